Background: an optimization exercise with open tools, aiming at small area and a short achievable clock period. Do not read the settings as production practice. At most, simulation tests tie the RTL to the original design; equivalence was not proved. Order is by start time. A run may have started before the one above it ended, and the first run may already hold edits. The series may have gaps, and a smaller design here may also do less where the tests do not look. The RTL of runs 1 to 3, 7, 9 to 16, 21 to 23, 25 to 32 and 36 was laid out without a check of its function. Power figures rest on the tool's default switching activity, not on a simulated workload.

==> design/flow/design.v <==
module cla(A,B,CIN,COUT,S);
input [3:0] A,B ;
input CIN ;
output COUT ;
output [3:0] S ;
wire [3:0] P,G ;
assign P = A^B ;
assign G = A&B ;
wire [3:0] Carry ;
assign Carry[0] = G[0] | (P[0]&CIN) ;
assign Carry[1] = G[1] | (P[1]&G[0]) | (P[1]&P[0]&CIN) ;
assign Carry[2] = G[2] | (P[2]&G[1]) | (P[2]&P[1]&G[0]) | (P[2]&P[1]&P[0]&CIN) ;
assign Carry[3] = G[3] | (P[3]&G[2]) | (P[3]&P[2]&G[1]) | (P[3]&P[2]&P[1]&G[0]) | (P[3]&P[2]&P[1]&P[0]&CIN) ;
assign COUT = Carry[3] ;
assign S = P ^ {Carry[2:0],CIN} ;
endmodule 
module hcla(A,B,CIN,COUT,S);
		input  [1:0] A, B;
		input  CIN;
		output COUT;
		output [1:0] S;
	wire [1:0] P, G; 
	assign P = A ^ B;
	assign G = A & B;
	wire [1:0] CARRY;
	assign CARRY[0] = G[0] | (P[0] & CIN);										 
	assign CARRY[1] = G[1] | (P[1] & G[0]) | (P[1] & P[0] & CIN);		 
	assign COUT  = CARRY[1];
	assign S = P ^ {CARRY[0], CIN};
endmodule 
module ha(A,B,SUM,COUT);
		input  A, B;
		output SUM, COUT;
	assign SUM  = A^B;
	assign COUT = A&B;
endmodule
module ocla(A,CIN,COUT,S);
		input  [3:0] A;
		input  CIN;
		output COUT;
		output [3:0] S;
	wire [3:0] CARRY;	
	assign CARRY[0] = (A[0] & CIN);								 
	assign CARRY[1] = (A[1] & A[0] & CIN);						 
	assign CARRY[2] = (A[2] & A[1] & A[0] & CIN);			 
	assign CARRY[3] = (A[3] & A[2] & A[1] & A[0] & CIN);	 
	assign COUT  = CARRY[3];
	assign S = A ^ {CARRY[2:0], CIN};
endmodule 
module tcla(A,CIN,COUT,S);
		input  [1:0] A;
		input  CIN;
		output COUT;
		output [1:0] S;
	wire [1:0] CARRY;
	assign CARRY[0] = (A[0] & CIN);				 
	assign CARRY[1] = (A[1] & A[0] & CIN);		 
	assign COUT  = CARRY[1];
	assign S = A ^ {CARRY[0], CIN};
endmodule 
module twos_cla(B,CIN,COUT,S);
		input  [3:0] B;
		input  CIN;
		output COUT;
		output [3:0] S;
	wire [3:0] CARRY;
	assign CARRY[0] = (B[0] & CIN);								 
	assign CARRY[1] = (B[1] & B[0] & CIN);						 
	assign CARRY[2] = (B[2] & B[1] & B[0] & CIN);			 
	assign CARRY[3] = (B[3] & B[2] & B[1] & B[0] & CIN);	 
	assign COUT  = CARRY[3];
	assign S = (B ^ {CARRY[2:0], CIN});
endmodule 
module cla_add(A,B,CIN,OUT,OF);
		input  [23:0] A,B;
		input   CIN;
		output [23:0] OUT;
		output  OF;
	wire COUT0, COUT1, COUT2, COUT3, COUT4,COUT5;
	cla claalu_0(.A(A[3:0]), .B(B[3:0]^{4{CIN}}), .CIN(CIN),   .COUT(COUT0), .S(OUT[3:0]));
	cla claalu_1(.A(A[7:4]), .B(B[7:4]^{4{CIN}}), .CIN(COUT0), .COUT(COUT1), .S(OUT[7:4]));
	cla claalu_2(.A(A[11:8]), .B(B[11:8]^{4{CIN}}), .CIN(COUT1), .COUT(COUT2), .S(OUT[11:8]));
	cla claalu_3(.A(A[15:12]), .B(B[15:12]^{4{CIN}}), .CIN(COUT2), .COUT(COUT3), .S(OUT[15:12]));
	cla claalu_4(.A(A[19:16]),	.B(B[19:16]^{4{CIN}}), .CIN(COUT3), .COUT(COUT4), .S(OUT[19:16]));
	cla claalu_5(.A(A[23:20]),	.B(B[23:20]^{4{CIN}}), .CIN(COUT4), .COUT(COUT5), .S(OUT[23:20]));
	assign OF = COUT5;
endmodule 
module twoscomp(B,OUT);
		input  [23:0] B;
		output [23:0] OUT;
	wire COUT0, COUT1, COUT2, COUT3, COUT4;
	twos_cla t0(.B(~B[3:0]), .CIN(1'b1),   .COUT(COUT0), .S(OUT[3:0]));
	twos_cla t1(.B(~B[7:4]), .CIN(COUT0),  .COUT(COUT1), .S(OUT[7:4]));
	twos_cla t2(.B(~B[11:8]), .CIN(COUT1),  .COUT(COUT2), .S(OUT[11:8]));
	twos_cla t3(.B(~B[15:12]), .CIN(COUT2),  .COUT(COUT3), .S(OUT[15:12]));
	twos_cla t4(.B(~B[19:16]), .CIN(COUT3),  .COUT(COUT4), .S(OUT[19:16]));
	twos_cla t5(.B(~B[23:20]), .CIN(COUT4),  .COUT(),      .S(OUT[23:20]));
endmodule 
module shifter(IN,BY,OUT);
		input  [23:0] IN;
		input  [7:0]  BY;
		output reg [23:0] OUT;
	wire COUT_INT;
	wire [3:0] BY_COMPL_L0WER,BY_COMP_UPPER;
	wire [7:0] BY_COMPL;
	assign BY_COMPL = {BY_COMP_UPPER,BY_COMPL_L0WER} ;	
	twos_cla t_shft0(
		.B(~BY[3:0]), 
		.CIN(1'b1),   
		.COUT(COUT_INT), 
		.S(BY_COMPL_L0WER)
	);
	twos_cla t_shft1(
		.B(~BY[7:4]), 
		.CIN(COUT_INT),   
		.COUT(), 
		.S(BY_COMP_UPPER)
	);
	always@(*) 
    begin
		if (BY[7] == 1'b0) 
            begin	 
			    OUT = IN >> BY;
		    end 
        else 
            begin					 
			    OUT = IN >> BY_COMPL;
		    end
	end
endmodule 
module normal(IN,INOF,OUT,COUNT,ZEROFLAG);
			input  [23:0] IN;
			input  INOF;
			output reg [22:0] OUT;
			output reg [7:0] COUNT;
			output reg ZEROFLAG;
	always@(*) 
	begin
		if (INOF == 1'b1) 
		begin
			OUT   <= IN[23:1];	COUNT <= 8'b1;	  ZEROFLAG <= 1'b0;
		end 
		else 
		begin
			casez (IN)			
				24'b1???????????????????????:
					begin
						OUT <= IN[22:0];	COUNT <= 8'd0;  ZEROFLAG <= 1'b0;
					end 
				24'b01??????????????????????:
					begin
						OUT <= {IN[21:0], 1'b0};  COUNT <= -8'd1;  ZEROFLAG <= 1'b0;
					end
				24'b001?????????????????????:
					begin
						OUT <= {IN[20:0], 2'b0};  COUNT <= -8'd2;  ZEROFLAG <= 1'b0;
					end 
				24'b0001????????????????????:
					begin
						OUT <= {IN[19:0], 3'b0};  COUNT <= -8'd3;  ZEROFLAG <= 1'b0;
					end 
				24'b00001???????????????????:
					begin
						OUT <= {IN[18:0], 4'b0};  COUNT <= -8'd4;  ZEROFLAG <= 1'b0;
					end 
				24'b000001??????????????????:
					begin
						OUT <= {IN[17:0], 5'b0};  COUNT <= -8'd5;  ZEROFLAG <= 1'b0;
					end 
				24'b0000001?????????????????:
					begin
						OUT <= {IN[16:0], 6'b0};  COUNT <= -8'd6;  ZEROFLAG <= 1'b0;
					end 
				24'b00000001????????????????:
					begin
						OUT <= {IN[15:0], 7'b0};  COUNT <= -8'd7;  ZEROFLAG <= 1'b0;
					end 
				24'b000000001???????????????:
					begin
						OUT <= {IN[14:0], 8'b0};  COUNT <= -8'd8;  ZEROFLAG <= 1'b0;
					end 
				24'b0000000001??????????????:
					begin
						OUT <= {IN[13:0], 9'b0};  COUNT <= -8'd9;  ZEROFLAG <= 1'b0;
					end 
				24'b00000000001?????????????:
					begin
						OUT <= {IN[12:0], 10'b0};  COUNT <= -8'd10;  ZEROFLAG <= 1'b0;
					end 
				24'b000000000001????????????:
					begin
						OUT <= {IN[11:0], 11'b0};  COUNT <= -8'd11;  ZEROFLAG <= 1'b0;
					end 
				24'b0000000000001???????????:
					begin
						OUT <= {IN[10:0], 12'b0};  COUNT <= -8'd12;  ZEROFLAG <= 1'b0;
					end 
				24'b00000000000001??????????:
					begin
						OUT <= {IN[9:0], 13'b0};  COUNT <= -8'd13;  ZEROFLAG <= 1'b0;
					end 
				24'b000000000000001?????????:
					begin
						OUT <= {IN[8:0], 14'b0};  COUNT <= -8'd14;  ZEROFLAG <= 1'b0;
					end 
				24'b0000000000000001????????:
					begin
						OUT <= {IN[7:0], 15'b0};  COUNT <= -8'd15;  ZEROFLAG <= 1'b0;
					end 
				24'b00000000000000001???????:
					begin
						OUT <= {IN[6:0], 16'b0};  COUNT <= -8'd16;  ZEROFLAG <= 1'b0;
					end 
				24'b000000000000000001??????:
					begin
						OUT <= {IN[5:0], 17'b0};  COUNT <= -8'd17;  ZEROFLAG <= 1'b0;
					end 
				24'b0000000000000000001?????:
					begin
						OUT <= {IN[4:0], 18'b0};  COUNT <= -8'd18;  ZEROFLAG <= 1'b0;
					end 
				24'b00000000000000000001????:
					begin
						OUT <= {IN[3:0], 19'b0};  COUNT <= -8'd19;  ZEROFLAG <= 1'b0;
					end 
				24'b000000000000000000001???:
					begin
						OUT <= {IN[2:0], 20'b0};  COUNT <= -8'd20;  ZEROFLAG <= 1'b0;
					end 
				24'b0000000000000000000001??:
					begin
						OUT <= {IN[1:0], 21'b0};  COUNT <= -8'd21;  ZEROFLAG <= 1'b0;
					end 
				24'b00000000000000000000001?:
					begin
						OUT <= {IN[0], 22'b0};  COUNT <= -8'd22;  ZEROFLAG <= 1'b0;
					end
				24'b000000000000000000000001:
					begin
						OUT <= {23'b0};  COUNT <= -8'd23;  ZEROFLAG <= 1'b0;
					end
				default:
					begin
						OUT <= {23'b0};  COUNT <= -8'd24;  ZEROFLAG <= 1'b1;
					end 
			endcase
		end
	end
endmodule 
module mul_l1(A,B,OUT12,OUT34,OUT56,OUT78,OUT910,OUT1112,OUT1314,OUT1516,OUT1718,OUT1920,OUT2122,OUT2324);
input [23:0] A,B ;
output [2:0] OUT12 ;
output [4:0] OUT34 ;
output [6:0] OUT56 ;
output [8:0] OUT78 ;
output [10:0] OUT910 ;
output [12:0] OUT1112 ;
output [14:0] OUT1314 ;
output [16:0] OUT1516 ;
output [18:0] OUT1718 ;
output [20:0] OUT1920 ;
output [22:0] OUT2122 ;
output [24:0] OUT2324 ;
	wire W1;
	wire [1:0] W2;
	wire [2:0] W3;
	wire [3:0] W4;
	wire [4:0] W5;
	wire [5:0] W6;
	wire [6:0] W7;
	wire [7:0] W8;
	wire [8:0] W9;
	wire [9:0] W10;
	wire [10:0] W11;
	wire [11:0] W12;
	wire [12:0] W13;
	wire [13:0] W14;
	wire [14:0] W15;
	wire [15:0] W16;
	wire [16:0] W17;
	wire [17:0] W18;
	wire [18:0] W19;
	wire [19:0] W20;
	wire [20:0] W21;
	wire [21:0] W22;
	wire [22:0] W23;
	wire [23:0] W24;
	assign W1  = (B[0]  == 1'b1) ? A[23]    : 1'b0;
	assign W2  = (B[1]  == 1'b1) ? A[23:22] : 2'b0;
	assign W3  = (B[2]  == 1'b1) ? A[23:21] : 3'b0;
	assign W4  = (B[3]  == 1'b1) ? A[23:20] : 4'b0;
	assign W5  = (B[4]  == 1'b1) ? A[23:19] : 5'b0;
	assign W6  = (B[5]  == 1'b1) ? A[23:18] : 6'b0;
	assign W7  = (B[6]  == 1'b1) ? A[23:17] : 7'b0;
	assign W8  = (B[7]  == 1'b1) ? A[23:16] : 8'b0;
	assign W9  = (B[8]  == 1'b1) ? A[23:15] : 9'b0;
	assign W10 = (B[9]  == 1'b1) ? A[23:14] : 10'b0;
	assign W11 = (B[10] == 1'b1) ? A[23:13] : 11'b0;
	assign W12 = (B[11] == 1'b1) ? A[23:12] : 12'b0;
	assign W13 = (B[12] == 1'b1) ? A[23:11] : 13'b0;
	assign W14 = (B[13] == 1'b1) ? A[23:10] : 14'b0;
	assign W15 = (B[14] == 1'b1) ? A[23:9]  : 15'b0;
	assign W16 = (B[15] == 1'b1) ? A[23:8]  : 16'b0;
	assign W17 = (B[16] == 1'b1) ? A[23:7]  : 17'b0;
	assign W18 = (B[17] == 1'b1) ? A[23:6]  : 18'b0;
	assign W19 = (B[18] == 1'b1) ? A[23:5]  : 19'b0;
	assign W20 = (B[19] == 1'b1) ? A[23:4]  : 20'b0;
	assign W21 = (B[20] == 1'b1) ? A[23:3]  : 21'b0;
	assign W22 = (B[21] == 1'b1) ? A[23:2]  : 22'b0;
	assign W23 = (B[22] == 1'b1) ? A[23:1]  : 23'b0;
	assign W24 = (B[23] == 1'b1) ? A[23:0]  : 24'b0;
	hcla l1_00(.A({1'b0,W1}), .B(W2), .CIN(1'b0), .COUT(OUT12[2]), .S(OUT12[1:0]));
	cla  l1_10(.A({1'b0,W3}), .B(W4), .CIN(1'b0), .COUT(OUT34[4]), .S(OUT34[3:0]));
	wire CARRY56;
	cla  l1_20(.A(W5[3:0]), .B(W6[3:0]), .CIN(1'b0), .COUT(CARRY56), .S(OUT56[3:0]));
	hcla l1_21(.A({1'b0,W5[4]}), .B(W6[5:4]), .CIN(CARRY56), .COUT(OUT56[6]), .S(OUT56[5:4]));
	wire CARRY78;
	cla  l1_30(.A(W7[3:0]), .B(W8[3:0]), .CIN(1'b0), .COUT(CARRY78), .S(OUT78[3:0]));
	cla  l1_31(.A({1'b0,W7[6:4]}), .B(W8[7:4]), .CIN(CARRY78), .COUT(OUT78[8]), .S(OUT78[7:4]));
	wire CARRY910_0, CARRY910_1;
	cla  l1_40(.A(W9[3:0]), .B(W10[3:0]), .CIN(1'b0), .COUT(CARRY910_0), .S(OUT910[3:0]));
	cla  l1_41(.A(W9[7:4]), .B(W10[7:4]), .CIN(CARRY910_0), .COUT(CARRY910_1), .S(OUT910[7:4]));
	hcla l1_42(.A({1'b0,W9[8]}), .B(W10[9:8]), .CIN(CARRY910_1), .COUT(OUT910[10]), .S(OUT910[9:8]));
	wire CARRY1112_0, CARRY1112_1;
	cla  l1_50(.A(W11[3:0]), .B(W12[3:0]), .CIN(1'b0), .COUT(CARRY1112_0), .S(OUT1112[3:0]));
	cla  l1_51(.A(W11[7:4]), .B(W12[7:4]), .CIN(CARRY1112_0), .COUT(CARRY1112_1), .S(OUT1112[7:4]));
	cla  l1_52(.A({1'b0,W11[10:8]}), .B(W12[11:8]), .CIN(CARRY1112_1), .COUT(OUT1112[12]), .S(OUT1112[11:8]));
	wire CARRY1314_0, CARRY1314_1, CARRY1314_2;
	cla  l1_60(.A(W13[3:0]), .B(W14[3:0]), .CIN(1'b0), .COUT(CARRY1314_0), .S(OUT1314[3:0]));
	cla  l1_61(.A(W13[7:4]), .B(W14[7:4]), .CIN(CARRY1314_0), .COUT(CARRY1314_1), .S(OUT1314[7:4]));
	cla  l1_62(.A(W13[11:8]), .B(W14[11:8]), .CIN(CARRY1314_1), .COUT(CARRY1314_2), .S(OUT1314[11:8]));
	hcla l1_63(.A({1'b0,W13[12]}), .B(W14[13:12]), .CIN(CARRY1314_2), .COUT(OUT1314[14]), .S(OUT1314[13:12]));
	wire CARRY1516_0, CARRY1516_1, CARRY1516_2;
	cla  l1_70(.A(W15[3:0]), .B(W16[3:0]), .CIN(1'b0), .COUT(CARRY1516_0), .S(OUT1516[3:0]));
	cla  l1_71(.A(W15[7:4]), .B(W16[7:4]), .CIN(CARRY1516_0), .COUT(CARRY1516_1), .S(OUT1516[7:4]));
	cla  l1_72(.A(W15[11:8]), .B(W16[11:8]), .CIN(CARRY1516_1), .COUT(CARRY1516_2), .S(OUT1516[11:8]));
	cla  l1_73(.A({1'b0,W15[14:12]}), .B(W16[15:12]), .CIN(CARRY1516_2), .COUT(OUT1516[16]), .S(OUT1516[15:12]));
	wire CARRY1718_0, CARRY1718_1, CARRY1718_2, CARRY1718_3;
	cla  l1_80(.A(W17[3:0]), .B(W18[3:0]), .CIN(1'b0), .COUT(CARRY1718_0), .S(OUT1718[3:0]));
	cla  l1_81(.A(W17[7:4]), .B(W18[7:4]), .CIN(CARRY1718_0), .COUT(CARRY1718_1), .S(OUT1718[7:4]));
	cla  l1_82(.A(W17[11:8]), .B(W18[11:8]), .CIN(CARRY1718_1), .COUT(CARRY1718_2), .S(OUT1718[11:8]));
	cla  l1_83(.A(W17[15:12]), .B(W18[15:12]), .CIN(CARRY1718_2), .COUT(CARRY1718_3), .S(OUT1718[15:12]));
	hcla l1_84(.A({1'b0,W17[16]}), .B(W18[17:16]), .CIN(CARRY1718_3), .COUT(OUT1718[18]), .S(OUT1718[17:16]));
	wire CARRY1920_0, CARRY1920_1, CARRY1920_2, CARRY1920_3;
	cla  l1_90(.A(W19[3:0]), .B(W20[3:0]), .CIN(1'b0), .COUT(CARRY1920_0), .S(OUT1920[3:0]));
	cla  l1_91(.A(W19[7:4]), .B(W20[7:4]), .CIN(CARRY1920_0), .COUT(CARRY1920_1), .S(OUT1920[7:4]));
	cla  l1_92(.A(W19[11:8]), .B(W20[11:8]), .CIN(CARRY1920_1), .COUT(CARRY1920_2), .S(OUT1920[11:8]));
	cla  l1_93(.A(W19[15:12]), .B(W20[15:12]), .CIN(CARRY1920_2), .COUT(CARRY1920_3), .S(OUT1920[15:12]));
	cla  l1_94(.A({1'b0,W19[18:16]}), .B(W20[19:16]), .CIN(CARRY1920_3), .COUT(OUT1920[20]), .S(OUT1920[19:16]));
	wire CARRY2122_0, CARRY2122_1, CARRY2122_2, CARRY2122_3, CARRY2122_4;
	cla  l1_100(.A(W21[3:0]), .B(W22[3:0]), .CIN(1'b0), .COUT(CARRY2122_0), .S(OUT2122[3:0]));
	cla  l1_101(.A(W21[7:4]), .B(W22[7:4]), .CIN(CARRY2122_0), .COUT(CARRY2122_1), .S(OUT2122[7:4]));
	cla  l1_102(.A(W21[11:8]), .B(W22[11:8]), .CIN(CARRY2122_1), .COUT(CARRY2122_2), .S(OUT2122[11:8]));
	cla  l1_103(.A(W21[15:12]), .B(W22[15:12]), .CIN(CARRY2122_2), .COUT(CARRY2122_3), .S(OUT2122[15:12]));
	cla  l1_104(.A(W21[19:16]), .B(W22[19:16]), .CIN(CARRY2122_3), .COUT(CARRY2122_4), .S(OUT2122[19:16]));
	hcla l1_105(.A({1'b0,W21[20]}), .B(W22[21:20]), .CIN(CARRY2122_4), .COUT(OUT2122[22]), .S(OUT2122[21:20]));
	wire CARRY2324_0, CARRY2324_1, CARRY2324_2, CARRY2324_3, CARRY2324_4;
	cla  l1_110(.A(W23[3:0]), .B(W24[3:0]), .CIN(1'b0), .COUT(CARRY2324_0), .S(OUT2324[3:0]));
	cla  l1_111(.A(W23[7:4]), .B(W24[7:4]), .CIN(CARRY2324_0), .COUT(CARRY2324_1), .S(OUT2324[7:4]));
	cla  l1_112(.A(W23[11:8]), .B(W24[11:8]), .CIN(CARRY2324_1), .COUT(CARRY2324_2), .S(OUT2324[11:8]));
	cla  l1_113(.A(W23[15:12]), .B(W24[15:12]), .CIN(CARRY2324_2), .COUT(CARRY2324_3), .S(OUT2324[15:12]));
	cla  l1_114(.A(W23[19:16]), .B(W24[19:16]), .CIN(CARRY2324_3), .COUT(CARRY2324_4), .S(OUT2324[19:16]));
	cla  l1_115(.A({1'b0,W23[22:20]}), .B(W24[23:20]), .CIN(CARRY2324_4), .COUT(OUT2324[24]), .S(OUT2324[23:20]));
endmodule
module mul_l2(W12,W34,W56,W78,W910,W1112,W1314,W1516,W1718,W1920,W2122,W2324,OUT1234,OUT5678,OUT9101112,OUT13141516,OUT17181920,OUT21222324);
    input  [2:0]  W12;
	input  [4:0]  W34;
	input  [6:0]  W56;
	input  [8:0]  W78;
	input  [10:0] W910;
	input  [12:0] W1112;
	input  [14:0] W1314;
	input  [16:0] W1516;
	input  [18:0] W1718;
	input  [20:0] W1920;
	input  [22:0] W2122;
	input  [24:0] W2324;
	output [5:0]  OUT1234;
	output [9:0]  OUT5678;
	output [13:0] OUT9101112;
	output [17:0] OUT13141516;
	output [21:0] OUT17181920;
	output [24:0] OUT21222324 ;
	wire CARRY1234_0;
	cla l2_00(.A({1'b0,W12}), .B(W34[3:0]), .CIN(1'b0), .COUT(CARRY1234_0), .S(OUT1234[3:0]));
	ha  l2_01(.A(W34[4]), .B(CARRY1234_0), .COUT(OUT1234[5]), .SUM(OUT1234[4]));
	wire CARRY5678_0, CARRY5678_1;
	cla l2_10(.A(W56[3:0]), .B(W78[3:0]), .CIN(1'b0), .COUT(CARRY5678_0), .S(OUT5678[3:0]));
	cla l2_11(.A({1'b0,W56[6:4]}), .B(W78[7:4]), .CIN(CARRY5678_0), .COUT(CARRY5678_1), .S(OUT5678[7:4]));
	ha  l2_12(.A(W78[8]), .B(CARRY5678_1), .COUT(OUT5678[9]), .SUM(OUT5678[8]));
	wire CARRY9101112_0, CARRY9101112_1, CARRY9101112_2;
	cla l2_20(.A(W910[3:0]), .B(W1112[3:0]), .CIN(1'b0), .COUT(CARRY9101112_0), .S(OUT9101112[3:0]));
	cla l2_21(.A(W910[7:4]), .B(W1112[7:4]), .CIN(CARRY9101112_0), .COUT(CARRY9101112_1), .S(OUT9101112[7:4]));
	cla l2_22(.A({1'b0,W910[10:8]}), .B(W1112[11:8]), .CIN(CARRY9101112_1), .COUT(CARRY9101112_2), .S(OUT9101112[11:8]));
	ha  l2_23(.A(W1112[12]), .B(CARRY9101112_2), .COUT(OUT9101112[13]), .SUM(OUT9101112[12]));
	wire CARRY13141516_0, CARRY13141516_1, CARRY13141516_2, CARRY13141516_3;
	cla l2_30(.A(W1314[3:0]), .B(W1516[3:0]), .CIN(1'b0), .COUT(CARRY13141516_0), .S(OUT13141516[3:0]));
	cla l2_31(.A(W1314[7:4]), .B(W1516[7:4]), .CIN(CARRY13141516_0), .COUT(CARRY13141516_1), .S(OUT13141516[7:4]));
	cla l2_32(.A(W1314[11:8]), .B(W1516[11:8]), .CIN(CARRY13141516_1), .COUT(CARRY13141516_2), .S(OUT13141516[11:8]));
	cla l2_33(.A({1'b0,W1314[14:12]}), .B(W1516[15:12]), .CIN(CARRY13141516_2), .COUT(CARRY13141516_3), .S(OUT13141516[15:12]));
	ha  l2_34(.A(W1516[16]), .B(CARRY13141516_3), .COUT(OUT13141516[17]), .SUM(OUT13141516[16]));
	wire CARRY17181920_0, CARRY17181920_1, CARRY17181920_2, CARRY17181920_3, CARRY17181920_4;
	cla l2_40(.A(W1718[3:0]), .B(W1920[3:0]), .CIN(1'b0), .COUT(CARRY17181920_0), .S(OUT17181920[3:0]));
	cla l2_41(.A(W1718[7:4]), .B(W1920[7:4]), .CIN(CARRY17181920_0), .COUT(CARRY17181920_1), .S(OUT17181920[7:4]));
	cla l2_42(.A(W1718[11:8]), .B(W1920[11:8]), .CIN(CARRY17181920_1), .COUT(CARRY17181920_2), .S(OUT17181920[11:8]));
	cla l2_43(.A(W1718[15:12]), .B(W1920[15:12]), .CIN(CARRY17181920_2), .COUT(CARRY17181920_3), .S(OUT17181920[15:12]));
	cla l2_44(.A({1'b0,W1718[18:16]}), .B(W1920[19:16]), .CIN(CARRY17181920_3), .COUT(CARRY17181920_4), .S(OUT17181920[19:16]));
	ha  l2_45(.A(W1920[20]), .B(CARRY17181920_4), .COUT(OUT17181920[21]), .SUM(OUT17181920[20]));
	wire CARRY21222324_0, CARRY21222324_1, CARRY21222324_2, CARRY21222324_3, CARRY21222324_4, CARRY21222324_5;
	cla l2_50(.A(W2122[3:0]), .B(W2324[3:0]), .CIN(1'b0), .COUT(CARRY21222324_0), .S(OUT21222324[3:0]));
	cla l2_51(.A(W2122[7:4]), .B(W2324[7:4]), .CIN(CARRY21222324_0), .COUT(CARRY21222324_1), .S(OUT21222324[7:4]));
	cla l2_52(.A(W2122[11:8]), .B(W2324[11:8]), .CIN(CARRY21222324_1), .COUT(CARRY21222324_2), .S(OUT21222324[11:8]));
	cla l2_53(.A(W2122[15:12]), .B(W2324[15:12]), .CIN(CARRY21222324_2), .COUT(CARRY21222324_3), .S(OUT21222324[15:12]));
	cla l2_54(.A(W2122[19:16]), .B(W2324[19:16]), .CIN(CARRY21222324_3), .COUT(CARRY21222324_4), .S(OUT21222324[19:16]));
	cla l2_55(.A({1'b0,W2122[22:20]}), .B(W2324[23:20]), .CIN(CARRY21222324_4), .COUT(CARRY21222324_5), .S(OUT21222324[23:20]));
	ha  l2_56(.A(W2324[24]), .B(CARRY21222324_5), .COUT(), .SUM(OUT21222324[24]));
endmodule 
module mul_l3(W1234,W5678,W9101112,W13141516,W17181920,W21222324,OUT12345678,OUT910111213141516,OUT1718192021222324);
        input  [5:0]  W1234;
		input  [9:0]  W5678;
		input  [13:0] W9101112;
		input  [17:0] W13141516;
		input  [21:0] W17181920;
		input  [24:0] W21222324;
		output [10:0] OUT12345678;
		output [18:0] OUT910111213141516;
		output [24:0] OUT1718192021222324;
	wire CARRY12345678_0, CARRY12345678_1;
	cla  l3_00(.A(W1234[3:0]), .B(W5678[3:0]), .CIN(1'b0), .COUT(CARRY12345678_0), .S(OUT12345678[3:0]));
	cla  l3_01(.A({2'b0,W1234[5:4]}), .B(W5678[7:4]), .CIN(CARRY12345678_0), .COUT(CARRY12345678_1), .S(OUT12345678[7:4]));
	tcla l3_02(.A(W5678[9:8]), .CIN(CARRY12345678_1), .COUT(OUT12345678[10]), .S(OUT12345678[9:8]));
	wire CARRY910111213141516_0, CARRY910111213141516_1, CARRY910111213141516_2, CARRY910111213141516_3;
	cla  l3_10(.A(W9101112[3:0]), .B(W13141516[3:0]), .CIN(1'b0), .COUT(CARRY910111213141516_0), .S(OUT910111213141516[3:0]));
	cla  l3_11(.A(W9101112[7:4]), .B(W13141516[7:4]), .CIN(CARRY910111213141516_0), .COUT(CARRY910111213141516_1), .S(OUT910111213141516[7:4]));
	cla  l3_12(.A(W9101112[11:8]), .B(W13141516[11:8]), .CIN(CARRY910111213141516_1), .COUT(CARRY910111213141516_2), .S(OUT910111213141516[11:8]));
	cla  l3_13(.A({2'b0,W9101112[13:12]}), .B(W13141516[15:12]), .CIN(CARRY910111213141516_2), .COUT(CARRY910111213141516_3), .S(OUT910111213141516[15:12]));
	tcla l3_14(.A(W13141516[17:16]), .CIN(CARRY910111213141516_3), .COUT(OUT910111213141516[18]), .S(OUT910111213141516[17:16]));
	wire CARRY1718192021222324_0, CARRY1718192021222324_1, CARRY1718192021222324_2, CARRY1718192021222324_3, CARRY1718192021222324_4, CARRY1718192021222324_5;
	cla l3_20(.A(W17181920[3:0]), .B(W21222324[3:0]), .CIN(1'b0), .COUT(CARRY1718192021222324_0), .S(OUT1718192021222324[3:0]));
	cla l3_21(.A(W17181920[7:4]), .B(W21222324[7:4]), .CIN(CARRY1718192021222324_0), .COUT(CARRY1718192021222324_1), .S(OUT1718192021222324[7:4]));
	cla l3_22(.A(W17181920[11:8]), .B(W21222324[11:8]), .CIN(CARRY1718192021222324_1), .COUT(CARRY1718192021222324_2), .S(OUT1718192021222324[11:8]));
	cla l3_23(.A(W17181920[15:12]), .B(W21222324[15:12]), .CIN(CARRY1718192021222324_2), .COUT(CARRY1718192021222324_3), .S(OUT1718192021222324[15:12]));
	cla l3_24(.A(W17181920[19:16]), .B(W21222324[19:16]), .CIN(CARRY1718192021222324_3), .COUT(CARRY1718192021222324_4), .S(OUT1718192021222324[19:16]));
	cla l3_25(.A({2'b0,W17181920[21:20]}), .B(W21222324[23:20]), .CIN(CARRY1718192021222324_4), .COUT(CARRY1718192021222324_5), .S(OUT1718192021222324[23:20]));
	ha  l3_26(.A(W21222324[24]), .B(CARRY1718192021222324_5), .COUT(), .SUM(OUT1718192021222324[24]));
endmodule 
module mul_l4(W12345678,W910111213141516,W1718192021222324,OUT12345678910111213141516,OUT1718192021222324);
		input  [10:0] W12345678;
		input  [18:0] W910111213141516;
		input  [24:0] W1718192021222324;
		output [19:0] OUT12345678910111213141516;
		output [24:0] OUT1718192021222324;
	wire CARRY12345678910111213141516_0, CARRY12345678910111213141516_1, CARRY12345678910111213141516_2, CARRY12345678910111213141516_3;
	cla  l4_00(.A(W12345678[3:0]), .B(W910111213141516[3:0]), .CIN(1'b0), .COUT(CARRY12345678910111213141516_0), .S(OUT12345678910111213141516[3:0]));
	cla  l4_01(.A(W12345678[7:4]), .B(W910111213141516[7:4]), .CIN(CARRY12345678910111213141516_0), .COUT(CARRY12345678910111213141516_1), .S(OUT12345678910111213141516[7:4]));
	cla  l4_02(.A({1'b0,W12345678[10:8]}), .B(W910111213141516[11:8]), .CIN(CARRY12345678910111213141516_1), .COUT(CARRY12345678910111213141516_2), .S(OUT12345678910111213141516[11:8]));
	ocla l4_03(.A(W910111213141516[15:12]), .CIN(CARRY12345678910111213141516_2), .COUT(CARRY12345678910111213141516_3), .S(OUT12345678910111213141516[15:12]));
	ocla l4_04(.A({1'b0,W910111213141516[18:16]}), .CIN(CARRY12345678910111213141516_3), .COUT(), .S(OUT12345678910111213141516[19:16]));
	assign OUT1718192021222324 = W1718192021222324;
endmodule 
module mul_l5(W12345678910111213141516,W1718192021222324,OUT);
		input  [19:0] W12345678910111213141516;
		input  [24:0] W1718192021222324;
		output [24:0] OUT;
	wire CARRY_0, CARRY_1, CARRY_2, CARRY_3, CARRY_4, CARRY_5;
	cla  l5_00(.A(W12345678910111213141516[3:0]), .B(W1718192021222324[3:0]), .CIN(1'b0), .COUT(CARRY_0), .S(OUT[3:0]));
	cla  l5_01(.A(W12345678910111213141516[7:4]), .B(W1718192021222324[7:4]), .CIN(CARRY_0), .COUT(CARRY_1), .S(OUT[7:4]));
	cla  l5_02(.A(W12345678910111213141516[11:8]), .B(W1718192021222324[11:8]), .CIN(CARRY_1), .COUT(CARRY_2), .S(OUT[11:8]));
	cla  l5_03(.A(W12345678910111213141516[15:12]), .B(W1718192021222324[15:12]), .CIN(CARRY_2), .COUT(CARRY_3), .S(OUT[15:12]));
	cla  l5_04(.A(W12345678910111213141516[19:16]), .B(W1718192021222324[19:16]), .CIN(CARRY_3), .COUT(CARRY_4), .S(OUT[19:16]));
	ocla l5_05(.A(W1718192021222324[23:20]), .CIN(CARRY_4), .COUT(CARRY_5), .S(OUT[23:20]));
	ha   l5_06(.A(W1718192021222324[24]), .B(CARRY_5), .COUT(), .SUM(OUT[24]));
endmodule 
module alu(FPUCLK,RST,A,B,CTRL,OUT);
input FPUCLK,RST;
input [31:0] A,B;
input [2:0] CTRL;
output reg [31:0] OUT;
    parameter ADD = 3'b000 ;
    parameter SUB = 3'b001 ;
    parameter MUL = 3'b010 ;
    parameter DIV = 3'b011 ;
    parameter NONE = 3'b111 ;
    reg [23:0] APP0,APP1,BPP0,BPP1,RESM2 ;       
    reg [31:0] OUT0, SP0, SP1, SP2;              
    reg ASIGN0, ASIGN1, BSIGN0, BSIGN1, SIGN2, OF2, SPBIT0, SPBIT1, SPBIT2;  
    reg [2:0]  CTRL0, CTRL1, CTRL2;     
    reg [7:0] EXPONENT, AEXP0, BEXP0;            
	reg  EXPCIN;			                                 
	wire [7:0] EXPCAL_w_int, EXPCAL_w;		                 
	wire COUT_EX0, COUT_EX1;
	reg  [7:0]  EXPCARRY1, EXPCARRY2, ADDNORM;	 
	reg  EXPZFLAG0, EXPZFLAG1, EXPZFLAG2;
	cla claexp_00(.A(A[26:23]), .B(B[26:23]^{4{EXPCIN}}), .CIN(EXPCIN),   .COUT(COUT_EX0), .S(EXPCAL_w_int[3:0]));	
	cla claexp_01(.A(A[30:27]), .B(B[30:27]^{4{EXPCIN}}), .CIN(COUT_EX0), .COUT(),         .S(EXPCAL_w_int[7:4]));
	cla claexp_10(.A(EXPCAL_w_int[3:0]), .B(ADDNORM[3:0]), .CIN(1'b0),     .COUT(COUT_EX1), .S(EXPCAL_w[3:0]));	
	cla claexp_11(.A(EXPCAL_w_int[7:4]), .B(ADDNORM[7:4]), .CIN(COUT_EX1), .COUT(),         .S(EXPCAL_w[7:4]));
    reg [7:0] EXPCAL0;   
    reg [23:0] TBSHIFTED ;
    wire [23:0] SHIFTOUT_w ;
    shifter shift_0
    (
        .IN(TBSHIFTED),
        .BY(EXPCAL0),
        .OUT(SHIFTOUT_w)
    );
	reg  [23:0] A_ALUIN, B_ALUIN;
	wire [23:0] ALUOUT;
	reg ALUCIN;
	wire OVERFLOW;
    cla_add cla_add0
    (
		.A(A_ALUIN),
		.B(B_ALUIN),
		.CIN(ALUCIN),
		.OUT(ALUOUT),
		.OF(OVERFLOW)
	);
	wire [23:0] TWOSOUT;
	twoscomp twosconv0
    (
		.B(ALUOUT),
		.OUT(TWOSOUT)
	);
    wire [22:0] NORMOUT ;
    wire NORMFLAG , NORMZERO ;
    wire [7:0] NORM_SHIFT , NORM_SHAMT ;
    reg [7:0] NORM_MULSHIFT ;
    reg NORMCIN ;
    normal normalize0
    (
		.IN(RESM2),
		.INOF(OF2),
		.OUT(NORMOUT),
		.COUNT(NORM_SHIFT),
		.ZEROFLAG(NORMZERO)
	);
	wire COUT_SRES;
	wire [7:0] EXPSRES;
	assign NORM_SHAMT = (CTRL2 == MUL) ? NORM_MULSHIFT : NORM_SHIFT;   
	cla clasresexp_0(.A(EXPCARRY2[3:0]),.B(NORM_SHAMT[3:0]^{4{NORMCIN}}), .CIN(NORMCIN)  , .COUT(COUT_SRES), .S(EXPSRES[3:0]));
	cla clasresexp_1(.A(EXPCARRY2[7:4]),.B(NORM_SHAMT[7:4]^{4{NORMCIN}}), .CIN(COUT_SRES), .COUT(),          .S(EXPSRES[7:4]));
	wire [2:0]  WML1_12;
	wire [4:0]  WML1_34;
	wire [6:0]  WML1_56;
	wire [8:0]  WML1_78;
	wire [10:0] WML1_910;
	wire [12:0] WML1_1112;
	wire [14:0] WML1_1314;
	wire [16:0] WML1_1516;
	wire [18:0] WML1_1718;
	wire [20:0] WML1_1920;
	wire [22:0] WML1_2122;
	wire [24:0] WML1_2324;
	reg [2:0]  RML1_12;
	reg [4:0]  RML1_34;
	reg [6:0]  RML1_56;
	reg [8:0]  RML1_78;
	reg [10:0] RML1_910;
	reg [12:0] RML1_1112;
	reg [14:0] RML1_1314;
	reg [16:0] RML1_1516;
	reg [18:0] RML1_1718;
	reg [20:0] RML1_1920;
	reg [22:0] RML1_2122;
	reg [24:0] RML1_2324;
	mul_l1 l1
    (   .A(APP0),
        .B(BPP0),
        .OUT12(WML1_12),
        .OUT34(WML1_34), 
        .OUT56(WML1_56), 
        .OUT78(WML1_78), 
        .OUT910(WML1_910), 
        .OUT1112(WML1_1112), 
		.OUT1314(WML1_1314), 
        .OUT1516(WML1_1516), 
        .OUT1718(WML1_1718), 
        .OUT1920(WML1_1920), 
        .OUT2122(WML1_2122), 
        .OUT2324(WML1_2324)
    );
	wire [5:0]  WML2_1234;
	wire [9:0]  WML2_5678;
	wire [13:0] WML2_9101112;
	wire [17:0] WML2_13141516;
	wire [21:0] WML2_17181920;
	wire [24:0] WML2_21222324;	
	mul_l2 l2
    (   
        .W12(RML1_12), 
        .W34(RML1_34), 
        .W56(RML1_56), 
        .W78(RML1_78), 
        .W910(RML1_910), 
        .W1112(RML1_1112), 
        .W1314(RML1_1314), 
        .W1516(RML1_1516), 
		.W1718(RML1_1718), 
        .W1920(RML1_1920), 
        .W2122(RML1_2122), 
        .W2324(RML1_2324), 
        .OUT1234(WML2_1234), 
        .OUT5678(WML2_5678),
		.OUT9101112(WML2_9101112), 
        .OUT13141516(WML2_13141516), 
        .OUT17181920(WML2_17181920), 
        .OUT21222324(WML2_21222324)
    );
	wire [10:0] WML3_12345678;
	wire [18:0] WML3_910111213141516;
	wire [24:0] WML3_1718192021222324;
	reg [10:0] RML3_12345678;
	reg [18:0] RML3_910111213141516;
	reg [24:0] RML3_1718192021222324;
	mul_l3 l3
    (
        .W1234(WML2_1234), 
        .W5678(WML2_5678), 
        .W9101112(WML2_9101112), 
        .W13141516(WML2_13141516), 
        .W17181920(WML2_17181920), 
		.W21222324(WML2_21222324), 
        .OUT12345678(WML3_12345678), 
        .OUT910111213141516(WML3_910111213141516), 
		.OUT1718192021222324(WML3_1718192021222324)
    );
    wire [19:0] WML4_12345678910111213141516;
	wire [24:0] WML4_1718192021222324;	
	mul_l4 l4
    (
        .W12345678(RML3_12345678), 
        .W910111213141516(RML3_910111213141516), 
        .W1718192021222324(RML3_1718192021222324), 
		.OUT12345678910111213141516(WML4_12345678910111213141516), 
        .OUT1718192021222324(WML4_1718192021222324)
    );
    wire [24:0] WML5_OUT;
	mul_l5 l5
    (
        .W12345678910111213141516(WML4_12345678910111213141516), 
        .W1718192021222324(WML4_1718192021222324), 
        .OUT(WML5_OUT)
    );
always @(*) 
begin
    if (CTRL == ADD | CTRL == SUB) 
	begin
        ADDNORM = 8'b0;
        EXPCIN = 1'b1;
    end
    else if (CTRL == MUL) 
	begin
        ADDNORM = 8'b10000001;    
        EXPCIN = 1'b0;
    end
    else
	begin
        ADDNORM = 8'b0;
        EXPCIN = 1'b1;
    end
    if (CTRL0 == ADD | CTRL0 == SUB) 
	begin
        if (EXPCAL0[7] == 1'b0)
            TBSHIFTED = BPP0;  
        else
            TBSHIFTED = APP0;  
    end
    else
        TBSHIFTED = 24'b0;
    if (CTRL1 == ADD) 
	begin
        if (((ASIGN1 == 1'b0) & (BSIGN1 == 1'b0)) | ((ASIGN1 == 1'b1) & (BSIGN1 == 1'b1)))  
		begin
            A_ALUIN = APP1;
            B_ALUIN = BPP1;
            ALUCIN = 1'b0;
        end
        else if ((ASIGN1 == 1'b0) & (BSIGN1 == 1'b1))   
		begin
            A_ALUIN = APP1;
            B_ALUIN = BPP1;
            ALUCIN = 1'b1;
        end
        else if ((ASIGN1 == 1'b1) & (BSIGN1 == 1'b0))   
		begin
            A_ALUIN = BPP1;
            B_ALUIN = APP1;
            ALUCIN = 1'b1;
        end
        else 
		begin
            A_ALUIN = 24'b0;
            B_ALUIN = 24'b0;
            ALUCIN = 1'b0;
        end
    end
    else if (CTRL1 == SUB) 
	begin
        if (((ASIGN1 == 1'b0) & (BSIGN1 == 1'b1)) | ((ASIGN1 == 1'b1) & (BSIGN1 == 1'b0)))   
		begin
            A_ALUIN = APP1;
            B_ALUIN = BPP1;
            ALUCIN = 1'b0;
        end
        else if ((ASIGN1 == 1'b0) & (BSIGN1 == 1'b0))   
		begin
            A_ALUIN = APP1;
            B_ALUIN = BPP1;
            ALUCIN = 1'b1;
        end
        else if ((ASIGN1 == 1'b1) & (BSIGN1 == 1'b1))   
		begin
            A_ALUIN = BPP1;
            B_ALUIN = APP1;
            ALUCIN = 1'b1;
        end
        else 
		begin
            A_ALUIN = 24'b0;
            B_ALUIN = 24'b0;
            ALUCIN = 1'b0;
        end
    end
    else 
	begin
        A_ALUIN = 24'b0;
        B_ALUIN = 24'b0;
        ALUCIN = 1'b0;
    end
    if ((CTRL2 == ADD) | (CTRL2 == SUB)) 
	begin
        NORMCIN = 1'b0;
        if ((EXPZFLAG2 == 1'b1) & (NORMZERO == 1'b1)) 
		begin
            NORM_MULSHIFT = 7'b0;
            EXPONENT = 8'b0;
        end
        else 
		begin
            NORM_MULSHIFT = 7'b0;
            EXPONENT = EXPSRES;
        end
    end
    else if (CTRL2 == MUL) 
	begin
        NORMCIN = 1'b0;
        if (WML5_OUT[24] == 1'b0) 
		begin
            NORM_MULSHIFT = 7'b0;
            EXPONENT = EXPCARRY2;
        end
        else 
		begin
            NORM_MULSHIFT = 7'b1;
            EXPONENT = EXPSRES;
        end
    end
    else 
	begin
        NORMCIN = 1'b0;
        NORM_MULSHIFT = 7'b0;
        EXPONENT = EXPSRES;
    end
end
    always @(posedge FPUCLK or negedge RST)
    begin
		if (~RST) begin
			APP0    <= 24'b0;
			BPP0    <= 24'b0;
			ASIGN0  <= 1'b0;
			BSIGN0  <= 1'b0;
			AEXP0	  <= 8'b0;
			BEXP0	  <= 8'b0;
			EXPCAL0 <= 8'b0;
			CTRL0	  <= 3'b0;
			EXPZFLAG0 <= 1'b0;
			EXPZFLAG1 <= 1'b0;
			CTRL1  <= 3'b0;					
			ASIGN1 <= 1'b0;
			BSIGN1 <= 1'b0;
			APP1      <= 24'b0;
			BPP1      <= 24'b0;
			EXPCARRY1 <= 8'b0; 	
			RML1_12   <= 3'b0;
			RML1_34   <= 5'b0;
			RML1_56   <= 7'b0;
			RML1_78   <= 9'b0;
			RML1_910  <= 11'b0;
			RML1_1112 <= 13'b0;
			RML1_1314 <= 15'b0;
			RML1_1516 <= 17'b0;
			RML1_1718 <= 19'b0;
			RML1_1920 <= 21'b0;
			RML1_2122 <= 23'b0;
			RML1_2324 <= 25'b0;
			EXPZFLAG2 <= 1'b0;
			CTRL2 <= 3'b0;
			RESM2 <= 24'b0;
			OF2  <= 1'b0;
			EXPCARRY2 <= 3'b0;
			SIGN2 <= 1'b0;
			RML3_12345678         <= 11'b0;
			RML3_910111213141516  <= 19'b0;
			RML3_1718192021222324 <= 25'b0;
			OUT <= 23'b0;
			SPBIT0 <= 1'b0;
			SP0 <= 31'b0;
			SPBIT1 <= 1'b0;
			SP1 <= 31'b0;
			SPBIT2 <= 1'b0;
			SP2 <= 31'b0;	
		end      
        else
        begin
            if(CTRL == ADD | CTRL == SUB | CTRL == MUL)
            begin
                APP0 <= {1'b1,A[22:0]};
                BPP0 <= {1'b1,B[22:0]};
                ASIGN0 <= A[31];
                BSIGN0 <= B[31];
                AEXP0 <= A[30:23];
                BEXP0 <= B[30:23];
                EXPCAL0 <= EXPCAL_w;
                CTRL0 <= CTRL;
            end
            if(EXPCAL_w == 8'b0) 
                EXPZFLAG0 <= 1'b1 ;
            else
                EXPZFLAG0 <= 1'b0 ;
			if (CTRL == ADD) 
            begin
				if (A[30:23] == 8'b11111111) 
                begin
					SPBIT0 <= 1'b1;
					SP0 <= {A[31],3'b111,28'hf800000};	 
				end 
                else if (B[30:23] == 8'b11111111) 
                begin
					SPBIT0 <= 1'b1;
					SP0 <= {B[31],3'b111,28'hf800000};	 
				end 
                else if (A == 32'b0) 
                begin
					SPBIT0 <= 1'b1;
					SP0 <= B;
				end 
                else if (B == 32'b0) 
                begin
					SPBIT0 <= 1'b1;
					SP0 <= A;
				end 
                else 
                begin
					SPBIT0 <= 1'b0;
					SP0 <= 32'b0;
				end
            end
            else if (CTRL == SUB)   
            begin
                if (A[30:23] == 8'b11111111) 
                begin
					SPBIT0 <= 1'b1;
					SP0 <= {A[31],3'b111,28'hf800000};	 
				end 
                else if (B[30:23] == 8'b11111111) 
                begin
					SPBIT0 <= 1'b1;
					SP0 <= {B[31],3'b111,28'hf800000};	 
				end 
                else if (A == 32'b0) 
                begin
					SPBIT0 <= 1'b1;
					SP0 <= {1'b1,B[30:0]};
				end 
                else if (B == 32'b0) 
                begin
					SPBIT0 <= 1'b1;
					SP0 <= A;
				end 
                else 
                begin
					SPBIT0 <= 1'b0;
					SP0 <= 32'b0;
				end
            end
            else if (CTRL == MUL) 
            begin
				if (A[30:23] == 8'b11111111 | B[30:23] == 8'b11111111) 
                begin
					SPBIT0 <= 1'b1;
					SP0 <= {A[31]^B[31],3'b111,28'hf800000};	 
				end 
                else if (A == 32'b0 | B == 32'b0) 
                begin
					SPBIT0 <= 1'b1;
					SP0 <= 32'b0;	
				end 
                else 
                begin
					SPBIT0 <= 1'b0;
					SP0 <= 32'b0;
				end	
			end 
            else 
            begin
				SPBIT0 <= 1'b0;
				SP0 <= 32'b0;
			end
            if (CTRL0 == ADD | CTRL0 == SUB)
            begin
                EXPZFLAG1 <= EXPZFLAG0 ;
                CTRL1 <= CTRL0 ;
                ASIGN1 <= ASIGN0 ;
                BSIGN1 <= BSIGN0 ;
                if (EXPCAL0[7] == 1'b0) 
                begin			 
					APP1      <= APP0;
					BPP1      <= SHIFTOUT_w;
					EXPCARRY1  <= AEXP0; 
				end 
                else 
                begin			 
					APP1  	 <= SHIFTOUT_w;
					BPP1      <= BPP0;
					EXPCARRY1  <= BEXP0;					
				end
            end
            else if (CTRL0 == MUL)
            begin
                CTRL1  <= CTRL0;
				ASIGN1 <= ASIGN0;
				BSIGN1 <= BSIGN0;
				EXPCARRY1 <= EXPCAL0;
				RML1_12   <= WML1_12;
				RML1_34   <= WML1_34;
				RML1_56   <= WML1_56;
				RML1_78   <= WML1_78;
				RML1_910  <= WML1_910;
				RML1_1112 <= WML1_1112;
				RML1_1314 <= WML1_1314;
				RML1_1516 <= WML1_1516;
				RML1_1718 <= WML1_1718;
				RML1_1920 <= WML1_1920;
				RML1_2122 <= WML1_2122;
				RML1_2324 <= WML1_2324;
            end
            SPBIT1 <= SPBIT0 ;
            SP1 <= SP0 ;
        if (CTRL1 == ADD) 
        begin
			EXPZFLAG2 <= EXPZFLAG1;
			CTRL2 <= CTRL1;
			if (((ASIGN1 == 1'b0) & (BSIGN1 == 1'b0)) | ((ASIGN1 == 1'b1) & (BSIGN1 == 1'b1))) 
            begin 	 
				RESM2 <= ALUOUT;
				OF2  <= OVERFLOW;
				EXPCARRY2 <= EXPCARRY1;
				SIGN2 <= ASIGN1;
			end 
            else if ((ASIGN1 == 1'b0) & (BSIGN1 == 1'b1)) 
            begin
				if (OVERFLOW == 1'b0) 
                begin
						RESM2 <= TWOSOUT;
                end
				else 
                begin
						RESM2 <= ALUOUT;
				end	
					OF2 <= 1'b0;
					EXPCARRY2 <= EXPCARRY1;
					SIGN2 <= ~OVERFLOW;
			end 
            else if ((ASIGN1 == 1'b1) & (BSIGN1 == 1'b0)) 
            begin
					if (OVERFLOW == 1'b0) 
                    begin
						RESM2 <= TWOSOUT;
					end 
                    else 
                    begin
						RESM2 <= ALUOUT;
					end
					OF2 <= 1'b0;
					EXPCARRY2 <= EXPCARRY1;
					SIGN2 <= ~OVERFLOW;
				end
			end 
            else if (CTRL1 == SUB) 
            begin
				CTRL2 <= CTRL1;
				EXPZFLAG2 <= EXPZFLAG1;
				if (((ASIGN1 == 1'b0) & (BSIGN1 == 1'b1)) | ((ASIGN1 == 1'b1) & (BSIGN1 == 1'b0))) 
                begin 	 
					RESM2 <= ALUOUT;
					OF2 <= OVERFLOW;
					EXPCARRY2 <= EXPCARRY1;
					SIGN2 <= ASIGN1;
				end 
                else if ((ASIGN1 == 1'b0) & (BSIGN1 == 1'b0)) 
                begin
					if (OVERFLOW == 1'b0) 
                    begin
						RESM2 <= TWOSOUT;
					end 
                    else 
                    begin
						RESM2 <= ALUOUT;
					end
					OF2 <= 1'b0;
					EXPCARRY2 <= EXPCARRY1;
					SIGN2 <= ~OVERFLOW;
				end 
                else if ((ASIGN1 == 1'b1) & (BSIGN1 == 1'b1))   
                begin
					if (OVERFLOW == 1'b0) 
                    begin
						RESM2 <= TWOSOUT;
					end 
                    else 
                    begin
						RESM2 <= ALUOUT;
					end
					OF2 <= 1'b0;
					EXPCARRY2 <= EXPCARRY1;
					SIGN2 <= ~OVERFLOW;
				end
			end 
            else if (CTRL1 == MUL) 
            begin
				CTRL2 <= CTRL1;
				EXPCARRY2 <= EXPCARRY1;
				SIGN2 <= ASIGN1 ^ BSIGN1;
				RML3_12345678         <= WML3_12345678;
				RML3_910111213141516  <= WML3_910111213141516;
				RML3_1718192021222324 <= WML3_1718192021222324;
			end
			SP2 <= SP1;
			SPBIT2 <= SPBIT1;
			if (SPBIT2) 
            begin
				OUT <= SP2;
			end 
            else 
            begin
				if ((CTRL2 == ADD)|(CTRL2 == SUB)) 
                begin
					OUT <= {SIGN2, EXPONENT, NORMOUT};
				end 
                else if (CTRL2 == MUL) 
                begin
					if (WML5_OUT[24] == 1'b0) 
                    begin
						OUT <= {SIGN2, EXPONENT, WML5_OUT[22:0]};
					end 
                    else 
                    begin
						OUT <= {SIGN2, EXPONENT, WML5_OUT[23:1]};
					end
				end 
			end
        end
    end
endmodule
==> design/flow/run.sh <==
#!/bin/bash
# synth_recipe.tcl (not shown) runs the flow's synth.tcl, then flattens the netlist and writes it again
# the make line also repeats each setting of config.mk as NAME=value (left out here)
make -C /OpenROAD-flow-scripts/flow DESIGN_CONFIG=/design/flow/config.mk WORK_HOME=/design/flow/orfs CLKGATE_MAP_FILE= SYNTH_SCRIPT=/design/flow/synth_recipe.tcl finish
==> design/flow/config.mk <==
export PLATFORM = sky130hd
export DESIGN_NAME = alu
export DESIGN_NICKNAME = alu
export VERILOG_FILES = /design/flow/design.v
export SDC_FILE = /design/flow/constraint.sdc
export NUM_CORES = 4
export LEC_CHECK = 0
export CAP_MARGIN = 20
export CELL_PAD_IN_SITES_DETAIL_PLACEMENT = 1
export CORE_MARGIN = 2
export CORE_UTILIZATION = 35
export SLEW_MARGIN = 20
==> design/flow/constraint.sdc <==
create_clock -name core_clock -period 7.0 [get_ports {FPUCLK}]
set_input_delay 1.4000 -clock core_clock [delete_from_list [all_inputs] [get_ports {FPUCLK}]]
set_output_delay 1.4000 -clock core_clock [all_outputs]
set_load 0.01 [all_outputs]
==> reports/metrics.csv, run 1 <==
metric;value;unit
Comb pwr share;0.589;
clk buf depth;3;
most frequent CP cell;a21o_1;
VDD IR max;0.2507;mV
Post-Synthesis Cells;4665;
worst setup path start;RML3_910111213141516[1];
Synth area leader;dfrtp_1;
GRT Overall Usage;0.2335;
placed cell count;6064;
hold_sp;SP0[5];
Netlist cell types;93;
Lkg Pwr;21.64;nW
post-synthesis async set-or-reset flop share;1.000;
worst-path fanout max;4;
H-tree Lvls;2;
Tightest Hold Check Type;reg -> reg;
starting density of the core;0.3532;
fin cells;6179;
top cells by area, synth;dfrtp_1 (33%), ha_1 (11%), nand2_1 (7.1%);
number of global-route vias before repair;36559;
post-DP HPWL;101500;um
max frequency;0.1504;GHz
WL/cell;22.47;um
PortBufs;100;
Worst slew margin;0.2575;
Syn Std Cell Area;40390;sq um
sw frac;0.4739;
Initial DRC Count;3085;
cts repair resizes;0;
fin crit period;6.647;ns
clk latency of the worst-skew pair;0.67;ns
Routed Antenna Nets;0;
crit share post-route;0.9496;
outcome;finished clean;
Nets;5132;
Worst-Margin Slew;1.114;ns
Vias/cell;5.688;
maxcap violations;0;
initial antenna violation count;18;
CP Buf/Inv Count;2;
area of the multi-input gates;25370;sq um
die area;118100;sq um
Top Family by Delay on Critical Path;compound AO/OA/AOI/OAI gates;
# IOs;101;
Register Area;13290;sq um
Slew Viols, Final;0;
clock power share;0.174;
drt drc;0;
NetSw;0.009975;W
Congestion Overflow GR;0;
Final Setup Violations;0;
Post-CTS Setup Bufs;0;
CTS Sinks;531;
Reg2Reg Launch Point;RML3_910111213141516[1];
drt pass-1 iters;9;
largest net degree at the start of global routing;170;
Critical Path End Type;flip-flop;
Final Hold Fails;0;
Die H;343.7;um
CTS tree;yes;
final wirelength;138800;um
CP arrival;7.17;ns
hold-fix buffers at CTS;0;
Yosys top cell area share;0.3290;
clock skew;0.02694;ns
sequential power share;0.237;
Synth warnings;3;
CTS Root Cell;clkbuf_16;
#FFs+latches synth;531;
PD cells;465.8;nW/um^2
required time of the critical path;7.52;ns
Avg Cell Area, Syn;8.658;sq um
DIE WIDTH;343.7;um
crit start category;flip-flop;
CP max-delay cell;nor4b_2;
row cnt;124;
Layout Area Growth over Synthesis;11.90;%
EDFF count, synth;0;
# fillers;13371;
ys flop type;dfrtp_1;
register area share after synthesis;0.3290;
Synth Net Count;5183;
CTS clk-pin slew, worst paths;0.06;ns
core area;114300;sq um
GPL Wtd Cong;0.9384;
Finished Core Util;0.3953;
Via Count;35146;
layout cell share with drive strength beyond 1;0.05852;
slowest stage delay, CP;0.46;ns
critical path class;reg -> reg;
Int Pwr;0.01108;W
Inserted Clock Buffers;60;
global-route wire length before repair;216100;um
==> kinds of logic (layout without fill, tap and decap cells) <==
| kind of cell | count (synthesis) | count (layout) | synth area share |
|---|---|---|---|
| AO/OA/AOI/OAI | 1150 | 1150 | 0.1863 |
| XOR/XNOR | 291 | 291 | 0.06329 |
| adder cells (fa/ha/maj) | 451 | 451 | 0.1567 |
| buffers and inverters | 486 | 486 | 0.04541 |
| flip-flops | 531 | 531 | 0.3290 |
| multiplexers | 104 | 104 | 0.02695 |
| other | 0 | 2 | 0 |
| AND/OR/NAND/NOR | 1652 | 1652 | 0.1924 |
==> final timing paths <==
kind                                       to  cells after the start  slack [ns]
worst min register to register         SP1[5]                      0        0.35
max in group asynchronous       RML1_1920[13]                      2        4.74
worst max register to register        OUT[30]                     32        0.35
min in group asynchronous        RML1_1516[4]                      1        0.79
worst max-delay path                  OUT[30]                     32        0.35
worst min-delay path                   SP1[5]                      0        0.35
==> worst register-to-register path: cells and delay by family (launching register included) <==
family | cells | cell delay (ns)
AOI/OAI and AO/OA | 21 | 3.83
xor gates and xnor gates | 1 | 0.10
adders and majority gates | 4 | 1.10
buffers and inverters | 2 | 0.22
DFF | 1 | 0.40
and+or+nand+nor | 4 | 0.89
==> power by group through the flow <==
stage / sequential (W) / clock [W] / combinational (W)
final: 0.00500 / 0.00366 / 0.0124
after detailed placement: 0.00504 / 0 / 0.0122
after global placement: 0.00499 / 0 / 0.0117
after CTS: 0.00499 / 0.00371 / 0.0123
after floorplan: 0.00449 / 0 / 0.00843
after global routing: 0.00512 / 0.00382 / 0.0136
==> Yosys cell counts, types with 6 or more instances <==
library cell	number
nand2b_1	20
a21oi_1	221
o21a_1	29
a211o_1	10
xnor2_1	175
o31ai_1	24
mux2i_1	66
nand3_1	50
mux2_2	38
a31oi_1	19
nor2_1	265
a21o_1	105
a2111oi_0	10
buf_1	28
or2_2	10
a41o_1	6
ha_1	357
a222oi_1	22
buf_2	8
a22oi_1	63
inv_1	189
clkbuf_1	257
a22o_1	36
and3_1	41
or3_1	37
fa_1	92
a221o_1	13
o21bai_1	35
xor2_1	115
nor4_1	32
a221oi_1	51
a211oi_1	44
dfrtp_1	531
and4_1	7
a31o_2	7
and2_1	280
nor2b_1	30
nand2_1	761
o211ai_1	30
nand4_1	25
o21ai_0	354
nor3_1	62
==> per-layer routing <==
metal  vias up  GRT usage  share of wire
met5         -          0        0.00048
met4        10    0.06769          0.030
met3       257    0.03824          0.067
met2      1045     0.3645           0.44
met1     17700     0.3316           0.46
li1      16134          -              -
==> cells in the final DEF, fill, tap and decap left out, types with 50 or more instances in the layout <==
| master | netlist | routed |
|---|---|---|
| a21o_1 | 105 | 105 |
| a21oi_1 | 221 | 220 |
| a221oi_1 | 51 | 51 |
| a22oi_1 | 63 | 63 |
| and2_1 | 280 | 279 |
| buf_4 | 0 | 77 |
| clkbuf_16 | 0 | 60 |
| clkdlybuf4s50_1 | 0 | 99 |
| dfrtp_1 | 531 | 529 |
| fa_1 | 92 | 92 |
| ha_1 | 357 | 357 |
| inv_1 | 189 | 189 |
| mux2i_1 | 66 | 66 |
| nand2_1 | 761 | 758 |
| nand3_1 | 50 | 50 |
| nor2_1 | 265 | 261 |
| nor3_1 | 62 | 62 |
| o21ai_0 | 354 | 354 |
| xnor2_1 | 175 | 175 |
| xor2_1 | 115 | 115 |
==> through the flow <==
stage	TNS (ns)	total power, W	setup WS [ns]	cell area (sq um)	hold slack (ns)
after global placement	0	0.01669	0.2415	42890	0.3342
final	0	0.02105	0.3528	45200	0.3479
after CTS	0	0.02100	0.02301	45160	0.3474
after floorplan	0	0.01292	0.3611	40390	0.3312
after global routing	-0.01112	0.02255	-0.01039	45190	0.3488
after detailed placement	0	0.01719	0.08561	42890	0.3358
==> final cells by class <==
type,instances,share of cell area
Tap cell,1512,0.04186
Inverter,193,0.01603
Timing Repair Buffer,180,0.03638
Sequential cell,531,0.2941
Clock inverter,30,0.01154
Multi-Input combinational cell,3648,0.5613
Clock buffer,83,0.03867
Antenna cell,2,0.0001107
==> state kept, by name, summed over array words and instances (netlist names), 21 cells and up <==
register,cells
SP2,32
RML3_1718192021222324,25
SP0,32
OUT,32
RESM2,24
RML1_2122,23
APP1,24
RML1_2324,25
APP0,24
RML1_1920,21
BPP1,24
BPP0,23
SP1,32
==> inputs of run 2 (changes only) <==
==> design/flow/design.v (replaced) <==
module alu(FPUCLK, RST, A, B, CTRL, OUT);
  input FPUCLK, RST;
  input [31:0] A, B;
  input [2:0] CTRL;
  output reg [31:0] OUT;
  wire s1, c2, s3, c4, s5, c6, s7, c8, s9, c10, s11, c12, s13, c14, s15, c16, s17, c18, s19, c20, s21, c22, s23, c24, s25, c26, s27, c28, s29, c30, s31, c32, s33, c34, s35, c36, s37, c38, s39, c40, s41, c42, s43, c44, s45, c46, s47, c48, s49, c50, s51, c52, s53, c54, s55, c56, s57, c58, s59, c60, s61, c62, s63, c64, s65, c66, s67, c68, s69, c70, s71, c72, s73, c74, s75, c76, s77, c78, s79, c80, s81, c82, s83, c84, s85, c86, s87, c88, s89, c90, s91, c92, s93, c94, s95, c96, s97, c98, s99, c100, s101, c102, s103, c104, s105, c106, s107, c108, s109, c110, s111, c112, s113, c114, s115, c116, s117, c118, s119, c120, s121, c122, s123, c124, s125, c126, s127, c128, s129, c130, s131, c132, s133, c134, s135, c136, s137, c138, s139, c140, s141, c142, s143, c144, s145, c146, s147, c148, s149, c150, s151, c152, s153, c154, s155, c156, s157, c158, s159, c160, s161, c162, s163, c164, s165, c166, s167, c168, s169, c170, s171, c172, s173, c174, s175, c176, s177, c178, s179, c180, s181, c182, s183, c184, s185, c186, s187, c188, s189, c190, s191, c192, s193, c194, s195, c196, s197, c198, s199, c200, s201, c202, s203, c204, s205, c206, s207, c208, s209, c210, s211, c212, s213, c214, s215, c216, s217, c218, s219, c220, s221, c222, s223, c224, s225, c226, s227, c228, s229, c230, s231, c232, s233, c234, s235, c236, s237, c238, s239, c240, s241, c242, s243, c244, s245, c246, s247, c248, s249, c250, s251, c252, s253, c254, s255, c256, s257, c258, s259, c260, s261, c262, s263, c264, s265, c266, s267, c268, s269, c270, s271, c272, s273, c274, s275, c276, s277, c278, s279, c280, s281, c282, s283, c284, s285, c286, s287, c288, s289, c290, s291, c292, s293, c294, s295, c296, s297, c298, s299, c300, s301, c302, s303, c304, s305, c306, s307, c308, s309, c310, s311, c312, s313, c314, s315, c316, s317, c318, s319, c320, s321, c322, s323, c324, s325, c326, s327, c328, s329, c330, s331, c332, s333, c334, s335, c336, s337, c338, s339, c340, s341, c342, s343, c344, s345, c346, s347, c348, s349, c350, s351, c352, s353, c354, s355, c356, s357, c358, s359, c360, s361, c362, s363, c364, s365, c366, s367, c368, s369, c370, s371, c372, s373, c374, s375, c376, s377, c378, s379, c380, s381, c382, s383, c384, s385, c386, s387, c388, s389, c390, s391, c392, s393, c394, s395, c396, s397, c398, s399, c400, s401, c402, s403, c404, s405, c406, s407, c408, s409, c410, s411, c412, s413, c414, s415, c416, s417, c418, s419, c420, s421, c422, s423, c424, s425, c426, s427, c428, s429, c430, s431, c432, s433, c434, s435, c436, s437, c438, s439, c440, s441, c442, s443, c444, s445, c446, s447, c448, s449, c450, s451, c452, s453, c454, s455, c456, s457, c458, s459, c460, s461, c462, s463, c464, s465, c466, s467, c468, s469, c470, s471, c472, s473, c474, s475, c476, s477, c478, s479, c480, s481, c482, s483, c484, s485, c486, s487, c488, s489, c490, s491, c492, s493, c494, s495, c496, s497, c498, s499, c500, s501, c502, s503, c504, s505, c506, s507, c508, s509, c510, s511, c512, s513, c514, s515, c516, s517, c518, s519, c520, s521, c522, s523, c524, s525, c526;
  reg [31:0] r1_a, r1_b;
  reg r1_mul, r1_sub;
  always @(posedge FPUCLK) begin
    r1_a <= A; r1_b <= B;
    r1_mul <= CTRL[1]; r1_sub <= CTRL[0];
  end
  wire sa = r1_a[31], sb = r1_b[31];
  wire [7:0] ea = r1_a[30:23], eb = r1_b[30:23];
  wire [22:0] ma = r1_a[22:0], mb = r1_b[22:0];
  wire a_inf = &ea, b_inf = &eb;
  wire a_zero = ~|r1_a, b_zero = ~|r1_b;
  wire [8:0] dab = {1'b0, ea} - {1'b0, eb};
  wire [7:0] dba = eb - ea;
  wire d_zero = (ea == eb);
  wire f_lt = (ma < mb);
  wire sp_b = a_zero;             
  wire sp_a = ~a_zero & b_zero;   
  wire sel_b = sp_b | (~sp_a & (dab[7] | (d_zero & f_lt)));
  wire [7:0] sh = sel_b ? dba : dab[7:0];
  wire sh_big = (sh > 8'd23) | sp_a | sp_b;
  wire [23:0] big = sel_b ? {1'b1, mb} : {1'b1, ma};
  wire [23:0] sml0 = sel_b ? {1'b1, ma} : {1'b1, mb};
  wire [23:0] sml = sh_big ? 24'd0 : (sml0 >> sh[4:0]);
  wire [7:0] e_add = sel_b ? eb : ea;
  wire eff_sub = sa ^ sb ^ r1_sub;
  wire s_add = sp_b ? (sb | r1_sub) : (sel_b ? (sb ^ r1_sub) : sa);
  wire inf_s_add = a_inf ? sa : sb;
  wire [7:0] e_mul = ea + eb + 8'h81;
  wire s_mul = sa ^ sb;
  assign s1 = mb[0] ^ (ma[22] & mb[1]) ^ (ma[21] & mb[2]);
  assign c2 = (mb[0] & (ma[22] & mb[1])) | (mb[0] & (ma[21] & mb[2])) | ((ma[22] & mb[1]) & (ma[21] & mb[2]));
  assign s3 = (ma[20] & mb[3]) ^ (ma[19] & mb[4]) ^ (ma[18] & mb[5]);
  assign c4 = ((ma[20] & mb[3]) & (ma[19] & mb[4])) | ((ma[20] & mb[3]) & (ma[18] & mb[5])) | ((ma[19] & mb[4]) & (ma[18] & mb[5]));
  assign s5 = (ma[17] & mb[6]) ^ (ma[16] & mb[7]);
  assign c6 = (ma[17] & mb[6]) & (ma[16] & mb[7]);
  assign s7 = mb[1] ^ (ma[22] & mb[2]) ^ (ma[21] & mb[3]);
  assign c8 = (mb[1] & (ma[22] & mb[2])) | (mb[1] & (ma[21] & mb[3])) | ((ma[22] & mb[2]) & (ma[21] & mb[3]));
  assign s9 = (ma[20] & mb[4]) ^ (ma[19] & mb[5]) ^ (ma[18] & mb[6]);
  assign c10 = ((ma[20] & mb[4]) & (ma[19] & mb[5])) | ((ma[20] & mb[4]) & (ma[18] & mb[6])) | ((ma[19] & mb[5]) & (ma[18] & mb[6]));
  assign s11 = (ma[17] & mb[7]) ^ (ma[16] & mb[8]) ^ (ma[15] & mb[9]);
  assign c12 = ((ma[17] & mb[7]) & (ma[16] & mb[8])) | ((ma[17] & mb[7]) & (ma[15] & mb[9])) | ((ma[16] & mb[8]) & (ma[15] & mb[9]));
  assign s13 = (ma[14] & mb[10]) ^ (ma[13] & mb[11]);
  assign c14 = (ma[14] & mb[10]) & (ma[13] & mb[11]);
  assign s15 = mb[2] ^ (ma[22] & mb[3]) ^ (ma[21] & mb[4]);
  assign c16 = (mb[2] & (ma[22] & mb[3])) | (mb[2] & (ma[21] & mb[4])) | ((ma[22] & mb[3]) & (ma[21] & mb[4]));
  assign s17 = (ma[20] & mb[5]) ^ (ma[19] & mb[6]) ^ (ma[18] & mb[7]);
  assign c18 = ((ma[20] & mb[5]) & (ma[19] & mb[6])) | ((ma[20] & mb[5]) & (ma[18] & mb[7])) | ((ma[19] & mb[6]) & (ma[18] & mb[7]));
  assign s19 = (ma[17] & mb[8]) ^ (ma[16] & mb[9]) ^ (ma[15] & mb[10]);
  assign c20 = ((ma[17] & mb[8]) & (ma[16] & mb[9])) | ((ma[17] & mb[8]) & (ma[15] & mb[10])) | ((ma[16] & mb[9]) & (ma[15] & mb[10]));
  assign s21 = (ma[14] & mb[11]) ^ (ma[13] & mb[12]);
  assign c22 = (ma[14] & mb[11]) & (ma[13] & mb[12]);
  assign s23 = mb[3] ^ (ma[22] & mb[4]) ^ (ma[21] & mb[5]);
  assign c24 = (mb[3] & (ma[22] & mb[4])) | (mb[3] & (ma[21] & mb[5])) | ((ma[22] & mb[4]) & (ma[21] & mb[5]));
  assign s25 = (ma[20] & mb[6]) ^ (ma[19] & mb[7]) ^ (ma[18] & mb[8]);
  assign c26 = ((ma[20] & mb[6]) & (ma[19] & mb[7])) | ((ma[20] & mb[6]) & (ma[18] & mb[8])) | ((ma[19] & mb[7]) & (ma[18] & mb[8]));
  assign s27 = (ma[17] & mb[9]) ^ (ma[16] & mb[10]) ^ (ma[15] & mb[11]);
  assign c28 = ((ma[17] & mb[9]) & (ma[16] & mb[10])) | ((ma[17] & mb[9]) & (ma[15] & mb[11])) | ((ma[16] & mb[10]) & (ma[15] & mb[11]));
  assign s29 = mb[4] ^ (ma[22] & mb[5]) ^ (ma[21] & mb[6]);
  assign c30 = (mb[4] & (ma[22] & mb[5])) | (mb[4] & (ma[21] & mb[6])) | ((ma[22] & mb[5]) & (ma[21] & mb[6]));
  assign s31 = (ma[20] & mb[7]) ^ (ma[19] & mb[8]) ^ (ma[18] & mb[9]);
  assign c32 = ((ma[20] & mb[7]) & (ma[19] & mb[8])) | ((ma[20] & mb[7]) & (ma[18] & mb[9])) | ((ma[19] & mb[8]) & (ma[18] & mb[9]));
  assign s33 = mb[5] ^ (ma[22] & mb[6]) ^ (ma[21] & mb[7]);
  assign c34 = (mb[5] & (ma[22] & mb[6])) | (mb[5] & (ma[21] & mb[7])) | ((ma[22] & mb[6]) & (ma[21] & mb[7]));
  assign s35 = s1 ^ s3 ^ s5;
  assign c36 = (s1 & s3) | (s1 & s5) | (s3 & s5);
  assign s37 = (ma[15] & mb[8]) ^ (ma[14] & mb[9]) ^ (ma[13] & mb[10]);
  assign c38 = ((ma[15] & mb[8]) & (ma[14] & mb[9])) | ((ma[15] & mb[8]) & (ma[13] & mb[10])) | ((ma[14] & mb[9]) & (ma[13] & mb[10]));
  assign s39 = (ma[12] & mb[11]) ^ (ma[11] & mb[12]) ^ (ma[10] & mb[13]);
  assign c40 = ((ma[12] & mb[11]) & (ma[11] & mb[12])) | ((ma[12] & mb[11]) & (ma[10] & mb[13])) | ((ma[11] & mb[12]) & (ma[10] & mb[13]));
  assign s41 = s7 ^ s9 ^ s11;
  assign c42 = (s7 & s9) | (s7 & s11) | (s9 & s11);
  assign s43 = s13 ^ (ma[12] & mb[12]) ^ (ma[11] & mb[13]);
  assign c44 = (s13 & (ma[12] & mb[12])) | (s13 & (ma[11] & mb[13])) | ((ma[12] & mb[12]) & (ma[11] & mb[13]));
  assign s45 = (ma[10] & mb[14]) ^ (ma[9] & mb[15]) ^ (ma[8] & mb[16]);
  assign c46 = ((ma[10] & mb[14]) & (ma[9] & mb[15])) | ((ma[10] & mb[14]) & (ma[8] & mb[16])) | ((ma[9] & mb[15]) & (ma[8] & mb[16]));
  assign s47 = (ma[7] & mb[17]) ^ (ma[6] & mb[18]) ^ (ma[5] & mb[19]);
  assign c48 = ((ma[7] & mb[17]) & (ma[6] & mb[18])) | ((ma[7] & mb[17]) & (ma[5] & mb[19])) | ((ma[6] & mb[18]) & (ma[5] & mb[19]));
  assign s49 = (ma[4] & mb[20]) ^ (ma[3] & mb[21]);
  assign c50 = (ma[4] & mb[20]) & (ma[3] & mb[21]);
  assign s51 = s15 ^ s17 ^ s19;
  assign c52 = (s15 & s17) | (s15 & s19) | (s17 & s19);
  assign s53 = s21 ^ (ma[12] & mb[13]) ^ (ma[11] & mb[14]);
  assign c54 = (s21 & (ma[12] & mb[13])) | (s21 & (ma[11] & mb[14])) | ((ma[12] & mb[13]) & (ma[11] & mb[14]));
  assign s55 = (ma[10] & mb[15]) ^ (ma[9] & mb[16]) ^ (ma[8] & mb[17]);
  assign c56 = ((ma[10] & mb[15]) & (ma[9] & mb[16])) | ((ma[10] & mb[15]) & (ma[8] & mb[17])) | ((ma[9] & mb[16]) & (ma[8] & mb[17]));
  assign s57 = (ma[7] & mb[18]) ^ (ma[6] & mb[19]) ^ (ma[5] & mb[20]);
  assign c58 = ((ma[7] & mb[18]) & (ma[6] & mb[19])) | ((ma[7] & mb[18]) & (ma[5] & mb[20])) | ((ma[6] & mb[19]) & (ma[5] & mb[20]));
  assign s59 = (ma[4] & mb[21]) ^ (ma[3] & mb[22]) ^ ma[2];
  assign c60 = ((ma[4] & mb[21]) & (ma[3] & mb[22])) | ((ma[4] & mb[21]) & ma[2]) | ((ma[3] & mb[22]) & ma[2]);
  assign s61 = c8 ^ c10;
  assign c62 = c8 & c10;
  assign s63 = s23 ^ s25 ^ s27;
  assign c64 = (s23 & s25) | (s23 & s27) | (s25 & s27);
  assign s65 = (ma[14] & mb[12]) ^ (ma[13] & mb[13]) ^ (ma[12] & mb[14]);
  assign c66 = ((ma[14] & mb[12]) & (ma[13] & mb[13])) | ((ma[14] & mb[12]) & (ma[12] & mb[14])) | ((ma[13] & mb[13]) & (ma[12] & mb[14]));
  assign s67 = (ma[11] & mb[15]) ^ (ma[10] & mb[16]) ^ (ma[9] & mb[17]);
  assign c68 = ((ma[11] & mb[15]) & (ma[10] & mb[16])) | ((ma[11] & mb[15]) & (ma[9] & mb[17])) | ((ma[10] & mb[16]) & (ma[9] & mb[17]));
  assign s69 = (ma[8] & mb[18]) ^ (ma[7] & mb[19]) ^ (ma[6] & mb[20]);
  assign c70 = ((ma[8] & mb[18]) & (ma[7] & mb[19])) | ((ma[8] & mb[18]) & (ma[6] & mb[20])) | ((ma[7] & mb[19]) & (ma[6] & mb[20]));
  assign s71 = (ma[5] & mb[21]) ^ (ma[4] & mb[22]) ^ ma[3];
  assign c72 = ((ma[5] & mb[21]) & (ma[4] & mb[22])) | ((ma[5] & mb[21]) & ma[3]) | ((ma[4] & mb[22]) & ma[3]);
  assign s73 = c16 ^ c18 ^ c20;
  assign c74 = (c16 & c18) | (c16 & c20) | (c18 & c20);
  assign s75 = s29 ^ s31 ^ (ma[17] & mb[10]);
  assign c76 = (s29 & s31) | (s29 & (ma[17] & mb[10])) | (s31 & (ma[17] & mb[10]));
  assign s77 = (ma[16] & mb[11]) ^ (ma[15] & mb[12]) ^ (ma[14] & mb[13]);
  assign c78 = ((ma[16] & mb[11]) & (ma[15] & mb[12])) | ((ma[16] & mb[11]) & (ma[14] & mb[13])) | ((ma[15] & mb[12]) & (ma[14] & mb[13]));
  assign s79 = (ma[13] & mb[14]) ^ (ma[12] & mb[15]) ^ (ma[11] & mb[16]);
  assign c80 = ((ma[13] & mb[14]) & (ma[12] & mb[15])) | ((ma[13] & mb[14]) & (ma[11] & mb[16])) | ((ma[12] & mb[15]) & (ma[11] & mb[16]));
  assign s81 = (ma[10] & mb[17]) ^ (ma[9] & mb[18]) ^ (ma[8] & mb[19]);
  assign c82 = ((ma[10] & mb[17]) & (ma[9] & mb[18])) | ((ma[10] & mb[17]) & (ma[8] & mb[19])) | ((ma[9] & mb[18]) & (ma[8] & mb[19]));
  assign s83 = (ma[7] & mb[20]) ^ (ma[6] & mb[21]) ^ (ma[5] & mb[22]);
  assign c84 = ((ma[7] & mb[20]) & (ma[6] & mb[21])) | ((ma[7] & mb[20]) & (ma[5] & mb[22])) | ((ma[6] & mb[21]) & (ma[5] & mb[22]));
  assign s85 = ma[4] ^ c24 ^ c26;
  assign c86 = (ma[4] & c24) | (ma[4] & c26) | (c24 & c26);
  assign s87 = s33 ^ (ma[20] & mb[8]) ^ (ma[19] & mb[9]);
  assign c88 = (s33 & (ma[20] & mb[8])) | (s33 & (ma[19] & mb[9])) | ((ma[20] & mb[8]) & (ma[19] & mb[9]));
  assign s89 = (ma[18] & mb[10]) ^ (ma[17] & mb[11]) ^ (ma[16] & mb[12]);
  assign c90 = ((ma[18] & mb[10]) & (ma[17] & mb[11])) | ((ma[18] & mb[10]) & (ma[16] & mb[12])) | ((ma[17] & mb[11]) & (ma[16] & mb[12]));
  assign s91 = (ma[15] & mb[13]) ^ (ma[14] & mb[14]) ^ (ma[13] & mb[15]);
  assign c92 = ((ma[15] & mb[13]) & (ma[14] & mb[14])) | ((ma[15] & mb[13]) & (ma[13] & mb[15])) | ((ma[14] & mb[14]) & (ma[13] & mb[15]));
  assign s93 = (ma[12] & mb[16]) ^ (ma[11] & mb[17]) ^ (ma[10] & mb[18]);
  assign c94 = ((ma[12] & mb[16]) & (ma[11] & mb[17])) | ((ma[12] & mb[16]) & (ma[10] & mb[18])) | ((ma[11] & mb[17]) & (ma[10] & mb[18]));
  assign s95 = (ma[9] & mb[19]) ^ (ma[8] & mb[20]) ^ (ma[7] & mb[21]);
  assign c96 = ((ma[9] & mb[19]) & (ma[8] & mb[20])) | ((ma[9] & mb[19]) & (ma[7] & mb[21])) | ((ma[8] & mb[20]) & (ma[7] & mb[21]));
  assign s97 = (ma[6] & mb[22]) ^ ma[5] ^ c30;
  assign c98 = ((ma[6] & mb[22]) & ma[5]) | ((ma[6] & mb[22]) & c30) | (ma[5] & c30);
  assign s99 = mb[6] ^ (ma[22] & mb[7]) ^ (ma[21] & mb[8]);
  assign c100 = (mb[6] & (ma[22] & mb[7])) | (mb[6] & (ma[21] & mb[8])) | ((ma[22] & mb[7]) & (ma[21] & mb[8]));
  assign s101 = (ma[20] & mb[9]) ^ (ma[19] & mb[10]) ^ (ma[18] & mb[11]);
  assign c102 = ((ma[20] & mb[9]) & (ma[19] & mb[10])) | ((ma[20] & mb[9]) & (ma[18] & mb[11])) | ((ma[19] & mb[10]) & (ma[18] & mb[11]));
  assign s103 = (ma[17] & mb[12]) ^ (ma[16] & mb[13]) ^ (ma[15] & mb[14]);
  assign c104 = ((ma[17] & mb[12]) & (ma[16] & mb[13])) | ((ma[17] & mb[12]) & (ma[15] & mb[14])) | ((ma[16] & mb[13]) & (ma[15] & mb[14]));
  assign s105 = (ma[14] & mb[15]) ^ (ma[13] & mb[16]) ^ (ma[12] & mb[17]);
  assign c106 = ((ma[14] & mb[15]) & (ma[13] & mb[16])) | ((ma[14] & mb[15]) & (ma[12] & mb[17])) | ((ma[13] & mb[16]) & (ma[12] & mb[17]));
  assign s107 = (ma[11] & mb[18]) ^ (ma[10] & mb[19]) ^ (ma[9] & mb[20]);
  assign c108 = ((ma[11] & mb[18]) & (ma[10] & mb[19])) | ((ma[11] & mb[18]) & (ma[9] & mb[20])) | ((ma[10] & mb[19]) & (ma[9] & mb[20]));
  assign s109 = (ma[8] & mb[21]) ^ (ma[7] & mb[22]) ^ ma[6];
  assign c110 = ((ma[8] & mb[21]) & (ma[7] & mb[22])) | ((ma[8] & mb[21]) & ma[6]) | ((ma[7] & mb[22]) & ma[6]);
  assign s111 = mb[7] ^ (ma[22] & mb[8]) ^ (ma[21] & mb[9]);
  assign c112 = (mb[7] & (ma[22] & mb[8])) | (mb[7] & (ma[21] & mb[9])) | ((ma[22] & mb[8]) & (ma[21] & mb[9]));
  assign s113 = (ma[20] & mb[10]) ^ (ma[19] & mb[11]) ^ (ma[18] & mb[12]);
  assign c114 = ((ma[20] & mb[10]) & (ma[19] & mb[11])) | ((ma[20] & mb[10]) & (ma[18] & mb[12])) | ((ma[19] & mb[11]) & (ma[18] & mb[12]));
  assign s115 = (ma[17] & mb[13]) ^ (ma[16] & mb[14]) ^ (ma[15] & mb[15]);
  assign c116 = ((ma[17] & mb[13]) & (ma[16] & mb[14])) | ((ma[17] & mb[13]) & (ma[15] & mb[15])) | ((ma[16] & mb[14]) & (ma[15] & mb[15]));
  assign s117 = (ma[14] & mb[16]) ^ (ma[13] & mb[17]) ^ (ma[12] & mb[18]);
  assign c118 = ((ma[14] & mb[16]) & (ma[13] & mb[17])) | ((ma[14] & mb[16]) & (ma[12] & mb[18])) | ((ma[13] & mb[17]) & (ma[12] & mb[18]));
  assign s119 = (ma[11] & mb[19]) ^ (ma[10] & mb[20]) ^ (ma[9] & mb[21]);
  assign c120 = ((ma[11] & mb[19]) & (ma[10] & mb[20])) | ((ma[11] & mb[19]) & (ma[9] & mb[21])) | ((ma[10] & mb[20]) & (ma[9] & mb[21]));
  assign s121 = mb[8] ^ (ma[22] & mb[9]) ^ (ma[21] & mb[10]);
  assign c122 = (mb[8] & (ma[22] & mb[9])) | (mb[8] & (ma[21] & mb[10])) | ((ma[22] & mb[9]) & (ma[21] & mb[10]));
  assign s123 = (ma[20] & mb[11]) ^ (ma[19] & mb[12]) ^ (ma[18] & mb[13]);
  assign c124 = ((ma[20] & mb[11]) & (ma[19] & mb[12])) | ((ma[20] & mb[11]) & (ma[18] & mb[13])) | ((ma[19] & mb[12]) & (ma[18] & mb[13]));
  assign s125 = (ma[17] & mb[14]) ^ (ma[16] & mb[15]) ^ (ma[15] & mb[16]);
  assign c126 = ((ma[17] & mb[14]) & (ma[16] & mb[15])) | ((ma[17] & mb[14]) & (ma[15] & mb[16])) | ((ma[16] & mb[15]) & (ma[15] & mb[16]));
  assign s127 = (ma[14] & mb[17]) ^ (ma[13] & mb[18]) ^ (ma[12] & mb[19]);
  assign c128 = ((ma[14] & mb[17]) & (ma[13] & mb[18])) | ((ma[14] & mb[17]) & (ma[12] & mb[19])) | ((ma[13] & mb[18]) & (ma[12] & mb[19]));
  assign s129 = mb[9] ^ (ma[22] & mb[10]) ^ (ma[21] & mb[11]);
  assign c130 = (mb[9] & (ma[22] & mb[10])) | (mb[9] & (ma[21] & mb[11])) | ((ma[22] & mb[10]) & (ma[21] & mb[11]));
  assign s131 = (ma[20] & mb[12]) ^ (ma[19] & mb[13]) ^ (ma[18] & mb[14]);
  assign c132 = ((ma[20] & mb[12]) & (ma[19] & mb[13])) | ((ma[20] & mb[12]) & (ma[18] & mb[14])) | ((ma[19] & mb[13]) & (ma[18] & mb[14]));
  assign s133 = (ma[17] & mb[15]) ^ (ma[16] & mb[16]) ^ (ma[15] & mb[17]);
  assign c134 = ((ma[17] & mb[15]) & (ma[16] & mb[16])) | ((ma[17] & mb[15]) & (ma[15] & mb[17])) | ((ma[16] & mb[16]) & (ma[15] & mb[17]));
  assign s135 = mb[10] ^ (ma[22] & mb[11]) ^ (ma[21] & mb[12]);
  assign c136 = (mb[10] & (ma[22] & mb[11])) | (mb[10] & (ma[21] & mb[12])) | ((ma[22] & mb[11]) & (ma[21] & mb[12]));
  assign s137 = (ma[20] & mb[13]) ^ (ma[19] & mb[14]) ^ (ma[18] & mb[15]);
  assign c138 = ((ma[20] & mb[13]) & (ma[19] & mb[14])) | ((ma[20] & mb[13]) & (ma[18] & mb[15])) | ((ma[19] & mb[14]) & (ma[18] & mb[15]));
  assign s139 = mb[11] ^ (ma[22] & mb[12]) ^ (ma[21] & mb[13]);
  assign c140 = (mb[11] & (ma[22] & mb[12])) | (mb[11] & (ma[21] & mb[13])) | ((ma[22] & mb[12]) & (ma[21] & mb[13]));
  assign s141 = s35 ^ s37 ^ s39;
  assign c142 = (s35 & s37) | (s35 & s39) | (s37 & s39);
  assign s143 = (ma[9] & mb[14]) ^ (ma[8] & mb[15]) ^ (ma[7] & mb[16]);
  assign c144 = ((ma[9] & mb[14]) & (ma[8] & mb[15])) | ((ma[9] & mb[14]) & (ma[7] & mb[16])) | ((ma[8] & mb[15]) & (ma[7] & mb[16]));
  assign s145 = s41 ^ s43 ^ s45;
  assign c146 = (s41 & s43) | (s41 & s45) | (s43 & s45);
  assign s147 = s47 ^ s49 ^ (ma[2] & mb[22]);
  assign c148 = (s47 & s49) | (s47 & (ma[2] & mb[22])) | (s49 & (ma[2] & mb[22]));
  assign s149 = ma[1] ^ c2 ^ c4;
  assign c150 = (ma[1] & c2) | (ma[1] & c4) | (c2 & c4);
  assign s151 = s51 ^ s53 ^ s55;
  assign c152 = (s51 & s53) | (s51 & s55) | (s53 & s55);
  assign s153 = s57 ^ s59 ^ s61;
  assign c154 = (s57 & s59) | (s57 & s61) | (s59 & s61);
  assign s155 = c12 ^ c14 ^ c42;
  assign c156 = (c12 & c14) | (c12 & c42) | (c14 & c42);
  assign s157 = c44 ^ c46;
  assign c158 = c44 & c46;
  assign s159 = s63 ^ s65 ^ s67;
  assign c160 = (s63 & s65) | (s63 & s67) | (s65 & s67);
  assign s161 = s69 ^ s71 ^ s73;
  assign c162 = (s69 & s71) | (s69 & s73) | (s71 & s73);
  assign s163 = c22 ^ c52 ^ c54;
  assign c164 = (c22 & c52) | (c22 & c54) | (c52 & c54);
  assign s165 = c56 ^ c58 ^ c60;
  assign c166 = (c56 & c58) | (c56 & c60) | (c58 & c60);
  assign s167 = s75 ^ s77 ^ s79;
  assign c168 = (s75 & s77) | (s75 & s79) | (s77 & s79);
  assign s169 = s81 ^ s83 ^ s85;
  assign c170 = (s81 & s83) | (s81 & s85) | (s83 & s85);
  assign s171 = c28 ^ c64 ^ c66;
  assign c172 = (c28 & c64) | (c28 & c66) | (c64 & c66);
  assign s173 = c68 ^ c70 ^ c72;
  assign c174 = (c68 & c70) | (c68 & c72) | (c70 & c72);
  assign s175 = s87 ^ s89 ^ s91;
  assign c176 = (s87 & s89) | (s87 & s91) | (s89 & s91);
  assign s177 = s93 ^ s95 ^ s97;
  assign c178 = (s93 & s95) | (s93 & s97) | (s95 & s97);
  assign s179 = c32 ^ c76 ^ c78;
  assign c180 = (c32 & c76) | (c32 & c78) | (c76 & c78);
  assign s181 = c80 ^ c82 ^ c84;
  assign c182 = (c80 & c82) | (c80 & c84) | (c82 & c84);
  assign s183 = s99 ^ s101 ^ s103;
  assign c184 = (s99 & s101) | (s99 & s103) | (s101 & s103);
  assign s185 = s105 ^ s107 ^ s109;
  assign c186 = (s105 & s107) | (s105 & s109) | (s107 & s109);
  assign s187 = c34 ^ c88 ^ c90;
  assign c188 = (c34 & c88) | (c34 & c90) | (c88 & c90);
  assign s189 = c92 ^ c94 ^ c96;
  assign c190 = (c92 & c94) | (c92 & c96) | (c94 & c96);
  assign s191 = s111 ^ s113 ^ s115;
  assign c192 = (s111 & s113) | (s111 & s115) | (s113 & s115);
  assign s193 = s117 ^ s119 ^ (ma[8] & mb[22]);
  assign c194 = (s117 & s119) | (s117 & (ma[8] & mb[22])) | (s119 & (ma[8] & mb[22]));
  assign s195 = ma[7] ^ c100 ^ c102;
  assign c196 = (ma[7] & c100) | (ma[7] & c102) | (c100 & c102);
  assign s197 = c104 ^ c106 ^ c108;
  assign c198 = (c104 & c106) | (c104 & c108) | (c106 & c108);
  assign s199 = s121 ^ s123 ^ s125;
  assign c200 = (s121 & s123) | (s121 & s125) | (s123 & s125);
  assign s201 = s127 ^ (ma[11] & mb[20]) ^ (ma[10] & mb[21]);
  assign c202 = (s127 & (ma[11] & mb[20])) | (s127 & (ma[10] & mb[21])) | ((ma[11] & mb[20]) & (ma[10] & mb[21]));
  assign s203 = (ma[9] & mb[22]) ^ ma[8] ^ c112;
  assign c204 = ((ma[9] & mb[22]) & ma[8]) | ((ma[9] & mb[22]) & c112) | (ma[8] & c112);
  assign s205 = c114 ^ c116 ^ c118;
  assign c206 = (c114 & c116) | (c114 & c118) | (c116 & c118);
  assign s207 = s129 ^ s131 ^ s133;
  assign c208 = (s129 & s131) | (s129 & s133) | (s131 & s133);
  assign s209 = (ma[14] & mb[18]) ^ (ma[13] & mb[19]) ^ (ma[12] & mb[20]);
  assign c210 = ((ma[14] & mb[18]) & (ma[13] & mb[19])) | ((ma[14] & mb[18]) & (ma[12] & mb[20])) | ((ma[13] & mb[19]) & (ma[12] & mb[20]));
  assign s211 = (ma[11] & mb[21]) ^ (ma[10] & mb[22]) ^ ma[9];
  assign c212 = ((ma[11] & mb[21]) & (ma[10] & mb[22])) | ((ma[11] & mb[21]) & ma[9]) | ((ma[10] & mb[22]) & ma[9]);
  assign s213 = c122 ^ c124 ^ c126;
  assign c214 = (c122 & c124) | (c122 & c126) | (c124 & c126);
  assign s215 = s135 ^ s137 ^ (ma[17] & mb[16]);
  assign c216 = (s135 & s137) | (s135 & (ma[17] & mb[16])) | (s137 & (ma[17] & mb[16]));
  assign s217 = (ma[16] & mb[17]) ^ (ma[15] & mb[18]) ^ (ma[14] & mb[19]);
  assign c218 = ((ma[16] & mb[17]) & (ma[15] & mb[18])) | ((ma[16] & mb[17]) & (ma[14] & mb[19])) | ((ma[15] & mb[18]) & (ma[14] & mb[19]));
  assign s219 = (ma[13] & mb[20]) ^ (ma[12] & mb[21]) ^ (ma[11] & mb[22]);
  assign c220 = ((ma[13] & mb[20]) & (ma[12] & mb[21])) | ((ma[13] & mb[20]) & (ma[11] & mb[22])) | ((ma[12] & mb[21]) & (ma[11] & mb[22]));
  assign s221 = ma[10] ^ c130 ^ c132;
  assign c222 = (ma[10] & c130) | (ma[10] & c132) | (c130 & c132);
  assign s223 = s139 ^ (ma[20] & mb[14]) ^ (ma[19] & mb[15]);
  assign c224 = (s139 & (ma[20] & mb[14])) | (s139 & (ma[19] & mb[15])) | ((ma[20] & mb[14]) & (ma[19] & mb[15]));
  assign s225 = (ma[18] & mb[16]) ^ (ma[17] & mb[17]) ^ (ma[16] & mb[18]);
  assign c226 = ((ma[18] & mb[16]) & (ma[17] & mb[17])) | ((ma[18] & mb[16]) & (ma[16] & mb[18])) | ((ma[17] & mb[17]) & (ma[16] & mb[18]));
  assign s227 = (ma[15] & mb[19]) ^ (ma[14] & mb[20]) ^ (ma[13] & mb[21]);
  assign c228 = ((ma[15] & mb[19]) & (ma[14] & mb[20])) | ((ma[15] & mb[19]) & (ma[13] & mb[21])) | ((ma[14] & mb[20]) & (ma[13] & mb[21]));
  assign s229 = (ma[12] & mb[22]) ^ ma[11] ^ c136;
  assign c230 = ((ma[12] & mb[22]) & ma[11]) | ((ma[12] & mb[22]) & c136) | (ma[11] & c136);
  assign s231 = mb[12] ^ (ma[22] & mb[13]) ^ (ma[21] & mb[14]);
  assign c232 = (mb[12] & (ma[22] & mb[13])) | (mb[12] & (ma[21] & mb[14])) | ((ma[22] & mb[13]) & (ma[21] & mb[14]));
  assign s233 = (ma[20] & mb[15]) ^ (ma[19] & mb[16]) ^ (ma[18] & mb[17]);
  assign c234 = ((ma[20] & mb[15]) & (ma[19] & mb[16])) | ((ma[20] & mb[15]) & (ma[18] & mb[17])) | ((ma[19] & mb[16]) & (ma[18] & mb[17]));
  assign s235 = (ma[17] & mb[18]) ^ (ma[16] & mb[19]) ^ (ma[15] & mb[20]);
  assign c236 = ((ma[17] & mb[18]) & (ma[16] & mb[19])) | ((ma[17] & mb[18]) & (ma[15] & mb[20])) | ((ma[16] & mb[19]) & (ma[15] & mb[20]));
  assign s237 = (ma[14] & mb[21]) ^ (ma[13] & mb[22]) ^ ma[12];
  assign c238 = ((ma[14] & mb[21]) & (ma[13] & mb[22])) | ((ma[14] & mb[21]) & ma[12]) | ((ma[13] & mb[22]) & ma[12]);
  assign s239 = mb[13] ^ (ma[22] & mb[14]) ^ (ma[21] & mb[15]);
  assign c240 = (mb[13] & (ma[22] & mb[14])) | (mb[13] & (ma[21] & mb[15])) | ((ma[22] & mb[14]) & (ma[21] & mb[15]));
  assign s241 = (ma[20] & mb[16]) ^ (ma[19] & mb[17]) ^ (ma[18] & mb[18]);
  assign c242 = ((ma[20] & mb[16]) & (ma[19] & mb[17])) | ((ma[20] & mb[16]) & (ma[18] & mb[18])) | ((ma[19] & mb[17]) & (ma[18] & mb[18]));
  assign s243 = (ma[17] & mb[19]) ^ (ma[16] & mb[20]) ^ (ma[15] & mb[21]);
  assign c244 = ((ma[17] & mb[19]) & (ma[16] & mb[20])) | ((ma[17] & mb[19]) & (ma[15] & mb[21])) | ((ma[16] & mb[20]) & (ma[15] & mb[21]));
  assign s245 = mb[14] ^ (ma[22] & mb[15]) ^ (ma[21] & mb[16]);
  assign c246 = (mb[14] & (ma[22] & mb[15])) | (mb[14] & (ma[21] & mb[16])) | ((ma[22] & mb[15]) & (ma[21] & mb[16]));
  assign s247 = (ma[20] & mb[17]) ^ (ma[19] & mb[18]) ^ (ma[18] & mb[19]);
  assign c248 = ((ma[20] & mb[17]) & (ma[19] & mb[18])) | ((ma[20] & mb[17]) & (ma[18] & mb[19])) | ((ma[19] & mb[18]) & (ma[18] & mb[19]));
  assign s249 = mb[15] ^ (ma[22] & mb[16]) ^ (ma[21] & mb[17]);
  assign c250 = (mb[15] & (ma[22] & mb[16])) | (mb[15] & (ma[21] & mb[17])) | ((ma[22] & mb[16]) & (ma[21] & mb[17]));
  assign s251 = s141 ^ s143 ^ (ma[6] & mb[17]);
  assign c252 = (s141 & s143) | (s141 & (ma[6] & mb[17])) | (s143 & (ma[6] & mb[17]));
  assign s253 = (ma[5] & mb[18]) ^ (ma[4] & mb[19]);
  assign c254 = (ma[5] & mb[18]) & (ma[4] & mb[19]);
  assign s255 = s145 ^ s147 ^ s149;
  assign c256 = (s145 & s147) | (s145 & s149) | (s147 & s149);
  assign s257 = c6 ^ c36 ^ c38;
  assign c258 = (c6 & c36) | (c6 & c38) | (c36 & c38);
  assign s259 = c40 ^ c142;
  assign c260 = c40 & c142;
  assign s261 = s151 ^ s153 ^ s155;
  assign c262 = (s151 & s153) | (s151 & s155) | (s153 & s155);
  assign s263 = s157 ^ c48 ^ c50;
  assign c264 = (s157 & c48) | (s157 & c50) | (c48 & c50);
  assign s265 = c146 ^ c148 ^ c150;
  assign c266 = (c146 & c148) | (c146 & c150) | (c148 & c150);
  assign s267 = s159 ^ s161 ^ s163;
  assign c268 = (s159 & s161) | (s159 & s163) | (s161 & s163);
  assign s269 = s165 ^ c62 ^ c152;
  assign c270 = (s165 & c62) | (s165 & c152) | (c62 & c152);
  assign s271 = c154 ^ c156 ^ c158;
  assign c272 = (c154 & c156) | (c154 & c158) | (c156 & c158);
  assign s273 = s167 ^ s169 ^ s171;
  assign c274 = (s167 & s169) | (s167 & s171) | (s169 & s171);
  assign s275 = s173 ^ c74 ^ c160;
  assign c276 = (s173 & c74) | (s173 & c160) | (c74 & c160);
  assign s277 = c162 ^ c164 ^ c166;
  assign c278 = (c162 & c164) | (c162 & c166) | (c164 & c166);
  assign s279 = s175 ^ s177 ^ s179;
  assign c280 = (s175 & s177) | (s175 & s179) | (s177 & s179);
  assign s281 = s181 ^ c86 ^ c168;
  assign c282 = (s181 & c86) | (s181 & c168) | (c86 & c168);
  assign s283 = c170 ^ c172 ^ c174;
  assign c284 = (c170 & c172) | (c170 & c174) | (c172 & c174);
  assign s285 = s183 ^ s185 ^ s187;
  assign c286 = (s183 & s185) | (s183 & s187) | (s185 & s187);
  assign s287 = s189 ^ c98 ^ c176;
  assign c288 = (s189 & c98) | (s189 & c176) | (c98 & c176);
  assign s289 = c178 ^ c180 ^ c182;
  assign c290 = (c178 & c180) | (c178 & c182) | (c180 & c182);
  assign s291 = s191 ^ s193 ^ s195;
  assign c292 = (s191 & s193) | (s191 & s195) | (s193 & s195);
  assign s293 = s197 ^ c110 ^ c184;
  assign c294 = (s197 & c110) | (s197 & c184) | (c110 & c184);
  assign s295 = c186 ^ c188 ^ c190;
  assign c296 = (c186 & c188) | (c186 & c190) | (c188 & c190);
  assign s297 = s199 ^ s201 ^ s203;
  assign c298 = (s199 & s201) | (s199 & s203) | (s201 & s203);
  assign s299 = s205 ^ c120 ^ c192;
  assign c300 = (s205 & c120) | (s205 & c192) | (c120 & c192);
  assign s301 = c194 ^ c196 ^ c198;
  assign c302 = (c194 & c196) | (c194 & c198) | (c196 & c198);
  assign s303 = s207 ^ s209 ^ s211;
  assign c304 = (s207 & s209) | (s207 & s211) | (s209 & s211);
  assign s305 = s213 ^ c128 ^ c200;
  assign c306 = (s213 & c128) | (s213 & c200) | (c128 & c200);
  assign s307 = c202 ^ c204 ^ c206;
  assign c308 = (c202 & c204) | (c202 & c206) | (c204 & c206);
  assign s309 = s215 ^ s217 ^ s219;
  assign c310 = (s215 & s217) | (s215 & s219) | (s217 & s219);
  assign s311 = s221 ^ c134 ^ c208;
  assign c312 = (s221 & c134) | (s221 & c208) | (c134 & c208);
  assign s313 = c210 ^ c212 ^ c214;
  assign c314 = (c210 & c212) | (c210 & c214) | (c212 & c214);
  assign s315 = s223 ^ s225 ^ s227;
  assign c316 = (s223 & s225) | (s223 & s227) | (s225 & s227);
  assign s317 = s229 ^ c138 ^ c216;
  assign c318 = (s229 & c138) | (s229 & c216) | (c138 & c216);
  assign s319 = c218 ^ c220 ^ c222;
  assign c320 = (c218 & c220) | (c218 & c222) | (c220 & c222);
  assign s321 = s231 ^ s233 ^ s235;
  assign c322 = (s231 & s233) | (s231 & s235) | (s233 & s235);
  assign s323 = s237 ^ c140 ^ c224;
  assign c324 = (s237 & c140) | (s237 & c224) | (c140 & c224);
  assign s325 = c226 ^ c228 ^ c230;
  assign c326 = (c226 & c228) | (c226 & c230) | (c228 & c230);
  assign s327 = s239 ^ s241 ^ s243;
  assign c328 = (s239 & s241) | (s239 & s243) | (s241 & s243);
  assign s329 = (ma[14] & mb[22]) ^ ma[13] ^ c232;
  assign c330 = ((ma[14] & mb[22]) & ma[13]) | ((ma[14] & mb[22]) & c232) | (ma[13] & c232);
  assign s331 = c234 ^ c236 ^ c238;
  assign c332 = (c234 & c236) | (c234 & c238) | (c236 & c238);
  assign s333 = s245 ^ s247 ^ (ma[17] & mb[20]);
  assign c334 = (s245 & s247) | (s245 & (ma[17] & mb[20])) | (s247 & (ma[17] & mb[20]));
  assign s335 = (ma[16] & mb[21]) ^ (ma[15] & mb[22]) ^ ma[14];
  assign c336 = ((ma[16] & mb[21]) & (ma[15] & mb[22])) | ((ma[16] & mb[21]) & ma[14]) | ((ma[15] & mb[22]) & ma[14]);
  assign s337 = c240 ^ c242 ^ c244;
  assign c338 = (c240 & c242) | (c240 & c244) | (c242 & c244);
  assign s339 = s249 ^ (ma[20] & mb[18]) ^ (ma[19] & mb[19]);
  assign c340 = (s249 & (ma[20] & mb[18])) | (s249 & (ma[19] & mb[19])) | ((ma[20] & mb[18]) & (ma[19] & mb[19]));
  assign s341 = (ma[18] & mb[20]) ^ (ma[17] & mb[21]) ^ (ma[16] & mb[22]);
  assign c342 = ((ma[18] & mb[20]) & (ma[17] & mb[21])) | ((ma[18] & mb[20]) & (ma[16] & mb[22])) | ((ma[17] & mb[21]) & (ma[16] & mb[22]));
  assign s343 = ma[15] ^ c246 ^ c248;
  assign c344 = (ma[15] & c246) | (ma[15] & c248) | (c246 & c248);
  assign s345 = mb[16] ^ (ma[22] & mb[17]) ^ (ma[21] & mb[18]);
  assign c346 = (mb[16] & (ma[22] & mb[17])) | (mb[16] & (ma[21] & mb[18])) | ((ma[22] & mb[17]) & (ma[21] & mb[18]));
  assign s347 = (ma[20] & mb[19]) ^ (ma[19] & mb[20]) ^ (ma[18] & mb[21]);
  assign c348 = ((ma[20] & mb[19]) & (ma[19] & mb[20])) | ((ma[20] & mb[19]) & (ma[18] & mb[21])) | ((ma[19] & mb[20]) & (ma[18] & mb[21]));
  assign s349 = (ma[17] & mb[22]) ^ ma[16] ^ c250;
  assign c350 = ((ma[17] & mb[22]) & ma[16]) | ((ma[17] & mb[22]) & c250) | (ma[16] & c250);
  assign s351 = mb[17] ^ (ma[22] & mb[18]) ^ (ma[21] & mb[19]);
  assign c352 = (mb[17] & (ma[22] & mb[18])) | (mb[17] & (ma[21] & mb[19])) | ((ma[22] & mb[18]) & (ma[21] & mb[19]));
  assign s353 = (ma[20] & mb[20]) ^ (ma[19] & mb[21]) ^ (ma[18] & mb[22]);
  assign c354 = ((ma[20] & mb[20]) & (ma[19] & mb[21])) | ((ma[20] & mb[20]) & (ma[18] & mb[22])) | ((ma[19] & mb[21]) & (ma[18] & mb[22]));
  assign s355 = mb[18] ^ (ma[22] & mb[19]) ^ (ma[21] & mb[20]);
  assign c356 = (mb[18] & (ma[22] & mb[19])) | (mb[18] & (ma[21] & mb[20])) | ((ma[22] & mb[19]) & (ma[21] & mb[20]));
  assign s357 = s251 ^ s253 ^ (ma[3] & mb[20]);
  assign c358 = (s251 & s253) | (s251 & (ma[3] & mb[20])) | (s253 & (ma[3] & mb[20]));
  assign s359 = s255 ^ s257 ^ s259;
  assign c360 = (s255 & s257) | (s255 & s259) | (s257 & s259);
  assign s361 = c144 ^ c252;
  assign c362 = c144 & c252;
  assign s363 = s261 ^ s263 ^ s265;
  assign c364 = (s261 & s263) | (s261 & s265) | (s263 & s265);
  assign s365 = c256 ^ c258 ^ c260;
  assign c366 = (c256 & c258) | (c256 & c260) | (c258 & c260);
  assign s367 = s267 ^ s269 ^ s271;
  assign c368 = (s267 & s269) | (s267 & s271) | (s269 & s271);
  assign s369 = c262 ^ c264 ^ c266;
  assign c370 = (c262 & c264) | (c262 & c266) | (c264 & c266);
  assign s371 = s273 ^ s275 ^ s277;
  assign c372 = (s273 & s275) | (s273 & s277) | (s275 & s277);
  assign s373 = c268 ^ c270 ^ c272;
  assign c374 = (c268 & c270) | (c268 & c272) | (c270 & c272);
  assign s375 = s279 ^ s281 ^ s283;
  assign c376 = (s279 & s281) | (s279 & s283) | (s281 & s283);
  assign s377 = c274 ^ c276 ^ c278;
  assign c378 = (c274 & c276) | (c274 & c278) | (c276 & c278);
  assign s379 = s285 ^ s287 ^ s289;
  assign c380 = (s285 & s287) | (s285 & s289) | (s287 & s289);
  assign s381 = c280 ^ c282 ^ c284;
  assign c382 = (c280 & c282) | (c280 & c284) | (c282 & c284);
  assign s383 = s291 ^ s293 ^ s295;
  assign c384 = (s291 & s293) | (s291 & s295) | (s293 & s295);
  assign s385 = c286 ^ c288 ^ c290;
  assign c386 = (c286 & c288) | (c286 & c290) | (c288 & c290);
  assign s387 = s297 ^ s299 ^ s301;
  assign c388 = (s297 & s299) | (s297 & s301) | (s299 & s301);
  assign s389 = c292 ^ c294 ^ c296;
  assign c390 = (c292 & c294) | (c292 & c296) | (c294 & c296);
  assign s391 = s303 ^ s305 ^ s307;
  assign c392 = (s303 & s305) | (s303 & s307) | (s305 & s307);
  assign s393 = c298 ^ c300 ^ c302;
  assign c394 = (c298 & c300) | (c298 & c302) | (c300 & c302);
  assign s395 = s309 ^ s311 ^ s313;
  assign c396 = (s309 & s311) | (s309 & s313) | (s311 & s313);
  assign s397 = c304 ^ c306 ^ c308;
  assign c398 = (c304 & c306) | (c304 & c308) | (c306 & c308);
  assign s399 = s315 ^ s317 ^ s319;
  assign c400 = (s315 & s317) | (s315 & s319) | (s317 & s319);
  assign s401 = c310 ^ c312 ^ c314;
  assign c402 = (c310 & c312) | (c310 & c314) | (c312 & c314);
  assign s403 = s321 ^ s323 ^ s325;
  assign c404 = (s321 & s323) | (s321 & s325) | (s323 & s325);
  assign s405 = c316 ^ c318 ^ c320;
  assign c406 = (c316 & c318) | (c316 & c320) | (c318 & c320);
  assign s407 = s327 ^ s329 ^ s331;
  assign c408 = (s327 & s329) | (s327 & s331) | (s329 & s331);
  assign s409 = c322 ^ c324 ^ c326;
  assign c410 = (c322 & c324) | (c322 & c326) | (c324 & c326);
  assign s411 = s333 ^ s335 ^ s337;
  assign c412 = (s333 & s335) | (s333 & s337) | (s335 & s337);
  assign s413 = c328 ^ c330 ^ c332;
  assign c414 = (c328 & c330) | (c328 & c332) | (c330 & c332);
  assign s415 = s339 ^ s341 ^ s343;
  assign c416 = (s339 & s341) | (s339 & s343) | (s341 & s343);
  assign s417 = c334 ^ c336 ^ c338;
  assign c418 = (c334 & c336) | (c334 & c338) | (c336 & c338);
  assign s419 = s345 ^ s347 ^ s349;
  assign c420 = (s345 & s347) | (s345 & s349) | (s347 & s349);
  assign s421 = c340 ^ c342 ^ c344;
  assign c422 = (c340 & c342) | (c340 & c344) | (c342 & c344);
  assign s423 = s351 ^ s353 ^ ma[17];
  assign c424 = (s351 & s353) | (s351 & ma[17]) | (s353 & ma[17]);
  assign s425 = c346 ^ c348 ^ c350;
  assign c426 = (c346 & c348) | (c346 & c350) | (c348 & c350);
  assign s427 = s355 ^ (ma[20] & mb[21]) ^ (ma[19] & mb[22]);
  assign c428 = (s355 & (ma[20] & mb[21])) | (s355 & (ma[19] & mb[22])) | ((ma[20] & mb[21]) & (ma[19] & mb[22]));
  assign s429 = ma[18] ^ c352 ^ c354;
  assign c430 = (ma[18] & c352) | (ma[18] & c354) | (c352 & c354);
  assign s431 = mb[19] ^ (ma[22] & mb[20]) ^ (ma[21] & mb[21]);
  assign c432 = (mb[19] & (ma[22] & mb[20])) | (mb[19] & (ma[21] & mb[21])) | ((ma[22] & mb[20]) & (ma[21] & mb[21]));
  assign s433 = (ma[20] & mb[22]) ^ ma[19] ^ c356;
  assign c434 = ((ma[20] & mb[22]) & ma[19]) | ((ma[20] & mb[22]) & c356) | (ma[19] & c356);
  assign s435 = mb[20] ^ (ma[22] & mb[21]) ^ (ma[21] & mb[22]);
  assign c436 = (mb[20] & (ma[22] & mb[21])) | (mb[20] & (ma[21] & mb[22])) | ((ma[22] & mb[21]) & (ma[21] & mb[22]));
  reg [89:0] r2_m;
  reg [22:0] r2_big;
  reg [23:0] r2_sml;
  reg [7:0] r2_e;
  reg r2_mul, r2_sub, r2_s, r2_inf, r2_zero;
  always @(posedge FPUCLK) begin
    r2_m <= {ma[22], mb[22], c436, ma[21], (ma[22] & mb[22]), mb[21], c434, c432, ma[20], s435, c430, c428, s433, s431, c426, c424, s429, s427, c422, c420, s425, s423, c418, c416, s421, s419, c414, c412, s417, s415, c410, c408, s413, s411, c406, c404, s409, s407, c402, c400, s405, s403, c398, c396, s401, s399, c394, c392, s397, s395, c390, c388, s393, s391, c386, c384, s389, s387, c382, c380, s385, s383, c378, c376, s381, s379, c374, c372, s377, s375, c370, c368, s373, s371, c366, c364, s369, s367, c362, c360, s365, s363, c358, c254, s361, s359, ma[0], (ma[1] & mb[22]), (ma[2] & mb[21]), s357};
    r2_big <= big[22:0];
    r2_sml <= sml;
    r2_e <= r1_mul ? e_mul : e_add;
    r2_mul <= r1_mul;
    r2_sub <= eff_sub;
    r2_s <= r1_mul ? s_mul : ((a_inf | b_inf) ? inf_s_add : s_add);
    r2_inf <= a_inf | b_inf;
    r2_zero <= r1_mul & (a_zero | b_zero);
  end
  assign s437 = r2_m[0] ^ r2_m[1];
  assign c438 = r2_m[0] & r2_m[1];
  assign s439 = r2_m[4] ^ r2_m[5] ^ r2_m[6];
  assign c440 = (r2_m[4] & r2_m[5]) | (r2_m[4] & r2_m[6]) | (r2_m[5] & r2_m[6]);
  assign s441 = r2_m[8] ^ r2_m[9] ^ r2_m[10];
  assign c442 = (r2_m[8] & r2_m[9]) | (r2_m[8] & r2_m[10]) | (r2_m[9] & r2_m[10]);
  assign s443 = r2_m[12] ^ r2_m[13] ^ r2_m[14];
  assign c444 = (r2_m[12] & r2_m[13]) | (r2_m[12] & r2_m[14]) | (r2_m[13] & r2_m[14]);
  assign s445 = r2_m[16] ^ r2_m[17] ^ r2_m[18];
  assign c446 = (r2_m[16] & r2_m[17]) | (r2_m[16] & r2_m[18]) | (r2_m[17] & r2_m[18]);
  assign s447 = r2_m[20] ^ r2_m[21] ^ r2_m[22];
  assign c448 = (r2_m[20] & r2_m[21]) | (r2_m[20] & r2_m[22]) | (r2_m[21] & r2_m[22]);
  assign s449 = r2_m[24] ^ r2_m[25] ^ r2_m[26];
  assign c450 = (r2_m[24] & r2_m[25]) | (r2_m[24] & r2_m[26]) | (r2_m[25] & r2_m[26]);
  assign s451 = r2_m[28] ^ r2_m[29] ^ r2_m[30];
  assign c452 = (r2_m[28] & r2_m[29]) | (r2_m[28] & r2_m[30]) | (r2_m[29] & r2_m[30]);
  assign s453 = r2_m[32] ^ r2_m[33] ^ r2_m[34];
  assign c454 = (r2_m[32] & r2_m[33]) | (r2_m[32] & r2_m[34]) | (r2_m[33] & r2_m[34]);
  assign s455 = r2_m[36] ^ r2_m[37] ^ r2_m[38];
  assign c456 = (r2_m[36] & r2_m[37]) | (r2_m[36] & r2_m[38]) | (r2_m[37] & r2_m[38]);
  assign s457 = r2_m[40] ^ r2_m[41] ^ r2_m[42];
  assign c458 = (r2_m[40] & r2_m[41]) | (r2_m[40] & r2_m[42]) | (r2_m[41] & r2_m[42]);
  assign s459 = r2_m[44] ^ r2_m[45] ^ r2_m[46];
  assign c460 = (r2_m[44] & r2_m[45]) | (r2_m[44] & r2_m[46]) | (r2_m[45] & r2_m[46]);
  assign s461 = r2_m[48] ^ r2_m[49] ^ r2_m[50];
  assign c462 = (r2_m[48] & r2_m[49]) | (r2_m[48] & r2_m[50]) | (r2_m[49] & r2_m[50]);
  assign s463 = r2_m[52] ^ r2_m[53] ^ r2_m[54];
  assign c464 = (r2_m[52] & r2_m[53]) | (r2_m[52] & r2_m[54]) | (r2_m[53] & r2_m[54]);
  assign s465 = r2_m[56] ^ r2_m[57] ^ r2_m[58];
  assign c466 = (r2_m[56] & r2_m[57]) | (r2_m[56] & r2_m[58]) | (r2_m[57] & r2_m[58]);
  assign s467 = r2_m[60] ^ r2_m[61] ^ r2_m[62];
  assign c468 = (r2_m[60] & r2_m[61]) | (r2_m[60] & r2_m[62]) | (r2_m[61] & r2_m[62]);
  assign s469 = r2_m[64] ^ r2_m[65] ^ r2_m[66];
  assign c470 = (r2_m[64] & r2_m[65]) | (r2_m[64] & r2_m[66]) | (r2_m[65] & r2_m[66]);
  assign s471 = r2_m[68] ^ r2_m[69] ^ r2_m[70];
  assign c472 = (r2_m[68] & r2_m[69]) | (r2_m[68] & r2_m[70]) | (r2_m[69] & r2_m[70]);
  assign s473 = r2_m[72] ^ r2_m[73] ^ r2_m[74];
  assign c474 = (r2_m[72] & r2_m[73]) | (r2_m[72] & r2_m[74]) | (r2_m[73] & r2_m[74]);
  assign s475 = r2_m[76] ^ r2_m[77] ^ r2_m[78];
  assign c476 = (r2_m[76] & r2_m[77]) | (r2_m[76] & r2_m[78]) | (r2_m[77] & r2_m[78]);
  assign s477 = r2_m[80] ^ r2_m[81] ^ r2_m[82];
  assign c478 = (r2_m[80] & r2_m[81]) | (r2_m[80] & r2_m[82]) | (r2_m[81] & r2_m[82]);
  assign s479 = r2_m[84] ^ r2_m[85] ^ r2_m[86];
  assign c480 = (r2_m[84] & r2_m[85]) | (r2_m[84] & r2_m[86]) | (r2_m[85] & r2_m[86]);
  assign s481 = s437 ^ r2_m[2];
  assign c482 = s437 & r2_m[2];
  assign s483 = s439 ^ r2_m[7] ^ c438;
  assign c484 = (s439 & r2_m[7]) | (s439 & c438) | (r2_m[7] & c438);
  assign s485 = s441 ^ r2_m[11] ^ c440;
  assign c486 = (s441 & r2_m[11]) | (s441 & c440) | (r2_m[11] & c440);
  assign s487 = s443 ^ r2_m[15] ^ c442;
  assign c488 = (s443 & r2_m[15]) | (s443 & c442) | (r2_m[15] & c442);
  assign s489 = s445 ^ r2_m[19] ^ c444;
  assign c490 = (s445 & r2_m[19]) | (s445 & c444) | (r2_m[19] & c444);
  assign s491 = s447 ^ r2_m[23] ^ c446;
  assign c492 = (s447 & r2_m[23]) | (s447 & c446) | (r2_m[23] & c446);
  assign s493 = s449 ^ r2_m[27] ^ c448;
  assign c494 = (s449 & r2_m[27]) | (s449 & c448) | (r2_m[27] & c448);
  assign s495 = s451 ^ r2_m[31] ^ c450;
  assign c496 = (s451 & r2_m[31]) | (s451 & c450) | (r2_m[31] & c450);
  assign s497 = s453 ^ r2_m[35] ^ c452;
  assign c498 = (s453 & r2_m[35]) | (s453 & c452) | (r2_m[35] & c452);
  assign s499 = s455 ^ r2_m[39] ^ c454;
  assign c500 = (s455 & r2_m[39]) | (s455 & c454) | (r2_m[39] & c454);
  assign s501 = s457 ^ r2_m[43] ^ c456;
  assign c502 = (s457 & r2_m[43]) | (s457 & c456) | (r2_m[43] & c456);
  assign s503 = s459 ^ r2_m[47] ^ c458;
  assign c504 = (s459 & r2_m[47]) | (s459 & c458) | (r2_m[47] & c458);
  assign s505 = s461 ^ r2_m[51] ^ c460;
  assign c506 = (s461 & r2_m[51]) | (s461 & c460) | (r2_m[51] & c460);
  assign s507 = s463 ^ r2_m[55] ^ c462;
  assign c508 = (s463 & r2_m[55]) | (s463 & c462) | (r2_m[55] & c462);
  assign s509 = s465 ^ r2_m[59] ^ c464;
  assign c510 = (s465 & r2_m[59]) | (s465 & c464) | (r2_m[59] & c464);
  assign s511 = s467 ^ r2_m[63] ^ c466;
  assign c512 = (s467 & r2_m[63]) | (s467 & c466) | (r2_m[63] & c466);
  assign s513 = s469 ^ r2_m[67] ^ c468;
  assign c514 = (s469 & r2_m[67]) | (s469 & c468) | (r2_m[67] & c468);
  assign s515 = s471 ^ r2_m[71] ^ c470;
  assign c516 = (s471 & r2_m[71]) | (s471 & c470) | (r2_m[71] & c470);
  assign s517 = s473 ^ r2_m[75] ^ c472;
  assign c518 = (s473 & r2_m[75]) | (s473 & c472) | (r2_m[75] & c472);
  assign s519 = s475 ^ r2_m[79] ^ c474;
  assign c520 = (s475 & r2_m[79]) | (s475 & c474) | (r2_m[79] & c474);
  assign s521 = s477 ^ r2_m[83] ^ c476;
  assign c522 = (s477 & r2_m[83]) | (s477 & c476) | (r2_m[83] & c476);
  assign s523 = s479 ^ r2_m[87] ^ c478;
  assign c524 = (s479 & r2_m[87]) | (s479 & c478) | (r2_m[87] & c478);
  assign s525 = r2_m[88] ^ r2_m[89] ^ c480;
  assign c526 = (r2_m[88] & r2_m[89]) | (r2_m[88] & c480) | (r2_m[89] & c480);
  wire [24:0] mrow0 = {1'b0, 1'b1, s525, s523, s521, s519, s517, s515, s513, s511, s509, s507, s505, s503, s501, s499, s497, s495, s493, s491, s489, s487, s485, s483, s481};
  wire [24:0] mrow1 = {1'b0, c526, c524, c522, c520, c518, c516, c514, c512, c510, c508, c506, c504, c502, c500, c498, c496, c494, c492, c490, c488, c486, c484, c482, r2_m[3]};
  wire [24:0] msum = mrow0 + mrow1;
  wire [24:0] asum = {1'b0, 1'b1, r2_big} + {1'b0, r2_sml ^ {24{r2_sub}}} + r2_sub;
  wire [24:0] m3 = r2_mul ? msum : {asum[24] & ~r2_sub, asum[23:0]};
  reg [24:0] r3_m;
  reg [7:0] r3_e;
  reg r3_s, r3_inf, r3_zero;
  always @(posedge FPUCLK) begin
    r3_m <= m3;
    r3_e <= r2_e;
    r3_s <= r2_s;
    r3_inf <= r2_inf;
    r3_zero <= r2_zero;
  end
  reg [4:0] lz;
  integer i;
  always @(*) begin
    lz = 5'd24;
    for (i = 0; i < 24; i = i + 1)
      if (r3_m[i]) lz = 5'd23 - i;
  end
  wire [23:0] nsh = r3_m[23:0] << lz;
  wire m_zero = ~|r3_m;
  wire [22:0] frac = r3_m[24] ? r3_m[23:1] : nsh[22:0];
  wire [7:0] e_n = r3_m[24] ? r3_e + 8'd1 : r3_e - {3'b0, lz};
  wire [31:0] res = r3_inf ? {r3_s, 8'hff, 23'd0} :
                    (r3_zero | m_zero) ? 32'd0 : {r3_s, e_n, frac};
  always @(posedge FPUCLK or negedge RST) begin
    if (!RST) OUT <= 32'd0;
    else OUT <= res;
  end
endmodule
==> reports/metrics.csv, run 2 <==
metric;value;unit
cts repair resizes;0;
die area;63130;sq um
PD cells;505.5;nW/um^2
worst setup path start;r1_b[7];
outcome;finished clean;
setup tns final;0;ns
Int Pwr;0.006423;W
largest net degree at the start of global routing;73;
Synth warnings;1;
GPL Wtd Cong;0.9318;
Synth Net Count;2624;
RSZ-0062 raised after global routing;no;
post-DP HPWL;54240;um
Layout Area Growth over Synthesis;14.96;%
global-route wire length before repair;112700;um
initial antenna violation count;0;
Worst-Margin Slew;1.021;ns
clk buf depth;3;
Cell Area, Placed;23370;sq um
Worst slew margin;0.3160;
# IOs;101;
Tightest Hold Check Type;reg -> reg;
clock skew;0.03294;ns
Yosys top cell area share;0.2414;
required time of the critical path;7.45;ns
NetSw;0.006011;W
fin crit period;5.215;ns
crit share post-route;0.7451;
clock power share;0.156;
Reg2Reg Launch Point;r1_b[7];
core area;60360;sq um
drt pass-1 iters;5;
# fillers;6781;
top-count cell post-synth;fa_1;
row cnt;90;
worst-path fanout max;20;
Vias/cell;5.485;
design area;24600;sq um
Syn Std Cell Area;21400;sq um
clk latency of the worst-skew pair;0.57;ns
hold-fix buffers at CTS;0;
starting density of the core;0.3545;
Nets;2716;
Comb pwr share;0.643;
final wirelength;73740;um
Lkg Pwr;10.99;nW
H-tree Lvls;2;
most common cell after layout, fill and taps aside;fa_1;
sw frac;0.4834;
Via Count;16845;
Synth area leader;fa_1;
Final Power;0.01243;W
sequential power share;0.201;
WL/cell;24.01;um
most frequent cells after synthesis;fa_1 (258), dfxtp_1 (252), inv_1 (234), nor2_1 (160), nand2_1 (150);
DIE WIDTH;251.3;um
#FFs+latches synth;284;
Avg Cell Area, Syn;9.851;sq um
Biggest register;r2_m;
layout cell share with drive strength beyond 1;0.07561;
FF-to-FF End;r2_sml[3];
most frequent cells in the layout;fa_1 (258), dfxtp_1 (251), inv_1 (234);
Routed Antenna Nets;0;
max frequency;0.1917;GHz
CTS Sinks;284;
crit start category;flip-flop;
top cells by area, synth;fa_1 (24%), dfxtp_1 (24%), ha_1 (7.3%);
drt drc;0;
Final Hold Fails;0;
Final Setup Violations;0;
CTS tree;yes;
PortBufs;99;
EDFF count, synth;0;
Post-Synthesis Cells;2172;
number of global-route vias before repair;18618;
register area share after synthesis;0.2732;
VDD IR max;0.2638;mV
GRT Overall Usage;0.2365;
CP arrival;5.67;ns
ys flop type;dfxtp_1;
reg-to-reg slack, setup;1.78;ns
post-synthesis async set-or-reset flop share;0.1127;
Initial DRC Count;1243;
max reg flops;90;
Slew Viols, Final;0;
Netlist cell types;79;
CP Capture Point;r2_sml[3];
Die H;251.3;um
maxcap violations;0;
worst reg2reg path depth;14;
Congestion Overflow GR;0;
CTS clk-pin slew, worst paths;0.07;ns
Critical Path End Type;flip-flop;
critical path class;reg -> reg;
Inserted Clock Buffers;35;
CTS Root Cell;clkbuf_16;
Post-CTS Setup Bufs;0;
run 2: cell count changes after synthesis, moves of 105 or more:
cell,previous run,this run
and2_1,280,146
clkbuf_1,257,74
dfrtp_1,531,32
dfxtp_1,0,252
fa_1,92,258
ha_1,357,125
nand2_1,761,150
nor2_1,265,160
o21ai_0,354,92
xnor2_1,175,41
run 2: worst min-delay path by stage:
stage              end  cells after the start  slack (ns)  startpoint
6_report       r3_zero                      0        0.32     r2_zero
5_1_grt        r3_e[4]                      0        0.33     r2_e[4]
4_1_cts        r3_zero                      0        0.33     r2_zero
3_5_place_dp   r3_zero                      0        0.31     r2_zero
3_3_place_gp   r3_e[4]                      0        0.32     r2_e[4]
2_1_floorplan  r3_e[0]                      0        0.31     r2_e[0]
run 2: kinds of logic after synthesis:
| logic type | after synthesis | share of synthesized area |
|---|---|---|
| flip-flops | 284 | 0.2732 |
| XOR/XNOR | 87 | 0.03631 |
| AND/OR/NAND/NOR | 606 | 0.1396 |
| buffers and inverters | 336 | 0.06082 |
| adder cells (fa/ha/maj) | 383 | 0.3145 |
| AO/OA/AOI/OAI | 374 | 0.1120 |
| multiplexers | 102 | 0.06350 |
run 2: worst max-delay path, cell delays in order, from the launching register on:
cell,delay [ns]
dfxtp_1,0.77
inv_1,0.30
ha_1,0.36
nand4_1,0.09
nor3_1,0.28
nand2_1,0.09
o211ai_1,0.42
a311oi_4,0.28
nor2_4,0.51
mux2i_4,0.84
buf_4,0.30
mux2i_1,0.31
mux2_2,0.24
a2bb2oi_1,0.19
o21ai_0,0.10
run 2: power by group through the flow:
stage,sequential (W),combinational (W),clock (W)
after floorplan,0.00242,0.00500,0
after global placement,0.00251,0.00751,0
after detailed placement,0.00253,0.00783,0
after CTS,0.00250,0.00793,0.00197
after global routing,0.00256,0.00864,0.00204
final,0.00250,0.00800,0.00193
run 2: routing by layer:
metal	vias to the layer above	wire length, um	GRT usage
met4	0	4375	0.1241
met5	-	0	0
met3	219	5228	0.04380
met2	700	33940	0.3843
met1	8564	30190	0.3000
li1	7362	-	-
run 2: final cells by class:
| cell class | count | area, sq um | area share |
|---|---|---|---|
| antenna | 1 | 2.502 | 0.0001017 |
| clock buffer | 41 | 928.4 | 0.03774 |
| clock inverter | 20 | 291.5 | 0.01185 |
| inverter | 244 | 915.9 | 0.03723 |
| multi-input combinational | 1552 | 14270 | 0.5802 |
| sequential | 284 | 5847 | 0.2377 |
| tap | 782 | 978.4 | 0.03978 |
| timing repair buffer | 147 | 1364 | 0.05544 |
run 2: per-stage QoR:
| stage | hold slack (ns) | setup slack [ns] | utilization | cells |
|---|---|---|---|---|
| finish | 0.3244 | 1.785 | 0.4075 | 3071 |
| global route | 0.3339 | 1.617 | 0.4075 | 3070 |
| floorplan | 0.3096 | 2.876 | - | 2172 |
| global placement | 0.3159 | 1.996 | 0.3872 | 3009 |
| CTS | 0.3254 | 1.863 | 0.4074 | 3070 |
| detailed placement | 0.3143 | 1.881 | 0.3872 | 3009 |
==> inputs of run 3 (changes only) <==
--- a/design/flow/design.v
+++ b/design/flow/design.v
@@ -4,5 +4,5 @@
   input [2:0] CTRL;
   output reg [31:0] OUT;
-  wire s1, c2, s3, c4, s5, c6, s7, c8, s9, c10, s11, c12, s13, c14, s15, c16, s17, c18, s19, c20, s21, c22, s23, c24, s25, c26, s27, c28, s29, c30, s31, c32, s33, c34, s35, c36, s37, c38, s39, c40, s41, c42, s43, c44, s45, c46, s47, c48, s49, c50, s51, c52, s53, c54, s55, c56, s57, c58, s59, c60, s61, c62, s63, c64, s65, c66, s67, c68, s69, c70, s71, c72, s73, c74, s75, c76, s77, c78, s79, c80, s81, c82, s83, c84, s85, c86, s87, c88, s89, c90, s91, c92, s93, c94, s95, c96, s97, c98, s99, c100, s101, c102, s103, c104, s105, c106, s107, c108, s109, c110, s111, c112, s113, c114, s115, c116, s117, c118, s119, c120, s121, c122, s123, c124, s125, c126, s127, c128, s129, c130, s131, c132, s133, c134, s135, c136, s137, c138, s139, c140, s141, c142, s143, c144, s145, c146, s147, c148, s149, c150, s151, c152, s153, c154, s155, c156, s157, c158, s159, c160, s161, c162, s163, c164, s165, c166, s167, c168, s169, c170, s171, c172, s173, c174, s175, c176, s177, c178, s179, c180, s181, c182, s183, c184, s185, c186, s187, c188, s189, c190, s191, c192, s193, c194, s195, c196, s197, c198, s199, c200, s201, c202, s203, c204, s205, c206, s207, c208, s209, c210, s211, c212, s213, c214, s215, c216, s217, c218, s219, c220, s221, c222, s223, c224, s225, c226, s227, c228, s229, c230, s231, c232, s233, c234, s235, c236, s237, c238, s239, c240, s241, c242, s243, c244, s245, c246, s247, c248, s249, c250, s251, c252, s253, c254, s255, c256, s257, c258, s259, c260, s261, c262, s263, c264, s265, c266, s267, c268, s269, c270, s271, c272, s273, c274, s275, c276, s277, c278, s279, c280, s281, c282, s283, c284, s285, c286, s287, c288, s289, c290, s291, c292, s293, c294, s295, c296, s297, c298, s299, c300, s301, c302, s303, c304, s305, c306, s307, c308, s309, c310, s311, c312, s313, c314, s315, c316, s317, c318, s319, c320, s321, c322, s323, c324, s325, c326, s327, c328, s329, c330, s331, c332, s333, c334, s335, c336, s337, c338, s339, c340, s341, c342, s343, c344, s345, c346, s347, c348, s349, c350, s351, c352, s353, c354, s355, c356, s357, c358, s359, c360, s361, c362, s363, c364, s365, c366, s367, c368, s369, c370, s371, c372, s373, c374, s375, c376, s377, c378, s379, c380, s381, c382, s383, c384, s385, c386, s387, c388, s389, c390, s391, c392, s393, c394, s395, c396, s397, c398, s399, c400, s401, c402, s403, c404, s405, c406, s407, c408, s409, c410, s411, c412, s413, c414, s415, c416, s417, c418, s419, c420, s421, c422, s423, c424, s425, c426, s427, c428, s429, c430, s431, c432, s433, c434, s435, c436, s437, c438, s439, c440, s441, c442, s443, c444, s445, c446, s447, c448, s449, c450, s451, c452, s453, c454, s455, c456, s457, c458, s459, c460, s461, c462, s463, c464, s465, c466, s467, c468, s469, c470, s471, c472, s473, c474, s475, c476, s477, c478, s479, c480, s481, c482, s483, c484, s485, c486, s487, c488, s489, c490, s491, c492, s493, c494, s495, c496, s497, c498, s499, c500, s501, c502, s503, c504, s505, c506, s507, c508, s509, c510, s511, c512, s513, c514, s515, c516, s517, c518, s519, c520, s521, c522, s523, c524, s525, c526;
+  wire s1, c2, s3, c4, s5, c6, s7, c8, s9, c10, s11, c12, s13, c14, s15, c16, s17, c18, s19, c20, s21, c22, s23, c24, s25, c26, s27, c28, s29, c30, s31, c32, s33, c34, s35, c36, s37, c38, s39, c40, s41, c42, s43, c44, s45, c46, s47, c48, s49, c50, s51, c52, s53, c54, s55, c56, s57, c58, s59, c60, s61, c62, s63, c64, s65, c66, s67, c68, s69, c70, s71, c72, s73, c74, s75, c76, s77, c78, s79, c80, s81, c82, s83, c84, s85, c86, s87, c88, s89, c90, s91, c92, s93, c94, s95, c96, s97, c98, s99, c100, s101, c102, s103, c104, s105, c106, s107, c108, s109, c110, s111, c112, s113, c114, s115, c116, s117, c118, s119, c120, s121, c122, s123, c124, s125, c126, s127, c128, s129, c130, s131, c132, s133, c134, s135, c136, s137, c138, s139, c140, s141, c142, s143, c144, s145, c146, s147, c148, s149, c150, s151, c152, s153, c154, s155, c156, s157, c158, s159, c160, s161, c162, s163, c164, s165, c166, s167, c168, s169, c170, s171, c172, s173, c174, s175, c176, s177, c178, s179, c180, s181, c182, s183, c184, s185, c186, s187, c188, s189, c190, s191, c192, s193, c194, s195, c196, s197, c198, s199, c200, s201, c202, s203, c204, s205, c206, s207, c208, s209, c210, s211, c212, s213, c214, s215, c216, s217, c218, s219, c220, s221, c222, s223, c224, s225, c226, s227, c228, s229, c230, s231, c232, s233, c234, s235, c236, s237, c238, s239, c240, s241, c242, s243, c244, s245, c246, s247, c248, s249, c250, s251, c252, s253, c254, s255, c256, s257, c258, s259, c260, s261, c262, s263, c264, s265, c266, s267, c268, s269, c270, s271, c272, s273, c274, s275, c276, s277, c278, s279, c280, s281, c282, s283, c284, s285, c286, s287, c288, s289, c290, s291, c292, s293, c294, s295, c296, s297, c298, s299, c300, s301, c302, s303, c304, s305, c306, s307, c308, s309, c310, s311, c312, s313, c314, s315, c316, s317, c318, s319, c320, s321, c322, s323, c324, s325, c326, s327, c328, s329, c330, s331, c332, s333, c334, s335, c336, s337, c338, s339, c340, s341, c342, s343, c344, s345, c346, s347, c348, s349, c350, s351, c352, s353, c354, s355, c356, s357, c358, s359, c360, s361, c362, s363, c364, s365, c366, s367, c368, s369, c370, s371, c372, s373, c374, s375, c376, s377, c378, s379, c380, s381, c382, s383, c384, s385, c386, s387, c388, s389, c390, s391, c392, s393, c394, s395, c396, s397, c398, s399, c400, s401, c402, s403, c404, s405, c406, s407, c408, s409, c410, s411, c412, s413, c414, s415, c416, s417, c418, s419, c420, s421, c422, s423, c424, s425, c426, s427, c428, s429, c430, s431, c432, s433, c434, s435, c436, s437, c438, s439, c440, s441, c442, s443, c444, s445, c446, s447, c448, s449, c450, s451, c452, s453, c454, s455, c456, s457, c458, s459, c460, s461, c462, s463, c464, s465, c466, s467, c468, s469, c470, s471, c472, s473, c474, s475, c476, s477, c478, s479, c480, s481, c482, s483, c484, s485, c486, s487, c488, s489, c490, s491, c492, s493, c494, s495, c496, s497, c498, s499, c500, s501, c502, s503, c504, s505, c506, s507, c508, s509, c510, s511, c512, s513, c514, s515, c516, s517, c518, s519, c520, s521, c522, s523, c524, s525, c526, s527, c528;
   reg [31:0] r1_a, r1_b;
   reg r1_mul, r1_sub;
@@ -28,6 +28,7 @@
   wire [23:0] sml0 = sel_b ? {1'b1, ma} : {1'b1, mb};
   wire [23:0] sml = sh_big ? 24'd0 : (sml0 >> sh[4:0]);
-  wire [7:0] e_add = sel_b ? eb : ea;
   wire eff_sub = sa ^ sb ^ r1_sub;
+  wire [23:0] smx = sml ^ {24{eff_sub}};
+  wire [7:0] e_add = sel_b ? eb : ea;
   wire s_add = sp_b ? (sb | r1_sub) : (sel_b ? (sb ^ r1_sub) : sa);
   wire inf_s_add = a_inf ? sa : sb;
@@ -470,16 +471,12 @@
   assign s435 = mb[20] ^ (ma[22] & mb[21]) ^ (ma[21] & mb[22]);
   assign c436 = (mb[20] & (ma[22] & mb[21])) | (mb[20] & (ma[21] & mb[22])) | ((ma[22] & mb[21]) & (ma[21] & mb[22]));
-  reg [89:0] r2_m;
-  reg [22:0] r2_big;
-  reg [23:0] r2_sml;
+  reg [91:0] r2_m;
   reg [7:0] r2_e;
   reg r2_mul, r2_sub, r2_s, r2_inf, r2_zero;
   always @(posedge FPUCLK) begin
-    r2_m <= {ma[22], mb[22], c436, ma[21], (ma[22] & mb[22]), mb[21], c434, c432, ma[20], s435, c430, c428, s433, s431, c426, c424, s429, s427, c422, c420, s425, s423, c418, c416, s421, s419, c414, c412, s417, s415, c410, c408, s413, s411, c406, c404, s409, s407, c402, c400, s405, s403, c398, c396, s401, s399, c394, c392, s397, s395, c390, c388, s393, s391, c386, c384, s389, s387, c382, c380, s385, s383, c378, c376, s381, s379, c374, c372, s377, s375, c370, c368, s373, s371, c366, c364, s369, s367, c362, c360, s365, s363, c358, c254, s361, s359, ma[0], (ma[1] & mb[22]), (ma[2] & mb[21]), s357};
-    r2_big <= big[22:0];
-    r2_sml <= sml;
+    r2_m <= {(r1_mul ? 1'b0 : smx[23]), (r1_mul ? 1'b0 : big[23]), (r1_mul ? ma[22] : smx[22]), (r1_mul ? mb[22] : big[22]), (r1_mul & c436), (r1_mul & ma[21]), (r1_mul ? (ma[22] & mb[22]) : smx[21]), (r1_mul ? mb[21] : big[21]), (r1_mul & c434), (r1_mul & c432), (r1_mul ? ma[20] : smx[20]), (r1_mul ? s435 : big[20]), (r1_mul & c430), (r1_mul & c428), (r1_mul ? s433 : smx[19]), (r1_mul ? s431 : big[19]), (r1_mul & c426), (r1_mul & c424), (r1_mul ? s429 : smx[18]), (r1_mul ? s427 : big[18]), (r1_mul & c422), (r1_mul & c420), (r1_mul ? s425 : smx[17]), (r1_mul ? s423 : big[17]), (r1_mul & c418), (r1_mul & c416), (r1_mul ? s421 : smx[16]), (r1_mul ? s419 : big[16]), (r1_mul & c414), (r1_mul & c412), (r1_mul ? s417 : smx[15]), (r1_mul ? s415 : big[15]), (r1_mul & c410), (r1_mul & c408), (r1_mul ? s413 : smx[14]), (r1_mul ? s411 : big[14]), (r1_mul & c406), (r1_mul & c404), (r1_mul ? s409 : smx[13]), (r1_mul ? s407 : big[13]), (r1_mul & c402), (r1_mul & c400), (r1_mul ? s405 : smx[12]), (r1_mul ? s403 : big[12]), (r1_mul & c398), (r1_mul & c396), (r1_mul ? s401 : smx[11]), (r1_mul ? s399 : big[11]), (r1_mul & c394), (r1_mul & c392), (r1_mul ? s397 : smx[10]), (r1_mul ? s395 : big[10]), (r1_mul & c390), (r1_mul & c388), (r1_mul ? s393 : smx[9]), (r1_mul ? s391 : big[9]), (r1_mul & c386), (r1_mul & c384), (r1_mul ? s389 : smx[8]), (r1_mul ? s387 : big[8]), (r1_mul & c382), (r1_mul & c380), (r1_mul ? s385 : smx[7]), (r1_mul ? s383 : big[7]), (r1_mul & c378), (r1_mul & c376), (r1_mul ? s381 : smx[6]), (r1_mul ? s379 : big[6]), (r1_mul & c374), (r1_mul & c372), (r1_mul ? s377 : smx[5]), (r1_mul ? s375 : big[5]), (r1_mul & c370), (r1_mul & c368), (r1_mul ? s373 : smx[4]), (r1_mul ? s371 : big[4]), (r1_mul & c366), (r1_mul & c364), (r1_mul ? s369 : smx[3]), (r1_mul ? s367 : big[3]), (r1_mul & c362), (r1_mul & c360), (r1_mul ? s365 : smx[2]), (r1_mul ? s363 : big[2]), (r1_mul & c358), (r1_mul & c254), (r1_mul ? s361 : smx[1]), (r1_mul ? s359 : big[1]), (r1_mul & ma[0]), (r1_mul ? (ma[1] & mb[22]) : eff_sub), (r1_mul ? (ma[2] & mb[21]) : smx[0]), (r1_mul ? s357 : big[0])};
     r2_e <= r1_mul ? e_mul : e_add;
     r2_mul <= r1_mul;
-    r2_sub <= eff_sub;
+    r2_sub <= ~r1_mul & eff_sub;
     r2_s <= r1_mul ? s_mul : ((a_inf | b_inf) ? inf_s_add : s_add);
     r2_inf <= a_inf | b_inf;
@@ -576,9 +573,10 @@
   assign s525 = r2_m[88] ^ r2_m[89] ^ c480;
   assign c526 = (r2_m[88] & r2_m[89]) | (r2_m[88] & c480) | (r2_m[89] & c480);
-  wire [24:0] mrow0 = {1'b0, 1'b1, s525, s523, s521, s519, s517, s515, s513, s511, s509, s507, s505, s503, s501, s499, s497, s495, s493, s491, s489, s487, s485, s483, s481};
+  assign s527 = r2_m[90] ^ r2_m[91] ^ r2_mul;
+  assign c528 = (r2_m[90] & r2_m[91]) | (r2_m[90] & r2_mul) | (r2_m[91] & r2_mul);
+  wire [24:0] mrow0 = {c528, s527, s525, s523, s521, s519, s517, s515, s513, s511, s509, s507, s505, s503, s501, s499, s497, s495, s493, s491, s489, s487, s485, s483, s481};
   wire [24:0] mrow1 = {1'b0, c526, c524, c522, c520, c518, c516, c514, c512, c510, c508, c506, c504, c502, c500, c498, c496, c494, c492, c490, c488, c486, c484, c482, r2_m[3]};
   wire [24:0] msum = mrow0 + mrow1;
-  wire [24:0] asum = {1'b0, 1'b1, r2_big} + {1'b0, r2_sml ^ {24{r2_sub}}} + r2_sub;
-  wire [24:0] m3 = r2_mul ? msum : {asum[24] & ~r2_sub, asum[23:0]};
+  wire [24:0] m3 = {msum[24] & ~r2_sub, msum[23:0]};
   reg [24:0] r3_m;
   reg [7:0] r3_e;
--- a/design/flow/config.mk
+++ b/design/flow/config.mk
@@ -10,3 +10,4 @@
 export CORE_MARGIN = 2
 export CORE_UTILIZATION = 35
+export SETUP_SLACK_MARGIN = 3
 export SLEW_MARGIN = 20
==> reports/metrics.csv, run 3 <==
metric;value;unit
setup tns final;0;ns
CTS clk-pin slew, worst paths;0.06;ns
Final Hold Fails;0;
fin crit period;4.321;ns
Vias/cell;5.465;
CTS Sinks;239;
PD cells;430.2;nW/um^2
die area;59460;sq um
most frequent cells after synthesis;inv_1 (294), fa_1 (258), dfxtp_1 (207), nor2_1 (203), and2_1 (167);
register area share after synthesis;0.2456;
CP arrival;4.77;ns
DIE WIDTH;243.8;um
clock power share;0.134;
Routed Antenna Nets;0;
Initial DRC Count;1284;
slowest stage delay, CP;0.56;ns
mux cell area share after synthesis;0.07712;
Compound-Gate Fraction of Synth Area;0.09601;
simple-gate share of the synthesized area;0.1596;
drt drc;0;
Congestion Overflow GR;0;
top-count cell post-synth;inv_1;
starting density of the core;0.3557;
crit share post-route;0.6173;
clk buf depth;3;
clk latency of the worst-skew pair;0.59;ns
top cells by area, synth;fa_1 (26%), dfxtp_1 (21%), ha_1 (6.5%);
met2 Track Usage GR;0.4274;
Synth Net Count;2567;
initial antenna violation count;1;
xor-xnor portion of the synthesized cell area;0.02250;
Biggest register;r2_m;
cells along the critical path;clkinvlp_4 -> buf_8 -> ha_4 -> nand4_1 -> nor4_2 -> a311oi_2 -> buf_4 -> a211oi_4 -> buf_12 -> buf_16 -> mux4_2 -> mux4_2 -> a22o_1 -> a31oi_1 -> mux2i_1 -> o211ai_1;
Synth warnings;1;
critical path class;reg -> reg;
# IOs;101;
main combinational cell family by area after synthesis;adder cells;
CP Buf/Inv Count;5;
Int Pwr;0.005982;W
Synth Area in Adders;0.3212;
H-tree Lvls;1;
maxcap violations;0;
Lkg Pwr;11.37;nW
core area;56600;sq um
Layout Area Growth over Synthesis;25.09;%
GRT Overall Usage;0.2493;
CTS tree;yes;
Comb pwr share;0.668;
#FFs+latches synth;239;
Nets;2776;
row cnt;87;
Worst-Margin Slew;0.9278;ns
VDD IR max;0.2785;mV
GPL Wtd Cong;0.9226;
Slew Viols, Final;0;
Netlist cell types;73;
NetSw;0.004853;W
PortBufs;99;
Yosys top cell area share;0.2565;
fin worst setup slack;2.679;ns
Place WS;1.982;ns
Worst slew margin;0.3792;
WL/cell;24.45;um
final wirelength;76320;um
post-DP HPWL;53580;um
CP max-delay cell;mux4_2;
most common cell after layout, fill and taps aside;inv_1;
Post-Synthesis Cells;2136;
Syn Std Cell Area;20130;sq um
ys flop type;dfxtp_1;
crit start category;flip-flop;
Inserted Clock Buffers;29;
Die H;243.8;um
# fillers;6373;
max frequency;0.2314;GHz
EDFF count, synth;0;
Avg Cell Area, Syn;9.426;sq um
clock skew;0.02687;ns
post-synthesis async set-or-reset flop share;0.1339;
hold-fix buffers at CTS;0;
Critical Path End Type;flip-flop;
largest net degree at the start of global routing;61;
Final Setup Violations;0;
RSZ-0062 raised after global routing;yes;
most frequent CP cell;mux4_2;
Synth area leader;fa_1;
Top Family by Delay on Critical Path;multiplexers;
number of global-route vias before repair;18774;
worst-path fanout max;7;
layout cell share with drive strength beyond 1;0.1936;
max reg flops;92;
Antenna Cells;0;
met3 usage;0.03756;
outcome;finished clean;
sequential power share;0.197;
met1 Track Usage GR;0.3065;
most frequent cells in the layout;inv_1 (281), fa_1 (254), nor2_1 (199);
required time of the critical path;7.45;ns
drt pass-1 iters;5;
CTS Root Cell;clkbuf_16;
Via Count;17061;
global-route wire length before repair;112900;um
sw frac;0.4479;
busiest layer in global routing;met2;
Tightest Hold Check Type;reg -> reg;
run 3: routing by layer:
layer	up-vias	wire, um	part of all wire
met5	-	0	0
met1	8679	29360	0.38
met2	790	36740	0.48
li1	7328	-	-
met4	0	4781	0.063
met3	264	5440	0.071
run 3: cells by family (layout without fill, tap and decap cells):
logic type                 Yosys count  in the layout
adders and majority gates          362            362
xor gates and xnor gates            50             50
DFF                                239            239
and+or+nand+nor                    658            659
AOI/OAI and AO/OA                  300            301
buffers and inverters              405            632
muxes                              122            123
run 3: power groups by stage:
stage,Combinational [W],Clock (W),Sequential [W]
2_1_floorplan,0.00405,0,0.00207
3_3_place_gp,0.00575,0,0.00213
3_5_place_dp,0.00596,0,0.00215
4_1_cts,0.00655,0.00148,0.00213
5_1_grt,0.00787,0.00154,0.00218
6_report,0.00724,0.00146,0.00214
run 3: worst paths after layout:
path / from / endpoint / slack (ns) / depth (start not counted)
max: r1_b[20] / r2_m[29] / 2.68 / 16
min: r2_e[3] / r3_e[3] / 0.32 / 0
max reg2reg: r1_b[20] / r2_m[29] / 2.68 / 16
min reg2reg: r2_e[3] / r3_e[3] / 0.32 / 0
max in group asynchronous: RST / OUT[19] / 5.48 / 2
min in group asynchronous: RST / OUT[10] / 1.22 / 2
run 3: area by class of cell:
cell class	instances	area (sq um)	share of cell area
repair buffers	273	2586	0.1027
inverters	307	1210	0.04804
clock inverters	15	122.6	0.004868
clock buffers	37	785.8	0.03120
flip-flops and latches	239	5020	0.1993
multi-input cells	1495	14520	0.5764
well taps	756	945.9	0.03756
run 3: timing repair:
item,4_1_cts,5_1_grt
cloned,2,4
setup endpoints to repair,50,64
gates resized for setup,141,139
pin swaps,28,52
setup buffers,71,43
run 3: metrics by stage:
| stage | util | total power (W) | instance area (sq um) | hold WS (ns) | std cells |
|---|---|---|---|---|---|
| floorplan | - | 0.006121 | 20140 | 0.3096 | 2136 |
| CTS | 0.4263 | 0.01016 | 24130 | 0.3221 | 3075 |
| finish | 0.4450 | 0.01083 | 25190 | 0.3226 | 3122 |
| global route | 0.4450 | 0.01159 | 25190 | 0.3355 | 3122 |
| global placement | 0.3906 | 0.007874 | 22110 | 0.3140 | 2950 |
| detailed placement | 0.3906 | 0.008112 | 22110 | 0.3135 | 2950 |
==> run 4: too many edits to list; what changed since run 3 <==
design/flow/design.v: 608 -> 624 lines; modules unchanged: 0
  alu: edited, 608 -> 624 lines, not shown
--- a/design/flow/config.mk
+++ b/design/flow/config.mk
@@ -10,4 +10,4 @@
 export CORE_MARGIN = 2
 export CORE_UTILIZATION = 35
-export SETUP_SLACK_MARGIN = 3
+export SETUP_SLACK_MARGIN = 4
 export SLEW_MARGIN = 20
==> reports/metrics.csv, run 4 <==
metric;value;unit
required time of the critical path;7.46;ns
most frequent cells after synthesis;inv_1 (312), and2_1 (262), fa_1 (258), dfxtp_1 (206), nand2_1 (142);
register area share after synthesis;0.2373;
final wirelength;76070;um
placed cell count;3003;
GPL Wtd Cong;0.9238;
VDD IR max;0.2698;mV
Lkg Pwr;11.94;nW
# IOs;101;
Yosys top cell area share;0.2489;
Critical Path End Type;flip-flop;
CTS clk-pin slew, worst paths;0.06;ns
max reg flops;92;
DIE WIDTH;247.5;um
Vias/cell;5.432;
GRT Overall Usage;0.2401;
CP arrival;4.24;ns
#FFs+latches synth;238;
core area;58800;sq um
PD cells;503.0;nW/um^2
clock skew;0.04735;ns
Layout Area Growth over Synthesis;32.12;%
Synth warnings;1;
Int Pwr;0.007357;W
Routed Antenna Nets;0;
Comb pwr share;0.704;
Initial DRC Count;1003;
global-route wire length before repair;113000;um
Avg Cell Area, Syn;9.301;sq um
most common cell after layout, fill and taps aside;inv_1;
RSZ-0062 raised after global routing;yes;
Post-Synthesis Cells;2231;
top-count cell post-synth;inv_1;
H-tree Lvls;1;
sw frac;0.4664;
outcome;finished clean;
Synth area leader;fa_1;
post-synthesis async set-or-reset flop share;0.1345;
row cnt;89;
largest net degree at the start of global routing;88;
Final Power;0.01379;W
most frequent cells in the layout;inv_1 (255), and2_1 (233), fa_1 (184);
crit start category;input port;
clk latency of the worst-skew pair;0.61;ns
Synth Net Count;2651;
ys flop type;dfxtp_1;
Slew Viols, Final;0;
fin crit period;3.777;ns
hold-fix buffers at CTS;0;
WL/cell;23.65;um
starting density of the core;0.3529;
Inserted Clock Buffers;28;
Netlist cell types;82;
Nets;2842;
drt drc;0;
drt pass-1 iters;5;
critical path class;in -> reg;
Final Hold Fails;0;
CTS tree;yes;
Worst-Margin Slew;1.139;ns
Worst slew margin;0.2382;
setup tns final;0;ns
Via Count;17475;
clk buf depth;3;
sequential power share;0.181;
worst-path fanout max;4;
Congestion Overflow GR;0;
number of global-route vias before repair;19430;
max frequency;0.2648;GHz
largest registers;r2_m (92), OUT (32), r3_m (25);
fin cells;3217;
Antenna Cells;0;
CTS Sinks;238;
Syn Std Cell Area;20750;sq um
PortBufs;99;
die area;61250;sq um
Die H;247.5;um
EDFF count, synth;0;
CTS Root Cell;clkbuf_16;
NetSw;0.006432;W
layout cell share with drive strength beyond 1;0.3130;
initial antenna violation count;2;
Biggest register;r2_m;
maxcap violations;0;
Final Setup Violations;0;
top cells by area, synth;fa_1 (25%), dfxtp_1 (20%), and2_1 (7.9%);
clock power share;0.116;
post-DP HPWL;49700;um
Tightest Hold Check Type;reg -> reg;
crit share post-route;0.5396;
run 4: changes by cell type in the layout (fill, tap and decap cells not counted), sizes merged, moves of 13 or more:
cell           delta
nor2             -86
a22oi            +16
mux2             +38
and2             +95
xnor2            +15
dlymetal6s2s     +17
clkdlybuf4s50    -54
mux2i            -57
buf              +21
inv              +26
nor2b            +14
nand3            -18
nand2b           +13
o21ai            +24
run 4: critical path: stages:
cell and delay [ns]:
dlygate4sd2_1 0.33, ha_1 0.37, nor2b_1 0.18, a2111oi_4 0.36, o21ai_2 0.13, a21oi_4 0.19
o311ai_4 0.12, buf_6 0.15, a21oi_4 0.18, buf_12 0.16, buf_12 0.13, buf_12 0.11
buf_16 0.11, mux2_4 0.30
run 4: kinds of logic after synthesis:
kind of cell,synth area share
and+or+nand+nor,0.1717
buffers and inverters,0.08050
AOI/OAI and AO/OA,0.1184
adders and majority gates,0.3050
DFF,0.2373
muxes,0.06000
xor gates and xnor gates,0.02701
run 4: repair_timing:
| action | 4_1_cts | 5_1_grt |
|---|---|---|
| hold endpoints to repair | 0 | 0 |
| gates resized for setup | 519 | 260 |
| pin swaps | 136 | 128 |
| cloned | 14 | 0 |
| setup endpoints to repair | 159 | 145 |
| setup buffers | 110 | 38 |
run 4: routing by layer:
layer  vias up  track usage  part of all wire
li1       7660            -                 -
met1      8967       0.2916              0.39
met2       653       0.4316              0.50
met3       193      0.02703             0.056
met4         2      0.09775             0.048
met5         -            0           0.00017
run 4: path summary, 6_finish.rpt:
path | cells past startpoint | slack (ns) | from | endpoint
max in group asynchronous | 2 | 5.52 | RST | OUT[28]
min in group asynchronous | 2 | 1.20 | RST | OUT[11]
hold / removal | 0 | 0.33 | r1_inf | r2_inf
setup reg to reg | 10 | 3.27 | ma[15] | r2_m[4]
hold reg to reg | 0 | 0.33 | r1_inf | r2_inf
setup / recovery | 14 | 3.22 | A[14] | mb[0]
run 4: area by class of cell:
class	count	area, sq um
clock buffers	34	763.2
clock inverters	18	252.7
fillers	6542	31380
inverters	314	1222
multi-input cells	1561	16160
flip-flops and latches	238	5066
well taps	773	967.2
repair buffers	278	2970
repair inverters	1	8.758
run 4: power groups by stage:
stage / logic [W] / clock network [W] / registers [W]
after floorplan: 0.00546 / 0 / 0.00217
after global placement: 0.00726 / 0 / 0.00243
after detailed placement: 0.00764 / 0 / 0.00246
after CTS: 0.00898 / 0.00162 / 0.00245
after global routing: 0.0106 / 0.00168 / 0.00254
final: 0.00970 / 0.00159 / 0.00249
run 4: stage by stage:
stage	instance area, sq um	setup slack (ns)	hold WS, ns	utilization
detailed placement	22800	1.616	0.3135	0.3878
CTS	26230	3.290	0.3281	0.4462
global route	27420	3.191	0.3326	0.4663
finish	27420	3.223	0.3267	0.4663
global placement	22800	1.651	0.3139	0.3878
floorplan	21380	3.312	0.3096	-
==> inputs of run 5 (changes only) <==
--- a/design/flow/config.mk
+++ b/design/flow/config.mk
@@ -10,4 +10,4 @@
 export CORE_MARGIN = 2
 export CORE_UTILIZATION = 35
-export SETUP_SLACK_MARGIN = 4
+export SETUP_SLACK_MARGIN = 2
 export SLEW_MARGIN = 20
==> reports/metrics.csv, run 5 <==
metric;value;unit
Initial DRC Count;979;
crit start category;input port;
Nets;2678;
outcome;finished clean;
drt drc;0;
most common cell after layout, fill and taps aside;inv_1;
PortBufs;99;
Antenna Cells;0;
clk buf depth;3;
largest registers;r2_m (92), OUT (32), r3_m (25);
most frequent cells in the layout;inv_1 (312), and2_1 (262), fa_1 (258);
CTS clk-pin slew, worst paths;0.06;ns
hold-fix buffers at CTS;0;
CTS Sinks;238;
core area;58800;sq um
EDFF count, synth;0;
initial antenna violation count;4;
CP arrival;5.16;ns
critical path class;in -> reg;
#FFs+latches synth;238;
worst-path fanout max;69;
PD cells;485.5;nW/um^2
die area;61250;sq um
cells along the critical path;clkdlybuf4s50_1 -> inv_1 -> ha_1 -> nor2b_1 -> o21ai_1 -> a21o_1 -> a21oi_1 -> o21ai_0 -> o311ai_1 -> buf_4 -> a21oi_4 -> buf_6 -> mux2_2;
Lkg Pwr;10.30;nW
Top Family by Delay on Critical Path;buffers and inverters;
number of global-route vias before repair;18142;
setup tns final;0;ns
Die H;247.5;um
Slew Viols, Final;0;
H-tree Lvls;1;
starting density of the core;0.3529;
max frequency;0.2125;GHz
maxcap violations;0;
max reg flops;92;
CP max-delay cell;clkdlybuf4s50_1;
Syn Std Cell Area;20750;sq um
drt pass-1 iters;5;
Synth Net Count;2651;
DIE WIDTH;247.5;um
Register Area;4930;sq um
Worst-Margin Slew;1.160;ns
row cnt;89;
ys flop type;dfxtp_1;
global-route wire length before repair;104300;um
Synth warnings;1;
Congestion Overflow GR;0;
Yosys top cell area share;0.2489;
Final Power;0.01134;W
post-synthesis async set-or-reset flop share;0.1345;
area of the multi-input gates;14170;sq um
final wirelength;66170;um
Final Setup Violations;0;
Tightest Hold Check Type;reg -> reg;
Vias/cell;5.371;
crit share post-route;0.6722;
CP Buf/Inv Count;4;
Netlist cell types;82;
fin crit period;4.706;ns
top cells by area, synth;fa_1 (25%), dfxtp_1 (20%), and2_1 (7.9%);
GPL Wtd Cong;0.8921;
CTS Root Cell;clkbuf_16;
Final Hold Fails;0;
Post-Synthesis Cells;2231;
layout cell share with drive strength beyond 1;0.06667;
WL/cell;21.68;um
largest net degree at the start of global routing;70;
clock skew;0.01893;ns
Biggest register;r2_m;
Layout Area Growth over Synthesis;12.57;%
post-DP HPWL;50900;um
Critical Path End Type;flip-flop;
Synth area leader;fa_1;
register area share after synthesis;0.2373;
VDD IR max;0.2551;mV
Routed Antenna Nets;0;
CTS tree;yes;
Avg Cell Area, Syn;9.301;sq um
RSZ-0062 raised after global routing;no;
top-count cell post-synth;inv_1;
Via Count;16397;
most frequent cells after synthesis;inv_1 (312), and2_1 (262), fa_1 (258), dfxtp_1 (206), nand2_1 (142);
GRT Overall Usage;0.2196;
clk latency of the worst-skew pair;0.58;ns
Worst slew margin;0.2255;
# fillers;6756;
Inserted Clock Buffers;28;
required time of the critical path;7.45;ns
# IOs;101;
slowest stage delay, CP;0.74;ns
==> run 5: cell counts after synthesis <==
Identical to the previous run, type by type.
==> run 5: metrics by stage <==
step	util	std cells	setup slack (ns)	hold slack, ns	cell area, sq um
CTS	0.3972	3053	2.148	0.3188	23350
detailed placement	0.3801	3001	1.544	0.3135	22350
floorplan	-	2231	3.124	0.3096	20750
finish	0.3973	3053	2.294	0.3161	23360
global placement	0.3801	3001	1.642	0.3121	22350
global route	0.3973	3053	2.132	0.3248	23360
==> run 5: path summary, 6_finish.rpt <==
kind | from | to | slack, ns | depth (start not counted)
worst max-delay path | A[24] | ma[21] | 2.29 | 13
worst min-delay path | r2_e[5] | r3_e[5] | 0.32 | 0
worst max register to register | r2_m[4] | r3_m[23] | 2.51 | 14
worst min register to register | r2_e[5] | r3_e[5] | 0.32 | 0
max in group asynchronous | RST | OUT[20] | 5.51 | 2
min in group asynchronous | RST | OUT[6] | 1.21 | 2
==> run 5: logic make-up after synthesis <==
kind of cell               count (synthesis)  share of synthesized area
and+or+nand+nor                          677                     0.1717
DFF                                      238                     0.2373
AOI/OAI and AO/OA                        373                     0.1184
muxes                                     96                    0.06000
adders and majority gates                351                     0.3050
buffers and inverters                    432                    0.08050
xor gates and xnor gates                  64                    0.02701
==> run 5: where the power goes <==
group	total (W)	switching, W	internal [W]
clock	0.00157	0.000632	0.000935
combinational	0.00734	0.00415	0.00320
sequential	0.00243	0.000558	0.00187
==> run 5: layout make-up <==
cell class                 instances  area share
multi-input combinational       1561      0.6065
sequential                       238      0.2111
inverter                         314     0.05046
timing repair buffer             115     0.04773
tap                              773     0.04141
clock buffer                      33     0.03257
clock inverter                    19     0.01028
==> run 5: timing repair <==
item	4_1_cts	5_1_grt
setup buffers	0	0
resized for setup	0	1
setup endpoints to repair	0	24
==> run 5: layer usage <==
layer  track usage  wire length (um)  up-vias
li1              -                 -     7328
met2        0.3872             32760      549
met5             0                 0        -
met1        0.2775             27390     8377
met4       0.07608              2403        0
met3       0.02519              3622      143
==> inputs of run 6 (changes only) <==
--- a/design/flow/config.mk
+++ b/design/flow/config.mk
@@ -10,4 +10,4 @@
 export CORE_MARGIN = 2
 export CORE_UTILIZATION = 35
-export SETUP_SLACK_MARGIN = 2
+export SETUP_SLACK_MARGIN = 5
 export SLEW_MARGIN = 20
==> reports/metrics.csv, run 6 <==
metric;value;unit
outcome;finished clean;
clock skew;0.02174;ns
Lkg Pwr;12.57;nW
CP Buf/Inv Count;8;
Slew Viols, Final;0;
post-synthesis async set-or-reset flop share;0.1345;
EDFF count, synth;0;
WL/cell;25.12;um
largest registers;r2_m (92), OUT (32), r3_m (25);
Synth Net Count;2651;
most frequent cells in the layout;inv_1 (241), and2_1 (191), fa_1 (153);
maxcap violations;0;
Final Hold Fails;0;
largest net degree at the start of global routing;88;
CTS tree;yes;
# fillers;6403;
starting density of the core;0.3529;
required time of the critical path;7.49;ns
top cells by area, synth;fa_1 (25%), dfxtp_1 (20%), and2_1 (7.9%);
clk buf depth;3;
row cnt;89;
die area;61250;sq um
Top Family by Delay on Critical Path;compound AO/OA/AOI/OAI gates;
final wirelength;83080;um
Nets;2932;
Inserted Clock Buffers;27;
core area;58800;sq um
Final Power;0.01530;W
global-route wire length before repair;120000;um
Finished Core Util;0.4934;
RSZ-0062 raised after global routing;yes;
Biggest register;r2_m;
hold-fix buffers at CTS;0;
top-count cell post-synth;inv_1;
CP arrival;4.54;ns
CTS clk-pin slew, worst paths;0.07;ns
number of global-route vias before repair;20426;
Worst slew margin;0.2786;
#FFs+latches synth;238;
H-tree Lvls;1;
most frequent cells after synthesis;inv_1 (312), and2_1 (262), fa_1 (258), dfxtp_1 (206), nand2_1 (142);
GPL Wtd Cong;0.8972;
# IOs;101;
CP max-delay cell;a2111oi_4;
VDD IR max;0.3167;mV
worst setup path start;B[9];
most common cell after layout, fill and taps aside;inv_1;
Worst-Margin Slew;1.078;ns
design area;29010;sq um
Post-Synthesis Cells;2231;
CTS Root Cell;clkbuf_16;
register area share after synthesis;0.2373;
Netlist cell types;82;
GRT Overall Usage;0.2564;
clk latency of the worst-skew pair;0.60;ns
Tightest Hold Check Type;reg -> reg;
Yosys top cell area share;0.2489;
Synth warnings;1;
Critical Path End Type;flip-flop;
Vias/cell;5.550;
crit share post-route;0.5781;
crit start category;input port;
Final Setup Violations;0;
Initial DRC Count;1232;
setup tns final;0;ns
Layout Area Growth over Synthesis;39.80;%
hold_sp;r2_e[4];
slowest stage delay, CP;0.46;ns
Via Count;18355;
DIE WIDTH;247.5;um
Congestion Overflow GR;0;
ys flop type;dfxtp_1;
post-DP HPWL;49490;um
PD cells;527.3;nW/um^2
CTS Sinks;238;
worst-path fanout max;7;
initial antenna violation count;1;
cells along the critical path;buf_12 -> inv_12 -> ha_4 -> a21o_1 -> a221o_1 -> a2111oi_4 -> o21ai_1 -> a21oi_2 -> o311ai_2 -> buf_6 -> a21oi_4 -> buf_12 -> buf_12 -> buf_12 -> buf_16 -> buf_6 -> nand2_2 -> o21ai_1;
PortBufs;99;
drt drc;0;
Syn Std Cell Area;20750;sq um
Reg2Reg Launch Point;ma[15];
layout cell share with drive strength beyond 1;0.4212;
Die H;247.5;um
Cell Area, Placed;22970;sq um
Routed Antenna Nets;0;
drt pass-1 iters;5;
most frequent CP cell;buf_12;
Synth area leader;fa_1;
Avg Cell Area, Syn;9.301;sq um
max reg flops;92;
fin crit period;4.047;ns
critical path class;in -> reg;
max frequency;0.2471;GHz
[run 6: cell counts after synthesis]
Identical to the previous run, type by type.
[run 6: cell families (layout without fill, tap and decap cells)]
family | Yosys count | after routing | share of synthesized area
simple gates | 677 | 677 | 0.1717
buf+inv | 432 | 733 | 0.08050
compound gates | 373 | 374 | 0.1184
fa+ha+maj | 351 | 351 | 0.3050
flops | 238 | 238 | 0.2373
mux | 96 | 96 | 0.06000
xor+xnor | 64 | 64 | 0.02701
other cells | 0 | 1 | 0
[run 6: area by class of cell]
type | instances | area, sq um | area share
Antenna cell | 1 | 2.502 | 0.00008626
Clock buffer | 36 | 792.0 | 0.02730
Clock inverter | 14 | 215.2 | 0.007419
Inverter | 314 | 1226 | 0.04227
Multi-Input combinational cell | 1562 | 16940 | 0.5839
Sequential cell | 238 | 5082 | 0.1752
Tap cell | 773 | 967.2 | 0.03334
Timing Repair Buffer | 367 | 3770 | 0.1300
Timing Repair inverter | 2 | 16.27 | 0.0005607
[run 6: through the flow]
step | worst slack, ns | hold slack (ns) | cells
2_1_floorplan | 3.312 | 0.3096 | 2231
3_3_place_gp | 1.635 | 0.3154 | 3000
3_5_place_dp | 1.583 | 0.3135 | 3000
4_1_cts | 3.319 | 0.3288 | 3233
5_1_grt | 2.956 | 0.3326 | 3306
6_report | 2.953 | 0.3291 | 3307
[run 6: metal layers]
metal	GRT usage	share of wire
met5	0	0.00022
met4	0.1161	0.057
met3	0.03266	0.059
met2	0.4599	0.51
met1	0.3052	0.38
[run 6: path summary, 6_finish.rpt]
| kind | to | slack (ns) | cells past startpoint |
|---|---|---|---|
| worst min-delay path | r3_e[4] | 0.33 | 0 |
| worst max register to register | r2_m[4] | 3.29 | 10 |
| max in group asynchronous | OUT[30] | 5.49 | 2 |
| min in group asynchronous | OUT[17] | 1.22 | 2 |
| worst max-delay path | mb[12] | 2.95 | 18 |
| worst min register to register | r3_e[4] | 0.33 | 0 |
[run 6: report_power, final]
part           leakage, nW  switching [W]  internal, W  total, W
Sequential            2.11       0.000553      0.00191   0.00247
Combinational         9.97        0.00583      0.00538    0.0112
Clock                0.491       0.000664     0.000956   0.00162
[run 6: repair_timing]
action,in CTS,in global routing
resized for setup,974,236
pin swaps,213,137
setup endpoints to repair,236,233
buffers inserted,167,72
gates cloned,16,1
==> run 7: too many edits to list; what changed since run 6 <==
design/flow/design.v: 624 -> 877 lines; modules unchanged: 0
  alu: edited, 624 -> 877 lines, shown in part
==> module alu as of run 7, first 5 of 877 lines <==
module alu(FPUCLK, RST, A, B, CTRL, OUT);
  input FPUCLK, RST;
  input [31:0] A, B;
  input [2:0] CTRL;
  output reg [31:0] OUT;
--- a/design/flow/config.mk
+++ b/design/flow/config.mk
@@ -10,4 +10,4 @@
 export CORE_MARGIN = 2
 export CORE_UTILIZATION = 35
-export SETUP_SLACK_MARGIN = 5
+export SETUP_SLACK_MARGIN = 4
 export SLEW_MARGIN = 20
==> reports/metrics.csv, run 7 <==
metric;value;unit
Critical Path End Type;flip-flop;
Routed Antenna Nets;0;
post-synthesis async set-or-reset flop share;0.1345;
core area;61480;sq um
GRT Overall Usage;0.2345;
clk latency of the worst-skew pair;0.58;ns
starting density of the core;0.3525;
hold-fix buffers at CTS;0;
die area;63930;sq um
# fillers;7134;
layout cell share with drive strength beyond 1;0.2262;
outcome;finished clean;
fin crit period;3.582;ns
RSZ-0062 raised after global routing;yes;
Vias/cell;5.677;
drt pass-1 iters;7;
Netlist cell types;89;
Yosys top cell area share;0.1903;
largest net degree at the start of global routing;83;
CTS tree;yes;
GPL Wtd Cong;0.9286;
initial antenna violation count;0;
Final Hold Fails;0;
PD cells;593.7;nW/um^2
Synth warnings;1;
most common cell after layout, fill and taps aside;xnor2_1;
EDFF count, synth;0;
final wirelength;83810;um
Avg Cell Area, Syn;8.081;sq um
Inserted Clock Buffers;27;
crit share post-route;0.5118;
#FFs+latches synth;238;
WL/cell;23.10;um
Synth Net Count;2849;
largest registers;r2_m (92), OUT (32), r3_m (25);
Die H;252.8;um
Syn Std Cell Area;21670;sq um
Lkg Pwr;10.92;nW
Slew Viols, Final;0;
CTS Root Cell;clkbuf_16;
CP arrival;4.02;ns
Tightest Hold Check Type;reg -> reg;
max reg flops;92;
critical path class;in -> reg;
DIE WIDTH;252.8;um
Via Count;20597;
top cells by area, synth;dfxtp_1 (19%), xnor2_1 (16%), nand2_1 (6.8%);
number of global-route vias before repair;20997;
Biggest register;r2_m;
Final Power;0.01643;W
CTS Sinks;238;
H-tree Lvls;1;
maxcap violations;0;
setup tns final;0;ns
design area;27670;sq um
Congestion Overflow GR;0;
clock skew;0.02239;ns
Final Setup Violations;0;
post-DP HPWL;50120;um
Initial DRC Count;1473;
most frequent cells after synthesis;xnor2_1 (400), nand2_1 (391), dfxtp_1 (206), nor2_1 (183), a21oi_1 (159);
Fin Hold WS;0.3268;ns
worst-path fanout max;5;
Worst slew margin;0.1540;
Layout Area Growth over Synthesis;27.68;%
# IOs;101;
Finished Core Util;0.4500;
top-count cell post-synth;xnor2_1;
clk buf depth;3;
crit start category;input port;
PortBufs;99;
CTS clk-pin slew, worst paths;0.06;ns
Antenna Cells;0;
Synth area leader;dfxtp_1;
ys flop type;dfxtp_1;
Nets;2984;
drt drc;0;
global-route wire length before repair;118300;um
most frequent cells in the layout;xnor2_1 (375), nand2_1 (368), nor2_1 (169);
register area share after synthesis;0.2272;
row cnt;91;
Cell Area, Placed;23340;sq um
Worst-Margin Slew;1.265;ns
VDD IR max;0.3350;mV
max frequency;0.2791;GHz
Post-Synthesis Cells;2682;
required time of the critical path;7.44;ns
==> run 7: cell count changes after synthesis, moves of 34 or more <==
cell / previous run / this run
xnor2_1: 51 / 400
fa_1: 258 / 5
nand2_1: 142 / 391
and2_1: 262 / 34
inv_1: 312 / 113
maj3_1: 0 / 145
xor2_1: 13 / 143
a21oi_1: 82 / 159
nor2_1: 118 / 183
buf_2: 14 / 48
==> run 7: final timing paths <==
kind	slack, ns	from	cells after the start	end
setup / recovery	3.42	A[26]	14	r1_shbig
hold / removal	0.33	r1_e[1]	0	r2_e[1]
setup reg to reg	3.53	r3_m[18]	16	OUT[30]
hold reg to reg	0.33	r1_e[1]	0	r2_e[1]
max in group asynchronous	5.44	RST	2	OUT[26]
min in group asynchronous	1.25	RST	2	OUT[9]
==> run 7: repair_timing <==
item | in CTS | in global routing
setup endpoints to repair | 145 | 124
pin swaps | 72 | 114
cloned | 7 | 5
gates resized for setup | 444 | 295
setup buffers | 57 | 59
==> run 7: report_power, final <==
| group | internal (W) | switching (W) | total [W] | leakage [nW] |
|---|---|---|---|---|
| registers | 0.00194 | 0.000618 | 0.00255 | 2.11 |
| clock network | 0.000906 | 0.000622 | 0.00153 | 0.453 |
| logic | 0.00583 | 0.00652 | 0.0123 | 8.36 |
| total | 0.00867 | 0.00776 | 0.0164 | 10.9 |
==> run 7: per-stage QoR <==
stage / setup slack [ns] / instances
floorplan: 3.139 / 2682
global placement: 1.497 / 3450
detailed placement: 1.408 / 3450
CTS: 3.575 / 3564
global route: 3.360 / 3628
finish: 3.418 / 3628
==> run 7: critical path, stage by stage <==
cell and delay [ns]:
buf_6 0.11, inv_2 0.07, ha_4 0.32, clkinvlp_4 0.11, a211oi_2 0.27, o22a_2 0.29
xnor2_4 0.14, buf_6 0.18, buf_6 0.14, mux2i_4 0.27, o21bai_1 0.11, a21oi_1 0.20
mux2i_1 0.25, nand4b_1 0.14
==> run 7: cell type report <==
type | instances | area [sq um] | area share
Timing Repair Buffer | 253 | 2633 | 0.09514
Sequential cell | 238 | 5027 | 0.1817
Multi-Input combinational cell | 2179 | 17600 | 0.6361
Tap cell | 790 | 988.4 | 0.03572
Inverter | 118 | 476.7 | 0.01723
Clock inverter | 13 | 190.2 | 0.006873
Clock buffer | 37 | 753.2 | 0.02722
==> run 7: layer usage <==
layer	track usage	vias up	wire length, um
met5	0	-	0
met4	0.1043	0	4774
met3	0.03516	309	4720
met2	0.4105	801	40620
met1	0.2834	10155	33700
li1	-	9332	-
==> run 7: logic make-up after synthesis <==
kind of cell | Yosys count | synth area share
fa+ha+maj | 248 | 0.1279
buf+inv | 265 | 0.05323
simple gates | 767 | 0.1528
xor+xnor | 557 | 0.2338
flops | 238 | 0.2272
mux | 122 | 0.06593
compound gates | 485 | 0.1391
==> inputs of run 8 (changes only) <==
==> design/flow/design.v: back to that of run 4 <==
==> design/flow/flow/run.sh (new file) <==
#!/bin/bash
set -euo pipefail
cd "$(dirname "$0")/.."
export BUFFER_PORTS_ARGS="-buffer_cell sky130_fd_sc_hd__buf_2"
bash standard.sh > standard_flow.log 2>&1
==> design/flow/standard.sh (new file) <==
#!/bin/bash
# synth_recipe.tcl (not shown) runs the flow's synth.tcl, then flattens the netlist and writes it again
# the make line also repeats each setting of config.mk as NAME=value (left out here)
make -C /OpenROAD-flow-scripts/flow DESIGN_CONFIG=/design/flow/config.mk WORK_HOME=/design/flow/orfs CLKGATE_MAP_FILE= SYNTH_SCRIPT=/design/flow/synth_recipe.tcl "${@:-finish}"
removed: design/flow/run.sh
==> reports/metrics.csv, run 8 <==
metric;value;unit
outcome;finished clean;
post-synthesis async set-or-reset flop share;0.1345;
register area share after synthesis;0.2373;
most frequent cells after synthesis;inv_1 (312), and2_1 (262), fa_1 (258), dfxtp_1 (206), nand2_1 (142);
die area;61250;sq um
top cells by area, synth;fa_1 (25%), dfxtp_1 (20%), and2_1 (7.9%);
ys flop type;dfxtp_1;
CTS Root Cell;clkbuf_16;
CTS tree;yes;
Die H;247.5;um
Antenna Cells;0;
Inserted Clock Buffers;28;
Final Setup Violations;0;
CP Buf/Inv Count;3;
Post-Synthesis Cells;2231;
most frequent CP cell;fa_2;
PD cells;508.4;nW/um^2
Synth Net Count;2651;
Congestion Overflow GR;0;
# IOs;101;
#FFs+latches synth;238;
CTS clk-pin slew, worst paths;0.07;ns
worst-path fanout max;6;
Layout Area Growth over Synthesis;28.06;%
initial antenna violation count;0;
Worst slew margin;0.3159;
required time of the critical path;7.46;ns
slowest stage delay, CP;0.55;ns
Critical Path End Type;flip-flop;
drt drc;0;
GPL Wtd Cong;0.9065;
Final Hold Fails;0;
Syn Std Cell Area;20750;sq um
EDFF count, synth;0;
Worst-Margin Slew;1.025;ns
critical path class;reg -> reg;
hold-fix buffers at CTS;0;
Synth warnings;1;
CP arrival;4.14;ns
Yosys top cell area share;0.2489;
CTS Sinks;238;
DIE WIDTH;247.5;um
max reg flops;92;
drt pass-1 iters;8;
GRT Overall Usage;0.2372;
# fillers;6539;
Synth area leader;fa_1;
fin crit period;3.675;ns
maxcap violations;0;
largest registers;r2_m (92), OUT (32), r3_m (25);
most common cell after layout, fill and taps aside;inv_1;
Biggest register;r2_m;
clk buf depth;3;
Via Count;17357;
max frequency;0.2721;GHz
setup tns final;0;ns
top-count cell post-synth;inv_1;
Vias/cell;5.436;
starting density of the core;0.3529;
global-route wire length before repair;111600;um
VDD IR max;0.2397;mV
Slew Viols, Final;0;
cells along the critical path;buf_12 -> and2_4 -> fa_1 -> fa_1 -> inv_2 -> fa_2 -> inv_2 -> fa_2 -> fa_2 -> mux2_2;
Routed Antenna Nets;0;
largest net degree at the start of global routing;51;
Top Family by Delay on Critical Path;adder cells;
Initial DRC Count;1014;
RSZ-0062 raised after global routing;yes;
clock skew;0.04407;ns
core area;58800;sq um
Nets;2818;
PortBufs;99;
clk latency of the worst-skew pair;0.61;ns
Tightest Hold Check Type;reg -> reg;
Final Power;0.01351;W
crit start category;flip-flop;
Netlist cell types;82;
CP max-delay cell;fa_1;
H-tree Lvls;1;
WL/cell;23.48;um
number of global-route vias before repair;19217;
Lkg Pwr;11.69;nW
final wirelength;74990;um
most frequent cells in the layout;inv_1 (260), and2_1 (217), fa_1 (191);
row cnt;89;
post-DP HPWL;49440;um
layout cell share with drive strength beyond 1;0.3273;
crit share post-route;0.5249;
Avg Cell Area, Syn;9.301;sq um
-- run 8: cell types whose count changed in the layout (fill, tap and decap cells not counted), moves of 143 or more --
cell | previous run | this run
inv_1 | 91 | 260
fa_1 | 2 | 191
nand2_1 | 368 | 114
and2_1 | 34 | 217
xnor2_1 | 375 | 46
maj3_1 | 143 | 0
-- run 8: timing repair --
item	in CTS	in global routing
endpoints found under the setup margin	157	146
gates cloned	15	0
buffers inserted	96	31
pin swaps	118	114
resized for setup	379	211
-- run 8: logic make-up (layout without fill, tap and decap cells) --
kind of cell | after synthesis | count (layout) | synth area share
xor+xnor | 64 | 64 | 0.02701
simple gates | 677 | 677 | 0.1717
mux | 96 | 96 | 0.06000
compound gates | 373 | 374 | 0.1184
buf+inv | 432 | 620 | 0.08050
flops | 238 | 238 | 0.2373
fa+ha+maj | 351 | 351 | 0.3050
-- run 8: worst paths after layout --
kind                       startpoint       end  slack [ns]  cells past startpoint
hold / removal                r1_e[4]   r2_e[4]        0.33                      0
setup reg to reg               ma[20]  r2_m[16]        3.33                     10
setup / recovery               ma[20]  r2_m[16]        3.33                     10
hold reg to reg               r1_e[4]   r2_e[4]        0.33                      0
max in group asynchronous         RST    OUT[2]        5.67                      1
min in group asynchronous         RST   OUT[23]        0.86                      1
-- run 8: cell type report --
class	instances	area, sq um	share of cell area
timing repair inverter	1	8.758	0.0003296
tap	773	967.2	0.03640
clock inverter	18	225.2	0.008476
timing repair buffer	253	2328	0.08763
clock buffer	34	774.5	0.02915
sequential	238	5062	0.1905
inverter	314	1217	0.04582
multi-input combinational	1562	15990	0.6017
-- run 8: metrics by stage --
stage | worst slack, ns | util | cells | hold slack, ns | instance area [sq um]
4_1_cts | 3.315 | 0.4344 | 3162 | 0.3281 | 25540
5_1_grt | 3.221 | 0.4519 | 3193 | 0.3371 | 26570
3_5_place_dp | 2.163 | 0.3788 | 2999 | 0.3135 | 22270
3_3_place_gp | 2.179 | 0.3788 | 2999 | 0.3149 | 22270
2_1_floorplan | 3.312 | - | 2231 | 0.3096 | 21380
6_report | 3.325 | 0.4519 | 3193 | 0.3270 | 26570
-- run 8: routing by layer --
layer  global-route usage  wire length [um]  up-vias
met4               0.1081              3549        0
met3              0.03136              4509      206
li1                     -                 -     7607
met2               0.4242             37690      671
met5                    0                 0        -
met1               0.2824             29240     8873
-- run 8: power by group --
part | switching (W) | leakage [nW] | internal [W]
registers | 0.000571 | 2.11 | 0.00190
clock network | 0.000657 | 0.493 | 0.000914
logic | 0.00516 | 9.08 | 0.00430
total | 0.00639 | 11.7 | 0.00712
--- run 9: outline of the changes from run 8 ---
design/flow/design.v: 624 -> 877 lines; modules unchanged: 0
  alu: edited, 624 -> 877 lines, shown in part
==> module alu as of run 9, first 5 of 877 lines <==
module alu(FPUCLK, RST, A, B, CTRL, OUT);
  input FPUCLK, RST;
  input [31:0] A, B;
  input [2:0] CTRL;
  output reg [31:0] OUT;
removed: design/flow/flow/run.sh
removed: design/flow/standard.sh
==> design/flow/run.sh (new file) <==
#!/bin/bash
# synth_recipe.tcl (not shown) runs the flow's synth.tcl, then flattens the netlist and writes it again
# the make line also repeats each setting of config.mk as NAME=value (left out here)
make -C /OpenROAD-flow-scripts/flow DESIGN_CONFIG=/design/flow/config.mk WORK_HOME=/design/flow/orfs CLKGATE_MAP_FILE= SYNTH_SCRIPT=/design/flow/synth_recipe.tcl finish
==> reports/metrics.csv, run 9 <==
metric;value;unit
outcome;finished clean;
Congestion Overflow GR;0;
most frequent cells after synthesis;xnor2_1 (391), nand2_1 (362), dfxtp_1 (185), nor2_1 (172), maj3_1 (162);
PD cells;638.1;nW/um^2
Final Hold Fails;0;
CTS Root Cell;clkbuf_16;
CP arrival;4.54;ns
CTS clk-pin slew, worst paths;0.07;ns
post-synthesis async set-or-reset flop share;0.1475;
Die H;249.4;um
global-route wire length before repair;127600;um
drt pass-1 iters;8;
Avg Cell Area, Syn;8.099;sq um
EDFF count, synth;0;
met3 usage;0.04485;
worst-path fanout max;5;
# IOs;101;
Post-Synthesis Cells;2603;
Initial DRC Count;2226;
CTS tree;yes;
GRT Overall Usage;0.2593;
met2 Track Usage GR;0.4569;
ys flop type;dfxtp_1;
max reg flops;71;
CTS Sinks;217;
layout cell share with drive strength beyond 1;0.3160;
Synth warnings;1;
VDD IR max;0.3609;mV
met1 Track Usage GR;0.2992;
largest net degree at the start of global routing;73;
Netlist cell types;77;
Cell Area, Placed;22850;sq um
fin crit period;4.061;ns
H-tree Lvls;1;
most frequent cells in the layout;nand2_1 (329), xnor2_1 (286), buf_4 (181);
post-DP HPWL;50730;um
PortBufs;99;
Nets;3047;
top cells by area, synth;dfxtp_1 (18%), xnor2_1 (16%), maj3_1 (7.7%);
placed cell count;3351;
fin worst setup slack;2.939;ns
initial antenna violation count;4;
Tightest Hold Check Type;reg -> reg;
Synth Net Count;2770;
Lkg Pwr;12.14;nW
RSZ-0062 raised after global routing;yes;
DIE WIDTH;249.4;um
busiest layer in global routing;met2;
setup tns final;0;ns
max frequency;0.2463;GHz
Place WS;1.287;ns
crit share post-route;0.5801;
most common cell after layout, fill and taps aside;nand2_1;
Critical Path End Type;flip-flop;
crit start category;input port;
clk buf depth;3;
design area;29410;sq um
Fin Hold WS;0.3281;ns
largest registers;r2_m (71), OUT (32), r3_m (25);
core area;59240;sq um
hold-fix buffers at CTS;0;
Vias/cell;6.160;
GPL Wtd Cong;0.8820;
clk latency of the worst-skew pair;0.62;ns
die area;62220;sq um
drt drc;0;
critical path class;in -> reg;
fin cells;3676;
Synth area leader;dfxtp_1;
row cnt;89;
Inserted Clock Buffers;26;
Final Setup Violations;0;
Yosys top cell area share;0.1757;
top-count cell post-synth;xnor2_1;
#FFs+latches synth;217;
Biggest register;r2_m;
WL/cell;29.22;um
final wirelength;107400;um
Worst-Margin Slew;0.9986;ns
required time of the critical path;7.48;ns
maxcap violations;0;
Slew Viols, Final;0;
register area share after synthesis;0.2136;
Routed Antenna Nets;0;
Syn Std Cell Area;21080;sq um
Worst slew margin;0.3335;
number of global-route vias before repair;22243;
starting density of the core;0.3559;
Via Count;22644;
clock skew;0.04666;ns
Layout Area Growth over Synthesis;39.49;%
run 9: changes by cell type after synthesis, sizes merged, moves of 69 or more:
cell	delta
and2	-240
fa	-253
buf	+69
nand2	+227
inv	-197
maj3	+177
xnor2	+355
xor2	+142
run 9: layout make-up:
type                       instances  area (sq um)
tap                              773         967.2
multi-input combinational       2119         18090
timing repair inverter             1         11.26
sequential                       217          4681
inverter                         118         501.7
fill                            6649         29830
clock inverter                    16         197.7
antenna                            4         10.01
clock buffer                      31         689.4
timing repair buffer             397          4257
run 9: final timing paths:
kind,start,depth (start not counted),slack (ns),to
max in group asynchronous,RST,2,5.49,OUT[23]
setup reg to reg,r3_m[1],19,2.94,OUT[29]
setup / recovery,B[15],15,2.94,ma[13]
min in group asynchronous,RST,2,1.22,OUT[14]
hold reg to reg,r1_e[6],0,0.33,r2_e[6]
hold / removal,r1_e[6],0,0.33,r2_e[6]
run 9: repair_timing:
action / in CTS / in global routing
setup buffers: 119 / 131
resized for setup: 437 / 398
cloned: 15 / 9
pin swaps: 110 / 208
setup endpoints to repair: 145 / 128
run 9: kinds of logic after synthesis:
| family | synth area share |
|---|---|
| buf+inv | 0.05460 |
| compound gates | 0.1291 |
| simple gates | 0.1448 |
| fa+ha+maj | 0.1449 |
| xor+xnor | 0.2464 |
| flops | 0.2136 |
| mux | 0.06653 |
run 9: metrics by stage:
stage	total power [W]	util
after global placement	0.01204	0.3857
after global routing	0.01947	0.4963
final	0.01877	0.4964
after CTS	0.01509	0.4429
after floorplan	0.01020	-
after detailed placement	0.01246	0.3857
run 9: worst max-delay path, cell delays in order:
cell and delay, ns:
dlygate4sd2_1 0.31, inv_1 0.19, ha_1 0.24, a21o_1 0.23, a21o_1 0.20, a21oi_2 0.21
o21a_1 0.18, o2111ai_2 0.13, a41oi_2 0.28, o22a_4 0.22, o21a_4 0.20, buf_12 0.13
buf_12 0.11, buf_8 0.13, mux2_4 0.36
run 9: power breakdown:
group / total [W] / internal [W] / switching [W]
Combinational: 0.0149 / 0.00703 / 0.00792
Sequential: 0.00233 / 0.00177 / 0.000563
Clock: 0.00148 / 0.000824 / 0.000659
Total: 0.0188 / 0.00962 / 0.00914
run 9: layer usage:
metal	wire, um	up-vias	share of wire
met5	23	-	0.00021
met4	10580	4	0.099
met3	10800	729	0.10
met2	49720	1504	0.46
met1	36270	11055	0.34
li1	-	9352	-
==> inputs of run 10 (changes only) <==
==> design/flow/flow/run.sh (new file) <==
#!/bin/bash
set -euo pipefail
cd "$(dirname "$0")/.."
export BUFFER_PORTS_ARGS="-buffer_cell sky130_fd_sc_hd__buf_2"
bash standard.sh > standard_flow.log 2>&1
==> design/flow/standard.sh (new file) <==
#!/bin/bash
# synth_recipe.tcl (not shown) runs the flow's synth.tcl, then flattens the netlist and writes it again
# the make line also repeats each setting of config.mk as NAME=value (left out here)
make -C /OpenROAD-flow-scripts/flow DESIGN_CONFIG=/design/flow/config.mk WORK_HOME=/design/flow/orfs CLKGATE_MAP_FILE= SYNTH_SCRIPT=/design/flow/synth_recipe.tcl "${@:-finish}"
removed: design/flow/run.sh
==> reports/metrics.csv, run 10 <==
metric;value;unit
outcome;finished clean;
core area;59240;sq um
top-count cell post-synth;xnor2_1;
Place WS;1.758;ns
top cells by area, synth;dfxtp_1 (18%), xnor2_1 (16%), maj3_1 (7.7%);
worst reg2reg path depth;11;
max reg flops;71;
drt pass-1 iters;9;
crit start category;flip-flop;
hold-fix buffers at CTS;0;
Biggest register;r2_m;
Hold EP;r2_e[4];
CTS Sinks;217;
Avg Cell Area, Syn;8.099;sq um
CP max-delay cell;xor2_1;
required time of the critical path;7.45;ns
CTS clk-pin slew, worst paths;0.08;ns
fin cells;3666;
crit share post-route;0.7329;
RSZ-0062 raised after global routing;yes;
Reg2Reg Launch Point;ma[9];
maxcap violations;0;
H-tree Lvls;1;
Congestion Overflow GR;0;
Comb pwr share;0.812;
WL/cell;32.76;um
ys flop type;dfxtp_1;
layout cell share with drive strength beyond 1;0.3432;
GRT Overall Usage;0.2513;
DIE WIDTH;249.4;um
clock skew;0.02770;ns
CTS tree;yes;
worst setup path start;ma[9];
drt drc;0;
CP arrival;5.58;ns
# fillers;6660;
Initial DRC Count;2849;
initial antenna violation count;13;
Top Family by Delay on Critical Path;XOR/XNOR gates;
Finished Core Util;0.4907;
Via Count;23910;
largest registers;r2_m (71), OUT (32), r3_m (25);
register area share after synthesis;0.2136;
most frequent cells in the layout;nand2_1 (321), xnor2_1 (267), buf_4 (184);
Slew Viols, Final;0;
clk latency of the worst-skew pair;0.59;ns
NetSw;0.01018;W
clock power share;0.069;
Inserted Clock Buffers;25;
Synth warnings;1;
row cnt;89;
worst-path fanout max;13;
Worst-Margin Slew;1.185;ns
Routed Antenna Nets;0;
GPL Wtd Cong;0.8791;
Lkg Pwr;12.15;nW
starting density of the core;0.3559;
Final Setup Violations;0;
# IOs;101;
Tightest Hold Check Type;reg -> reg;
sw frac;0.5187;
sequential power share;0.119;
Syn Std Cell Area;21080;sq um
die area;62220;sq um
#FFs+latches synth;217;
largest net degree at the start of global routing;72;
most frequent cells after synthesis;xnor2_1 (391), nand2_1 (362), dfxtp_1 (185), nor2_1 (172), maj3_1 (162);
most common cell after layout, fill and taps aside;nand2_1;
Die H;249.4;um
max frequency;0.1949;GHz
CTS Root Cell;clkbuf_16;
fin worst setup slack;1.870;ns
Final Hold Fails;0;
design area;29070;sq um
hold_sp;r1_e[4];
Critical Path End Type;flip-flop;
Netlist cell types;77;
setup tns final;0;ns
Worst slew margin;0.2074;
slowest stage delay, CP;0.96;ns
EDFF count, synth;0;
clk buf depth;3;
Int Pwr;0.009444;W
post-synthesis async set-or-reset flop share;0.1475;
final wirelength;120100;um
Post-Synthesis Cells;2603;
reg-to-reg slack, setup;1.87;ns
post-DP HPWL;50560;um
CP Buf/Inv Count;1;
Layout Area Growth over Synthesis;37.88;%
VDD IR max;0.4599;mV
placed cell count;3353;
global-route wire length before repair;124600;um
Vias/cell;6.522;
cells along the critical path;nand2_1 -> maj3_1 -> maj3_1 -> and3_1 -> nor2b_2 -> xor2_1 -> buf_4 -> xnor2_1 -> xnor2_1 -> o21bai_1 -> a21oi_1;
Yosys top cell area share;0.1757;
fin crit period;5.130;ns
critical path class;reg -> reg;
Cell Area, Placed;22370;sq um
Synth Net Count;2770;
PD cells;675.1;nW/um^2
number of global-route vias before repair;22121;
Synth area leader;dfxtp_1;
PortBufs;99;
Hold Path Depth;0;
FF-to-FF End;r2_m[23];
Nets;3034;
run 10: worst max path at each step:
stage	to	slack [ns]	depth (start not counted)
3_3_place_gp	ma[16]	1.75	11
6_report	r2_m[23]	1.87	11
5_1_grt	r2_m[18]	1.93	11
4_1_cts	OUT[30]	3.29	18
2_1_floorplan	OUT[30]	3.16	21
3_5_place_dp	ma[19]	1.76	11
run 10: area by class of cell:
| cell class | count | area, sq um | area share |
|---|---|---|---|
| antenna | 8 | 20.02 | 0.0006887 |
| clock buffer | 33 | 716.9 | 0.02466 |
| clock inverter | 12 | 95.09 | 0.003271 |
| inverter | 118 | 511.7 | 0.01761 |
| multi-input combinational | 2121 | 18190 | 0.6258 |
| sequential | 217 | 4677 | 0.1609 |
| tap | 773 | 967.2 | 0.03327 |
| timing repair buffer | 383 | 3880 | 0.1335 |
| timing repair inverter | 1 | 8.758 | 0.0003013 |
run 10: power by group through the flow:
stage	logic [W]	registers (W)	clock network (W)
after floorplan	0.00819	0.00202	0
after global placement	0.00973	0.00225	0
after detailed placement	0.0101	0.00228	0
after CTS	0.0116	0.00225	0.00131
after global routing	0.0163	0.00234	0.00141
final	0.0159	0.00233	0.00135
run 10: through the flow:
stage          hold WS [ns]  total power (W)
2_1_floorplan        0.3096          0.01020
3_3_place_gp         0.3124          0.01198
3_5_place_dp         0.3135          0.01240
4_1_cts              0.3260          0.01516
5_1_grt              0.3322          0.02009
6_report             0.3263          0.01962
run 10: worst reg2reg max path, stage by stage, from the launching register on:
cell and delay (ns):
dfxtp_4 0.59, nand2_1 0.44, maj3_1 0.56, maj3_1 0.41, and3_1 0.20, nor2b_2 0.32, xor2_1 0.96, buf_4 0.26
xnor2_1 0.11, xnor2_1 0.77, o21bai_1 0.26, a21oi_1 0.11
run 10: logic make-up (layout without fill, tap and decap cells):
logic type / after synthesis / in the layout / share of synthesized area
simple gates: 708 / 708 / 0.1448
xor+xnor: 568 / 568 / 0.2464
compound gates: 442 / 446 / 0.1291
fa+ha+maj: 275 / 275 / 0.1449
buf+inv: 269 / 547 / 0.05460
flops: 217 / 217 / 0.2136
mux: 124 / 124 / 0.06653
other cells: 0 / 8 / 0
run 10: layer usage:
layer | routed length (um) | share of wire | GRT usage
met2 | 52240 | 0.44 | 0.4375
met3 | 15830 | 0.13 | 0.05413
met1 | 38210 | 0.32 | 0.2853
met5 | 127 | 0.0011 | 0
met4 | 13680 | 0.11 | 0.1399
run 10: repair_timing:
item	in CTS	in global routing
gates resized for setup	307	427
setup buffers	96	136
endpoints found under the setup margin	142	130
cloned	16	12
pin swaps	111	221
==> inputs of run 11 (changes only) <==
--- a/design/flow/design.v
+++ b/design/flow/design.v
@@ -3,5 +3,5 @@
   input [31:0] A, B;
   input [2:0] CTRL;
-  output reg [31:0] OUT;
+  output [31:0] OUT;
   wire s1, c2, x3, s4, c5, x6, s7, c8, s9, c10, x11, s12, c13, x14, s15, c16, x17, s18, c19, s20, c21, x22, s23, c24, x25, s26, c27, x28, s29, c30, s31, c32, x33, s34, c35, x36, s37, c38, x39, s40, c41, x42, s43, c44, x45, s46, c47, x48, s49, c50, x51, s52, c53, x54, s55, c56, x57, s58, c59, x60, s61, c62, x63, s64, c65, x66, s67, c68, x69, s70, c71, s72, c73, x74, s75, c76, x77, s78, c79, x80, s81, c82, x83, s84, c85, x86, s87, c88, s89, c90, x91, s92, c93, x94, s95, c96, x97, s98, c99, x100, s101, c102, x103, s104, c105, x106, s107, c108, x109, s110, c111, x112, s113, c114, x115, s116, c117, x118, s119, c120, x121, s122, c123, x124, s125, c126, x127, s128, c129, x130, s131, c132, x133, s134, c135, x136, s137, c138, x139, s140, c141, x142, s143, c144, x145, s146, c147, x148, s149, c150, x151, s152, c153, x154, s155, c156, x157, s158, c159, x160, s161, c162, x163, s164, c165, x166, s167, c168, x169, s170, c171, x172, s173, c174, x175, s176, c177, x178, s179, c180, x181, s182, c183, x184, s185, c186, x187, s188, c189, x190, s191, c192, x193, s194, c195, x196, s197, c198, x199, s200, c201, x202, s203, c204, x205, s206, c207, x208, s209, c210, x211, s212, c213, x214, s215, c216, x217, s218, c219, x220, s221, c222, x223, s224, c225, x226, s227, c228, x229, s230, c231, s232, c233, x234, s235, c236, x237, s238, c239, x240, s241, c242, x243, s244, c245, x246, s247, c248, x249, s250, c251, x252, s253, c254, x255, s256, c257, x258, s259, c260, x261, s262, c263, x264, s265, c266, x267, s268, c269, x270, s271, c272, x273, s274, c275, x276, s277, c278, x279, s280, c281, x282, s283, c284, x285, s286, c287, x288, s289, c290, x291, s292, c293, x294, s295, c296, x297, s298, c299, x300, s301, c302, x303, s304, c305, x306, s307, c308, x309, s310, c311, x312, s313, c314, x315, s316, c317, x318, s319, c320, x321, s322, c323, x324, s325, c326, x327, s328, c329, x330, s331, c332, x333, s334, c335, x336, s337, c338, x339, s340, c341, x342, s343, c344, x345, s346, c347, x348, s349, c350, x351, s352, c353, x354, s355, c356, x357, s358, c359, x360, s361, c362, x363, s364, c365, x366, s367, c368, x369, s370, c371, x372, s373, c374, s375, c376, x377, s378, c379, x380, s381, c382, s383, c384, x385, s386, c387, x388, s389, c390, x391, s392, c393, x394, s395, c396, x397, s398, c399, x400, s401, c402, x403, s404, c405, x406, s407, c408, x409, s410, c411, x412, s413, c414, x415, s416, c417, x418, s419, c420, x421, s422, c423, x424, s425, c426, x427, s428, c429, x430, s431, c432, x433, s434, c435, x436, s437, c438, x439, s440, c441, x442, s443, c444, x445, s446, c447, x448, s449, c450, x451, s452, c453, x454, s455, c456, x457, s458, c459, x460, s461, c462, x463, s464, c465, x466, s467, c468, x469, s470, c471, x472, s473, c474, x475, s476, c477, x478, s479, c480, x481, s482, c483, x484, s485, c486, x487, s488, c489, x490, s491, c492, x493, s494, c495, x496, s497, c498, x499, s500, c501, x502, s503, c504, x505, s506, c507, x508, s509, c510, x511, s512, c513, x514, s515, c516, x517, s518, c519, x520, s521, c522, x523, s524, c525, x526, s527, c528, x529, s530, c531, x532, s533, c534, s535, c536, x537, s538, c539, x540, s541, c542, x543, s544, c545, x546, s547, c548, x549, s550, c551, x552, s553, c554, x555, s556, c557, x558, s559, c560, x561, s562, c563, x564, s565, c566, x567, s568, c569, x570, s571, c572, x573, s574, c575, x576, s577, c578, x579, s580, c581, x582, s583, c584, x585, s586, c587, x588, s589, c590, x591, s592, c593, x594, s595, c596, x597, s598, c599, x600, s601, c602, x603, s604, c605, x606, s607, c608, x609, s610, c611, x612, s613, c614, x615, s616, c617, x618, s619, c620, x621, s622, c623, x624, s625, c626, x627, s628, c629, x630, s631, c632, x633, s634, c635, x636, s637, c638, x639, s640, c641, x642, s643, c644, x645, s646, c647, s648, c649, x650, s651, c652, x653, s654, c655, x656, s657, c658, x659, s660, c661, x662, s663, c664, x665, s666, c667, x668, s669, c670, x671, s672, c673, x674, s675, c676, x677, s678, c679, x680, s681, c682, x683, s684, c685, x686, s687, c688, x689, s690, c691, x692, s693, c694, x695, s696, c697, x698, s699, c700, x701, s702, c703, x704, s705, c706, x707, s708, c709, x710, s711, c712, s713, c714, x715, s716, c717, x718, s719, c720, x721, s722, c723, x724, s725, c726, x727, s728, c729, x730, s731, c732, x733, s734, c735, x736, s737, c738, x739, s740, c741, x742, s743, c744, x745, s746, c747, x748, s749, c750, x751, s752, c753, x754, s755, c756, x757, s758, c759, x760, s761, c762, x763, s764, c765, x766, s767, c768, x769, s770, c771, x772, s773, c774, x775, s776, c777, x778, s779, c780, x781;
   wire mul0 = CTRL[1], sub0 = CTRL[0];
@@ -28,10 +28,11 @@
   wire s_mul = sa ^ sb;
   reg [22:0] ma, mb;        
-  reg r1_mul, r1_sub, r1_shbig, r1_s, r1_inf, r1_zero;
+  reg r1_swap, r1_mul, r1_sub, r1_shbig, r1_s, r1_inf, r1_zero;
   reg [4:0] r1_sh;
   reg [7:0] r1_e;
   always @(posedge FPUCLK) begin
-    ma <= swap ? fb : fa;
-    mb <= swap ? fa : fb;
+    ma <= fa;
+    mb <= fb;
+    r1_swap <= swap;
     r1_mul <= mul0;
     r1_sub <= ~mul0 & eff_sub;
@@ -43,6 +44,8 @@
     r1_zero <= mul0 & (a_zero | b_zero);
   end
-  wire [23:0] big = {1'b1, ma};
-  wire [23:0] sh0 = r1_shbig ? 24'd0 : {1'b1, mb};
+  wire [22:0] xa = r1_swap ? mb : ma;
+  wire [22:0] xb = r1_swap ? ma : mb;
+  wire [23:0] big = {1'b1, xa};
+  wire [23:0] sh0 = r1_shbig ? 24'd0 : {1'b1, xb};
   wire [23:0] sh1 = r1_sh[0] ? {1'b0, sh0[23:1]} : sh0;
   wire [23:0] sh2 = r1_sh[1] ? {2'b0, sh1[23:2]} : sh1;
@@ -868,10 +871,23 @@
   wire m_zero = ~|r3_m;
   wire [22:0] frac = r3_m[24] ? r3_m[23:1] : nsh[22:0];
-  wire [7:0] e_n = r3_m[24] ? r3_e + 8'd1 : r3_e - {3'b0, lz};
-  wire [31:0] res = r3_inf ? {r3_s, 8'hff, 23'd0} :
-                    (r3_zero | m_zero) ? 32'd0 : {r3_s, e_n, frac};
+  wire [7:0] r3_e1 = r3_e + 8'd1;
+  wire kill = r3_zero | m_zero;                  
+  wire fixed = r3_inf | kill;                    
+  wire [7:0] e_base = r3_inf ? 8'hff : kill ? 8'h00 : (r3_m[24] ? r3_e1 : r3_e);
+  wire [4:0] e_dec = (fixed | r3_m[24]) ? 5'd0 : lz;
+  reg r4_s;
+  reg [7:0] r4_e;
+  reg [4:0] r4_d;
+  reg [22:0] r4_f;
   always @(posedge FPUCLK or negedge RST) begin
-    if (!RST) OUT <= 32'd0;
-    else OUT <= res;
+    if (!RST) begin
+      r4_s <= 1'b0; r4_e <= 8'd0; r4_d <= 5'd0; r4_f <= 23'd0;
+    end else begin
+      r4_s <= r3_s & (r3_inf | ~kill);
+      r4_e <= e_base;
+      r4_d <= e_dec;
+      r4_f <= fixed ? 23'd0 : frac;
+    end
   end
+  assign OUT = {r4_s, r4_e - {3'b0, r4_d}, r4_f};
 endmodule
--- a/design/flow/config.mk
+++ b/design/flow/config.mk
@@ -12,2 +12,3 @@
 export SETUP_SLACK_MARGIN = 4
 export SLEW_MARGIN = 20
+export TNS_END_PERCENT = 5
==> reports/metrics.csv, run 11 <==
metric;value;unit
Die H;250.5;um
Reg2Reg Launch Point;r3_m[19];
crit start category;flip-flop;
#FFs+latches synth;223;
H-tree Lvls;1;
Slew Viols, Final;0;
post-synthesis async set-or-reset flop share;0.1659;
clk latency of the worst-skew pair;0.56;ns
CTS clk-pin slew, worst paths;0.06;ns
critical path class;reg -> out;
Syn Std Cell Area;21270;sq um
Inserted Clock Buffers;25;
Nets;2822;
Layout Area Growth over Synthesis;17.54;%
area of the multi-input gates;16110;sq um
top-count cell post-synth;xnor2_1;
hold_sp;r1_zero;
cells along the critical path;ha_4 -> fa_2 -> inv_1 -> a21oi_2 -> o21bai_2 -> buf_4 -> xor2_1 -> buf_2;
max reg flops;71;
Initial DRC Count;1210;
number of global-route vias before repair;20931;
CTS Root Cell;clkbuf_16;
worst setup path start;r4_d[0];
drt drc;0;
Via Count;19796;
final wirelength;78660;um
outcome;finished clean;
drt pass-1 iters;5;
largest registers;r2_m (71), r3_m (25);
RSZ-0062 raised after global routing;yes;
# IOs;101;
slowest stage delay, CP;0.40;ns
maxcap violations;0;
global-route wire length before repair;120200;um
most frequent cells in the layout;xnor2_1 (348), nand2_1 (343), nor2_1 (168);
required time of the critical path;5.60;ns
hold-fix buffers at CTS;0;
PD cells;399.9;nW/um^2
starting density of the core;0.3531;
row cnt;90;
Vias/cell;5.716;
GPL Wtd Cong;0.9007;
Congestion Overflow GR;0;
Final Hold Fails;0;
max frequency;0.2693;GHz
crit share post-route;0.5304;
Critical Path End Type;output port;
Final Setup Violations;0;
Finished Core Util;0.4150;
clock skew;0.02627;ns
design area;25000;sq um
register area share after synthesis;0.2186;
setup tns final;0;ns
Post-Synthesis Cells;2565;
initial antenna violation count;7;
layout cell share with drive strength beyond 1;0.1566;
Routed Antenna Nets;0;
CTS Sinks;223;
clk buf depth;3;
EDFF count, synth;0;
Synth warnings;1;
ys flop type;dfxtp_1;
Synth Net Count;2730;
Netlist cell types;72;
post-DP HPWL;51920;um
most frequent cells after synthesis;xnor2_1 (362), nand2_1 (347), dfxtp_1 (186), maj3_1 (170), nor2_1 (170);
CP arrival;2.31;ns
Worst slew margin;0.3361;
largest net degree at the start of global routing;52;
top cells by area, synth;dfxtp_1 (18%), xnor2_1 (15%), maj3_1 (8.0%);
Yosys top cell area share;0.1751;
DIE WIDTH;250.5;um
Worst-Margin Slew;0.9945;ns
CTS tree;yes;
fin crit period;3.713;ns
WL/cell;22.71;um
die area;62760;sq um
Tightest Hold Check Type;reg -> reg;
PortBufs;99;
core area;60250;sq um
most common cell after layout, fill and taps aside;xnor2_1;
Register Area;4747;sq um
Synth area leader;dfxtp_1;
Biggest register;r2_m;
Lkg Pwr;10.36;nW
Cell Area, Placed;22530;sq um
VDD IR max;0.2184;mV
CP max-delay cell;dfrtp_1;
# fillers;6998;
Avg Cell Area, Syn;8.293;sq um
worst-path fanout max;2;
GRT Overall Usage;0.2431;
CP Buf/Inv Count;3;
Top Family by Delay on Critical Path;adder cells;
-- run 11: cell type report --
| class | count | share of cell area |
|---|---|---|
| Tap cell | 782 | 0.03914 |
| Clock inverter | 14 | 0.008708 |
| Antenna cell | 6 | 0.0006005 |
| Sequential cell | 223 | 0.1899 |
| Multi-Input combinational cell | 2083 | 0.6444 |
| Inverter | 114 | 0.01772 |
| Clock buffer | 31 | 0.02672 |
| Timing Repair Buffer | 210 | 0.07287 |
-- run 11: final timing paths --
check / end / slack, ns / cells after the start
max: OUT[27] / 3.29 / 8
min: r2_zero / 0.31 / 0
max reg2reg: r4_f[19] / 3.46 / 9
min reg2reg: r2_zero / 0.31 / 0
max in group asynchronous: r4_d[0] / 5.57 / 1
min in group asynchronous: r4_f[9] / 0.93 / 1
-- run 11: through the flow --
step	instances	worst slack, ns	hold WS [ns]	power (W)
2_1_floorplan	2565	3.428	0.3096	0.006488
3_3_place_gp	3336	2.696	0.3121	0.007764
3_5_place_dp	3336	2.708	0.3135	0.008000
4_1_cts	3441	3.250	0.2995	0.009746
5_1_grt	3459	3.177	0.3151	0.01065
6_report	3463	3.287	0.3120	0.009999
-- run 11: what timing repair did --
item / CTS / global route
buffers inserted: 52 / 16
setup endpoints to repair: 107 / 94
gates cloned: 8 / 0
pin swaps: 33 / 36
gates resized for setup: 135 / 64
-- run 11: routing by layer --
layer | vias up | track usage | part of all wire
met4 | 4 | 0.1172 | 0.054
li1 | 8991 | - | -
met3 | 291 | 0.04126 | 0.067
met5 | - | 0 | 0.00032
met2 | 764 | 0.4167 | 0.47
met1 | 9746 | 0.2952 | 0.41
-- run 11: logic make-up after synthesis --
group | synth area share
buf+inv | 0.04759
xor+xnor | 0.2492
compound gates | 0.1318
simple gates | 0.1496
flops | 0.2186
fa+ha+maj | 0.1404
mux | 0.06288
-- run 11: where the power goes --
group / switching (W) / total [W] / internal (W)
Combinational: 0.00358 / 0.00649 / 0.00291
Sequential: 0.000399 / 0.00208 / 0.00168
Clock: 0.000562 / 0.00143 / 0.000869
==> inputs of run 12 (changes only) <==
--- a/design/flow/config.mk
+++ b/design/flow/config.mk
@@ -10,4 +10,5 @@
 export CORE_MARGIN = 2
 export CORE_UTILIZATION = 35
+export CTS_BUF_LIST = sky130_fd_sc_hd__clkbuf_8
 export SETUP_SLACK_MARGIN = 4
 export SLEW_MARGIN = 20
==> reports/metrics.csv, run 12 <==
metric;value;unit
Critical Path End Type;output port;
GPL Wtd Cong;0.9007;
Final Setup Violations;0;
Final Hold Fails;0;
Congestion Overflow GR;0;
global-route wire length before repair;122600;um
CTS clk-pin slew, worst paths;0.07;ns
number of global-route vias before repair;21373;
hold-fix buffers at CTS;0;
Worst-Margin Slew;1.014;ns
FF-to-FF End;r4_f[16];
CP arrival;2.38;ns
crit share post-route;0.5404;
Routed Antenna Nets;0;
Synth warnings;1;
CTS Root Cell;clkbuf_8;
hold_sp;r1_zero;
mux cell area share after synthesis;0.06288;
Inserted Clock Buffers;39;
post-DP HPWL;51920;um
Reg2Reg Launch Point;r3_m[23];
Worst slew margin;0.3228;
drt pass-1 iters;5;
clock skew;0.03312;ns
crit start category;flip-flop;
layout cell share with drive strength beyond 1;0.1697;
largest registers;r2_m (71), r3_m (25);
die area;62760;sq um
most frequent cells after synthesis;xnor2_1 (362), nand2_1 (347), dfxtp_1 (186), maj3_1 (170), nor2_1 (170);
PD cells;403.6;nW/um^2
RSZ-0062 raised after global routing;yes;
Compound-Gate Fraction of Synth Area;0.1318;
Slew Viols, Final;0;
top cells by area, synth;dfxtp_1 (18%), xnor2_1 (15%), maj3_1 (8.0%);
CTS Sinks;223;
worst reg2reg path depth;10;
simple-gate share of the synthesized area;0.1496;
maxcap violations;0;
outcome;finished clean;
PortBufs;99;
Tightest Hold Check Type;reg -> reg;
EDFF count, synth;0;
Final Power;0.01017;W
post-synthesis async set-or-reset flop share;0.1659;
most common cell after layout, fill and taps aside;xnor2_1;
Yosys top cell area share;0.1751;
CP Capture Point;OUT[30];
max frequency;0.2644;GHz
reg-to-reg slack, setup;3.38;ns
Netlist cell types;72;
#FFs+latches synth;223;
Synth area leader;dfxtp_1;
xor-xnor portion of the synthesized cell area;0.2492;
row cnt;90;
required time of the critical path;5.60;ns
register area share after synthesis;0.2186;
main combinational cell family by area after synthesis;XOR/XNOR gates;
core area;60250;sq um
slowest stage delay, CP;0.38;ns
DIE WIDTH;250.5;um
Die H;250.5;um
Layout Area Growth over Synthesis;18.50;%
worst-path fanout max;2;
worst setup path start;r4_d[1];
Syn Std Cell Area;21270;sq um
H-tree Lvls;2;
starting density of the core;0.3531;
CP max-delay cell;dfrtp_1;
Lkg Pwr;10.49;nW
GRT Overall Usage;0.2485;
CTS tree;yes;
Synth Area in Adders;0.1404;
ys flop type;dfxtp_1;
Avg Cell Area, Syn;8.293;sq um
top-count cell post-synth;xnor2_1;
VDD IR max;0.1628;mV
most frequent cells in the layout;xnor2_1 (344), nand2_1 (343), nor2_1 (169);
Via Count;19965;
cells along the critical path;inv_1 -> ha_1 -> a21o_1 -> a21oi_2 -> o21bai_1 -> a21o_1 -> nor3_2 -> xor2_1 -> buf_2;
Post-Synthesis Cells;2565;
WL/cell;23.10;um
most frequent CP cell;a21o_1;
initial antenna violation count;7;
Hold Path Depth;0;
Biggest register;r2_m;
max reg flops;71;
Nets;2842;
Vias/cell;5.717;
final wirelength;80660;um
clk latency of the worst-skew pair;0.59;ns
largest net degree at the start of global routing;52;
# IOs;101;
fin crit period;3.783;ns
setup tns final;0;ns
critical path class;reg -> out;
drt drc;0;
Synth Net Count;2730;
clk buf depth;3;
Initial DRC Count;1349;
[run 12: routing by layer]
metal / wire length, um / track usage
met5: 23 / 0
met4: 4414 / 0.1257
met3: 5467 / 0.04687
met2: 38070 / 0.4247
met1: 32690 / 0.2975
[run 12: cell type report]
type	instances	area, sq um
fill	7032	35040
multi-input combinational	2083	16150
sequential	223	4753
timing repair buffer	216	1907
tap	782	978.4
clock buffer	49	674.4
inverter	114	452.9
clock inverter	20	281.5
antenna	5	12.51
[run 12: where the power goes]
group          internal, W  total, W  switching [W]
Sequential         0.00168   0.00208       0.000402
Combinational      0.00297   0.00659        0.00362
Clock             0.000894   0.00150       0.000601
Total              0.00555    0.0102        0.00463
[run 12: worst min path at each step]
stage | end | slack (ns)
finish | r2_zero | 0.31
global route | r2_zero | 0.30
CTS | r2_zero | 0.29
detailed placement | r2_e[6] | 0.31
global placement | r3_zero | 0.31
floorplan | r2_e[0] | 0.31
[run 12: logic make-up (layout without fill, tap and decap cells)]
kind of cell               Yosys count  in the layout
and+or+nand+nor                    727            727
xor gates and xnor gates           527            527
AOI/OAI and AO/OA                  452            452
adders and majority gates          270            270
buffers and inverters              259            399
DFF                                223            223
muxes                              107            107
other                                0              5
[run 12: critical path, delay by kind of cell, from the launching register on]
family	cells	cell delay, ns
XOR/XNOR	1	0.21
adder cells (fa/ha/maj)	1	0.27
flip-flops	1	0.38
buffers and inverters	2	0.23
AND/OR/NAND/NOR	1	0.13
AO/OA/AOI/OAI	4	0.57
[run 12: what timing repair did]
| action | CTS | global route |
|---|---|---|
| gates cloned | 9 | 0 |
| resized for setup | 153 | 61 |
| endpoints found under the setup margin | 108 | 106 |
| pin swaps | 41 | 39 |
| buffers inserted | 53 | 20 |
[run 12: stage by stage]
stage | instances | hold WS [ns] | utilization | instance area [sq um] | worst slack [ns]
after floorplan | 2565 | 0.3096 | - | 21370 | 3.428
after global placement | 3336 | 0.3121 | 0.3740 | 22530 | 2.696
after detailed placement | 3336 | 0.3135 | 0.3740 | 22530 | 2.708
after CTS | 3467 | 0.2950 | 0.4115 | 24790 | 3.098
after global routing | 3491 | 0.3014 | 0.4183 | 25200 | 3.128
final | 3492 | 0.3088 | 0.4184 | 25210 | 3.217
==> inputs of run 13 (changes only) <==
--- a/design/flow/design.v
+++ b/design/flow/design.v
@@ -22,13 +22,11 @@
   wire swap = ~mul0 & sel_b;
   wire eff_sub = sa ^ sb ^ sub0;
-  wire [7:0] e_add = sel_b ? eb : ea;
-  wire s_add = sp_b ? (sb | sub0) : (sel_b ? (sb ^ sub0) : sa);
   wire inf_s_add = a_inf ? sa : sb;
   wire [7:0] e_mul = ea + eb + 8'h81;
   wire s_mul = sa ^ sb;
   reg [22:0] ma, mb;        
-  reg r1_swap, r1_mul, r1_sub, r1_shbig, r1_s, r1_inf, r1_zero;
+  reg r1_swap, r1_mul, r1_sub, r1_shbig, r1_sa, r1_sb, r1_inf, r1_zero;
   reg [4:0] r1_sh;
-  reg [7:0] r1_e;
+  reg [7:0] r1_ea, r1_eb;
   always @(posedge FPUCLK) begin
     ma <= fa;
@@ -39,6 +37,8 @@
     r1_shbig <= sh_big;
     r1_sh <= sh[4:0];
-    r1_e <= mul0 ? e_mul : e_add;
-    r1_s <= mul0 ? s_mul : ((a_inf | b_inf) ? inf_s_add : s_add);
+    r1_ea <= mul0 ? e_mul : ea;
+    r1_eb <= eb;
+    r1_sa <= mul0 ? s_mul : ((a_inf | b_inf) ? inf_s_add : sa);
+    r1_sb <= (a_inf | b_inf) ? inf_s_add : (sp_b ? (sb | sub0) : (sb ^ sub0));
     r1_inf <= a_inf | b_inf;
     r1_zero <= mul0 & (a_zero | b_zero);
@@ -769,8 +769,8 @@
   always @(posedge FPUCLK) begin
     r2_m <= {(r1_mul ? 1'b0 : smx[23]), (r1_mul ? 1'b0 : big[23]), (r1_mul & c709), (r1_mul ? ma[22] : smx[22]), (r1_mul ? mb[22] : big[22]), (r1_mul & c706), (r1_mul ? c644 : smx[21]), (r1_mul ? s708 : big[21]), (r1_mul & c703), (r1_mul ? c641 : smx[20]), (r1_mul ? s705 : big[20]), (r1_mul & c700), (r1_mul ? c635 : smx[19]), (r1_mul ? s702 : big[19]), (r1_mul & c697), (r1_mul ? c629 : smx[18]), (r1_mul ? s699 : big[18]), (r1_mul & c694), (r1_mul ? c623 : smx[17]), (r1_mul ? s696 : big[17]), (r1_mul & c691), (r1_mul ? c617 : smx[16]), (r1_mul ? s693 : big[16]), (r1_mul & c688), (r1_mul ? c611 : smx[15]), (r1_mul ? s690 : big[15]), (r1_mul & c685), (r1_mul ? c605 : smx[14]), (r1_mul ? s687 : big[14]), (r1_mul & c682), (r1_mul ? c599 : smx[13]), (r1_mul ? s684 : big[13]), (r1_mul & c679), (r1_mul ? c593 : smx[12]), (r1_mul ? s681 : big[12]), (r1_mul & c676), (r1_mul ? c587 : smx[11]), (r1_mul ? s678 : big[11]), (r1_mul & c673), (r1_mul ? c581 : smx[10]), (r1_mul ? s675 : big[10]), (r1_mul & c670), (r1_mul ? c575 : smx[9]), (r1_mul ? s672 : big[9]), (r1_mul & c667), (r1_mul ? c569 : smx[8]), (r1_mul ? s669 : big[8]), (r1_mul & c664), (r1_mul ? c563 : smx[7]), (r1_mul ? s666 : big[7]), (r1_mul & c661), (r1_mul ? c557 : smx[6]), (r1_mul ? s663 : big[6]), (r1_mul & c658), (r1_mul ? c551 : smx[5]), (r1_mul ? s660 : big[5]), (r1_mul & c655), (r1_mul ? c545 : smx[4]), (r1_mul ? s657 : big[4]), (r1_mul & c652), (r1_mul ? c539 : smx[3]), (r1_mul ? s654 : big[3]), (r1_mul & c649), (r1_mul ? c534 : smx[2]), (r1_mul ? s651 : big[2]), (r1_mul & c647), (r1_mul ? c528 : smx[1]), (r1_mul ? s648 : big[1]), (r1_mul ? ma[0] : r1_sub), (r1_mul ? (ma[1] & mb[22]) : smx[0]), (r1_mul ? s646 : big[0])};
-    r2_e <= r1_e;
+    r2_e <= r1_swap ? r1_eb : r1_ea;
     r2_mul <= r1_mul;
     r2_sub <= r1_sub;
-    r2_s <= r1_s;
+    r2_s <= r1_swap ? r1_sb : r1_sa;
     r2_inf <= r1_inf;
     r2_zero <= r1_zero;
@@ -876,18 +876,23 @@
   wire [7:0] e_base = r3_inf ? 8'hff : kill ? 8'h00 : (r3_m[24] ? r3_e1 : r3_e);
   wire [4:0] e_dec = (fixed | r3_m[24]) ? 5'd0 : lz;
-  reg r4_s;
-  reg [7:0] r4_e;
-  reg [4:0] r4_d;
+  wire [5:0] e_lo = {1'b0, e_base[4:0]} - {1'b0, e_dec};
+  wire [2:0] e_hm1 = e_base[7:5] - 3'd1;
+  reg r4_s, r4_b, r4_fx;
+  reg [4:0] r4_lo;
+  reg [2:0] r4_hi, r4_hm1;
   reg [22:0] r4_f;
   always @(posedge FPUCLK or negedge RST) begin
     if (!RST) begin
-      r4_s <= 1'b0; r4_e <= 8'd0; r4_d <= 5'd0; r4_f <= 23'd0;
+      r4_s <= 1'b0; r4_b <= 1'b0; r4_fx <= 1'b0; r4_lo <= 5'd0; r4_hi <= 3'd0; r4_hm1 <= 3'd0; r4_f <= 23'd0;
     end else begin
       r4_s <= r3_s & (r3_inf | ~kill);
-      r4_e <= e_base;
-      r4_d <= e_dec;
-      r4_f <= fixed ? 23'd0 : frac;
+      r4_b <= e_lo[5];
+      r4_lo <= e_lo[4:0];
+      r4_hi <= e_base[7:5];
+      r4_hm1 <= e_hm1;
+      r4_fx <= fixed;
+      r4_f <= frac;
     end
   end
-  assign OUT = {r4_s, r4_e - {3'b0, r4_d}, r4_f};
+  assign OUT = {r4_s, r4_b ? r4_hm1 : r4_hi, r4_lo, r4_f & {23{~r4_fx}}};
 endmodule
--- a/design/flow/config.mk
+++ b/design/flow/config.mk
@@ -10,5 +10,4 @@
 export CORE_MARGIN = 2
 export CORE_UTILIZATION = 35
-export CTS_BUF_LIST = sky130_fd_sc_hd__clkbuf_8
 export SETUP_SLACK_MARGIN = 4
 export SLEW_MARGIN = 20
==> reports/metrics.csv, run 13 <==
metric;value;unit
CP arrival;3.99;ns
crit share post-route;0.5086;
top-count cell post-synth;xnor2_1;
Slew Viols, Final;0;
required time of the critical path;7.43;ns
Netlist cell types;71;
FF-to-FF End;r3_m[24];
number of global-route vias before repair;19945;
drt drc;0;
CP Depth;14;
outcome;finished clean;
Post-Synthesis Cells;2599;
Cell Area, Placed;22500;sq um
EDFF count, synth;0;
Top Family by Delay on Critical Path;compound AO/OA/AOI/OAI gates;
Worst slew margin;0.2956;
drt pass-1 iters;5;
post-synthesis async set-or-reset flop share;0.1595;
ys flop type;dfxtp_1;
Nets;2845;
Avg Cell Area, Syn;8.226;sq um
WL/cell;21.92;um
#FFs+latches synth;232;
Reg2Reg Launch Point;r2_m[0];
CTS Root Cell;clkbuf_16;
PD cells;421.1;nW/um^2
top cells by area, synth;dfxtp_1 (18%), xnor2_1 (17%), maj3_1 (7.6%);
register area share after synthesis;0.2259;
design area;24930;sq um
most frequent cells after synthesis;xnor2_1 (407), nand2_1 (362), dfxtp_1 (195), nor2_1 (165), maj3_1 (162);
Layout Area Growth over Synthesis;16.62;%
RSZ-0062 raised after global routing;yes;
most common cell after layout, fill and taps aside;xnor2_1;
maxcap violations;0;
M1 WL;31240;um
clk buf depth;3;
Final Setup Violations;0;
# fillers;7137;
VDD IR max;0.2060;mV
max reg flops;71;
Vias/cell;5.635;
H-tree Lvls;1;
final wirelength;76240;um
max frequency;0.2809;GHz
largest net degree at the start of global routing;52;
Inserted Clock Buffers;24;
post-DP HPWL;48190;um
row cnt;90;
cells along the critical path;buf_2 -> inv_1 -> ha_1 -> inv_1 -> nor2_1 -> nor2_1 -> o22ai_1 -> nor2_2 -> xnor2_4 -> mux2_4 -> o31ai_1 -> a21oi_1 -> xnor2_1 -> nand2_1;
CTS tree;yes;
Final Hold Fails;0;
setup tns final;0;ns
Congestion Overflow GR;0;
GRT Overall Usage;0.2194;
Routed Antenna Nets;0;
CP Capture Point;r1_shbig;
initial antenna violation count;0;
Antenna Cells;0;
clk latency of the worst-skew pair;0.57;ns
CP Buf/Inv Count;3;
Worst-Margin Slew;1.055;ns
global-route wire length before repair;110200;um
CP max-delay cell;mux2_4;
reg-to-reg slack, setup;3.62;ns
clock skew;0.02521;ns
Die H;251.2;um
Syn Std Cell Area;21380;sq um
Initial DRC Count;1374;
Final Power;0.01050;W
Top Metal Used;met4;
fin worst setup slack;3.440;ns
Tightest Hold Check Type;reg -> reg;
crit start category;input port;
Via Count;19603;
Biggest register;r2_m;
Synth Net Count;2765;
Yosys top cell area share;0.1826;
critical path class;in -> reg;
worst reg2reg path depth;15;
starting density of the core;0.3542;
CTS clk-pin slew, worst paths;0.07;ns
worst setup path start;A[28];
Synth warnings;1;
Lkg Pwr;10.15;nW
GPL Wtd Cong;0.8732;
routed wl met3;5125;um
fin crit period;3.560;ns
PortBufs;99;
die area;63080;sq um
DIE WIDTH;251.2;um
slowest stage delay, CP;0.36;ns
worst-path fanout max;7;
core area;60360;sq um
Critical Path End Type;flip-flop;
largest registers;r2_m (71), r3_m (25);
most frequent cells in the layout;xnor2_1 (388), nand2_1 (361), nor2_1 (162);
Place WS;2.806;ns
CTS Sinks;232;
# IOs;101;
Synth area leader;dfxtp_1;
routed length on met2;35950;um
layout cell share with drive strength beyond 1;0.1717;
run 13: changes by cell type after synthesis, sizes merged, moves of 19 or more:
cell and change:
xnor2 +46, buf +28, clkbuf -25, nor2b +25, xnor3 -21, mux2 +19
run 13: final cells by class:
| cell class | count | area, sq um | share of cell area |
|---|---|---|---|
| clock buffer | 28 | 666.9 | 0.02675 |
| clock inverter | 16 | 175.2 | 0.007025 |
| inverter | 121 | 457.9 | 0.01837 |
| multi-input combinational | 2098 | 16020 | 0.6424 |
| sequential | 232 | 4955 | 0.1987 |
| tap | 782 | 978.4 | 0.03924 |
| timing repair buffer | 202 | 1684 | 0.06754 |
run 13: timing repair:
| action | in CTS | in global routing |
|---|---|---|
| endpoints found under the setup margin | 121 | 113 |
| gates resized for setup | 121 | 80 |
| hold buffers | 0 | 0 |
| pin swaps | 37 | 50 |
| gates cloned | 2 | 7 |
| buffers inserted | 35 | 33 |
run 13: kinds of logic (layout without fill, tap and decap cells):
kind of cell | Yosys count | count (layout) | synth area share
AO/OA/AOI/OAI | 427 | 427 | 0.1214
AND/OR/NAND/NOR | 719 | 719 | 0.1457
adder cells (fa/ha/maj) | 270 | 270 | 0.1402
flip-flops | 232 | 232 | 0.2259
XOR/XNOR | 559 | 559 | 0.2417
buffers and inverters | 269 | 367 | 0.05115
multiplexers | 123 | 123 | 0.07409
run 13: worst min path at each step:
stage | start | end | slack, ns | cells past startpoint
2_1_floorplan | r1_inf | r2_inf | 0.31 | 0
3_3_place_gp | r2_zero | r3_zero | 0.31 | 0
3_5_place_dp | r2_s | r3_s | 0.31 | 0
4_1_cts | r2_s | r3_s | 0.33 | 0
5_1_grt | r2_inf | r3_inf | 0.33 | 0
6_report | r2_inf | r3_inf | 0.33 | 0
run 13: power by group:
group          internal, W  switching, W
Combinational      0.00318       0.00372
Clock             0.000796      0.000586
Sequential         0.00175      0.000467
Total              0.00573       0.00477
run 13: per-stage QoR:
| stage | instances | util | hold slack (ns) |
|---|---|---|---|
| after floorplan | 2599 | - | 0.3096 |
| after global placement | 3357 | 0.3727 | 0.3115 |
| after detailed placement | 3357 | 0.3727 | 0.3135 |
| after CTS | 3438 | 0.3998 | 0.3288 |
| after global routing | 3479 | 0.4131 | 0.3337 |
| final | 3479 | 0.4131 | 0.3280 |
run 13: worst reg2reg max path: stages (launching register included):
cell,delay [ns]
dfxtp_2,0.33
ha_4,0.24
ha_4,0.16
fa_2,0.39
a21o_1,0.19
a21oi_2,0.20
o21bai_2,0.10
a21oi_2,0.21
o21bai_2,0.10
a211oi_2,0.24
and3b_2,0.26
o31ai_4,0.33
buf_4,0.18
o41ai_2,0.06
xnor2_1,0.23
nor2_1,0.07
run 13: per-layer routing:
layer | global-route usage | up-vias
li1 | - | 8930
met1 | 0.2743 | 9645
met2 | 0.3803 | 760
met3 | 0.02661 | 268
met4 | 0.09320 | 0
met5 | 0 | -
==> inputs of run 14 (changes only) <==
--- a/design/flow/config.mk
+++ b/design/flow/config.mk
@@ -6,4 +6,5 @@
 export NUM_CORES = 4
 export LEC_CHECK = 0
+export ABC_AREA = 1
 export CAP_MARGIN = 20
 export CELL_PAD_IN_SITES_DETAIL_PLACEMENT = 1
==> reports/metrics.csv, run 14 <==
metric;value;unit
CTS Sinks;232;
crit share post-route;0.4941;
EDFF count, synth;0;
clk latency of the worst-skew pair;0.61;ns
Comb pwr share;0.636;
PortBufs;99;
PD cells;375.5;nW/um^2
Avg Cell Area, Syn;6.115;sq um
top-count cell post-synth;nand2_1;
Via Count;25865;
Synth warnings;1;
VDD IR max;0.2055;mV
CTS clk-pin slew, worst paths;0.06;ns
max frequency;0.2891;GHz
number of global-route vias before repair;24871;
CTS tree;yes;
layout cell share with drive strength beyond 1;0.1589;
WL/cell;20.70;um
top cells by area, synth;nand2_1 (19%), dfxtp_1 (18%), inv_1 (7.4%);
ys flop type;dfxtp_1;
critical path class;reg -> reg;
maxcap violations;0;
Final Hold Fails;0;
row cnt;91;
Routed Antenna Nets;0;
most frequent cells after synthesis;nand2_1 (1074), inv_1 (427), nand3_1 (307), nor2_1 (227), dfxtp_1 (195);
Layout Area Growth over Synthesis;21.46;%
Worst-Margin Slew;0.9730;ns
final wirelength;93270;um
core area;61370;sq um
fin crit period;3.459;ns
largest registers;r2_m (71), r3_m (25);
Worst slew margin;0.3504;
initial antenna violation count;0;
clock skew;0.02927;ns
required time of the critical path;7.49;ns
Finished Core Util;0.4283;
most frequent cells in the layout;nand2_1 (1040), inv_1 (401), nand3_1 (274);
Tightest Hold Check Type;reg -> reg;
post-synthesis async set-or-reset flop share;0.1595;
# IOs;101;
Syn Std Cell Area;21640;sq um
register area share after synthesis;0.2232;
Vias/cell;5.741;
Lkg Pwr;13.50;nW
starting density of the core;0.3526;
most common cell after layout, fill and taps aside;nand2_1;
Inserted Clock Buffers;27;
Int Pwr;0.004936;W
GRT Overall Usage;0.2650;
Critical Path End Type;flip-flop;
drt pass-1 iters;6;
GPL Wtd Cong;0.9493;
clock power share;0.152;
DIE WIDTH;252.7;um
Die H;252.7;um
global-route wire length before repair;134300;um
H-tree Lvls;1;
CP arrival;3.95;ns
Yosys top cell area share;0.1863;
die area;63830;sq um
Slew Viols, Final;0;
sequential power share;0.212;
largest net degree at the start of global routing;72;
# fillers;8058;
max reg flops;71;
Netlist cell types;63;
sw frac;0.5000;
worst-path fanout max;14;
Congestion Overflow GR;0;
Post-Synthesis Cells;3539;
Nets;3861;
Synth area leader;nand2_1;
crit start category;flip-flop;
Biggest register;r2_m;
Final Setup Violations;0;
RSZ-0062 raised after global routing;yes;
#FFs+latches synth;232;
Synth Net Count;3705;
setup tns final;0;ns
CTS Root Cell;clkbuf_16;
drt drc;0;
Initial DRC Count;2283;
outcome;finished clean;
clk buf depth;3;
post-DP HPWL;62340;um
NetSw;0.004936;W
## run 14: power by group through the flow
stage | clock [W] | sequential (W) | combinational [W]
after floorplan | 0 | 0.00193 | 0.00383
after global placement | 0 | 0.00207 | 0.00494
after detailed placement | 0 | 0.00209 | 0.00511
after CTS | 0.00152 | 0.00207 | 0.00559
after global routing | 0.00158 | 0.00213 | 0.00686
final | 0.00150 | 0.00209 | 0.00628
## run 14: path summary, 6_finish.rpt
| path | slack (ns) | cells after the start | start | to |
|---|---|---|---|---|
| max | 3.54 | 18 | mb[14] | r2_m[9] |
| min | 0.33 | 0 | r2_e[5] | r3_e[5] |
| max reg2reg | 3.54 | 18 | mb[14] | r2_m[9] |
| min reg2reg | 0.33 | 0 | r2_e[5] | r3_e[5] |
| max in group asynchronous | 5.58 | 1 | RST | r4_lo[1] |
| min in group asynchronous | 0.91 | 1 | RST | r4_f[19] |
## run 14: area by class of cell
class                   count  area (sq um)  area share
well taps                 790         988.4     0.03760
inverters                 443          1768     0.06726
multi-input cells        2734         15630      0.5948
clock buffers              37         764.5     0.02908
repair buffers            254          2046     0.07783
clock inverters            11         157.7    0.005998
diodes                      1         2.502  0.00009520
repair inverters            3         15.01   0.0005712
flip-flops and latches    232          4910      0.1868
## run 14: repair_timing
action | 4_1_cts | 5_1_grt
resized for setup | 157 | 216
setup endpoints to repair | 120 | 122
gates cloned | 5 | 6
hold buffers | 0 | 0
pin swaps | 23 | 83
setup buffers | 40 | 78
## run 14: kinds of logic after synthesis
logic type / synth area share
AOI/OAI and AO/OA: 0.1512
xor gates and xnor gates: 0.08250
adders and majority gates: 0.07031
buffers and inverters: 0.1051
DFF: 0.2232
muxes: 0.007574
and+or+nand+nor: 0.3601
## run 14: critical path, stage by stage, from the launching register on
cell      delay (ns)
dfxtp_1         0.31
buf_4           0.27
inv_2           0.20
o21ai_2         0.27
a21boi_0        0.33
ha_1            0.31
inv_1           0.10
nor2_1          0.06
nor2_1          0.20
xor2_1          0.24
nand3b_1        0.21
nand3b_1        0.17
buf_4           0.18
nand2_2         0.08
inv_1           0.06
nand2_1         0.08
nand2_1         0.10
nand2_1         0.09
nand2_1         0.07
## run 14: metal layers
layer	vias up	global-route usage	part of all wire
met2	1179	0.4496	0.46
met4	0	0.1366	0.070
li1	11883	-	-
met3	429	0.04851	0.084
met5	-	0	0
met1	12374	0.3189	0.39
## run 14: metrics by stage
step	cells	hold WS, ns	worst slack, ns	area, sq um	power, W
4_1_cts	4420	0.3293	3.783	24760	0.009183
3_3_place_gp	4327	0.3109	2.723	22800	0.007010
2_1_floorplan	3539	0.3096	3.583	21700	0.005759
3_5_place_dp	4327	0.3144	2.689	22800	0.007200
5_1_grt	4504	0.3368	3.412	26280	0.01056
6_report	4505	0.3266	3.541	26290	0.009871
==> inputs of run 15 (changes only) <==
--- a/design/flow/design.v
+++ b/design/flow/design.v
@@ -11,6 +11,8 @@
   wire a_inf = &ea, b_inf = &eb;
   wire a_zero = ~|A, b_zero = ~|B;
-  wire [7:0] dab = ea - eb;
-  wire [7:0] dba = eb - ea;
+  wire [7:0] ex = ea + (eb ^ {8{~mul0}}) + 8'd1;
+  wire [7:0] dab = ex;
+  wire neg = dab[7];
+  wire [6:0] u = dab[6:0] ^ {7{neg}};    
   wire d_zero = (ea == eb);
   wire f_lt = (fa < fb);
@@ -18,14 +20,14 @@
   wire sp_a = ~a_zero & b_zero;   
   wire sel_b = sp_b | (~sp_a & (dab[7] | (d_zero & f_lt)));
-  wire [7:0] sh = dab[7] ? dba : dab;
-  wire sh_big = (sh > 8'd23) | sp_a | sp_b;
+  wire sh_big = (|u[6:5]) | (&u[4:3]) | (neg & (u[4:0] == 5'd23)) | sp_a | sp_b;
   wire swap = ~mul0 & sel_b;
   wire eff_sub = sa ^ sb ^ sub0;
   wire inf_s_add = a_inf ? sa : sb;
-  wire [7:0] e_mul = ea + eb + 8'h81;
+  wire [7:0] e_mul = ex ^ 8'h80;
   wire s_mul = sa ^ sb;
   reg [22:0] ma, mb;        
   reg r1_swap, r1_mul, r1_sub, r1_shbig, r1_sa, r1_sb, r1_inf, r1_zero;
   reg [4:0] r1_sh;
+  reg r1_neg;
   reg [7:0] r1_ea, r1_eb;
   always @(posedge FPUCLK) begin
@@ -36,5 +38,6 @@
     r1_sub <= ~mul0 & eff_sub;
     r1_shbig <= sh_big;
-    r1_sh <= sh[4:0];
+    r1_sh <= u[4:0];
+    r1_neg <= neg;
     r1_ea <= mul0 ? e_mul : ea;
     r1_eb <= eb;
@@ -52,5 +55,6 @@
   wire [23:0] sh3 = r1_sh[2] ? {4'b0, sh2[23:4]} : sh2;
   wire [23:0] sh4 = r1_sh[3] ? {8'b0, sh3[23:8]} : sh3;
-  wire [23:0] sml = r1_sh[4] ? {16'b0, sh4[23:16]} : sh4;
+  wire [23:0] sh5 = r1_sh[4] ? {16'b0, sh4[23:16]} : sh4;
+  wire [23:0] sml = r1_neg ? {1'b0, sh5[23:1]} : sh5;
   wire [23:0] smx = sml ^ {24{r1_sub}};
   assign x3 = mb[0] ^ (ma[22] & mb[1]);
--- a/design/flow/config.mk
+++ b/design/flow/config.mk
@@ -6,5 +6,4 @@
 export NUM_CORES = 4
 export LEC_CHECK = 0
-export ABC_AREA = 1
 export CAP_MARGIN = 20
 export CELL_PAD_IN_SITES_DETAIL_PLACEMENT = 1
==> reports/metrics.csv, run 15 <==
metric;value;unit
Congestion Overflow GR;0;
PD cells;435.9;nW/um^2
fin crit period;3.604;ns
WL/cell;21.62;um
most frequent cells in the layout;xnor2_1 (384), nand2_1 (359), maj3_1 (152);
drt drc;0;
required time of the critical path;7.44;ns
Nets;2814;
most frequent cells after synthesis;xnor2_1 (396), nand2_1 (361), dfxtp_1 (196), maj3_1 (158), a21oi_1 (149);
Lkg Pwr;10.05;nW
Biggest register;r2_m;
Yosys top cell area share;0.1840;
row cnt;90;
clk latency of the worst-skew pair;0.56;ns
RSZ-0062 raised after global routing;yes;
drt pass-1 iters;5;
global-route wire length before repair;115400;um
Post-Synthesis Cells;2589;
Worst-Margin Slew;0.9269;ns
Int Pwr;0.005808;W
clk buf depth;3;
Synth area leader;dfxtp_1;
Netlist cell types;68;
CP arrival;4.05;ns
sw frac;0.4604;
hold-fix buffers at CTS;0;
GPL Wtd Cong;0.8951;
top cells by area, synth;dfxtp_1 (18%), xnor2_1 (16%), maj3_1 (7.4%);
M1 WL;30990;um
setup tns final;0;ns
#FFs+latches synth;233;
core area;60250;sq um
Critical Path End Type;flip-flop;
maxcap violations;0;
GRT Overall Usage;0.2310;
clock power share;0.124;
largest net degree at the start of global routing;59;
PortBufs;99;
CTS clk-pin slew, worst paths;0.07;ns
# IOs;101;
EDFF count, synth;0;
die area;62920;sq um
worst-path fanout max;3;
Slew Viols, Final;0;
Avg Cell Area, Syn;8.237;sq um
Syn Std Cell Area;21330;sq um
layout cell share with drive strength beyond 1;0.1618;
crit start category;flip-flop;
Comb pwr share;0.661;
Final Hold Fails;0;
Synth warnings;1;
CTS Root Cell;clkbuf_16;
Tightest Hold Check Type;reg -> reg;
Routed Antenna Nets;0;
max reg flops;71;
clock skew;0.02123;ns
largest registers;r2_m (71), r3_m (25);
crit share post-route;0.5149;
critical path class;reg -> reg;
Top Metal Used;met5;
post-DP HPWL;47520;um
post-synthesis async set-or-reset flop share;0.1588;
Initial DRC Count;1386;
sequential power share;0.215;
top-count cell post-synth;xnor2_1;
CTS Sinks;233;
routed wl met3;4573;um
Vias/cell;5.603;
H-tree Lvls;1;
final wirelength;75040;um
NetSw;0.004955;W
VDD IR max;0.2246;mV
Synth Net Count;2733;
DIE WIDTH;250.8;um
ys flop type;dfxtp_1;
CTS tree;yes;
Fin Hold WS;0.3290;ns
Final Setup Violations;0;
max frequency;0.2775;GHz
Inserted Clock Buffers;25;
Layout Area Growth over Synthesis;15.77;%
Final Power;0.01076;W
register area share after synthesis;0.2274;
number of global-route vias before repair;20461;
outcome;finished clean;
# fillers;7111;
most common cell after layout, fill and taps aside;xnor2_1;
initial antenna violation count;6;
routed length on met2;35950;um
Die H;250.8;um
Worst slew margin;0.3821;
starting density of the core;0.3540;
Via Count;19449;
-- run 15: cell types whose count changed after synthesis, sizes merged, moves of 65 or more --
cell / previous run / this run
maj3: 27 / 164
xnor2: 72 / 399
nand3: 314 / 34
nand4: 80 / 15
nand2: 1075 / 361
nor2: 227 / 147
mux2i: 13 / 85
inv: 442 / 102
o21ai: 225 / 136
-- run 15: worst paths after layout --
kind / start / to / slack (ns) / depth (start not counted)
min in group asynchronous: RST / r4_f[19] / 0.94 / 1
worst max-delay path: r2_m[6] / r3_m[24] / 3.40 / 15
worst min register to register: r2_zero / r3_zero / 0.33 / 0
max in group asynchronous: RST / r4_s / 5.54 / 1
worst max register to register: r2_m[6] / r3_m[24] / 3.40 / 15
worst min-delay path: r2_zero / r3_zero / 0.33 / 0
-- run 15: stage by stage --
| step | std cells | setup slack, ns | utilization | area [sq um] |
|---|---|---|---|---|
| floorplan | 2589 | 3.505 | - | 21430 |
| global placement | 3343 | 2.948 | 0.3727 | 22450 |
| detailed placement | 3343 | 2.818 | 0.3727 | 22450 |
| CTS | 3461 | 3.508 | 0.4054 | 24420 |
| global route | 3470 | 3.275 | 0.4098 | 24690 |
| finish | 3471 | 3.396 | 0.4098 | 24690 |
-- run 15: critical path, cell delays in order (launching register included) --
cell and delay [ns]:
dfxtp_1 0.35, xnor2_1 0.29, xnor2_2 0.18, ha_4 0.25, a21o_1 0.20, a21oi_2 0.17, o21bai_1 0.09, a21oi_2 0.24
o21bai_1 0.12, a31o_2 0.30, a2111oi_4 0.49, o21a_1 0.22, o21ai_2 0.09, a221oi_2 0.28, xor2_1 0.17, nor2_1 0.06
-- run 15: cell families after synthesis --
family | after synthesis | share of synthesized area
AOI/OAI and AO/OA | 445 | 0.1262
and+or+nand+nor | 704 | 0.1446
DFF | 233 | 0.2274
adders and majority gates | 239 | 0.1224
xor gates and xnor gates | 563 | 0.2474
muxes | 146 | 0.08319
buffers and inverters | 259 | 0.04887
-- run 15: area by class of cell --
class                           instances  area [sq um]  area share
Antenna cell                            1         2.502   0.0001014
Clock buffer                           33         695.7     0.02818
Multi-Input combinational cell       2097         15800      0.6399
Clock inverter                         12         111.4    0.004510
Timing Repair Buffer                  210          1743     0.07059
Sequential cell                       233          4961      0.2009
Tap cell                              782         978.4     0.03963
Inverter                              103         399.1     0.01617
-- run 15: metal layers --
metal	global-route usage	vias up
met1	0.2841	9578
met3	0.03375	239
met2	0.3992	694
met5	0	-
li1	-	8928
met4	0.1037	10
-- run 15: power by group through the flow --
stage / logic (W) / clock network, W / registers [W]
global route: 0.00770 / 0.00140 / 0.00237
detailed placement: 0.00637 / 0 / 0.00233
CTS: 0.00672 / 0.00134 / 0.00229
floorplan: 0.00514 / 0 / 0.00200
global placement: 0.00617 / 0 / 0.00231
finish: 0.00711 / 0.00133 / 0.00232
-- run 15: what timing repair did --
action / CTS / global route
gates resized for setup: 116 / 44
endpoints found under the setup margin: 128 / 120
pin swaps: 42 / 35
setup buffers: 66 / 8
gates cloned: 7 / 1
==> inputs of run 16 (changes only) <==
--- a/design/flow/config.mk
+++ b/design/flow/config.mk
@@ -9,5 +9,5 @@
 export CELL_PAD_IN_SITES_DETAIL_PLACEMENT = 1
 export CORE_MARGIN = 2
-export CORE_UTILIZATION = 35
+export CORE_UTILIZATION = 55
 export SETUP_SLACK_MARGIN = 4
 export SLEW_MARGIN = 20
==> reports/metrics.csv, run 16 <==
metric;value;unit
RSZ-0062 raised after global routing;yes;
row cnt;72;
CTS Root Cell;clkbuf_16;
Die H;200.9;um
Worst slew margin;0.2290;
drt drc;0;
post-synthesis async set-or-reset flop share;0.1588;
layout cell share with drive strength beyond 1;0.1760;
drt pass-1 iters;6;
EDFF count, synth;0;
register area share after synthesis;0.2274;
CP Buf/Inv Count;2;
DIE WIDTH;200.9;um
post-DP HPWL;48100;um
Nets;2827;
clk latency of the worst-skew pair;0.59;ns
outcome;finished clean;
max reg flops;71;
max frequency;0.2773;GHz
H-tree Lvls;1;
Final Hold Fails;0;
initial antenna violation count;4;
Inserted Clock Buffers;28;
busiest layer in global routing;met2;
VDD IR max;0.2985;mV
Final Setup Violations;0;
PD cells;462.5;nW/um^2
WL/cell;26.16;um
final wirelength;84360;um
met3 usage;0.08295;
reg-to-reg slack, setup;3.39;ns
CP max-delay cell;dfxtp_2;
fin crit period;3.606;ns
worst reg2reg path depth;13;
ys flop type;dfxtp_1;
Lkg Pwr;10.29;nW
clk buf depth;3;
Biggest register;r2_m;
met1 Track Usage GR;0.4545;
Layout Area Growth over Synthesis;16.45;%
slowest stage delay, CP;0.57;ns
hold_sp;r2_e[3];
CP Depth;13;
CTS tree;yes;
most frequent CP cell;xnor2_1;
required time of the critical path;7.50;ns
CTS clk-pin slew, worst paths;0.06;ns
#FFs+latches synth;233;
Synth area leader;dfxtp_1;
Syn Std Cell Area;21330;sq um
Hold Path Depth;0;
critical path class;reg -> reg;
cells along the critical path;nand2_1 -> xnor3_1 -> xnor2_1 -> xnor2_1 -> buf_4 -> xnor2_2 -> buf_4 -> maj3_2 -> xnor2_1 -> xnor2_1 -> xnor2_1 -> nand2_1 -> o21ai_1;
FF-to-FF End;r2_m[9];
core area;38470;sq um
Slew Viols, Final;0;
largest net degree at the start of global routing;78;
Synth Net Count;2733;
Critical Path End Type;flip-flop;
Via Count;20545;
Yosys top cell area share;0.1840;
most common cell after layout, fill and taps aside;xnor2_1;
Reg2Reg Launch Point;mb[3];
# IOs;101;
hold-fix buffers at CTS;0;
top-count cell post-synth;xnor2_1;
most frequent cells after synthesis;xnor2_1 (396), nand2_1 (361), dfxtp_1 (196), maj3_1 (158), a21oi_1 (149);
most frequent cells in the layout;xnor2_1 (372), nand2_1 (357), dfxtp_1 (158);
Tightest Hold Check Type;reg -> reg;
CP arrival;4.10;ns
PortBufs;99;
setup tns final;0;ns
design area;24840;sq um
top cells by area, synth;dfxtp_1 (18%), xnor2_1 (16%), maj3_1 (7.4%);
Routed Antenna Nets;0;
worst-path fanout max;11;
CTS Sinks;233;
Avg Cell Area, Syn;8.237;sq um
starting density of the core;0.5544;
clock skew;0.03402;ns
Cell Area, Placed;22150;sq um
largest registers;r2_m (71), r3_m (25);
crit start category;flip-flop;
number of global-route vias before repair;22154;
maxcap violations;0;
GPL Wtd Cong;0.8731;
Hold EP;r3_e[3];
Worst-Margin Slew;1.155;ns
Top Family by Delay on Critical Path;XOR/XNOR gates;
crit share post-route;0.5152;
Vias/cell;6.373;
die area;40370;sq um
met2 Track Usage GR;0.6906;
Post-Synthesis Cells;2589;
Congestion Overflow GR;0;
GRT Overall Usage;0.3966;
Synth warnings;1;
global-route wire length before repair;125900;um
Initial DRC Count;1481;
Netlist cell types;68;
==> run 16: cell count changes in the layout (fill, tap and decap cells not counted), moves of 4 or more <==
cell | previous run | this run
dfxtp_2 | 23 | 15
xnor2_2 | 14 | 25
xnor2_1 | 384 | 372
nor4_4 | 0 | 4
dfxtp_1 | 151 | 158
clkinv_2 | 4 | 11
==> run 16: kinds of logic (layout without fill, tap and decap cells) <==
group	after synthesis	in the layout	share of synthesized area
DFF	233	233	0.2274
other	0	1	0
muxes	146	146	0.08319
buffers and inverters	259	375	0.04887
xor gates and xnor gates	563	563	0.2474
AOI/OAI and AO/OA	445	445	0.1262
adders and majority gates	239	239	0.1224
and+or+nand+nor	704	704	0.1446
==> run 16: repair_timing <==
action | in CTS | in global routing
pin swaps | 51 | 39
setup buffers | 67 | 13
endpoints found under the setup margin | 130 | 121
resized for setup | 165 | 45
gates cloned | 9 | 0
==> run 16: metal layers <==
layer / vias up / share of wire
met3: 426 / 0.083
met1: 10103 / 0.37
met4: 6 / 0.065
met5: - / 0.00051
met2: 1064 / 0.48
li1: 8946 / -
==> run 16: area by class of cell <==
class	instances	area [sq um]
Antenna cell	1	2.502
Clock buffer	36	770.7
Clock inverter	16	127.6
Fill cell	4471	13630
Inverter	103	399.1
Multi-Input combinational cell	2097	16030
Sequential cell	233	4955
Tap cell	518	648.1
Timing Repair Buffer	220	1907
==> run 16: stage by stage <==
| stage | hold slack, ns | instances | setup slack [ns] | util | total power [W] |
|---|---|---|---|---|---|
| final | 0.3272 | 3224 | 3.394 | 0.6456 | 0.01149 |
| after global routing | 0.3352 | 3223 | 3.319 | 0.6456 | 0.01213 |
| after CTS | 0.3272 | 3210 | 3.434 | 0.6378 | 0.01076 |
| after detailed placement | 0.3135 | 3082 | 2.855 | 0.5757 | 0.008707 |
| after global placement | 0.3115 | 3082 | 2.847 | 0.5757 | 0.008420 |
| after floorplan | 0.3096 | 2589 | 3.505 | - | 0.007141 |
==> run 16: worst max-delay path by stage <==
| stage | startpoint | end | slack [ns] |
|---|---|---|---|
| floorplan | B[8] | r1_swap | 3.50 |
| global placement | B[1] | r1_swap | 2.85 |
| detailed placement | B[1] | r1_swap | 2.85 |
| CTS | r2_m[1] | r3_m[24] | 3.43 |
| global route | mb[3] | r2_m[9] | 3.32 |
| finish | mb[3] | r2_m[9] | 3.39 |
==> run 16: power by group <==
part / switching [W] / internal (W)
Sequential: 0.000507 / 0.00179
Combinational: 0.00422 / 0.00350
Clock: 0.000645 / 0.000818
Total: 0.00538 / 0.00611
==> run 16: worst register-to-register path: stages (launching register included) <==
cell and delay [ns]:
dfxtp_2 0.57, nand2_1 0.27, xnor3_1 0.56, xnor2_1 0.21, xnor2_1 0.27, buf_4 0.18
xnor2_2 0.10, buf_4 0.17, maj3_2 0.33, xnor2_1 0.15, xnor2_1 0.28, xnor2_1 0.19
nand2_1 0.10, o21ai_1 0.15
--- run 17: outline of the changes from run 16 ---
design/flow/design.v: 902 -> 645 lines; modules unchanged: 0
  alu: edited, 902 -> 645 lines, shown in part
==> module alu as of run 17, first 5 of 645 lines <==
module alu(FPUCLK, RST, A, B, CTRL, OUT);
  input FPUCLK, RST;
  input [31:0] A, B;
  input [2:0] CTRL;
  output [31:0] OUT;
--- a/design/flow/config.mk
+++ b/design/flow/config.mk
@@ -9,5 +9,5 @@
 export CELL_PAD_IN_SITES_DETAIL_PLACEMENT = 1
 export CORE_MARGIN = 2
-export CORE_UTILIZATION = 55
+export CORE_UTILIZATION = 35
 export SETUP_SLACK_MARGIN = 4
 export SLEW_MARGIN = 20
==> reports/metrics.csv, run 17 <==
metric;value;unit
initial antenna violation count;2;
Cell Area, Placed;22210;sq um
post-DP HPWL;48800;um
Inserted Clock Buffers;29;
setup tns final;0;ns
Biggest register;r2_m;
Initial DRC Count;933;
row cnt;89;
GPL Wtd Cong;0.8793;
VDD IR max;0.2766;mV
crit share post-route;0.5225;
Int Pwr;0.005313;W
# fillers;6681;
Congestion Overflow GR;0;
Vias/cell;5.325;
max frequency;0.2734;GHz
Synth area leader;fa_1;
most frequent cells after synthesis;inv_1 (301), and2_1 (263), fa_1 (258), dfxtp_1 (216), nand2_1 (162);
Tightest Hold Check Type;reg -> reg;
NetSw;0.004423;W
PD cells;401.3;nW/um^2
maxcap violations;0;
worst-path fanout max;4;
critical path class;reg -> reg;
CTS clk-pin slew, worst paths;0.07;ns
core area;59020;sq um
Yosys top cell area share;0.2477;
crit start category;flip-flop;
drt pass-1 iters;5;
largest net degree at the start of global routing;61;
EDFF count, synth;0;
GRT Overall Usage;0.2270;
die area;61550;sq um
largest registers;r2_m (92), r3_m (25);
Critical Path End Type;flip-flop;
RSZ-0062 raised after global routing;yes;
H-tree Lvls;1;
top cells by area, synth;fa_1 (25%), dfxtp_1 (21%), and2_1 (7.9%);
met2 Track Usage GR;0.3870;
sequential power share;0.241;
Lkg Pwr;11.09;nW
PortBufs;99;
Final Setup Violations;0;
Die H;248.1;um
fin worst setup slack;3.343;ns
met1 Track Usage GR;0.2819;
max reg flops;92;
CP arrival;4.16;ns
Syn Std Cell Area;20860;sq um
CTS tree;yes;
reg-to-reg slack, setup;3.34;ns
clock power share;0.163;
Final Hold Fails;0;
#FFs+latches synth;253;
Synth Net Count;2600;
Place WS;2.686;ns
CTS Root Cell;clkbuf_16;
outcome;finished clean;
CTS Sinks;253;
# IOs;101;
Post-Synthesis Cells;2181;
WL/cell;22.74;um
global-route wire length before repair;106500;um
post-synthesis async set-or-reset flop share;0.1462;
clk latency of the worst-skew pair;0.59;ns
final wirelength;69960;um
top-count cell post-synth;inv_1;
design area;24260;sq um
drt drc;0;
Layout Area Growth over Synthesis;16.31;%
most frequent cells in the layout;inv_1 (291), fa_1 (253), and2_1 (248);
Avg Cell Area, Syn;9.562;sq um
Worst slew margin;0.2575;
met3 usage;0.03900;
Netlist cell types;80;
Synth warnings;1;
Via Count;16385;
most common cell after layout, fill and taps aside;inv_1;
Nets;2699;
starting density of the core;0.3534;
required time of the critical path;7.51;ns
Worst-Margin Slew;1.112;ns
register area share after synthesis;0.2517;
sw frac;0.4543;
clock skew;0.01234;ns
busiest layer in global routing;met2;
fin crit period;3.657;ns
layout cell share with drive strength beyond 1;0.1707;
ys flop type;dfxtp_1;
clk buf depth;3;
hold-fix buffers at CTS;0;
DIE WIDTH;248.1;um
Slew Viols, Final;0;
number of global-route vias before repair;18029;
Routed Antenna Nets;0;
Comb pwr share;0.596;
## run 17: cell types whose count changed in the layout (fill, tap and decap cells not counted), sizes merged, moves of 164 or more
cell / change
nand2: -199
and2: +232
fa: +255
maj3: -164
inv: +202
xnor2: -356
## run 17: final timing paths
kind	cells after the start	to	from
worst max-delay path	14	r3_m[23]	r2_m[4]
worst min-delay path	0	r3_e[1]	r2_e[1]
worst max register to register	14	r3_m[23]	r2_m[4]
worst min register to register	0	r3_e[1]	r2_e[1]
max in group asynchronous	1	r4_hi[1]	RST
min in group asynchronous	1	r4_f[5]	RST
## run 17: final cells by class
| type | count | area [sq um] | area share |
|---|---|---|---|
| Tap cell | 773 | 967.2 | 0.03987 |
| Timing Repair Buffer | 180 | 1413 | 0.05823 |
| Clock buffer | 36 | 782.0 | 0.03224 |
| Antenna cell | 2 | 5.005 | 0.0002063 |
| Inverter | 303 | 1164 | 0.04797 |
| Sequential cell | 253 | 5325 | 0.2195 |
| Multi-Input combinational cell | 1513 | 14400 | 0.5938 |
| Clock inverter | 17 | 198.9 | 0.008201 |
## run 17: cell families after synthesis
kind of cell               Yosys count  share of synthesized area
DFF                                253                     0.2517
xor gates and xnor gates            63                    0.02736
AOI/OAI and AO/OA                  294                    0.09125
buffers and inverters              415                    0.07673
muxes                              136                    0.07967
and+or+nand+nor                    670                     0.1704
adders and majority gates          350                     0.3029
## run 17: routing by layer
metal	vias up	wire, um
li1	7220	-
met1	8360	28080
met2	596	34170
met3	207	4400
met4	2	3296
met5	-	13
## run 17: worst max-delay path, stage by stage, from the launching register on
cell and delay (ns):
dfxtp_2 0.32, fa_1 0.52, inv_1 0.05, fa_1 0.49, inv_2 0.06, ha_4 0.25
a211oi_4 0.25, o21ai_1 0.10, a31o_2 0.27, o311a_4 0.35, o31ai_4 0.19, a211o_1 0.21
nand2_2 0.08, a311oi_2 0.28, xnor2_1 0.16
## run 17: power by group through the flow
stage / combinational, W / clock, W / sequential (W)
finish: 0.00580 / 0.00159 / 0.00235
global route: 0.00640 / 0.00168 / 0.00240
CTS: 0.00563 / 0.00162 / 0.00231
detailed placement: 0.00520 / 0 / 0.00234
global placement: 0.00501 / 0 / 0.00231
floorplan: 0.00376 / 0 / 0.00210
## run 17: what timing repair did
action                     CTS  global route
setup endpoints to repair  125           129
buffers inserted            32            16
gates cloned                 5             0
gates resized for setup     85            74
pin swaps                   30            20
## run 17: through the flow
step,hold slack (ns),instances,util,total power [W]
after floorplan,0.3096,2181,-,0.005858
after global placement,0.3137,2969,0.3763,0.007319
after detailed placement,0.3154,2969,0.3763,0.007536
after CTS,0.3234,3059,0.4046,0.009558
after global routing,0.3331,3075,0.4109,0.01049
final,0.3207,3077,0.4110,0.009735
==> inputs of run 18 (changes only) <==
==> design/flow/flow/run.sh (replaced) <==
#!/bin/bash
set -euo pipefail
cd "$(dirname "$0")/.."
export BUFFER_PORTS_ARGS="-buffer_cell sky130_fd_sc_hd__buf_2"
export SYNTH_ARGS="-noabc"
bash standard.sh > standard_flow.log 2>&1
==> reports/metrics.csv, run 18 <==
metric;value;unit
worst-path fanout max;15;
GPL Wtd Cong;0.9437;
Synth Net Count;2462;
most frequent cells in the layout;and2_1 (291), fa_1 (238), dfxtp_1 (189);
FF-to-FF End;r2_m[12];
max reg flops;92;
maxcap violations;0;
drt drc;0;
DIE WIDTH;247.4;um
GRT Overall Usage;0.2265;
largest registers;r2_m (92), r3_m (25);
Netlist cell types;89;
Via Count;16242;
layout cell share with drive strength beyond 1;0.1769;
register area share after synthesis;0.2533;
Final Power;0.01030;W
post-DP HPWL;49520;um
Biggest register;r2_m;
Tightest Hold Check Type;reg -> reg;
Synth warnings;1;
PortBufs;99;
Slew Viols, Final;0;
initial antenna violation count;1;
RSZ-0062 raised after global routing;yes;
fin crit period;3.461;ns
Comb pwr share;0.612;
H-tree Lvls;1;
Int Pwr;0.005734;W
required time of the critical path;7.43;ns
slowest stage delay, CP;0.57;ns
clk buf depth;3;
CTS Sinks;253;
Congestion Overflow GR;0;
Hold Path Depth;0;
Worst-Margin Slew;1.154;ns
Cell Area, Placed;21970;sq um
EDFF count, synth;0;
Reg2Reg Launch Point;mb[11];
Top Family by Delay on Critical Path;adder cells;
cells along the critical path;buf_6 -> and2_1 -> fa_1 -> fa_2 -> fa_2 -> fa_1 -> fa_1 -> nand2_1 -> o21ai_2;
starting density of the core;0.3525;
Nets;2530;
Layout Area Growth over Synthesis;14.43;%
CTS tree;yes;
most frequent CP cell;fa_1;
max frequency;0.2889;GHz
Vias/cell;5.601;
ys flop type;dfxtp_1;
worst reg2reg path depth;9;
critical path class;reg -> reg;
CTS Root Cell;clkbuf_16;
#FFs+latches synth;253;
largest net degree at the start of global routing;70;
fin worst setup slack;3.539;ns
clock skew;0.01741;ns
outcome;finished clean;
CP Buf/Inv Count;1;
VDD IR max;0.2921;mV
Lkg Pwr;10.00;nW
sequential power share;0.227;
Final Hold Fails;0;
CP max-delay cell;fa_2;
Critical Path End Type;flip-flop;
setup tns final;0;ns
sw frac;0.4436;
final wirelength;68890;um
Avg Cell Area, Syn;10.18;sq um
Hold EP;r3_zero;
crit share post-route;0.4944;
Routed Antenna Nets;0;
NetSw;0.004571;W
die area;61180;sq um
PD cells;434.4;nW/um^2
WL/cell;23.75;um
# IOs;101;
Final Setup Violations;0;
Die H;247.4;um
top-count cell post-synth;and2_1;
Post-Synthesis Cells;2037;
worst setup path start;mb[11];
post-synthesis async set-or-reset flop share;0.1462;
most frequent cells after synthesis;and2_1 (299), fa_1 (258), dfxtp_1 (216), nand2_1 (110), ha_1 (98);
top cells by area, synth;fa_1 (25%), dfxtp_1 (21%), and2_1 (9.0%);
crit start category;flip-flop;
CTS clk-pin slew, worst paths;0.06;ns
design area;23720;sq um
Syn Std Cell Area;20730;sq um
clk latency of the worst-skew pair;0.58;ns
Yosys top cell area share;0.2492;
reg-to-reg slack, setup;3.54;ns
drt pass-1 iters;6;
CP arrival;3.89;ns
hold_sp;r2_zero;
most common cell after layout, fill and taps aside;and2_1;
number of global-route vias before repair;17956;
Synth area leader;fa_1;
core area;58800;sq um
row cnt;89;
Inserted Clock Buffers;30;
Finished Core Util;0.4034;
global-route wire length before repair;106300;um
clock power share;0.162;
Initial DRC Count;1258;
Worst slew margin;0.2295;
Place WS;2.668;ns
[run 18: what timing repair did]
item	4_1_cts	5_1_grt
gates resized for setup	84	43
endpoints found under the hold margin	0	0
setup endpoints to repair	117	129
pin swaps	34	36
buffers inserted	17	8
cloned	2	0
hold buffers	0	0
[run 18: metal layers]
metal / track usage / part of all wire / up-vias
li1: - / - / 7077
met1: 0.2920 / 0.41 / 8379
met2: 0.3887 / 0.49 / 624
met3: 0.03363 / 0.061 / 162
met4: 0.07520 / 0.036 / 0
met5: 0 / 0 / -
[run 18: how the worst max path moves through the flow]
stage                     endpoint  depth (start not counted)
final                     r2_m[12]                          9
after global routing      r3_m[22]                         11
after CTS                  r2_m[0]                          9
after detailed placement  r2_m[12]                          9
after global placement    r2_m[16]                          9
after floorplan           r1_shbig                         10
[run 18: final cells by class]
type / instances / area (sq um)
clock buffers: 41 / 884.6
well taps: 773 / 967.2
clock inverters: 12 / 176.4
diodes: 1 / 2.502
repair buffers: 150 / 1015
multi-input cells: 1585 / 15030
flip-flops and latches: 253 / 5324
inverters: 85 / 319.1
fillers: 6582 / 35080
[run 18: logic make-up after synthesis]
| kind of cell | share of synthesized area |
|---|---|
| simple gates | 0.1818 |
| compound gates | 0.1170 |
| fa+ha+maj | 0.3083 |
| flops | 0.2533 |
| buf+inv | 0.03863 |
| mux | 0.07262 |
| xor+xnor | 0.02831 |
[run 18: power by group through the flow]
stage | Sequential, W | Clock (W) | Combinational [W]
finish | 0.00234 | 0.00166 | 0.00630
global route | 0.00238 | 0.00175 | 0.00689
CTS | 0.00233 | 0.00169 | 0.00577
detailed placement | 0.00236 | 0 | 0.00555
global placement | 0.00234 | 0 | 0.00536
floorplan | 0.00209 | 0 | 0.00412
[run 18: worst register-to-register path, cell delays in order (launching register included)]
cell and delay (ns):
dfxtp_1 0.32, buf_6 0.21, and2_1 0.18, fa_1 0.45, fa_2 0.57, fa_2 0.46
fa_1 0.53, fa_1 0.43, nand2_1 0.10, o21ai_2 0.07
[run 18: per-stage QoR]
stage	hold WS, ns	std cells
floorplan	0.3096	2037
global placement	0.3110	2819
detailed placement	0.3135	2819
CTS	0.3142	2891
global route	0.3268	2899
finish	0.3233	2900
==> inputs of run 19 (changes only) <==
--- a/design/flow/config.mk
+++ b/design/flow/config.mk
@@ -12,3 +12,3 @@
 export SETUP_SLACK_MARGIN = 4
 export SLEW_MARGIN = 20
-export TNS_END_PERCENT = 5
+export TNS_END_PERCENT = 20
==> reports/metrics.csv, run 19 <==
metric;value;unit
outcome;finished clean;
most frequent cells after synthesis;and2_1 (299), fa_1 (258), dfxtp_1 (216), nand2_1 (110), ha_1 (98);
required time of the critical path;7.49;ns
Synth warnings;1;
Avg Cell Area, Syn;10.18;sq um
Yosys top cell area share;0.2492;
Initial DRC Count;1395;
worst-path fanout max;6;
top-count cell post-synth;and2_1;
Final Hold Fails;0;
ys flop type;dfxtp_1;
Final Setup Violations;0;
Die H;247.4;um
largest registers;r2_m (92), r3_m (25);
clk latency of the worst-skew pair;0.58;ns
fin crit period;3.497;ns
Syn Std Cell Area;20730;sq um
maxcap violations;0;
# IOs;101;
Layout Area Growth over Synthesis;18.02;%
Worst slew margin;0.2582;
Post-Synthesis Cells;2037;
Critical Path End Type;flip-flop;
fin cells;2928;
PortBufs;99;
most frequent cells in the layout;and2_1 (276), fa_1 (205), dfxtp_1 (168);
Nets;2559;
CTS Root Cell;clkbuf_16;
final wirelength;74910;um
crit start category;flip-flop;
CTS Sinks;253;
Routed Antenna Nets;0;
WL/cell;25.58;um
Final Power;0.01058;W
max frequency;0.2859;GHz
die area;61180;sq um
largest net degree at the start of global routing;71;
Vias/cell;5.715;
post-DP HPWL;50750;um
Place WS;3.034;ns
Tightest Hold Check Type;reg -> reg;
H-tree Lvls;1;
Worst-Margin Slew;1.111;ns
Lkg Pwr;10.20;nW
hold-fix buffers at CTS;0;
placed cell count;2816;
DIE WIDTH;247.4;um
CP arrival;3.98;ns
Cell Area, Placed;21980;sq um
GPL Wtd Cong;0.9360;
GRT Overall Usage;0.2417;
core area;58800;sq um
Synth area leader;fa_1;
Biggest register;r2_m;
RSZ-0062 raised after global routing;yes;
clock skew;0.03259;ns
Via Count;16734;
drt pass-1 iters;5;
design area;24460;sq um
register area share after synthesis;0.2533;
critical path class;reg -> reg;
reg-to-reg slack, setup;3.50;ns
Inserted Clock Buffers;29;
max reg flops;92;
starting density of the core;0.3525;
crit share post-route;0.4996;
clk buf depth;3;
CTS tree;yes;
most common cell after layout, fill and taps aside;and2_1;
number of global-route vias before repair;18307;
Congestion Overflow GR;0;
Netlist cell types;89;
EDFF count, synth;0;
setup tns final;0;ns
post-synthesis async set-or-reset flop share;0.1462;
VDD IR max;0.2640;mV
#FFs+latches synth;253;
top cells by area, synth;fa_1 (25%), dfxtp_1 (21%), and2_1 (9.0%);
PD cells;432.7;nW/um^2
global-route wire length before repair;112000;um
Slew Viols, Final;0;
initial antenna violation count;1;
drt drc;0;
layout cell share with drive strength beyond 1;0.2419;
row cnt;89;
Synth Net Count;2462;
fin worst setup slack;3.503;ns
CTS clk-pin slew, worst paths;0.07;ns
# fillers;6505;
## run 19: changes by cell type in the layout (fill, tap and decap cells not counted), sizes merged
| cell | delta |
|---|---|
| clkinv | -1 |
| bufbuf | +2 |
| inv | +4 |
| buf | +23 |
## run 19: metal layers
metal  vias up  share of wire  GRT usage
met5         -              0          0
met4         0          0.051     0.1194
met3       206          0.065    0.03817
met2       731           0.49     0.4037
met1      8653           0.40     0.3042
li1       7144              -          -
## run 19: per-stage QoR
stage            util  hold WS [ns]
2_1_floorplan       -        0.3096
4_1_cts        0.4046        0.3220
3_3_place_gp   0.3738        0.3132
6_report       0.4161        0.3214
3_5_place_dp   0.3738        0.3143
5_1_grt        0.4160        0.3345
## run 19: path summary, 6_finish.rpt
check / startpoint / to / depth (start not counted)
max: ma[20] / r2_m[12] / 9
min: r2_e[5] / r3_e[5] / 0
max reg2reg: ma[20] / r2_m[12] / 9
min reg2reg: r2_e[5] / r3_e[5] / 0
max in group asynchronous: RST / r4_f[2] / 1
min in group asynchronous: RST / r4_f[1] / 1
## run 19: cell families (layout without fill, tap and decap cells)
| group | Yosys count | after routing | synth area share |
|---|---|---|---|
| and+or+nand+nor | 687 | 687 | 0.1818 |
| AOI/OAI and AO/OA | 357 | 357 | 0.1170 |
| adders and majority gates | 356 | 356 | 0.3083 |
| DFF | 253 | 253 | 0.2533 |
| buffers and inverters | 199 | 316 | 0.03863 |
| muxes | 118 | 118 | 0.07262 |
| xor gates and xnor gates | 67 | 67 | 0.02831 |
| other | 0 | 1 | 0 |
## run 19: timing repair
item                       4_1_cts  5_1_grt
gates resized for setup        122      161
pin swaps                       45       62
setup endpoints to repair      107      123
buffers inserted                38       18
cloned                           4        0
## run 19: cell type report
class	instances	area [sq um]	area share
multi-input combinational	1585	15400	0.6296
antenna	1	2.502	0.0001023
sequential	253	5365	0.2193
clock buffer	36	803.3	0.03284
tap	773	967.2	0.03954
inverter	85	326.6	0.01335
clock inverter	15	198.9	0.008133
timing repair buffer	180	1396	0.05708
## run 19: power breakdown
part,switching (W),internal [W],total (W)
sequential,0.000540,0.00189,0.00243
clock,0.000646,0.000963,0.00161
combinational,0.00359,0.00295,0.00654
## run 19: critical path, stage by stage (launching register included)
cell	delay (ns)
dfxtp_4	0.36
buf_12	0.14
and2_1	0.16
fa_2	0.58
fa_2	0.45
fa_2	0.56
fa_2	0.46
fa_2	0.55
nand2_1	0.05
o21ai_1	0.09
==> inputs of run 20 (changes only) <==
--- a/design/flow/config.mk
+++ b/design/flow/config.mk
@@ -10,5 +10,5 @@
 export CORE_MARGIN = 2
 export CORE_UTILIZATION = 35
-export SETUP_SLACK_MARGIN = 4
+export SETUP_SLACK_MARGIN = 5
 export SLEW_MARGIN = 20
-export TNS_END_PERCENT = 20
+export TNS_END_PERCENT = 5
==> reports/metrics.csv, run 20 <==
metric;value;unit
outcome;finished clean;
post-DP HPWL;50600;um
core area;58800;sq um
largest registers;r2_m (92), r3_m (25);
sequential power share;0.218;
Routed Antenna Nets;0;
Int Pwr;0.006101;W
initial antenna violation count;2;
post-synthesis async set-or-reset flop share;0.1462;
FF-to-FF End;r2_m[4];
GRT Overall Usage;0.2397;
hold_sp;r2_e[3];
#FFs+latches synth;253;
Avg Cell Area, Syn;10.18;sq um
CTS clk-pin slew, worst paths;0.06;ns
clock skew;0.02165;ns
Fin Hold WS;0.3283;ns
PortBufs;99;
most common cell after layout, fill and taps aside;and2_1;
max frequency;0.2895;GHz
clock power share;0.154;
die area;61180;sq um
Reg2Reg Launch Point;ma[21];
Netlist cell types;89;
crit start category;flip-flop;
Worst slew margin;0.2475;
# IOs;101;
worst reg2reg path depth;9;
Synth warnings;1;
top-count cell post-synth;and2_1;
Lkg Pwr;10.53;nW
slowest stage delay, CP;0.61;ns
# fillers;6461;
Final Hold Fails;0;
Congestion Overflow GR;0;
Via Count;17065;
Slew Viols, Final;0;
CP Buf/Inv Count;1;
most frequent cells after synthesis;and2_1 (299), fa_1 (258), dfxtp_1 (216), nand2_1 (110), ha_1 (98);
Initial DRC Count;1470;
reg-to-reg slack, setup;3.55;ns
register area share after synthesis;0.2533;
max reg flops;92;
H-tree Lvls;1;
sw frac;0.4477;
most frequent CP cell;fa_2;
CP arrival;3.87;ns
starting density of the core;0.3525;
Syn Std Cell Area;20730;sq um
NetSw;0.004945;W
drt drc;0;
Critical Path End Type;flip-flop;
Place WS;2.888;ns
Synth Net Count;2462;
Final Setup Violations;0;
row cnt;89;
fin worst setup slack;3.546;ns
Vias/cell;5.736;
fin cells;2975;
worst-path fanout max;4;
placed cell count;2819;
ys flop type;dfxtp_1;
Hold EP;r3_e[3];
global-route wire length before repair;111100;um
WL/cell;25.77;um
largest net degree at the start of global routing;73;
fin crit period;3.454;ns
Comb pwr share;0.628;
Synth area leader;fa_1;
number of global-route vias before repair;18075;
CTS Sinks;253;
required time of the critical path;7.42;ns
Worst-Margin Slew;1.127;ns
maxcap violations;0;
clk buf depth;3;
Die H;247.4;um
clk latency of the worst-skew pair;0.57;ns
top cells by area, synth;fa_1 (25%), dfxtp_1 (21%), and2_1 (9.0%);
Tightest Hold Check Type;reg -> reg;
cells along the critical path;buf_8 -> and2_1 -> fa_1 -> fa_2 -> fa_2 -> fa_1 -> fa_2 -> nand2_1 -> o21ai_0;
final wirelength;76660;um
layout cell share with drive strength beyond 1;0.2576;
PD cells;439.9;nW/um^2
Yosys top cell area share;0.2492;
crit share post-route;0.4934;
Post-Synthesis Cells;2037;
CP max-delay cell;fa_2;
most frequent cells in the layout;and2_1 (283), fa_1 (227), dfxtp_1 (168);
Biggest register;r2_m;
DIE WIDTH;247.4;um
EDFF count, synth;0;
critical path class;reg -> reg;
CTS Root Cell;clkbuf_16;
CTS tree;yes;
drt pass-1 iters;6;
Top Family by Delay on Critical Path;adder cells;
worst setup path start;ma[21];
VDD IR max;0.2967;mV
Nets;2604;
Layout Area Growth over Synthesis;21.14;%
GPL Wtd Cong;0.9102;
setup tns final;0;ns
Inserted Clock Buffers;28;
Hold Path Depth;0;
RSZ-0062 raised after global routing;yes;
## run 20: changes by cell type in the layout (fill, tap and decap cells not counted), sizes merged
cell      change
clkbuf        +1
buf          +44
clkinv        +2
bufinv        +2
clkinvlp      -1
or4           +1
inv           -2
## run 20: area by class of cell
class / count / area [sq um] / area share
flip-flops and latches: 253 / 5378 / 0.2142
diodes: 1 / 2.502 / 0.00009966
multi-input cells: 1586 / 15590 / 0.6210
well taps: 773 / 967.2 / 0.03852
inverters: 85 / 331.6 / 0.01321
clock buffers: 36 / 833.3 / 0.03319
repair buffers: 225 / 1759 / 0.07006
clock inverters: 16 / 244.0 / 0.009717
## run 20: kinds of logic (layout without fill, tap and decap cells)
family                   Yosys count  in the layout  share of synthesized area
AND/OR/NAND/NOR                  687            688                     0.1818
AO/OA/AOI/OAI                    357            357                     0.1170
XOR/XNOR                          67             67                    0.02831
multiplexers                     118            118                    0.07262
other                              0              1                          0
adder cells (fa/ha/maj)          356            356                     0.3083
flip-flops                       253            253                     0.2533
buffers and inverters            199            362                    0.03863
## run 20: timing repair
| action | in CTS | in global routing |
|---|---|---|
| hold buffers | 0 | 0 |
| gates resized for setup | 109 | 209 |
| setup endpoints to repair | 187 | 190 |
| pin swaps | 51 | 66 |
| setup buffers | 38 | 58 |
| gates cloned | 4 | 3 |
## run 20: metal layers
metal | GRT usage | share of wire | up-vias | wire, um
li1 | - | - | 7231 | -
met1 | 0.3067 | 0.40 | 8787 | 30290
met2 | 0.4087 | 0.49 | 823 | 37220
met3 | 0.03157 | 0.071 | 224 | 5425
met4 | 0.09739 | 0.049 | 0 | 3723
met5 | 0 | 0 | - | 0
## run 20: how the worst max path moves through the flow
stage               slack [ns]        to  cells past startpoint
floorplan                 3.61  r1_shbig                     10
global placement          2.97  r2_m[12]                      9
detailed placement        2.89  r2_m[12]                      9
CTS                       3.53   r2_m[8]                      9
global route              3.45  r3_m[22]                     11
finish                    3.55   r2_m[4]                      9
## run 20: per-stage QoR
step | total power [W] | instance area, sq um | utilization
global placement | 0.007755 | 21980 | 0.3738
floorplan | 0.006213 | 20840 | -
CTS | 0.01013 | 23830 | 0.4052
global route | 0.01174 | 25110 | 0.4270
detailed placement | 0.007941 | 21980 | 0.3738
finish | 0.01105 | 25110 | 0.4271
## run 20: power by group through the flow
stage / clock network [W] / logic [W] / registers, W
after detailed placement: 0 / 0.00556 / 0.00238
after CTS: 0.00171 / 0.00608 / 0.00234
after floorplan: 0 / 0.00412 / 0.00209
final: 0.00170 / 0.00694 / 0.00241
after global routing: 0.00180 / 0.00749 / 0.00244
after global placement: 0 / 0.00539 / 0.00237
## Run 21: large edit since run 20, in outline
design/flow/design.v: 645 -> 651 lines; modules unchanged: 0
  alu: edited, 645 -> 651 lines, not shown
--- a/design/flow/config.mk
+++ b/design/flow/config.mk
@@ -10,5 +10,5 @@
 export CORE_MARGIN = 2
 export CORE_UTILIZATION = 35
-export SETUP_SLACK_MARGIN = 5
+export SETUP_SLACK_MARGIN = 4
 export SLEW_MARGIN = 20
 export TNS_END_PERCENT = 5
==> reports/metrics.csv, run 21 <==
metric;value;unit
outcome;finished clean;
layout cell share with drive strength beyond 1;0.1988;
Register Area;5383;sq um
Reg2Reg Launch Point;r1_mul;
Biggest register;r2_m;
PD cells;432.6;nW/um^2
required time of the critical path;7.45;ns
post-DP HPWL;49100;um
Congestion Overflow GR;0;
worst reg2reg path depth;8;
Fin Hold WS;0.3229;ns
register area share after synthesis;0.2569;
cells along the critical path;buf_12 -> and3_4 -> fa_1 -> fa_1 -> fa_1 -> fa_2 -> fa_1 -> or4b_1;
CP max-delay cell;fa_1;
Vias/cell;5.854;
most common cell after layout, fill and taps aside;and3_1;
Post-Synthesis Cells;1998;
number of global-route vias before repair;18266;
GRT Overall Usage;0.2361;
post-synthesis async set-or-reset flop share;0.1457;
Final Setup Violations;0;
critical path class;reg -> reg;
FF-to-FF End;r2_m[17];
Antenna Cells;0;
Worst-Margin Slew;0.9844;ns
hold-fix buffers at CTS;0;
CTS Sinks;254;
# fillers;6344;
top-count cell post-synth;and3_1;
maxcap violations;0;
most frequent cells after synthesis;and3_1 (260), fa_1 (256), dfxtp_1 (217), clkbuf_1 (120), nor2_1 (112);
CP arrival;4.17;ns
EDFF count, synth;0;
Yosys top cell area share;0.2498;
top cells by area, synth;fa_1 (25%), dfxtp_1 (21%), and3_1 (7.9%);
clock skew;0.03017;ns
CP Capture Point;r2_m[17];
Final Hold Fails;0;
crit share post-route;0.5310;
#FFs+latches synth;254;
# IOs;101;
most frequent cells in the layout;and3_1 (252), fa_1 (220), dfxtp_1 (171);
Synth Net Count;2413;
CTS tree;yes;
largest net degree at the start of global routing;52;
drt drc;0;
crit start category;flip-flop;
Finished Core Util;0.4126;
worst setup path start;r1_mul;
row cnt;88;
Lkg Pwr;11.11;nW
Synth area leader;fa_1;
Worst slew margin;0.3334;
Inserted Clock Buffers;28;
RSZ-0062 raised after global routing;yes;
Slew Viols, Final;0;
slowest stage delay, CP;0.57;ns
core area;57810;sq um
WL/cell;25.31;um
reg-to-reg slack, setup;3.28;ns
Avg Cell Area, Syn;10.27;sq um
setup tns final;0;ns
Netlist cell types;81;
starting density of the core;0.3549;
GPL Wtd Cong;0.9273;
CTS clk-pin slew, worst paths;0.07;ns
worst-path fanout max;13;
area of the multi-input gates;14860;sq um
Via Count;16608;
Critical Path End Type;flip-flop;
most frequent CP cell;fa_1;
Tightest Hold Check Type;reg -> reg;
clk buf depth;3;
Die H;246.1;um
initial antenna violation count;1;
Synth warnings;1;
largest registers;r2_m (91), r3_m (25);
max reg flops;91;
Nets;2465;
global-route wire length before repair;109800;um
H-tree Lvls;1;
clk latency of the worst-skew pair;0.59;ns
Initial DRC Count;1215;
Layout Area Growth over Synthesis;16.26;%
die area;60570;sq um
fin crit period;3.717;ns
Final Power;0.01032;W
VDD IR max;0.2682;mV
DIE WIDTH;246.1;um
Routed Antenna Nets;0;
Syn Std Cell Area;20520;sq um
max frequency;0.2691;GHz
PortBufs;99;
ys flop type;dfxtp_1;
final wirelength;71810;um
CTS Root Cell;clkbuf_16;
drt pass-1 iters;5;
run 21: critical path, delay by kind of cell, from the launching register on:
| family | cells | cell delay (ns) |
|---|---|---|
| adders and majority gates | 5 | 2.40 |
| DFF | 1 | 0.38 |
| buffers and inverters | 1 | 0.16 |
| and+or+nand+nor | 2 | 0.65 |
run 21: metal layers:
| layer | part of all wire | up-vias | track usage |
|---|---|---|---|
| li1 | - | 7153 | - |
| met1 | 0.41 | 8540 | 0.3034 |
| met2 | 0.48 | 715 | 0.3995 |
| met3 | 0.068 | 200 | 0.03529 |
| met4 | 0.043 | 0 | 0.09037 |
| met5 | 0 | - | 0 |
run 21: repair_timing:
| item | 4_1_cts | 5_1_grt |
|---|---|---|
| cloned | 10 | 0 |
| resized for setup | 93 | 101 |
| endpoints found under the setup margin | 144 | 135 |
| hold endpoints to repair | 0 | 0 |
| setup buffers | 12 | 15 |
| pin swaps | 41 | 35 |
run 21: kinds of logic (layout without fill, tap and decap cells):
logic type      after synthesis  after routing  share of synthesized area
compound gates              347            347                     0.1177
xor+xnor                     67             67                    0.02897
fa+ha+maj                   346            346                     0.3047
buf+inv                     217            291                    0.04190
flops                       254            254                     0.2569
mux                         122            122                    0.07580
simple gates                645            645                     0.1741
run 21: worst min-delay path by stage:
stage          startpoint      end  depth (start not counted)
2_1_floorplan      r1_inf   r2_inf                          0
3_3_place_gp       r1_inf   r2_inf                          0
6_report          r2_e[7]  r3_e[7]                          0
4_1_cts           r2_e[7]  r3_e[7]                          0
3_5_place_dp      r2_e[2]  r3_e[2]                          0
5_1_grt           r2_e[7]  r3_e[7]                          0
run 21: power breakdown:
part	internal [W]	switching, W	total (W)	leakage, nW
clock	0.000905	0.000640	0.00154	0.470
sequential	0.00191	0.000449	0.00236	2.26
combinational	0.00287	0.00354	0.00642	8.38
run 21: final cells by class:
cell class	count	share of cell area
inverters	78	0.01227
well taps	765	0.04013
clock inverters	17	0.007711
clock buffers	35	0.03268
multi-input cells	1527	0.6231
flip-flops and latches	254	0.2257
repair buffers	161	0.05843
run 21: stage by stage:
stage / std cells / setup slack [ns] / cell area [sq um]
CTS: 2822 / 3.295 / 23350
global placement: 2748 / 2.511 / 21650
detailed placement: 2748 / 2.330 / 21650
floorplan: 1998 / 3.332 / 20610
finish: 2837 / 3.283 / 23850
global route: 2837 / 3.205 / 23850
==> inputs of run 22 (changes only) <==
--- a/design/flow/design.v
+++ b/design/flow/design.v
@@ -22,5 +22,5 @@
   wire [7:0] e_mul = ea + eb + 8'h81;
   wire s_mul = sa ^ sb;
-  reg [22:0] ma, mb;        
+  reg [22:0] nma, nmb;      
   reg r1_swap, r1_mul, r1_sub, r1_sa, r1_sb, r1_inf, r1_zero;
   reg [7:0] r1_d;
@@ -28,6 +28,6 @@
   reg [7:0] r1_ea, r1_eb;
   always @(posedge FPUCLK) begin
-    ma <= fa;
-    mb <= fb;
+    nma <= ~fa;
+    nmb <= ~fb;
     r1_swap <= swap;
     r1_mul <= mul0;
@@ -42,4 +42,5 @@
     r1_zero <= mul0 & (a_zero | b_zero);
   end
+  wire [22:0] ma = ~nma, mb = ~nmb;
   wire [22:0] mg = mb & {23{r1_mul}};
   wire [22:0] mag = ma & {23{r1_mul}};
==> reports/metrics.csv, run 22 <==
metric;value;unit
placed cell count;2711;
CTS Root Cell;clkbuf_16;
fin crit period;3.709;ns
EDFF count, synth;0;
PD cells;445.8;nW/um^2
setup tns final;0;ns
WL/cell;24.41;um
register area share after synthesis;0.2685;
max reg flops;91;
most frequent CP cell;fa_1;
Synth area leader;fa_1;
clk buf depth;3;
Post-Synthesis Cells;1952;
post-DP HPWL;49260;um
Inserted Clock Buffers;29;
Yosys top cell area share;0.2611;
slowest stage delay, CP;0.56;ns
crit share post-route;0.5299;
clk latency of the worst-skew pair;0.59;ns
top-count cell post-synth;nor2_1;
ys flop type;dfxtp_1;
Worst slew margin;0.1872;
Final Hold Fails;0;
number of global-route vias before repair;17428;
Slew Viols, Final;0;
most common cell after layout, fill and taps aside;nor2_1;
PortBufs;99;
Reg2Reg Launch Point;r2_m[4];
initial antenna violation count;2;
# fillers;6224;
Syn Std Cell Area;19630;sq um
largest net degree at the start of global routing;55;
hold-fix buffers at CTS;0;
Die H;240.8;um
Layout Area Growth over Synthesis;15.80;%
fin cells;2811;
Biggest register;r2_m;
Critical Path End Type;flip-flop;
H-tree Lvls;1;
most frequent cells in the layout;nor2_1 (316), fa_1 (249), dfxtp_1 (195);
GRT Overall Usage;0.2401;
GPL Wtd Cong;0.9253;
Lkg Pwr;10.23;nW
worst-path fanout max;5;
CTS tree;yes;
hold_sp;r2_e[7];
Netlist cell types;81;
most frequent cells after synthesis;nor2_1 (335), fa_1 (256), dfxtp_1 (217), inv_1 (115), ha_1 (90);
Worst-Margin Slew;1.218;ns
CP max-delay cell;fa_1;
clock skew;0.01445;ns
critical path class;reg -> reg;
max frequency;0.2696;GHz
worst setup path start;r2_m[4];
Tightest Hold Check Type;reg -> reg;
Congestion Overflow GR;0;
Synth Net Count;2367;
drt pass-1 iters;6;
Synth warnings;1;
die area;57980;sq um
Initial DRC Count;1220;
CTS Sinks;254;
Final Setup Violations;0;
drt drc;0;
global-route wire length before repair;105100;um
row cnt;86;
VDD IR max;0.3238;mV
starting density of the core;0.3549;
top cells by area, synth;fa_1 (26%), dfxtp_1 (22%), nor2_1 (6.4%);
largest registers;r2_m (91), r3_m (25);
CP arrival;4.18;ns
core area;55310;sq um
post-synthesis async set-or-reset flop share;0.1457;
layout cell share with drive strength beyond 1;0.1866;
maxcap violations;0;
Vias/cell;5.646;
Routed Antenna Nets;0;
Antenna Cells;0;
crit start category;flip-flop;
CTS clk-pin slew, worst paths;0.07;ns
Avg Cell Area, Syn;10.05;sq um
cells along the critical path;fa_1 -> fa_2 -> buf_4 -> fa_1 -> a211oi_2 -> o21a_1 -> o21ai_1 -> nand2_1 -> o2111ai_4 -> a31oi_4 -> o21ai_4 -> a311o_1;
#FFs+latches synth;254;
final wirelength;68610;um
# IOs;101;
outcome;finished clean;
Via Count;15872;
Nets;2455;
RSZ-0062 raised after global routing;yes;
required time of the critical path;7.47;ns
DIE WIDTH;240.8;um
run 22: cell count changes after synthesis, moves of 18 or more:
cell,previous run,this run
a21oi_1,76,56
and2_1,51,2
and3_1,260,9
clkbuf_1,120,88
inv_1,78,115
mux2i_1,73,53
nand2b_1,11,31
nor2_1,112,335
nor2b_1,34,52
run 22: power by group:
group / switching [W] / leakage (nW) / internal, W
clock: 0.000675 / 0.520 / 0.00100
combinational: 0.00356 / 7.46 / 0.00259
sequential: 0.000409 / 2.25 / 0.00189
total: 0.00465 / 10.2 / 0.00548
run 22: cells by family after synthesis:
kind of cell | Yosys count | synth area share
mux | 117 | 0.07727
simple gates | 612 | 0.1422
xor+xnor | 78 | 0.03615
fa+ha+maj | 346 | 0.3185
flops | 254 | 0.2685
compound gates | 319 | 0.1112
buf+inv | 226 | 0.04616
run 22: layout make-up:
class,instances,area (sq um),share of cell area
multi-input cells,1475,13920,0.6126
flip-flops and latches,254,5303,0.2333
repair buffers,163,1072,0.04718
well taps,748,935.9,0.04118
clock buffers,38,842.1,0.03705
inverters,117,439.2,0.01932
clock inverters,16,212.7,0.009359
run 22: metal layers:
metal	global-route usage	vias to the layer above	wire [um]	share of wire
met1	0.3086	8228	28690	0.42
met3	0.03649	189	4420	0.064
met2	0.4062	681	32590	0.47
met4	0.09559	0	2912	0.042
met5	0	-	0	0
li1	-	6774	-	-
run 22: final timing paths:
path,cells past startpoint,to,slack (ns)
max,12,r3_m[24],3.29
min,0,r3_e[7],0.33
max reg2reg,12,r3_m[24],3.29
min reg2reg,0,r3_e[7],0.33
max in group asynchronous,1,r4_f[7],5.63
min in group asynchronous,1,r4_lo[0],0.89
run 22: metrics by stage:
stage / instance area, sq um / util / total power, W / setup WS (ns) / hold slack (ns)
detailed placement: 20830 / 0.3766 / 0.007670 / 2.241 / 0.3143
global placement: 20820 / 0.3764 / 0.007453 / 2.330 / 0.3113
floorplan: 19800 / - / 0.005871 / 3.492 / 0.3096
global route: 22730 / 0.4109 / 0.01077 / 3.158 / 0.3369
CTS: 22490 / 0.4066 / 0.009818 / 3.355 / 0.3297
finish: 22730 / 0.4109 / 0.01013 / 3.291 / 0.3260
run 22: critical path: cells and delay by family, from the launching register on:
family / cells / cell delay [ns]
buf+inv: 1 / 0.17
flops: 1 / 0.32
compound gates: 7 / 1.42
simple gates: 1 / 0.17
fa+ha+maj: 3 / 1.50
run 22: repair_timing:
| action | 4_1_cts | 5_1_grt |
|---|---|---|
| gates resized for setup | 69 | 37 |
| setup endpoints to repair | 131 | 135 |
| gates cloned | 6 | 0 |
| pin swaps | 20 | 21 |
| buffers inserted | 29 | 11 |
--- run 23: outline of the changes from run 22 ---
design/flow/design.v: 652 -> 650 lines; modules unchanged: 0
  alu: edited, 652 -> 650 lines, shown in part
==> module alu as of run 23, first 5 of 650 lines <==
module alu(FPUCLK, RST, A, B, CTRL, OUT);
  input FPUCLK, RST;
  input [31:0] A, B;
  input [2:0] CTRL;
  output [31:0] OUT;
--- a/design/flow/config.mk
+++ b/design/flow/config.mk
@@ -10,5 +10,5 @@
 export CORE_MARGIN = 2
 export CORE_UTILIZATION = 35
-export SETUP_SLACK_MARGIN = 4
+export SETUP_SLACK_MARGIN = 3.6
 export SLEW_MARGIN = 20
 export TNS_END_PERCENT = 5
==> reports/metrics.csv, run 23 <==
metric;value;unit
outcome;finished clean;
CP max-delay cell;fa_1;
final wirelength;67370;um
crit share post-route;0.5617;
top-count cell post-synth;nor2_1;
Top Family by Delay on Critical Path;adder cells;
hold_sp;r2_e[0];
most frequent CP cell;or4_4;
PD cells;440.0;nW/um^2
Vias/cell;5.548;
max reg flops;92;
global-route wire length before repair;103700;um
required time of the critical path;7.50;ns
Netlist cell types;72;
maxcap violations;0;
Reg2Reg Launch Point;r2_m[28];
CTS Root Cell;clkbuf_16;
drt pass-1 iters;5;
design area;22820;sq um
Synth Net Count;2485;
ys flop type;dfxtp_1;
Layout Area Growth over Synthesis;13.15;%
Worst-Margin Slew;1.114;ns
initial antenna violation count;0;
hold-fix buffers at CTS;0;
setup tns final;0;ns
largest net degree at the start of global routing;101;
Routed Antenna Nets;0;
Finished Core Util;0.4024;
Synth area leader;fa_1;
layout cell share with drive strength beyond 1;0.1759;
slowest stage delay, CP;0.57;ns
max frequency;0.2543;GHz
fin worst setup slack;3.068;ns
Slew Viols, Final;0;
Die H;244.1;um
EDFF count, synth;0;
Tightest Hold Check Type;reg -> reg;
Cell Area, Placed;21400;sq um
Hold Path Depth;0;
Lkg Pwr;10.00;nW
placed cell count;2833;
worst reg2reg path depth;12;
Antenna Cells;0;
post-synthesis async set-or-reset flop share;0.1445;
row cnt;87;
core area;56710;sq um
Yosys top cell area share;0.2551;
CP arrival;4.44;ns
Final Hold Fails;0;
fin cells;2899;
VDD IR max;0.2330;mV
Critical Path End Type;flip-flop;
most frequent cells in the layout;nor2_1 (310), fa_1 (243), dfxtp_1 (199);
register area share after synthesis;0.2633;
clk buf depth;3;
Final Setup Violations;0;
Inserted Clock Buffers;29;
Nets;2536;
GPL Wtd Cong;0.9506;
clk latency of the worst-skew pair;0.59;ns
top cells by area, synth;fa_1 (26%), dfxtp_1 (22%), nor2_1 (5.8%);
critical path class;reg -> reg;
DIE WIDTH;244.1;um
CTS tree;yes;
crit start category;flip-flop;
post-DP HPWL;48980;um
largest registers;r2_m (92), r3_m (25);
Post-Synthesis Cells;2069;
cells along the critical path;fa_1 -> fa_2 -> ha_4 -> or4_4 -> a21o_1 -> o211ai_1 -> o41a_1 -> o31ai_2 -> or4_4 -> a31o_4 -> a21oi_2 -> xnor2_1;
FF-to-FF End;r3_m[23];
# IOs;101;
most common cell after layout, fill and taps aside;nor2_1;
CTS clk-pin slew, worst paths;0.06;ns
most frequent cells after synthesis;nor2_1 (310), fa_1 (257), dfxtp_1 (219), inv_1 (157), clkbuf_1 (101);
Syn Std Cell Area;20170;sq um
WL/cell;23.24;um
CP Buf/Inv Count;0;
fin crit period;3.932;ns
Avg Cell Area, Syn;9.749;sq um
reg-to-reg slack, setup;3.07;ns
Initial DRC Count;1012;
CP Depth;12;
# fillers;6365;
Congestion Overflow GR;0;
Worst slew margin;0.2564;
H-tree Lvls;1;
die area;59570;sq um
CTS Sinks;256;
starting density of the core;0.3557;
worst-path fanout max;4;
number of global-route vias before repair;17798;
Via Count;16085;
#FFs+latches synth;256;
Synth warnings;1;
GRT Overall Usage;0.2246;
clock skew;0.01370;ns
Place WS;2.800;ns
Biggest register;r2_m;
PortBufs;99;
RSZ-0062 raised after global routing;yes;
drt drc;0;
Hold EP;r3_e[0];
## run 23: cell type report
type                    instances  area, sq um  share of cell area
well taps                     756        945.9             0.04145
clock inverters                18        183.9            0.008059
multi-input cells            1534        14030              0.6148
inverters                     157        589.3             0.02582
clock buffers                  36        813.3             0.03563
flip-flops and latches        256         5343              0.2341
repair buffers                142        915.9             0.04013
## run 23: worst max-delay path by stage
stage	from	end	slack (ns)
2_1_floorplan	r2_m[36]	r3_m[23]	3.49
3_3_place_gp	r3_m[23]	r4_lo[4]	2.79
3_5_place_dp	nma[17]	r2_m[4]	2.80
4_1_cts	r2_m[36]	r3_m[23]	3.13
5_1_grt	r2_m[4]	r3_m[23]	3.01
6_report	r2_m[28]	r3_m[23]	3.07
## run 23: power breakdown
group | switching, W | internal, W
registers | 0.000376 | 0.00190
clock network | 0.000660 | 0.000910
logic | 0.00348 | 0.00271
## run 23: logic make-up (layout without fill, tap and decap cells)
| group | Yosys count | in the layout | share of synthesized area |
|---|---|---|---|
| and+or+nand+nor | 651 | 651 | 0.1496 |
| adders and majority gates | 347 | 347 | 0.3109 |
| AOI/OAI and AO/OA | 342 | 342 | 0.1086 |
| buffers and inverters | 279 | 353 | 0.05415 |
| DFF | 256 | 256 | 0.2633 |
| muxes | 127 | 127 | 0.08399 |
| xor gates and xnor gates | 67 | 67 | 0.02946 |
## run 23: metrics by stage
step	total power, W	hold slack (ns)
detailed placement	0.008039	0.3135
floorplan	0.006244	0.3096
finish	0.01004	0.3232
global placement	0.007861	0.3126
global route	0.01077	0.3316
CTS	0.009800	0.3244
## run 23: layer usage
layer  global-route usage  share of wire  vias up
met5                    0              0        -
met4              0.08931          0.045        0
met3              0.03073          0.055      174
met2               0.3800           0.48      578
met1               0.2902           0.42     8283
li1                     -              -     7050
## run 23: timing repair
action	CTS	global route
gates resized for setup	48	25
pin swaps	15	24
endpoints found under the setup margin	79	90
cloned	2	0
buffers inserted	4	6
==> inputs of run 24 (changes only) <==
--- a/design/flow/design.v
+++ b/design/flow/design.v
@@ -12,4 +12,5 @@
   wire a_zero = ~|A, b_zero = ~|B;
   wire [7:0] dab = ea - eb;
+  wire [7:0] dba = eb - ea;
   wire d_zero = (ea == eb);
   wire f_lt = (fa < fb);
@@ -17,4 +18,6 @@
   wire sp_a = ~a_zero & b_zero;   
   wire sel_b = sp_b | (~sp_a & (dab[7] | (d_zero & f_lt)));
+  wire [7:0] sh = dab[7] ? dba : dab;
+  wire sh_big = (sh > 8'd23) | sp_a | sp_b;
   wire swap = ~mul0 & sel_b;
   wire eff_sub = sa ^ sb ^ sub0;
@@ -22,17 +25,16 @@
   wire [7:0] e_mul = ea + eb + 8'h81;
   wire s_mul = sa ^ sb;
-  reg [22:0] nma, nmb;      
-  reg r1_swap, r1_mul, r1_sub, r1_sa, r1_sb, r1_inf, r1_zero;
-  reg [7:0] r1_d;
-  reg r1_sp;
+  reg [22:0] ma, mb;        
+  reg r1_swap, r1_mul, r1_sub, r1_shbig, r1_sa, r1_sb, r1_inf, r1_zero;
+  reg [4:0] r1_sh;
   reg [7:0] r1_ea, r1_eb;
   always @(posedge FPUCLK) begin
-    nma <= ~fa;
-    nmb <= ~fb;
+    ma <= fa;
+    mb <= fb;
     r1_swap <= swap;
     r1_mul <= mul0;
     r1_sub <= ~mul0 & eff_sub;
-    r1_d <= dab;
-    r1_sp <= sp_a | sp_b;
+    r1_shbig <= sh_big;
+    r1_sh <= sh[4:0];
     r1_ea <= mul0 ? e_mul : ea;
     r1_eb <= eb;
@@ -42,20 +44,13 @@
     r1_zero <= mul0 & (a_zero | b_zero);
   end
-  wire [22:0] ma = ~nma, mb = ~nmb;
   wire [22:0] xa = r1_swap ? mb : ma;
   wire [22:0] xb = r1_swap ? ma : mb;
   wire [23:0] big = {1'b1, xa};
-  wire neg = r1_d[7];
-  wire [6:0] u = r1_d[6:0] ^ {7{neg}};
-  wire [4:0] r1_sh = u[4:0];
-  wire r1_shbig = (|u[6:5]) | (&u[4:3]) | (neg & (u[4:0] == 5'd23)) | r1_sp;
-  wire [23:0] sh0 = {1'b1, xb};
+  wire [23:0] sh0 = r1_shbig ? 24'd0 : {1'b1, xb};
   wire [23:0] sh1 = r1_sh[0] ? {1'b0, sh0[23:1]} : sh0;
   wire [23:0] sh2 = r1_sh[1] ? {2'b0, sh1[23:2]} : sh1;
   wire [23:0] sh3 = r1_sh[2] ? {4'b0, sh2[23:4]} : sh2;
   wire [23:0] sh4 = r1_sh[3] ? {8'b0, sh3[23:8]} : sh3;
-  wire [23:0] sh5 = r1_sh[4] ? {16'b0, sh4[23:16]} : sh4;
-  wire [23:0] sh6 = neg ? {1'b0, sh5[23:1]} : sh5;
-  wire [23:0] sml = r1_shbig ? 24'd0 : sh6;
+  wire [23:0] sml = r1_sh[4] ? {16'b0, sh4[23:16]} : sh4;
   wire [23:0] smx = sml ^ {24{r1_sub}};
   assign s1 = mb[0] ^ (ma[22] & mb[1]) ^ (ma[21] & mb[2]);
==> reports/metrics.csv, run 24 <==
metric;value;unit
Post-Synthesis Cells;2037;
most common cell after layout, fill and taps aside;and2_1;
Comb pwr share;0.605;
register area share after synthesis;0.2533;
Compound-Gate Fraction of Synth Area;0.1170;
Layout Area Growth over Synthesis;13.75;%
most frequent cells in the layout;and2_1 (293), fa_1 (249), dfxtp_1 (190);
Die H;247.4;um
most frequent cells after synthesis;and2_1 (299), fa_1 (258), dfxtp_1 (216), nand2_1 (110), ha_1 (98);
Congestion Overflow GR;0;
die area;61180;sq um
NetSw;0.004437;W
crit share post-route;0.4941;
number of global-route vias before repair;18190;
clock power share;0.155;
max frequency;0.2891;GHz
EDFF count, synth;0;
Nets;2527;
CP arrival;3.88;ns
Reg2Reg Launch Point;ma[21];
#FFs+latches synth;253;
post-synthesis async set-or-reset flop share;0.1462;
Routed Antenna Nets;0;
Critical Path End Type;flip-flop;
outcome;finished clean;
Via Count;16257;
core area;58800;sq um
VDD IR max;0.2383;mV
top cells by area, synth;fa_1 (25%), dfxtp_1 (21%), and2_1 (9.0%);
H-tree Lvls;1;
main combinational cell family by area after synthesis;adder cells;
CTS clk-pin slew, worst paths;0.06;ns
sw frac;0.4554;
Inserted Clock Buffers;29;
xor-xnor portion of the synthesized cell area;0.02831;
Int Pwr;0.005306;W
Final Hold Fails;0;
Final Setup Violations;0;
Synth Area in Adders;0.3083;
ys flop type;dfxtp_1;
drt pass-1 iters;5;
post-DP HPWL;50040;um
final wirelength;70280;um
sequential power share;0.240;
crit start category;flip-flop;
Avg Cell Area, Syn;10.18;sq um
fin crit period;3.459;ns
FF-to-FF End;r2_m[12];
Biggest register;r2_m;
Vias/cell;5.612;
DIE WIDTH;247.4;um
Hold Path Depth;0;
Lkg Pwr;10.02;nW
Synth Net Count;2462;
Hold EP;r3_e[3];
PD cells;413.2;nW/um^2
global-route wire length before repair;109600;um
reg-to-reg slack, setup;3.54;ns
CTS Sinks;253;
largest net degree at the start of global routing;66;
Worst-Margin Slew;1.130;ns
WL/cell;24.26;um
max reg flops;92;
largest registers;r2_m (92), r3_m (25);
clk latency of the worst-skew pair;0.57;ns
CTS tree;yes;
# fillers;6586;
layout cell share with drive strength beyond 1;0.1634;
GRT Overall Usage;0.2343;
critical path class;reg -> reg;
Synth warnings;1;
top-count cell post-synth;and2_1;
clk buf depth;3;
Netlist cell types;89;
Slew Viols, Final;0;
Finished Core Util;0.4010;
row cnt;89;
CTS Root Cell;clkbuf_16;
GPL Wtd Cong;0.9010;
worst setup path start;ma[21];
Synth area leader;fa_1;
Register Area;5310;sq um
worst reg2reg path depth;9;
area of the multi-input gates;14860;sq um
worst-path fanout max;10;
simple-gate share of the synthesized area;0.1818;
Worst slew margin;0.2454;
starting density of the core;0.3525;
Tightest Hold Check Type;reg -> reg;
RSZ-0062 raised after global routing;yes;
# IOs;101;
clock skew;0.01482;ns
PortBufs;99;
Initial DRC Count;1179;
drt drc;0;
initial antenna violation count;1;
required time of the critical path;7.43;ns
mux cell area share after synthesis;0.07262;
Syn Std Cell Area;20730;sq um
maxcap violations;0;
Yosys top cell area share;0.2492;
hold_sp;r2_e[3];
setup tns final;0;ns
## run 24: changes by cell type after synthesis, sizes merged, moves of 14 or more
cell	change
and2	+258
clkbuf	-14
inv	-72
nand2	+17
nor2	-219
or2	-41
## run 24: per-stage QoR
stage          cells  hold WS (ns)  total power, W  setup slack, ns  area [sq um]
6_report        2897        0.3224        0.009743            3.541         23580
5_1_grt         2896        0.3203         0.01047            3.431         23570
4_1_cts         2896        0.3186        0.009667            3.572         23530
3_5_place_dp    2823        0.3132        0.007913            3.012         21960
3_3_place_gp    2823        0.3105        0.007727            3.035         21960
2_1_floorplan   2037        0.3096        0.006208            3.564         20790
## run 24: cell type report
class	instances	share of cell area
Clock buffer	35	0.03343
Multi-Input combinational cell	1585	0.6305
Sequential cell	253	0.2252
Inverter	85	0.01353
Timing Repair Buffer	148	0.04951
Clock inverter	17	0.006687
Antenna cell	1	0.0001061
Tap cell	773	0.04102
## run 24: logic make-up (layout without fill, tap and decap cells)
logic type                 after synthesis  count (layout)
other                                    0               1
adders and majority gates              356             356
buffers and inverters                  199             285
DFF                                    253             253
AOI/OAI and AO/OA                      357             357
muxes                                  118             118
xor gates and xnor gates                67              67
and+or+nand+nor                        687             687
## run 24: timing repair
action / 4_1_cts / 5_1_grt
setup endpoints to repair: 60 / 31
gates cloned: 8 / 0
gates resized for setup: 91 / 9
buffers inserted: 13 / 0
pin swaps: 41 / 1
hold buffers: 0 / 0
hold endpoints to repair: 0 / 0
## run 24: worst max-delay path, stage by stage, from the launching register on
cell and delay [ns]:
dfxtp_4 0.35, buf_12 0.15, and2_4 0.15, fa_1 0.49
fa_1 0.60, fa_1 0.45, fa_1 0.54, fa_1 0.43
nand2_1 0.08, o21ai_1 0.08
## run 24: worst max-delay path by stage
stage               endpoint  depth (start not counted)  slack [ns]
CTS                 r2_m[12]                          9        3.57
detailed placement  r1_shbig                         11        3.01
global route        r3_m[22]                         11        3.43
finish              r2_m[12]                          9        3.54
global placement    r1_shbig                         11        3.04
floorplan           r2_m[21]                          9        3.56
## run 24: power by group through the flow
stage / clock (W) / sequential [W] / combinational (W)
6_report: 0.00151 / 0.00234 / 0.00589
5_1_grt: 0.00161 / 0.00238 / 0.00648
4_1_cts: 0.00154 / 0.00232 / 0.00580
3_5_place_dp: 0 / 0.00234 / 0.00557
3_3_place_gp: 0 / 0.00233 / 0.00540
2_1_floorplan: 0 / 0.00209 / 0.00412
## run 24: routing by layer
metal,track usage,wire length [um],vias up
met1,0.2984,29160,8426
met5,0,0,-
met4,0.08612,2829,0
met3,0.03449,4115,165
li1,-,-,7063
met2,0.4026,34170,603
==> inputs of run 25 (changes only) <==
--- a/design/flow/design.v
+++ b/design/flow/design.v
@@ -12,5 +12,4 @@
   wire a_zero = ~|A, b_zero = ~|B;
   wire [7:0] dab = ea - eb;
-  wire [7:0] dba = eb - ea;
   wire d_zero = (ea == eb);
   wire f_lt = (fa < fb);
@@ -18,6 +17,4 @@
   wire sp_a = ~a_zero & b_zero;   
   wire sel_b = sp_b | (~sp_a & (dab[7] | (d_zero & f_lt)));
-  wire [7:0] sh = dab[7] ? dba : dab;
-  wire sh_big = (sh > 8'd23) | sp_a | sp_b;
   wire swap = ~mul0 & sel_b;
   wire eff_sub = sa ^ sb ^ sub0;
@@ -25,16 +22,17 @@
   wire [7:0] e_mul = ea + eb + 8'h81;
   wire s_mul = sa ^ sb;
-  reg [22:0] ma, mb;        
-  reg r1_swap, r1_mul, r1_sub, r1_shbig, r1_sa, r1_sb, r1_inf, r1_zero;
-  reg [4:0] r1_sh;
+  reg [22:0] nma, nmb;      
+  reg r1_swap, r1_mul, r1_sub, r1_sa, r1_sb, r1_inf, r1_zero;
+  reg [7:0] r1_d;
+  reg r1_sp;
   reg [7:0] r1_ea, r1_eb;
   always @(posedge FPUCLK) begin
-    ma <= fa;
-    mb <= fb;
+    nma <= ~(swap ? fb : fa);    
+    nmb <= ~(swap ? fa : fb);
     r1_swap <= swap;
     r1_mul <= mul0;
     r1_sub <= ~mul0 & eff_sub;
-    r1_shbig <= sh_big;
-    r1_sh <= sh[4:0];
+    r1_d <= dab;
+    r1_sp <= sp_a | sp_b;
     r1_ea <= mul0 ? e_mul : ea;
     r1_eb <= eb;
@@ -44,13 +42,20 @@
     r1_zero <= mul0 & (a_zero | b_zero);
   end
-  wire [22:0] xa = r1_swap ? mb : ma;
-  wire [22:0] xb = r1_swap ? ma : mb;
+  wire [22:0] ma = ~nma, mb = ~nmb;
+  wire [22:0] xa = ma;
+  wire [22:0] xb = mb;
   wire [23:0] big = {1'b1, xa};
-  wire [23:0] sh0 = r1_shbig ? 24'd0 : {1'b1, xb};
+  wire neg = r1_d[7];
+  wire [6:0] u = r1_d[6:0] ^ {7{neg}};
+  wire [4:0] r1_sh = u[4:0];
+  wire r1_shbig = (|u[6:5]) | (&u[4:3]) | (neg & (u[4:0] == 5'd23)) | r1_sp;
+  wire [23:0] sh0 = {1'b1, xb};
   wire [23:0] sh1 = r1_sh[0] ? {1'b0, sh0[23:1]} : sh0;
   wire [23:0] sh2 = r1_sh[1] ? {2'b0, sh1[23:2]} : sh1;
   wire [23:0] sh3 = r1_sh[2] ? {4'b0, sh2[23:4]} : sh2;
   wire [23:0] sh4 = r1_sh[3] ? {8'b0, sh3[23:8]} : sh3;
-  wire [23:0] sml = r1_sh[4] ? {16'b0, sh4[23:16]} : sh4;
+  wire [23:0] sh5 = r1_sh[4] ? {16'b0, sh4[23:16]} : sh4;
+  wire [23:0] sh6 = neg ? {1'b0, sh5[23:1]} : sh5;
+  wire [23:0] sml = r1_shbig ? 24'd0 : sh6;
   wire [23:0] smx = sml ^ {24{r1_sub}};
   assign s1 = mb[0] ^ (ma[22] & mb[1]) ^ (ma[21] & mb[2]);
==> reports/metrics.csv, run 25 <==
metric;value;unit
Initial DRC Count;1015;
Tightest Hold Check Type;reg -> reg;
busiest layer in global routing;met2;
maxcap violations;0;
Synth warnings;1;
drt pass-1 iters;5;
Final Power;0.01238;W
global-route wire length before repair;103600;um
register area share after synthesis;0.2646;
CP max-delay cell;fa_1;
GRT Overall Usage;0.2243;
PortBufs;99;
layout cell share with drive strength beyond 1;0.1596;
largest registers;r2_m (92), r3_m (25);
hold-fix buffers at CTS;0;
number of global-route vias before repair;17787;
post-synthesis async set-or-reset flop share;0.1445;
EDFF count, synth;0;
PD cells;547.3;nW/um^2
most frequent cells in the layout;nor2_1 (302), fa_1 (250), dfxtp_1 (191);
Syn Std Cell Area;20070;sq um
Congestion Overflow GR;0;
CTS clk-pin slew, worst paths;0.06;ns
Cell Area, Placed;21220;sq um
FF-to-FF End;r3_m[17];
starting density of the core;0.3553;
Vias/cell;5.553;
top cells by area, synth;fa_1 (26%), dfxtp_1 (22%), nor2_1 (5.7%);
Antenna Cells;0;
Nets;2514;
initial antenna violation count;0;
cells along the critical path;fa_1 -> fa_1 -> ha_1 -> a21o_1 -> a21o_1 -> a2111oi_4 -> o211ai_1 -> a2111oi_4 -> buf_4 -> o31ai_2 -> a21o_1 -> a21oi_2 -> xnor2_2;
Top Family by Delay on Critical Path;compound AO/OA/AOI/OAI gates;
top-count cell post-synth;nor2_1;
drt drc;0;
CTS tree;yes;
#FFs+latches synth;256;
largest net degree at the start of global routing;68;
Final Hold Fails;0;
Slew Viols, Final;0;
clk latency of the worst-skew pair;0.59;ns
# fillers;6340;
core area;56500;sq um
ys flop type;dfxtp_1;
worst setup path start;r2_m[6];
crit start category;flip-flop;
Via Count;15960;
Reg2Reg Launch Point;r2_m[6];
met3 usage;0.03261;
Worst-Margin Slew;1.039;ns
met2 Track Usage GR;0.3850;
most frequent cells after synthesis;nor2_1 (303), fa_1 (257), dfxtp_1 (219), inv_1 (134), a21oi_1 (94);
CTS Root Cell;clkbuf_16;
Post-Synthesis Cells;2050;
CP arrival;4.24;ns
outcome;finished clean;
most frequent CP cell;a21o_1;
Synth area leader;fa_1;
CP Buf/Inv Count;1;
clock skew;0.02536;ns
Fin Hold WS;0.3252;ns
final wirelength;66740;um
CP Depth;13;
Lkg Pwr;10.13;nW
clk buf depth;3;
RSZ-0062 raised after global routing;yes;
CTS Sinks;256;
slowest stage delay, CP;0.55;ns
met1 Track Usage GR;0.2834;
reg-to-reg slack, setup;3.25;ns
required time of the critical path;7.49;ns
DIE WIDTH;243.5;um
Synth Net Count;2466;
Final Setup Violations;0;
H-tree Lvls;1;
row cnt;87;
max reg flops;92;
Biggest register;r2_m;
Critical Path End Type;flip-flop;
VDD IR max;0.2726;mV
CP Capture Point;r3_m[17];
WL/cell;23.22;um
max frequency;0.2666;GHz
# IOs;101;
worst reg2reg path depth;13;
Worst slew margin;0.3023;
critical path class;reg -> reg;
post-DP HPWL;48640;um
Avg Cell Area, Syn;9.790;sq um
GPL Wtd Cong;0.9341;
fin crit period;3.751;ns
most common cell after layout, fill and taps aside;nor2_1;
Routed Antenna Nets;0;
Layout Area Growth over Synthesis;12.72;%
worst-path fanout max;2;
Die H;243.5;um
Yosys top cell area share;0.2563;
Inserted Clock Buffers;29;
crit share post-route;0.5359;
setup tns final;0;ns
die area;59280;sq um
design area;22620;sq um
Netlist cell types;80;
[run 25: cell types whose count changed after synthesis, moves of 12 or more]
cell,before,now
inv_1,83,134
nand2_1,110,86
mux4_2,21,3
nor3_1,35,23
and2_1,299,44
or2_2,9,54
mux2i_1,62,91
nand3_1,26,53
mux4_1,0,16
nor2_1,91,303
xnor2_1,48,34
[run 25: worst min path at each step]
stage / from / endpoint / depth (start not counted)
after floorplan: r1_inf / r2_inf / 0
after global placement: r2_e[3] / r3_e[3] / 0
after detailed placement: r2_e[7] / r3_e[7] / 0
after CTS: r2_e[7] / r3_e[7] / 0
after global routing: r2_e[4] / r3_e[4] / 0
final: r1_zero / r2_zero / 0
[run 25: what timing repair did]
action / in CTS / in global routing
buffers inserted: 4 / 11
pin swaps: 8 / 21
setup endpoints to repair: 128 / 148
cloned: 1 / 0
resized for setup: 23 / 52
[run 25: cells by family after synthesis]
logic type	Yosys count	share of synthesized area
AOI/OAI and AO/OA	327	0.1045
xor gates and xnor gates	61	0.02830
adders and majority gates	347	0.3124
buffers and inverters	253	0.05056
DFF	256	0.2646
muxes	132	0.08223
and+or+nand+nor	674	0.1573
[run 25: power breakdown]
group / switching [W] / total [W] / leakage, nW / internal, W
combinational: 0.00468 / 0.00823 / 7.37 / 0.00355
clock: 0.000632 / 0.00159 / 0.488 / 0.000959
sequential: 0.000568 / 0.00256 / 2.28 / 0.00199
[run 25: final cells by class]
| cell class | instances | area [sq um] | area share |
|---|---|---|---|
| timing repair buffer | 133 | 762.0 | 0.03368 |
| clock inverter | 9 | 145.1 | 0.006415 |
| inverter | 136 | 510.5 | 0.02256 |
| tap | 756 | 945.9 | 0.04181 |
| sequential | 256 | 5365 | 0.2371 |
| clock buffer | 42 | 855.8 | 0.03783 |
| multi-input combinational | 1542 | 14040 | 0.6206 |
[run 25: layer usage]
metal,part of all wire,routed length (um)
met3,0.066,4423
met1,0.41,27460
met5,0,0
met4,0.042,2812
met2,0.48,32040
[run 25: through the flow]
step                      std cells  worst slack, ns    util
after global routing           2874            3.169  0.4005
final                          2874            3.249  0.4005
after CTS                      2863            3.077  0.3956
after global placement         2807            2.016  0.3755
after floorplan                2050            3.570       -
after detailed placement       2807            1.966  0.3755
==> inputs of run 26 (changes only) <==
--- a/design/flow/config.mk
+++ b/design/flow/config.mk
@@ -10,5 +10,5 @@
 export CORE_MARGIN = 2
 export CORE_UTILIZATION = 35
-export SETUP_SLACK_MARGIN = 3.6
+export SETUP_SLACK_MARGIN = 4
 export SLEW_MARGIN = 20
 export TNS_END_PERCENT = 5
==> reports/metrics.csv, run 26 <==
metric;value;unit
setup tns final;0;ns
layout cell share with drive strength beyond 1;0.2021;
# IOs;101;
sequential power share;0.200;
Syn Std Cell Area;20070;sq um
Synth area leader;fa_1;
Register Area;5384;sq um
CP Capture Point;r3_m[17];
PD cells;530.9;nW/um^2
VDD IR max;0.2584;mV
#FFs+latches synth;256;
Yosys top cell area share;0.2563;
most frequent cells in the layout;nor2_1 (299), fa_1 (246), dfxtp_1 (192);
most frequent cells after synthesis;nor2_1 (303), fa_1 (257), dfxtp_1 (219), inv_1 (134), a21oi_1 (94);
Final Setup Violations;0;
Congestion Overflow GR;0;
worst reg2reg path depth;13;
Vias/cell;5.499;
DIE WIDTH;243.5;um
core area;56500;sq um
Avg Cell Area, Syn;9.790;sq um
Via Count;16100;
Cell Area, Placed;21320;sq um
final wirelength;67310;um
Initial DRC Count;888;
EDFF count, synth;0;
required time of the critical path;7.49;ns
Netlist cell types;80;
starting density of the core;0.3553;
largest net degree at the start of global routing;88;
post-DP HPWL;48260;um
RSZ-0062 raised after global routing;yes;
drt pass-1 iters;5;
PortBufs;99;
initial antenna violation count;0;
CTS Root Cell;clkbuf_16;
top cells by area, synth;fa_1 (26%), dfxtp_1 (22%), nor2_1 (5.7%);
Final Hold Fails;0;
GPL Wtd Cong;0.9438;
drt drc;0;
row cnt;87;
largest registers;r2_m (92), r3_m (25);
Lkg Pwr;10.56;nW
Nets;2566;
die area;59280;sq um
post-synthesis async set-or-reset flop share;0.1445;
maxcap violations;0;
CTS clk-pin slew, worst paths;0.06;ns
clock skew;0.01780;ns
crit start category;flip-flop;
Tightest Hold Check Type;reg -> reg;
CP arrival;4.26;ns
number of global-route vias before repair;17981;
Comb pwr share;0.674;
sw frac;0.4722;
fin worst setup slack;3.227;ns
clk buf depth;3;
max reg flops;92;
critical path class;reg -> reg;
most common cell after layout, fill and taps aside;nor2_1;
global-route wire length before repair;104600;um
Synth Net Count;2466;
# fillers;6261;
max frequency;0.2650;GHz
Post-Synthesis Cells;2050;
Antenna Cells;0;
clock power share;0.126;
CTS tree;yes;
Critical Path End Type;flip-flop;
Worst slew margin;0.3025;
top-count cell post-synth;nor2_1;
NetSw;0.005913;W
Int Pwr;0.006609;W
Reg2Reg Launch Point;r2_m[5];
WL/cell;22.99;um
Synth warnings;1;
GRT Overall Usage;0.2265;
FF-to-FF End;r3_m[17];
ys flop type;dfxtp_1;
Layout Area Growth over Synthesis;17.51;%
Routed Antenna Nets;0;
worst-path fanout max;3;
clk latency of the worst-skew pair;0.59;ns
worst setup path start;r2_m[5];
Slew Viols, Final;0;
Worst-Margin Slew;1.039;ns
Biggest register;r2_m;
outcome;finished clean;
CTS Sinks;256;
crit share post-route;0.5391;
Place WS;2.192;ns
register area share after synthesis;0.2646;
Inserted Clock Buffers;29;
design area;23590;sq um
H-tree Lvls;1;
fin crit period;3.773;ns
Die H;243.5;um
reg-to-reg slack, setup;3.23;ns
area of the multi-input gates;14290;sq um
## run 26: cell families (layout without fill, tap and decap cells)
group	after synthesis	count (layout)	share of synthesized area
DFF	256	256	0.2646
buffers and inverters	253	375	0.05056
and+or+nand+nor	674	674	0.1573
muxes	132	132	0.08223
xor gates and xnor gates	61	61	0.02830
adders and majority gates	347	347	0.3124
AOI/OAI and AO/OA	327	327	0.1045
## run 26: power by group through the flow
stage          combinational [W]  clock, W  sequential [W]
2_1_floorplan            0.00553         0         0.00224
3_3_place_gp             0.00741         0         0.00251
3_5_place_dp             0.00768         0         0.00254
4_1_cts                  0.00804   0.00161         0.00249
5_1_grt                  0.00932   0.00167         0.00256
6_report                 0.00844   0.00157         0.00251
## run 26: layer usage
metal	wire length [um]	vias up	global-route usage
met4	3056	0	0.09239
met2	31930	623	0.3834
met3	4472	198	0.03437
li1	-	7070	-
met5	0	-	0
met1	27850	8209	0.2891
## run 26: final cells by class
| type | instances | share of cell area |
|---|---|---|
| clock inverter | 15 | 0.007533 |
| timing repair buffer | 186 | 0.06106 |
| clock buffer | 38 | 0.03480 |
| multi-input combinational | 1541 | 0.6057 |
| tap | 756 | 0.04011 |
| sequential | 256 | 0.2283 |
| inverter | 136 | 0.02249 |
## run 26: stage by stage
| step | util | instances | hold slack, ns | power (W) |
|---|---|---|---|---|
| 4_1_cts | 0.4127 | 2915 | 0.3317 | 0.01213 |
| 5_1_grt | 0.4175 | 2928 | 0.3416 | 0.01355 |
| 6_report | 0.4175 | 2928 | 0.3270 | 0.01252 |
| 3_3_place_gp | 0.3768 | 2810 | 0.3157 | 0.009916 |
| 2_1_floorplan | - | 2050 | 0.3096 | 0.007770 |
| 3_5_place_dp | 0.3774 | 2811 | 0.3157 | 0.01022 |
## run 26: worst min-delay path by stage
| stage | from | to | cells past startpoint |
|---|---|---|---|
| floorplan | r1_inf | r2_inf | 0 |
| global placement | r2_e[7] | r3_e[7] | 0 |
| detailed placement | r2_e[4] | r3_e[4] | 0 |
| CTS | r2_zero | r3_zero | 0 |
| global route | r2_e[3] | r3_e[3] | 0 |
| finish | r2_zero | r3_zero | 0 |
## run 26: timing repair
item | CTS | global route
pin swaps | 48 | 22
buffers inserted | 49 | 13
gates resized for setup | 148 | 36
hold buffers | 0 | 0
setup endpoints to repair | 182 | 178
endpoints found under the hold margin | 0 | 0
cloned | 2 | 0
## run 26: critical path, stage by stage (launching register included)
cell	delay [ns]
dfxtp_2	0.32
fa_1	0.56
fa_1	0.44
ha_1	0.30
a21o_1	0.16
a21o_1	0.19
a2111oi_4	0.38
o211ai_1	0.22
a2111oi_4	0.34
buf_6	0.18
o31ai_4	0.08
a21o_1	0.18
a21oi_2	0.19
xnor2_2	0.15
==> inputs of run 27 (changes only) <==
--- a/design/flow/config.mk
+++ b/design/flow/config.mk
@@ -10,5 +10,5 @@
 export CORE_MARGIN = 2
 export CORE_UTILIZATION = 35
-export SETUP_SLACK_MARGIN = 4
+export SETUP_SLACK_MARGIN = 4.4
 export SLEW_MARGIN = 20
 export TNS_END_PERCENT = 5
==> reports/metrics.csv, run 27 <==
metric;value;unit
Netlist cell types;80;
Worst slew margin;0.3031;
Synth area leader;fa_1;
Lkg Pwr;10.59;nW
die area;59280;sq um
PD cells;530.8;nW/um^2
Slew Viols, Final;0;
clk latency of the worst-skew pair;0.59;ns
CP arrival;4.26;ns
Worst-Margin Slew;1.045;ns
core area;56500;sq um
PortBufs;99;
CTS tree;yes;
mux cell area share after synthesis;0.08223;
global-route wire length before repair;104600;um
fin crit period;3.771;ns
row cnt;87;
top-count cell post-synth;nor2_1;
maxcap violations;0;
number of global-route vias before repair;17981;
post-DP HPWL;48260;um
Final Hold Fails;0;
GPL Wtd Cong;0.9438;
CTS Sinks;256;
Via Count;16188;
crit share post-route;0.5387;
setup tns final;0;ns
Post-Synthesis Cells;2050;
Compound-Gate Fraction of Synth Area;0.1045;
Syn Std Cell Area;20070;sq um
design area;23730;sq um
drt drc;0;
starting density of the core;0.3553;
Congestion Overflow GR;0;
# IOs;101;
Vias/cell;5.525;
CTS Root Cell;clkbuf_16;
EDFF count, synth;0;
Final Setup Violations;0;
RSZ-0062 raised after global routing;yes;
drt pass-1 iters;5;
Layout Area Growth over Synthesis;18.25;%
max frequency;0.2652;GHz
required time of the critical path;7.49;ns
CP max-delay cell;fa_1;
hold-fix buffers at CTS;0;
most frequent cells in the layout;nor2_1 (298), fa_1 (245), dfxtp_1 (187);
most common cell after layout, fill and taps aside;nor2_1;
Nets;2568;
area of the multi-input gates;14400;sq um
clk buf depth;3;
clock skew;0.01666;ns
post-synthesis async set-or-reset flop share;0.1445;
Critical Path End Type;flip-flop;
Routed Antenna Nets;0;
Synth Net Count;2466;
Yosys top cell area share;0.2563;
#FFs+latches synth;256;
WL/cell;22.93;um
VDD IR max;0.2574;mV
GRT Overall Usage;0.2265;
Initial DRC Count;940;
DIE WIDTH;243.5;um
Avg Cell Area, Syn;9.790;sq um
Tightest Hold Check Type;reg -> reg;
simple-gate share of the synthesized area;0.1573;
ys flop type;dfxtp_1;
main combinational cell family by area after synthesis;adder cells;
max reg flops;92;
most frequent CP cell;a21o_1;
critical path class;reg -> reg;
Antenna Cells;0;
Register Area;5393;sq um
outcome;finished clean;
initial antenna violation count;0;
slowest stage delay, CP;0.55;ns
layout cell share with drive strength beyond 1;0.2102;
# fillers;6253;
cells along the critical path;fa_1 -> fa_1 -> ha_1 -> a21o_1 -> a21o_1 -> a2111oi_4 -> o211ai_1 -> a2111oi_4 -> buf_6 -> o31ai_4 -> a21o_1 -> a21oi_2 -> xnor2_2;
reg-to-reg slack, setup;3.23;ns
largest registers;r2_m (92), r3_m (25);
register area share after synthesis;0.2646;
H-tree Lvls;1;
CTS clk-pin slew, worst paths;0.06;ns
largest net degree at the start of global routing;88;
worst-path fanout max;3;
xor-xnor portion of the synthesized cell area;0.02830;
top cells by area, synth;fa_1 (26%), dfxtp_1 (22%), nor2_1 (5.7%);
most frequent cells after synthesis;nor2_1 (303), fa_1 (257), dfxtp_1 (219), inv_1 (134), a21oi_1 (94);
crit start category;flip-flop;
Die H;243.5;um
Biggest register;r2_m;
Cell Area, Placed;21320;sq um
Synth Area in Adders;0.3124;
Synth warnings;1;
Inserted Clock Buffers;29;
final wirelength;67200;um
==> run 27: final timing paths <==
kind,startpoint,endpoint,cells after the start
min,r2_zero,r3_zero,0
min reg2reg,r2_zero,r3_zero,0
min in group asynchronous,RST,r4_f[15],1
max,r2_m[5],r3_m[17],13
max in group asynchronous,RST,r4_fx,1
max reg2reg,r2_m[5],r3_m[17],13
==> run 27: worst max-delay path: cells and delay by family (launching register included) <==
family / cells / cell delay [ns]
compound gates: 8 / 1.75
fa+ha+maj: 3 / 1.29
flops: 1 / 0.32
buf+inv: 1 / 0.18
xor+xnor: 1 / 0.15
==> run 27: per-stage QoR <==
stage | setup WS (ns) | utilization | hold slack, ns | instances | total power [W]
4_1_cts | 3.069 | 0.4127 | 0.3317 | 2915 | 0.01213
5_1_grt | 3.096 | 0.4201 | 0.3416 | 2930 | 0.01364
2_1_floorplan | 3.587 | - | 0.3096 | 2050 | 0.007770
6_report | 3.229 | 0.4201 | 0.3271 | 2930 | 0.01260
3_3_place_gp | 1.992 | 0.3768 | 0.3157 | 2810 | 0.009916
3_5_place_dp | 2.192 | 0.3774 | 0.3157 | 2811 | 0.01022
==> run 27: kinds of logic (layout without fill, tap and decap cells) <==
logic type / after synthesis / after routing
compound gates: 327 / 327
xor+xnor: 61 / 61
fa+ha+maj: 347 / 347
buf+inv: 253 / 377
flops: 256 / 256
mux: 132 / 132
simple gates: 674 / 674
==> run 27: final cells by class <==
cell class | count | share of cell area
inverters | 136 | 0.02235
clock buffers | 38 | 0.03458
repair buffers | 188 | 0.06200
well taps | 756 | 0.03985
multi-input cells | 1541 | 0.6065
clock inverters | 15 | 0.007486
flip-flops and latches | 256 | 0.2272
==> run 27: timing repair <==
action	4_1_cts	5_1_grt
setup buffers	49	15
pin swaps	48	22
gates resized for setup	148	60
setup endpoints to repair	210	210
cloned	2	0
==> run 27: metal layers <==
metal  vias up  global-route usage  routed length [um]
met3       205             0.03437                4284
met1      8258              0.2891               27830
met5         -                   0                   0
met4         0             0.09239                3106
met2       650              0.3834               31980
li1       7075                   -                   -
==> run 27: power breakdown <==
group,switching (W),internal (W)
registers,0.000536,0.00200
logic,0.00478,0.00370
clock network,0.000638,0.000939
total,0.00595,0.00664
==> inputs of run 28 (changes only) <==
--- a/design/flow/design.v
+++ b/design/flow/design.v
@@ -12,4 +12,5 @@
   wire a_zero = ~|A, b_zero = ~|B;
   wire [7:0] dab = ea - eb;
+  wire [7:0] dba = eb - ea;
   wire d_zero = (ea == eb);
   wire f_lt = (fa < fb);
@@ -17,4 +18,6 @@
   wire sp_a = ~a_zero & b_zero;   
   wire sel_b = sp_b | (~sp_a & (dab[7] | (d_zero & f_lt)));
+  wire [7:0] sh = dab[7] ? dba : dab;
+  wire sh_big = (sh > 8'd23) | sp_a | sp_b;
   wire swap = ~mul0 & sel_b;
   wire eff_sub = sa ^ sb ^ sub0;
@@ -23,16 +26,15 @@
   wire s_mul = sa ^ sb;
   reg [22:0] nma, nmb;      
-  reg r1_swap, r1_mul, r1_sub, r1_sa, r1_sb, r1_inf, r1_zero;
-  reg [7:0] r1_d;
-  reg r1_sp;
+  reg r1_swap, r1_mul, r1_sub, r1_shbig, r1_sa, r1_sb, r1_inf, r1_zero;
+  reg [4:0] r1_sh;
   reg [7:0] r1_ea, r1_eb;
   always @(posedge FPUCLK) begin
-    nma <= ~(swap ? fb : fa);    
-    nmb <= ~(swap ? fa : fb);
+    nma <= ~fa;
+    nmb <= ~fb;
     r1_swap <= swap;
     r1_mul <= mul0;
     r1_sub <= ~mul0 & eff_sub;
-    r1_d <= dab;
-    r1_sp <= sp_a | sp_b;
+    r1_shbig <= sh_big;
+    r1_sh <= sh[4:0];
     r1_ea <= mul0 ? e_mul : ea;
     r1_eb <= eb;
@@ -43,19 +45,13 @@
   end
   wire [22:0] ma = ~nma, mb = ~nmb;
-  wire [22:0] xa = ma;
-  wire [22:0] xb = mb;
+  wire [22:0] xa = r1_swap ? mb : ma;
+  wire [22:0] xb = r1_swap ? ma : mb;
   wire [23:0] big = {1'b1, xa};
-  wire neg = r1_d[7];
-  wire [6:0] u = r1_d[6:0] ^ {7{neg}};
-  wire [4:0] r1_sh = u[4:0];
-  wire r1_shbig = (|u[6:5]) | (&u[4:3]) | (neg & (u[4:0] == 5'd23)) | r1_sp;
-  wire [23:0] sh0 = {1'b1, xb};
+  wire [23:0] sh0 = r1_shbig ? 24'd0 : {1'b1, xb};
   wire [23:0] sh1 = r1_sh[0] ? {1'b0, sh0[23:1]} : sh0;
   wire [23:0] sh2 = r1_sh[1] ? {2'b0, sh1[23:2]} : sh1;
   wire [23:0] sh3 = r1_sh[2] ? {4'b0, sh2[23:4]} : sh2;
   wire [23:0] sh4 = r1_sh[3] ? {8'b0, sh3[23:8]} : sh3;
-  wire [23:0] sh5 = r1_sh[4] ? {16'b0, sh4[23:16]} : sh4;
-  wire [23:0] sh6 = neg ? {1'b0, sh5[23:1]} : sh5;
-  wire [23:0] sml = r1_shbig ? 24'd0 : sh6;
+  wire [23:0] sml = r1_sh[4] ? {16'b0, sh4[23:16]} : sh4;
   wire [23:0] smx = sml ^ {24{r1_sub}};
   assign s1 = mb[0] ^ (ma[22] & mb[1]) ^ (ma[21] & mb[2]);
--- a/design/flow/config.mk
+++ b/design/flow/config.mk
@@ -10,5 +10,5 @@
 export CORE_MARGIN = 2
 export CORE_UTILIZATION = 35
-export SETUP_SLACK_MARGIN = 4.4
+export SETUP_SLACK_MARGIN = 3.6
 export SLEW_MARGIN = 20
 export TNS_END_PERCENT = 5
==> reports/metrics.csv, run 28 <==
metric;value;unit
global-route wire length before repair;106100;um
Routed Antenna Nets;0;
Antenna Cells;0;
maxcap violations;0;
Yosys top cell area share;0.2563;
Register Area;5300;sq um
Die H;244.0;um
clk buf depth;3;
H-tree Lvls;1;
core area;56710;sq um
hold-fix buffers at CTS;0;
Congestion Overflow GR;0;
Nets;2593;
sw frac;0.4606;
Comb pwr share;0.622;
Via Count;16385;
fin crit period;3.685;ns
clk latency of the worst-skew pair;0.57;ns
NetSw;0.004668;W
top-count cell post-synth;nor2_1;
final wirelength;67810;um
most common cell after layout, fill and taps aside;nor2_1;
# fillers;6448;
post-synthesis async set-or-reset flop share;0.1462;
clock skew;0.02208;ns
Post-Synthesis Cells;2111;
crit share post-route;0.5264;
WL/cell;23.01;um
max frequency;0.2714;GHz
starting density of the core;0.3554;
Avg Cell Area, Syn;9.548;sq um
Slew Viols, Final;0;
Lkg Pwr;10.11;nW
number of global-route vias before repair;18547;
row cnt;87;
sequential power share;0.225;
ys flop type;dfxtp_1;
Worst slew margin;0.3754;
Final Hold Fails;0;
Critical Path End Type;flip-flop;
post-DP HPWL;48090;um
crit start category;flip-flop;
GPL Wtd Cong;0.9187;
drt drc;0;
RSZ-0062 raised after global routing;yes;
Final Setup Violations;0;
clock power share;0.153;
Worst-Margin Slew;0.9369;ns
largest net degree at the start of global routing;73;
required time of the critical path;7.42;ns
Synth warnings;1;
CTS tree;yes;
die area;59520;sq um
Netlist cell types;78;
register area share after synthesis;0.2605;
placed cell count;2873;
drt pass-1 iters;5;
Layout Area Growth over Synthesis;13.99;%
DIE WIDTH;244.0;um
initial antenna violation count;0;
EDFF count, synth;0;
largest registers;r2_m (92), r3_m (25);
layout cell share with drive strength beyond 1;0.1707;
# IOs;101;
Int Pwr;0.005467;W
CTS clk-pin slew, worst paths;0.06;ns
CTS Sinks;253;
#FFs+latches synth;253;
outcome;finished clean;
area of the multi-input gates;14050;sq um
Initial DRC Count;1153;
VDD IR max;0.3464;mV
fin cells;2947;
GRT Overall Usage;0.2281;
top cells by area, synth;fa_1 (26%), dfxtp_1 (21%), ha_1 (6.1%);
most frequent cells after synthesis;nor2_1 (303), fa_1 (258), dfxtp_1 (216), inv_1 (166), nand2_1 (123);
Inserted Clock Buffers;29;
critical path class;reg -> reg;
Syn Std Cell Area;20160;sq um
Vias/cell;5.560;
Synth area leader;fa_1;
worst-path fanout max;7;
Synth Net Count;2536;
most frequent cells in the layout;nor2_1 (302), fa_1 (250), dfxtp_1 (196);
CP arrival;4.11;ns
Finished Core Util;0.4051;
setup tns final;0;ns
max reg flops;92;
Tightest Hold Check Type;reg -> reg;
PortBufs;99;
PD cells;441.2;nW/um^2
Biggest register;r2_m;
CTS Root Cell;clkbuf_16;
## run 28: per-layer routing
metal / share of wire / vias to the layer above / GRT usage
li1: - / 7126 / -
met1: 0.40 / 8333 / 0.2805
met2: 0.49 / 709 / 0.3981
met3: 0.064 / 217 / 0.03512
met4: 0.044 / 0 / 0.09469
met5: 0 / - / 0
## run 28: final cells by class
| class | count | area share |
|---|---|---|
| tap | 756 | 0.04117 |
| sequential | 253 | 0.2307 |
| multi-input combinational | 1571 | 0.6116 |
| clock buffer | 39 | 0.03725 |
| clock inverter | 15 | 0.006263 |
| inverter | 168 | 0.02745 |
| timing repair buffer | 145 | 0.04564 |
## run 28: final timing paths
kind                       cells after the start  endpoint  slack [ns]    start
max                                           10   r2_m[4]        3.32  nma[22]
max in group asynchronous                      1  r4_f[19]        5.57      RST
min reg2reg                                    0   r2_zero        0.34  r1_zero
min in group asynchronous                      1   r4_f[1]        0.92      RST
min                                            0   r2_zero        0.34  r1_zero
max reg2reg                                   10   r2_m[4]        3.32  nma[22]
## run 28: repair_timing
action                                  4_1_cts  5_1_grt
pin swaps                                    48        6
gates cloned                                  5        0
endpoints found under the setup margin       78       77
buffers inserted                             11        4
gates resized for setup                      90        8
## run 28: power groups by stage
stage	registers [W]	logic [W]	clock network, W
2_1_floorplan	0.00210	0.00396	0
3_3_place_gp	0.00228	0.00535	0
3_5_place_dp	0.00229	0.00555	0
4_1_cts	0.00227	0.00617	0.00158
5_1_grt	0.00233	0.00687	0.00164
6_report	0.00228	0.00631	0.00155
## run 28: kinds of logic (layout without fill, tap and decap cells)
family / count (synthesis) / after routing / share of synthesized area
adders and majority gates: 356 / 356 / 0.3171
and+or+nand+nor: 708 / 708 / 0.1653
muxes: 101 / 101 / 0.06468
AOI/OAI and AO/OA: 340 / 340 / 0.1078
DFF: 253 / 253 / 0.2605
xor gates and xnor gates: 66 / 66 / 0.02868
buffers and inverters: 287 / 367 / 0.05599
## run 28: metrics by stage
stage / hold slack (ns) / total power (W) / worst slack (ns) / area, sq um
after floorplan: 0.3096 / 0.006063 / 3.481 / 20180
after global placement: 0.3146 / 0.007624 / 3.004 / 21300
after detailed placement: 0.3135 / 0.007837 / 2.908 / 21310
after CTS: 0.3351 / 0.01001 / 3.311 / 22910
after global routing: 0.3454 / 0.01083 / 3.229 / 22980
final: 0.3363 / 0.01014 / 3.315 / 22980
## run 28: worst max-delay path, stage by stage, from the launching register on
cell     delay [ns]
dfxtp_4        0.35
buf_12         0.14
or2_2          0.33
fa_1           0.53
inv_1          0.06
fa_1           0.55
fa_1           0.46
fa_1           0.52
fa_1           0.43
nand2_1        0.09
o21ai_0        0.10
==> inputs of run 29 (changes only) <==
--- a/design/flow/design.v
+++ b/design/flow/design.v
@@ -25,11 +25,11 @@
   wire [7:0] e_mul = ea + eb + 8'h81;
   wire s_mul = sa ^ sb;
-  reg [22:0] nma, nmb;      
+  reg [22:0] ma, mb;        
   reg r1_swap, r1_mul, r1_sub, r1_shbig, r1_sa, r1_sb, r1_inf, r1_zero;
   reg [4:0] r1_sh;
   reg [7:0] r1_ea, r1_eb;
   always @(posedge FPUCLK) begin
-    nma <= ~fa;
-    nmb <= ~fb;
+    ma <= swap ? fb : fa;    
+    mb <= swap ? fa : fb;
     r1_swap <= swap;
     r1_mul <= mul0;
@@ -44,7 +44,6 @@
     r1_zero <= mul0 & (a_zero | b_zero);
   end
-  wire [22:0] ma = ~nma, mb = ~nmb;
-  wire [22:0] xa = r1_swap ? mb : ma;
-  wire [22:0] xb = r1_swap ? ma : mb;
+  wire [22:0] xa = ma;
+  wire [22:0] xb = mb;
   wire [23:0] big = {1'b1, xa};
   wire [23:0] sh0 = r1_shbig ? 24'd0 : {1'b1, xb};
==> reports/metrics.csv, run 29 <==
metric;value;unit
sequential power share;0.200;
Reg2Reg Launch Point;r2_m[28];
maxcap violations;0;
Synth Net Count;2409;
global-route wire length before repair;101000;um
CTS Sinks;253;
DIE WIDTH;246.9;um
Compound-Gate Fraction of Synth Area;0.09843;
Die H;246.9;um
drt pass-1 iters;5;
most frequent cells after synthesis;and2_1 (297), fa_1 (258), dfxtp_1 (216), nor2_1 (108), ha_1 (98);
Finished Core Util;0.4058;
Vias/cell;5.448;
crit share post-route;0.5360;
CP arrival;4.24;ns
max frequency;0.2665;GHz
Final Setup Violations;0;
Int Pwr;0.006786;W
required time of the critical path;7.49;ns
drt drc;0;
# fillers;6430;
Routed Antenna Nets;0;
simple-gate share of the synthesized area;0.1738;
NetSw;0.005705;W
Final Power;0.01249;W
CTS Root Cell;clkbuf_16;
top-count cell post-synth;and2_1;
crit start category;flip-flop;
Post-Synthesis Cells;1984;
Nets;2506;
main combinational cell family by area after synthesis;adder cells;
Netlist cell types;86;
WL/cell;23.04;um
# IOs;101;
CTS tree;yes;
register area share after synthesis;0.2541;
Worst-Margin Slew;1.079;ns
Tightest Hold Check Type;reg -> reg;
die area;60980;sq um
CTS clk-pin slew, worst paths;0.06;ns
GPL Wtd Cong;0.9021;
Synth area leader;fa_1;
RSZ-0062 raised after global routing;yes;
Layout Area Growth over Synthesis;15.29;%
hold-fix buffers at CTS;0;
hold_sp;r2_e[7];
xor-xnor portion of the synthesized cell area;0.02962;
Syn Std Cell Area;20660;sq um
Synth warnings;1;
Inserted Clock Buffers;28;
most frequent cells in the layout;and2_1 (284), fa_1 (247), dfxtp_1 (187);
setup tns final;0;ns
largest net degree at the start of global routing;102;
initial antenna violation count;0;
clk buf depth;3;
clock power share;0.123;
layout cell share with drive strength beyond 1;0.2112;
GRT Overall Usage;0.2159;
most common cell after layout, fill and taps aside;and2_1;
post-DP HPWL;46640;um
H-tree Lvls;1;
worst-path fanout max;3;
#FFs+latches synth;253;
Critical Path End Type;flip-flop;
Initial DRC Count;1058;
fin worst setup slack;3.248;ns
Comb pwr share;0.677;
VDD IR max;0.2935;mV
number of global-route vias before repair;17242;
Yosys top cell area share;0.2500;
Congestion Overflow GR;0;
PortBufs;99;
top cells by area, synth;fa_1 (25%), dfxtp_1 (21%), and2_1 (9.0%);
Via Count;15662;
Final Hold Fails;0;
max reg flops;92;
worst setup path start;r2_m[28];
Place WS;1.754;ns
EDFF count, synth;0;
starting density of the core;0.3520;
Synth Area in Adders;0.3094;
critical path class;reg -> reg;
PD cells;524.4;nW/um^2
final wirelength;66240;um
outcome;finished clean;
mux cell area share after synthesis;0.09570;
ys flop type;dfxtp_1;
Lkg Pwr;10.14;nW
clk latency of the worst-skew pair;0.59;ns
largest registers;r2_m (92), r3_m (25);
fin crit period;3.752;ns
Biggest register;r2_m;
post-synthesis async set-or-reset flop share;0.1462;
core area;58690;sq um
clock skew;0.02724;ns
Slew Viols, Final;0;
Antenna Cells;0;
Worst slew margin;0.2798;
sw frac;0.4567;
Avg Cell Area, Syn;10.41;sq um
row cnt;89;
## run 29: power groups by stage
| stage | combinational (W) | clock (W) | sequential (W) |
|---|---|---|---|
| finish | 0.00845 | 0.00154 | 0.00250 |
| global route | 0.00930 | 0.00163 | 0.00255 |
| CTS | 0.00805 | 0.00157 | 0.00251 |
| detailed placement | 0.00767 | 0 | 0.00253 |
| global placement | 0.00740 | 0 | 0.00251 |
| floorplan | 0.00557 | 0 | 0.00223 |
## run 29: final timing paths
path	to	slack [ns]	cells past startpoint
max	r3_m[23]	3.25	13
min	r3_e[7]	0.32	0
max reg2reg	r3_m[23]	3.25	13
min reg2reg	r3_e[7]	0.32	0
max in group asynchronous	r4_f[0]	5.58	1
min in group asynchronous	r4_hi[1]	0.91	1
## run 29: worst max-delay path: stages, from the launching register on
cell and delay [ns]:
dfxtp_1 0.32, fa_2 0.59, fa_2 0.47, ha_4 0.21
a21o_1 0.22, a2111oi_4 0.34, buf_4 0.19, o21a_1 0.13
o21ai_2 0.08, a41o_1 0.22, o31a_1 0.26, o21a_1 0.21
o41ai_2 0.25, xnor2_1 0.16
## run 29: cell families after synthesis
kind of cell | count (synthesis)
compound gates | 294
xor+xnor | 69
fa+ha+maj | 356
buf+inv | 185
flops | 253
mux | 168
simple gates | 659
## run 29: layer usage
layer / global-route usage / wire, um
met5: 0 / 0
met2: 0.3650 / 32130
met4: 0.09337 / 2785
met1: 0.2783 / 28270
met3: 0.02464 / 3051
## run 29: metrics by stage
step | std cells | area [sq um] | hold slack (ns)
2_1_floorplan | 1984 | 20780 | 0.3096
3_3_place_gp | 2765 | 21890 | 0.3143
4_1_cts | 2836 | 23240 | 0.3277
5_1_grt | 2875 | 23820 | 0.3321
6_report | 2875 | 23820 | 0.3248
3_5_place_dp | 2765 | 21890 | 0.3135
## run 29: layout make-up
| cell class | count | area [sq um] | share of cell area |
|---|---|---|---|
| Clock buffer | 40 | 795.8 | 0.03341 |
| Clock inverter | 11 | 166.4 | 0.006987 |
| Inverter | 72 | 286.5 | 0.01203 |
| Multi-Input combinational cell | 1547 | 14990 | 0.6294 |
| Sequential cell | 253 | 5331 | 0.2239 |
| Tap cell | 773 | 967.2 | 0.04061 |
| Timing Repair Buffer | 179 | 1280 | 0.05374 |
## run 29: timing repair
item | CTS | global route
setup buffers | 18 | 36
pin swaps | 22 | 39
gates resized for setup | 65 | 72
endpoints found under the setup margin | 115 | 124
cloned | 2 | 3
==> inputs of run 30 (changes only) <==
--- a/design/flow/design.v
+++ b/design/flow/design.v
@@ -12,5 +12,4 @@
   wire a_zero = ~|A, b_zero = ~|B;
   wire [7:0] dab = ea - eb;
-  wire [7:0] dba = eb - ea;
   wire d_zero = (ea == eb);
   wire f_lt = (fa < fb);
@@ -18,6 +17,4 @@
   wire sp_a = ~a_zero & b_zero;   
   wire sel_b = sp_b | (~sp_a & (dab[7] | (d_zero & f_lt)));
-  wire [7:0] sh = dab[7] ? dba : dab;
-  wire sh_big = (sh > 8'd23) | sp_a | sp_b;
   wire swap = ~mul0 & sel_b;
   wire eff_sub = sa ^ sb ^ sub0;
@@ -25,16 +22,17 @@
   wire [7:0] e_mul = ea + eb + 8'h81;
   wire s_mul = sa ^ sb;
-  reg [22:0] ma, mb;        
-  reg r1_swap, r1_mul, r1_sub, r1_shbig, r1_sa, r1_sb, r1_inf, r1_zero;
-  reg [4:0] r1_sh;
+  reg [22:0] nma, nmb;      
+  reg r1_swap, r1_mul, r1_sub, r1_sa, r1_sb, r1_inf, r1_zero;
+  reg [7:0] r1_d;
+  reg r1_sp;
   reg [7:0] r1_ea, r1_eb;
   always @(posedge FPUCLK) begin
-    ma <= swap ? fb : fa;    
-    mb <= swap ? fa : fb;
+    nma <= ~(swap ? fb : fa);    
+    nmb <= ~(swap ? fa : fb);
     r1_swap <= swap;
     r1_mul <= mul0;
     r1_sub <= ~mul0 & eff_sub;
-    r1_shbig <= sh_big;
-    r1_sh <= sh[4:0];
+    r1_d <= dab;
+    r1_sp <= sp_a | sp_b;
     r1_ea <= mul0 ? e_mul : ea;
     r1_eb <= eb;
@@ -44,13 +42,20 @@
     r1_zero <= mul0 & (a_zero | b_zero);
   end
+  wire [22:0] ma = ~nma, mb = ~nmb;
   wire [22:0] xa = ma;
   wire [22:0] xb = mb;
   wire [23:0] big = {1'b1, xa};
-  wire [23:0] sh0 = r1_shbig ? 24'd0 : {1'b1, xb};
+  wire neg = r1_d[7];
+  wire [6:0] u = r1_d[6:0] ^ {7{neg}};
+  wire [4:0] r1_sh = u[4:0];
+  wire r1_shbig = (|u[6:5]) | (&u[4:3]) | (neg & (u[4:0] == 5'd23)) | r1_sp;
+  wire [23:0] sh0 = {1'b1, xb};
   wire [23:0] sh1 = r1_sh[0] ? {1'b0, sh0[23:1]} : sh0;
   wire [23:0] sh2 = r1_sh[1] ? {2'b0, sh1[23:2]} : sh1;
   wire [23:0] sh3 = r1_sh[2] ? {4'b0, sh2[23:4]} : sh2;
   wire [23:0] sh4 = r1_sh[3] ? {8'b0, sh3[23:8]} : sh3;
-  wire [23:0] sml = r1_sh[4] ? {16'b0, sh4[23:16]} : sh4;
+  wire [23:0] sh5 = r1_sh[4] ? {16'b0, sh4[23:16]} : sh4;
+  wire [23:0] sh6 = neg ? {1'b0, sh5[23:1]} : sh5;
+  wire [23:0] sml = r1_shbig ? 24'd0 : sh6;
   wire [23:0] smx = sml ^ {24{r1_sub}};
   assign s1 = mb[0] ^ (ma[22] & mb[1]) ^ (ma[21] & mb[2]);
--- a/design/flow/config.mk
+++ b/design/flow/config.mk
@@ -10,5 +10,5 @@
 export CORE_MARGIN = 2
 export CORE_UTILIZATION = 35
-export SETUP_SLACK_MARGIN = 3.6
+export SETUP_SLACK_MARGIN = 2.8
 export SLEW_MARGIN = 20
 export TNS_END_PERCENT = 5
==> reports/metrics.csv, run 30 <==
metric;value;unit
outcome;finished clean;
GPL Wtd Cong;0.9304;
fin worst setup slack;2.662;ns
Hold EP;r3_zero;
CTS clk-pin slew, worst paths;0.06;ns
Initial DRC Count;963;
# IOs;101;
number of global-route vias before repair;17559;
largest net degree at the start of global routing;86;
Fin Hold WS;0.3276;ns
Synth area leader;fa_1;
CTS tree;yes;
layout cell share with drive strength beyond 1;0.1347;
Congestion Overflow GR;0;
Slew Viols, Final;0;
Reg2Reg Launch Point;nma[21];
clk buf depth;3;
Inserted Clock Buffers;30;
Layout Area Growth over Synthesis;11.34;%
die area;59280;sq um
core area;56500;sq um
mux cell area share after synthesis;0.08223;
RSZ-0062 raised after global routing;yes;
CTS Root Cell;clkbuf_16;
worst reg2reg path depth;9;
Syn Std Cell Area;20070;sq um
final wirelength;64600;um
Final Hold Fails;0;
max reg flops;92;
max frequency;0.2305;GHz
Tightest Hold Check Type;reg -> reg;
Biggest register;r2_m;
Worst slew margin;0.2010;
xor-xnor portion of the synthesized cell area;0.02830;
most frequent CP cell;fa_1;
GRT Overall Usage;0.2164;
DIE WIDTH;243.5;um
Post-Synthesis Cells;2050;
Netlist cell types;80;
CP arrival;4.83;ns
slowest stage delay, CP;1.07;ns
clock skew;0.01792;ns
Vias/cell;5.517;
global-route wire length before repair;100600;um
hold_sp;r2_zero;
drt pass-1 iters;5;
PD cells;522.5;nW/um^2
#FFs+latches synth;256;
most common cell after layout, fill and taps aside;nor2_1;
Top Family by Delay on Critical Path;adder cells;
initial antenna violation count;0;
clk latency of the worst-skew pair;0.57;ns
Critical Path End Type;flip-flop;
Lkg Pwr;10.10;nW
setup tns final;0;ns
Worst-Margin Slew;1.197;ns
Nets;2516;
required time of the critical path;7.49;ns
ys flop type;dfxtp_1;
CTS Sinks;256;
Place WS;1.869;ns
register area share after synthesis;0.2646;
Yosys top cell area share;0.2563;
main combinational cell family by area after synthesis;adder cells;
reg-to-reg slack, setup;2.66;ns
CP max-delay cell;dfxtp_1;
most frequent cells in the layout;nor2_1 (303), fa_1 (257), dfxtp_1 (216);
row cnt;87;
largest registers;r2_m (92), r3_m (25);
Synth Area in Adders;0.3124;
worst-path fanout max;23;
Antenna Cells;0;
VDD IR max;0.2446;mV
simple-gate share of the synthesized area;0.1573;
CP Buf/Inv Count;1;
drt drc;0;
maxcap violations;0;
critical path class;reg -> reg;
Via Count;15889;
crit share post-route;0.6198;
Synth warnings;1;
post-synthesis async set-or-reset flop share;0.1445;
EDFF count, synth;0;
Avg Cell Area, Syn;9.790;sq um
top-count cell post-synth;nor2_1;
PortBufs;99;
Final Setup Violations;0;
crit start category;flip-flop;
Routed Antenna Nets;0;
most frequent cells after synthesis;nor2_1 (303), fa_1 (257), dfxtp_1 (219), inv_1 (134), a21oi_1 (94);
Die H;243.5;um
Synth Net Count;2466;
top cells by area, synth;fa_1 (26%), dfxtp_1 (22%), nor2_1 (5.7%);
WL/cell;22.43;um
fin crit period;4.338;ns
cells along the critical path;or2_2 -> fa_1 -> inv_1 -> fa_1 -> fa_1 -> fa_1 -> fa_1 -> nand2_1 -> nand3_1;
# fillers;6395;
Hold Path Depth;0;
Cell Area, Placed;21240;sq um
design area;22350;sq um
FF-to-FF End;r2_m[21];
post-DP HPWL;47590;um
H-tree Lvls;1;
starting density of the core;0.3553;
Compound-Gate Fraction of Synth Area;0.1045;
-- run 30: cell count changes after synthesis, sizes merged, moves of 27 or more --
| cell | before | now |
|---|---|---|
| a21oi | 68 | 95 |
| inv | 72 | 134 |
| mux2i | 49 | 91 |
| nor2 | 108 | 303 |
| nand3 | 17 | 53 |
| and2 | 298 | 44 |
| mux2 | 106 | 22 |
| or2 | 5 | 55 |
-- run 30: where the power goes --
| group | switching (W) | total, W | internal, W | leakage, nW |
|---|---|---|---|---|
| Clock | 0.000656 | 0.00159 | 0.000934 | 0.506 |
| Sequential | 0.000477 | 0.00247 | 0.00199 | 2.27 |
| Combinational | 0.00435 | 0.00762 | 0.00327 | 7.32 |
| Total | 0.00549 | 0.0117 | 0.00619 | 10.1 |
-- run 30: worst max path at each step --
stage / start / end / slack (ns) / depth (start not counted)
global placement: B[24] / nma[8] / 2.22 / 13
detailed placement: B[24] / nma[6] / 1.87 / 13
floorplan: nma[18] / r2_m[17] / 3.31 / 10
CTS: r2_m[4] / r3_m[21] / 2.65 / 12
finish: nma[21] / r2_m[21] / 2.66 / 9
global route: nma[21] / r2_m[21] / 2.61 / 9
-- run 30: kinds of logic after synthesis --
logic type	count (synthesis)
buffers and inverters	253
adders and majority gates	347
DFF	256
xor gates and xnor gates	61
and+or+nand+nor	674
muxes	132
AOI/OAI and AO/OA	327
-- run 30: stage by stage --
| stage | utilization | power [W] | instances |
|---|---|---|---|
| floorplan | - | 0.007713 | 2050 |
| global placement | 0.3759 | 0.009615 | 2815 |
| detailed placement | 0.3759 | 0.009991 | 2815 |
| CTS | 0.3941 | 0.01164 | 2872 |
| global route | 0.3955 | 0.01269 | 2880 |
| finish | 0.3955 | 0.01168 | 2880 |
-- run 30: metal layers --
metal  share of wire  vias up  global-route usage  wire length (um)
li1                -     6973                   -                 -
met1            0.41     8121              0.2662             26240
met2            0.49      604              0.3802             31710
met3           0.060      191             0.03217              3849
met4           0.043        0             0.08553              2803
met5               0        -                   0                 0
-- run 30: repair_timing --
| action | CTS | global route |
|---|---|---|
| hold buffers | 0 | 0 |
| setup endpoints to repair | 23 | 50 |
| gates cloned | 1 | 0 |
| setup buffers | 0 | 8 |
| pin swaps | 1 | 1 |
| resized for setup | 0 | 2 |
-- run 30: area by class of cell --
cell class,count,area (sq um),area share
Clock buffer,37,838.3,0.03751
Sequential cell,256,5314,0.2378
Tap cell,756,945.9,0.04233
Timing Repair Buffer,134,758.2,0.03393
Clock inverter,19,181.4,0.008119
Multi-Input combinational cell,1542,13800,0.6175
Inverter,136,510.5,0.02284
==> inputs of run 31 (changes only) <==
--- a/design/flow/config.mk
+++ b/design/flow/config.mk
@@ -10,5 +10,5 @@
 export CORE_MARGIN = 2
 export CORE_UTILIZATION = 35
-export SETUP_SLACK_MARGIN = 2.8
+export SETUP_SLACK_MARGIN = 3.2
 export SLEW_MARGIN = 20
 export TNS_END_PERCENT = 5
==> reports/metrics.csv, run 31 <==
metric;value;unit
outcome;finished clean;
Antenna Cells;0;
Yosys top cell area share;0.2563;
core area;56500;sq um
Place WS;1.869;ns
reg-to-reg slack, setup;3.15;ns
Critical Path End Type;flip-flop;
top cells by area, synth;fa_1 (26%), dfxtp_1 (22%), nor2_1 (5.7%);
fin crit period;3.845;ns
die area;59280;sq um
post-synthesis async set-or-reset flop share;0.1445;
Final Hold Fails;0;
EDFF count, synth;0;
PortBufs;99;
most common cell after layout, fill and taps aside;nor2_1;
H-tree Lvls;1;
final wirelength;65010;um
Nets;2514;
Post-Synthesis Cells;2050;
row cnt;87;
Die H;243.5;um
register area share after synthesis;0.2646;
mux cell area share after synthesis;0.08223;
Netlist cell types;80;
GRT Overall Usage;0.2167;
Synth Net Count;2466;
CTS Sinks;256;
Initial DRC Count;915;
Worst-Margin Slew;1.191;ns
starting density of the core;0.3553;
setup tns final;0;ns
GPL Wtd Cong;0.9304;
main combinational cell family by area after synthesis;adder cells;
Tightest Hold Check Type;reg -> reg;
Lkg Pwr;10.12;nW
largest net degree at the start of global routing;86;
maxcap violations;0;
Inserted Clock Buffers;30;
CP arrival;4.34;ns
hold-fix buffers at CTS;0;
FF-to-FF End;r3_m[17];
Finished Core Util;0.3975;
Routed Antenna Nets;0;
crit start category;flip-flop;
Cell Area, Placed;21240;sq um
worst setup path start;r2_m[6];
design area;22460;sq um
Vias/cell;5.531;
layout cell share with drive strength beyond 1;0.1461;
max frequency;0.2601;GHz
Worst slew margin;0.2051;
post-DP HPWL;47590;um
Hold Path Depth;0;
largest registers;r2_m (92), r3_m (25);
crit share post-route;0.5493;
critical path class;reg -> reg;
worst reg2reg path depth;13;
initial antenna violation count;0;
Compound-Gate Fraction of Synth Area;0.1045;
PD cells;530.2;nW/um^2
clk latency of the worst-skew pair;0.57;ns
# fillers;6374;
Via Count;15917;
number of global-route vias before repair;17554;
drt drc;0;
Syn Std Cell Area;20070;sq um
Congestion Overflow GR;0;
Avg Cell Area, Syn;9.790;sq um
worst-path fanout max;3;
most frequent cells in the layout;nor2_1 (302), fa_1 (255), dfxtp_1 (204);
max reg flops;92;
Final Setup Violations;0;
Synth warnings;1;
CTS clk-pin slew, worst paths;0.06;ns
# IOs;101;
#FFs+latches synth;256;
Biggest register;r2_m;
VDD IR max;0.2485;mV
global-route wire length before repair;100600;um
Reg2Reg Launch Point;r2_m[6];
fin worst setup slack;3.155;ns
drt pass-1 iters;5;
WL/cell;22.59;um
DIE WIDTH;243.5;um
CP Capture Point;r3_m[17];
Layout Area Growth over Synthesis;11.89;%
clock skew;0.02018;ns
CTS tree;yes;
most frequent cells after synthesis;nor2_1 (303), fa_1 (257), dfxtp_1 (219), inv_1 (134), a21oi_1 (94);
Synth area leader;fa_1;
Slew Viols, Final;0;
CTS Root Cell;clkbuf_16;
xor-xnor portion of the synthesized cell area;0.02830;
Synth Area in Adders;0.3124;
clk buf depth;3;
RSZ-0062 raised after global routing;yes;
required time of the critical path;7.49;ns
top-count cell post-synth;nor2_1;
ys flop type;dfxtp_1;
simple-gate share of the synthesized area;0.1573;
-- run 31: metal layers --
layer,global-route usage,share of wire,up-vias
met5,0,0,-
met1,0.2665,0.41,8143
met2,0.3815,0.49,612
met3,0.03173,0.056,194
li1,-,-,6968
met4,0.08427,0.044,0
-- run 31: worst min-delay path by stage --
| stage | startpoint | end |
|---|---|---|
| 6_report | r2_zero | r3_zero |
| 5_1_grt | r2_e[1] | r3_e[1] |
| 4_1_cts | r2_zero | r3_zero |
| 3_5_place_dp | r2_zero | r3_zero |
| 3_3_place_gp | r2_zero | r3_zero |
| 2_1_floorplan | r1_inf | r2_inf |
-- run 31: report_power, final --
group,internal [W],switching [W]
Combinational,0.00339,0.00446
Clock,0.000933,0.000656
Sequential,0.00199,0.000481
Total,0.00631,0.00560
-- run 31: cell families after synthesis --
group | after synthesis
flip-flops | 256
AO/OA/AOI/OAI | 327
multiplexers | 132
AND/OR/NAND/NOR | 674
adder cells (fa/ha/maj) | 347
buffers and inverters | 253
XOR/XNOR | 61
-- run 31: area by class of cell --
type                            count  area, sq um  area share
Timing Repair Buffer              132        750.7     0.03343
Clock inverter                     19        181.4    0.008079
Multi-Input combinational cell   1542        13900      0.6188
Sequential cell                   256         5334      0.2375
Tap cell                          756        945.9     0.04212
Clock buffer                       37        838.3     0.03733
Inverter                          136        510.5     0.02273
-- run 31: worst max-delay path: stages (launching register included) --
cell	delay (ns)
dfxtp_2	0.33
fa_1	0.53
fa_2	0.61
ha_4	0.21
a21o_1	0.15
a21o_1	0.19
a2111oi_4	0.39
o211ai_1	0.22
a2111oi_4	0.34
buf_4	0.21
o31ai_1	0.11
a21o_1	0.22
a21oi_2	0.15
xnor2_1	0.12
-- run 31: repair_timing --
item / 4_1_cts / 5_1_grt
buffers inserted: 1 / 5
endpoints found under the hold margin: 0 / 0
pin swaps: 1 / 12
endpoints found under the setup margin: 88 / 96
cloned: 1 / 0
resized for setup: 2 / 33
-- run 31: stage by stage --
stage	total power, W	cells	hold WS, ns
after floorplan	0.007713	2050	0.3096
after CTS	0.01168	2873	0.3298
after detailed placement	0.009991	2815	0.3151
final	0.01191	2878	0.3277
after global placement	0.009615	2815	0.3120
after global routing	0.01292	2878	0.3365
==> inputs of run 32 (changes only) <==
--- a/design/flow/design.v
+++ b/design/flow/design.v
@@ -23,20 +23,18 @@
   wire s_mul = sa ^ sb;
   reg [22:0] nma, nmb;      
-  reg r1_swap, r1_mul, r1_sub, r1_sa, r1_sb, r1_inf, r1_zero;
+  reg r1_mul, r1_sub, r1_s, r1_inf, r1_zero;
   reg [7:0] r1_d;
   reg r1_sp;
-  reg [7:0] r1_ea, r1_eb;
+  reg [7:0] r1_e;
   always @(posedge FPUCLK) begin
     nma <= ~(swap ? fb : fa);    
     nmb <= ~(swap ? fa : fb);
-    r1_swap <= swap;
     r1_mul <= mul0;
     r1_sub <= ~mul0 & eff_sub;
     r1_d <= dab;
     r1_sp <= sp_a | sp_b;
-    r1_ea <= mul0 ? e_mul : ea;
-    r1_eb <= eb;
-    r1_sa <= mul0 ? s_mul : ((a_inf | b_inf) ? inf_s_add : sa);
-    r1_sb <= (a_inf | b_inf) ? inf_s_add : (sp_b ? (sb | sub0) : (sb ^ sub0));
+    r1_e <= mul0 ? e_mul : (swap ? eb : ea);
+    r1_s <= swap ? ((a_inf | b_inf) ? inf_s_add : (sp_b ? (sb | sub0) : (sb ^ sub0)))
+                 : (mul0 ? s_mul : ((a_inf | b_inf) ? inf_s_add : sa));
     r1_inf <= a_inf | b_inf;
     r1_zero <= mul0 & (a_zero | b_zero);
@@ -500,8 +498,8 @@
   always @(posedge FPUCLK) begin
     r2_m <= {(r1_mul ? 1'b0 : smx[23]), (r1_mul ? 1'b0 : big[23]), (r1_mul ? ma[22] : smx[22]), (r1_mul ? mb[22] : big[22]), (r1_mul & c436), (r1_mul & ma[21]), (r1_mul ? (ma[22] & mb[22]) : smx[21]), (r1_mul ? mb[21] : big[21]), (r1_mul & c434), (r1_mul & c432), (r1_mul ? ma[20] : smx[20]), (r1_mul ? s435 : big[20]), (r1_mul & c430), (r1_mul & c428), (r1_mul ? s433 : smx[19]), (r1_mul ? s431 : big[19]), (r1_mul & c426), (r1_mul & c424), (r1_mul ? s429 : smx[18]), (r1_mul ? s427 : big[18]), (r1_mul & c422), (r1_mul & c420), (r1_mul ? s425 : smx[17]), (r1_mul ? s423 : big[17]), (r1_mul & c418), (r1_mul & c416), (r1_mul ? s421 : smx[16]), (r1_mul ? s419 : big[16]), (r1_mul & c414), (r1_mul & c412), (r1_mul ? s417 : smx[15]), (r1_mul ? s415 : big[15]), (r1_mul & c410), (r1_mul & c408), (r1_mul ? s413 : smx[14]), (r1_mul ? s411 : big[14]), (r1_mul & c406), (r1_mul & c404), (r1_mul ? s409 : smx[13]), (r1_mul ? s407 : big[13]), (r1_mul & c402), (r1_mul & c400), (r1_mul ? s405 : smx[12]), (r1_mul ? s403 : big[12]), (r1_mul & c398), (r1_mul & c396), (r1_mul ? s401 : smx[11]), (r1_mul ? s399 : big[11]), (r1_mul & c394), (r1_mul & c392), (r1_mul ? s397 : smx[10]), (r1_mul ? s395 : big[10]), (r1_mul & c390), (r1_mul & c388), (r1_mul ? s393 : smx[9]), (r1_mul ? s391 : big[9]), (r1_mul & c386), (r1_mul & c384), (r1_mul ? s389 : smx[8]), (r1_mul ? s387 : big[8]), (r1_mul & c382), (r1_mul & c380), (r1_mul ? s385 : smx[7]), (r1_mul ? s383 : big[7]), (r1_mul & c378), (r1_mul & c376), (r1_mul ? s381 : smx[6]), (r1_mul ? s379 : big[6]), (r1_mul & c374), (r1_mul & c372), (r1_mul ? s377 : smx[5]), (r1_mul ? s375 : big[5]), (r1_mul & c370), (r1_mul & c368), (r1_mul ? s373 : smx[4]), (r1_mul ? s371 : big[4]), (r1_mul & c366), (r1_mul & c364), (r1_mul ? s369 : smx[3]), (r1_mul ? s367 : big[3]), (r1_mul & c362), (r1_mul & c360), (r1_mul ? s365 : smx[2]), (r1_mul ? s363 : big[2]), (r1_mul & c358), (r1_mul & c254), (r1_mul ? s361 : smx[1]), (r1_mul ? s359 : big[1]), (r1_mul & ma[0]), (r1_mul ? (ma[1] & mb[22]) : r1_sub), (r1_mul ? (ma[2] & mb[21]) : smx[0]), (r1_mul ? s357 : big[0])};
-    r2_e <= r1_swap ? r1_eb : r1_ea;
+    r2_e <= r1_e;
     r2_mul <= r1_mul;
     r2_sub <= r1_sub;
-    r2_s <= r1_swap ? r1_sb : r1_sa;
+    r2_s <= r1_s;
     r2_inf <= r1_inf;
     r2_zero <= r1_zero;
--- a/design/flow/config.mk
+++ b/design/flow/config.mk
@@ -10,5 +10,5 @@
 export CORE_MARGIN = 2
 export CORE_UTILIZATION = 35
-export SETUP_SLACK_MARGIN = 3.2
+export SETUP_SLACK_MARGIN = 3.6
 export SLEW_MARGIN = 20
 export TNS_END_PERCENT = 5
==> reports/metrics.csv, run 32 <==
metric;value;unit
CTS Sinks;246;
global-route wire length before repair;98500;um
Synth warnings;1;
post-DP HPWL;46330;um
CP Buf/Inv Count;0;
slowest stage delay, CP;0.58;ns
die area;59060;sq um
Slew Viols, Final;0;
CTS Root Cell;clkbuf_16;
Synth area leader;fa_1;
CP max-delay cell;fa_1;
required time of the critical path;7.40;ns
Critical Path End Type;flip-flop;
Synth Net Count;2472;
VDD IR max;0.2558;mV
Netlist cell types;74;
Inserted Clock Buffers;27;
most frequent CP cell;fa_1;
cells along the critical path;nor2_1 -> fa_1 -> fa_1 -> fa_1 -> fa_2 -> fa_2 -> a21o_1 -> mux2_4 -> o22ai_2 -> a31oi_2;
# fillers;6476;
Vias/cell;5.460;
max frequency;0.2539;GHz
Syn Std Cell Area;20000;sq um
Top Family by Delay on Critical Path;adder cells;
Tightest Hold Check Type;reg -> reg;
number of global-route vias before repair;17357;
post-synthesis async set-or-reset flop share;0.1504;
# IOs;101;
fin crit period;3.938;ns
crit share post-route;0.5626;
clk latency of the worst-skew pair;0.56;ns
worst-path fanout max;12;
Lkg Pwr;9.975;nW
drt drc;0;
RSZ-0062 raised after global routing;yes;
Nets;2525;
Routed Antenna Nets;0;
starting density of the core;0.3546;
crit start category;flip-flop;
most common cell after layout, fill and taps aside;nor2_1;
outcome;finished clean;
setup tns final;0;ns
WL/cell;21.92;um
CTS tree;yes;
PortBufs;99;
top-count cell post-synth;nor2_1;
DIE WIDTH;243.0;um
Worst-Margin Slew;0.9440;ns
H-tree Lvls;1;
drt pass-1 iters;5;
Congestion Overflow GR;0;
ys flop type;dfxtp_1;
Final Setup Violations;0;
hold-fix buffers at CTS;0;
max reg flops;92;
most frequent cells in the layout;nor2_1 (299), fa_1 (238), dfxtp_1 (190);
initial antenna violation count;0;
Post-Synthesis Cells;2056;
Die H;243.0;um
core area;56390;sq um
clock skew;0.02681;ns
Layout Area Growth over Synthesis;12.68;%
GRT Overall Usage;0.2120;
Yosys top cell area share;0.2573;
Initial DRC Count;1095;
Via Count;15753;
GPL Wtd Cong;0.9089;
CTS clk-pin slew, worst paths;0.06;ns
critical path class;reg -> reg;
Avg Cell Area, Syn;9.725;sq um
largest registers;r2_m (92), r3_m (25);
layout cell share with drive strength beyond 1;0.1653;
Worst slew margin;0.3701;
Biggest register;r2_m;
EDFF count, synth;0;
register area share after synthesis;0.2556;
fin worst setup slack;3.062;ns
#FFs+latches synth;246;
final wirelength;63240;um
most frequent cells after synthesis;nor2_1 (299), fa_1 (257), dfxtp_1 (209), inv_1 (132), nand2_1 (119);
Final Hold Fails;0;
Place WS;1.915;ns
Antenna Cells;0;
row cnt;87;
PD cells;504.9;nW/um^2
CP arrival;4.33;ns
maxcap violations;0;
largest net degree at the start of global routing;100;
top cells by area, synth;fa_1 (26%), dfxtp_1 (21%), ha_1 (5.6%);
clk buf depth;3;
[run 32: cell types whose count changed in the layout (fill, tap and decap cells not counted), moves of 10 or more]
cell and change:
dfxtp_1 -14, mux4_1 -16, a21oi_1 -20, mux4_2 +17
nand2_1 +35, mux2i_1 +10, fa_2 +17, nand3_1 -27
fa_1 -17
[run 32: timing repair]
item | 4_1_cts | 5_1_grt
endpoints found under the setup margin | 128 | 123
setup buffers | 10 | 5
cloned | 3 | 0
pin swaps | 12 | 25
gates resized for setup | 43 | 42
[run 32: per-stage QoR]
stage	power, W	std cells	util	hold slack [ns]	instance area, sq um
2_1_floorplan	0.007476	2056	-	0.3096	20080
3_3_place_gp	0.009301	2818	0.3753	0.3142	21160
3_5_place_dp	0.009603	2818	0.3753	0.3135	21160
4_1_cts	0.01117	2880	0.3956	0.3268	22300
5_1_grt	0.01240	2885	0.3996	0.3368	22530
6_report	0.01138	2885	0.3996	0.3247	22530
[run 32: final cells by class]
class,count,area (sq um),share of cell area
tap,756,945.9,0.04198
clock inverter,10,93.84,0.004165
multi-input combinational,1556,14080,0.6247
timing repair buffer,145,973.4,0.04320
inverter,133,519.2,0.02305
clock buffer,39,772.0,0.03426
sequential,246,5151,0.2286
[run 32: final timing paths]
kind                              start       end  slack (ns)  cells after the start
worst max-delay path             nmb[7]  r2_m[21]        3.06                     10
worst min-delay path            r1_e[3]   r2_e[3]        0.32                      0
worst max register to register   nmb[7]  r2_m[21]        3.06                     10
worst min register to register  r1_e[3]   r2_e[3]        0.32                      0
max in group asynchronous           RST   r4_f[5]        5.56                      1
min in group asynchronous           RST  r4_f[22]        0.94                      1
[run 32: where the power goes]
part | switching [W] | internal, W
Clock | 0.000585 | 0.000806
Sequential | 0.000461 | 0.00193
Combinational | 0.00422 | 0.00338
Total | 0.00526 | 0.00611
[run 32: per-layer routing]
layer,global-route usage,routed length (um),vias up
met5,0,0,-
met4,0.08679,2685,0
met3,0.02831,3796,157
met2,0.3567,30170,587
met1,0.2746,26590,7977
li1,-,-,7032
[run 32: cell families after synthesis]
logic type | count (synthesis) | share of synthesized area
flip-flops | 246 | 0.2556
AO/OA/AOI/OAI | 327 | 0.1073
multiplexers | 138 | 0.08266
buffers and inverters | 255 | 0.05375
AND/OR/NAND/NOR | 684 | 0.1601
XOR/XNOR | 59 | 0.02697
adder cells (fa/ha/maj) | 347 | 0.3136
==> inputs of run 33 (changes only) <==
==> design/flow/design.v: back to that of run 17 <==
--- a/design/flow/config.mk
+++ b/design/flow/config.mk
@@ -10,4 +10,6 @@
 export CORE_MARGIN = 2
 export CORE_UTILIZATION = 35
+export CTS_CLUSTER_DIAMETER = 80
+export CTS_CLUSTER_SIZE = 30
 export SETUP_SLACK_MARGIN = 3.6
 export SLEW_MARGIN = 20
==> reports/metrics.csv, run 33 <==
metric;value;unit
outcome;finished clean;
Syn Std Cell Area;20730;sq um
Final Hold Fails;0;
CP arrival;3.95;ns
clock skew;0.02618;ns
required time of the critical path;7.41;ns
top cells by area, synth;fa_1 (25%), dfxtp_1 (21%), and2_1 (9.0%);
initial antenna violation count;1;
Top Metal Used;met4;
#FFs+latches synth;253;
largest registers;r2_m (92), r3_m (25);
Synth warnings;1;
GRT Overall Usage;0.2321;
largest net degree at the start of global routing;66;
Inserted Clock Buffers;18;
critical path class;reg -> reg;
Biggest register;r2_m;
# IOs;101;
maxcap violations;0;
worst setup path start;ma[16];
global-route wire length before repair;108700;um
Routed Antenna Nets;0;
final wirelength;69690;um
GPL Wtd Cong;0.9010;
Worst-Margin Slew;1.100;ns
register area share after synthesis;0.2533;
Reg2Reg Launch Point;ma[16];
most frequent cells after synthesis;and2_1 (299), fa_1 (258), dfxtp_1 (216), nand2_1 (110), ha_1 (98);
CTS Root Cell;clkbuf_16;
Tightest Hold Check Type;reg -> reg;
CTS clk-pin slew, worst paths;0.11;ns
drt drc;0;
worst-path fanout max;20;
Congestion Overflow GR;0;
layout cell share with drive strength beyond 1;0.1548;
PortBufs;99;
Netlist cell types;89;
Worst slew margin;0.2654;
most frequent cells in the layout;and2_1 (296), fa_1 (246), dfxtp_1 (191);
Vias/cell;5.616;
Critical Path End Type;flip-flop;
ys flop type;dfxtp_1;
number of global-route vias before repair;17949;
Slew Viols, Final;0;
VDD IR max;0.3042;mV
Yosys top cell area share;0.2492;
CTS tree;yes;
EDFF count, synth;0;
hold_sp;r2_e[2];
Via Count;16135;
post-synthesis async set-or-reset flop share;0.1462;
crit share post-route;0.5050;
post-DP HPWL;50040;um
die area;61180;sq um
Place WS;3.012;ns
H-tree Lvls;1;
top-count cell post-synth;and2_1;
core area;58800;sq um
Synth Net Count;2462;
drt pass-1 iters;7;
Layout Area Growth over Synthesis;12.19;%
setup tns final;0;ns
Final Setup Violations;0;
fin crit period;3.535;ns
DIE WIDTH;247.4;um
Die H;247.4;um
fin worst setup slack;3.465;ns
Avg Cell Area, Syn;10.18;sq um
row cnt;89;
crit start category;flip-flop;
max reg flops;92;
clk latency of the worst-skew pair;0.54;ns
Lkg Pwr;9.841;nW
PD cells;404.1;nW/um^2
clk buf depth;3;
most common cell after layout, fill and taps aside;and2_1;
Nets;2513;
max frequency;0.2829;GHz
hold-fix buffers at CTS;0;
RSZ-0062 raised after global routing;yes;
CTS Sinks;253;
starting density of the core;0.3525;
Post-Synthesis Cells;2037;
M1 WL;29140;um
Initial DRC Count;1224;
routed wl met3;3981;um
Antenna Cells;0;
Synth area leader;fa_1;
routed length on met2;33230;um
WL/cell;24.26;um
run 33: worst paths after layout:
check,endpoint,slack (ns),cells after the start
setup / recovery,r2_m[12],3.47,9
hold / removal,r3_e[2],0.32,0
setup reg to reg,r2_m[12],3.47,9
hold reg to reg,r3_e[2],0.32,0
max in group asynchronous,r4_f[3],5.54,1
min in group asynchronous,r4_f[18],0.94,1
run 33: final cells by class:
class                           count  area (sq um)
Fill cell                        6612         35540
Timing Repair Buffer              145          1105
Clock buffer                       21         503.0
Inverter                           85         319.1
Tap cell                          773         967.2
Sequential cell                   253          5316
Multi-Input combinational cell   1585         14860
Clock inverter                     11         187.7
run 33: power breakdown:
part,internal (W),switching (W),leakage [nW],total [W]
registers,0.00187,0.000451,2.25,0.00233
clock network,0.000571,0.000636,0.327,0.00121
logic,0.00254,0.00333,7.26,0.00586
run 33: worst max-delay path: stages (launching register included):
cell and delay, ns:
dfxtp_1 0.36, buf_8 0.23, and2_1 0.19, fa_1 0.46, fa_2 0.57, fa_2 0.45, fa_1 0.53, fa_1 0.43
nand2_1 0.10, o21ai_2 0.07
run 33: repair_timing:
item / 4_1_cts / 5_1_grt
setup endpoints to repair: 62 / 38
pin swaps: 27 / 8
cloned: 7 / 0
buffers inserted: 11 / 0
gates resized for setup: 83 / 14
run 33: kinds of logic (layout without fill, tap and decap cells):
kind of cell,after synthesis,after routing,synth area share
and+or+nand+nor,687,687,0.1818
AOI/OAI and AO/OA,357,357,0.1170
adders and majority gates,356,356,0.3083
DFF,253,253,0.2533
buffers and inverters,199,262,0.03863
muxes,118,118,0.07262
xor gates and xnor gates,67,67,0.02831
run 33: per-layer routing:
metal,global-route usage,up-vias
met1,0.2996,8357
met3,0.03201,170
met2,0.3909,589
met4,0.09616,0
met5,0,-
li1,-,7019
run 33: stage by stage:
step	area (sq um)	power, W	std cells	hold slack (ns)	utilization
floorplan	20790	0.006208	2037	0.3096	-
global placement	21960	0.007727	2823	0.3105	0.3736
detailed placement	21960	0.007913	2823	0.3132	0.3736
CTS	23190	0.009321	2873	0.3121	0.3945
global route	23250	0.01013	2873	0.3205	0.3955
finish	23250	0.009398	2873	0.3248	0.3955
==> inputs of run 34 (changes only) <==
--- a/design/flow/config.mk
+++ b/design/flow/config.mk
@@ -10,6 +10,5 @@
 export CORE_MARGIN = 2
 export CORE_UTILIZATION = 35
-export CTS_CLUSTER_DIAMETER = 80
-export CTS_CLUSTER_SIZE = 30
+export PLACE_DENSITY = 0.7
 export SETUP_SLACK_MARGIN = 3.6
 export SLEW_MARGIN = 20
==> reports/metrics.csv, run 34 <==
metric;value;unit
Layout Area Growth over Synthesis;12.94;%
CTS clk-pin slew, worst paths;0.07;ns
slowest stage delay, CP;0.57;ns
Syn Std Cell Area;20730;sq um
drt pass-1 iters;5;
Fin Hold WS;0.3260;ns
CTS Root Cell;clkbuf_16;
Congestion Overflow GR;0;
core area;58800;sq um
placed cell count;2820;
Final Setup Violations;0;
crit share post-route;0.5217;
number of global-route vias before repair;19078;
Final Power;0.01025;W
max frequency;0.2738;GHz
post-DP HPWL;52720;um
Via Count;17012;
Top Family by Delay on Critical Path;compound AO/OA/AOI/OAI gates;
post-synthesis async set-or-reset flop share;0.1462;
hold-fix buffers at CTS;0;
required time of the critical path;7.50;ns
Synth Net Count;2462;
setup tns final;0;ns
layout cell share with drive strength beyond 1;0.1578;
Synth area leader;fa_1;
Netlist cell types;89;
global-route wire length before repair;117000;um
largest registers;r2_m (92), r3_m (25);
GPL Wtd Cong;0.9588;
top cells by area, synth;fa_1 (25%), dfxtp_1 (21%), and2_1 (9.0%);
Post-Synthesis Cells;2037;
VDD IR max;0.2550;mV
ys flop type;dfxtp_1;
cells along the critical path;fa_1 -> fa_1 -> ha_1 -> a21o_1 -> a21oi_1 -> a31oi_1 -> a41oi_2 -> a21oi_2 -> a21o_1 -> a21oi_1 -> xnor2_1;
Critical Path End Type;flip-flop;
WL/cell;26.68;um
Nets;2526;
most frequent cells in the layout;and2_1 (296), fa_1 (252), dfxtp_1 (193);
Final Hold Fails;0;
largest net degree at the start of global routing;108;
most common cell after layout, fill and taps aside;and2_1;
Vias/cell;5.868;
Yosys top cell area share;0.2492;
Avg Cell Area, Syn;10.18;sq um
fin cells;2899;
# fillers;6565;
Tightest Hold Check Type;reg -> reg;
H-tree Lvls;1;
maxcap violations;0;
GRT Overall Usage;0.2522;
die area;61180;sq um
CP max-delay cell;fa_1;
drt drc;0;
row cnt;89;
Finished Core Util;0.3981;
clock skew;0.01458;ns
#FFs+latches synth;253;
worst-path fanout max;4;
clk latency of the worst-skew pair;0.58;ns
starting density of the core;0.3525;
register area share after synthesis;0.2533;
DIE WIDTH;247.4;um
PortBufs;99;
outcome;finished clean;
crit start category;flip-flop;
CP Buf/Inv Count;0;
initial antenna violation count;2;
Worst-Margin Slew;1.227;ns
critical path class;reg -> reg;
CTS tree;yes;
Initial DRC Count;1466;
# IOs;101;
final wirelength;77340;um
Routed Antenna Nets;0;
Die H;247.4;um
Biggest register;r2_m;
Slew Viols, Final;0;
clk buf depth;3;
CTS Sinks;253;
max reg flops;92;
Synth warnings;1;
RSZ-0062 raised after global routing;yes;
fin crit period;3.652;ns
Inserted Clock Buffers;28;
Worst slew margin;0.1811;
PD cells;437.7;nW/um^2
top-count cell post-synth;and2_1;
CP arrival;4.15;ns
most frequent cells after synthesis;and2_1 (299), fa_1 (258), dfxtp_1 (216), nand2_1 (110), ha_1 (98);
Lkg Pwr;9.935;nW
EDFF count, synth;0;
## run 34: changes by cell type in the layout (fill, tap and decap cells not counted), sizes merged
cell,delta
inv,-3
clkinvlp,+3
clkinv,+3
buf,+8
bufbuf,-5
clkbuf,+13
diode,+3
bufinv,+4
## run 34: area by class of cell
class | instances | area (sq um) | share of cell area
multi-input combinational | 1585 | 14850 | 0.6343
sequential | 253 | 5304 | 0.2266
timing repair buffer | 148 | 987.2 | 0.04217
tap | 773 | 967.2 | 0.04132
clock buffer | 34 | 764.5 | 0.03266
inverter | 85 | 319.1 | 0.01363
clock inverter | 18 | 210.2 | 0.008980
antenna | 3 | 7.507 | 0.0003207
## run 34: cell families (layout without fill, tap and decap cells)
logic type,after synthesis,in the layout,synth area share
AND/OR/NAND/NOR,687,687,0.1818
AO/OA/AOI/OAI,357,357,0.1170
adder cells (fa/ha/maj),356,356,0.3083
flip-flops,253,253,0.2533
buffers and inverters,199,285,0.03863
multiplexers,118,118,0.07262
XOR/XNOR,67,67,0.02831
other,0,3,0
## run 34: repair_timing
item / 4_1_cts / 5_1_grt
setup endpoints to repair: 70 / 50
resized for setup: 68 / 8
hold endpoints to repair: 0 / 0
pin swaps: 24 / 1
gates cloned: 2 / 0
buffers inserted: 22 / 0
## run 34: per-stage QoR
stage	cell area, sq um	setup WS (ns)
floorplan	20790	3.564
global placement	21940	2.829
detailed placement	21940	2.733
CTS	23360	3.513
global route	23400	3.281
finish	23410	3.348
## run 34: power by group
part / total (W) / internal [W] / switching, W / leakage (nW)
registers: 0.00239 / 0.00188 / 0.000509 / 2.25
clock network: 0.00160 / 0.000929 / 0.000673 / 0.473
logic: 0.00626 / 0.00264 / 0.00362 / 7.21
## run 34: metal layers
metal  GRT usage  up-vias  part of all wire
met1      0.2982     8678              0.38
met2      0.4306      926              0.48
met4      0.1284        0             0.062
li1            -     7068                 -
met3     0.05515      340             0.079
met5           0        -                 0
## run 34: final timing paths
check | depth (start not counted) | from | endpoint | slack [ns]
setup / recovery | 11 | r2_m[48] | r3_m[22] | 3.35
hold / removal | 0 | r2_zero | r3_zero | 0.33
setup reg to reg | 11 | r2_m[48] | r3_m[22] | 3.35
hold reg to reg | 0 | r2_zero | r3_zero | 0.33
max in group asynchronous | 1 | RST | r4_f[17] | 5.59
min in group asynchronous | 1 | RST | r4_f[19] | 0.91
==> inputs of run 35 (changes only) <==
--- a/design/flow/config.mk
+++ b/design/flow/config.mk
@@ -7,8 +7,7 @@
 export LEC_CHECK = 0
 export CAP_MARGIN = 20
-export CELL_PAD_IN_SITES_DETAIL_PLACEMENT = 1
+export CELL_PAD_IN_SITES_DETAIL_PLACEMENT = 0
 export CORE_MARGIN = 2
 export CORE_UTILIZATION = 35
-export PLACE_DENSITY = 0.7
 export SETUP_SLACK_MARGIN = 3.6
 export SLEW_MARGIN = 20
==> reports/metrics.csv, run 35 <==
metric;value;unit
sequential power share;0.237;
Lkg Pwr;9.977;nW
H-tree Lvls;1;
Netlist cell types;89;
CP max-delay cell;fa_1;
required time of the critical path;7.41;ns
post-synthesis async set-or-reset flop share;0.1462;
CTS Root Cell;clkbuf_16;
most frequent cells in the layout;and2_1 (296), fa_1 (249), dfxtp_1 (192);
PD cells;416.1;nW/um^2
global-route wire length before repair;98650;um
setup tns final;0;ns
CTS clk-pin slew, worst paths;0.06;ns
worst-path fanout max;13;
Worst slew margin;0.3042;
Yosys top cell area share;0.2492;
clk latency of the worst-skew pair;0.58;ns
initial antenna violation count;0;
most common cell after layout, fill and taps aside;and2_1;
CP Capture Point;r2_m[16];
Inserted Clock Buffers;29;
maxcap violations;0;
clock skew;0.02302;ns
worst setup path start;ma[21];
WL/cell;22.03;um
outcome;finished clean;
Slew Viols, Final;0;
drt drc;0;
row cnt;89;
Reg2Reg Launch Point;ma[21];
Critical Path End Type;flip-flop;
Nets;2527;
Final Setup Violations;0;
max frequency;0.2851;GHz
die area;61180;sq um
Int Pwr;0.005438;W
layout cell share with drive strength beyond 1;0.1616;
clock power share;0.165;
Register Area;5308;sq um
Via Count;15717;
Synth area leader;fa_1;
EDFF count, synth;0;
register area share after synthesis;0.2533;
worst reg2reg path depth;9;
final wirelength;63840;um
crit start category;flip-flop;
top cells by area, synth;fa_1 (25%), dfxtp_1 (21%), and2_1 (9.0%);
Layout Area Growth over Synthesis;13.45;%
post-DP HPWL;46340;um
critical path class;reg -> reg;
Initial DRC Count;1194;
GRT Overall Usage;0.2109;
CP arrival;3.92;ns
Die H;247.4;um
Comb pwr share;0.598;
largest registers;r2_m (92), r3_m (25);
top-count cell post-synth;and2_1;
core area;58800;sq um
Syn Std Cell Area;20730;sq um
Tightest Hold Check Type;reg -> reg;
max reg flops;92;
RSZ-0062 raised after global routing;yes;
fin crit period;3.508;ns
cells along the critical path;buf_12 -> and2_1 -> fa_1 -> fa_1 -> fa_1 -> fa_2 -> fa_1 -> nand2_1 -> o21ai_0;
CTS Sinks;253;
drt pass-1 iters;7;
most frequent CP cell;fa_1;
FF-to-FF End;r2_m[16];
NetSw;0.004346;W
most frequent cells after synthesis;and2_1 (299), fa_1 (258), dfxtp_1 (216), nand2_1 (110), ha_1 (98);
reg-to-reg slack, setup;3.49;ns
area of the multi-input gates;14850;sq um
Avg Cell Area, Syn;10.18;sq um
number of global-route vias before repair;16490;
CTS tree;yes;
GPL Wtd Cong;0.9010;
starting density of the core;0.3525;
Synth Net Count;2462;
Congestion Overflow GR;0;
largest net degree at the start of global routing;66;
hold-fix buffers at CTS;0;
Post-Synthesis Cells;2037;
Vias/cell;5.425;
Worst-Margin Slew;1.042;ns
slowest stage delay, CP;0.58;ns
Final Hold Fails;0;
# fillers;5750;
ys flop type;dfxtp_1;
PortBufs;99;
sw frac;0.4442;
VDD IR max;0.2768;mV
Biggest register;r2_m;
crit share post-route;0.5011;
#FFs+latches synth;253;
# IOs;101;
Synth warnings;1;
DIE WIDTH;247.4;um
Final Power;0.009784;W
clk buf depth;3;
Routed Antenna Nets;0;
run 35: cell counts after synthesis:
No cell type changed its count.
run 35: worst min-delay path by stage:
stage               to  depth (start not counted)    start  slack (ns)
6_report       r2_zero                          0  r1_zero        0.32
5_1_grt        r3_e[4]                          0  r2_e[4]        0.33
4_1_cts        r3_e[2]                          0  r2_e[2]        0.32
3_5_place_dp   r2_zero                          0  r1_zero        0.31
3_3_place_gp   r3_zero                          0  r2_zero        0.31
2_1_floorplan   r2_inf                          0   r1_inf        0.31
run 35: what timing repair did:
item,CTS,global route
resized for setup,73,17
pin swaps,24,9
buffers inserted,16,1
gates cloned,4,0
endpoints found under the setup margin,55,36
run 35: stage by stage:
| stage | cells | instance area (sq um) | hold slack [ns] | worst slack, ns | util |
|---|---|---|---|---|---|
| global route | 2895 | 23510 | 0.3332 | 3.429 | 0.3999 |
| global placement | 2823 | 21960 | 0.3105 | 3.035 | 0.3736 |
| floorplan | 2037 | 20790 | 0.3096 | 3.564 | - |
| finish | 2897 | 23520 | 0.3241 | 3.492 | 0.3999 |
| detailed placement | 2823 | 21960 | 0.3132 | 2.996 | 0.3736 |
| CTS | 2894 | 23440 | 0.3197 | 3.527 | 0.3986 |
run 35: cell families (layout without fill, tap and decap cells):
| kind of cell | Yosys count | after routing | share of synthesized area |
|---|---|---|---|
| buffers and inverters | 199 | 284 | 0.03863 |
| DFF | 253 | 253 | 0.2533 |
| adders and majority gates | 356 | 356 | 0.3083 |
| AOI/OAI and AO/OA | 357 | 357 | 0.1170 |
| muxes | 118 | 118 | 0.07262 |
| other | 0 | 2 | 0 |
| and+or+nand+nor | 687 | 687 | 0.1818 |
| xor gates and xnor gates | 67 | 67 | 0.02831 |
run 35: area by class of cell:
class,instances,share of cell area
Sequential cell,253,0.2257
Inverter,85,0.01357
Multi-Input combinational cell,1585,0.6313
Tap cell,773,0.04113
Antenna cell,2,0.0002128
Clock inverter,20,0.01085
Timing Repair Buffer,148,0.04517
Clock buffer,31,0.03203
run 35: power by group through the flow:
stage	registers, W	clock network [W]	logic (W)
floorplan	0.00209	0	0.00412
global placement	0.00233	0	0.00540
detailed placement	0.00234	0	0.00546
CTS	0.00231	0.00164	0.00572
global route	0.00237	0.00171	0.00644
finish	0.00232	0.00161	0.00585
run 35: worst max-delay path, delay by kind of cell, from the launching register on:
| family | cells | cell delay [ns] |
|---|---|---|
| adders and majority gates | 5 | 2.51 |
| AOI/OAI and AO/OA | 1 | 0.09 |
| buffers and inverters | 1 | 0.14 |
| DFF | 1 | 0.35 |
| and+or+nand+nor | 2 | 0.24 |
run 35: per-layer routing:
metal	track usage	wire (um)	vias up
li1	-	-	7082
met1	0.2822	27610	7856
met2	0.3478	29710	640
met3	0.03330	4235	139
met4	0.07080	2281	0
met5	0	0	-
==> inputs of run 36 (changes only) <==
--- a/design/flow/design.v
+++ b/design/flow/design.v
@@ -25,11 +25,11 @@
   wire [7:0] e_mul = ea + eb + 8'h81;
   wire s_mul = sa ^ sb;
-  reg [22:0] ma, mb;        
+  reg [22:0] nma, nmb;      
   reg r1_swap, r1_mul, r1_sub, r1_shbig, r1_sa, r1_sb, r1_inf, r1_zero;
   reg [4:0] r1_sh;
   reg [7:0] r1_ea, r1_eb;
   always @(posedge FPUCLK) begin
-    ma <= fa;
-    mb <= fb;
+    nma <= ~fa;
+    nmb <= ~fb;
     r1_swap <= swap;
     r1_mul <= mul0;
@@ -44,4 +44,5 @@
     r1_zero <= mul0 & (a_zero | b_zero);
   end
+  wire [22:0] ma = ~nma, mb = ~nmb;
   wire [22:0] xa = r1_swap ? mb : ma;
   wire [22:0] xb = r1_swap ? ma : mb;
--- a/design/flow/config.mk
+++ b/design/flow/config.mk
@@ -7,8 +7,8 @@
 export LEC_CHECK = 0
 export CAP_MARGIN = 20
-export CELL_PAD_IN_SITES_DETAIL_PLACEMENT = 0
+export CELL_PAD_IN_SITES_DETAIL_PLACEMENT = 1
 export CORE_MARGIN = 2
 export CORE_UTILIZATION = 35
-export SETUP_SLACK_MARGIN = 3.6
+export SETUP_SLACK_MARGIN = 4
 export SLEW_MARGIN = 20
 export TNS_END_PERCENT = 5
==> reports/metrics.csv, run 36 <==
metric;value;unit
outcome;finished clean;
Critical Path End Type;flip-flop;
sequential power share;0.232;
top cells by area, synth;fa_1 (26%), dfxtp_1 (21%), ha_1 (6.1%);
largest registers;r2_m (92), r3_m (25);
Comb pwr share;0.603;
PD cells;427.9;nW/um^2
most common cell after layout, fill and taps aside;nor2_1;
# IOs;101;
drt pass-1 iters;5;
max reg flops;92;
CP arrival;4.02;ns
clk latency of the worst-skew pair;0.57;ns
CTS clk-pin slew, worst paths;0.07;ns
GPL Wtd Cong;0.9214;
die area;59520;sq um
crit start category;flip-flop;
Hold Path Depth;0;
H-tree Lvls;1;
post-synthesis async set-or-reset flop share;0.1462;
Slew Viols, Final;0;
Congestion Overflow GR;0;
EDFF count, synth;0;
Lkg Pwr;10.17;nW
core area;56710;sq um
setup tns final;0;ns
CTS Sinks;253;
post-DP HPWL;47490;um
Biggest register;r2_m;
Inserted Clock Buffers;29;
Netlist cell types;78;
CP Buf/Inv Count;1;
Final Hold Fails;0;
Worst-Margin Slew;0.9465;ns
ys flop type;dfxtp_1;
worst-path fanout max;22;
DIE WIDTH;244.0;um
most frequent cells in the layout;nor2_1 (303), fa_1 (244), dfxtp_1 (191);
Avg Cell Area, Syn;9.548;sq um
Final Power;0.009905;W
layout cell share with drive strength beyond 1;0.1853;
hold-fix buffers at CTS;0;
Post-Synthesis Cells;2111;
Yosys top cell area share;0.2563;
maxcap violations;0;
Top Family by Delay on Critical Path;adder cells;
Die H;244.0;um
sw frac;0.4496;
Initial DRC Count;1291;
clk buf depth;3;
reg-to-reg slack, setup;3.37;ns
largest net degree at the start of global routing;64;
required time of the critical path;7.38;ns
Synth area leader;fa_1;
area of the multi-input gates;14090;sq um
Syn Std Cell Area;20160;sq um
number of global-route vias before repair;18058;
Synth warnings;1;
global-route wire length before repair;103300;um
clock power share;0.166;
Int Pwr;0.005452;W
crit share post-route;0.5190;
hold_sp;r2_zero;
NetSw;0.004453;W
CTS Root Cell;clkbuf_16;
Vias/cell;5.536;
FF-to-FF End;r2_m[8];
Synth Net Count;2536;
Worst slew margin;0.3690;
top-count cell post-synth;nor2_1;
Layout Area Growth over Synthesis;14.84;%
GRT Overall Usage;0.2215;
register area share after synthesis;0.2605;
CTS tree;yes;
VDD IR max;0.2765;mV
starting density of the core;0.3554;
clock skew;0.02584;ns
initial antenna violation count;1;
# fillers;6448;
RSZ-0062 raised after global routing;yes;
cells along the critical path;buf_6 -> nor2_1 -> fa_1 -> fa_1 -> fa_1 -> fa_1 -> fa_1 -> nand2_1 -> o21ai_0;
Routed Antenna Nets;0;
max frequency;0.2752;GHz
most frequent CP cell;fa_1;
slowest stage delay, CP;0.53;ns
Final Setup Violations;0;
Tightest Hold Check Type;reg -> reg;
most frequent cells after synthesis;nor2_1 (303), fa_1 (258), dfxtp_1 (216), inv_1 (166), nand2_1 (123);
CP max-delay cell;fa_1;
#FFs+latches synth;253;
PortBufs;99;
fin crit period;3.633;ns
drt drc;0;
final wirelength;67220;um
row cnt;87;
Reg2Reg Launch Point;nma[18];
WL/cell;22.68;um
worst reg2reg path depth;9;
Hold EP;r3_zero;
Via Count;16408;
Register Area;5314;sq um
critical path class;reg -> reg;
Nets;2611;
-- run 36: worst max path at each step --
stage	from	cells past startpoint	end	slack, ns
6_report	nma[18]	9	r2_m[8]	3.37
3_5_place_dp	A[24]	11	r1_swap	3.04
5_1_grt	r2_m[36]	12	r3_m[23]	3.28
4_1_cts	r2_m[36]	12	r3_m[23]	3.42
3_3_place_gp	A[24]	11	r1_swap	3.15
2_1_floorplan	nma[21]	10	r2_m[16]	3.65
-- run 36: repair_timing --
item,in CTS,in global routing
pin swaps,11,8
setup buffers,10,21
gates resized for setup,68,40
gates cloned,2,2
endpoints found under the setup margin,130,147
-- run 36: cell families (layout without fill, tap and decap cells) --
kind of cell    count (synthesis)  in the layout  synth area share
compound gates                340            342            0.1078
xor+xnor                       66             66           0.02868
fa+ha+maj                     356            356            0.3171
buf+inv                       287            381           0.05599
flops                         253            253            0.2605
mux                           101            101           0.06468
other cells                     0              1                 0
simple gates                  708            708            0.1653
-- run 36: final cells by class --
type                    instances  share of cell area
multi-input cells            1573              0.6086
flip-flops and latches        253              0.2296
repair buffers                161             0.04870
well taps                     756             0.04086
clock buffers                  35             0.03454
inverters                     168             0.02724
clock inverters                17             0.01038
diodes                          1           0.0001081
-- run 36: routing by layer --
metal / GRT usage / wire, um / up-vias
met1: 0.2794 / 27610 / 8420
met4: 0.08429 / 2802 / 0
met5: 0 / 0 / -
li1: - / - / 7136
met2: 0.3773 / 32420 / 662
met3: 0.04006 / 4385 / 190
-- run 36: power by group through the flow --
stage / Combinational, W / Clock (W) / Sequential [W]
3_5_place_dp: 0.00543 / 0 / 0.00230
3_3_place_gp: 0.00520 / 0 / 0.00228
4_1_cts: 0.00560 / 0.00167 / 0.00227
5_1_grt: 0.00654 / 0.00173 / 0.00234
6_report: 0.00597 / 0.00164 / 0.00230
2_1_floorplan: 0.00400 / 0 / 0.00210
-- run 36: worst reg2reg max path, stage by stage (launching register included) --
cell and delay [ns]:
dfxtp_1 0.35, buf_6 0.32, nor2_1 0.11, fa_1 0.53, fa_1 0.45, fa_1 0.53, fa_1 0.45, fa_1 0.49
nand2_1 0.09, o21ai_0 0.13
-- run 36: through the flow --
stage	hold WS, ns	std cells	worst slack (ns)	area [sq um]	util
2_1_floorplan	0.3096	2111	3.649	20300	-
3_3_place_gp	0.3130	2876	3.146	21380	0.3770
3_5_place_dp	0.3135	2876	3.041	21390	0.3771
4_1_cts	0.3275	2940	3.418	22770	0.4016
5_1_grt	0.3450	2963	3.277	23140	0.4081
6_report	0.3276	2964	3.367	23150	0.4081
==> inputs of run 37 (changes only) <==
--- a/design/flow/design.v
+++ b/design/flow/design.v
@@ -25,11 +25,11 @@
   wire [7:0] e_mul = ea + eb + 8'h81;
   wire s_mul = sa ^ sb;
-  reg [22:0] nma, nmb;      
+  reg [22:0] ma, mb;        
   reg r1_swap, r1_mul, r1_sub, r1_shbig, r1_sa, r1_sb, r1_inf, r1_zero;
   reg [4:0] r1_sh;
   reg [7:0] r1_ea, r1_eb;
   always @(posedge FPUCLK) begin
-    nma <= ~fa;
-    nmb <= ~fb;
+    ma <= fa;
+    mb <= fb;
     r1_swap <= swap;
     r1_mul <= mul0;
@@ -44,5 +44,4 @@
     r1_zero <= mul0 & (a_zero | b_zero);
   end
-  wire [22:0] ma = ~nma, mb = ~nmb;
   wire [22:0] xa = r1_swap ? mb : ma;
   wire [22:0] xb = r1_swap ? ma : mb;
--- a/design/flow/config.mk
+++ b/design/flow/config.mk
@@ -10,5 +10,5 @@
 export CORE_MARGIN = 2
 export CORE_UTILIZATION = 35
-export SETUP_SLACK_MARGIN = 4
+export SETUP_SLACK_MARGIN = 3.6
 export SLEW_MARGIN = 20
-export TNS_END_PERCENT = 5
+export TNS_END_PERCENT = 0
==> reports/metrics.csv, run 37 <==
metric;value;unit
GPL Wtd Cong;0.9010;
most frequent cells in the layout;and2_1 (293), fa_1 (249), dfxtp_1 (190);
GRT Overall Usage;0.2331;
Lkg Pwr;9.966;nW
final wirelength;70030;um
Biggest register;r2_m;
Syn Std Cell Area;20730;sq um
PD cells;414.4;nW/um^2
Place WS;3.012;ns
max frequency;0.2867;GHz
CTS tree;yes;
Yosys top cell area share;0.2492;
PortBufs;99;
CTS Sinks;253;
Netlist cell types;89;
top-count cell post-synth;and2_1;
setup tns final;0;ns
RSZ-0062 raised after global routing;yes;
Final Hold Fails;0;
clock skew;0.01565;ns
WL/cell;24.22;um
drt pass-1 iters;5;
core area;58800;sq um
CP max-delay cell;fa_1;
layout cell share with drive strength beyond 1;0.1610;
outcome;finished clean;
required time of the critical path;7.43;ns
maxcap violations;0;
crit share post-route;0.4982;
Worst-Margin Slew;1.100;ns
Tightest Hold Check Type;reg -> reg;
Top Family by Delay on Critical Path;adder cells;
Layout Area Growth over Synthesis;13.24;%
die area;61180;sq um
Synth warnings;1;
#FFs+latches synth;253;
DIE WIDTH;247.4;um
Congestion Overflow GR;0;
largest registers;r2_m (92), r3_m (25);
cells along the critical path;buf_12 -> and2_4 -> fa_1 -> fa_1 -> fa_1 -> fa_2 -> fa_1 -> nand2_1 -> o21ai_2;
post-synthesis async set-or-reset flop share;0.1462;
Vias/cell;5.633;
clk latency of the worst-skew pair;0.57;ns
crit start category;flip-flop;
Final Setup Violations;0;
Via Count;16284;
Routed Antenna Nets;0;
Nets;2522;
ys flop type;dfxtp_1;
fin worst setup slack;3.512;ns
worst-path fanout max;11;
starting density of the core;0.3525;
register area share after synthesis;0.2533;
EDFF count, synth;0;
number of global-route vias before repair;18167;
Critical Path End Type;flip-flop;
# IOs;101;
slowest stage delay, CP;0.56;ns
largest net degree at the start of global routing;66;
fin crit period;3.488;ns
most frequent cells after synthesis;and2_1 (299), fa_1 (258), dfxtp_1 (216), nand2_1 (110), ha_1 (98);
initial antenna violation count;0;
VDD IR max;0.2387;mV
Initial DRC Count;1213;
H-tree Lvls;1;
most frequent CP cell;fa_1;
Slew Viols, Final;0;
Die H;247.4;um
drt drc;0;
CTS clk-pin slew, worst paths;0.06;ns
top cells by area, synth;fa_1 (25%), dfxtp_1 (21%), and2_1 (9.0%);
hold-fix buffers at CTS;0;
most common cell after layout, fill and taps aside;and2_1;
Antenna Cells;0;
critical path class;reg -> reg;
post-DP HPWL;50040;um
CP arrival;3.91;ns
Post-Synthesis Cells;2037;
Inserted Clock Buffers;29;
row cnt;89;
max reg flops;92;
global-route wire length before repair;109200;um
Worst slew margin;0.2658;
CP Buf/Inv Count;1;
Synth area leader;fa_1;
CTS Root Cell;clkbuf_16;
Synth Net Count;2462;
Avg Cell Area, Syn;10.18;sq um
clk buf depth;3;
[run 37: cell types whose count changed in the layout (fill, tap and decap cells not counted), moves of 10 or more]
cell     delta
and2_1    +243
nor2_1    -213
inv_1      -80
or2_2      -36
mux2i_1    +18
o21ai_0    -17
buf_4      -14
nand2_1    -11
buf_6      -10
o31ai_1    +10
[run 37: per-stage QoR]
| step | hold slack, ns | instances | util | cell area, sq um | total power, W |
|---|---|---|---|---|---|
| after CTS | 0.3186 | 2891 | 0.3987 | 23440 | 0.009660 |
| after global placement | 0.3105 | 2823 | 0.3736 | 21960 | 0.007727 |
| after global routing | 0.3218 | 2891 | 0.3992 | 23470 | 0.01045 |
| after floorplan | 0.3096 | 2037 | - | 20790 | 0.006208 |
| final | 0.3226 | 2891 | 0.3992 | 23470 | 0.009728 |
| after detailed placement | 0.3132 | 2823 | 0.3736 | 21960 | 0.007913 |
[run 37: metal layers]
metal | up-vias | GRT usage | part of all wire
met5 | - | 0 | 0
met4 | 0 | 0.08612 | 0.041
met3 | 178 | 0.03612 | 0.063
met2 | 643 | 0.3972 | 0.48
met1 | 8413 | 0.2984 | 0.42
li1 | 7050 | - | -
[run 37: where the power goes]
part	leakage (nW)	internal, W	switching (W)	total, W
combinational	7.25	0.00254	0.00334	0.00588
clock	0.462	0.000876	0.000640	0.00152
sequential	2.25	0.00188	0.000454	0.00233
total	9.97	0.00530	0.00443	0.00973
[run 37: final timing paths]
kind,slack (ns),startpoint,endpoint,cells past startpoint
worst max-delay path,3.51,ma[18],r2_m[16],9
worst min-delay path,0.32,r2_e[3],r3_e[3],0
worst max register to register,3.51,ma[18],r2_m[16],9
worst min register to register,0.32,r2_e[3],r3_e[3],0
max in group asynchronous,5.56,RST,r4_f[7],1
min in group asynchronous,0.92,RST,r4_f[17],1
[run 37: area by class of cell]
cell class,count,area [sq um]
repair buffers,143,1080
flip-flops and latches,253,5308
fillers,6589,35320
clock buffers,35,788.3
well taps,773,967.2
multi-input cells,1585,14850
inverters,85,319.1
clock inverters,17,157.7
[run 37: cells by family after synthesis]
kind of cell,synth area share
mux,0.07262
xor+xnor,0.02831
buf+inv,0.03863
simple gates,0.1818
flops,0.2533
compound gates,0.1170
fa+ha+maj,0.3083
[run 37: timing repair]
action                     in CTS  in global routing
pin swaps                      41                  0
buffers inserted               10                  0
cloned                          6                  0
gates resized for setup        90                  7
setup endpoints to repair      60                 31
==> inputs of run 38 (changes only) <==
--- a/design/flow/config.mk
+++ b/design/flow/config.mk
@@ -12,3 +12,3 @@
 export SETUP_SLACK_MARGIN = 3.6
 export SLEW_MARGIN = 20
-export TNS_END_PERCENT = 0
+export TNS_END_PERCENT = 2
==> reports/metrics.csv, run 38 <==
metric;value;unit
largest net degree at the start of global routing;66;
placed cell count;2823;
Routed Antenna Nets;0;
Netlist cell types;89;
# IOs;101;
Antenna Cells;0;
mux cell area share after synthesis;0.07262;
hold-fix buffers at CTS;0;
Syn Std Cell Area;20730;sq um
Final Setup Violations;0;
CP arrival;3.91;ns
most frequent CP cell;fa_1;
Via Count;16284;
clock power share;0.156;
die area;61180;sq um
Initial DRC Count;1213;
critical path class;reg -> reg;
top-count cell post-synth;and2_1;
Post-Synthesis Cells;2037;
most common cell after layout, fill and taps aside;and2_1;
Vias/cell;5.633;
post-DP HPWL;50040;um
Avg Cell Area, Syn;10.18;sq um
drt pass-1 iters;5;
sequential power share;0.240;
crit share post-route;0.4982;
DIE WIDTH;247.4;um
CTS Sinks;253;
design area;23470;sq um
PD cells;414.4;nW/um^2
Worst-Margin Slew;1.100;ns
Final Power;0.009728;W
xor-xnor portion of the synthesized cell area;0.02831;
drt drc;0;
Inserted Clock Buffers;29;
worst-path fanout max;11;
Worst slew margin;0.2658;
GRT Overall Usage;0.2331;
clk latency of the worst-skew pair;0.57;ns
layout cell share with drive strength beyond 1;0.1610;
Synth Area in Adders;0.3083;
CTS clk-pin slew, worst paths;0.06;ns
WL/cell;24.22;um
CP Buf/Inv Count;1;
initial antenna violation count;0;
outcome;finished clean;
RSZ-0062 raised after global routing;yes;
simple-gate share of the synthesized area;0.1818;
register area share after synthesis;0.2533;
maxcap violations;0;
ys flop type;dfxtp_1;
Cell Area, Placed;21960;sq um
EDFF count, synth;0;
H-tree Lvls;1;
NetSw;0.004433;W
crit start category;flip-flop;
Comb pwr share;0.604;
CTS Root Cell;clkbuf_16;
Final Hold Fails;0;
setup tns final;0;ns
fin crit period;3.488;ns
cells along the critical path;buf_12 -> and2_4 -> fa_1 -> fa_1 -> fa_1 -> fa_2 -> fa_1 -> nand2_1 -> o21ai_2;
clock skew;0.01565;ns
max frequency;0.2867;GHz
Biggest register;r2_m;
number of global-route vias before repair;18167;
Synth area leader;fa_1;
Congestion Overflow GR;0;
Slew Viols, Final;0;
Compound-Gate Fraction of Synth Area;0.1170;
#FFs+latches synth;253;
global-route wire length before repair;109200;um
# fillers;6589;
Yosys top cell area share;0.2492;
Layout Area Growth over Synthesis;13.24;%
Lkg Pwr;9.966;nW
Nets;2522;
starting density of the core;0.3525;
PortBufs;99;
VDD IR max;0.2387;mV
final wirelength;70030;um
core area;58800;sq um
row cnt;89;
post-synthesis async set-or-reset flop share;0.1462;
top cells by area, synth;fa_1 (25%), dfxtp_1 (21%), and2_1 (9.0%);
largest registers;r2_m (92), r3_m (25);
Tightest Hold Check Type;reg -> reg;
sw frac;0.4557;
max reg flops;92;
Int Pwr;0.005295;W
CP max-delay cell;fa_1;
Die H;247.4;um
CTS tree;yes;
clk buf depth;3;
most frequent cells in the layout;and2_1 (293), fa_1 (249), dfxtp_1 (190);
GPL Wtd Cong;0.9010;
main combinational cell family by area after synthesis;adder cells;
Synth Net Count;2462;
fin cells;2891;
required time of the critical path;7.43;ns
most frequent cells after synthesis;and2_1 (299), fa_1 (258), dfxtp_1 (216), nand2_1 (110), ha_1 (98);
slowest stage delay, CP;0.56;ns
Synth warnings;1;
Top Family by Delay on Critical Path;adder cells;
Critical Path End Type;flip-flop;
==> run 38: cell counts after synthesis <==
No cell type changed its count.
==> run 38: per-layer routing <==
layer  share of wire  track usage  vias up
met2            0.48       0.3972      643
li1                -            -     7050
met5               0            0        -
met4           0.041      0.08612        0
met3           0.063      0.03612      178
met1            0.42       0.2984     8413
==> run 38: timing repair <==
action / in CTS / in global routing
pin swaps: 41 / 0
cloned: 6 / 0
endpoints found under the setup margin: 60 / 31
buffers inserted: 10 / 0
gates resized for setup: 90 / 7
==> run 38: power groups by stage <==
stage / logic, W / registers [W] / clock network, W
after CTS: 0.00580 / 0.00232 / 0.00154
after global routing: 0.00647 / 0.00238 / 0.00161
after floorplan: 0.00412 / 0.00209 / 0
after detailed placement: 0.00557 / 0.00234 / 0
after global placement: 0.00540 / 0.00233 / 0
final: 0.00588 / 0.00233 / 0.00152
==> run 38: logic make-up (layout without fill, tap and decap cells) <==
kind of cell | Yosys count | in the layout
AOI/OAI and AO/OA | 357 | 357
xor gates and xnor gates | 67 | 67
adders and majority gates | 356 | 356
buffers and inverters | 199 | 280
DFF | 253 | 253
muxes | 118 | 118
and+or+nand+nor | 687 | 687
==> run 38: cell type report <==
class,instances,area (sq um),share of cell area
clock inverters,17,157.7,0.006716
clock buffers,35,788.3,0.03358
multi-input cells,1585,14850,0.6328
repair buffers,143,1080,0.04600
well taps,773,967.2,0.04120
inverters,85,319.1,0.01359
flip-flops and latches,253,5308,0.2261
==> run 38: path summary, 6_finish.rpt <==
path                              start  slack, ns  endpoint  cells past startpoint
worst max-delay path             ma[18]       3.51  r2_m[16]                      9
worst min-delay path            r2_e[3]       0.32   r3_e[3]                      0
worst max register to register   ma[18]       3.51  r2_m[16]                      9
worst min register to register  r2_e[3]       0.32   r3_e[3]                      0
max in group asynchronous           RST       5.56   r4_f[7]                      1
min in group asynchronous           RST       0.92  r4_f[17]                      1
==> run 38: metrics by stage <==
| stage | util | hold WS (ns) | setup slack (ns) |
|---|---|---|---|
| global placement | 0.3736 | 0.3105 | 3.035 |
| floorplan | - | 0.3096 | 3.564 |
| detailed placement | 0.3736 | 0.3132 | 3.012 |
| global route | 0.3992 | 0.3218 | 3.424 |
| CTS | 0.3987 | 0.3186 | 3.572 |
| finish | 0.3992 | 0.3226 | 3.512 |

[static timing again, ports no longer ideal]
No port has a modelled driver above. Below, the same layouts with a new extraction and two added sets of constraints.
Step 1 (the two cells are an assumption about what drives the block):
set clk [get_ports {FPUCLK}]
set_driving_cell -lib_cell sky130_fd_sc_hd__clkbuf_16 $clk
set_driving_cell -lib_cell sky130_fd_sc_hd__buf_2 [delete_from_list [all_inputs] $clk]
Step 2 also shifts input and output timing later by t, the mid clock arrival at the registers, as if the neighbouring blocks saw the same clock.
a / b / c = ideal ports / drivers / drivers and shift; a / b = the first two.
run | shift t [ns] | slack for setup (ns) | worst setup path at the end | cell pins on the clock port's net
run 1 | 0.722 | 0.353 / 0.353 / 0.353 | register to register | 1
run 2 | 0.616 | 1.785 / 1.785 / 1.785 | register to register | 1
run 3 | 0.635 | 2.679 / 2.679 / 2.679 | register to register | 1
run 4 | 0.639 | 3.223 / 3.240 / 2.601 | input to register | 1
run 5 | 0.628 | 2.294 / 2.328 / 1.700 | input to register | 1
run 6 | 0.639 | 2.953 / 2.958 / 2.319 | input to register | 1
run 7 | 0.620 | 3.418 / 3.419 / 2.799 | input to register | 1
run 8 | 0.641 | 3.325 / 3.325 / 2.730 | input to register | 1
run 9 | 0.658 | 2.939 / 2.945 / 2.309 | input to register | 1
run 10 | 0.637 | 1.870 / 1.870 / 1.870 | register to register | 1
run 11 | 0.609 | 3.287 / 3.223 / 2.817 | input to register | 1
run 12 | 0.638 | 3.217 / 3.154 / 2.849 | input to register | 1
run 13 | 0.615 | 3.440 / 3.478 / 2.863 | input to register | 1
run 14 | 0.659 | 3.541 / 3.541 / 3.093 | input to register | 1
run 15 | 0.609 | 3.396 / 3.396 / 3.030 | input to register | 1
run 16 | 0.629 | 3.394 / 3.394 / 2.848 | input to register | 1
run 17 | 0.647 | 3.343 / 3.343 / 2.791 | input to register | 1
run 18 | 0.623 | 3.539 / 3.539 / 2.958 | input to register | 1
run 19 | 0.621 | 3.503 / 3.503 / 3.274 | input to register | 1
run 20 | 0.621 | 3.546 / 3.546 / 3.327 | input to register | 1
run 21 | 0.631 | 3.283 / 3.283 / 2.974 | input to register | 1
run 22 | 0.635 | 3.291 / 3.291 / 3.036 | input to register | 1
run 23 | 0.638 | 3.068 / 3.068 / 3.019 | input to register | 1
run 24 | 0.617 | 3.541 / 3.541 / 2.983 | input to register | 1
run 25 | 0.631 | 3.249 / 3.249 / 2.858 | input to register | 1
run 26 | 0.644 | 3.227 / 3.227 / 3.025 | input to register | 1
run 27 | 0.646 | 3.229 / 3.229 / 3.033 | input to register | 1
run 28 | 0.613 | 3.315 / 3.315 / 2.858 | input to register | 1
run 29 | 0.635 | 3.248 / 3.248 / 2.893 | input to register | 1
run 30 | 0.619 | 2.662 / 2.662 / 2.373 | input to register | 1
run 31 | 0.620 | 3.155 / 3.155 / 2.632 | input to register | 1
run 32 | 0.607 | 3.062 / 3.062 / 2.857 | input to register | 1
run 33 | 0.585 | 3.465 / 3.465 / 2.974 | input to register | 1
run 34 | 0.625 | 3.348 / 3.348 / 2.862 | input to register | 1
run 35 | 0.620 | 3.492 / 3.492 / 2.968 | input to register | 1
run 36 | 0.608 | 3.367 / 3.367 / 2.955 | input to register | 1
run 37 | 0.618 | 3.512 / 3.512 / 2.941 | input to register | 1
run 38 | 0.618 | 3.512 / 3.512 / 2.941 | input to register | 1
After both steps every run listed still meets setup and hold. The setup slack of run 6, which loses most, moves by +0.005 ns with the drivers and by -0.634 ns with both steps.
